Background: an optimization exercise with open tools, aiming at small area and a short achievable clock period. Do not read the settings as production practice.
RTL that was checked went through simulation tests only; none was proved equivalent to the original.
Order is by start time. A run may have started before the one above it ended, and the first run may already hold edits.
Some runs may be left out. An edit can pass the tests and still lose a function that they never use.
The RTL of runs 2, 3, 5 and 6 was laid out without a check of its function.

<file path="flow/config.mk">
export PLATFORM = sky130hd
export DESIGN_NAME = P_MUL
export DESIGN_NICKNAME = P_MUL
export VERILOG_FILES = /design/flow/design.v
export SDC_FILE = /design/flow/constraint.sdc
export NUM_CORES = 4
export LEC_CHECK = 0
export CAP_MARGIN = 20
export CORE_MARGIN = 2
export CORE_UTILIZATION = 40
export SLEW_MARGIN = 20
</file>
<file path="flow/constraint.sdc">
create_clock -name core_clock -period 8.0 [get_ports {clk}]
set_input_delay 1.6000 -clock core_clock [delete_from_list [all_inputs] [get_ports {clk}]]
set_output_delay 1.6000 -clock core_clock [all_outputs]
set_load 0.01 [all_outputs]
</file>
<file path="flow/design.v">
module P_MUL(
	in_1,
	in_2,
	in_3,
	in_valid,
	rst_n,
	clk,
    out_valid,
	out
);
input [46:0] in_1, in_2;
input [47:0] in_3;
input in_valid, rst_n, clk;
output logic out_valid;
output logic [95:0] out;
logic in_valid_1, in_valid_1_comb;
logic [46:0] in_1_reg, in_1_comb, in_2_reg, in_2_comb;
logic [47:0] in_3_reg, in_3_comb;
logic [47:0] in_a_comb, in_a_reg;
logic [47:0] in_b_comb, in_b_reg;
logic in_valid_2;
logic in_valid_3;
logic [31:0] p1, p2, p3, p4, p5, p6, p7, p8, p9;
logic [31:0] p1_comb, p2_comb, p3_comb, p4_comb, p5_comb, p6_comb, p7_comb, p8_comb, p9_comb;
logic [95:0] p1_shift, p2_shift, p3_shift; 
logic [95:0] p4_shift, p5_shift, p6_shift; 
logic [95:0] p7_shift, p8_shift, p9_shift; 
logic [95:0] out_comb;
assign in_1_comb = (in_valid) ? in_1 : 0;
assign in_2_comb = (in_valid) ? in_2 : 0;
assign in_3_comb = (in_valid) ? in_3 : 0;
always_ff @(posedge clk or negedge rst_n) begin 
    if(!rst_n)
        in_1_reg <= 0;
    else
        in_1_reg <= in_1_comb;
end
always_ff @(posedge clk or negedge rst_n) begin 
    if(!rst_n)
        in_2_reg <= 0;
    else
        in_2_reg <= in_2_comb;
end
always_ff @(posedge clk or negedge rst_n) begin 
    if(!rst_n)
        in_3_reg <= 0;
    else
        in_3_reg <= in_3_comb;
end
always_ff @(posedge clk or negedge rst_n) begin 
    if(!rst_n)
        in_valid_1 <= 0;
    else
        in_valid_1 <= in_valid;
end
assign in_a_comb = in_1_reg + in_2_reg;
assign in_b_comb = in_3_reg;
always_ff @(posedge clk or negedge rst_n) begin 
    if(!rst_n)
        in_valid_2 <= 0;
    else
        in_valid_2 <= in_valid_1;
end
always_ff @(posedge clk or negedge rst_n) begin 
    if(!rst_n)
        in_a_reg <= 0;
    else
        in_a_reg <= in_a_comb;
end
always_ff @(posedge clk or negedge rst_n) begin 
    if(!rst_n)
        in_b_reg <= 0;
    else
        in_b_reg <= in_b_comb;
end
assign p1_comb = in_a_reg[15:0] * in_b_reg[15:0];
assign p2_comb = in_a_reg[31:16] * in_b_reg[15:0];
assign p3_comb = in_a_reg[47:32] * in_b_reg[15:0];
assign p4_comb = in_a_reg[15:0] * in_b_reg[31:16];
assign p5_comb = in_a_reg[31:16] * in_b_reg[31:16];
assign p6_comb = in_a_reg[47:32] * in_b_reg[31:16];
assign p7_comb = in_a_reg[15:0] * in_b_reg[47:32];
assign p8_comb = in_a_reg[31:16] * in_b_reg[47:32];
assign p9_comb = in_a_reg[47:32] * in_b_reg[47:32];
always_ff @(posedge clk or negedge rst_n) begin 
    if(!rst_n)
        in_valid_3 <= 0;
    else
        in_valid_3 <= in_valid_2;
end
always_ff @(posedge clk or negedge rst_n) begin 
    if(!rst_n) begin
        p1 <= 0;
        p2 <= 0;
        p3 <= 0;
        p4 <= 0;
        p5 <= 0;
        p6 <= 0;
        p7 <= 0;
        p8 <= 0;
        p9 <= 0;
    end else begin
        p1 <= p1_comb;
        p2 <= p2_comb;
        p3 <= p3_comb;
        p4 <= p4_comb;
        p5 <= p5_comb;
        p6 <= p6_comb;
        p7 <= p7_comb;
        p8 <= p8_comb;
        p9 <= p9_comb;
    end
end
always_ff @(posedge clk or negedge rst_n) begin 
    if(!rst_n)
        out_valid <= 0;
    else
        out_valid <= in_valid_3;
end
assign p1_shift = p1;
assign p2_shift = p2 << 16;
assign p3_shift = p3 << 32;
assign p4_shift = p4 << 16;
assign p5_shift = p5 << 32;
assign p6_shift = p6 << 48;
assign p7_shift = p7 << 32;
assign p8_shift = p8 << 48;
assign p9_shift = p9 << 64;
assign out_comb = (p1_shift + p2_shift + p3_shift) + (p4_shift + p5_shift + p6_shift) + (p7_shift + p8_shift + p9_shift);
always_ff @(posedge clk or negedge rst_n) begin 
    if(!rst_n)
        out <= 0;
    else
        out <= out_comb;
end
endmodule
</file>
<file path="flow/run.sh">
#!/bin/bash
# synth_recipe.tcl (not shown) runs the flow's synth.tcl, then flattens the netlist and writes it again
# the make line also repeats each setting of config.mk as NAME=value (left out here)
make -C /OpenROAD-flow-scripts/flow DESIGN_CONFIG=/design/flow/config.mk WORK_HOME=/design/flow/orfs CLKGATE_MAP_FILE= SYNTH_SCRIPT=/design/flow/synth_recipe.tcl finish
</file>
==> metrics.cfg, run 1 <==
[run_status]
status=finished clean

[die]
start_util_pct=40.2
core_sq_um=254000
row_count=185
die_height_microns=509
io_pins=242
dieArea_sq_um=259000
die_w_microns=509

[drt]
wirelength_microns=292000
viasPerCell=5.14
ant_nets=0
via_count=73000
drtIter0Drc=4706
route.detailed.drc=0
wl_per_cell_microns=20.6
drt_first_pass_iters=6

[placed_design]
io_buffers=241
place.gp.congestion=0.926
hpwl_microns=237000

[timing]
relSlewSlack_pct=19.6
worstMarginPinSlew_ps=1210
finalMaxSlewViolations=0
timing.setup.tns_ps=0
setup_violations=0
min_period_over_period_pct=90.9
fin_skew_ps=48.6
finalHoldViolCount=0
hold_ws_ps=345
min_period_ps=7270
rsz0062_at_grt=false
max_freq_ghz=0.138

[global_routing]
grt_pass1_wl_microns=460000
first_global_vias=79500
overflow=0
grt_usage_pct=23.0
grt_max_degree=150
antenna_found_initial=26

[synthesis]
synth_top_area_share_pct=36.8
ys.flop_type=dfrtp_1
syn_inst=10700
synth.distinct_cells=77
synth.avg_cell_area_sq_um=9.52
yosysSeqAreaShare_pct=15.3
ys_ff_latch=626
netlist_area_sq_um=102000
synthTopCellsByArea=fa_1 37%, dfrtp_1 15%, ha_1 14%, inv_1 7.7%, and2_1 7.4%
async_reset_ff_share_pct=100
yosys_warnings=1
synth_edf_count=0
synth_top_area_cell=fa_1

[final_layout]
largest_register=out
final_cell_mix=2,100 x inv_1, 1,876 x fa_1, 1,405 x nand2_1, 1,206 x and2_1, 1,111 x ha_1
area_delta_synth_final_pct=9.56
drive_gt1_share_pct=4.13
nets=13900
final_common_cell=inv_1
largest_reg_flops=96

[clocking]
h-tree-depth=3
root_buffer=clkbuf_16
postCtsHoldBufs=0
cts_made_buffers=86
cts_sinks=626
path_clk_slew_ps=70
cts_resized=0
clk_latency_ps=770
cts_tree=yes
post_cts_buffers=0
clockBufferDepth=3

[worst_setup_path]
worstSetupPathType=reg -> reg
worstPathMaxFanout=19
cp.arrival_ps=7940
cp-end-kind=flip-flop
start_kind=flip-flop
crit_required_ps=8670

[worst_hold_path]
hold_class=reg -> reg

[job]
maxCapViolations=0

[metrics by stage]
step | utilization [%] | instances | setup WS [ps] | instance area, sq um
2_1_floorplan | - | 10700 | 1350 | 102000
3_3_place_gp | 42.8 | 14000 | 752 | 109000
3_5_place_dp | 42.8 | 14000 | 721 | 109000
4_1_cts | 44.0 | 14200 | 689 | 112000
5_1_grt | 44.0 | 14200 | 313 | 112000
6_report | 44.0 | 14200 | 728 | 112000
[layer usage]
layer | GRT usage [%] | up-vias | share of wire, % | wire length (microns)
li1 | - | 32500 | - | -
met1 | 31.0 | 37700 | 43 | 124000
met2 | 37.5 | 2223 | 47 | 137000
met3 | 4.07 | 498 | 6.7 | 19500
met4 | 7.76 | 12 | 3.7 | 10800
met5 | 0 | - | 0.028 | 81
[worst max-delay path, stage by stage (launching register included)]
cell	delay [ps]
dfrtp_1	1080
buf_4	280
nand2_1	70
fa_1	510
inv_1	50
fa_1	530
ha_1	140
inv_1	50
fa_1	460
fa_1	560
inv_1	50
fa_1	440
ha_1	330
o21ai_0	200
nand2b_1	130
nand3_1	120
o21ai_1	110
a221o_1	430
a311oi_2	380
o21ai_1	290
o21a_1	320
a221o_1	310
a21oi_1	180
xnor2_1	130
[cell usage after synthesis, types with 9 or more instances]
| master | number |
|---|---|
| and3_1 | 37 |
| a21oi_1 | 317 |
| o211ai_1 | 15 |
| and4_1 | 9 |
| and2_1 | 1206 |
| clkbuf_1 | 543 |
| or2_2 | 16 |
| o31ai_1 | 17 |
| xor2_1 | 125 |
| a221oi_1 | 11 |
| inv_1 | 2100 |
| o21bai_1 | 63 |
| nand2_1 | 1405 |
| a31oi_1 | 33 |
| fa_1 | 1876 |
| o21ai_1 | 9 |
| nand2b_1 | 42 |
| a21o_1 | 216 |
| nand3_1 | 65 |
| o21ai_0 | 140 |
| dfrtp_1 | 626 |
| ha_1 | 1111 |
| o22ai_1 | 10 |
| a211oi_1 | 29 |
| nor2_1 | 160 |
| a21boi_0 | 11 |
| a221o_1 | 9 |
| xnor2_1 | 235 |
| or3_1 | 12 |
| nor2b_1 | 54 |
| o21a_1 | 41 |
| nor3_1 | 38 |
| nand4_1 | 44 |
[path summary, 6_finish.rpt]
path | from | end | slack [ps] | depth (start not counted)
worst min-delay path | p1[14] | out[14] | 340 | 0
max in group asynchronous | rst_n | p6[16] | 5420 | 3
worst max-delay path | in_a_reg[4] | p1[31] | 730 | 23
worst min register to register | p1[14] | out[14] | 340 | 0
worst max register to register | in_a_reg[4] | p1[31] | 730 | 23
min in group asynchronous | rst_n | out[21] | 880 | 1
[cell type report]
type	count	area (sq um)
multi-input combinational	7451	76500
antenna	6	15.0
clock buffer	109	2340
clock inverter	51	673
inverter	2100	7880
timing repair buffer	483	4570
tap	3366	4210
sequential	626	15700
fill	24300	142000
[logic make-up after synthesis]
family,share of synthesized area (%)
AOI/OAI and AO/OA,6.36
and+or+nand+nor,15.1
adders and majority gates,50.4
xor gates and xnor gates,3.09
DFF,15.3
buffers and inverters,9.75
Power of run 1 is not shown: the default activity estimate is doubtful for this run.
==> run 2: too many edits to list; what changed since run 1 <==
flow/design.v: 136 -> 6028 lines; modules unchanged: 0
  P_MUL: edited, 136 -> 6020 lines, shown in part
  pm_fa: new, 4 lines
  pm_ha: new, 4 lines
==> module P_MUL, changes in run 2, first 71 of 6143 lines <==
@@ -1,11 +1,11 @@
 module P_MUL(
-	in_1,
-	in_2,
-	in_3,
-	in_valid,
-	rst_n,
-	clk,
+    in_1,
+    in_2,
+    in_3,
+    in_valid,
+    rst_n,
+    clk,
     out_valid,
-	out
+    out
 );
 input [46:0] in_1, in_2;
@@ -14,123 +14,6007 @@
 output logic out_valid;
 output logic [95:0] out;
-logic in_valid_1, in_valid_1_comb;
-logic [46:0] in_1_reg, in_1_comb, in_2_reg, in_2_comb;
-logic [47:0] in_3_reg, in_3_comb;
-logic [47:0] in_a_comb, in_a_reg;
-logic [47:0] in_b_comb, in_b_reg;
-logic in_valid_2;
-logic in_valid_3;
-logic [31:0] p1, p2, p3, p4, p5, p6, p7, p8, p9;
-logic [31:0] p1_comb, p2_comb, p3_comb, p4_comb, p5_comb, p6_comb, p7_comb, p8_comb, p9_comb;
-logic [95:0] p1_shift, p2_shift, p3_shift; 
-logic [95:0] p4_shift, p5_shift, p6_shift; 
-logic [95:0] p7_shift, p8_shift, p9_shift; 
-logic [95:0] out_comb;
-assign in_1_comb = (in_valid) ? in_1 : 0;
-assign in_2_comb = (in_valid) ? in_2 : 0;
-assign in_3_comb = (in_valid) ? in_3 : 0;
-always_ff @(posedge clk or negedge rst_n) begin 
-    if(!rst_n)
-        in_1_reg <= 0;
-    else
-        in_1_reg <= in_1_comb;
+logic [47:0] s_r, c_r;
+logic v1, v2;
+always_ff @(posedge clk) begin
+    s_r <= {1'b0, in_1} + {1'b0, in_2};
+    c_r <= in_3;
 end
-always_ff @(posedge clk or negedge rst_n) begin 
-    if(!rst_n)
-        in_2_reg <= 0;
-    else
-        in_2_reg <= in_2_comb;
-end
-always_ff @(posedge clk or negedge rst_n) begin 
-    if(!rst_n)
-        in_3_reg <= 0;
-    else
-        in_3_reg <= in_3_comb;
-end
-always_ff @(posedge clk or negedge rst_n) begin 
-    if(!rst_n)
-        in_valid_1 <= 0;
-    else
-        in_valid_1 <= in_valid;
-end
-assign in_a_comb = in_1_reg + in_2_reg;
-assign in_b_comb = in_3_reg;
-always_ff @(posedge clk or negedge rst_n) begin 
-    if(!rst_n)
==> module pm_fa as of run 2 <==
module pm_fa(input a, input b, input c, output s, output co);
assign s = a ^ b ^ c;
assign co = (a & b) | (a & c) | (b & c);
endmodule
==> module pm_ha as of run 2 <==
module pm_ha(input a, input b, output s, output co);
assign s = a ^ b;
assign co = a & b;
endmodule
--- a/flow/config.mk
+++ b/flow/config.mk
@@ -6,6 +6,8 @@
 export NUM_CORES = 4
 export LEC_CHECK = 0
+export ABC_AREA = 1
 export CAP_MARGIN = 20
 export CORE_MARGIN = 2
 export CORE_UTILIZATION = 40
 export SLEW_MARGIN = 20
+export SYNTH_HIERARCHICAL = 1
==> metrics.cfg, run 2 <==
[die]
die_height_microns=403
dieArea_sq_um=162000
start_util_pct=40.3
core_sq_um=158000
die_w_microns=403
io_pins=242
row_count=146

[worst_setup_path]
worstSetupPathType=reg -> reg
cp-end-kind=flip-flop
critPathMostFrequentCell=fa_1
crit_cells=14
path_cells=nand2_1 -> inv_1 -> nor2_1 -> inv_1 -> buf_12 -> o22ai_1 -> xor2_1 -> fa_1 -> fa_1 -> fa_1 -> fa_1 -> fa_1 -> fa_1 -> fa_1
cp_top_family=adder cells
critPathBufInv=3
worstPathMaxFanout=34
slowest_stage=dfxtp_2
r2r_cells=14
start_kind=flip-flop
slowest_delay_ps=780
cp.arrival_ps=6640
crit_required_ps=8510

[drt]
ant_nets=0
wirelength_microns=305000
wl_per_cell_microns=31.8
via_count=59900
drtIter0Drc=8362
viasPerCell=6.24
route.detailed.drc=0
drt_first_pass_iters=12

[global_routing]
grt_max_degree=52
grt_usage_pct=37.0
first_global_vias=61100
antenna_found_initial=29
grt_pass1_wl_microns=434000
overflow=0

[timing]
min_period_ps=6120
max_freq_ghz=0.163
min_period_over_period_pct=76.5
relSlewSlack_pct=18.2
setup_violations=0
finalMaxSlewViolations=0
finalHoldViolCount=0
hold_ws_ps=351
timing.setup.tns_ps=0
rsz0062_at_grt=false
fin_skew_ps=39.8
worstMarginPinSlew_ps=1230

[final_layout]
largest_register=xq
largest_reg_flops=96
drive_gt1_share_pct=5.61
final_util_pct=43.8
multi_input_area_sq_um=52200
area_delta_synth_final_pct=8.69
fillers=15700
final_common_cell=nand2_1
nets=8934
regArea_sq_um=5880
final_area_sq_um=69200
top_regs=xq: 96 flops, yq: 95 flops
final_cell_mix=1,371 x nand2_1, 1,231 x xor2_1, 1,128 x o22ai_1, 1,105 x fa_1, 760 x inv_1

[clocking]
root_buffer=clkbuf_16
clk_latency_ps=670
clockBufferDepth=3
path_clk_slew_ps=60
cts_tree=yes
post_cts_buffers=0
cts_resized=0
cts_made_buffers=42
h-tree-depth=2
postCtsHoldBufs=0
cts_sinks=289

[worst_hold_path]
hold_class=reg -> reg
min_path_cells=0

[synthesis]
ys.flop_type=dfxtp_1
async_reset_ff_share_pct=0.692
netlist_area_sq_um=63700
ys_ff_latch=289
synth.avg_cell_area_sq_um=8.35
syn_inst=7622
yosysSeqAreaShare_pct=9.10
synth_top_area_share_pct=34.7
netlist_top_cells_count=1,372 x nand2_1, 1,232 x xor2_1, 1,128 x o22ai_1, 1,105 x fa_1, 773 x inv_1
synthMostInstantiatedCell=nand2_1
synth_top_area_cell=fa_1
yosys_warnings=7
synth_edf_count=0
synth.distinct_cells=42
synthTopCellsByArea=fa_1 35%, xor2_1 17%, o22ai_1 11%, dfxtp_1 9.0%, nand2_1 8.1%

[placed_design]
hpwl_microns=221000
place.gp.congestion=1.05
io_buffers=241
dpl-instance-area_sq_um=67700

[run_status]
status=finished clean

[job]
maxCapViolations=0

==> run 2: cell types whose count changed in the layout (fill, tap and decap cells not counted), moves of 192 or more <==
cell	previous run	this run
a21o_1	216	6
a21oi_1	317	125
and2_1	1206	6
dfrtp_1	604	2
dfxtp_1	0	263
fa_1	1876	1105
ha_1	1111	212
inv_1	2100	760
o22ai_1	10	1128
xnor2_1	235	5
xor2_1	125	1231
==> run 2: cell families after synthesis <==
| family | synth area share [%] |
|---|---|
| buffers and inverters | 9.46 |
| AOI/OAI and AO/OA | 13.1 |
| xor gates and xnor gates | 17.0 |
| other | 0.00589 |
| adders and majority gates | 38.9 |
| and+or+nand+nor | 12.4 |
| DFF | 9.10 |
==> run 2: layout make-up <==
type / instances / share of cell area (%)
Inverter: 820 / 4.45
Timing Repair Buffer: 415 / 5.68
Antenna cell: 13 / 0.0470
Multi-Input combinational cell: 5904 / 75.4
Clock inverter: 27 / 0.436
Clock buffer: 51 / 1.70
Sequential cell: 289 / 8.50
Tap cell: 2072 / 3.75
==> run 2: path summary, 6_finish.rpt <==
path,slack (ps),endpoint,startpoint
worst min register to register,350,v2,v1
max in group asynchronous,6770,v2,rst_n
worst max-delay path,1880,yq[44],c_r[1]
min in group asynchronous,1110,v1,rst_n
worst max register to register,1880,yq[44],c_r[1]
worst min-delay path,350,v2,v1
==> run 2: routing by layer <==
layer  vias to the layer above  routed length [microns]  share of wire, %  global-route usage [%]
li1                      24300                        -                 -                       -
met1                     29000                   107000                35                    43.8
met2                      5173                   126000                41                    54.7
met3                      1459                    45400                15                    16.2
met4                        30                    25200               8.3                    23.7
met5                         -                      404              0.13                       0
==> run 2: through the flow <==
step / setup WS, ps / std cells
floorplan: 3320 / 7645
finish: 1880 / 9591
global placement: 2020 / 9491
global route: 1830 / 9578
CTS: 2070 / 9576
detailed placement: 2100 / 9498
==> run 2: per-module statistics from Yosys, one instance, submodules excluded <==
module / times used / cells inside / cell area, sq um / flip-flops and latches
pm_ha: 70 / 1 / 12.5 / 0
P_MUL: 1 / 6448 / 40700 / 289
pm_fa: 1104 / 1 / 20.0 / 0
Power of run 2 is not shown: default switching activity piles up to over one toggle a cycle in this logic, so the estimate is an artifact.
--- run 3: outline of the changes from run 2 ---
flow/design.v: 6028 -> 8969 lines; modules unchanged: 2
  P_MUL: edited, 6020 -> 8400 lines, shown in part
  pm_o22ai: new, 3 lines
  pm_nor2: new, 3 lines
  pm_or2: new, 3 lines
  pm_xor2: new, 3 lines
  pm_xnor2: new, 3 lines
  pm_inv: new, 3 lines
  pm_padd: new, 172 lines
  pm_fadd: new, 371 lines
==> module P_MUL, changes in run 3, first 85 of 8415 lines <==
@@ -14,1195 +14,2376 @@
 output logic out_valid;
 output logic [95:0] out;
-logic [47:0] s_r, c_r;
-logic v1, v2;
+wire [47:0] ns_sum;   
+pm_padd u_padd (.a(in_1), .b(in_2), .s(ns_sum));
+wire [48:0] cx = {in_3, 1'b0};
+logic [47:0] ns_r;
+logic [23:0] none_r, ntwo_r, neg_r;
+logic nc47_r;
+logic v1, v2, v3;
 always_ff @(posedge clk) begin
-    s_r <= {1'b0, in_1} + {1'b0, in_2};
-    c_r <= in_3;
+    ns_r <= ns_sum;
+    nc47_r <= ~in_3[47];
 end
-logic [23:0] one, two, neg, nneg;
-wire [48:0] cx = {c_r, 1'b0};
 genvar gi;
 generate for (gi = 0; gi < 24; gi = gi + 1) begin : g_enc
-    assign one[gi]  = cx[2*gi+1] ^ cx[2*gi];
-    assign two[gi]  = (cx[2*gi+2] & ~cx[2*gi+1] & ~cx[2*gi]) | (~cx[2*gi+2] & cx[2*gi+1] & cx[2*gi]);
-    assign neg[gi]  = cx[2*gi+2];
-    assign nneg[gi] = ~cx[2*gi+2];
+    always_ff @(posedge clk) begin
+        none_r[gi] <= ~(cx[2*gi+1] ^ cx[2*gi]);
+        ntwo_r[gi] <= ~((cx[2*gi+2] & ~cx[2*gi+1] & ~cx[2*gi]) | (~cx[2*gi+2] & cx[2*gi+1] & cx[2*gi]));
+        neg_r[gi] <= cx[2*gi+2];
+    end
 end endgenerate
+wire [23:0] nneg = ~neg_r;
 wire pp0_0;
+wire sl0_0;
 wire pp0_1;
+wire sl0_1;
 wire pp0_2;
+wire sl0_2;
 wire pp0_3;
+wire sl0_3;
 wire pp0_4;
+wire sl0_4;
 wire pp0_5;
+wire sl0_5;
 wire pp0_6;
+wire sl0_6;
 wire pp0_7;
+wire sl0_7;
 wire pp0_8;
+wire sl0_8;
 wire pp0_9;
+wire sl0_9;
 wire pp0_10;
+wire sl0_10;
 wire pp0_11;
+wire sl0_11;
 wire pp0_12;
+wire sl0_12;
 wire pp0_13;
+wire sl0_13;
 wire pp0_14;
+wire sl0_14;
 wire pp0_15;
+wire sl0_15;
 wire pp0_16;
+wire sl0_16;
 wire pp0_17;
+wire sl0_17;
 wire pp0_18;
+wire sl0_18;
 wire pp0_19;
+wire sl0_19;
 wire pp0_20;
+wire sl0_20;
 wire pp0_21;
+wire sl0_21;
 wire pp0_22;
+wire sl0_22;
 wire pp0_23;
+wire sl0_23;
 wire pp0_24;
+wire sl0_24;
 wire pp0_25;
+wire sl0_25;
==> module pm_o22ai as of run 3 <==
module pm_o22ai(input a1, input a2, input b1, input b2, output y);
assign y = ~((a1 | a2) & (b1 | b2));
endmodule
==> module pm_nor2 as of run 3 <==
module pm_nor2(input a, input b, output y);
assign y = ~(a | b);
endmodule
==> module pm_or2 as of run 3 <==
module pm_or2(input a, input b, output y);
assign y = a | b;
endmodule
==> module pm_xor2 as of run 3 <==
module pm_xor2(input a, input b, output y);
assign y = a ^ b;
endmodule
==> module pm_xnor2 as of run 3 <==
module pm_xnor2(input a, input b, output y);
assign y = ~(a ^ b);
endmodule
==> module pm_inv as of run 3 <==
module pm_inv(input a, output y);
assign y = ~a;
endmodule
==> module pm_padd as of run 3 <==
module pm_padd(input [46:0] a, input [46:0] b, output [47:0] s);
wire [46:0] p0 = a ^ b;
wire [46:0] g0 = a & b;
wire gg0 = g0[1] | (p0[1] & g0[0]);
wire gg1 = g0[3] | (p0[3] & g0[2]);
wire pp1 = p0[3] & p0[2];
wire gg2 = g0[5] | (p0[5] & g0[4]);
wire pp2 = p0[5] & p0[4];
wire gg3 = g0[7] | (p0[7] & g0[6]);
wire pp3 = p0[7] & p0[6];
wire gg4 = g0[9] | (p0[9] & g0[8]);
wire pp4 = p0[9] & p0[8];
wire gg5 = g0[11] | (p0[11] & g0[10]);
wire pp5 = p0[11] & p0[10];
wire gg6 = g0[13] | (p0[13] & g0[12]);
wire pp6 = p0[13] & p0[12];
wire gg7 = g0[15] | (p0[15] & g0[14]);
wire pp7 = p0[15] & p0[14];
wire gg8 = g0[17] | (p0[17] & g0[16]);
wire pp8 = p0[17] & p0[16];
wire gg9 = g0[19] | (p0[19] & g0[18]);
wire pp9 = p0[19] & p0[18];
wire gg10 = g0[21] | (p0[21] & g0[20]);
wire pp10 = p0[21] & p0[20];
wire gg11 = g0[23] | (p0[23] & g0[22]);
wire pp11 = p0[23] & p0[22];
wire gg12 = g0[25] | (p0[25] & g0[24]);
wire pp12 = p0[25] & p0[24];
wire gg13 = g0[27] | (p0[27] & g0[26]);
wire pp13 = p0[27] & p0[26];
wire gg14 = g0[29] | (p0[29] & g0[28]);
wire pp14 = p0[29] & p0[28];
wire gg15 = g0[31] | (p0[31] & g0[30]);
wire pp15 = p0[31] & p0[30];
wire gg16 = g0[33] | (p0[33] & g0[32]);
wire pp16 = p0[33] & p0[32];
wire gg17 = g0[35] | (p0[35] & g0[34]);
wire pp17 = p0[35] & p0[34];
wire gg18 = g0[37] | (p0[37] & g0[36]);
wire pp18 = p0[37] & p0[36];
wire gg19 = g0[39] | (p0[39] & g0[38]);
wire pp19 = p0[39] & p0[38];
wire gg20 = g0[41] | (p0[41] & g0[40]);
wire pp20 = p0[41] & p0[40];
wire gg21 = g0[43] | (p0[43] & g0[42]);
wire pp21 = p0[43] & p0[42];
wire gg22 = g0[45] | (p0[45] & g0[44]);
wire pp22 = p0[45] & p0[44];
wire gg23 = gg1 | (pp1 & gg0);
wire gg24 = gg3 | (pp3 & gg2);
wire pp24 = pp3 & pp2;
wire gg25 = gg5 | (pp5 & gg4);
wire pp25 = pp5 & pp4;
wire gg26 = gg7 | (pp7 & gg6);
wire pp26 = pp7 & pp6;
wire gg27 = gg9 | (pp9 & gg8);
wire pp27 = pp9 & pp8;
wire gg28 = gg11 | (pp11 & gg10);
wire pp28 = pp11 & pp10;
wire gg29 = gg13 | (pp13 & gg12);
wire pp29 = pp13 & pp12;
wire gg30 = gg15 | (pp15 & gg14);
wire pp30 = pp15 & pp14;
wire gg31 = gg17 | (pp17 & gg16);
wire pp31 = pp17 & pp16;
wire gg32 = gg19 | (pp19 & gg18);
wire pp32 = pp19 & pp18;
wire gg33 = gg21 | (pp21 & gg20);
wire pp33 = pp21 & pp20;
wire gg34 = gg24 | (pp24 & gg23);
wire gg35 = gg26 | (pp26 & gg25);
wire pp35 = pp26 & pp25;
wire gg36 = gg28 | (pp28 & gg27);
wire pp36 = pp28 & pp27;
wire gg37 = gg30 | (pp30 & gg29);
wire pp37 = pp30 & pp29;
wire gg38 = gg32 | (pp32 & gg31);
wire pp38 = pp32 & pp31;
wire gg39 = gg35 | (pp35 & gg34);
wire gg40 = gg37 | (pp37 & gg36);
wire pp40 = pp37 & pp36;
wire gg41 = gg40 | (pp40 & gg39);
wire gg42 = gg36 | (pp36 & gg39);
wire gg43 = gg38 | (pp38 & gg41);
wire gg44 = gg25 | (pp25 & gg34);
wire gg45 = gg27 | (pp27 & gg39);
wire gg46 = gg29 | (pp29 & gg42);
wire gg47 = gg31 | (pp31 & gg41);
wire gg48 = gg33 | (pp33 & gg43);
wire gg49 = gg2 | (pp2 & gg23);
wire gg50 = gg4 | (pp4 & gg34);
wire gg51 = gg6 | (pp6 & gg44);
wire gg52 = gg8 | (pp8 & gg39);
wire gg53 = gg10 | (pp10 & gg45);
wire gg54 = gg12 | (pp12 & gg42);
wire gg55 = gg14 | (pp14 & gg46);
wire gg56 = gg16 | (pp16 & gg41);
wire gg57 = gg18 | (pp18 & gg47);
wire gg58 = gg20 | (pp20 & gg43);
wire gg59 = gg22 | (pp22 & gg48);
wire gg60 = g0[2] | (p0[2] & gg0);
wire gg61 = g0[4] | (p0[4] & gg23);
wire gg62 = g0[6] | (p0[6] & gg49);
wire gg63 = g0[8] | (p0[8] & gg34);
wire gg64 = g0[10] | (p0[10] & gg50);
wire gg65 = g0[12] | (p0[12] & gg44);
wire gg66 = g0[14] | (p0[14] & gg51);
wire gg67 = g0[16] | (p0[16] & gg39);
wire gg68 = g0[18] | (p0[18] & gg52);
wire gg69 = g0[20] | (p0[20] & gg45);
wire gg70 = g0[22] | (p0[22] & gg53);
wire gg71 = g0[24] | (p0[24] & gg42);
wire gg72 = g0[26] | (p0[26] & gg54);
wire gg73 = g0[28] | (p0[28] & gg46);
wire gg74 = g0[30] | (p0[30] & gg55);
wire gg75 = g0[32] | (p0[32] & gg41);
wire gg76 = g0[34] | (p0[34] & gg56);
wire gg77 = g0[36] | (p0[36] & gg47);
wire gg78 = g0[38] | (p0[38] & gg57);
wire gg79 = g0[40] | (p0[40] & gg43);
wire gg80 = g0[42] | (p0[42] & gg58);
wire gg81 = g0[44] | (p0[44] & gg48);
wire gg82 = g0[46] | (p0[46] & gg59);
assign s[0] = ~p0[0];
assign s[1] = ~(p0[1] ^ g0[0]);
assign s[2] = ~(p0[2] ^ gg0);
assign s[3] = ~(p0[3] ^ gg60);
assign s[4] = ~(p0[4] ^ gg23);
assign s[5] = ~(p0[5] ^ gg61);
assign s[6] = ~(p0[6] ^ gg49);
assign s[7] = ~(p0[7] ^ gg62);
assign s[8] = ~(p0[8] ^ gg34);
assign s[9] = ~(p0[9] ^ gg63);
assign s[10] = ~(p0[10] ^ gg50);
assign s[11] = ~(p0[11] ^ gg64);
assign s[12] = ~(p0[12] ^ gg44);
assign s[13] = ~(p0[13] ^ gg65);
assign s[14] = ~(p0[14] ^ gg51);
assign s[15] = ~(p0[15] ^ gg66);
assign s[16] = ~(p0[16] ^ gg39);
assign s[17] = ~(p0[17] ^ gg67);
assign s[18] = ~(p0[18] ^ gg52);
assign s[19] = ~(p0[19] ^ gg68);
assign s[20] = ~(p0[20] ^ gg45);
assign s[21] = ~(p0[21] ^ gg69);
assign s[22] = ~(p0[22] ^ gg53);
assign s[23] = ~(p0[23] ^ gg70);
assign s[24] = ~(p0[24] ^ gg42);
assign s[25] = ~(p0[25] ^ gg71);
assign s[26] = ~(p0[26] ^ gg54);
assign s[27] = ~(p0[27] ^ gg72);
assign s[28] = ~(p0[28] ^ gg46);
assign s[29] = ~(p0[29] ^ gg73);
assign s[30] = ~(p0[30] ^ gg55);
assign s[31] = ~(p0[31] ^ gg74);
assign s[32] = ~(p0[32] ^ gg41);
assign s[33] = ~(p0[33] ^ gg75);
assign s[34] = ~(p0[34] ^ gg56);
assign s[35] = ~(p0[35] ^ gg76);
assign s[36] = ~(p0[36] ^ gg47);
assign s[37] = ~(p0[37] ^ gg77);
assign s[38] = ~(p0[38] ^ gg57);
assign s[39] = ~(p0[39] ^ gg78);
assign s[40] = ~(p0[40] ^ gg43);
assign s[41] = ~(p0[41] ^ gg79);
assign s[42] = ~(p0[42] ^ gg58);
assign s[43] = ~(p0[43] ^ gg80);
assign s[44] = ~(p0[44] ^ gg48);
assign s[45] = ~(p0[45] ^ gg81);
assign s[46] = ~(p0[46] ^ gg59);
assign s[47] = ~gg82;
endmodule
==> module pm_fadd as of run 3 <==
module pm_fadd(input [95:0] a, input [95:0] b, output [95:0] s);
wire [95:0] p0 = a ^ b;
wire [95:0] g0 = a & b;
wire gg0 = g0[1] | (p0[1] & g0[0]);
wire gg1 = g0[3] | (p0[3] & g0[2]);
wire pp1 = p0[3] & p0[2];
wire gg2 = g0[5] | (p0[5] & g0[4]);
wire pp2 = p0[5] & p0[4];
wire gg3 = g0[7] | (p0[7] & g0[6]);
wire pp3 = p0[7] & p0[6];
wire gg4 = g0[9] | (p0[9] & g0[8]);
wire pp4 = p0[9] & p0[8];
wire gg5 = g0[11] | (p0[11] & g0[10]);
wire pp5 = p0[11] & p0[10];
wire gg6 = g0[13] | (p0[13] & g0[12]);
wire pp6 = p0[13] & p0[12];
wire gg7 = g0[15] | (p0[15] & g0[14]);
wire pp7 = p0[15] & p0[14];
wire gg8 = g0[17] | (p0[17] & g0[16]);
wire pp8 = p0[17] & p0[16];
wire gg9 = g0[19] | (p0[19] & g0[18]);
wire pp9 = p0[19] & p0[18];
wire gg10 = g0[21] | (p0[21] & g0[20]);
wire pp10 = p0[21] & p0[20];
wire gg11 = g0[23] | (p0[23] & g0[22]);
wire pp11 = p0[23] & p0[22];
wire gg12 = g0[25] | (p0[25] & g0[24]);
wire pp12 = p0[25] & p0[24];
wire gg13 = g0[27] | (p0[27] & g0[26]);
wire pp13 = p0[27] & p0[26];
wire gg14 = g0[29] | (p0[29] & g0[28]);
wire pp14 = p0[29] & p0[28];
wire gg15 = g0[31] | (p0[31] & g0[30]);
wire pp15 = p0[31] & p0[30];
wire gg16 = g0[33] | (p0[33] & g0[32]);
wire pp16 = p0[33] & p0[32];
wire gg17 = g0[35] | (p0[35] & g0[34]);
wire pp17 = p0[35] & p0[34];
wire gg18 = g0[37] | (p0[37] & g0[36]);
wire pp18 = p0[37] & p0[36];
wire gg19 = g0[39] | (p0[39] & g0[38]);
wire pp19 = p0[39] & p0[38];
wire gg20 = g0[41] | (p0[41] & g0[40]);
wire pp20 = p0[41] & p0[40];
wire gg21 = g0[43] | (p0[43] & g0[42]);
wire pp21 = p0[43] & p0[42];
wire gg22 = g0[45] | (p0[45] & g0[44]);
wire pp22 = p0[45] & p0[44];
wire gg23 = g0[47] | (p0[47] & g0[46]);
wire pp23 = p0[47] & p0[46];
wire gg24 = g0[49] | (p0[49] & g0[48]);
wire pp24 = p0[49] & p0[48];
wire gg25 = g0[51] | (p0[51] & g0[50]);
wire pp25 = p0[51] & p0[50];
wire gg26 = g0[53] | (p0[53] & g0[52]);
wire pp26 = p0[53] & p0[52];
wire gg27 = g0[55] | (p0[55] & g0[54]);
wire pp27 = p0[55] & p0[54];
wire gg28 = g0[57] | (p0[57] & g0[56]);
wire pp28 = p0[57] & p0[56];
wire gg29 = g0[59] | (p0[59] & g0[58]);
wire pp29 = p0[59] & p0[58];
wire gg30 = g0[61] | (p0[61] & g0[60]);
wire pp30 = p0[61] & p0[60];
wire gg31 = g0[63] | (p0[63] & g0[62]);
wire pp31 = p0[63] & p0[62];
wire gg32 = g0[65] | (p0[65] & g0[64]);
wire pp32 = p0[65] & p0[64];
wire gg33 = g0[67] | (p0[67] & g0[66]);
wire pp33 = p0[67] & p0[66];
wire gg34 = g0[69] | (p0[69] & g0[68]);
wire pp34 = p0[69] & p0[68];
wire gg35 = g0[71] | (p0[71] & g0[70]);
wire pp35 = p0[71] & p0[70];
wire gg36 = g0[73] | (p0[73] & g0[72]);
wire pp36 = p0[73] & p0[72];
wire gg37 = g0[75] | (p0[75] & g0[74]);
wire pp37 = p0[75] & p0[74];
wire gg38 = g0[77] | (p0[77] & g0[76]);
wire pp38 = p0[77] & p0[76];
wire gg39 = g0[79] | (p0[79] & g0[78]);
wire pp39 = p0[79] & p0[78];
wire gg40 = g0[81] | (p0[81] & g0[80]);
wire pp40 = p0[81] & p0[80];
wire gg41 = g0[83] | (p0[83] & g0[82]);
wire pp41 = p0[83] & p0[82];
wire gg42 = g0[85] | (p0[85] & g0[84]);
wire pp42 = p0[85] & p0[84];
wire gg43 = g0[87] | (p0[87] & g0[86]);
wire pp43 = p0[87] & p0[86];
wire gg44 = g0[89] | (p0[89] & g0[88]);
wire pp44 = p0[89] & p0[88];
wire gg45 = g0[91] | (p0[91] & g0[90]);
wire pp45 = p0[91] & p0[90];
wire gg46 = g0[93] | (p0[93] & g0[92]);
wire pp46 = p0[93] & p0[92];
wire gg47 = g0[95] | (p0[95] & g0[94]);
wire pp47 = p0[95] & p0[94];
wire gg48 = gg1 | (pp1 & gg0);
wire gg49 = gg3 | (pp3 & gg2);
wire pp49 = pp3 & pp2;
wire gg50 = gg5 | (pp5 & gg4);
wire pp50 = pp5 & pp4;
wire gg51 = gg7 | (pp7 & gg6);
wire pp51 = pp7 & pp6;
wire gg52 = gg9 | (pp9 & gg8);
wire pp52 = pp9 & pp8;
wire gg53 = gg11 | (pp11 & gg10);
wire pp53 = pp11 & pp10;
wire gg54 = gg13 | (pp13 & gg12);
wire pp54 = pp13 & pp12;
wire gg55 = gg15 | (pp15 & gg14);
wire pp55 = pp15 & pp14;
wire gg56 = gg17 | (pp17 & gg16);
wire pp56 = pp17 & pp16;
wire gg57 = gg19 | (pp19 & gg18);
wire pp57 = pp19 & pp18;
wire gg58 = gg21 | (pp21 & gg20);
wire pp58 = pp21 & pp20;
wire gg59 = gg23 | (pp23 & gg22);
wire pp59 = pp23 & pp22;
wire gg60 = gg25 | (pp25 & gg24);
wire pp60 = pp25 & pp24;
wire gg61 = gg27 | (pp27 & gg26);
wire pp61 = pp27 & pp26;
wire gg62 = gg29 | (pp29 & gg28);
wire pp62 = pp29 & pp28;
wire gg63 = gg31 | (pp31 & gg30);
wire pp63 = pp31 & pp30;
wire gg64 = gg33 | (pp33 & gg32);
wire pp64 = pp33 & pp32;
wire gg65 = gg35 | (pp35 & gg34);
wire pp65 = pp35 & pp34;
wire gg66 = gg37 | (pp37 & gg36);
wire pp66 = pp37 & pp36;
wire gg67 = gg39 | (pp39 & gg38);
wire pp67 = pp39 & pp38;
wire gg68 = gg41 | (pp41 & gg40);
wire pp68 = pp41 & pp40;
wire gg69 = gg43 | (pp43 & gg42);
wire pp69 = pp43 & pp42;
wire gg70 = gg45 | (pp45 & gg44);
wire pp70 = pp45 & pp44;
wire gg71 = gg47 | (pp47 & gg46);
wire pp71 = pp47 & pp46;
wire gg72 = gg49 | (pp49 & gg48);
wire gg73 = gg51 | (pp51 & gg50);
wire pp73 = pp51 & pp50;
wire gg74 = gg53 | (pp53 & gg52);
wire pp74 = pp53 & pp52;
wire gg75 = gg55 | (pp55 & gg54);
wire pp75 = pp55 & pp54;
wire gg76 = gg57 | (pp57 & gg56);
wire pp76 = pp57 & pp56;
wire gg77 = gg59 | (pp59 & gg58);
wire pp77 = pp59 & pp58;
wire gg78 = gg61 | (pp61 & gg60);
wire pp78 = pp61 & pp60;
wire gg79 = gg63 | (pp63 & gg62);
wire pp79 = pp63 & pp62;
wire gg80 = gg65 | (pp65 & gg64);
wire pp80 = pp65 & pp64;
wire gg81 = gg67 | (pp67 & gg66);
wire pp81 = pp67 & pp66;
wire gg82 = gg69 | (pp69 & gg68);
wire pp82 = pp69 & pp68;
wire gg83 = gg71 | (pp71 & gg70);
wire pp83 = pp71 & pp70;
wire gg84 = gg73 | (pp73 & gg72);
wire gg85 = gg75 | (pp75 & gg74);
wire pp85 = pp75 & pp74;
wire gg86 = gg77 | (pp77 & gg76);
wire pp86 = pp77 & pp76;
wire gg87 = gg79 | (pp79 & gg78);
wire pp87 = pp79 & pp78;
wire gg88 = gg81 | (pp81 & gg80);
wire pp88 = pp81 & pp80;
wire gg89 = gg83 | (pp83 & gg82);
wire pp89 = pp83 & pp82;
wire gg90 = gg85 | (pp85 & gg84);
wire gg91 = gg87 | (pp87 & gg86);
wire pp91 = pp87 & pp86;
wire gg92 = gg89 | (pp89 & gg88);
wire pp92 = pp89 & pp88;
wire gg93 = gg91 | (pp91 & gg90);
wire gg94 = gg92 | (pp92 & gg93);
wire gg95 = gg86 | (pp86 & gg90);
wire gg96 = gg88 | (pp88 & gg93);
wire gg97 = gg74 | (pp74 & gg84);
wire gg98 = gg76 | (pp76 & gg90);
wire gg99 = gg78 | (pp78 & gg95);
wire gg100 = gg80 | (pp80 & gg93);
wire gg101 = gg82 | (pp82 & gg96);
wire gg102 = gg50 | (pp50 & gg72);
wire gg103 = gg52 | (pp52 & gg84);
wire gg104 = gg54 | (pp54 & gg97);
wire gg105 = gg56 | (pp56 & gg90);
wire gg106 = gg58 | (pp58 & gg98);
wire gg107 = gg60 | (pp60 & gg95);
wire gg108 = gg62 | (pp62 & gg99);
wire gg109 = gg64 | (pp64 & gg93);
wire gg110 = gg66 | (pp66 & gg100);
wire gg111 = gg68 | (pp68 & gg96);
wire gg112 = gg70 | (pp70 & gg101);
wire gg113 = gg2 | (pp2 & gg48);
wire gg114 = gg4 | (pp4 & gg72);
wire gg115 = gg6 | (pp6 & gg102);
wire gg116 = gg8 | (pp8 & gg84);
wire gg117 = gg10 | (pp10 & gg103);
wire gg118 = gg12 | (pp12 & gg97);
wire gg119 = gg14 | (pp14 & gg104);
wire gg120 = gg16 | (pp16 & gg90);
wire gg121 = gg18 | (pp18 & gg105);
wire gg122 = gg20 | (pp20 & gg98);
wire gg123 = gg22 | (pp22 & gg106);
wire gg124 = gg24 | (pp24 & gg95);
wire gg125 = gg26 | (pp26 & gg107);
wire gg126 = gg28 | (pp28 & gg99);
wire gg127 = gg30 | (pp30 & gg108);
wire gg128 = gg32 | (pp32 & gg93);
wire gg129 = gg34 | (pp34 & gg109);
wire gg130 = gg36 | (pp36 & gg100);
wire gg131 = gg38 | (pp38 & gg110);
wire gg132 = gg40 | (pp40 & gg96);
wire gg133 = gg42 | (pp42 & gg111);
wire gg134 = gg44 | (pp44 & gg101);
wire gg135 = gg46 | (pp46 & gg112);
wire gg136 = g0[2] | (p0[2] & gg0);
wire gg137 = g0[4] | (p0[4] & gg48);
wire gg138 = g0[6] | (p0[6] & gg113);
wire gg139 = g0[8] | (p0[8] & gg72);
wire gg140 = g0[10] | (p0[10] & gg114);
wire gg141 = g0[12] | (p0[12] & gg102);
wire gg142 = g0[14] | (p0[14] & gg115);
wire gg143 = g0[16] | (p0[16] & gg84);
wire gg144 = g0[18] | (p0[18] & gg116);
wire gg145 = g0[20] | (p0[20] & gg103);
wire gg146 = g0[22] | (p0[22] & gg117);
wire gg147 = g0[24] | (p0[24] & gg97);
wire gg148 = g0[26] | (p0[26] & gg118);
wire gg149 = g0[28] | (p0[28] & gg104);
wire gg150 = g0[30] | (p0[30] & gg119);
wire gg151 = g0[32] | (p0[32] & gg90);
wire gg152 = g0[34] | (p0[34] & gg120);
wire gg153 = g0[36] | (p0[36] & gg105);
wire gg154 = g0[38] | (p0[38] & gg121);
wire gg155 = g0[40] | (p0[40] & gg98);
wire gg156 = g0[42] | (p0[42] & gg122);
wire gg157 = g0[44] | (p0[44] & gg106);
wire gg158 = g0[46] | (p0[46] & gg123);
wire gg159 = g0[48] | (p0[48] & gg95);
wire gg160 = g0[50] | (p0[50] & gg124);
wire gg161 = g0[52] | (p0[52] & gg107);
wire gg162 = g0[54] | (p0[54] & gg125);
wire gg163 = g0[56] | (p0[56] & gg99);
wire gg164 = g0[58] | (p0[58] & gg126);
wire gg165 = g0[60] | (p0[60] & gg108);
wire gg166 = g0[62] | (p0[62] & gg127);
wire gg167 = g0[64] | (p0[64] & gg93);
wire gg168 = g0[66] | (p0[66] & gg128);
wire gg169 = g0[68] | (p0[68] & gg109);
wire gg170 = g0[70] | (p0[70] & gg129);
wire gg171 = g0[72] | (p0[72] & gg100);
wire gg172 = g0[74] | (p0[74] & gg130);
wire gg173 = g0[76] | (p0[76] & gg110);
wire gg174 = g0[78] | (p0[78] & gg131);
wire gg175 = g0[80] | (p0[80] & gg96);
wire gg176 = g0[82] | (p0[82] & gg132);
wire gg177 = g0[84] | (p0[84] & gg111);
wire gg178 = g0[86] | (p0[86] & gg133);
wire gg179 = g0[88] | (p0[88] & gg101);
wire gg180 = g0[90] | (p0[90] & gg134);
wire gg181 = g0[92] | (p0[92] & gg112);
wire gg182 = g0[94] | (p0[94] & gg135);
assign s[0] = p0[0];
assign s[1] = (p0[1] ^ g0[0]);
assign s[2] = (p0[2] ^ gg0);
assign s[3] = (p0[3] ^ gg136);
assign s[4] = (p0[4] ^ gg48);
assign s[5] = (p0[5] ^ gg137);
assign s[6] = (p0[6] ^ gg113);
assign s[7] = (p0[7] ^ gg138);
assign s[8] = (p0[8] ^ gg72);
assign s[9] = (p0[9] ^ gg139);
assign s[10] = (p0[10] ^ gg114);
assign s[11] = (p0[11] ^ gg140);
assign s[12] = (p0[12] ^ gg102);
assign s[13] = (p0[13] ^ gg141);
assign s[14] = (p0[14] ^ gg115);
assign s[15] = (p0[15] ^ gg142);
assign s[16] = (p0[16] ^ gg84);
assign s[17] = (p0[17] ^ gg143);
assign s[18] = (p0[18] ^ gg116);
assign s[19] = (p0[19] ^ gg144);
assign s[20] = (p0[20] ^ gg103);
assign s[21] = (p0[21] ^ gg145);
assign s[22] = (p0[22] ^ gg117);
assign s[23] = (p0[23] ^ gg146);
assign s[24] = (p0[24] ^ gg97);
assign s[25] = (p0[25] ^ gg147);
assign s[26] = (p0[26] ^ gg118);
assign s[27] = (p0[27] ^ gg148);
assign s[28] = (p0[28] ^ gg104);
assign s[29] = (p0[29] ^ gg149);
assign s[30] = (p0[30] ^ gg119);
assign s[31] = (p0[31] ^ gg150);
assign s[32] = (p0[32] ^ gg90);
assign s[33] = (p0[33] ^ gg151);
assign s[34] = (p0[34] ^ gg120);
assign s[35] = (p0[35] ^ gg152);
assign s[36] = (p0[36] ^ gg105);
assign s[37] = (p0[37] ^ gg153);
assign s[38] = (p0[38] ^ gg121);
assign s[39] = (p0[39] ^ gg154);
assign s[40] = (p0[40] ^ gg98);
assign s[41] = (p0[41] ^ gg155);
assign s[42] = (p0[42] ^ gg122);
assign s[43] = (p0[43] ^ gg156);
assign s[44] = (p0[44] ^ gg106);
assign s[45] = (p0[45] ^ gg157);
assign s[46] = (p0[46] ^ gg123);
assign s[47] = (p0[47] ^ gg158);
assign s[48] = (p0[48] ^ gg95);
assign s[49] = (p0[49] ^ gg159);
assign s[50] = (p0[50] ^ gg124);
assign s[51] = (p0[51] ^ gg160);
assign s[52] = (p0[52] ^ gg107);
assign s[53] = (p0[53] ^ gg161);
assign s[54] = (p0[54] ^ gg125);
assign s[55] = (p0[55] ^ gg162);
assign s[56] = (p0[56] ^ gg99);
assign s[57] = (p0[57] ^ gg163);
assign s[58] = (p0[58] ^ gg126);
assign s[59] = (p0[59] ^ gg164);
assign s[60] = (p0[60] ^ gg108);
assign s[61] = (p0[61] ^ gg165);
assign s[62] = (p0[62] ^ gg127);
assign s[63] = (p0[63] ^ gg166);
assign s[64] = (p0[64] ^ gg93);
assign s[65] = (p0[65] ^ gg167);
assign s[66] = (p0[66] ^ gg128);
assign s[67] = (p0[67] ^ gg168);
assign s[68] = (p0[68] ^ gg109);
assign s[69] = (p0[69] ^ gg169);
assign s[70] = (p0[70] ^ gg129);
assign s[71] = (p0[71] ^ gg170);
assign s[72] = (p0[72] ^ gg100);
assign s[73] = (p0[73] ^ gg171);
assign s[74] = (p0[74] ^ gg130);
assign s[75] = (p0[75] ^ gg172);
assign s[76] = (p0[76] ^ gg110);
assign s[77] = (p0[77] ^ gg173);
assign s[78] = (p0[78] ^ gg131);
assign s[79] = (p0[79] ^ gg174);
assign s[80] = (p0[80] ^ gg96);
assign s[81] = (p0[81] ^ gg175);
assign s[82] = (p0[82] ^ gg132);
assign s[83] = (p0[83] ^ gg176);
assign s[84] = (p0[84] ^ gg111);
assign s[85] = (p0[85] ^ gg177);
assign s[86] = (p0[86] ^ gg133);
assign s[87] = (p0[87] ^ gg178);
assign s[88] = (p0[88] ^ gg101);
assign s[89] = (p0[89] ^ gg179);
assign s[90] = (p0[90] ^ gg134);
assign s[91] = (p0[91] ^ gg180);
assign s[92] = (p0[92] ^ gg112);
assign s[93] = (p0[93] ^ gg181);
assign s[94] = (p0[94] ^ gg135);
assign s[95] = (p0[95] ^ gg182);
endmodule
--- a/flow/config.mk
+++ b/flow/config.mk
@@ -6,5 +6,4 @@
 export NUM_CORES = 4
 export LEC_CHECK = 0
-export ABC_AREA = 1
 export CAP_MARGIN = 20
 export CORE_MARGIN = 2
==> metrics.cfg, run 3 <==
[run_status]
status=finished clean

[timing]
max_freq_ghz=0.191
min_period_ps=5250
fin_skew_ps=46.2
relSlewSlack_pct=16.9
rsz0062_at_grt=false
finalHoldViolCount=0
worstMarginPinSlew_ps=1250
setup_violations=0
timing.setup.tns_ps=0
min_period_over_period_pct=65.6
finalMaxSlewViolations=0

[global_routing]
grt_max_degree=52
grt_usage_pct=31.7
antenna_found_initial=14
overflow=0
first_global_vias=50500
grt_pass1_wl_microns=335000

[clocking]
cts_tree=yes
cts_sinks=411
post_cts_buffers=0
clockBufferDepth=3
clk_latency_ps=690
root_buffer=clkbuf_16
path_clk_slew_ps=60
h-tree-depth=2
cts_made_buffers=52
cts_resized=0
postCtsHoldBufs=0

[synthesis]
netlist_top_cells_count=1,224 x xor2_1, 1,158 x fa_1, 1,128 x o22ai_1, 408 x dfxtp_1, 202 x ha_1
ys.flop_type=dfxtp_1
synth.distinct_cells=61
synthTopCellsByArea=fa_1 42%, xor2_1 19%, dfxtp_1 15%, o22ai_1 13%, ha_1 4.5%
synth.avg_cell_area_sq_um=11.5
ys_ff_latch=411
synthMostInstantiatedCell=xor2_1
synth_top_area_share_pct=41.7
syn_inst=4812
netlist_area_sq_um=55600
synth_edf_count=0
yosysSeqAreaShare_pct=14.8
async_reset_ff_share_pct=0.730
yosys_warnings=7
synth_top_area_cell=fa_1

[final_layout]
area_delta_synth_final_pct=13.9
nets=6745
fillers=12600
top_regs=t_r: 191 flops, out: 96 flops, ns_r: 48 flops
final_cell_mix=1,224 x xor2_1, 1,158 x fa_1, 1,128 x o22ai_1, 288 x dfxtp_1, 241 x clkdlybuf4s50_1
drive_gt1_share_pct=6.91
multi_input_area_sq_um=46900
largest_reg_flops=191
largest_register=t_r
final_common_cell=xor2_1
regArea_sq_um=8460

[drt]
via_count=46900
wl_per_cell_microns=31.8
drtIter0Drc=6655
wirelength_microns=225000
viasPerCell=6.63
route.detailed.drc=0
ant_nets=0
drt_first_pass_iters=9

[worst_setup_path]
reg2reg_from=ntwo_r[16]
startpoint=ntwo_r[16]
worstSetupPathType=reg -> reg
r2r_cells=10
worstPathMaxFanout=33
cp.arrival_ps=5800
crit_required_ps=8550
cp-end-kind=flip-flop
start_kind=flip-flop

[placed_design]
hpwl_microns=149000
place.gp.congestion=0.975
io_buffers=241

[die]
dieArea_sq_um=142000
die_w_microns=377
io_pins=242
die_height_microns=377
core_sq_um=138000
start_util_pct=40.4
row_count=136

[worst_hold_path]
hold_class=reg -> reg
min_path_cells=0
worstHoldStart=v1

[job]
maxCapViolations=0

-- run 3: worst paths after layout --
check / endpoint / slack (ps)
max in group asynchronous: v2 / 6730
worst min register to register: v2 / 350
min in group asynchronous: out_valid / 1130
worst max-delay path: t_r[106] / 2750
worst max register to register: t_r[106] / 2750
worst min-delay path: v2 / 350
-- run 3: per-module statistics from Yosys, one instance, submodules excluded, excerpt --
| module | cells | cell area [sq um] |
|---|---|---|
| pm_nor2 | 1 | 3.75 |
| pm_fa | 1 | 20.0 |
| pm_or2 | 1 | 6.26 |
| pm_ha | 1 | 12.5 |
| pm_fadd | 456 | 4030 |
| pm_xnor2 | 1 | 8.76 |
| pm_xor2 | 1 | 8.76 |
-- run 3: area by class of cell --
type / instances / share of cell area, %
Clock inverter: 25 / 0.544
Tap cell: 1794 / 3.55
Multi-Input combinational cell: 4277 / 74.0
Sequential cell: 411 / 13.4
Timing Repair Buffer: 374 / 5.43
Clock buffer: 69 / 2.33
Antenna cell: 6 / 0.0237
Inverter: 124 / 0.735
-- run 3: worst max-delay path: stages, from the launching register on --
cell and delay (ps):
dfxtp_2 750, buf_4 580, o22ai_1 160, xor2_1 210, fa_1 500, fa_1 570
fa_1 440, fa_1 490, fa_1 410, fa_1 560, fa_1 420
-- run 3: cell families after synthesis --
group	share of synthesized area [%]
adders and majority gates	46.3
buffers and inverters	0.838
DFF	14.8
other	0.00675
AOI/OAI and AO/OA	15.3
and+or+nand+nor	2.47
xor gates and xnor gates	20.3
-- run 3: metrics by stage --
stage               area (sq um)  utilization (%)  std cells  hold slack [ps]  setup slack, ps
finish                     63300             46.0       7080              346             2750
detailed placement         61500             44.7       6980              338             2910
global route               63300             46.0       7076              355             2740
CTS                        63300             46.0       7074              350             2900
global placement           61500             44.7       6980              338             2950
floorplan                  55600                -       4812              331             2540
-- run 3: per-layer routing --
| layer | GRT usage, % | up-vias | wire length [microns] |
|---|---|---|---|
| li1 | - | 18100 | - |
| met2 | 48.3 | 4259 | 97600 |
| met1 | 39.4 | 23400 | 79700 |
| met3 | 11.0 | 1156 | 32900 |
| met5 | 0.549 | - | 138 |
| met4 | 17.1 | 20 | 14800 |
Power of run 3 is left out for the same reason.
==> run 4: changes to the inputs <==
--- a/flow/design.v
+++ b/flow/design.v
@@ -8194,194 +8194,194 @@
 pm_inv u_hs64 (.a(ppl_44), .y(hs64));
 assign hc64 = ppl_44;
-pm_ha u_hs65 (.a(neg_r[2]), .b(pp0_4), .s(hs65), .co(hc65));
-pm_ha u_hs66 (.a(pp0_5), .b(pp1_3), .s(hs66), .co(hc66));
-pm_fa u_fs924 (.a(pp1_4), .b(pp2_2), .c(pp3_0), .s(fs924), .co(fc924));
-pm_fa u_fs925 (.a(pp2_3), .b(pp3_1), .c(hc59), .s(fs925), .co(fc925));
-pm_fa u_fs926 (.a(pp4_0), .b(hc60), .c(fs760), .s(fs926), .co(fc926));
-pm_fa u_fs927 (.a(fc760), .b(hc61), .c(fs761), .s(fs927), .co(fc927));
-pm_fa u_fs928 (.a(fc761), .b(hc62), .c(fs762), .s(fs928), .co(fc928));
-pm_fa u_fs929 (.a(fc762), .b(fs764), .c(fc763), .s(fs929), .co(fc929));
-pm_fa u_fs930 (.a(fc764), .b(fs766), .c(fc765), .s(fs930), .co(fc930));
-pm_fa u_fs931 (.a(fc766), .b(fc767), .c(fs768), .s(fs931), .co(fc931));
-pm_fa u_fs932 (.a(fc768), .b(fc769), .c(fs770), .s(fs932), .co(fc932));
-pm_fa u_fs933 (.a(fc770), .b(fc771), .c(fs772), .s(fs933), .co(fc933));
-pm_fa u_fs934 (.a(fc772), .b(fc773), .c(fs774), .s(fs934), .co(fc934));
-pm_fa u_fs935 (.a(fc774), .b(fs776), .c(fc775), .s(fs935), .co(fc935));
-pm_fa u_fs936 (.a(fc776), .b(fs778), .c(fc777), .s(fs936), .co(fc936));
-pm_fa u_fs937 (.a(fc778), .b(fs780), .c(fc779), .s(fs937), .co(fc937));
-pm_fa u_fs938 (.a(fc780), .b(fc781), .c(fs782), .s(fs938), .co(fc938));
-pm_fa u_fs939 (.a(fc782), .b(fc783), .c(fs784), .s(fs939), .co(fc939));
-pm_fa u_fs940 (.a(fc784), .b(fc785), .c(fs786), .s(fs940), .co(fc940));
-pm_fa u_fs941 (.a(fc786), .b(fc787), .c(fs788), .s(fs941), .co(fc941));
-pm_fa u_fs942 (.a(fc788), .b(fc789), .c(fs790), .s(fs942), .co(fc942));
-pm_fa u_fs943 (.a(fc790), .b(fc791), .c(fs792), .s(fs943), .co(fc943));
-pm_fa u_fs944 (.a(fc792), .b(fs794), .c(fc793), .s(fs944), .co(fc944));
-pm_fa u_fs945 (.a(fc794), .b(fs796), .c(fc795), .s(fs945), .co(fc945));
-pm_fa u_fs946 (.a(fc796), .b(fs798), .c(fc797), .s(fs946), .co(fc946));
-pm_fa u_fs947 (.a(fc798), .b(fs800), .c(fc799), .s(fs947), .co(fc947));
-pm_fa u_fs948 (.a(fc800), .b(fc801), .c(fs802), .s(fs948), .co(fc948));
-pm_fa u_fs949 (.a(fc802), .b(fc803), .c(fs804), .s(fs949), .co(fc949));
-pm_fa u_fs950 (.a(fc804), .b(fc805), .c(fs806), .s(fs950), .co(fc950));
-pm_fa u_fs951 (.a(fc806), .b(fc807), .c(fs808), .s(fs951), .co(fc951));
-pm_fa u_fs952 (.a(fc808), .b(fc809), .c(fs810), .s(fs952), .co(fc952));
-pm_fa u_fs953 (.a(fc810), .b(fc811), .c(fs812), .s(fs953), .co(fc953));
-pm_fa u_fs954 (.a(fc812), .b(fc813), .c(fs814), .s(fs954), .co(fc954));
-pm_fa u_fs955 (.a(fc814), .b(fc815), .c(fs816), .s(fs955), .co(fc955));
-pm_fa u_fs956 (.a(fc816), .b(fc817), .c(fs818), .s(fs956), .co(fc956));
-pm_fa u_fs957 (.a(fc818), .b(fs820), .c(fc819), .s(fs957), .co(fc957));
-pm_fa u_fs958 (.a(fc820), .b(fs822), .c(fc821), .s(fs958), .co(fc958));
-pm_fa u_fs959 (.a(fc822), .b(fs824), .c(fc823), .s(fs959), .co(fc959));
-pm_fa u_fs960 (.a(fc824), .b(fs826), .c(fc825), .s(fs960), .co(fc960));
-pm_fa u_fs961 (.a(fc826), .b(fs828), .c(fc827), .s(fs961), .co(fc961));
-pm_fa u_fs962 (.a(fc828), .b(fs830), .c(fc829), .s(fs962), .co(fc962));
-pm_fa u_fs963 (.a(fc830), .b(fc831), .c(fs832), .s(fs963), .co(fc963));
-pm_fa u_fs964 (.a(fc832), .b(fc833), .c(fs834), .s(fs964), .co(fc964));
-pm_fa u_fs965 (.a(fc834), .b(fc835), .c(fs836), .s(fs965), .co(fc965));
-pm_fa u_fs966 (.a(fc836), .b(fc837), .c(fs838), .s(fs966), .co(fc966));
-pm_fa u_fs967 (.a(fc838), .b(fc839), .c(fs840), .s(fs967), .co(fc967));
-pm_fa u_fs968 (.a(fc840), .b(fc841), .c(fs842), .s(fs968), .co(fc968));
-pm_fa u_fs969 (.a(fc842), .b(fc843), .c(fs844), .s(fs969), .co(fc969));
-pm_fa u_fs970 (.a(fc844), .b(fc845), .c(fs846), .s(fs970), .co(fc970));
-pm_fa u_fs971 (.a(fc846), .b(fc847), .c(fs848), .s(fs971), .co(fc971));
-pm_fa u_fs972 (.a(fc848), .b(fc849), .c(fs850), .s(fs972), .co(fc972));
-pm_fa u_fs973 (.a(fc850), .b(fc851), .c(fs852), .s(fs973), .co(fc973));
-pm_fa u_fs974 (.a(fc852), .b(fc853), .c(fs854), .s(fs974), .co(fc974));
-pm_fa u_fs975 (.a(fc854), .b(fc855), .c(fs856), .s(fs975), .co(fc975));
-pm_fa u_fs976 (.a(fs858), .b(fc856), .c(fc857), .s(fs976), .co(fc976));
-pm_fa u_fs977 (.a(fc858), .b(fs860), .c(fc859), .s(fs977), .co(fc977));
-pm_fa u_fs978 (.a(fc860), .b(fs862), .c(fc861), .s(fs978), .co(fc978));
-pm_fa u_fs979 (.a(fc862), .b(fs864), .c(fc863), .s(fs979), .co(fc979));
-pm_fa u_fs980 (.a(fc864), .b(fs866), .c(fc865), .s(fs980), .co(fc980));
-pm_fa u_fs981 (.a(fc866), .b(fs868), .c(fc867), .s(fs981), .co(fc981));
-pm_fa u_fs982 (.a(fc868), .b(fs870), .c(fs871), .s(fs982), .co(fc982));
-pm_fa u_fs983 (.a(fc870), .b(fs872), .c(fs873), .s(fs983), .co(fc983));
-pm_fa u_fs984 (.a(fc872), .b(fc873), .c(fs874), .s(fs984), .co(fc984));
-pm_fa u_fs985 (.a(fc874), .b(fc875), .c(fs876), .s(fs985), .co(fc985));
-pm_fa u_fs986 (.a(fc876), .b(fc877), .c(fs878), .s(fs986), .co(fc986));
-pm_fa u_fs987 (.a(fc878), .b(fc879), .c(fs880), .s(fs987), .co(fc987));
-pm_fa u_fs988 (.a(fc880), .b(fc881), .c(fs882), .s(fs988), .co(fc988));
-pm_fa u_fs989 (.a(fc882), .b(fc883), .c(fs884), .s(fs989), .co(fc989));
-pm_fa u_fs990 (.a(fs886), .b(fc884), .c(fc885), .s(fs990), .co(fc990));
-pm_fa u_fs991 (.a(fc886), .b(fs888), .c(fc887), .s(fs991), .co(fc991));
-pm_fa u_fs992 (.a(fc888), .b(fs890), .c(fc889), .s(fs992), .co(fc992));
-pm_fa u_fs993 (.a(fc890), .b(fs892), .c(fc891), .s(fs993), .co(fc993));
-pm_fa u_fs994 (.a(fc892), .b(fs894), .c(fs895), .s(fs994), .co(fc994));
-pm_fa u_fs995 (.a(fc894), .b(fs896), .c(fs897), .s(fs995), .co(fc995));
-pm_fa u_fs996 (.a(fc896), .b(fc897), .c(fs898), .s(fs996), .co(fc996));
-pm_fa u_fs997 (.a(fc898), .b(fc899), .c(fs900), .s(fs997), .co(fc997));
-pm_fa u_fs998 (.a(fc900), .b(fc901), .c(fs902), .s(fs998), .co(fc998));
-pm_fa u_fs999 (.a(fs904), .b(fc902), .c(fc903), .s(fs999), .co(fc999));
-pm_fa u_fs1000 (.a(fc904), .b(fs906), .c(fc905), .s(fs1000), .co(fc1000));
-pm_fa u_fs1001 (.a(fc906), .b(fs908), .c(fc907), .s(fs1001), .co(fc1001));
-pm_fa u_fs1002 (.a(fc908), .b(fs910), .c(fs911), .s(fs1002), .co(fc1002));
-pm_fa u_fs1003 (.a(fc910), .b(fs912), .c(fs913), .s(fs1003), .co(fc1003));
-pm_fa u_fs1004 (.a(fc912), .b(fc913), .c(fs914), .s(fs1004), .co(fc1004));
-pm_fa u_fs1005 (.a(fs916), .b(fc914), .c(fc915), .s(fs1005), .co(fc1005));
-pm_fa u_fs1006 (.a(fc916), .b(fs918), .c(fc917), .s(fs1006), .co(fc1006));
-pm_fa u_fs1007 (.a(fc918), .b(fs920), .c(fs921), .s(fs1007), .co(fc1007));
-pm_fa u_fs1008 (.a(fc920), .b(fs922), .c(hs63), .s(fs1008), .co(fc1008));
-pm_fa u_fs1009 (.a(pp23_45), .b(fc922), .c(hc63), .s(fs1009), .co(fc1009));
-pm_fa u_fs1010 (.a(pp22_48), .b(pp23_46), .c(hs64), .s(fs1010), .co(fc1010));
-pm_fa u_fs1011 (.a(nneg[22]), .b(ppl_45), .c(pp23_47), .s(fs1011), .co(fc1011));
-pm_inv u_hs67 (.a(ppl_46), .y(hs67));
-assign hc67 = ppl_46;
-pm_ha u_hs68 (.a(neg_r[1]), .b(pp0_2), .s(hs68), .co(hc68));
-pm_ha u_hs69 (.a(pp0_3), .b(pp1_1), .s(hs69), .co(hc69));
-pm_fa u_fs1012 (.a(pp1_2), .b(pp2_0), .c(hs65), .s(fs1012), .co(fc1012));
-pm_fa u_fs1013 (.a(pp2_1), .b(hc65), .c(hs66), .s(fs1013), .co(fc1013));
-pm_fa u_fs1014 (.a(hc66), .b(fs924), .c(hs59), .s(fs1014), .co(fc1014));
-pm_fa u_fs1015 (.a(fc924), .b(hs60), .c(fs925), .s(fs1015), .co(fc1015));
-pm_fa u_fs1016 (.a(hs61), .b(fc925), .c(fs926), .s(fs1016), .co(fc1016));
-pm_fa u_fs1017 (.a(hs62), .b(fc926), .c(fs927), .s(fs1017), .co(fc1017));
-pm_fa u_fs1018 (.a(fc927), .b(fs928), .c(fs763), .s(fs1018), .co(fc1018));
-pm_fa u_fs1019 (.a(fc928), .b(fs765), .c(fs929), .s(fs1019), .co(fc1019));
-pm_fa u_fs1020 (.a(fs767), .b(fc929), .c(fs930), .s(fs1020), .co(fc1020));
-pm_fa u_fs1021 (.a(fs769), .b(fc930), .c(fs931), .s(fs1021), .co(fc1021));
-pm_fa u_fs1022 (.a(fs771), .b(fc931), .c(fs932), .s(fs1022), .co(fc1022));
-pm_fa u_fs1023 (.a(fs773), .b(fc932), .c(fs933), .s(fs1023), .co(fc1023));
-pm_fa u_fs1024 (.a(fc933), .b(fs934), .c(fs775), .s(fs1024), .co(fc1024));
-pm_fa u_fs1025 (.a(fc934), .b(fs777), .c(fs935), .s(fs1025), .co(fc1025));
-pm_fa u_fs1026 (.a(fs779), .b(fc935), .c(fs936), .s(fs1026), .co(fc1026));
-pm_fa u_fs1027 (.a(fs781), .b(fc936), .c(fs937), .s(fs1027), .co(fc1027));
-pm_fa u_fs1028 (.a(fs783), .b(fc937), .c(fs938), .s(fs1028), .co(fc1028));
-pm_fa u_fs1029 (.a(fs785), .b(fc938), .c(fs939), .s(fs1029), .co(fc1029));
-pm_fa u_fs1030 (.a(fs787), .b(fc939), .c(fs940), .s(fs1030), .co(fc1030));
-pm_fa u_fs1031 (.a(fs789), .b(fc940), .c(fs941), .s(fs1031), .co(fc1031));
-pm_fa u_fs1032 (.a(fs791), .b(fc941), .c(fs942), .s(fs1032), .co(fc1032));
-pm_fa u_fs1033 (.a(fc942), .b(fs943), .c(fs793), .s(fs1033), .co(fc1033));
-pm_fa u_fs1034 (.a(fc943), .b(fs795), .c(fs944), .s(fs1034), .co(fc1034));
-pm_fa u_fs1035 (.a(fs797), .b(fc944), .c(fs945), .s(fs1035), .co(fc1035));
-pm_fa u_fs1036 (.a(fs799), .b(fc945), .c(fs946), .s(fs1036), .co(fc1036));
-pm_fa u_fs1037 (.a(fs801), .b(fc946), .c(fs947), .s(fs1037), .co(fc1037));
-pm_fa u_fs1038 (.a(fs803), .b(fc947), .c(fs948), .s(fs1038), .co(fc1038));
-pm_fa u_fs1039 (.a(fs805), .b(fc948), .c(fs949), .s(fs1039), .co(fc1039));
-pm_fa u_fs1040 (.a(fs807), .b(fc949), .c(fs950), .s(fs1040), .co(fc1040));
-pm_fa u_fs1041 (.a(fs809), .b(fc950), .c(fs951), .s(fs1041), .co(fc1041));
-pm_fa u_fs1042 (.a(fs811), .b(fc951), .c(fs952), .s(fs1042), .co(fc1042));
-pm_fa u_fs1043 (.a(fs813), .b(fc952), .c(fs953), .s(fs1043), .co(fc1043));
-pm_fa u_fs1044 (.a(fs815), .b(fc953), .c(fs954), .s(fs1044), .co(fc1044));
-pm_fa u_fs1045 (.a(fs817), .b(fc954), .c(fs955), .s(fs1045), .co(fc1045));
-pm_fa u_fs1046 (.a(fc955), .b(fs956), .c(fs819), .s(fs1046), .co(fc1046));
-pm_fa u_fs1047 (.a(fc956), .b(fs821), .c(fs957), .s(fs1047), .co(fc1047));
-pm_fa u_fs1048 (.a(fs823), .b(fc957), .c(fs958), .s(fs1048), .co(fc1048));
-pm_fa u_fs1049 (.a(fs825), .b(fc958), .c(fs959), .s(fs1049), .co(fc1049));
-pm_fa u_fs1050 (.a(fs827), .b(fc959), .c(fs960), .s(fs1050), .co(fc1050));
-pm_fa u_fs1051 (.a(fs829), .b(fc960), .c(fs961), .s(fs1051), .co(fc1051));
-pm_fa u_fs1052 (.a(fs831), .b(fc961), .c(fs962), .s(fs1052), .co(fc1052));
-pm_fa u_fs1053 (.a(fs833), .b(fc962), .c(fs963), .s(fs1053), .co(fc1053));
-pm_fa u_fs1054 (.a(fs835), .b(fc963), .c(fs964), .s(fs1054), .co(fc1054));
-pm_fa u_fs1055 (.a(fs837), .b(fc964), .c(fs965), .s(fs1055), .co(fc1055));
-pm_fa u_fs1056 (.a(fs839), .b(fc965), .c(fs966), .s(fs1056), .co(fc1056));
-pm_fa u_fs1057 (.a(fs841), .b(fc966), .c(fs967), .s(fs1057), .co(fc1057));
-pm_fa u_fs1058 (.a(fs843), .b(fc967), .c(fs968), .s(fs1058), .co(fc1058));
-pm_fa u_fs1059 (.a(fs845), .b(fc968), .c(fs969), .s(fs1059), .co(fc1059));
-pm_fa u_fs1060 (.a(fs847), .b(fc969), .c(fs970), .s(fs1060), .co(fc1060));
-pm_fa u_fs1061 (.a(fs849), .b(fc970), .c(fs971), .s(fs1061), .co(fc1061));
-pm_fa u_fs1062 (.a(fs851), .b(fc971), .c(fs972), .s(fs1062), .co(fc1062));
-pm_fa u_fs1063 (.a(fs853), .b(fc972), .c(fs973), .s(fs1063), .co(fc1063));
-pm_fa u_fs1064 (.a(fs855), .b(fc973), .c(fs974), .s(fs1064), .co(fc1064));
-pm_fa u_fs1065 (.a(fs857), .b(fc974), .c(fs975), .s(fs1065), .co(fc1065));
-pm_fa u_fs1066 (.a(fs859), .b(fc975), .c(fs976), .s(fs1066), .co(fc1066));
-pm_fa u_fs1067 (.a(fs861), .b(fc976), .c(fs977), .s(fs1067), .co(fc1067));
-pm_fa u_fs1068 (.a(fs863), .b(fc977), .c(fs978), .s(fs1068), .co(fc1068));
-pm_fa u_fs1069 (.a(fs865), .b(fc978), .c(fs979), .s(fs1069), .co(fc1069));
-pm_fa u_fs1070 (.a(fs867), .b(fc979), .c(fs980), .s(fs1070), .co(fc1070));
-pm_fa u_fs1071 (.a(fs869), .b(fc980), .c(fs981), .s(fs1071), .co(fc1071));
-pm_fa u_fs1072 (.a(fc869), .b(fs982), .c(fc981), .s(fs1072), .co(fc1072));
-pm_fa u_fs1073 (.a(fc871), .b(fs983), .c(fc982), .s(fs1073), .co(fc1073));
-pm_fa u_fs1074 (.a(fs875), .b(fc983), .c(fs984), .s(fs1074), .co(fc1074));
-pm_fa u_fs1075 (.a(fs877), .b(fc984), .c(fs985), .s(fs1075), .co(fc1075));
-pm_fa u_fs1076 (.a(fs879), .b(fc985), .c(fs986), .s(fs1076), .co(fc1076));
-pm_fa u_fs1077 (.a(fs881), .b(fc986), .c(fs987), .s(fs1077), .co(fc1077));
-pm_fa u_fs1078 (.a(fs883), .b(fc987), .c(fs988), .s(fs1078), .co(fc1078));
-pm_fa u_fs1079 (.a(fs885), .b(fc988), .c(fs989), .s(fs1079), .co(fc1079));
-pm_fa u_fs1080 (.a(fs887), .b(fc989), .c(fs990), .s(fs1080), .co(fc1080));
-pm_fa u_fs1081 (.a(fs889), .b(fc990), .c(fs991), .s(fs1081), .co(fc1081));
-pm_fa u_fs1082 (.a(fs891), .b(fc991), .c(fs992), .s(fs1082), .co(fc1082));
-pm_fa u_fs1083 (.a(fs893), .b(fc992), .c(fs993), .s(fs1083), .co(fc1083));
-pm_fa u_fs1084 (.a(fc893), .b(fs994), .c(fc993), .s(fs1084), .co(fc1084));
-pm_fa u_fs1085 (.a(fc895), .b(fs995), .c(fc994), .s(fs1085), .co(fc1085));
-pm_fa u_fs1086 (.a(fs899), .b(fc995), .c(fs996), .s(fs1086), .co(fc1086));
-pm_fa u_fs1087 (.a(fs901), .b(fc996), .c(fs997), .s(fs1087), .co(fc1087));
-pm_fa u_fs1088 (.a(fs903), .b(fc997), .c(fs998), .s(fs1088), .co(fc1088));
-pm_fa u_fs1089 (.a(fs905), .b(fc998), .c(fs999), .s(fs1089), .co(fc1089));
-pm_fa u_fs1090 (.a(fs907), .b(fc999), .c(fs1000), .s(fs1090), .co(fc1090));
-pm_fa u_fs1091 (.a(fs909), .b(fc1000), .c(fs1001), .s(fs1091), .co(fc1091));
-pm_fa u_fs1092 (.a(fc909), .b(fs1002), .c(fc1001), .s(fs1092), .co(fc1092));
-pm_fa u_fs1093 (.a(fc911), .b(fs1003), .c(fc1002), .s(fs1093), .co(fc1093));
-pm_fa u_fs1094 (.a(fs915), .b(fc1003), .c(fs1004), .s(fs1094), .co(fc1094));
-pm_fa u_fs1095 (.a(fs917), .b(fc1004), .c(fs1005), .s(fs1095), .co(fc1095));
-pm_fa u_fs1096 (.a(fs919), .b(fc1005), .c(fs1006), .s(fs1096), .co(fc1096));
-pm_fa u_fs1097 (.a(fc919), .b(fs1007), .c(fc1006), .s(fs1097), .co(fc1097));
-pm_fa u_fs1098 (.a(fc921), .b(fs1008), .c(fc1007), .s(fs1098), .co(fc1098));
-pm_fa u_fs1099 (.a(fs923), .b(fc1008), .c(fs1009), .s(fs1099), .co(fc1099));
-pm_fa u_fs1100 (.a(fc923), .b(fs1010), .c(fc1009), .s(fs1100), .co(fc1100));
-pm_fa u_fs1101 (.a(hc64), .b(fs1011), .c(fc1010), .s(fs1101), .co(fc1101));
-pm_fa u_fs1102 (.a(pp23_48), .b(hs67), .c(fc1011), .s(fs1102), .co(fc1102));
-pm_fa u_fs1103 (.a(nneg[23]), .b(ppl_47), .c(hc67), .s(fs1103), .co(fc1103));
-logic [190:0] t_r;
-always_ff @(posedge clk) t_r <= {fs1103, fc1102, fs1102, fc1101, fs1101, fc1100, fs1100, fc1099, fs1099, fc1098, fs1098, fc1097, fs1097, fc1096, fs1096, fc1095, fs1095, fc1094, fs1094, fc1093, fs1093, fc1092, fs1092, fc1091, fs1091, fc1090, fs1090, fc1089, fs1089, fc1088, fs1088, fc1087, fs1087, fc1086, fs1086, fc1085, fs1085, fc1084, fs1084, fc1083, fs1083, fc1082, fs1082, fc1081, fs1081, fc1080, fs1080, fc1079, fs1079, fc1078, fs1078, fc1077, fs1077, fc1076, fs1076, fc1075, fs1075, fc1074, fs1074, fc1073, fs1073, fc1072, fs1072, fc1071, fs1071, fc1070, fs1070, fc1069, fs1069, fc1068, fs1068, fc1067, fs1067, fc1066, fs1066, fc1065, fs1065, fc1064, fs1064, fc1063, fs1063, fc1062, fs1062, fc1061, fs1061, fc1060, fs1060, fc1059, fs1059, fc1058, fs1058, fc1057, fs1057, fc1056, fs1056, fc1055, fs1055, fc1054, fs1054, fc1053, fs1053, fc1052, fs1052, fc1051, fs1051, fc1050, fs1050, fc1049, fs1049, fc1048, fs1048, fc1047, fs1047, fc1046, fs1046, fc1045, fs1045, fc1044, fs1044, fc1043, fs1043, fc1042, fs1042, fc1041, fs1041, fc1040, fs1040, fc1039, fs1039, fc1038, fs1038, fc1037, fs1037, fc1036, fs1036, fc1035, fs1035, fc1034, fs1034, fc1033, fs1033, fc1032, fs1032, fc1031, fs1031, fc1030, fs1030, fc1029, fs1029, fc1028, fs1028, fc1027, fs1027, fc1026, fs1026, fc1025, fs1025, fc1024, fs1024, fc1023, fs1023, fc1022, fs1022, fc1021, fs1021, fc1020, fs1020, fc1019, fs1019, fc1018, fs1018, fc1017, fs1017, fc1016, fs1016, fc1015, fs1015, fc1014, fs1014, fc1013, fs1013, fc1012, fs1012, hc69, hs69, hc68, pp1_0, hs68, pp0_1, pp0_0, neg_r[0]};
-wire [95:0] xs = {t_r[189], t_r[187], t_r[185], t_r[183], t_r[181], t_r[179], t_r[177], t_r[175], t_r[173], t_r[171], t_r[169], t_r[167], t_r[165], t_r[163], t_r[161], t_r[159], t_r[157], t_r[155], t_r[153], t_r[151], t_r[149], t_r[147], t_r[145], t_r[143], t_r[141], t_r[139], t_r[137], t_r[135], t_r[133], t_r[131], t_r[129], t_r[127], t_r[125], t_r[123], t_r[121], t_r[119], t_r[117], t_r[115], t_r[113], t_r[111], t_r[109], t_r[107], t_r[105], t_r[103], t_r[101], t_r[99], t_r[97], t_r[95], t_r[93], t_r[91], t_r[89], t_r[87], t_r[85], t_r[83], t_r[81], t_r[79], t_r[77], t_r[75], t_r[73], t_r[71], t_r[69], t_r[67], t_r[65], t_r[63], t_r[61], t_r[59], t_r[57], t_r[55], t_r[53], t_r[51], t_r[49], t_r[47], t_r[45], t_r[43], t_r[41], t_r[39], t_r[37], t_r[35], t_r[33], t_r[31], t_r[29], t_r[27], t_r[25], t_r[23], t_r[21], t_r[19], t_r[17], t_r[15], t_r[13], t_r[11], t_r[9], t_r[7], t_r[5], t_r[3], t_r[2], t_r[0]};
-wire [95:0] ys = {t_r[190], t_r[188], t_r[186], t_r[184], t_r[182], t_r[180], t_r[178], t_r[176], t_r[174], t_r[172], t_r[170], t_r[168], t_r[166], t_r[164], t_r[162], t_r[160], t_r[158], t_r[156], t_r[154], t_r[152], t_r[150], t_r[148], t_r[146], t_r[144], t_r[142], t_r[140], t_r[138], t_r[136], t_r[134], t_r[132], t_r[130], t_r[128], t_r[126], t_r[124], t_r[122], t_r[120], t_r[118], t_r[116], t_r[114], t_r[112], t_r[110], t_r[108], t_r[106], t_r[104], t_r[102], t_r[100], t_r[98], t_r[96], t_r[94], t_r[92], t_r[90], t_r[88], t_r[86], t_r[84], t_r[82], t_r[80], t_r[78], t_r[76], t_r[74], t_r[72], t_r[70], t_r[68], t_r[66], t_r[64], t_r[62], t_r[60], t_r[58], t_r[56], t_r[54], t_r[52], t_r[50], t_r[48], t_r[46], t_r[44], t_r[42], t_r[40], t_r[38], t_r[36], t_r[34], t_r[32], t_r[30], t_r[28], t_r[26], t_r[24], t_r[22], t_r[20], t_r[18], t_r[16], t_r[14], t_r[12], t_r[10], t_r[8], t_r[6], t_r[4], 1'b0, t_r[1]};
+logic [370:0] t_r;
+always_ff @(posedge clk) t_r <= {ppl_47, nneg[23], pp23_48, ppl_46, pp23_47, ppl_45, nneg[22], hc64, pp23_46, pp22_48, hs64, fc923, pp23_45, fs923, hc63, fc922, hs63, fs922, fc921, fc920, fs921, fs920, fc919, fc918, fs919, fs918, fc917, fc916, fs917, fs916, fc915, fc914, fs915, fs914, fc913, fc912, fs913, fs912, fc911, fc910, fs911, fs910, fc909, fc908, fs909, fs908, fc907, fc906, fs907, fs906, fc905, fc904, fs905, fs904, fc903, fc902, fs903, fs902, fc901, fc900, fs901, fs900, fc899, fc898, fs899, fs898, fc897, fc896, fs897, fs896, fc895, fc894, fs895, fs894, fc893, fc892, fs893, fs892, fc891, fc890, fs891, fs890, fc889, fc888, fs889, fs888, fc887, fc886, fs887, fs886, fc885, fc884, fs885, fs884, fc883, fc882, fs883, fs882, fc881, fc880, fs881, fs880, fc879, fc878, fs879, fs878, fc877, fc876, fs877, fs876, fc875, fc874, fs875, fs874, fc873, fc872, fs873, fs872, fc871, fc870, fs871, fs870, fc869, fc868, fs869, fs868, fc867, fc866, fs867, fs866, fc865, fc864, fs865, fs864, fc863, fc862, fs863, fs862, fc861, fc860, fs861, fs860, fc859, fc858, fs859, fs858, fc857, fc856, fs857, fs856, fc855, fc854, fs855, fs854, fc853, fc852, fs853, fs852, fc851, fc850, fs851, fs850, fc849, fc848, fs849, fs848, fc847, fc846, fs847, fs846, fc845, fc844, fs845, fs844, fc843, fc842, fs843, fs842, fc841, fc840, fs841, fs840, fc839, fc838, fs839, fs838, fc837, fc836, fs837, fs836, fc835, fc834, fs835, fs834, fc833, fc832, fs833, fs832, fc831, fc830, fs831, fs830, fc829, fc828, fs829, fs828, fc827, fc826, fs827, fs826, fc825, fc824, fs825, fs824, fc823, fc822, fs823, fs822, fc821, fc820, fs821, fs820, fc819, fc818, fs819, fs818, fc817, fc816, fs817, fs816, fc815, fc814, fs815, fs814, fc813, fc812, fs813, fs812, fc811, fc810, fs811, fs810, fc809, fc808, fs809, fs808, fc807, fc806, fs807, fs806, fc805, fc804, fs805, fs804, fc803, fc802, fs803, fs802, fc801, fc800, fs801, fs800, fc799, fc798, fs799, fs798, fc797, fc796, fs797, fs796, fc795, fc794, fs795, fs794, fc793, fc792, fs793, fs792, fc791, fc790, fs791, fs790, fc789, fc788, fs789, fs788, fc787, fc786, fs787, fs786, fc785, fc784, fs785, fs784, fc783, fc782, fs783, fs782, fc781, fc780, fs781, fs780, fc779, fc778, fs779, fs778, fc777, fc776, fs777, fs776, fc775, fc774, fs775, fs774, fc773, fc772, fs773, fs772, fc771, fc770, fs771, fs770, fc769, fc768, fs769, fs768, fc767, fc766, fs767, fs766, fc765, fc764, fs765, fs764, fc763, fc762, fs763, fs762, hc62, fc761, hs62, fs761, hc61, fc760, pp4_0, hs61, fs760, hc60, pp3_1, pp2_3, hs60, hc59, pp3_0, pp2_2, pp1_4, hs59, pp2_1, pp1_3, pp0_5, pp2_0, pp1_2, pp0_4, neg_r[2], pp1_1, pp0_3, pp1_0, pp0_2, neg_r[1], pp0_1, pp0_0, neg_r[0]};
+pm_ha u_hs65 (.a(t_r[8]), .b(t_r[9]), .s(hs65), .co(hc65));
+pm_ha u_hs66 (.a(t_r[12]), .b(t_r[13]), .s(hs66), .co(hc66));
+pm_fa u_fs924 (.a(t_r[15]), .b(t_r[16]), .c(t_r[17]), .s(fs924), .co(fc924));
+pm_fa u_fs925 (.a(t_r[19]), .b(t_r[20]), .c(t_r[21]), .s(fs925), .co(fc925));
+pm_fa u_fs926 (.a(t_r[23]), .b(t_r[24]), .c(t_r[25]), .s(fs926), .co(fc926));
+pm_fa u_fs927 (.a(t_r[27]), .b(t_r[28]), .c(t_r[29]), .s(fs927), .co(fc927));
+pm_fa u_fs928 (.a(t_r[31]), .b(t_r[32]), .c(t_r[33]), .s(fs928), .co(fc928));
+pm_fa u_fs929 (.a(t_r[35]), .b(t_r[36]), .c(t_r[37]), .s(fs929), .co(fc929));
+pm_fa u_fs930 (.a(t_r[39]), .b(t_r[40]), .c(t_r[41]), .s(fs930), .co(fc930));
+pm_fa u_fs931 (.a(t_r[43]), .b(t_r[44]), .c(t_r[45]), .s(fs931), .co(fc931));
+pm_fa u_fs932 (.a(t_r[47]), .b(t_r[48]), .c(t_r[49]), .s(fs932), .co(fc932));
+pm_fa u_fs933 (.a(t_r[51]), .b(t_r[52]), .c(t_r[53]), .s(fs933), .co(fc933));
+pm_fa u_fs934 (.a(t_r[55]), .b(t_r[56]), .c(t_r[57]), .s(fs934), .co(fc934));
+pm_fa u_fs935 (.a(t_r[59]), .b(t_r[60]), .c(t_r[61]), .s(fs935), .co(fc935));
+pm_fa u_fs936 (.a(t_r[63]), .b(t_r[64]), .c(t_r[65]), .s(fs936), .co(fc936));
+pm_fa u_fs937 (.a(t_r[67]), .b(t_r[68]), .c(t_r[69]), .s(fs937), .co(fc937));
+pm_fa u_fs938 (.a(t_r[71]), .b(t_r[72]), .c(t_r[73]), .s(fs938), .co(fc938));
+pm_fa u_fs939 (.a(t_r[75]), .b(t_r[76]), .c(t_r[77]), .s(fs939), .co(fc939));
+pm_fa u_fs940 (.a(t_r[79]), .b(t_r[80]), .c(t_r[81]), .s(fs940), .co(fc940));
+pm_fa u_fs941 (.a(t_r[83]), .b(t_r[84]), .c(t_r[85]), .s(fs941), .co(fc941));
+pm_fa u_fs942 (.a(t_r[87]), .b(t_r[88]), .c(t_r[89]), .s(fs942), .co(fc942));
+pm_fa u_fs943 (.a(t_r[91]), .b(t_r[92]), .c(t_r[93]), .s(fs943), .co(fc943));
+pm_fa u_fs944 (.a(t_r[95]), .b(t_r[96]), .c(t_r[97]), .s(fs944), .co(fc944));
+pm_fa u_fs945 (.a(t_r[99]), .b(t_r[100]), .c(t_r[101]), .s(fs945), .co(fc945));
+pm_fa u_fs946 (.a(t_r[103]), .b(t_r[104]), .c(t_r[105]), .s(fs946), .co(fc946));
+pm_fa u_fs947 (.a(t_r[107]), .b(t_r[108]), .c(t_r[109]), .s(fs947), .co(fc947));
+pm_fa u_fs948 (.a(t_r[111]), .b(t_r[112]), .c(t_r[113]), .s(fs948), .co(fc948));
+pm_fa u_fs949 (.a(t_r[115]), .b(t_r[116]), .c(t_r[117]), .s(fs949), .co(fc949));
+pm_fa u_fs950 (.a(t_r[119]), .b(t_r[120]), .c(t_r[121]), .s(fs950), .co(fc950));
+pm_fa u_fs951 (.a(t_r[123]), .b(t_r[124]), .c(t_r[125]), .s(fs951), .co(fc951));
+pm_fa u_fs952 (.a(t_r[127]), .b(t_r[128]), .c(t_r[129]), .s(fs952), .co(fc952));
+pm_fa u_fs953 (.a(t_r[131]), .b(t_r[132]), .c(t_r[133]), .s(fs953), .co(fc953));
+pm_fa u_fs954 (.a(t_r[135]), .b(t_r[136]), .c(t_r[137]), .s(fs954), .co(fc954));
+pm_fa u_fs955 (.a(t_r[139]), .b(t_r[140]), .c(t_r[141]), .s(fs955), .co(fc955));
+pm_fa u_fs956 (.a(t_r[143]), .b(t_r[144]), .c(t_r[145]), .s(fs956), .co(fc956));
+pm_fa u_fs957 (.a(t_r[147]), .b(t_r[148]), .c(t_r[149]), .s(fs957), .co(fc957));
+pm_fa u_fs958 (.a(t_r[151]), .b(t_r[152]), .c(t_r[153]), .s(fs958), .co(fc958));
+pm_fa u_fs959 (.a(t_r[155]), .b(t_r[156]), .c(t_r[157]), .s(fs959), .co(fc959));
+pm_fa u_fs960 (.a(t_r[159]), .b(t_r[160]), .c(t_r[161]), .s(fs960), .co(fc960));
+pm_fa u_fs961 (.a(t_r[163]), .b(t_r[164]), .c(t_r[165]), .s(fs961), .co(fc961));
+pm_fa u_fs962 (.a(t_r[167]), .b(t_r[168]), .c(t_r[169]), .s(fs962), .co(fc962));
+pm_fa u_fs963 (.a(t_r[171]), .b(t_r[172]), .c(t_r[173]), .s(fs963), .co(fc963));
+pm_fa u_fs964 (.a(t_r[175]), .b(t_r[176]), .c(t_r[177]), .s(fs964), .co(fc964));
+pm_fa u_fs965 (.a(t_r[179]), .b(t_r[180]), .c(t_r[181]), .s(fs965), .co(fc965));
+pm_fa u_fs966 (.a(t_r[183]), .b(t_r[184]), .c(t_r[185]), .s(fs966), .co(fc966));
+pm_fa u_fs967 (.a(t_r[187]), .b(t_r[188]), .c(t_r[189]), .s(fs967), .co(fc967));
+pm_fa u_fs968 (.a(t_r[191]), .b(t_r[192]), .c(t_r[193]), .s(fs968), .co(fc968));
+pm_fa u_fs969 (.a(t_r[195]), .b(t_r[196]), .c(t_r[197]), .s(fs969), .co(fc969));
+pm_fa u_fs970 (.a(t_r[199]), .b(t_r[200]), .c(t_r[201]), .s(fs970), .co(fc970));
+pm_fa u_fs971 (.a(t_r[203]), .b(t_r[204]), .c(t_r[205]), .s(fs971), .co(fc971));
+pm_fa u_fs972 (.a(t_r[207]), .b(t_r[208]), .c(t_r[209]), .s(fs972), .co(fc972));
+pm_fa u_fs973 (.a(t_r[211]), .b(t_r[212]), .c(t_r[213]), .s(fs973), .co(fc973));
+pm_fa u_fs974 (.a(t_r[215]), .b(t_r[216]), .c(t_r[217]), .s(fs974), .co(fc974));
+pm_fa u_fs975 (.a(t_r[219]), .b(t_r[220]), .c(t_r[221]), .s(fs975), .co(fc975));
+pm_fa u_fs976 (.a(t_r[223]), .b(t_r[224]), .c(t_r[225]), .s(fs976), .co(fc976));
+pm_fa u_fs977 (.a(t_r[227]), .b(t_r[228]), .c(t_r[229]), .s(fs977), .co(fc977));
+pm_fa u_fs978 (.a(t_r[231]), .b(t_r[232]), .c(t_r[233]), .s(fs978), .co(fc978));
+pm_fa u_fs979 (.a(t_r[235]), .b(t_r[236]), .c(t_r[237]), .s(fs979), .co(fc979));
+pm_fa u_fs980 (.a(t_r[239]), .b(t_r[240]), .c(t_r[241]), .s(fs980), .co(fc980));
+pm_fa u_fs981 (.a(t_r[243]), .b(t_r[244]), .c(t_r[245]), .s(fs981), .co(fc981));
+pm_fa u_fs982 (.a(t_r[247]), .b(t_r[248]), .c(t_r[249]), .s(fs982), .co(fc982));
+pm_fa u_fs983 (.a(t_r[251]), .b(t_r[252]), .c(t_r[253]), .s(fs983), .co(fc983));
+pm_fa u_fs984 (.a(t_r[255]), .b(t_r[256]), .c(t_r[257]), .s(fs984), .co(fc984));
+pm_fa u_fs985 (.a(t_r[259]), .b(t_r[260]), .c(t_r[261]), .s(fs985), .co(fc985));
+pm_fa u_fs986 (.a(t_r[263]), .b(t_r[264]), .c(t_r[265]), .s(fs986), .co(fc986));
+pm_fa u_fs987 (.a(t_r[267]), .b(t_r[268]), .c(t_r[269]), .s(fs987), .co(fc987));
+pm_fa u_fs988 (.a(t_r[271]), .b(t_r[272]), .c(t_r[273]), .s(fs988), .co(fc988));
+pm_fa u_fs989 (.a(t_r[275]), .b(t_r[276]), .c(t_r[277]), .s(fs989), .co(fc989));
+pm_fa u_fs990 (.a(t_r[279]), .b(t_r[280]), .c(t_r[281]), .s(fs990), .co(fc990));
+pm_fa u_fs991 (.a(t_r[283]), .b(t_r[284]), .c(t_r[285]), .s(fs991), .co(fc991));
+pm_fa u_fs992 (.a(t_r[287]), .b(t_r[288]), .c(t_r[289]), .s(fs992), .co(fc992));
+pm_fa u_fs993 (.a(t_r[291]), .b(t_r[292]), .c(t_r[293]), .s(fs993), .co(fc993));
+pm_fa u_fs994 (.a(t_r[295]), .b(t_r[296]), .c(t_r[297]), .s(fs994), .co(fc994));
+pm_fa u_fs995 (.a(t_r[299]), .b(t_r[300]), .c(t_r[301]), .s(fs995), .co(fc995));
+pm_fa u_fs996 (.a(t_r[303]), .b(t_r[304]), .c(t_r[305]), .s(fs996), .co(fc996));
+pm_fa u_fs997 (.a(t_r[307]), .b(t_r[308]), .c(t_r[309]), .s(fs997), .co(fc997));
+pm_fa u_fs998 (.a(t_r[311]), .b(t_r[312]), .c(t_r[313]), .s(fs998), .co(fc998));
+pm_fa u_fs999 (.a(t_r[315]), .b(t_r[316]), .c(t_r[317]), .s(fs999), .co(fc999));
+pm_fa u_fs1000 (.a(t_r[319]), .b(t_r[320]), .c(t_r[321]), .s(fs1000), .co(fc1000));
+pm_fa u_fs1001 (.a(t_r[323]), .b(t_r[324]), .c(t_r[325]), .s(fs1001), .co(fc1001));
+pm_fa u_fs1002 (.a(t_r[327]), .b(t_r[328]), .c(t_r[329]), .s(fs1002), .co(fc1002));
+pm_fa u_fs1003 (.a(t_r[331]), .b(t_r[332]), .c(t_r[333]), .s(fs1003), .co(fc1003));
+pm_fa u_fs1004 (.a(t_r[335]), .b(t_r[336]), .c(t_r[337]), .s(fs1004), .co(fc1004));
+pm_fa u_fs1005 (.a(t_r[339]), .b(t_r[340]), .c(t_r[341]), .s(fs1005), .co(fc1005));
+pm_fa u_fs1006 (.a(t_r[343]), .b(t_r[344]), .c(t_r[345]), .s(fs1006), .co(fc1006));
+pm_fa u_fs1007 (.a(t_r[347]), .b(t_r[348]), .c(t_r[349]), .s(fs1007), .co(fc1007));
+pm_fa u_fs1008 (.a(t_r[351]), .b(t_r[352]), .c(t_r[353]), .s(fs1008), .co(fc1008));
+pm_fa u_fs1009 (.a(t_r[355]), .b(t_r[356]), .c(t_r[357]), .s(fs1009), .co(fc1009));
+pm_fa u_fs1010 (.a(t_r[359]), .b(t_r[360]), .c(t_r[361]), .s(fs1010), .co(fc1010));
+pm_fa u_fs1011 (.a(t_r[363]), .b(t_r[364]), .c(t_r[365]), .s(fs1011), .co(fc1011));
+pm_inv u_hs67 (.a(t_r[367]), .y(hs67));
+assign hc67 = t_r[367];
+pm_ha u_hs68 (.a(t_r[3]), .b(t_r[4]), .s(hs68), .co(hc68));
+pm_ha u_hs69 (.a(t_r[6]), .b(t_r[7]), .s(hs69), .co(hc69));
+pm_fa u_fs1012 (.a(t_r[10]), .b(t_r[11]), .c(hs65), .s(fs1012), .co(fc1012));
+pm_fa u_fs1013 (.a(t_r[14]), .b(hc65), .c(hs66), .s(fs1013), .co(fc1013));
+pm_fa u_fs1014 (.a(t_r[18]), .b(hc66), .c(fs924), .s(fs1014), .co(fc1014));
+pm_fa u_fs1015 (.a(t_r[22]), .b(fc924), .c(fs925), .s(fs1015), .co(fc1015));
+pm_fa u_fs1016 (.a(t_r[26]), .b(fc925), .c(fs926), .s(fs1016), .co(fc1016));
+pm_fa u_fs1017 (.a(t_r[30]), .b(fc926), .c(fs927), .s(fs1017), .co(fc1017));
+pm_fa u_fs1018 (.a(t_r[34]), .b(fc927), .c(fs928), .s(fs1018), .co(fc1018));
+pm_fa u_fs1019 (.a(t_r[38]), .b(fc928), .c(fs929), .s(fs1019), .co(fc1019));
+pm_fa u_fs1020 (.a(t_r[42]), .b(fc929), .c(fs930), .s(fs1020), .co(fc1020));
+pm_fa u_fs1021 (.a(t_r[46]), .b(fc930), .c(fs931), .s(fs1021), .co(fc1021));
+pm_fa u_fs1022 (.a(t_r[50]), .b(fc931), .c(fs932), .s(fs1022), .co(fc1022));
+pm_fa u_fs1023 (.a(t_r[54]), .b(fc932), .c(fs933), .s(fs1023), .co(fc1023));
+pm_fa u_fs1024 (.a(t_r[58]), .b(fc933), .c(fs934), .s(fs1024), .co(fc1024));
+pm_fa u_fs1025 (.a(t_r[62]), .b(fc934), .c(fs935), .s(fs1025), .co(fc1025));
+pm_fa u_fs1026 (.a(t_r[66]), .b(fc935), .c(fs936), .s(fs1026), .co(fc1026));
+pm_fa u_fs1027 (.a(t_r[70]), .b(fc936), .c(fs937), .s(fs1027), .co(fc1027));
+pm_fa u_fs1028 (.a(t_r[74]), .b(fc937), .c(fs938), .s(fs1028), .co(fc1028));
+pm_fa u_fs1029 (.a(t_r[78]), .b(fc938), .c(fs939), .s(fs1029), .co(fc1029));
+pm_fa u_fs1030 (.a(t_r[82]), .b(fc939), .c(fs940), .s(fs1030), .co(fc1030));
+pm_fa u_fs1031 (.a(t_r[86]), .b(fc940), .c(fs941), .s(fs1031), .co(fc1031));
+pm_fa u_fs1032 (.a(t_r[90]), .b(fc941), .c(fs942), .s(fs1032), .co(fc1032));
+pm_fa u_fs1033 (.a(t_r[94]), .b(fc942), .c(fs943), .s(fs1033), .co(fc1033));
+pm_fa u_fs1034 (.a(t_r[98]), .b(fc943), .c(fs944), .s(fs1034), .co(fc1034));
+pm_fa u_fs1035 (.a(t_r[102]), .b(fc944), .c(fs945), .s(fs1035), .co(fc1035));
+pm_fa u_fs1036 (.a(t_r[106]), .b(fc945), .c(fs946), .s(fs1036), .co(fc1036));
+pm_fa u_fs1037 (.a(t_r[110]), .b(fc946), .c(fs947), .s(fs1037), .co(fc1037));
+pm_fa u_fs1038 (.a(t_r[114]), .b(fc947), .c(fs948), .s(fs1038), .co(fc1038));
+pm_fa u_fs1039 (.a(t_r[118]), .b(fc948), .c(fs949), .s(fs1039), .co(fc1039));
+pm_fa u_fs1040 (.a(t_r[122]), .b(fc949), .c(fs950), .s(fs1040), .co(fc1040));
+pm_fa u_fs1041 (.a(t_r[126]), .b(fc950), .c(fs951), .s(fs1041), .co(fc1041));
+pm_fa u_fs1042 (.a(t_r[130]), .b(fc951), .c(fs952), .s(fs1042), .co(fc1042));
+pm_fa u_fs1043 (.a(t_r[134]), .b(fc952), .c(fs953), .s(fs1043), .co(fc1043));
+pm_fa u_fs1044 (.a(t_r[138]), .b(fc953), .c(fs954), .s(fs1044), .co(fc1044));
+pm_fa u_fs1045 (.a(t_r[142]), .b(fc954), .c(fs955), .s(fs1045), .co(fc1045));
+pm_fa u_fs1046 (.a(t_r[146]), .b(fc955), .c(fs956), .s(fs1046), .co(fc1046));
+pm_fa u_fs1047 (.a(t_r[150]), .b(fc956), .c(fs957), .s(fs1047), .co(fc1047));
+pm_fa u_fs1048 (.a(t_r[154]), .b(fc957), .c(fs958), .s(fs1048), .co(fc1048));
+pm_fa u_fs1049 (.a(t_r[158]), .b(fc958), .c(fs959), .s(fs1049), .co(fc1049));
+pm_fa u_fs1050 (.a(t_r[162]), .b(fc959), .c(fs960), .s(fs1050), .co(fc1050));
+pm_fa u_fs1051 (.a(t_r[166]), .b(fc960), .c(fs961), .s(fs1051), .co(fc1051));
+pm_fa u_fs1052 (.a(t_r[170]), .b(fc961), .c(fs962), .s(fs1052), .co(fc1052));
+pm_fa u_fs1053 (.a(t_r[174]), .b(fc962), .c(fs963), .s(fs1053), .co(fc1053));
+pm_fa u_fs1054 (.a(t_r[178]), .b(fc963), .c(fs964), .s(fs1054), .co(fc1054));
+pm_fa u_fs1055 (.a(t_r[182]), .b(fc964), .c(fs965), .s(fs1055), .co(fc1055));
+pm_fa u_fs1056 (.a(t_r[186]), .b(fc965), .c(fs966), .s(fs1056), .co(fc1056));
+pm_fa u_fs1057 (.a(t_r[190]), .b(fc966), .c(fs967), .s(fs1057), .co(fc1057));
+pm_fa u_fs1058 (.a(t_r[194]), .b(fc967), .c(fs968), .s(fs1058), .co(fc1058));
+pm_fa u_fs1059 (.a(t_r[198]), .b(fc968), .c(fs969), .s(fs1059), .co(fc1059));
+pm_fa u_fs1060 (.a(t_r[202]), .b(fc969), .c(fs970), .s(fs1060), .co(fc1060));
+pm_fa u_fs1061 (.a(t_r[206]), .b(fc970), .c(fs971), .s(fs1061), .co(fc1061));
+pm_fa u_fs1062 (.a(t_r[210]), .b(fc971), .c(fs972), .s(fs1062), .co(fc1062));
+pm_fa u_fs1063 (.a(t_r[214]), .b(fc972), .c(fs973), .s(fs1063), .co(fc1063));
+pm_fa u_fs1064 (.a(t_r[218]), .b(fc973), .c(fs974), .s(fs1064), .co(fc1064));
+pm_fa u_fs1065 (.a(t_r[222]), .b(fc974), .c(fs975), .s(fs1065), .co(fc1065));
+pm_fa u_fs1066 (.a(t_r[226]), .b(fc975), .c(fs976), .s(fs1066), .co(fc1066));
+pm_fa u_fs1067 (.a(t_r[230]), .b(fc976), .c(fs977), .s(fs1067), .co(fc1067));
+pm_fa u_fs1068 (.a(t_r[234]), .b(fc977), .c(fs978), .s(fs1068), .co(fc1068));
+pm_fa u_fs1069 (.a(t_r[238]), .b(fc978), .c(fs979), .s(fs1069), .co(fc1069));
+pm_fa u_fs1070 (.a(t_r[242]), .b(fc979), .c(fs980), .s(fs1070), .co(fc1070));
+pm_fa u_fs1071 (.a(t_r[246]), .b(fc980), .c(fs981), .s(fs1071), .co(fc1071));
+pm_fa u_fs1072 (.a(t_r[250]), .b(fc981), .c(fs982), .s(fs1072), .co(fc1072));
+pm_fa u_fs1073 (.a(t_r[254]), .b(fc982), .c(fs983), .s(fs1073), .co(fc1073));
+pm_fa u_fs1074 (.a(t_r[258]), .b(fc983), .c(fs984), .s(fs1074), .co(fc1074));
+pm_fa u_fs1075 (.a(t_r[262]), .b(fc984), .c(fs985), .s(fs1075), .co(fc1075));
+pm_fa u_fs1076 (.a(t_r[266]), .b(fc985), .c(fs986), .s(fs1076), .co(fc1076));
+pm_fa u_fs1077 (.a(t_r[270]), .b(fc986), .c(fs987), .s(fs1077), .co(fc1077));
+pm_fa u_fs1078 (.a(t_r[274]), .b(fc987), .c(fs988), .s(fs1078), .co(fc1078));
+pm_fa u_fs1079 (.a(t_r[278]), .b(fc988), .c(fs989), .s(fs1079), .co(fc1079));
+pm_fa u_fs1080 (.a(t_r[282]), .b(fc989), .c(fs990), .s(fs1080), .co(fc1080));
+pm_fa u_fs1081 (.a(t_r[286]), .b(fc990), .c(fs991), .s(fs1081), .co(fc1081));
+pm_fa u_fs1082 (.a(t_r[290]), .b(fc991), .c(fs992), .s(fs1082), .co(fc1082));
+pm_fa u_fs1083 (.a(t_r[294]), .b(fc992), .c(fs993), .s(fs1083), .co(fc1083));
+pm_fa u_fs1084 (.a(t_r[298]), .b(fc993), .c(fs994), .s(fs1084), .co(fc1084));
+pm_fa u_fs1085 (.a(t_r[302]), .b(fc994), .c(fs995), .s(fs1085), .co(fc1085));
+pm_fa u_fs1086 (.a(t_r[306]), .b(fc995), .c(fs996), .s(fs1086), .co(fc1086));
+pm_fa u_fs1087 (.a(t_r[310]), .b(fc996), .c(fs997), .s(fs1087), .co(fc1087));
+pm_fa u_fs1088 (.a(t_r[314]), .b(fc997), .c(fs998), .s(fs1088), .co(fc1088));
+pm_fa u_fs1089 (.a(t_r[318]), .b(fc998), .c(fs999), .s(fs1089), .co(fc1089));
+pm_fa u_fs1090 (.a(t_r[322]), .b(fc999), .c(fs1000), .s(fs1090), .co(fc1090));
+pm_fa u_fs1091 (.a(t_r[326]), .b(fc1000), .c(fs1001), .s(fs1091), .co(fc1091));
+pm_fa u_fs1092 (.a(t_r[330]), .b(fc1001), .c(fs1002), .s(fs1092), .co(fc1092));
+pm_fa u_fs1093 (.a(t_r[334]), .b(fc1002), .c(fs1003), .s(fs1093), .co(fc1093));
+pm_fa u_fs1094 (.a(t_r[338]), .b(fc1003), .c(fs1004), .s(fs1094), .co(fc1094));
+pm_fa u_fs1095 (.a(t_r[342]), .b(fc1004), .c(fs1005), .s(fs1095), .co(fc1095));
+pm_fa u_fs1096 (.a(t_r[346]), .b(fc1005), .c(fs1006), .s(fs1096), .co(fc1096));
+pm_fa u_fs1097 (.a(t_r[350]), .b(fc1006), .c(fs1007), .s(fs1097), .co(fc1097));
+pm_fa u_fs1098 (.a(t_r[354]), .b(fc1007), .c(fs1008), .s(fs1098), .co(fc1098));
+pm_fa u_fs1099 (.a(t_r[358]), .b(fc1008), .c(fs1009), .s(fs1099), .co(fc1099));
+pm_fa u_fs1100 (.a(t_r[362]), .b(fc1009), .c(fs1010), .s(fs1100), .co(fc1100));
+pm_fa u_fs1101 (.a(t_r[366]), .b(fc1010), .c(fs1011), .s(fs1101), .co(fc1101));
+pm_fa u_fs1102 (.a(t_r[368]), .b(fc1011), .c(hs67), .s(fs1102), .co(fc1102));
+pm_fa u_fs1103 (.a(t_r[369]), .b(t_r[370]), .c(hc67), .s(fs1103), .co(fc1103));
+wire [95:0] xs = {fc1102, fc1101, fc1100, fc1099, fc1098, fc1097, fc1096, fc1095, fc1094, fc1093, fc1092, fc1091, fc1090, fc1089, fc1088, fc1087, fc1086, fc1085, fc1084, fc1083, fc1082, fc1081, fc1080, fc1079, fc1078, fc1077, fc1076, fc1075, fc1074, fc1073, fc1072, fc1071, fc1070, fc1069, fc1068, fc1067, fc1066, fc1065, fc1064, fc1063, fc1062, fc1061, fc1060, fc1059, fc1058, fc1057, fc1056, fc1055, fc1054, fc1053, fc1052, fc1051, fc1050, fc1049, fc1048, fc1047, fc1046, fc1045, fc1044, fc1043, fc1042, fc1041, fc1040, fc1039, fc1038, fc1037, fc1036, fc1035, fc1034, fc1033, fc1032, fc1031, fc1030, fc1029, fc1028, fc1027, fc1026, fc1025, fc1024, fc1023, fc1022, fc1021, fc1020, fc1019, fc1018, fc1017, fc1016, fc1015, fc1014, fc1013, fc1012, hc69, hc68, hs68, t_r[2], t_r[0]};
+wire [95:0] ys = {fs1103, fs1102, fs1101, fs1100, fs1099, fs1098, fs1097, fs1096, fs1095, fs1094, fs1093, fs1092, fs1091, fs1090, fs1089, fs1088, fs1087, fs1086, fs1085, fs1084, fs1083, fs1082, fs1081, fs1080, fs1079, fs1078, fs1077, fs1076, fs1075, fs1074, fs1073, fs1072, fs1071, fs1070, fs1069, fs1068, fs1067, fs1066, fs1065, fs1064, fs1063, fs1062, fs1061, fs1060, fs1059, fs1058, fs1057, fs1056, fs1055, fs1054, fs1053, fs1052, fs1051, fs1050, fs1049, fs1048, fs1047, fs1046, fs1045, fs1044, fs1043, fs1042, fs1041, fs1040, fs1039, fs1038, fs1037, fs1036, fs1035, fs1034, fs1033, fs1032, fs1031, fs1030, fs1029, fs1028, fs1027, fs1026, fs1025, fs1024, fs1023, fs1022, fs1021, fs1020, fs1019, fs1018, fs1017, fs1016, fs1015, fs1014, fs1013, fs1012, hs69, t_r[5], 1'b0, t_r[1]};
 wire [95:0] o_sum;
 pm_fadd u_fadd (.a(xs), .b(ys), .s(o_sum));
==> metrics.cfg, run 4 <==
[global_routing]
grt_max_degree=50
antenna_found_initial=7
grt_usage_pct=30.9
grt_most_used_layer=met2
first_global_vias=53000
grt_pass1_wl_microns=348000
use_met1_pct=39.0
grt_util_met2_pct=47.3
overflow=0
grt_util_met3_pct=10.3

[synthesis]
synthTopCellsByArea=fa_1 39%, dfxtp_1 20%, xor2_1 18%, o22ai_1 12%, ha_1 4.3%
synth.distinct_cells=61
async_reset_ff_share_pct=0.508
netlist_top_cells_count=1,224 x xor2_1, 1,158 x fa_1, 1,128 x o22ai_1, 588 x dfxtp_1, 202 x ha_1
ys_ff_latch=591
yosysSeqAreaShare_pct=20.0
netlist_area_sq_um=59200
yosys_warnings=7
synth_top_area_share_pct=39.2
synth.avg_cell_area_sq_um=11.9
ys.flop_type=dfxtp_1
synth_edf_count=0
synthMostInstantiatedCell=xor2_1
syn_inst=4992
synth_top_area_cell=fa_1

[placed_design]
io_buffers=241
hpwl_microns=141000
place.gp.congestion=0.898

[drt]
route.detailed.drc=0
drtIter0Drc=7265
ant_nets=0
wirelength_microns=235000
drt_first_pass_iters=9
wl_per_cell_microns=31.8
viasPerCell=6.63
via_count=48900

[timing]
worstMarginPinSlew_ps=1300
timing.setup.tns_ps=0
min_period_ps=5620
min_period_over_period_pct=70.3
max_freq_ghz=0.178
finalMaxSlewViolations=0
relSlewSlack_pct=12.9
rsz0062_at_grt=false
fin_skew_ps=45.1
finalHoldViolCount=0
setup_violations=0

[clocking]
post_cts_buffers=0
postCtsHoldBufs=0
cts_made_buffers=74
cts_resized=0
cts_tree=yes
clk_latency_ps=710
h-tree-depth=3
root_buffer=clkbuf_16
cts_sinks=591
path_clk_slew_ps=60
clockBufferDepth=3

[die]
io_pins=242
start_util_pct=40.2
die_w_microns=389
dieArea_sq_um=151000
row_count=141
die_height_microns=389
core_sq_um=147000

[final_layout]
largest_reg_flops=371
drive_gt1_share_pct=6.49
multi_input_area_sq_um=46900
regArea_sq_um=12100
nets=6901
fillers=13500
area_delta_synth_final_pct=14.2
final_cell_mix=1,224 x xor2_1, 1,158 x fa_1, 1,128 x o22ai_1, 472 x dfxtp_1, 241 x clkdlybuf4s50_1
top_regs=t_r: 371 flops, out: 96 flops, ns_r: 48 flops
final_common_cell=xor2_1
largest_register=t_r

[worst_setup_path]
worstSetupPathType=reg -> reg
cp_top_family=compound AO/OA/AOI/OAI gates
slowest_delay_ps=1010
path_cells=fa_1 -> fa_1 -> ha_1 -> a21oi_1 -> o21ai_0 -> a211oi_1 -> nor2_1 -> a211oi_4 -> o32a_1 -> and2b_1 -> o21ai_1 -> fa_1 -> xor2_1
cp.arrival_ps=6220
critPathMostFrequentCell=fa_1
cp-end-kind=flip-flop
start_kind=flip-flop
worstPathMaxFanout=7
crit_required_ps=8600
slowest_stage=a211oi_4
critPathBufInv=0

[worst_hold_path]
hold_class=reg -> reg

[run_status]
status=finished clean

[job]
maxCapViolations=0

-- run 4: per-module statistics from Yosys, one instance, submodules excluded --
module | copies in the design | flip-flops and latches | cells inside
pm_o22ai | 1128 | 0 | 1
pm_fadd | 1 | 0 | 456
pm_inv | 6 | 0 | 1
pm_xnor2 | 18 | 0 | 1
pm_fa | 1086 | 0 | 1
P_MUL | 1 | 591 | 711
pm_xor2 | 1176 | 0 | 1
pm_nor2 | 96 | 0 | 1
pm_padd | 1 | 0 | 233
pm_or2 | 18 | 0 | 1
pm_ha | 64 | 0 | 1
-- run 4: worst paths after layout --
check,startpoint,end,slack [ps],depth (start not counted)
max,t_r[91],out[85],2380,13
min,v1,v2,350,0
max reg2reg,t_r[91],out[85],2380,13
min reg2reg,v1,v2,350,0
max in group asynchronous,rst_n,out_valid,6740,1
min in group asynchronous,rst_n,v1,1110,1
-- run 4: through the flow --
step / util, % / cell area [sq um] / std cells / setup WS (ps) / hold slack, ps
final: 45.9 / 67600 / 7388 / 2380 / 355
after global routing: 45.9 / 67600 / 7384 / 2380 / 368
after CTS: 45.9 / 67600 / 7384 / 2630 / 363
after detailed placement: 44.1 / 64900 / 7250 / 2640 / 337
after global placement: 44.1 / 64900 / 7250 / 2730 / 337
after floorplan: - / 59200 / 4992 / 3430 / 331
-- run 4: routing by layer --
metal,vias up,wire (microns)
met2,4634,103000
met1,24500,83600
met4,4,14600
met5,-,21
met3,1144,33700
li1,18700,-
-- run 4: kinds of logic (layout without fill, tap and decap cells) --
family / Yosys count / after routing / synth area share (%)
fa+ha+maj: 1360 / 1360 / 43.4
compound gates: 1352 / 1352 / 14.4
xor+xnor: 1287 / 1287 / 19.0
flops: 591 / 591 / 20.0
simple gates: 277 / 277 / 2.32
buf+inv: 124 / 586 / 0.787
other cells: 1 / 5 / 0.00634
-- run 4: cell type report --
| type | instances | share of cell area [%] |
|---|---|---|
| diodes | 4 | 0.0148 |
| clock buffers | 92 | 3.03 |
| clock inverters | 42 | 0.872 |
| inverters | 124 | 0.689 |
| multi-input cells | 4277 | 69.3 |
| flip-flops and latches | 591 | 18.0 |
| well taps | 1930 | 3.57 |
| repair buffers | 328 | 4.53 |
Power of run 4 is left out for the same reason.
==> run 5: changes to the inputs <==
==> flow/design.v: back to that of run 3 <==
--- a/flow/config.mk
+++ b/flow/config.mk
@@ -9,4 +9,5 @@
 export CORE_MARGIN = 2
 export CORE_UTILIZATION = 40
+export SETUP_SLACK_MARGIN = 4.0
 export SLEW_MARGIN = 20
 export SYNTH_HIERARCHICAL = 1
==> metrics.cfg, run 5 <==
[drt]
wl_per_cell_microns=40.0
viasPerCell=7.16
wirelength_microns=306000
routed.top_layer=met5
via_count=54900
route.met2.wl_microns=118000
drt_first_pass_iters=20
drtIter0Drc=10500
route.detailed.drc=0
m1WireLength_microns=92200
dr_wl_met3_microns=59100
ant_nets=0

[worst_hold_path]
worstHoldStart=v1
min_path_cells=0
hold_class=reg -> reg
whs_endpoint=v2

[clocking]
root_buffer=clkbuf_16
postCtsHoldBufs=0
cts_tree=yes
clk_latency_ps=730
h-tree-depth=2
path_clk_slew_ps=70
cts_sinks=411
cts_made_buffers=53
clockBufferDepth=3

[synthesis]
netlist_area_sq_um=55600
synth_top_area_share_pct=41.7
synthTopCellsByArea=fa_1 42%, xor2_1 19%, dfxtp_1 15%, o22ai_1 13%, ha_1 4.5%
yosys_warnings=7
synth.distinct_cells=61
synth_top_area_cell=fa_1
ys.flop_type=dfxtp_1
synth.avg_cell_area_sq_um=11.5
ys_ff_latch=411
synth_edf_count=0
yosysSeqAreaShare_pct=14.8
syn_inst=4812
async_reset_ff_share_pct=0.730
synthMostInstantiatedCell=xor2_1
netlist_top_cells_count=1,224 x xor2_1, 1,158 x fa_1, 1,128 x o22ai_1, 408 x dfxtp_1, 202 x ha_1

[die]
die_height_microns=377
io_pins=242
die_w_microns=377
start_util_pct=40.4
row_count=136
core_sq_um=138000
dieArea_sq_um=142000

[placed_design]
hpwl_microns=143000
io_buffers=241
place.gp.congestion=0.957
pre_cts_slack_ps=3020

[worst_setup_path]
worstPathMaxFanout=6
start_kind=flip-flop
r2r_setup_slack_ps=3390
worstSetupPathType=reg -> reg
crit_required_ps=8580
cp-end-kind=flip-flop
reg2reg_to=t_r[94]
reg2reg_from=ns_r[40]
cp.arrival_ps=5190
r2r_cells=10

[timing]
setup_ws_ps=3390
finalHoldViolCount=0
timing.setup.tns_ps=0
fin_skew_ps=41.6
min_period_ps=4610
relSlewSlack_pct=27.6
setup_violations=0
worstMarginPinSlew_ps=1080
rsz0062_at_grt=true
min_period_over_period_pct=57.7
hold_ws_ps=345
max_freq_ghz=0.217
finalMaxSlewViolations=0

[global_routing]
first_global_vias=55600
antenna_found_initial=33
overflow=0
grt_pass1_wl_microns=416000
grt_usage_pct=41.6
grt_max_degree=50

[job]
maxCapViolations=0

[final_layout]
largest_register=t_r
drive_gt1_share_pct=27.3
nets=7291
fillers=11000
top_regs=t_r: 191 flops, out: 96 flops, ns_r: 48 flops
final_common_cell=xor2_1
final_cell_mix=1,115 x xor2_1, 932 x o22ai_1, 809 x fa_1, 349 x fa_2, 287 x dfxtp_1
largest_reg_flops=191
area_delta_synth_final_pct=37.6

[run_status]
status=finished clean

## run 5: cell types whose count changed after synthesis, sizes merged
cell,delta
dfxtp,-180
## run 5: through the flow
stage | std cells | area, sq um | utilization, %
6_report | 7666 | 76500 | 55.6
5_1_grt | 7646 | 76400 | 55.5
4_1_cts | 7521 | 73300 | 53.3
3_5_place_dp | 6949 | 61600 | 44.8
3_3_place_gp | 6949 | 61600 | 44.8
2_1_floorplan | 4812 | 56200 | -
## run 5: cell families (layout without fill, tap and decap cells)
family / after synthesis / after routing / share of synthesized area, %
compound gates: 1352 / 1352 / 15.3
xor+xnor: 1287 / 1287 / 20.3
fa+ha+maj: 1360 / 1360 / 46.3
buf+inv: 124 / 1142 / 0.838
flops: 411 / 411 / 14.8
other cells: 1 / 43 / 0.00675
simple gates: 277 / 277 / 2.47
## run 5: worst max path at each step
stage | startpoint | endpoint | slack (ps) | cells past startpoint
detailed placement | neg_r[7] | t_r[94] | 3020 | 9
global route | ns_r[40] | t_r[108] | 3330 | 10
CTS | ns_r[38] | t_r[94] | 3510 | 11
finish | ns_r[40] | t_r[94] | 3390 | 10
global placement | neg_r[7] | t_r[90] | 3080 | 9
floorplan | neg_r[4] | t_r[90] | 3670 | 8
## run 5: cell type report
class | count | area [sq um] | area share (%)
Multi-Input combinational cell | 4277 | 50600 | 66.1
Clock buffer | 64 | 1460 | 1.91
Sequential cell | 411 | 8680 | 11.4
Timing Repair Buffer | 919 | 12600 | 16.5
Antenna cell | 42 | 105 | 0.137
Clock inverter | 35 | 300 | 0.393
Tap cell | 1794 | 2240 | 2.93
Inverter | 124 | 465 | 0.609
## run 5: timing repair
| item | 4_1_cts | 5_1_grt |
|---|---|---|
| resized for setup | 693 | 358 |
| pin swaps | 237 | 265 |
| buffers inserted | 445 | 93 |
| gates cloned | 28 | 10 |
| setup endpoints to repair | 163 | 148 |
## run 5: layer usage
metal  vias to the layer above  track usage [%]
met5                         -             6.83
met3                      2513             28.0
met1                     26800             43.9
met2                      6317             56.4
li1                      19200                -
met4                        59             33.7
## run 5: worst max-delay path, cell delays in order (launching register included)
cell     delay (ps)
dfxtp_4         570
buf_12          190
o22ai_4          90
xor2_2          190
fa_1            540
fa_2            490
fa_1            560
fa_2            490
fa_2            390
fa_2            550
fa_2            420
## run 5: Yosys stat by module (local to each module, per instance)
module,flops+latches,cells inside
P_MUL,411,531
pm_fadd,0,456
pm_padd,0,233
pm_fa,0,1
pm_ha,0,1
pm_xnor2,0,1
pm_xor2,0,1
pm_o22ai,0,1
pm_or2,0,1
pm_inv,0,1
pm_nor2,0,1
Power of run 5 is left out for the same reason.
--- run 6: outline of the changes from run 5 ---
flow/design.v: 8969 -> 10577 lines; modules unchanged: 8
  P_MUL: edited, 8400 -> 8400 lines, shown in part
  pm_nand2: new, 3 lines
  pm_a21oi: new, 3 lines
  pm_o21ai: new, 3 lines
  pm_padd: edited, 172 -> 690 lines, not shown
  pm_fadd: edited, 371 -> 1452 lines, not shown
==> module P_MUL, changes in run 6, first 27 of 568 lines <==
@@ -8022,192 +8022,194 @@
 pm_inv u_hs58 (.a(ppl_40), .y(hs58));
 assign hc58 = ppl_40;
-pm_ha u_hs59 (.a(neg_r[3]), .b(pp0_6), .s(hs59), .co(hc59));
-pm_ha u_hs60 (.a(pp0_7), .b(pp1_5), .s(hs60), .co(hc60));
-pm_fa u_fs760 (.a(neg_r[4]), .b(pp0_8), .c(pp1_6), .s(fs760), .co(fc760));
-pm_ha u_hs61 (.a(pp2_4), .b(pp3_2), .s(hs61), .co(hc61));
-pm_fa u_fs761 (.a(pp0_9), .b(pp1_7), .c(pp2_5), .s(fs761), .co(fc761));
-pm_ha u_hs62 (.a(pp3_3), .b(pp4_1), .s(hs62), .co(hc62));
-pm_fa u_fs762 (.a(pp1_8), .b(pp2_6), .c(pp3_4), .s(fs762), .co(fc762));
-pm_fa u_fs763 (.a(pp4_2), .b(pp5_0), .c(hs50), .s(fs763), .co(fc763));
-pm_fa u_fs764 (.a(pp2_7), .b(pp3_5), .c(pp4_3), .s(fs764), .co(fc764));
-pm_fa u_fs765 (.a(pp5_1), .b(hc50), .c(hs51), .s(fs765), .co(fc765));
-pm_fa u_fs766 (.a(pp4_4), .b(pp5_2), .c(pp6_0), .s(fs766), .co(fc766));
-pm_fa u_fs767 (.a(hc51), .b(fs544), .c(hs52), .s(fs767), .co(fc767));
-pm_fa u_fs768 (.a(pp5_3), .b(pp6_1), .c(fc544), .s(fs768), .co(fc768));
-pm_fa u_fs769 (.a(hc52), .b(fs545), .c(hs53), .s(fs769), .co(fc769));
-pm_fa u_fs770 (.a(pp7_0), .b(fc545), .c(hc53), .s(fs770), .co(fc770));
-pm_fa u_fs771 (.a(fs546), .b(fs547), .c(hs54), .s(fs771), .co(fc771));
-pm_fa u_fs772 (.a(fc546), .b(fc547), .c(hc54), .s(fs772), .co(fc772));
-pm_fa u_fs773 (.a(fs548), .b(fs549), .c(hs55), .s(fs773), .co(fc773));
-pm_fa u_fs774 (.a(fc548), .b(fc549), .c(hc55), .s(fs774), .co(fc774));
-pm_fa u_fs775 (.a(fs550), .b(fs551), .c(fs552), .s(fs775), .co(fc775));
-pm_fa u_fs776 (.a(fc550), .b(fc551), .c(fs553), .s(fs776), .co(fc776));
-pm_fa u_fs777 (.a(fs554), .b(fc552), .c(fs555), .s(fs777), .co(fc777));
-pm_fa u_fs778 (.a(fc553), .b(fc554), .c(fs556), .s(fs778), .co(fc778));
-pm_fa u_fs779 (.a(fs557), .b(fc555), .c(fs558), .s(fs779), .co(fc779));
==> module pm_nand2 as of run 6 <==
module pm_nand2(input a, input b, output y);
assign y = ~(a & b);
endmodule
==> module pm_a21oi as of run 6 <==
module pm_a21oi(input a1, input a2, input b1, output y);
assign y = ~((a1 & a2) | b1);
endmodule
==> module pm_o21ai as of run 6 <==
module pm_o21ai(input a1, input a2, input b1, output y);
assign y = ~((a1 | a2) & b1);
endmodule
--- a/flow/config.mk
+++ b/flow/config.mk
@@ -9,5 +9,5 @@
 export CORE_MARGIN = 2
 export CORE_UTILIZATION = 40
-export SETUP_SLACK_MARGIN = 4.0
+export SETUP_SLACK_MARGIN = 4.5
 export SLEW_MARGIN = 20
 export SYNTH_HIERARCHICAL = 1
==> metrics.cfg, run 6 <==
[worst_setup_path]
cp-end-kind=flip-flop
r2r_cells=18
worstSetupPathType=reg -> reg
slowest_stage=fa_2
worstPathMaxFanout=3
path_cells=fa_1 -> fa_1 -> fa_2 -> nor2_1 -> nor2_2 -> nand2_2 -> nor2_4 -> nand2_4 -> o21ai_4 -> a21oi_4 -> buf_12 -> buf_4 -> buf_6 -> o21ai_4 -> buf_6 -> inv_2 -> o21ai_2 -> xor2_1
reg2reg_from=t_r[305]
r2r_setup_slack_ps=3800
cp.arrival_ps=4830
reg2reg_to=out[69]
crit_required_ps=8630
start_kind=flip-flop
slowest_delay_ps=600

[clocking]
cts_made_buffers=89
cts_sinks=753
postCtsHoldBufs=0
cts_tree=yes
clk_latency_ps=740
path_clk_slew_ps=60
root_buffer=clkbuf_16
clockBufferDepth=3
h-tree-depth=3

[final_layout]
largest_reg_flops=533
area_delta_synth_final_pct=18.6
final_cell_mix=1,390 x xor2_1, 1,128 x o22ai_1, 1,066 x fa_1, 619 x dfxtp_1, 287 x nor2_1
nets=7356
drive_gt1_share_pct=13.0
final_common_cell=xor2_1
largest_register=t_r
top_regs=t_r: 533 flops, out: 96 flops, ns_r: 48 flops

[placed_design]
io_buffers=241
place.gp.congestion=0.953
hpwl_microns=154000

[synthesis]
synth-xor-area-share_pct=20.8
ys_ff_latch=753
netlist_top_cells_count=1,398 x xor2_1, 1,128 x o22ai_1, 1,086 x fa_1, 750 x dfxtp_1, 342 x nor2_1
synth.avg_cell_area_sq_um=11.3
yosysSeqAreaShare_pct=23.9
syn_inst=5593
yosys.area_share.adder_pct=35.7
synth_mux_area_share_pct=0
synth_top_family_by_area=adder cells
yosys.area_share.simple_pct=3.60
async_reset_ff_share_pct=0.398
synthMostInstantiatedCell=xor2_1
ys.flop_type=dfxtp_1
synth_edf_count=0
synth_top_area_cell=fa_1
synth.distinct_cells=18
synthTopCellsByArea=fa_1 34%, dfxtp_1 24%, xor2_1 19%, o22ai_1 11%, nor2_1 2.0%
netlist_area_sq_um=63200
synth_top_area_share_pct=34.4
yosys_warnings=7
synth_compound_area_share_pct=13.9

[timing]
fin_skew_ps=31.7
max_freq_ghz=0.238
finalHoldViolCount=0
min_period_ps=4200
timing.setup.tns_ps=0
finalMaxSlewViolations=0
relSlewSlack_pct=24.0
setup_violations=0
worstMarginPinSlew_ps=1140
rsz0062_at_grt=true
min_period_over_period_pct=52.5

[die]
die_height_microns=401
start_util_pct=40.4
dieArea_sq_um=161000
core_sq_um=157000
die_w_microns=401
row_count=145
io_pins=242

[global_routing]
overflow=0
antenna_found_initial=15
grt_usage_pct=32.0
grt_pass1_wl_microns=379000
grt_max_degree=50
first_global_vias=55500

[drt]
drtIter0Drc=8211
wl_per_cell_microns=32.7
wirelength_microns=268000
via_count=52900
viasPerCell=6.45
route.detailed.drc=0
ant_nets=0
drt_first_pass_iters=10

[worst_hold_path]
hold_class=reg -> reg
min_path_cells=0
whs_endpoint=out_valid
worstHoldStart=v2

[job]
maxCapViolations=0

[run_status]
status=finished clean

==> run 6: changes by cell type after synthesis, moves of 40 or more <==
cell | before | now
a21oi_2 | 5 | 83
xor2_1 | 1224 | 1398
nand2_1 | 43 | 180
buf_4 | 0 | 144
a21oi_1 | 90 | 23
xnor2_1 | 63 | 103
inv_1 | 124 | 70
o21ai_1 | 3 | 177
nor2_1 | 134 | 342
ha_1 | 202 | 64
dfxtp_1 | 408 | 750
a21o_1 | 45 | 0
fa_1 | 1158 | 1086
==> run 6: Yosys stat by module, one instance, submodules excluded, a selection <==
module | cells | times used
pm_fa | 1 | 1086
pm_xnor2 | 1 | 80
pm_o21ai | 1 | 177
pm_a21oi | 1 | 83
pm_padd | 48 | 1
pm_nor2 | 1 | 319
P_MUL | 873 | 1
pm_o22ai | 1 | 1128
pm_or2 | 1 | 18
pm_fadd | 96 | 1
pm_xor2 | 1 | 1398
pm_ha | 1 | 64
pm_nand2 | 1 | 179
==> run 6: critical path, delay by kind of cell (launching register included) <==
kind,cells,cell delay (ps)
and+or+nand+nor,5,820
DFF,1,330
AOI/OAI and AO/OA,4,530
xor gates and xnor gates,1,230
adders and majority gates,3,1620
buffers and inverters,5,560
==> run 6: repair_timing <==
action                     in CTS  in global routing
cloned                          0                  2
setup buffers                  76                 77
resized for setup             249                192
pin swaps                      71                 65
hold endpoints to repair        0                  0
setup endpoints to repair     183                137
==> run 6: per-stage QoR <==
stage	util (%)	area, sq um	instances	worst slack (ps)	hold WS (ps)
2_1_floorplan	-	63300	5595	4120	331
5_1_grt	47.9	75000	8193	3730	359
6_report	47.9	75000	8193	3800	348
3_5_place_dp	43.7	68400	7873	2940	337
4_1_cts	46.8	73300	8112	3950	352
3_3_place_gp	43.7	68400	7873	3000	332
==> run 6: how the worst max path moves through the flow <==
| stage | from | end | slack (ps) | cells after the start |
|---|---|---|---|---|
| after floorplan | t_r[30] | out[95] | 4120 | 17 |
| after global placement | t_r[35] | out[95] | 3000 | 16 |
| after detailed placement | t_r[53] | out[79] | 2940 | 16 |
| after CTS | t_r[55] | out[95] | 3950 | 19 |
| after global routing | t_r[137] | out[63] | 3730 | 17 |
| final | t_r[305] | out[69] | 3800 | 18 |
==> run 6: logic make-up after synthesis <==
kind of cell,count (synthesis)
DFF,753
adders and majority gates,1150
other,1
AOI/OAI and AO/OA,1411
and+or+nand+nor,563
xor gates and xnor gates,1501
buffers and inverters,214
==> run 6: cell type report <==
| type | count | area, sq um |
|---|---|---|
| antenna | 2 | 5.00 |
| clock buffer | 126 | 2630 |
| clock inverter | 37 | 427 |
| fill | 14000 | 81600 |
| inverter | 70 | 274 |
| multi-input combinational | 4628 | 47700 |
| sequential | 753 | 15500 |
| tap | 2058 | 2570 |
| timing repair buffer | 519 | 5860 |
==> run 6: routing by layer <==
metal / part of all wire (%) / vias up / GRT usage [%]
li1: - / 20400 / -
met1: 35 / 26200 / 40.0
met2: 42 / 4896 / 47.4
met3: 16 / 1317 / 13.1
met4: 6.5 / 24 / 16.2
met5: 0.074 / - / 0.297
Power of run 6 is left out for the same reason.
==> run 7: changes to the inputs <==
--- a/flow/design.v
+++ b/flow/design.v
@@ -9802,4 +9802,310 @@
 wire w676;
 wire w677;
+wire w678;
+wire w679;
+wire w680;
+wire w681;
+wire w682;
+wire w683;
+wire w684;
+wire w685;
+wire w686;
+wire w687;
+wire w688;
+wire w689;
+wire w690;
+wire w691;
+wire w692;
+wire w693;
+wire w694;
+wire w695;
+wire w696;
+wire w697;
+wire w698;
+wire w699;
+wire w700;
+wire w701;
+wire w702;
+wire w703;
+wire w704;
+wire w705;
+wire w706;
+wire w707;
+wire w708;
+wire w709;
+wire w710;
+wire w711;
+wire w712;
+wire w713;
+wire w714;
+wire w715;
+wire w716;
+wire w717;
+wire w718;
+wire w719;
+wire w720;
+wire w721;
+wire w722;
+wire w723;
+wire w724;
+wire w725;
+wire w726;
+wire w727;
+wire w728;
+wire w729;
+wire w730;
+wire w731;
+wire w732;
+wire w733;
+wire w734;
+wire w735;
+wire w736;
+wire w737;
+wire w738;
+wire w739;
+wire w740;
+wire w741;
+wire w742;
+wire w743;
+wire w744;
+wire w745;
+wire w746;
+wire w747;
+wire w748;
+wire w749;
+wire w750;
+wire w751;
+wire w752;
+wire w753;
+wire w754;
+wire w755;
+wire w756;
+wire w757;
+wire w758;
+wire w759;
+wire w760;
+wire w761;
+wire w762;
+wire w763;
+wire w764;
+wire w765;
+wire w766;
+wire w767;
+wire w768;
+wire w769;
+wire w770;
+wire w771;
+wire w772;
+wire w773;
+wire w774;
+wire w775;
+wire w776;
+wire w777;
+wire w778;
+wire w779;
+wire w780;
+wire w781;
+wire w782;
+wire w783;
+wire w784;
+wire w785;
+wire w786;
+wire w787;
+wire w788;
+wire w789;
+wire w790;
+wire w791;
+wire w792;
+wire w793;
+wire w794;
+wire w795;
+wire w796;
+wire w797;
+wire w798;
+wire w799;
+wire w800;
+wire w801;
+wire w802;
+wire w803;
+wire w804;
+wire w805;
+wire w806;
+wire w807;
+wire w808;
+wire w809;
+wire w810;
+wire w811;
+wire w812;
+wire w813;
+wire w814;
+wire w815;
+wire w816;
+wire w817;
+wire w818;
+wire w819;
+wire w820;
+wire w821;
+wire w822;
+wire w823;
+wire w824;
+wire w825;
+wire w826;
+wire w827;
+wire w828;
+wire w829;
+wire w830;
+wire w831;
+wire w832;
+wire w833;
+wire w834;
+wire w835;
+wire w836;
+wire w837;
+wire w838;
+wire w839;
+wire w840;
+wire w841;
+wire w842;
+wire w843;
+wire w844;
+wire w845;
+wire w846;
+wire w847;
+wire w848;
+wire w849;
+wire w850;
+wire w851;
+wire w852;
+wire w853;
+wire w854;
+wire w855;
+wire w856;
+wire w857;
+wire w858;
+wire w859;
+wire w860;
+wire w861;
+wire w862;
+wire w863;
+wire w864;
+wire w865;
+wire w866;
+wire w867;
+wire w868;
+wire w869;
+wire w870;
+wire w871;
+wire w872;
+wire w873;
+wire w874;
+wire w875;
+wire w876;
+wire w877;
+wire w878;
+wire w879;
+wire w880;
+wire w881;
+wire w882;
+wire w883;
+wire w884;
+wire w885;
+wire w886;
+wire w887;
+wire w888;
+wire w889;
+wire w890;
+wire w891;
+wire w892;
+wire w893;
+wire w894;
+wire w895;
+wire w896;
+wire w897;
+wire w898;
+wire w899;
+wire w900;
+wire w901;
+wire w902;
+wire w903;
+wire w904;
+wire w905;
+wire w906;
+wire w907;
+wire w908;
+wire w909;
+wire w910;
+wire w911;
+wire w912;
+wire w913;
+wire w914;
+wire w915;
+wire w916;
+wire w917;
+wire w918;
+wire w919;
+wire w920;
+wire w921;
+wire w922;
+wire w923;
+wire w924;
+wire w925;
+wire w926;
+wire w927;
+wire w928;
+wire w929;
+wire w930;
+wire w931;
+wire w932;
+wire w933;
+wire w934;
+wire w935;
+wire w936;
+wire w937;
+wire w938;
+wire w939;
+wire w940;
+wire w941;
+wire w942;
+wire w943;
+wire w944;
+wire w945;
+wire w946;
+wire w947;
+wire w948;
+wire w949;
+wire w950;
+wire w951;
+wire w952;
+wire w953;
+wire w954;
+wire w955;
+wire w956;
+wire w957;
+wire w958;
+wire w959;
+wire w960;
+wire w961;
+wire w962;
+wire w963;
+wire w964;
+wire w965;
+wire w966;
+wire w967;
+wire w968;
+wire w969;
+wire w970;
+wire w971;
+wire w972;
+wire w973;
+wire w974;
+wire w975;
+wire w976;
+wire w977;
+wire w978;
+wire w979;
+wire w980;
+wire w981;
+wire w982;
+wire w983;
 pm_nand2 u_w1 (.a(a[0]), .b(b[0]), .y(w1));
 pm_xor2 u_w2 (.a(a[0]), .b(b[0]), .y(w2));
@@ -10184,394 +10490,700 @@
 pm_o21ai u_w381 (.a1(w286), .a2(w282), .b1(w285), .y(w381));
 pm_nor2 u_w382 (.a(w286), .b(w283), .y(w382));
-pm_a21oi u_w383 (.a1(w290), .a2(w288), .b1(w289), .y(w383));
-pm_a21oi u_w384 (.a1(w294), .a2(w291), .b1(w293), .y(w384));
-pm_nand2 u_w385 (.a(w294), .b(w292), .y(w385));
-pm_a21oi u_w386 (.a1(w298), .a2(w295), .b1(w297), .y(w386));
-pm_nand2 u_w387 (.a(w298), .b(w296), .y(w387));
-pm_a21oi u_w388 (.a1(w302), .a2(w299), .b1(w301), .y(w388));
-pm_nand2 u_w389 (.a(w302), .b(w300), .y(w389));
-pm_a21oi u_w390 (.a1(w306), .a2(w303), .b1(w305), .y(w390));
-pm_nand2 u_w391 (.a(w306), .b(w304), .y(w391));
-pm_a21oi u_w392 (.a1(w310), .a2(w307), .b1(w309), .y(w392));
-pm_nand2 u_w393 (.a(w310), .b(w308), .y(w393));
-pm_a21oi u_w394 (.a1(w314), .a2(w311), .b1(w313), .y(w394));
-pm_nand2 u_w395 (.a(w314), .b(w312), .y(w395));
-pm_a21oi u_w396 (.a1(w318), .a2(w315), .b1(w317), .y(w396));
-pm_nand2 u_w397 (.a(w318), .b(w316), .y(w397));
-pm_a21oi u_w398 (.a1(w322), .a2(w319), .b1(w321), .y(w398));
-pm_nand2 u_w399 (.a(w322), .b(w320), .y(w399));
-pm_a21oi u_w400 (.a1(w326), .a2(w323), .b1(w325), .y(w400));
-pm_nand2 u_w401 (.a(w326), .b(w324), .y(w401));
-pm_a21oi u_w402 (.a1(w330), .a2(w327), .b1(w329), .y(w402));
-pm_nand2 u_w403 (.a(w330), .b(w328), .y(w403));
-pm_a21oi u_w404 (.a1(w334), .a2(w331), .b1(w333), .y(w404));
-pm_nand2 u_w405 (.a(w334), .b(w332), .y(w405));
-pm_a21oi u_w406 (.a1(w338), .a2(w335), .b1(w337), .y(w406));
-pm_nand2 u_w407 (.a(w338), .b(w336), .y(w407));
-pm_a21oi u_w408 (.a1(w342), .a2(w339), .b1(w341), .y(w408));
-pm_nand2 u_w409 (.a(w342), .b(w340), .y(w409));
-pm_a21oi u_w410 (.a1(w346), .a2(w343), .b1(w345), .y(w410));
-pm_nand2 u_w411 (.a(w346), .b(w344), .y(w411));
-pm_a21oi u_w412 (.a1(w350), .a2(w347), .b1(w349), .y(w412));
-pm_nand2 u_w413 (.a(w350), .b(w348), .y(w413));
-pm_a21oi u_w414 (.a1(w354), .a2(w351), .b1(w353), .y(w414));
-pm_nand2 u_w415 (.a(w354), .b(w352), .y(w415));
-pm_a21oi u_w416 (.a1(w358), .a2(w355), .b1(w357), .y(w416));
-pm_nand2 u_w417 (.a(w358), .b(w356), .y(w417));
-pm_a21oi u_w418 (.a1(w362), .a2(w359), .b1(w361), .y(w418));
-pm_nand2 u_w419 (.a(w362), .b(w360), .y(w419));
-pm_a21oi u_w420 (.a1(w366), .a2(w363), .b1(w365), .y(w420));
-pm_nand2 u_w421 (.a(w366), .b(w364), .y(w421));
-pm_a21oi u_w422 (.a1(w370), .a2(w367), .b1(w369), .y(w422));
-pm_nand2 u_w423 (.a(w370), .b(w368), .y(w423));
-pm_a21oi u_w424 (.a1(w374), .a2(w371), .b1(w373), .y(w424));
-pm_nand2 u_w425 (.a(w374), .b(w372), .y(w425));
-pm_a21oi u_w426 (.a1(w378), .a2(w375), .b1(w377), .y(w426));
-pm_nand2 u_w427 (.a(w378), .b(w376), .y(w427));
-pm_a21oi u_w428 (.a1(w382), .a2(w379), .b1(w381), .y(w428));
-pm_nand2 u_w429 (.a(w382), .b(w380), .y(w429));
-pm_o21ai u_w430 (.a1(w385), .a2(w383), .b1(w384), .y(w430));
-pm_o21ai u_w431 (.a1(w389), .a2(w386), .b1(w388), .y(w431));
-pm_nor2 u_w432 (.a(w389), .b(w387), .y(w432));
-pm_o21ai u_w433 (.a1(w393), .a2(w390), .b1(w392), .y(w433));
-pm_nor2 u_w434 (.a(w393), .b(w391), .y(w434));
-pm_o21ai u_w435 (.a1(w397), .a2(w394), .b1(w396), .y(w435));
-pm_nor2 u_w436 (.a(w397), .b(w395), .y(w436));
-pm_o21ai u_w437 (.a1(w401), .a2(w398), .b1(w400), .y(w437));
-pm_nor2 u_w438 (.a(w401), .b(w399), .y(w438));
-pm_o21ai u_w439 (.a1(w405), .a2(w402), .b1(w404), .y(w439));
-pm_nor2 u_w440 (.a(w405), .b(w403), .y(w440));
-pm_o21ai u_w441 (.a1(w409), .a2(w406), .b1(w408), .y(w441));
-pm_nor2 u_w442 (.a(w409), .b(w407), .y(w442));
-pm_o21ai u_w443 (.a1(w413), .a2(w410), .b1(w412), .y(w443));
-pm_nor2 u_w444 (.a(w413), .b(w411), .y(w444));
-pm_o21ai u_w445 (.a1(w417), .a2(w414), .b1(w416), .y(w445));
-pm_nor2 u_w446 (.a(w417), .b(w415), .y(w446));
-pm_o21ai u_w447 (.a1(w421), .a2(w418), .b1(w420), .y(w447));
-pm_nor2 u_w448 (.a(w421), .b(w419), .y(w448));
-pm_o21ai u_w449 (.a1(w425), .a2(w422), .b1(w424), .y(w449));
-pm_nor2 u_w450 (.a(w425), .b(w423), .y(w450));
-pm_o21ai u_w451 (.a1(w429), .a2(w426), .b1(w428), .y(w451));
-pm_nor2 u_w452 (.a(w429), .b(w427), .y(w452));
-pm_a21oi u_w453 (.a1(w432), .a2(w430), .b1(w431), .y(w453));
-pm_a21oi u_w454 (.a1(w436), .a2(w433), .b1(w435), .y(w454));
-pm_nand2 u_w455 (.a(w436), .b(w434), .y(w455));
-pm_a21oi u_w456 (.a1(w440), .a2(w437), .b1(w439), .y(w456));
-pm_nand2 u_w457 (.a(w440), .b(w438), .y(w457));
-pm_a21oi u_w458 (.a1(w444), .a2(w441), .b1(w443), .y(w458));
-pm_nand2 u_w459 (.a(w444), .b(w442), .y(w459));
-pm_a21oi u_w460 (.a1(w448), .a2(w445), .b1(w447), .y(w460));
-pm_nand2 u_w461 (.a(w448), .b(w446), .y(w461));
-pm_a21oi u_w462 (.a1(w452), .a2(w449), .b1(w451), .y(w462));
-pm_nand2 u_w463 (.a(w452), .b(w450), .y(w463));
-pm_o21ai u_w464 (.a1(w455), .a2(w453), .b1(w454), .y(w464));
-pm_o21ai u_w465 (.a1(w459), .a2(w456), .b1(w458), .y(w465));
-pm_nor2 u_w466 (.a(w459), .b(w457), .y(w466));
-pm_o21ai u_w467 (.a1(w463), .a2(w460), .b1(w462), .y(w467));
-pm_nor2 u_w468 (.a(w463), .b(w461), .y(w468));
-pm_a21oi u_w469 (.a1(w466), .a2(w464), .b1(w465), .y(w469));
-pm_inv u_w470 (.a(w469), .y(w470));
-pm_a21oi u_w471 (.a1(w468), .a2(w470), .b1(w467), .y(w471));
-pm_inv u_w472 (.a(w464), .y(w472));
-pm_o21ai u_w473 (.a1(w457), .a2(w472), .b1(w456), .y(w473));
-pm_o21ai u_w474 (.a1(w461), .a2(w469), .b1(w460), .y(w474));
-pm_inv u_w475 (.a(w453), .y(w475));
-pm_a21oi u_w476 (.a1(w434), .a2(w475), .b1(w433), .y(w476));
-pm_a21oi u_w477 (.a1(w438), .a2(w464), .b1(w437), .y(w477));
-pm_a21oi u_w478 (.a1(w442), .a2(w473), .b1(w441), .y(w478));
-pm_a21oi u_w479 (.a1(w446), .a2(w470), .b1(w445), .y(w479));
-pm_a21oi u_w480 (.a1(w450), .a2(w474), .b1(w449), .y(w480));
-pm_inv u_w481 (.a(w430), .y(w481));
-pm_o21ai u_w482 (.a1(w387), .a2(w481), .b1(w386), .y(w482));
-pm_o21ai u_w483 (.a1(w391), .a2(w453), .b1(w390), .y(w483));
-pm_o21ai u_w484 (.a1(w395), .a2(w476), .b1(w394), .y(w484));
-pm_o21ai u_w485 (.a1(w399), .a2(w472), .b1(w398), .y(w485));
-pm_o21ai u_w486 (.a1(w403), .a2(w477), .b1(w402), .y(w486));
-pm_inv u_w487 (.a(w473), .y(w487));
-pm_o21ai u_w488 (.a1(w407), .a2(w487), .b1(w406), .y(w488));
-pm_o21ai u_w489 (.a1(w411), .a2(w478), .b1(w410), .y(w489));
-pm_o21ai u_w490 (.a1(w415), .a2(w469), .b1(w414), .y(w490));
-pm_o21ai u_w491 (.a1(w419), .a2(w479), .b1(w418), .y(w491));
-pm_inv u_w492 (.a(w474), .y(w492));
-pm_o21ai u_w493 (.a1(w423), .a2(w492), .b1(w422), .y(w493));
-pm_o21ai u_w494 (.a1(w427), .a2(w480), .b1(w426), .y(w494));
-pm_inv u_w495 (.a(w383), .y(w495));
-pm_a21oi u_w496 (.a1(w292), .a2(w495), .b1(w291), .y(w496));
-pm_a21oi u_w497 (.a1(w296), .a2(w430), .b1(w295), .y(w497));
-pm_a21oi u_w498 (.a1(w300), .a2(w482), .b1(w299), .y(w498));
-pm_a21oi u_w499 (.a1(w304), .a2(w475), .b1(w303), .y(w499));
-pm_a21oi u_w500 (.a1(w308), .a2(w483), .b1(w307), .y(w500));
-pm_inv u_w501 (.a(w476), .y(w501));
-pm_a21oi u_w502 (.a1(w312), .a2(w501), .b1(w311), .y(w502));
-pm_a21oi u_w503 (.a1(w316), .a2(w484), .b1(w315), .y(w503));
-pm_a21oi u_w504 (.a1(w320), .a2(w464), .b1(w319), .y(w504));
-pm_a21oi u_w505 (.a1(w324), .a2(w485), .b1(w323), .y(w505));
-pm_inv u_w506 (.a(w477), .y(w506));
-pm_a21oi u_w507 (.a1(w328), .a2(w506), .b1(w327), .y(w507));
-pm_a21oi u_w508 (.a1(w332), .a2(w486), .b1(w331), .y(w508));
-pm_a21oi u_w509 (.a1(w336), .a2(w473), .b1(w335), .y(w509));
-pm_a21oi u_w510 (.a1(w340), .a2(w488), .b1(w339), .y(w510));
-pm_inv u_w511 (.a(w478), .y(w511));
-pm_a21oi u_w512 (.a1(w344), .a2(w511), .b1(w343), .y(w512));
-pm_a21oi u_w513 (.a1(w348), .a2(w489), .b1(w347), .y(w513));
-pm_a21oi u_w514 (.a1(w352), .a2(w470), .b1(w351), .y(w514));
-pm_a21oi u_w515 (.a1(w356), .a2(w490), .b1(w355), .y(w515));
-pm_inv u_w516 (.a(w479), .y(w516));
-pm_a21oi u_w517 (.a1(w360), .a2(w516), .b1(w359), .y(w517));
-pm_a21oi u_w518 (.a1(w364), .a2(w491), .b1(w363), .y(w518));
-pm_a21oi u_w519 (.a1(w368), .a2(w474), .b1(w367), .y(w519));
-pm_a21oi u_w520 (.a1(w372), .a2(w493), .b1(w371), .y(w520));
-pm_inv u_w521 (.a(w480), .y(w521));
-pm_a21oi u_w522 (.a1(w376), .a2(w521), .b1(w375), .y(w522));
-pm_a21oi u_w523 (.a1(w380), .a2(w494), .b1(w379), .y(w523));
-pm_inv u_w524 (.a(w288), .y(w524));
-pm_o21ai u_w525 (.a1(w7), .a2(w524), .b1(w6), .y(w525));
-pm_o21ai u_w526 (.a1(w13), .a2(w383), .b1(w12), .y(w526));
-pm_o21ai u_w527 (.a1(w19), .a2(w496), .b1(w18), .y(w527));
-pm_o21ai u_w528 (.a1(w25), .a2(w481), .b1(w24), .y(w528));
-pm_o21ai u_w529 (.a1(w31), .a2(w497), .b1(w30), .y(w529));
-pm_inv u_w530 (.a(w482), .y(w530));
-pm_o21ai u_w531 (.a1(w37), .a2(w530), .b1(w36), .y(w531));
-pm_o21ai u_w532 (.a1(w43), .a2(w498), .b1(w42), .y(w532));
-pm_o21ai u_w533 (.a1(w49), .a2(w453), .b1(w48), .y(w533));
-pm_o21ai u_w534 (.a1(w55), .a2(w499), .b1(w54), .y(w534));
-pm_inv u_w535 (.a(w483), .y(w535));
-pm_o21ai u_w536 (.a1(w61), .a2(w535), .b1(w60), .y(w536));
-pm_o21ai u_w537 (.a1(w67), .a2(w500), .b1(w66), .y(w537));
-pm_o21ai u_w538 (.a1(w73), .a2(w476), .b1(w72), .y(w538));
-pm_o21ai u_w539 (.a1(w79), .a2(w502), .b1(w78), .y(w539));
-pm_inv u_w540 (.a(w484), .y(w540));
-pm_o21ai u_w541 (.a1(w85), .a2(w540), .b1(w84), .y(w541));
-pm_o21ai u_w542 (.a1(w91), .a2(w503), .b1(w90), .y(w542));
-pm_o21ai u_w543 (.a1(w97), .a2(w472), .b1(w96), .y(w543));
-pm_o21ai u_w544 (.a1(w103), .a2(w504), .b1(w102), .y(w544));
-pm_inv u_w545 (.a(w485), .y(w545));
-pm_o21ai u_w546 (.a1(w109), .a2(w545), .b1(w108), .y(w546));
-pm_o21ai u_w547 (.a1(w115), .a2(w505), .b1(w114), .y(w547));
-pm_o21ai u_w548 (.a1(w121), .a2(w477), .b1(w120), .y(w548));
-pm_o21ai u_w549 (.a1(w127), .a2(w507), .b1(w126), .y(w549));
-pm_inv u_w550 (.a(w486), .y(w550));
-pm_o21ai u_w551 (.a1(w133), .a2(w550), .b1(w132), .y(w551));
-pm_o21ai u_w552 (.a1(w139), .a2(w508), .b1(w138), .y(w552));
-pm_o21ai u_w553 (.a1(w145), .a2(w487), .b1(w144), .y(w553));
-pm_o21ai u_w554 (.a1(w151), .a2(w509), .b1(w150), .y(w554));
-pm_inv u_w555 (.a(w488), .y(w555));
-pm_o21ai u_w556 (.a1(w157), .a2(w555), .b1(w156), .y(w556));
-pm_o21ai u_w557 (.a1(w163), .a2(w510), .b1(w162), .y(w557));
-pm_o21ai u_w558 (.a1(w169), .a2(w478), .b1(w168), .y(w558));
-pm_o21ai u_w559 (.a1(w175), .a2(w512), .b1(w174), .y(w559));
-pm_inv u_w560 (.a(w489), .y(w560));
-pm_o21ai u_w561 (.a1(w181), .a2(w560), .b1(w180), .y(w561));
-pm_o21ai u_w562 (.a1(w187), .a2(w513), .b1(w186), .y(w562));
-pm_o21ai u_w563 (.a1(w193), .a2(w469), .b1(w192), .y(w563));
-pm_o21ai u_w564 (.a1(w199), .a2(w514), .b1(w198), .y(w564));
-pm_inv u_w565 (.a(w490), .y(w565));
-pm_o21ai u_w566 (.a1(w205), .a2(w565), .b1(w204), .y(w566));
-pm_o21ai u_w567 (.a1(w211), .a2(w515), .b1(w210), .y(w567));
-pm_o21ai u_w568 (.a1(w217), .a2(w479), .b1(w216), .y(w568));
-pm_o21ai u_w569 (.a1(w223), .a2(w517), .b1(w222), .y(w569));
-pm_inv u_w570 (.a(w491), .y(w570));
-pm_o21ai u_w571 (.a1(w229), .a2(w570), .b1(w228), .y(w571));
-pm_o21ai u_w572 (.a1(w235), .a2(w518), .b1(w234), .y(w572));
-pm_o21ai u_w573 (.a1(w241), .a2(w492), .b1(w240), .y(w573));
-pm_o21ai u_w574 (.a1(w247), .a2(w519), .b1(w246), .y(w574));
-pm_inv u_w575 (.a(w493), .y(w575));
-pm_o21ai u_w576 (.a1(w253), .a2(w575), .b1(w252), .y(w576));
-pm_o21ai u_w577 (.a1(w259), .a2(w520), .b1(w258), .y(w577));
-pm_o21ai u_w578 (.a1(w265), .a2(w480), .b1(w264), .y(w578));
-pm_o21ai u_w579 (.a1(w271), .a2(w522), .b1(w270), .y(w579));
-pm_inv u_w580 (.a(w494), .y(w580));
-pm_o21ai u_w581 (.a1(w277), .a2(w580), .b1(w276), .y(w581));
-pm_o21ai u_w582 (.a1(w283), .a2(w523), .b1(w282), .y(w582));
-pm_xnor2 u_w583 (.a(w5), .b(w1), .y(w583));
-pm_xor2 u_w584 (.a(w8), .b(w288), .y(w584));
-pm_xor2 u_w585 (.a(w11), .b(w525), .y(w585));
-pm_xnor2 u_w586 (.a(w14), .b(w383), .y(w586));
-pm_xor2 u_w587 (.a(w17), .b(w526), .y(w587));
-pm_xnor2 u_w588 (.a(w20), .b(w496), .y(w588));
-pm_xor2 u_w589 (.a(w23), .b(w527), .y(w589));
-pm_xor2 u_w590 (.a(w26), .b(w430), .y(w590));
-pm_xor2 u_w591 (.a(w29), .b(w528), .y(w591));
-pm_xnor2 u_w592 (.a(w32), .b(w497), .y(w592));
-pm_xor2 u_w593 (.a(w35), .b(w529), .y(w593));
-pm_xor2 u_w594 (.a(w38), .b(w482), .y(w594));
-pm_xor2 u_w595 (.a(w41), .b(w531), .y(w595));
-pm_xnor2 u_w596 (.a(w44), .b(w498), .y(w596));
-pm_xor2 u_w597 (.a(w47), .b(w532), .y(w597));
-pm_xnor2 u_w598 (.a(w50), .b(w453), .y(w598));
-pm_xor2 u_w599 (.a(w53), .b(w533), .y(w599));
-pm_xnor2 u_w600 (.a(w56), .b(w499), .y(w600));
-pm_xor2 u_w601 (.a(w59), .b(w534), .y(w601));
-pm_xor2 u_w602 (.a(w62), .b(w483), .y(w602));
-pm_xor2 u_w603 (.a(w65), .b(w536), .y(w603));
-pm_xnor2 u_w604 (.a(w68), .b(w500), .y(w604));
-pm_xor2 u_w605 (.a(w71), .b(w537), .y(w605));
-pm_xnor2 u_w606 (.a(w74), .b(w476), .y(w606));
-pm_xor2 u_w607 (.a(w77), .b(w538), .y(w607));
-pm_xnor2 u_w608 (.a(w80), .b(w502), .y(w608));
-pm_xor2 u_w609 (.a(w83), .b(w539), .y(w609));
-pm_xor2 u_w610 (.a(w86), .b(w484), .y(w610));
-pm_xor2 u_w611 (.a(w89), .b(w541), .y(w611));
-pm_xnor2 u_w612 (.a(w92), .b(w503), .y(w612));
-pm_xor2 u_w613 (.a(w95), .b(w542), .y(w613));
-pm_xor2 u_w614 (.a(w98), .b(w464), .y(w614));
-pm_xor2 u_w615 (.a(w101), .b(w543), .y(w615));
-pm_xnor2 u_w616 (.a(w104), .b(w504), .y(w616));
-pm_xor2 u_w617 (.a(w107), .b(w544), .y(w617));
-pm_xor2 u_w618 (.a(w110), .b(w485), .y(w618));
-pm_xor2 u_w619 (.a(w113), .b(w546), .y(w619));
-pm_xnor2 u_w620 (.a(w116), .b(w505), .y(w620));
-pm_xor2 u_w621 (.a(w119), .b(w547), .y(w621));
-pm_xnor2 u_w622 (.a(w122), .b(w477), .y(w622));
-pm_xor2 u_w623 (.a(w125), .b(w548), .y(w623));
-pm_xnor2 u_w624 (.a(w128), .b(w507), .y(w624));
-pm_xor2 u_w625 (.a(w131), .b(w549), .y(w625));
-pm_xor2 u_w626 (.a(w134), .b(w486), .y(w626));
-pm_xor2 u_w627 (.a(w137), .b(w551), .y(w627));
-pm_xnor2 u_w628 (.a(w140), .b(w508), .y(w628));
-pm_xor2 u_w629 (.a(w143), .b(w552), .y(w629));
-pm_xor2 u_w630 (.a(w146), .b(w473), .y(w630));
-pm_xor2 u_w631 (.a(w149), .b(w553), .y(w631));
-pm_xnor2 u_w632 (.a(w152), .b(w509), .y(w632));
-pm_xor2 u_w633 (.a(w155), .b(w554), .y(w633));
-pm_xor2 u_w634 (.a(w158), .b(w488), .y(w634));
-pm_xor2 u_w635 (.a(w161), .b(w556), .y(w635));
-pm_xnor2 u_w636 (.a(w164), .b(w510), .y(w636));
-pm_xor2 u_w637 (.a(w167), .b(w557), .y(w637));
-pm_xnor2 u_w638 (.a(w170), .b(w478), .y(w638));
-pm_xor2 u_w639 (.a(w173), .b(w558), .y(w639));
-pm_xnor2 u_w640 (.a(w176), .b(w512), .y(w640));
-pm_xor2 u_w641 (.a(w179), .b(w559), .y(w641));
-pm_xor2 u_w642 (.a(w182), .b(w489), .y(w642));
-pm_xor2 u_w643 (.a(w185), .b(w561), .y(w643));
-pm_xnor2 u_w644 (.a(w188), .b(w513), .y(w644));
-pm_xor2 u_w645 (.a(w191), .b(w562), .y(w645));
-pm_xnor2 u_w646 (.a(w194), .b(w469), .y(w646));
-pm_xor2 u_w647 (.a(w197), .b(w563), .y(w647));
-pm_xnor2 u_w648 (.a(w200), .b(w514), .y(w648));
-pm_xor2 u_w649 (.a(w203), .b(w564), .y(w649));
-pm_xor2 u_w650 (.a(w206), .b(w490), .y(w650));
-pm_xor2 u_w651 (.a(w209), .b(w566), .y(w651));
-pm_xnor2 u_w652 (.a(w212), .b(w515), .y(w652));
-pm_xor2 u_w653 (.a(w215), .b(w567), .y(w653));
-pm_xnor2 u_w654 (.a(w218), .b(w479), .y(w654));
-pm_xor2 u_w655 (.a(w221), .b(w568), .y(w655));
-pm_xnor2 u_w656 (.a(w224), .b(w517), .y(w656));
-pm_xor2 u_w657 (.a(w227), .b(w569), .y(w657));
-pm_xor2 u_w658 (.a(w230), .b(w491), .y(w658));
-pm_xor2 u_w659 (.a(w233), .b(w571), .y(w659));
-pm_xnor2 u_w660 (.a(w236), .b(w518), .y(w660));
-pm_xor2 u_w661 (.a(w239), .b(w572), .y(w661));
-pm_xor2 u_w662 (.a(w242), .b(w474), .y(w662));
-pm_xor2 u_w663 (.a(w245), .b(w573), .y(w663));
-pm_xnor2 u_w664 (.a(w248), .b(w519), .y(w664));
-pm_xor2 u_w665 (.a(w251), .b(w574), .y(w665));
-pm_xor2 u_w666 (.a(w254), .b(w493), .y(w666));
-pm_xor2 u_w667 (.a(w257), .b(w576), .y(w667));
-pm_xnor2 u_w668 (.a(w260), .b(w520), .y(w668));
-pm_xor2 u_w669 (.a(w263), .b(w577), .y(w669));
-pm_xnor2 u_w670 (.a(w266), .b(w480), .y(w670));
-pm_xor2 u_w671 (.a(w269), .b(w578), .y(w671));
-pm_xnor2 u_w672 (.a(w272), .b(w522), .y(w672));
-pm_xor2 u_w673 (.a(w275), .b(w579), .y(w673));
-pm_xor2 u_w674 (.a(w278), .b(w494), .y(w674));
-pm_xor2 u_w675 (.a(w281), .b(w581), .y(w675));
-pm_xnor2 u_w676 (.a(w284), .b(w523), .y(w676));
-pm_xor2 u_w677 (.a(w287), .b(w582), .y(w677));
+pm_inv u_w383 (.a(w288), .y(w383));
+pm_o21ai u_w384 (.a1(w7), .a2(w383), .b1(w6), .y(w384));
+pm_a21oi u_w385 (.a1(w290), .a2(w288), .b1(w289), .y(w385));
+pm_inv u_w386 (.a(w291), .y(w386));
+pm_inv u_w387 (.a(w292), .y(w387));
+pm_o21ai u_w388 (.a1(w19), .a2(w386), .b1(w18), .y(w388));
+pm_nor2 u_w389 (.a(w19), .b(w387), .y(w389));
+pm_a21oi u_w390 (.a1(w294), .a2(w291), .b1(w293), .y(w390));
+pm_nand2 u_w391 (.a(w294), .b(w292), .y(w391));
+pm_inv u_w392 (.a(w295), .y(w392));
+pm_inv u_w393 (.a(w296), .y(w393));
+pm_o21ai u_w394 (.a1(w31), .a2(w392), .b1(w30), .y(w394));
+pm_nor2 u_w395 (.a(w31), .b(w393), .y(w395));
+pm_a21oi u_w396 (.a1(w298), .a2(w295), .b1(w297), .y(w396));
+pm_nand2 u_w397 (.a(w298), .b(w296), .y(w397));
+pm_inv u_w398 (.a(w299), .y(w398));
+pm_inv u_w399 (.a(w300), .y(w399));
+pm_o21ai u_w400 (.a1(w43), .a2(w398), .b1(w42), .y(w400));
+pm_nor2 u_w401 (.a(w43), .b(w399), .y(w401));
+pm_a21oi u_w402 (.a1(w302), .a2(w299), .b1(w301), .y(w402));
+pm_nand2 u_w403 (.a(w302), .b(w300), .y(w403));
+pm_inv u_w404 (.a(w303), .y(w404));
+pm_inv u_w405 (.a(w304), .y(w405));
+pm_o21ai u_w406 (.a1(w55), .a2(w404), .b1(w54), .y(w406));
+pm_nor2 u_w407 (.a(w55), .b(w405), .y(w407));
+pm_a21oi u_w408 (.a1(w306), .a2(w303), .b1(w305), .y(w408));
+pm_nand2 u_w409 (.a(w306), .b(w304), .y(w409));
+pm_inv u_w410 (.a(w307), .y(w410));
+pm_inv u_w411 (.a(w308), .y(w411));
+pm_o21ai u_w412 (.a1(w67), .a2(w410), .b1(w66), .y(w412));
+pm_nor2 u_w413 (.a(w67), .b(w411), .y(w413));
+pm_a21oi u_w414 (.a1(w310), .a2(w307), .b1(w309), .y(w414));
+pm_nand2 u_w415 (.a(w310), .b(w308), .y(w415));
+pm_inv u_w416 (.a(w311), .y(w416));
+pm_inv u_w417 (.a(w312), .y(w417));
+pm_o21ai u_w418 (.a1(w79), .a2(w416), .b1(w78), .y(w418));
+pm_nor2 u_w419 (.a(w79), .b(w417), .y(w419));
+pm_a21oi u_w420 (.a1(w314), .a2(w311), .b1(w313), .y(w420));
+pm_nand2 u_w421 (.a(w314), .b(w312), .y(w421));
+pm_inv u_w422 (.a(w315), .y(w422));
+pm_inv u_w423 (.a(w316), .y(w423));
+pm_o21ai u_w424 (.a1(w91), .a2(w422), .b1(w90), .y(w424));
+pm_nor2 u_w425 (.a(w91), .b(w423), .y(w425));
+pm_a21oi u_w426 (.a1(w318), .a2(w315), .b1(w317), .y(w426));
+pm_nand2 u_w427 (.a(w318), .b(w316), .y(w427));
+pm_inv u_w428 (.a(w319), .y(w428));
+pm_inv u_w429 (.a(w320), .y(w429));
+pm_o21ai u_w430 (.a1(w103), .a2(w428), .b1(w102), .y(w430));
+pm_nor2 u_w431 (.a(w103), .b(w429), .y(w431));
+pm_a21oi u_w432 (.a1(w322), .a2(w319), .b1(w321), .y(w432));
+pm_nand2 u_w433 (.a(w322), .b(w320), .y(w433));
+pm_inv u_w434 (.a(w323), .y(w434));
+pm_inv u_w435 (.a(w324), .y(w435));
+pm_o21ai u_w436 (.a1(w115), .a2(w434), .b1(w114), .y(w436));
+pm_nor2 u_w437 (.a(w115), .b(w435), .y(w437));
+pm_a21oi u_w438 (.a1(w326), .a2(w323), .b1(w325), .y(w438));
+pm_nand2 u_w439 (.a(w326), .b(w324), .y(w439));
+pm_inv u_w440 (.a(w327), .y(w440));
+pm_inv u_w441 (.a(w328), .y(w441));
+pm_o21ai u_w442 (.a1(w127), .a2(w440), .b1(w126), .y(w442));
+pm_nor2 u_w443 (.a(w127), .b(w441), .y(w443));
+pm_a21oi u_w444 (.a1(w330), .a2(w327), .b1(w329), .y(w444));
+pm_nand2 u_w445 (.a(w330), .b(w328), .y(w445));
+pm_inv u_w446 (.a(w331), .y(w446));
+pm_inv u_w447 (.a(w332), .y(w447));
+pm_o21ai u_w448 (.a1(w139), .a2(w446), .b1(w138), .y(w448));
+pm_nor2 u_w449 (.a(w139), .b(w447), .y(w449));
+pm_a21oi u_w450 (.a1(w334), .a2(w331), .b1(w333), .y(w450));
+pm_nand2 u_w451 (.a(w334), .b(w332), .y(w451));
+pm_inv u_w452 (.a(w335), .y(w452));
+pm_inv u_w453 (.a(w336), .y(w453));
+pm_o21ai u_w454 (.a1(w151), .a2(w452), .b1(w150), .y(w454));
+pm_nor2 u_w455 (.a(w151), .b(w453), .y(w455));
+pm_a21oi u_w456 (.a1(w338), .a2(w335), .b1(w337), .y(w456));
+pm_nand2 u_w457 (.a(w338), .b(w336), .y(w457));
+pm_inv u_w458 (.a(w339), .y(w458));
+pm_inv u_w459 (.a(w340), .y(w459));
+pm_o21ai u_w460 (.a1(w163), .a2(w458), .b1(w162), .y(w460));
+pm_nor2 u_w461 (.a(w163), .b(w459), .y(w461));
+pm_a21oi u_w462 (.a1(w342), .a2(w339), .b1(w341), .y(w462));
+pm_nand2 u_w463 (.a(w342), .b(w340), .y(w463));
+pm_inv u_w464 (.a(w343), .y(w464));
+pm_inv u_w465 (.a(w344), .y(w465));
+pm_o21ai u_w466 (.a1(w175), .a2(w464), .b1(w174), .y(w466));
+pm_nor2 u_w467 (.a(w175), .b(w465), .y(w467));
+pm_a21oi u_w468 (.a1(w346), .a2(w343), .b1(w345), .y(w468));
+pm_nand2 u_w469 (.a(w346), .b(w344), .y(w469));
+pm_inv u_w470 (.a(w347), .y(w470));
+pm_inv u_w471 (.a(w348), .y(w471));
+pm_o21ai u_w472 (.a1(w187), .a2(w470), .b1(w186), .y(w472));
+pm_nor2 u_w473 (.a(w187), .b(w471), .y(w473));
+pm_a21oi u_w474 (.a1(w350), .a2(w347), .b1(w349), .y(w474));
+pm_nand2 u_w475 (.a(w350), .b(w348), .y(w475));
+pm_inv u_w476 (.a(w351), .y(w476));
+pm_inv u_w477 (.a(w352), .y(w477));
+pm_o21ai u_w478 (.a1(w199), .a2(w476), .b1(w198), .y(w478));
+pm_nor2 u_w479 (.a(w199), .b(w477), .y(w479));
+pm_a21oi u_w480 (.a1(w354), .a2(w351), .b1(w353), .y(w480));
+pm_nand2 u_w481 (.a(w354), .b(w352), .y(w481));
+pm_inv u_w482 (.a(w355), .y(w482));
+pm_inv u_w483 (.a(w356), .y(w483));
+pm_o21ai u_w484 (.a1(w211), .a2(w482), .b1(w210), .y(w484));
+pm_nor2 u_w485 (.a(w211), .b(w483), .y(w485));
+pm_a21oi u_w486 (.a1(w358), .a2(w355), .b1(w357), .y(w486));
+pm_nand2 u_w487 (.a(w358), .b(w356), .y(w487));
+pm_inv u_w488 (.a(w359), .y(w488));
+pm_inv u_w489 (.a(w360), .y(w489));
+pm_o21ai u_w490 (.a1(w223), .a2(w488), .b1(w222), .y(w490));
+pm_nor2 u_w491 (.a(w223), .b(w489), .y(w491));
+pm_a21oi u_w492 (.a1(w362), .a2(w359), .b1(w361), .y(w492));
+pm_nand2 u_w493 (.a(w362), .b(w360), .y(w493));
+pm_inv u_w494 (.a(w363), .y(w494));
+pm_inv u_w495 (.a(w364), .y(w495));
+pm_o21ai u_w496 (.a1(w235), .a2(w494), .b1(w234), .y(w496));
+pm_nor2 u_w497 (.a(w235), .b(w495), .y(w497));
+pm_a21oi u_w498 (.a1(w366), .a2(w363), .b1(w365), .y(w498));
+pm_nand2 u_w499 (.a(w366), .b(w364), .y(w499));
+pm_inv u_w500 (.a(w367), .y(w500));
+pm_inv u_w501 (.a(w368), .y(w501));
+pm_o21ai u_w502 (.a1(w247), .a2(w500), .b1(w246), .y(w502));
+pm_nor2 u_w503 (.a(w247), .b(w501), .y(w503));
+pm_a21oi u_w504 (.a1(w370), .a2(w367), .b1(w369), .y(w504));
+pm_nand2 u_w505 (.a(w370), .b(w368), .y(w505));
+pm_inv u_w506 (.a(w371), .y(w506));
+pm_inv u_w507 (.a(w372), .y(w507));
+pm_o21ai u_w508 (.a1(w259), .a2(w506), .b1(w258), .y(w508));
+pm_nor2 u_w509 (.a(w259), .b(w507), .y(w509));
+pm_a21oi u_w510 (.a1(w374), .a2(w371), .b1(w373), .y(w510));
+pm_nand2 u_w511 (.a(w374), .b(w372), .y(w511));
+pm_inv u_w512 (.a(w375), .y(w512));
+pm_inv u_w513 (.a(w376), .y(w513));
+pm_o21ai u_w514 (.a1(w271), .a2(w512), .b1(w270), .y(w514));
+pm_nor2 u_w515 (.a(w271), .b(w513), .y(w515));
+pm_a21oi u_w516 (.a1(w378), .a2(w375), .b1(w377), .y(w516));
+pm_nand2 u_w517 (.a(w378), .b(w376), .y(w517));
+pm_inv u_w518 (.a(w379), .y(w518));
+pm_inv u_w519 (.a(w380), .y(w519));
+pm_o21ai u_w520 (.a1(w283), .a2(w518), .b1(w282), .y(w520));
+pm_nor2 u_w521 (.a(w283), .b(w519), .y(w521));
+pm_a21oi u_w522 (.a1(w382), .a2(w379), .b1(w381), .y(w522));
+pm_nand2 u_w523 (.a(w382), .b(w380), .y(w523));
+pm_o21ai u_w524 (.a1(w13), .a2(w385), .b1(w12), .y(w524));
+pm_inv u_w525 (.a(w385), .y(w525));
+pm_a21oi u_w526 (.a1(w292), .a2(w525), .b1(w291), .y(w526));
+pm_a21oi u_w527 (.a1(w389), .a2(w525), .b1(w388), .y(w527));
+pm_o21ai u_w528 (.a1(w391), .a2(w385), .b1(w390), .y(w528));
+pm_o21ai u_w529 (.a1(w37), .a2(w396), .b1(w36), .y(w529));
+pm_nor2 u_w530 (.a(w37), .b(w397), .y(w530));
+pm_inv u_w531 (.a(w396), .y(w531));
+pm_inv u_w532 (.a(w397), .y(w532));
+pm_a21oi u_w533 (.a1(w300), .a2(w531), .b1(w299), .y(w533));
+pm_nand2 u_w534 (.a(w300), .b(w532), .y(w534));
+pm_a21oi u_w535 (.a1(w401), .a2(w531), .b1(w400), .y(w535));
+pm_nand2 u_w536 (.a(w401), .b(w532), .y(w536));
+pm_o21ai u_w537 (.a1(w403), .a2(w396), .b1(w402), .y(w537));
+pm_nor2 u_w538 (.a(w403), .b(w397), .y(w538));
+pm_o21ai u_w539 (.a1(w61), .a2(w408), .b1(w60), .y(w539));
+pm_nor2 u_w540 (.a(w61), .b(w409), .y(w540));
+pm_inv u_w541 (.a(w408), .y(w541));
+pm_inv u_w542 (.a(w409), .y(w542));
+pm_a21oi u_w543 (.a1(w308), .a2(w541), .b1(w307), .y(w543));
+pm_nand2 u_w544 (.a(w308), .b(w542), .y(w544));
+pm_a21oi u_w545 (.a1(w413), .a2(w541), .b1(w412), .y(w545));
+pm_nand2 u_w546 (.a(w413), .b(w542), .y(w546));
+pm_o21ai u_w547 (.a1(w415), .a2(w408), .b1(w414), .y(w547));
+pm_nor2 u_w548 (.a(w415), .b(w409), .y(w548));
+pm_o21ai u_w549 (.a1(w85), .a2(w420), .b1(w84), .y(w549));
+pm_nor2 u_w550 (.a(w85), .b(w421), .y(w550));
+pm_inv u_w551 (.a(w420), .y(w551));
+pm_inv u_w552 (.a(w421), .y(w552));
+pm_a21oi u_w553 (.a1(w316), .a2(w551), .b1(w315), .y(w553));
+pm_nand2 u_w554 (.a(w316), .b(w552), .y(w554));
+pm_a21oi u_w555 (.a1(w425), .a2(w551), .b1(w424), .y(w555));
+pm_nand2 u_w556 (.a(w425), .b(w552), .y(w556));
+pm_o21ai u_w557 (.a1(w427), .a2(w420), .b1(w426), .y(w557));
+pm_nor2 u_w558 (.a(w427), .b(w421), .y(w558));
+pm_o21ai u_w559 (.a1(w109), .a2(w432), .b1(w108), .y(w559));
+pm_nor2 u_w560 (.a(w109), .b(w433), .y(w560));
+pm_inv u_w561 (.a(w432), .y(w561));
+pm_inv u_w562 (.a(w433), .y(w562));
+pm_a21oi u_w563 (.a1(w324), .a2(w561), .b1(w323), .y(w563));
+pm_nand2 u_w564 (.a(w324), .b(w562), .y(w564));
+pm_a21oi u_w565 (.a1(w437), .a2(w561), .b1(w436), .y(w565));
+pm_nand2 u_w566 (.a(w437), .b(w562), .y(w566));
+pm_o21ai u_w567 (.a1(w439), .a2(w432), .b1(w438), .y(w567));
+pm_nor2 u_w568 (.a(w439), .b(w433), .y(w568));
+pm_o21ai u_w569 (.a1(w133), .a2(w444), .b1(w132), .y(w569));
+pm_nor2 u_w570 (.a(w133), .b(w445), .y(w570));
+pm_inv u_w571 (.a(w444), .y(w571));
+pm_inv u_w572 (.a(w445), .y(w572));
+pm_a21oi u_w573 (.a1(w332), .a2(w571), .b1(w331), .y(w573));
+pm_nand2 u_w574 (.a(w332), .b(w572), .y(w574));
+pm_a21oi u_w575 (.a1(w449), .a2(w571), .b1(w448), .y(w575));
+pm_nand2 u_w576 (.a(w449), .b(w572), .y(w576));
+pm_o21ai u_w577 (.a1(w451), .a2(w444), .b1(w450), .y(w577));
+pm_nor2 u_w578 (.a(w451), .b(w445), .y(w578));
+pm_o21ai u_w579 (.a1(w157), .a2(w456), .b1(w156), .y(w579));
+pm_nor2 u_w580 (.a(w157), .b(w457), .y(w580));
+pm_inv u_w581 (.a(w456), .y(w581));
+pm_inv u_w582 (.a(w457), .y(w582));
+pm_a21oi u_w583 (.a1(w340), .a2(w581), .b1(w339), .y(w583));
+pm_nand2 u_w584 (.a(w340), .b(w582), .y(w584));
+pm_a21oi u_w585 (.a1(w461), .a2(w581), .b1(w460), .y(w585));
+pm_nand2 u_w586 (.a(w461), .b(w582), .y(w586));
+pm_o21ai u_w587 (.a1(w463), .a2(w456), .b1(w462), .y(w587));
+pm_nor2 u_w588 (.a(w463), .b(w457), .y(w588));
+pm_o21ai u_w589 (.a1(w181), .a2(w468), .b1(w180), .y(w589));
+pm_nor2 u_w590 (.a(w181), .b(w469), .y(w590));
+pm_inv u_w591 (.a(w468), .y(w591));
+pm_inv u_w592 (.a(w469), .y(w592));
+pm_a21oi u_w593 (.a1(w348), .a2(w591), .b1(w347), .y(w593));
+pm_nand2 u_w594 (.a(w348), .b(w592), .y(w594));
+pm_a21oi u_w595 (.a1(w473), .a2(w591), .b1(w472), .y(w595));
+pm_nand2 u_w596 (.a(w473), .b(w592), .y(w596));
+pm_o21ai u_w597 (.a1(w475), .a2(w468), .b1(w474), .y(w597));
+pm_nor2 u_w598 (.a(w475), .b(w469), .y(w598));
+pm_o21ai u_w599 (.a1(w205), .a2(w480), .b1(w204), .y(w599));
+pm_nor2 u_w600 (.a(w205), .b(w481), .y(w600));
+pm_inv u_w601 (.a(w480), .y(w601));
+pm_inv u_w602 (.a(w481), .y(w602));
+pm_a21oi u_w603 (.a1(w356), .a2(w601), .b1(w355), .y(w603));
+pm_nand2 u_w604 (.a(w356), .b(w602), .y(w604));
+pm_a21oi u_w605 (.a1(w485), .a2(w601), .b1(w484), .y(w605));
+pm_nand2 u_w606 (.a(w485), .b(w602), .y(w606));
+pm_o21ai u_w607 (.a1(w487), .a2(w480), .b1(w486), .y(w607));
+pm_nor2 u_w608 (.a(w487), .b(w481), .y(w608));
+pm_o21ai u_w609 (.a1(w229), .a2(w492), .b1(w228), .y(w609));
+pm_nor2 u_w610 (.a(w229), .b(w493), .y(w610));
+pm_inv u_w611 (.a(w492), .y(w611));
+pm_inv u_w612 (.a(w493), .y(w612));
+pm_a21oi u_w613 (.a1(w364), .a2(w611), .b1(w363), .y(w613));
+pm_nand2 u_w614 (.a(w364), .b(w612), .y(w614));
+pm_a21oi u_w615 (.a1(w497), .a2(w611), .b1(w496), .y(w615));
+pm_nand2 u_w616 (.a(w497), .b(w612), .y(w616));
+pm_o21ai u_w617 (.a1(w499), .a2(w492), .b1(w498), .y(w617));
+pm_nor2 u_w618 (.a(w499), .b(w493), .y(w618));
+pm_o21ai u_w619 (.a1(w253), .a2(w504), .b1(w252), .y(w619));
+pm_nor2 u_w620 (.a(w253), .b(w505), .y(w620));
+pm_inv u_w621 (.a(w504), .y(w621));
+pm_inv u_w622 (.a(w505), .y(w622));
+pm_a21oi u_w623 (.a1(w372), .a2(w621), .b1(w371), .y(w623));
+pm_nand2 u_w624 (.a(w372), .b(w622), .y(w624));
+pm_a21oi u_w625 (.a1(w509), .a2(w621), .b1(w508), .y(w625));
+pm_nand2 u_w626 (.a(w509), .b(w622), .y(w626));
+pm_o21ai u_w627 (.a1(w511), .a2(w504), .b1(w510), .y(w627));
+pm_nor2 u_w628 (.a(w511), .b(w505), .y(w628));
+pm_o21ai u_w629 (.a1(w277), .a2(w516), .b1(w276), .y(w629));
+pm_nor2 u_w630 (.a(w277), .b(w517), .y(w630));
+pm_inv u_w631 (.a(w516), .y(w631));
+pm_inv u_w632 (.a(w517), .y(w632));
+pm_a21oi u_w633 (.a1(w380), .a2(w631), .b1(w379), .y(w633));
+pm_nand2 u_w634 (.a(w380), .b(w632), .y(w634));
+pm_a21oi u_w635 (.a1(w521), .a2(w631), .b1(w520), .y(w635));
+pm_nand2 u_w636 (.a(w521), .b(w632), .y(w636));
+pm_o21ai u_w637 (.a1(w523), .a2(w516), .b1(w522), .y(w637));
+pm_nor2 u_w638 (.a(w523), .b(w517), .y(w638));
+pm_inv u_w639 (.a(w528), .y(w639));
+pm_o21ai u_w640 (.a1(w25), .a2(w639), .b1(w24), .y(w640));
+pm_a21oi u_w641 (.a1(w296), .a2(w528), .b1(w295), .y(w641));
+pm_a21oi u_w642 (.a1(w395), .a2(w528), .b1(w394), .y(w642));
+pm_o21ai u_w643 (.a1(w397), .a2(w639), .b1(w396), .y(w643));
+pm_a21oi u_w644 (.a1(w530), .a2(w528), .b1(w529), .y(w644));
+pm_o21ai u_w645 (.a1(w534), .a2(w639), .b1(w533), .y(w645));
+pm_o21ai u_w646 (.a1(w536), .a2(w639), .b1(w535), .y(w646));
+pm_a21oi u_w647 (.a1(w538), .a2(w528), .b1(w537), .y(w647));
+pm_inv u_w648 (.a(w547), .y(w648));
+pm_inv u_w649 (.a(w548), .y(w649));
+pm_o21ai u_w650 (.a1(w73), .a2(w648), .b1(w72), .y(w650));
+pm_nor2 u_w651 (.a(w73), .b(w649), .y(w651));
+pm_a21oi u_w652 (.a1(w312), .a2(w547), .b1(w311), .y(w652));
+pm_nand2 u_w653 (.a(w312), .b(w548), .y(w653));
+pm_a21oi u_w654 (.a1(w419), .a2(w547), .b1(w418), .y(w654));
+pm_nand2 u_w655 (.a(w419), .b(w548), .y(w655));
+pm_o21ai u_w656 (.a1(w421), .a2(w648), .b1(w420), .y(w656));
+pm_nor2 u_w657 (.a(w421), .b(w649), .y(w657));
+pm_a21oi u_w658 (.a1(w550), .a2(w547), .b1(w549), .y(w658));
+pm_nand2 u_w659 (.a(w550), .b(w548), .y(w659));
+pm_o21ai u_w660 (.a1(w554), .a2(w648), .b1(w553), .y(w660));
+pm_nor2 u_w661 (.a(w554), .b(w649), .y(w661));
+pm_o21ai u_w662 (.a1(w556), .a2(w648), .b1(w555), .y(w662));
+pm_nor2 u_w663 (.a(w556), .b(w649), .y(w663));
+pm_a21oi u_w664 (.a1(w558), .a2(w547), .b1(w557), .y(w664));
+pm_nand2 u_w665 (.a(w558), .b(w548), .y(w665));
+pm_inv u_w666 (.a(w567), .y(w666));
+pm_inv u_w667 (.a(w568), .y(w667));
+pm_o21ai u_w668 (.a1(w121), .a2(w666), .b1(w120), .y(w668));
+pm_nor2 u_w669 (.a(w121), .b(w667), .y(w669));
+pm_a21oi u_w670 (.a1(w328), .a2(w567), .b1(w327), .y(w670));
+pm_nand2 u_w671 (.a(w328), .b(w568), .y(w671));
+pm_a21oi u_w672 (.a1(w443), .a2(w567), .b1(w442), .y(w672));
+pm_nand2 u_w673 (.a(w443), .b(w568), .y(w673));
+pm_o21ai u_w674 (.a1(w445), .a2(w666), .b1(w444), .y(w674));
+pm_nor2 u_w675 (.a(w445), .b(w667), .y(w675));
+pm_a21oi u_w676 (.a1(w570), .a2(w567), .b1(w569), .y(w676));
+pm_nand2 u_w677 (.a(w570), .b(w568), .y(w677));
+pm_o21ai u_w678 (.a1(w574), .a2(w666), .b1(w573), .y(w678));
+pm_nor2 u_w679 (.a(w574), .b(w667), .y(w679));
+pm_o21ai u_w680 (.a1(w576), .a2(w666), .b1(w575), .y(w680));
+pm_nor2 u_w681 (.a(w576), .b(w667), .y(w681));
+pm_a21oi u_w682 (.a1(w578), .a2(w567), .b1(w577), .y(w682));
+pm_nand2 u_w683 (.a(w578), .b(w568), .y(w683));
+pm_inv u_w684 (.a(w587), .y(w684));
+pm_inv u_w685 (.a(w588), .y(w685));
+pm_o21ai u_w686 (.a1(w169), .a2(w684), .b1(w168), .y(w686));
+pm_nor2 u_w687 (.a(w169), .b(w685), .y(w687));
+pm_a21oi u_w688 (.a1(w344), .a2(w587), .b1(w343), .y(w688));
+pm_nand2 u_w689 (.a(w344), .b(w588), .y(w689));
+pm_a21oi u_w690 (.a1(w467), .a2(w587), .b1(w466), .y(w690));
+pm_nand2 u_w691 (.a(w467), .b(w588), .y(w691));
+pm_o21ai u_w692 (.a1(w469), .a2(w684), .b1(w468), .y(w692));
+pm_nor2 u_w693 (.a(w469), .b(w685), .y(w693));
+pm_a21oi u_w694 (.a1(w590), .a2(w587), .b1(w589), .y(w694));
+pm_nand2 u_w695 (.a(w590), .b(w588), .y(w695));
+pm_o21ai u_w696 (.a1(w594), .a2(w684), .b1(w593), .y(w696));
+pm_nor2 u_w697 (.a(w594), .b(w685), .y(w697));
+pm_o21ai u_w698 (.a1(w596), .a2(w684), .b1(w595), .y(w698));
+pm_nor2 u_w699 (.a(w596), .b(w685), .y(w699));
+pm_a21oi u_w700 (.a1(w598), .a2(w587), .b1(w597), .y(w700));
+pm_nand2 u_w701 (.a(w598), .b(w588), .y(w701));
+pm_inv u_w702 (.a(w607), .y(w702));
+pm_inv u_w703 (.a(w608), .y(w703));
+pm_o21ai u_w704 (.a1(w217), .a2(w702), .b1(w216), .y(w704));
+pm_nor2 u_w705 (.a(w217), .b(w703), .y(w705));
+pm_a21oi u_w706 (.a1(w360), .a2(w607), .b1(w359), .y(w706));
+pm_nand2 u_w707 (.a(w360), .b(w608), .y(w707));
+pm_a21oi u_w708 (.a1(w491), .a2(w607), .b1(w490), .y(w708));
+pm_nand2 u_w709 (.a(w491), .b(w608), .y(w709));
+pm_o21ai u_w710 (.a1(w493), .a2(w702), .b1(w492), .y(w710));
+pm_nor2 u_w711 (.a(w493), .b(w703), .y(w711));
+pm_a21oi u_w712 (.a1(w610), .a2(w607), .b1(w609), .y(w712));
+pm_nand2 u_w713 (.a(w610), .b(w608), .y(w713));
+pm_o21ai u_w714 (.a1(w614), .a2(w702), .b1(w613), .y(w714));
+pm_nor2 u_w715 (.a(w614), .b(w703), .y(w715));
+pm_o21ai u_w716 (.a1(w616), .a2(w702), .b1(w615), .y(w716));
+pm_nor2 u_w717 (.a(w616), .b(w703), .y(w717));
+pm_a21oi u_w718 (.a1(w618), .a2(w607), .b1(w617), .y(w718));
+pm_nand2 u_w719 (.a(w618), .b(w608), .y(w719));
+pm_inv u_w720 (.a(w627), .y(w720));
+pm_inv u_w721 (.a(w628), .y(w721));
+pm_o21ai u_w722 (.a1(w265), .a2(w720), .b1(w264), .y(w722));
+pm_nor2 u_w723 (.a(w265), .b(w721), .y(w723));
+pm_a21oi u_w724 (.a1(w376), .a2(w627), .b1(w375), .y(w724));
+pm_nand2 u_w725 (.a(w376), .b(w628), .y(w725));
+pm_a21oi u_w726 (.a1(w515), .a2(w627), .b1(w514), .y(w726));
+pm_nand2 u_w727 (.a(w515), .b(w628), .y(w727));
+pm_o21ai u_w728 (.a1(w517), .a2(w720), .b1(w516), .y(w728));
+pm_nor2 u_w729 (.a(w517), .b(w721), .y(w729));
+pm_a21oi u_w730 (.a1(w630), .a2(w627), .b1(w629), .y(w730));
+pm_nand2 u_w731 (.a(w630), .b(w628), .y(w731));
+pm_o21ai u_w732 (.a1(w634), .a2(w720), .b1(w633), .y(w732));
+pm_nor2 u_w733 (.a(w634), .b(w721), .y(w733));
+pm_o21ai u_w734 (.a1(w636), .a2(w720), .b1(w635), .y(w734));
+pm_nor2 u_w735 (.a(w636), .b(w721), .y(w735));
+pm_a21oi u_w736 (.a1(w638), .a2(w627), .b1(w637), .y(w736));
+pm_nand2 u_w737 (.a(w638), .b(w628), .y(w737));
+pm_o21ai u_w738 (.a1(w49), .a2(w647), .b1(w48), .y(w738));
+pm_inv u_w739 (.a(w647), .y(w739));
+pm_a21oi u_w740 (.a1(w304), .a2(w739), .b1(w303), .y(w740));
+pm_a21oi u_w741 (.a1(w407), .a2(w739), .b1(w406), .y(w741));
+pm_o21ai u_w742 (.a1(w409), .a2(w647), .b1(w408), .y(w742));
+pm_a21oi u_w743 (.a1(w540), .a2(w739), .b1(w539), .y(w743));
+pm_o21ai u_w744 (.a1(w544), .a2(w647), .b1(w543), .y(w744));
+pm_o21ai u_w745 (.a1(w546), .a2(w647), .b1(w545), .y(w745));
+pm_a21oi u_w746 (.a1(w548), .a2(w739), .b1(w547), .y(w746));
+pm_a21oi u_w747 (.a1(w651), .a2(w739), .b1(w650), .y(w747));
+pm_o21ai u_w748 (.a1(w653), .a2(w647), .b1(w652), .y(w748));
+pm_o21ai u_w749 (.a1(w655), .a2(w647), .b1(w654), .y(w749));
+pm_a21oi u_w750 (.a1(w657), .a2(w739), .b1(w656), .y(w750));
+pm_o21ai u_w751 (.a1(w659), .a2(w647), .b1(w658), .y(w751));
+pm_a21oi u_w752 (.a1(w661), .a2(w739), .b1(w660), .y(w752));
+pm_a21oi u_w753 (.a1(w663), .a2(w739), .b1(w662), .y(w753));
+pm_o21ai u_w754 (.a1(w665), .a2(w647), .b1(w664), .y(w754));
+pm_o21ai u_w755 (.a1(w145), .a2(w682), .b1(w144), .y(w755));
+pm_nor2 u_w756 (.a(w145), .b(w683), .y(w756));
+pm_inv u_w757 (.a(w682), .y(w757));
+pm_inv u_w758 (.a(w683), .y(w758));
+pm_a21oi u_w759 (.a1(w336), .a2(w757), .b1(w335), .y(w759));
+pm_nand2 u_w760 (.a(w336), .b(w758), .y(w760));
+pm_a21oi u_w761 (.a1(w455), .a2(w757), .b1(w454), .y(w761));
+pm_nand2 u_w762 (.a(w455), .b(w758), .y(w762));
+pm_o21ai u_w763 (.a1(w457), .a2(w682), .b1(w456), .y(w763));
+pm_nor2 u_w764 (.a(w457), .b(w683), .y(w764));
+pm_a21oi u_w765 (.a1(w580), .a2(w757), .b1(w579), .y(w765));
+pm_nand2 u_w766 (.a(w580), .b(w758), .y(w766));
+pm_o21ai u_w767 (.a1(w584), .a2(w682), .b1(w583), .y(w767));
+pm_nor2 u_w768 (.a(w584), .b(w683), .y(w768));
+pm_o21ai u_w769 (.a1(w586), .a2(w682), .b1(w585), .y(w769));
+pm_nor2 u_w770 (.a(w586), .b(w683), .y(w770));
+pm_a21oi u_w771 (.a1(w588), .a2(w757), .b1(w587), .y(w771));
+pm_nand2 u_w772 (.a(w588), .b(w758), .y(w772));
+pm_a21oi u_w773 (.a1(w687), .a2(w757), .b1(w686), .y(w773));
+pm_nand2 u_w774 (.a(w687), .b(w758), .y(w774));
+pm_o21ai u_w775 (.a1(w689), .a2(w682), .b1(w688), .y(w775));
+pm_nor2 u_w776 (.a(w689), .b(w683), .y(w776));
+pm_o21ai u_w777 (.a1(w691), .a2(w682), .b1(w690), .y(w777));
+pm_nor2 u_w778 (.a(w691), .b(w683), .y(w778));
+pm_a21oi u_w779 (.a1(w693), .a2(w757), .b1(w692), .y(w779));
+pm_nand2 u_w780 (.a(w693), .b(w758), .y(w780));
+pm_o21ai u_w781 (.a1(w695), .a2(w682), .b1(w694), .y(w781));
+pm_nor2 u_w782 (.a(w695), .b(w683), .y(w782));
+pm_a21oi u_w783 (.a1(w697), .a2(w757), .b1(w696), .y(w783));
+pm_nand2 u_w784 (.a(w697), .b(w758), .y(w784));
+pm_a21oi u_w785 (.a1(w699), .a2(w757), .b1(w698), .y(w785));
+pm_nand2 u_w786 (.a(w699), .b(w758), .y(w786));
+pm_o21ai u_w787 (.a1(w701), .a2(w682), .b1(w700), .y(w787));
+pm_nor2 u_w788 (.a(w701), .b(w683), .y(w788));
+pm_o21ai u_w789 (.a1(w241), .a2(w718), .b1(w240), .y(w789));
+pm_nor2 u_w790 (.a(w241), .b(w719), .y(w790));
+pm_inv u_w791 (.a(w718), .y(w791));
+pm_inv u_w792 (.a(w719), .y(w792));
+pm_a21oi u_w793 (.a1(w368), .a2(w791), .b1(w367), .y(w793));
+pm_nand2 u_w794 (.a(w368), .b(w792), .y(w794));
+pm_a21oi u_w795 (.a1(w503), .a2(w791), .b1(w502), .y(w795));
+pm_nand2 u_w796 (.a(w503), .b(w792), .y(w796));
+pm_o21ai u_w797 (.a1(w505), .a2(w718), .b1(w504), .y(w797));
+pm_nor2 u_w798 (.a(w505), .b(w719), .y(w798));
+pm_a21oi u_w799 (.a1(w620), .a2(w791), .b1(w619), .y(w799));
+pm_nand2 u_w800 (.a(w620), .b(w792), .y(w800));
+pm_o21ai u_w801 (.a1(w624), .a2(w718), .b1(w623), .y(w801));
+pm_nor2 u_w802 (.a(w624), .b(w719), .y(w802));
+pm_o21ai u_w803 (.a1(w626), .a2(w718), .b1(w625), .y(w803));
+pm_nor2 u_w804 (.a(w626), .b(w719), .y(w804));
+pm_a21oi u_w805 (.a1(w628), .a2(w791), .b1(w627), .y(w805));
+pm_nand2 u_w806 (.a(w628), .b(w792), .y(w806));
+pm_a21oi u_w807 (.a1(w723), .a2(w791), .b1(w722), .y(w807));
+pm_nand2 u_w808 (.a(w723), .b(w792), .y(w808));
+pm_o21ai u_w809 (.a1(w725), .a2(w718), .b1(w724), .y(w809));
+pm_nor2 u_w810 (.a(w725), .b(w719), .y(w810));
+pm_o21ai u_w811 (.a1(w727), .a2(w718), .b1(w726), .y(w811));
+pm_nor2 u_w812 (.a(w727), .b(w719), .y(w812));
+pm_a21oi u_w813 (.a1(w729), .a2(w791), .b1(w728), .y(w813));
+pm_nand2 u_w814 (.a(w729), .b(w792), .y(w814));
+pm_o21ai u_w815 (.a1(w731), .a2(w718), .b1(w730), .y(w815));
+pm_nor2 u_w816 (.a(w731), .b(w719), .y(w816));
+pm_a21oi u_w817 (.a1(w733), .a2(w791), .b1(w732), .y(w817));
+pm_nand2 u_w818 (.a(w733), .b(w792), .y(w818));
+pm_a21oi u_w819 (.a1(w735), .a2(w791), .b1(w734), .y(w819));
+pm_nand2 u_w820 (.a(w735), .b(w792), .y(w820));
+pm_o21ai u_w821 (.a1(w737), .a2(w718), .b1(w736), .y(w821));
+pm_nor2 u_w822 (.a(w737), .b(w719), .y(w822));
+pm_inv u_w823 (.a(w754), .y(w823));
+pm_o21ai u_w824 (.a1(w97), .a2(w823), .b1(w96), .y(w824));
+pm_a21oi u_w825 (.a1(w320), .a2(w754), .b1(w319), .y(w825));
+pm_a21oi u_w826 (.a1(w431), .a2(w754), .b1(w430), .y(w826));
+pm_o21ai u_w827 (.a1(w433), .a2(w823), .b1(w432), .y(w827));
+pm_a21oi u_w828 (.a1(w560), .a2(w754), .b1(w559), .y(w828));
+pm_o21ai u_w829 (.a1(w564), .a2(w823), .b1(w563), .y(w829));
+pm_o21ai u_w830 (.a1(w566), .a2(w823), .b1(w565), .y(w830));
+pm_a21oi u_w831 (.a1(w568), .a2(w754), .b1(w567), .y(w831));
+pm_a21oi u_w832 (.a1(w669), .a2(w754), .b1(w668), .y(w832));
+pm_o21ai u_w833 (.a1(w671), .a2(w823), .b1(w670), .y(w833));
+pm_o21ai u_w834 (.a1(w673), .a2(w823), .b1(w672), .y(w834));
+pm_a21oi u_w835 (.a1(w675), .a2(w754), .b1(w674), .y(w835));
+pm_o21ai u_w836 (.a1(w677), .a2(w823), .b1(w676), .y(w836));
+pm_a21oi u_w837 (.a1(w679), .a2(w754), .b1(w678), .y(w837));
+pm_a21oi u_w838 (.a1(w681), .a2(w754), .b1(w680), .y(w838));
+pm_o21ai u_w839 (.a1(w683), .a2(w823), .b1(w682), .y(w839));
+pm_a21oi u_w840 (.a1(w756), .a2(w754), .b1(w755), .y(w840));
+pm_o21ai u_w841 (.a1(w760), .a2(w823), .b1(w759), .y(w841));
+pm_o21ai u_w842 (.a1(w762), .a2(w823), .b1(w761), .y(w842));
+pm_a21oi u_w843 (.a1(w764), .a2(w754), .b1(w763), .y(w843));
+pm_o21ai u_w844 (.a1(w766), .a2(w823), .b1(w765), .y(w844));
+pm_a21oi u_w845 (.a1(w768), .a2(w754), .b1(w767), .y(w845));
+pm_a21oi u_w846 (.a1(w770), .a2(w754), .b1(w769), .y(w846));
+pm_o21ai u_w847 (.a1(w772), .a2(w823), .b1(w771), .y(w847));
+pm_o21ai u_w848 (.a1(w774), .a2(w823), .b1(w773), .y(w848));
+pm_a21oi u_w849 (.a1(w776), .a2(w754), .b1(w775), .y(w849));
+pm_a21oi u_w850 (.a1(w778), .a2(w754), .b1(w777), .y(w850));
+pm_o21ai u_w851 (.a1(w780), .a2(w823), .b1(w779), .y(w851));
+pm_a21oi u_w852 (.a1(w782), .a2(w754), .b1(w781), .y(w852));
+pm_o21ai u_w853 (.a1(w784), .a2(w823), .b1(w783), .y(w853));
+pm_o21ai u_w854 (.a1(w786), .a2(w823), .b1(w785), .y(w854));
+pm_a21oi u_w855 (.a1(w788), .a2(w754), .b1(w787), .y(w855));
+pm_o21ai u_w856 (.a1(w193), .a2(w855), .b1(w192), .y(w856));
+pm_inv u_w857 (.a(w855), .y(w857));
+pm_a21oi u_w858 (.a1(w352), .a2(w857), .b1(w351), .y(w858));
+pm_a21oi u_w859 (.a1(w479), .a2(w857), .b1(w478), .y(w859));
+pm_o21ai u_w860 (.a1(w481), .a2(w855), .b1(w480), .y(w860));
+pm_a21oi u_w861 (.a1(w600), .a2(w857), .b1(w599), .y(w861));
+pm_o21ai u_w862 (.a1(w604), .a2(w855), .b1(w603), .y(w862));
+pm_o21ai u_w863 (.a1(w606), .a2(w855), .b1(w605), .y(w863));
+pm_a21oi u_w864 (.a1(w608), .a2(w857), .b1(w607), .y(w864));
+pm_a21oi u_w865 (.a1(w705), .a2(w857), .b1(w704), .y(w865));
+pm_o21ai u_w866 (.a1(w707), .a2(w855), .b1(w706), .y(w866));
+pm_o21ai u_w867 (.a1(w709), .a2(w855), .b1(w708), .y(w867));
+pm_a21oi u_w868 (.a1(w711), .a2(w857), .b1(w710), .y(w868));
+pm_o21ai u_w869 (.a1(w713), .a2(w855), .b1(w712), .y(w869));
+pm_a21oi u_w870 (.a1(w715), .a2(w857), .b1(w714), .y(w870));
+pm_a21oi u_w871 (.a1(w717), .a2(w857), .b1(w716), .y(w871));
+pm_o21ai u_w872 (.a1(w719), .a2(w855), .b1(w718), .y(w872));
+pm_a21oi u_w873 (.a1(w790), .a2(w857), .b1(w789), .y(w873));
+pm_o21ai u_w874 (.a1(w794), .a2(w855), .b1(w793), .y(w874));
+pm_o21ai u_w875 (.a1(w796), .a2(w855), .b1(w795), .y(w875));
+pm_a21oi u_w876 (.a1(w798), .a2(w857), .b1(w797), .y(w876));
+pm_o21ai u_w877 (.a1(w800), .a2(w855), .b1(w799), .y(w877));
+pm_a21oi u_w878 (.a1(w802), .a2(w857), .b1(w801), .y(w878));
+pm_a21oi u_w879 (.a1(w804), .a2(w857), .b1(w803), .y(w879));
+pm_o21ai u_w880 (.a1(w806), .a2(w855), .b1(w805), .y(w880));
+pm_o21ai u_w881 (.a1(w808), .a2(w855), .b1(w807), .y(w881));
+pm_a21oi u_w882 (.a1(w810), .a2(w857), .b1(w809), .y(w882));
+pm_a21oi u_w883 (.a1(w812), .a2(w857), .b1(w811), .y(w883));
+pm_o21ai u_w884 (.a1(w814), .a2(w855), .b1(w813), .y(w884));
+pm_a21oi u_w885 (.a1(w816), .a2(w857), .b1(w815), .y(w885));
+pm_o21ai u_w886 (.a1(w818), .a2(w855), .b1(w817), .y(w886));
+pm_o21ai u_w887 (.a1(w820), .a2(w855), .b1(w819), .y(w887));
+pm_a21oi u_w888 (.a1(w822), .a2(w857), .b1(w821), .y(w888));
+pm_xnor2 u_w889 (.a(w5), .b(w1), .y(w889));
+pm_xor2 u_w890 (.a(w8), .b(w288), .y(w890));
+pm_xor2 u_w891 (.a(w11), .b(w384), .y(w891));
+pm_xnor2 u_w892 (.a(w14), .b(w385), .y(w892));
+pm_xor2 u_w893 (.a(w17), .b(w524), .y(w893));
+pm_xnor2 u_w894 (.a(w20), .b(w526), .y(w894));
+pm_xnor2 u_w895 (.a(w23), .b(w527), .y(w895));
+pm_xor2 u_w896 (.a(w26), .b(w528), .y(w896));
+pm_xor2 u_w897 (.a(w29), .b(w640), .y(w897));
+pm_xnor2 u_w898 (.a(w32), .b(w641), .y(w898));
+pm_xnor2 u_w899 (.a(w35), .b(w642), .y(w899));
+pm_xor2 u_w900 (.a(w38), .b(w643), .y(w900));
+pm_xnor2 u_w901 (.a(w41), .b(w644), .y(w901));
+pm_xor2 u_w902 (.a(w44), .b(w645), .y(w902));
+pm_xor2 u_w903 (.a(w47), .b(w646), .y(w903));
+pm_xnor2 u_w904 (.a(w50), .b(w647), .y(w904));
+pm_xor2 u_w905 (.a(w53), .b(w738), .y(w905));
+pm_xnor2 u_w906 (.a(w56), .b(w740), .y(w906));
+pm_xnor2 u_w907 (.a(w59), .b(w741), .y(w907));
+pm_xor2 u_w908 (.a(w62), .b(w742), .y(w908));
+pm_xnor2 u_w909 (.a(w65), .b(w743), .y(w909));
+pm_xor2 u_w910 (.a(w68), .b(w744), .y(w910));
+pm_xor2 u_w911 (.a(w71), .b(w745), .y(w911));
+pm_xnor2 u_w912 (.a(w74), .b(w746), .y(w912));
+pm_xnor2 u_w913 (.a(w77), .b(w747), .y(w913));
+pm_xor2 u_w914 (.a(w80), .b(w748), .y(w914));
+pm_xor2 u_w915 (.a(w83), .b(w749), .y(w915));
+pm_xnor2 u_w916 (.a(w86), .b(w750), .y(w916));
+pm_xor2 u_w917 (.a(w89), .b(w751), .y(w917));
+pm_xnor2 u_w918 (.a(w92), .b(w752), .y(w918));
+pm_xnor2 u_w919 (.a(w95), .b(w753), .y(w919));
+pm_xor2 u_w920 (.a(w98), .b(w754), .y(w920));
+pm_xor2 u_w921 (.a(w101), .b(w824), .y(w921));
+pm_xnor2 u_w922 (.a(w104), .b(w825), .y(w922));
+pm_xnor2 u_w923 (.a(w107), .b(w826), .y(w923));
+pm_xor2 u_w924 (.a(w110), .b(w827), .y(w924));
+pm_xnor2 u_w925 (.a(w113), .b(w828), .y(w925));
+pm_xor2 u_w926 (.a(w116), .b(w829), .y(w926));
+pm_xor2 u_w927 (.a(w119), .b(w830), .y(w927));
+pm_xnor2 u_w928 (.a(w122), .b(w831), .y(w928));
+pm_xnor2 u_w929 (.a(w125), .b(w832), .y(w929));
+pm_xor2 u_w930 (.a(w128), .b(w833), .y(w930));
+pm_xor2 u_w931 (.a(w131), .b(w834), .y(w931));
+pm_xnor2 u_w932 (.a(w134), .b(w835), .y(w932));
+pm_xor2 u_w933 (.a(w137), .b(w836), .y(w933));
+pm_xnor2 u_w934 (.a(w140), .b(w837), .y(w934));
+pm_xnor2 u_w935 (.a(w143), .b(w838), .y(w935));
+pm_xor2 u_w936 (.a(w146), .b(w839), .y(w936));
+pm_xnor2 u_w937 (.a(w149), .b(w840), .y(w937));
+pm_xor2 u_w938 (.a(w152), .b(w841), .y(w938));
+pm_xor2 u_w939 (.a(w155), .b(w842), .y(w939));
+pm_xnor2 u_w940 (.a(w158), .b(w843), .y(w940));
+pm_xor2 u_w941 (.a(w161), .b(w844), .y(w941));
+pm_xnor2 u_w942 (.a(w164), .b(w845), .y(w942));
+pm_xnor2 u_w943 (.a(w167), .b(w846), .y(w943));
+pm_xor2 u_w944 (.a(w170), .b(w847), .y(w944));
+pm_xor2 u_w945 (.a(w173), .b(w848), .y(w945));
+pm_xnor2 u_w946 (.a(w176), .b(w849), .y(w946));
+pm_xnor2 u_w947 (.a(w179), .b(w850), .y(w947));
+pm_xor2 u_w948 (.a(w182), .b(w851), .y(w948));
+pm_xnor2 u_w949 (.a(w185), .b(w852), .y(w949));
+pm_xor2 u_w950 (.a(w188), .b(w853), .y(w950));
+pm_xor2 u_w951 (.a(w191), .b(w854), .y(w951));
+pm_xnor2 u_w952 (.a(w194), .b(w855), .y(w952));
+pm_xor2 u_w953 (.a(w197), .b(w856), .y(w953));
+pm_xnor2 u_w954 (.a(w200), .b(w858), .y(w954));
+pm_xnor2 u_w955 (.a(w203), .b(w859), .y(w955));
+pm_xor2 u_w956 (.a(w206), .b(w860), .y(w956));
+pm_xnor2 u_w957 (.a(w209), .b(w861), .y(w957));
+pm_xor2 u_w958 (.a(w212), .b(w862), .y(w958));
+pm_xor2 u_w959 (.a(w215), .b(w863), .y(w959));
+pm_xnor2 u_w960 (.a(w218), .b(w864), .y(w960));
+pm_xnor2 u_w961 (.a(w221), .b(w865), .y(w961));
+pm_xor2 u_w962 (.a(w224), .b(w866), .y(w962));
+pm_xor2 u_w963 (.a(w227), .b(w867), .y(w963));
+pm_xnor2 u_w964 (.a(w230), .b(w868), .y(w964));
+pm_xor2 u_w965 (.a(w233), .b(w869), .y(w965));
+pm_xnor2 u_w966 (.a(w236), .b(w870), .y(w966));
+pm_xnor2 u_w967 (.a(w239), .b(w871), .y(w967));
+pm_xor2 u_w968 (.a(w242), .b(w872), .y(w968));
+pm_xnor2 u_w969 (.a(w245), .b(w873), .y(w969));
+pm_xor2 u_w970 (.a(w248), .b(w874), .y(w970));
+pm_xor2 u_w971 (.a(w251), .b(w875), .y(w971));
+pm_xnor2 u_w972 (.a(w254), .b(w876), .y(w972));
+pm_xor2 u_w973 (.a(w257), .b(w877), .y(w973));
+pm_xnor2 u_w974 (.a(w260), .b(w878), .y(w974));
+pm_xnor2 u_w975 (.a(w263), .b(w879), .y(w975));
+pm_xor2 u_w976 (.a(w266), .b(w880), .y(w976));
+pm_xor2 u_w977 (.a(w269), .b(w881), .y(w977));
+pm_xnor2 u_w978 (.a(w272), .b(w882), .y(w978));
+pm_xnor2 u_w979 (.a(w275), .b(w883), .y(w979));
+pm_xor2 u_w980 (.a(w278), .b(w884), .y(w980));
+pm_xnor2 u_w981 (.a(w281), .b(w885), .y(w981));
+pm_xor2 u_w982 (.a(w284), .b(w886), .y(w982));
+pm_xor2 u_w983 (.a(w287), .b(w887), .y(w983));
 assign s[0] = w2;
-assign s[1] = w583;
-assign s[2] = w584;
-assign s[3] = w585;
-assign s[4] = w586;
-assign s[5] = w587;
-assign s[6] = w588;
-assign s[7] = w589;
-assign s[8] = w590;
-assign s[9] = w591;
-assign s[10] = w592;
-assign s[11] = w593;
-assign s[12] = w594;
-assign s[13] = w595;
-assign s[14] = w596;
-assign s[15] = w597;
-assign s[16] = w598;
-assign s[17] = w599;
-assign s[18] = w600;
-assign s[19] = w601;
-assign s[20] = w602;
-assign s[21] = w603;
-assign s[22] = w604;
-assign s[23] = w605;
-assign s[24] = w606;
-assign s[25] = w607;
-assign s[26] = w608;
-assign s[27] = w609;
-assign s[28] = w610;
-assign s[29] = w611;
-assign s[30] = w612;
-assign s[31] = w613;
-assign s[32] = w614;
-assign s[33] = w615;
-assign s[34] = w616;
-assign s[35] = w617;
-assign s[36] = w618;
-assign s[37] = w619;
-assign s[38] = w620;
-assign s[39] = w621;
-assign s[40] = w622;
-assign s[41] = w623;
-assign s[42] = w624;
-assign s[43] = w625;
-assign s[44] = w626;
-assign s[45] = w627;
-assign s[46] = w628;
-assign s[47] = w629;
-assign s[48] = w630;
-assign s[49] = w631;
-assign s[50] = w632;
-assign s[51] = w633;
-assign s[52] = w634;
-assign s[53] = w635;
-assign s[54] = w636;
-assign s[55] = w637;
-assign s[56] = w638;
-assign s[57] = w639;
-assign s[58] = w640;
-assign s[59] = w641;
-assign s[60] = w642;
-assign s[61] = w643;
-assign s[62] = w644;
-assign s[63] = w645;
-assign s[64] = w646;
-assign s[65] = w647;
-assign s[66] = w648;
-assign s[67] = w649;
-assign s[68] = w650;
-assign s[69] = w651;
-assign s[70] = w652;
-assign s[71] = w653;
-assign s[72] = w654;
-assign s[73] = w655;
-assign s[74] = w656;
-assign s[75] = w657;
-assign s[76] = w658;
-assign s[77] = w659;
-assign s[78] = w660;
-assign s[79] = w661;
-assign s[80] = w662;
-assign s[81] = w663;
-assign s[82] = w664;
-assign s[83] = w665;
-assign s[84] = w666;
-assign s[85] = w667;
-assign s[86] = w668;
-assign s[87] = w669;
-assign s[88] = w670;
-assign s[89] = w671;
-assign s[90] = w672;
-assign s[91] = w673;
-assign s[92] = w674;
-assign s[93] = w675;
-assign s[94] = w676;
-assign s[95] = w677;
+assign s[1] = w889;
+assign s[2] = w890;
+assign s[3] = w891;
+assign s[4] = w892;
+assign s[5] = w893;
+assign s[6] = w894;
+assign s[7] = w895;
+assign s[8] = w896;
+assign s[9] = w897;
+assign s[10] = w898;
+assign s[11] = w899;
+assign s[12] = w900;
+assign s[13] = w901;
+assign s[14] = w902;
+assign s[15] = w903;
+assign s[16] = w904;
+assign s[17] = w905;
+assign s[18] = w906;
+assign s[19] = w907;
+assign s[20] = w908;
+assign s[21] = w909;
+assign s[22] = w910;
+assign s[23] = w911;
+assign s[24] = w912;
+assign s[25] = w913;
+assign s[26] = w914;
+assign s[27] = w915;
+assign s[28] = w916;
+assign s[29] = w917;
+assign s[30] = w918;
+assign s[31] = w919;
+assign s[32] = w920;
+assign s[33] = w921;
+assign s[34] = w922;
+assign s[35] = w923;
+assign s[36] = w924;
+assign s[37] = w925;
+assign s[38] = w926;
+assign s[39] = w927;
+assign s[40] = w928;
+assign s[41] = w929;
+assign s[42] = w930;
+assign s[43] = w931;
+assign s[44] = w932;
+assign s[45] = w933;
+assign s[46] = w934;
+assign s[47] = w935;
+assign s[48] = w936;
+assign s[49] = w937;
+assign s[50] = w938;
+assign s[51] = w939;
+assign s[52] = w940;
+assign s[53] = w941;
+assign s[54] = w942;
+assign s[55] = w943;
+assign s[56] = w944;
+assign s[57] = w945;
+assign s[58] = w946;
+assign s[59] = w947;
+assign s[60] = w948;
+assign s[61] = w949;
+assign s[62] = w950;
+assign s[63] = w951;
+assign s[64] = w952;
+assign s[65] = w953;
+assign s[66] = w954;
+assign s[67] = w955;
+assign s[68] = w956;
+assign s[69] = w957;
+assign s[70] = w958;
+assign s[71] = w959;
+assign s[72] = w960;
+assign s[73] = w961;
+assign s[74] = w962;
+assign s[75] = w963;
+assign s[76] = w964;
+assign s[77] = w965;
+assign s[78] = w966;
+assign s[79] = w967;
+assign s[80] = w968;
+assign s[81] = w969;
+assign s[82] = w970;
+assign s[83] = w971;
+assign s[84] = w972;
+assign s[85] = w973;
+assign s[86] = w974;
+assign s[87] = w975;
+assign s[88] = w976;
+assign s[89] = w977;
+assign s[90] = w978;
+assign s[91] = w979;
+assign s[92] = w980;
+assign s[93] = w981;
+assign s[94] = w982;
+assign s[95] = w983;
 endmodule
==> metrics.cfg, run 7 <==
[final_layout]
nets=7635
area_delta_synth_final_pct=18.7
top_regs=t_r: 533 flops, out: 96 flops, ns_r: 48 flops
final_cell_mix=1,377 x xor2_1, 1,128 x o22ai_1, 1,063 x fa_1, 619 x dfxtp_1, 339 x nor2_1
largest_register=t_r
fillers=14400
final_common_cell=xor2_1
drive_gt1_share_pct=13.8
largest_reg_flops=533

[drt]
routed.top_layer=met5
via_count=54200
dr_wl_met3_microns=37800
drt_first_pass_iters=7
route.met2.wl_microns=116000
viasPerCell=6.31
wirelength_microns=267000
ant_nets=0
wl_per_cell_microns=31.1
route.detailed.drc=0
drtIter0Drc=7944
m1WireLength_microns=95000

[worst_setup_path]
reg2reg_to=out[82]
critPathBufInv=4
startpoint=t_r[169]
slowest_delay_ps=620
reg2reg_from=t_r[169]
cp-end-kind=flip-flop
cp.arrival_ps=4530
r2r_setup_slack_ps=4170
r2r_cells=16
cp_top_family=adder cells
start_kind=flip-flop
crit_required_ps=8700
worstSetupPathType=reg -> reg
slowest_stage=fa_2
path_cells=fa_1 -> fa_1 -> fa_2 -> nand2_2 -> o21ai_4 -> a21oi_2 -> buf_6 -> o21ai_4 -> a21oi_4 -> o21ai_2 -> a21oi_4 -> buf_12 -> buf_4 -> buf_12 -> o21ai_1 -> xor2_1
worstPathMaxFanout=9

[synthesis]
synth.avg_cell_area_sq_um=11.0
synthTopCellsByArea=fa_1 34%, dfxtp_1 23%, xor2_1 19%, o22ai_1 11%, nor2_1 2.4%
synth_mux_area_share_pct=0
async_reset_ff_share_pct=0.398
yosysSeqAreaShare_pct=23.3
synthMostInstantiatedCell=xor2_1
synth_compound_area_share_pct=14.9
ys.flop_type=dfxtp_1
yosys.area_share.simple_pct=4.22
netlist_area_sq_um=64700
yosys_warnings=7
synth_edf_count=0
yosys.area_share.adder_pct=34.8
synth_top_area_share_pct=33.6
synth.distinct_cells=18
netlist_top_cells_count=1,383 x xor2_1, 1,128 x o22ai_1, 1,086 x fa_1, 750 x dfxtp_1, 410 x nor2_1
syn_inst=5899
synth_top_family_by_area=adder cells
synth-xor-area-share_pct=20.3
synth_top_area_cell=fa_1
ys_ff_latch=753

[timing]
timing.setup.tns_ps=0
finalMaxSlewViolations=0
relSlewSlack_pct=25.2
worstMarginPinSlew_ps=1120
rsz0062_at_grt=true
max_freq_ghz=0.261
fin_skew_ps=86.8
min_period_ps=3830
setup_violations=0
finalHoldViolCount=0
min_period_over_period_pct=47.9

[worst_hold_path]
worstHoldStart=v2
min_path_cells=0
hold_class=reg -> reg
whs_endpoint=out_valid

[die]
core_sq_um=161000
die_height_microns=406
die_w_microns=406
io_pins=242
row_count=147
dieArea_sq_um=165000
start_util_pct=40.3

[placed_design]
place.gp.congestion=0.943
io_buffers=241
hpwl_microns=155000

[job]
maxCapViolations=0

[clocking]
cts_made_buffers=93
cts_tree=yes
cts_sinks=753
clk_latency_ps=780
clockBufferDepth=3
postCtsHoldBufs=0
path_clk_slew_ps=60
root_buffer=clkbuf_16
h-tree-depth=3

[global_routing]
grt_usage_pct=31.5
first_global_vias=57200
grt_max_degree=50
overflow=0
antenna_found_initial=6
grt_pass1_wl_microns=382000

[run_status]
status=finished clean

## run 7: area by class of cell
cell class | instances | area [sq um] | area share [%]
inverters | 134 | 522 | 0.679
flip-flops and latches | 753 | 15500 | 20.2
clock buffers | 121 | 2620 | 3.40
clock inverters | 54 | 707 | 0.920
multi-input cells | 4870 | 49300 | 64.2
well taps | 2160 | 2700 | 3.52
diodes | 7 | 17.5 | 0.0228
repair buffers | 488 | 5420 | 7.06
## run 7: per-layer routing
layer / global-route usage [%] / vias up
met5: 0 / -
met4: 18.3 / 4
met3: 11.2 / 1339
met2: 47.6 / 4788
met1: 38.9 / 26700
li1: - / 21300
## run 7: worst max path at each step
stage          endpoint  slack (ps)  cells after the start
6_report        out[82]        4170                     16
5_1_grt         out[48]        4040                     16
4_1_cts         out[87]        4200                     16
3_5_place_dp    out[72]        2910                     14
3_3_place_gp    out[72]        2940                     14
2_1_floorplan   out[72]        3860                     14
## run 7: what timing repair did
action                                  CTS  global route
resized for setup                       256           198
endpoints found under the setup margin  177           120
pin swaps                                48            70
endpoints found under the hold margin     0             0
setup buffers                            78            58
gates cloned                              1             0
## run 7: cells by family (layout without fill, tap and decap cells)
logic type                 count (synthesis)  after routing
AOI/OAI and AO/OA                       1532           1532
xor gates and xnor gates                1501           1501
adders and majority gates               1150           1150
DFF                                      753            753
and+or+nand+nor                          684            684
buffers and inverters                    278            797
other                                      1             10
## run 7: stage by stage
step	setup slack, ps	util, %	instances	hold slack (ps)	instance area (sq um)
after floorplan	3860	-	5901	331	64900
after global placement	2940	43.6	8268	337	70100
after detailed placement	2910	43.6	8268	338	70100
after CTS	4200	46.9	8522	351	75400
after global routing	4040	47.8	8581	357	76800
final	4170	47.8	8587	346	76800
## run 7: Yosys stat by module (local to each module, per instance), excerpt
module / cells inside / area [sq um]
pm_ha: 1 / 12.5
pm_a21oi: 1 / 8.76
pm_nand2: 1 / 3.75
pm_or2: 1 / 6.26
pm_fa: 1 / 20.0
pm_inv: 1 / 3.75
pm_o21ai: 1 / 5.00
pm_nor2: 1 / 3.75
pm_padd: 48 / 360
pm_fadd: 96 / 721
Power of run 7 is left out for the same reason.
==> run 8: changes to the inputs <==
==> flow/design.v: back to that of run 4 <==
--- a/flow/config.mk
+++ b/flow/config.mk
@@ -9,5 +9,5 @@
 export CORE_MARGIN = 2
 export CORE_UTILIZATION = 40
-export SETUP_SLACK_MARGIN = 4.5
+export SETUP_SLACK_MARGIN = 4.0
 export SLEW_MARGIN = 20
 export SYNTH_HIERARCHICAL = 1
==> metrics.cfg, run 8 <==
[run_status]
status=finished clean

[die]
start_util_pct=40.2
dieArea_sq_um=151000
io_pins=242
die_height_microns=389
core_sq_um=147000
die_w_microns=389
row_count=141

[worst_setup_path]
cp-end-kind=flip-flop
cp.arrival_ps=4860
crit_required_ps=8570
worstPathMaxFanout=4
worstSetupPathType=reg -> reg
start_kind=flip-flop

[final_layout]
largest_reg_flops=371
final_cell_mix=1,218 x xor2_1, 1,128 x o22ai_1, 1,126 x fa_1, 463 x dfxtp_1, 214 x clkdlybuf4s50_1
nets=7000
drive_gt1_share_pct=10.4
top_regs=t_r: 371 flops, out: 96 flops, ns_r: 48 flops
largest_register=t_r
final_common_cell=xor2_1
area_delta_synth_final_pct=18.1
final_util_pct=47.4
final_area_sq_um=69900

[drt]
drtIter0Drc=7537
ant_nets=0
via_count=49900
route.detailed.drc=0
wl_per_cell_microns=33.8
drt_first_pass_iters=9
wirelength_microns=253000
viasPerCell=6.66

[clocking]
root_buffer=clkbuf_16
h-tree-depth=3
path_clk_slew_ps=60
cts_made_buffers=72
cts_sinks=591
postCtsHoldBufs=0
clk_latency_ps=760
cts_tree=yes
clockBufferDepth=3

[placed_design]
place.gp.congestion=0.909
dpl-instance-area_sq_um=65000
hpwl_microns=142000
io_buffers=241
pre_cts_slack_ps=2860

[synthesis]
synth.avg_cell_area_sq_um=11.9
netlist_top_cells_count=1,224 x xor2_1, 1,158 x fa_1, 1,128 x o22ai_1, 588 x dfxtp_1, 202 x ha_1
synth_top_area_cell=fa_1
ys_ff_latch=591
synth.distinct_cells=61
yosysSeqAreaShare_pct=20.0
synthTopCellsByArea=fa_1 39%, dfxtp_1 20%, xor2_1 18%, o22ai_1 12%, ha_1 4.3%
syn_inst=4992
yosys_warnings=7
synth_edf_count=0
ys.flop_type=dfxtp_1
async_reset_ff_share_pct=0.508
netlist_area_sq_um=59200
synthMostInstantiatedCell=xor2_1
synth_top_area_share_pct=39.2

[timing]
fin_skew_ps=80.2
timing.setup.tns_ps=0
max_freq_ghz=0.233
relSlewSlack_pct=22.4
setup_violations=0
min_period_over_period_pct=53.6
finalMaxSlewViolations=0
min_period_ps=4290
setup_ws_ps=3710
rsz0062_at_grt=true
worstMarginPinSlew_ps=1160
finalHoldViolCount=0

[job]
maxCapViolations=0

[worst_hold_path]
hold_class=reg -> reg

[global_routing]
grt_max_degree=50
overflow=0
use_met1_pct=39.2
grt_util_met2_pct=47.8
grt_util_met3_pct=13.5
grt_most_used_layer=met2
first_global_vias=53600
grt_pass1_wl_microns=361000
antenna_found_initial=10
grt_usage_pct=32.5

## run 8: cell count changes after synthesis, sizes merged, moves of 45 or more
| cell | change |
|---|---|
| buf | -144 |
| nand2 | -190 |
| dfxtp | -162 |
| xor2 | -159 |
| nor2 | -276 |
| xnor2 | -55 |
| o21ai | -192 |
| ha | +138 |
| a21o | +45 |
| fa | +72 |
| a21oi | -79 |
## run 8: path summary, 6_finish.rpt
kind,slack (ps),start,to,cells past startpoint
worst max-delay path,3710,t_r[15],out[85],14
worst min-delay path,350,v1,v2,0
worst max register to register,3710,t_r[15],out[85],14
worst min register to register,350,v1,v2,0
max in group asynchronous,6780,rst_n,v2,1
min in group asynchronous,1080,rst_n,v1,1
## run 8: routing by layer
| layer | vias up | share of wire, % |
|---|---|---|
| li1 | 18800 | - |
| met1 | 24800 | 34 |
| met2 | 4756 | 42 |
| met3 | 1443 | 16 |
| met4 | 24 | 8.2 |
| met5 | - | 0.12 |
## run 8: worst max-delay path, stage by stage (launching register included)
cell and delay (ps):
dfxtp_2 320, fa_1 480, fa_1 560, ha_4 220, o21ai_2 120, a21oi_2 70, nor3b_2 150, a2111o_2 570
a211oi_4 290, buf_12 180, o32a_4 280, and2b_2 240, o21ai_1 90, fa_1 390, xor2_1 170
## run 8: repair_timing
action / CTS / global route
setup buffers: 40 / 50
hold endpoints to repair: 0 / 0
pin swaps: 40 / 73
endpoints found under the setup margin: 189 / 128
gates resized for setup: 162 / 163
## run 8: cell families (layout without fill, tap and decap cells)
group / count (synthesis) / after routing / share of synthesized area (%)
compound gates: 1352 / 1352 / 14.4
xor+xnor: 1287 / 1287 / 19.0
fa+ha+maj: 1360 / 1360 / 43.4
buf+inv: 124 / 681 / 0.787
flops: 591 / 591 / 20.0
other cells: 1 / 7 / 0.00634
simple gates: 277 / 277 / 2.32
## run 8: cell type report
class / count / area, sq um
fill: 13400 / 77400
multi-input combinational: 4277 / 47700
sequential: 591 / 12200
timing repair buffer: 429 / 4720
tap: 1930 / 2410
clock buffer: 99 / 2050
inverter: 124 / 470
clock inverter: 29 / 314
antenna: 6 / 15.0
## run 8: per-module statistics from Yosys, one instance, submodules excluded
module	copies in the design	cells inside	cell area (sq um)
pm_xor2	1176	1	8.76
pm_inv	6	1	3.75
pm_nor2	96	1	3.75
pm_fa	1086	1	20.0
pm_padd	1	233	2030
P_MUL	1	711	12600
pm_o22ai	1128	1	6.26
pm_fadd	1	456	4030
pm_or2	18	1	6.26
pm_xnor2	18	1	8.76
pm_ha	64	1	12.5
## run 8: stage by stage
stage	hold WS (ps)	std cells
finish	350	7485
detailed placement	336	7261
CTS	357	7429
floorplan	331	4992
global placement	337	7260
global route	365	7480
Power of run 8 is left out for the same reason.
==> run 9: changes to the inputs <==
==> flow/design.v: back to that of run 7 <==
==> flow/flow/run.sh (new file) <==
#!/bin/bash
set -euo pipefail
export BUFFER_PORTS_ARGS="-buffer_cell sky130_fd_sc_hd__buf_1"
bash standard.sh > flow_make.log 2>&1
==> flow/standard.sh (new file) <==
#!/bin/bash
# synth_recipe.tcl (not shown) runs the flow's synth.tcl, then flattens the netlist and writes it again
# the make line also repeats each setting of config.mk as NAME=value (left out here)
make -C /OpenROAD-flow-scripts/flow DESIGN_CONFIG=/design/flow/config.mk WORK_HOME=/design/flow/orfs CLKGATE_MAP_FILE= SYNTH_SCRIPT=/design/flow/synth_recipe.tcl "${@:-finish}"
--- a/flow/config.mk
+++ b/flow/config.mk
@@ -9,5 +9,5 @@
 export CORE_MARGIN = 2
 export CORE_UTILIZATION = 40
-export SETUP_SLACK_MARGIN = 4.0
+export SETUP_SLACK_MARGIN = 4.5
 export SLEW_MARGIN = 20
 export SYNTH_HIERARCHICAL = 1
removed: flow/run.sh
==> metrics.cfg, run 9 <==
[run_status]
status=finished clean

[timing]
worstMarginPinSlew_ps=1190
finalHoldViolCount=0
hold_ws_ps=349
max_freq_ghz=0.254
min_period_over_period_pct=49.2
relSlewSlack_pct=20.5
timing.setup.tns_ps=0
rsz0062_at_grt=true
fin_skew_ps=61.2
min_period_ps=3940
setup_violations=0
finalMaxSlewViolations=0

[clocking]
clk_latency_ps=780
clockBufferDepth=3
root_buffer=clkbuf_16
path_clk_slew_ps=60
h-tree-depth=3
cts_made_buffers=92
cts_sinks=753
cts_tree=yes

[worst_hold_path]
min_path_cells=0
worstHoldStart=v1
hold_class=reg -> reg
whs_endpoint=v2

[placed_design]
io_buffers=241
hpwl_microns=155000
place.gp.congestion=0.945
dpl-instance-area_sq_um=68600

[job]
maxCapViolations=0

[final_layout]
largest_reg_flops=533
final_common_cell=xor2_1
final_area_sq_um=75300
drive_gt1_share_pct=13.8
area_delta_synth_final_pct=16.3
largest_register=t_r
nets=7657
fillers=14600
final_cell_mix=1,377 x xor2_1, 1,128 x o22ai_1, 1,066 x fa_1, 623 x dfxtp_1, 342 x nor2_1
top_regs=t_r: 533 flops, out: 96 flops, ns_r: 48 flops

[synthesis]
ys.flop_type=dfxtp_1
yosysSeqAreaShare_pct=23.3
netlist_top_cells_count=1,383 x xor2_1, 1,128 x o22ai_1, 1,086 x fa_1, 750 x dfxtp_1, 410 x nor2_1
netlist_area_sq_um=64700
synth_top_area_cell=fa_1
yosys_warnings=7
synth_top_area_share_pct=33.6
syn_inst=5899
synth_edf_count=0
synth.avg_cell_area_sq_um=11.0
ys_ff_latch=753
synthMostInstantiatedCell=xor2_1
async_reset_ff_share_pct=0.398
synth.distinct_cells=18
synthTopCellsByArea=fa_1 34%, dfxtp_1 23%, xor2_1 19%, o22ai_1 11%, nor2_1 2.4%

[worst_setup_path]
start_kind=flip-flop
crit_required_ps=8690
r2r_setup_slack_ps=4060
r2r_cells=16
cp-end-kind=flip-flop
reg2reg_to=out[72]
worstSetupPathType=reg -> reg
reg2reg_from=t_r[119]
cp.arrival_ps=4630
worstPathMaxFanout=12

[drt]
wl_per_cell_microns=31.4
ant_nets=0
wirelength_microns=270000
viasPerCell=6.33
via_count=54500
drt_first_pass_iters=7
route.detailed.drc=0
drtIter0Drc=7537

[die]
io_pins=242
core_sq_um=161000
die_w_microns=406
start_util_pct=40.3
dieArea_sq_um=165000
die_height_microns=406
row_count=147

[global_routing]
grt_usage_pct=31.7
grt_max_degree=52
antenna_found_initial=11
first_global_vias=57300
grt_pass1_wl_microns=382000
overflow=0

-- run 9: cell types whose count changed in the layout (fill, tap and decap cells not counted), moves of 159 or more --
cell,delta
xor2_1,+159
nand2_1,+176
nor2_1,+213
dfxtp_1,+160
o21ai_1,+172
clkdlybuf4s50_1,-214
buf_1,+241
-- run 9: layer usage --
layer / global-route usage (%) / up-vias / part of all wire [%]
li1: - / 21400 / -
met1: 38.9 / 26900 / 35
met2: 47.4 / 4837 / 42
met3: 11.9 / 1390 / 15
met4: 18.9 / 8 / 7.5
met5: 0.297 / - / 0.044
-- run 9: critical path: stages, from the launching register on --
cell and delay (ps):
dfxtp_1 310, fa_1 450, fa_1 570, fa_2 480
nor2_2 240, o21ai_4 110, a21oi_2 190, o21ai_1 110
a21oi_2 180, o21ai_4 90, buf_12 150, a21oi_4 160
buf_12 190, clkinvlp_4 130, buf_12 180, a21oi_2 160
xnor2_1 130
-- run 9: worst max path at each step --
stage	start	to	slack, ps	cells past startpoint
floorplan	t_r[30]	out[72]	3860	14
global placement	t_r[173]	out[72]	2980	14
detailed placement	t_r[173]	out[72]	2960	14
CTS	t_r[79]	out[72]	4140	16
global route	t_r[119]	out[91]	3990	16
finish	t_r[119]	out[72]	4060	16
-- run 9: Yosys stat by module (local to each module, per instance), a selection --
module    flops+latches  cells inside  copies in the design  cell area [sq um]
P_MUL               753           873                     1              15800
pm_ha                 0             1                    64               12.5
pm_fadd               0            96                     1                721
pm_nor2               0             1                   387               3.75
pm_o21ai              0             1                   230               5.00
pm_xnor2              0             1                    95               8.76
pm_xor2               0             1                  1383               8.76
pm_nand2              0             1                   232               3.75
pm_fa                 0             1                  1086               20.0
pm_padd               0            48                     1                360
-- run 9: area by class of cell --
type	count	area, sq um	share of cell area, %
Antenna cell	2	5.00	0.00665
Clock buffer	114	2500	3.31
Clock inverter	57	825	1.09
Inverter	134	526	0.698
Multi-Input combinational cell	4870	49100	65.2
Sequential cell	753	15500	20.6
Tap cell	2160	2700	3.59
Timing Repair Buffer	511	4130	5.49
-- run 9: cells by family (layout without fill, tap and decap cells) --
group / after synthesis / count (layout) / share of synthesized area, %
fa+ha+maj: 1150 / 1150 / 34.8
flops: 753 / 753 / 23.3
other cells: 1 / 5 / 0.00579
buf+inv: 278 / 816 / 2.45
compound gates: 1532 / 1532 / 14.9
xor+xnor: 1501 / 1501 / 20.3
simple gates: 684 / 684 / 4.22
-- run 9: timing repair --
action | in CTS | in global routing
gates resized for setup | 267 | 122
endpoints found under the setup margin | 176 | 113
pin swaps | 68 | 33
buffers inserted | 97 | 63
hold buffers | 0 | 0
-- run 9: through the flow --
stage	worst slack [ps]	instances	utilization [%]
final	4060	8601	46.9
after global routing	3990	8599	46.9
after CTS	4140	8536	46.1
after detailed placement	2960	8268	42.7
after global placement	2980	8268	42.7
after floorplan	3860	5901	-
Power of run 9 is left out for the same reason.
==> run 10: changes to the inputs <==
--- a/flow/design.v
+++ b/flow/design.v
@@ -8026,360 +8026,360 @@
 pm_ha u_hs59 (.a(t_r[15]), .b(t_r[16]), .s(hs59), .co(hc59));
 pm_ha u_hs60 (.a(t_r[20]), .b(t_r[21]), .s(hs60), .co(hc60));
-pm_fa u_fs760 (.a(t_r[24]), .b(t_r[25]), .c(t_r[26]), .s(fs760), .co(fc760));
+pm_fa_fast u_fs760 (.a(t_r[24]), .b(t_r[25]), .c(t_r[26]), .s(fs760), .co(fc760));
 pm_ha u_hs61 (.a(t_r[27]), .b(t_r[28]), .s(hs61), .co(hc61));
-pm_fa u_fs761 (.a(t_r[30]), .b(t_r[31]), .c(t_r[32]), .s(fs761), .co(fc761));
+pm_fa_fast u_fs761 (.a(t_r[30]), .b(t_r[31]), .c(t_r[32]), .s(fs761), .co(fc761));
 pm_ha u_hs62 (.a(t_r[33]), .b(t_r[34]), .s(hs62), .co(hc62));
-pm_fa u_fs762 (.a(t_r[35]), .b(t_r[36]), .c(t_r[37]), .s(fs762), .co(fc762));
-pm_fa u_fs763 (.a(t_r[38]), .b(t_r[39]), .c(t_r[40]), .s(fs763), .co(fc763));
-pm_fa u_fs764 (.a(t_r[41]), .b(t_r[42]), .c(t_r[43]), .s(fs764), .co(fc764));
-pm_fa u_fs765 (.a(t_r[44]), .b(t_r[45]), .c(t_r[46]), .s(fs765), .co(fc765));
-pm_fa u_fs766 (.a(t_r[47]), .b(t_r[48]), .c(t_r[49]), .s(fs766), .co(fc766));
-pm_fa u_fs767 (.a(t_r[50]), .b(t_r[51]), .c(t_r[52]), .s(fs767), .co(fc767));
-pm_fa u_fs768 (.a(t_r[53]), .b(t_r[54]), .c(t_r[55]), .s(fs768), .co(fc768));
-pm_fa u_fs769 (.a(t_r[56]), .b(t_r[57]), .c(t_r[58]), .s(fs769), .co(fc769));
-pm_fa u_fs770 (.a(t_r[59]), .b(t_r[60]), .c(t_r[61]), .s(fs770), .co(fc770));
-pm_fa u_fs771 (.a(t_r[62]), .b(t_r[63]), .c(t_r[64]), .s(fs771), .co(fc771));
-pm_fa u_fs772 (.a(t_r[65]), .b(t_r[66]), .c(t_r[67]), .s(fs772), .co(fc772));
-pm_fa u_fs773 (.a(t_r[68]), .b(t_r[69]), .c(t_r[70]), .s(fs773), .co(fc773));
-pm_fa u_fs774 (.a(t_r[71]), .b(t_r[72]), .c(t_r[73]), .s(fs774), .co(fc774));
-pm_fa u_fs775 (.a(t_r[74]), .b(t_r[75]), .c(t_r[76]), .s(fs775), .co(fc775));
-pm_fa u_fs776 (.a(t_r[77]), .b(t_r[78]), .c(t_r[79]), .s(fs776), .co(fc776));
-pm_fa u_fs777 (.a(t_r[80]), .b(t_r[81]), .c(t_r[82]), .s(fs777), .co(fc777));
-pm_fa u_fs778 (.a(t_r[83]), .b(t_r[84]), .c(t_r[85]), .s(fs778), .co(fc778));
-pm_fa u_fs779 (.a(t_r[86]), .b(t_r[87]), .c(t_r[88]), .s(fs779), .co(fc779));
-pm_fa u_fs780 (.a(t_r[89]), .b(t_r[90]), .c(t_r[91]), .s(fs780), .co(fc780));
-pm_fa u_fs781 (.a(t_r[92]), .b(t_r[93]), .c(t_r[94]), .s(fs781), .co(fc781));
-pm_fa u_fs782 (.a(t_r[95]), .b(t_r[96]), .c(t_r[97]), .s(fs782), .co(fc782));
-pm_fa u_fs783 (.a(t_r[98]), .b(t_r[99]), .c(t_r[100]), .s(fs783), .co(fc783));
-pm_fa u_fs784 (.a(t_r[101]), .b(t_r[102]), .c(t_r[103]), .s(fs784), .co(fc784));
-pm_fa u_fs785 (.a(t_r[104]), .b(t_r[105]), .c(t_r[106]), .s(fs785), .co(fc785));
-pm_fa u_fs786 (.a(t_r[107]), .b(t_r[108]), .c(t_r[109]), .s(fs786), .co(fc786));
-pm_fa u_fs787 (.a(t_r[110]), .b(t_r[111]), .c(t_r[112]), .s(fs787), .co(fc787));
-pm_fa u_fs788 (.a(t_r[113]), .b(t_r[114]), .c(t_r[115]), .s(fs788), .co(fc788));
-pm_fa u_fs789 (.a(t_r[116]), .b(t_r[117]), .c(t_r[118]), .s(fs789), .co(fc789));
-pm_fa u_fs790 (.a(t_r[119]), .b(t_r[120]), .c(t_r[121]), .s(fs790), .co(fc790));
-pm_fa u_fs791 (.a(t_r[122]), .b(t_r[123]), .c(t_r[124]), .s(fs791), .co(fc791));
-pm_fa u_fs792 (.a(t_r[125]), .b(t_r[126]), .c(t_r[127]), .s(fs792), .co(fc792));
-pm_fa u_fs793 (.a(t_r[128]), .b(t_r[129]), .c(t_r[130]), .s(fs793), .co(fc793));
-pm_fa u_fs794 (.a(t_r[131]), .b(t_r[132]), .c(t_r[133]), .s(fs794), .co(fc794));
-pm_fa u_fs795 (.a(t_r[134]), .b(t_r[135]), .c(t_r[136]), .s(fs795), .co(fc795));
-pm_fa u_fs796 (.a(t_r[137]), .b(t_r[138]), .c(t_r[139]), .s(fs796), .co(fc796));
-pm_fa u_fs797 (.a(t_r[140]), .b(t_r[141]), .c(t_r[142]), .s(fs797), .co(fc797));
-pm_fa u_fs798 (.a(t_r[143]), .b(t_r[144]), .c(t_r[145]), .s(fs798), .co(fc798));
-pm_fa u_fs799 (.a(t_r[146]), .b(t_r[147]), .c(t_r[148]), .s(fs799), .co(fc799));
-pm_fa u_fs800 (.a(t_r[149]), .b(t_r[150]), .c(t_r[151]), .s(fs800), .co(fc800));
-pm_fa u_fs801 (.a(t_r[152]), .b(t_r[153]), .c(t_r[154]), .s(fs801), .co(fc801));
-pm_fa u_fs802 (.a(t_r[155]), .b(t_r[156]), .c(t_r[157]), .s(fs802), .co(fc802));
-pm_fa u_fs803 (.a(t_r[158]), .b(t_r[159]), .c(t_r[160]), .s(fs803), .co(fc803));
-pm_fa u_fs804 (.a(t_r[161]), .b(t_r[162]), .c(t_r[163]), .s(fs804), .co(fc804));
-pm_fa u_fs805 (.a(t_r[164]), .b(t_r[165]), .c(t_r[166]), .s(fs805), .co(fc805));
-pm_fa u_fs806 (.a(t_r[167]), .b(t_r[168]), .c(t_r[169]), .s(fs806), .co(fc806));
-pm_fa u_fs807 (.a(t_r[170]), .b(t_r[171]), .c(t_r[172]), .s(fs807), .co(fc807));
-pm_fa u_fs808 (.a(t_r[173]), .b(t_r[174]), .c(t_r[175]), .s(fs808), .co(fc808));
-pm_fa u_fs809 (.a(t_r[176]), .b(t_r[177]), .c(t_r[178]), .s(fs809), .co(fc809));
-pm_fa u_fs810 (.a(t_r[179]), .b(t_r[180]), .c(t_r[181]), .s(fs810), .co(fc810));
-pm_fa u_fs811 (.a(t_r[182]), .b(t_r[183]), .c(t_r[184]), .s(fs811), .co(fc811));
-pm_fa u_fs812 (.a(t_r[185]), .b(t_r[186]), .c(t_r[187]), .s(fs812), .co(fc812));
-pm_fa u_fs813 (.a(t_r[188]), .b(t_r[189]), .c(t_r[190]), .s(fs813), .co(fc813));
-pm_fa u_fs814 (.a(t_r[191]), .b(t_r[192]), .c(t_r[193]), .s(fs814), .co(fc814));
-pm_fa u_fs815 (.a(t_r[194]), .b(t_r[195]), .c(t_r[196]), .s(fs815), .co(fc815));
-pm_fa u_fs816 (.a(t_r[197]), .b(t_r[198]), .c(t_r[199]), .s(fs816), .co(fc816));
-pm_fa u_fs817 (.a(t_r[200]), .b(t_r[201]), .c(t_r[202]), .s(fs817), .co(fc817));
-pm_fa u_fs818 (.a(t_r[203]), .b(t_r[204]), .c(t_r[205]), .s(fs818), .co(fc818));
-pm_fa u_fs819 (.a(t_r[206]), .b(t_r[207]), .c(t_r[208]), .s(fs819), .co(fc819));
-pm_fa u_fs820 (.a(t_r[209]), .b(t_r[210]), .c(t_r[211]), .s(fs820), .co(fc820));
-pm_fa u_fs821 (.a(t_r[212]), .b(t_r[213]), .c(t_r[214]), .s(fs821), .co(fc821));
-pm_fa u_fs822 (.a(t_r[215]), .b(t_r[216]), .c(t_r[217]), .s(fs822), .co(fc822));
-pm_fa u_fs823 (.a(t_r[218]), .b(t_r[219]), .c(t_r[220]), .s(fs823), .co(fc823));
-pm_fa u_fs824 (.a(t_r[221]), .b(t_r[222]), .c(t_r[223]), .s(fs824), .co(fc824));
-pm_fa u_fs825 (.a(t_r[224]), .b(t_r[225]), .c(t_r[226]), .s(fs825), .co(fc825));
-pm_fa u_fs826 (.a(t_r[227]), .b(t_r[228]), .c(t_r[229]), .s(fs826), .co(fc826));
-pm_fa u_fs827 (.a(t_r[230]), .b(t_r[231]), .c(t_r[232]), .s(fs827), .co(fc827));
-pm_fa u_fs828 (.a(t_r[233]), .b(t_r[234]), .c(t_r[235]), .s(fs828), .co(fc828));
-pm_fa u_fs829 (.a(t_r[236]), .b(t_r[237]), .c(t_r[238]), .s(fs829), .co(fc829));
-pm_fa u_fs830 (.a(t_r[239]), .b(t_r[240]), .c(t_r[241]), .s(fs830), .co(fc830));
-pm_fa u_fs831 (.a(t_r[242]), .b(t_r[243]), .c(t_r[244]), .s(fs831), .co(fc831));
-pm_fa u_fs832 (.a(t_r[245]), .b(t_r[246]), .c(t_r[247]), .s(fs832), .co(fc832));
-pm_fa u_fs833 (.a(t_r[248]), .b(t_r[249]), .c(t_r[250]), .s(fs833), .co(fc833));
-pm_fa u_fs834 (.a(t_r[251]), .b(t_r[252]), .c(t_r[253]), .s(fs834), .co(fc834));
-pm_fa u_fs835 (.a(t_r[254]), .b(t_r[255]), .c(t_r[256]), .s(fs835), .co(fc835));
-pm_fa u_fs836 (.a(t_r[257]), .b(t_r[258]), .c(t_r[259]), .s(fs836), .co(fc836));
-pm_fa u_fs837 (.a(t_r[260]), .b(t_r[261]), .c(t_r[262]), .s(fs837), .co(fc837));
-pm_fa u_fs838 (.a(t_r[263]), .b(t_r[264]), .c(t_r[265]), .s(fs838), .co(fc838));
-pm_fa u_fs839 (.a(t_r[266]), .b(t_r[267]), .c(t_r[268]), .s(fs839), .co(fc839));
-pm_fa u_fs840 (.a(t_r[269]), .b(t_r[270]), .c(t_r[271]), .s(fs840), .co(fc840));
-pm_fa u_fs841 (.a(t_r[272]), .b(t_r[273]), .c(t_r[274]), .s(fs841), .co(fc841));
-pm_fa u_fs842 (.a(t_r[275]), .b(t_r[276]), .c(t_r[277]), .s(fs842), .co(fc842));
-pm_fa u_fs843 (.a(t_r[278]), .b(t_r[279]), .c(t_r[280]), .s(fs843), .co(fc843));
-pm_fa u_fs844 (.a(t_r[281]), .b(t_r[282]), .c(t_r[283]), .s(fs844), .co(fc844));
-pm_fa u_fs845 (.a(t_r[284]), .b(t_r[285]), .c(t_r[286]), .s(fs845), .co(fc845));
-pm_fa u_fs846 (.a(t_r[287]), .b(t_r[288]), .c(t_r[289]), .s(fs846), .co(fc846));
-pm_fa u_fs847 (.a(t_r[290]), .b(t_r[291]), .c(t_r[292]), .s(fs847), .co(fc847));
-pm_fa u_fs848 (.a(t_r[293]), .b(t_r[294]), .c(t_r[295]), .s(fs848), .co(fc848));
-pm_fa u_fs849 (.a(t_r[296]), .b(t_r[297]), .c(t_r[298]), .s(fs849), .co(fc849));
-pm_fa u_fs850 (.a(t_r[299]), .b(t_r[300]), .c(t_r[301]), .s(fs850), .co(fc850));
-pm_fa u_fs851 (.a(t_r[302]), .b(t_r[303]), .c(t_r[304]), .s(fs851), .co(fc851));
-pm_fa u_fs852 (.a(t_r[305]), .b(t_r[306]), .c(t_r[307]), .s(fs852), .co(fc852));
-pm_fa u_fs853 (.a(t_r[308]), .b(t_r[309]), .c(t_r[310]), .s(fs853), .co(fc853));
-pm_fa u_fs854 (.a(t_r[311]), .b(t_r[312]), .c(t_r[313]), .s(fs854), .co(fc854));
-pm_fa u_fs855 (.a(t_r[314]), .b(t_r[315]), .c(t_r[316]), .s(fs855), .co(fc855));
-pm_fa u_fs856 (.a(t_r[317]), .b(t_r[318]), .c(t_r[319]), .s(fs856), .co(fc856));
-pm_fa u_fs857 (.a(t_r[320]), .b(t_r[321]), .c(t_r[322]), .s(fs857), .co(fc857));
-pm_fa u_fs858 (.a(t_r[323]), .b(t_r[324]), .c(t_r[325]), .s(fs858), .co(fc858));
-pm_fa u_fs859 (.a(t_r[326]), .b(t_r[327]), .c(t_r[328]), .s(fs859), .co(fc859));
-pm_fa u_fs860 (.a(t_r[329]), .b(t_r[330]), .c(t_r[331]), .s(fs860), .co(fc860));
-pm_fa u_fs861 (.a(t_r[332]), .b(t_r[333]), .c(t_r[334]), .s(fs861), .co(fc861));
-pm_fa u_fs862 (.a(t_r[335]), .b(t_r[336]), .c(t_r[337]), .s(fs862), .co(fc862));
-pm_fa u_fs863 (.a(t_r[338]), .b(t_r[339]), .c(t_r[340]), .s(fs863), .co(fc863));
-pm_fa u_fs864 (.a(t_r[341]), .b(t_r[342]), .c(t_r[343]), .s(fs864), .co(fc864));
-pm_fa u_fs865 (.a(t_r[344]), .b(t_r[345]), .c(t_r[346]), .s(fs865), .co(fc865));
-pm_fa u_fs866 (.a(t_r[347]), .b(t_r[348]), .c(t_r[349]), .s(fs866), .co(fc866));
-pm_fa u_fs867 (.a(t_r[350]), .b(t_r[351]), .c(t_r[352]), .s(fs867), .co(fc867));
-pm_fa u_fs868 (.a(t_r[353]), .b(t_r[354]), .c(t_r[355]), .s(fs868), .co(fc868));
-pm_fa u_fs869 (.a(t_r[356]), .b(t_r[357]), .c(t_r[358]), .s(fs869), .co(fc869));
-pm_fa u_fs870 (.a(t_r[359]), .b(t_r[360]), .c(t_r[361]), .s(fs870), .co(fc870));
-pm_fa u_fs871 (.a(t_r[362]), .b(t_r[363]), .c(t_r[364]), .s(fs871), .co(fc871));
-pm_fa u_fs872 (.a(t_r[365]), .b(t_r[366]), .c(t_r[367]), .s(fs872), .co(fc872));
-pm_fa u_fs873 (.a(t_r[368]), .b(t_r[369]), .c(t_r[370]), .s(fs873), .co(fc873));
-pm_fa u_fs874 (.a(t_r[371]), .b(t_r[372]), .c(t_r[373]), .s(fs874), .co(fc874));
-pm_fa u_fs875 (.a(t_r[374]), .b(t_r[375]), .c(t_r[376]), .s(fs875), .co(fc875));
-pm_fa u_fs876 (.a(t_r[377]), .b(t_r[378]), .c(t_r[379]), .s(fs876), .co(fc876));
-pm_fa u_fs877 (.a(t_r[380]), .b(t_r[381]), .c(t_r[382]), .s(fs877), .co(fc877));
-pm_fa u_fs878 (.a(t_r[383]), .b(t_r[384]), .c(t_r[385]), .s(fs878), .co(fc878));
-pm_fa u_fs879 (.a(t_r[386]), .b(t_r[387]), .c(t_r[388]), .s(fs879), .co(fc879));
-pm_fa u_fs880 (.a(t_r[389]), .b(t_r[390]), .c(t_r[391]), .s(fs880), .co(fc880));
-pm_fa u_fs881 (.a(t_r[392]), .b(t_r[393]), .c(t_r[394]), .s(fs881), .co(fc881));
-pm_fa u_fs882 (.a(t_r[395]), .b(t_r[396]), .c(t_r[397]), .s(fs882), .co(fc882));
-pm_fa u_fs883 (.a(t_r[398]), .b(t_r[399]), .c(t_r[400]), .s(fs883), .co(fc883));
-pm_fa u_fs884 (.a(t_r[401]), .b(t_r[402]), .c(t_r[403]), .s(fs884), .co(fc884));
-pm_fa u_fs885 (.a(t_r[404]), .b(t_r[405]), .c(t_r[406]), .s(fs885), .co(fc885));
-pm_fa u_fs886 (.a(t_r[407]), .b(t_r[408]), .c(t_r[409]), .s(fs886), .co(fc886));
-pm_fa u_fs887 (.a(t_r[410]), .b(t_r[411]), .c(t_r[412]), .s(fs887), .co(fc887));
-pm_fa u_fs888 (.a(t_r[413]), .b(t_r[414]), .c(t_r[415]), .s(fs888), .co(fc888));
-pm_fa u_fs889 (.a(t_r[416]), .b(t_r[417]), .c(t_r[418]), .s(fs889), .co(fc889));
-pm_fa u_fs890 (.a(t_r[419]), .b(t_r[420]), .c(t_r[421]), .s(fs890), .co(fc890));
-pm_fa u_fs891 (.a(t_r[422]), .b(t_r[423]), .c(t_r[424]), .s(fs891), .co(fc891));
-pm_fa u_fs892 (.a(t_r[425]), .b(t_r[426]), .c(t_r[427]), .s(fs892), .co(fc892));
-pm_fa u_fs893 (.a(t_r[428]), .b(t_r[429]), .c(t_r[430]), .s(fs893), .co(fc893));
-pm_fa u_fs894 (.a(t_r[431]), .b(t_r[432]), .c(t_r[433]), .s(fs894), .co(fc894));
-pm_fa u_fs895 (.a(t_r[434]), .b(t_r[435]), .c(t_r[436]), .s(fs895), .co(fc895));
-pm_fa u_fs896 (.a(t_r[437]), .b(t_r[438]), .c(t_r[439]), .s(fs896), .co(fc896));
-pm_fa u_fs897 (.a(t_r[440]), .b(t_r[441]), .c(t_r[442]), .s(fs897), .co(fc897));
-pm_fa u_fs898 (.a(t_r[443]), .b(t_r[444]), .c(t_r[445]), .s(fs898), .co(fc898));
-pm_fa u_fs899 (.a(t_r[446]), .b(t_r[447]), .c(t_r[448]), .s(fs899), .co(fc899));
-pm_fa u_fs900 (.a(t_r[449]), .b(t_r[450]), .c(t_r[451]), .s(fs900), .co(fc900));
-pm_fa u_fs901 (.a(t_r[452]), .b(t_r[453]), .c(t_r[454]), .s(fs901), .co(fc901));
-pm_fa u_fs902 (.a(t_r[455]), .b(t_r[456]), .c(t_r[457]), .s(fs902), .co(fc902));
-pm_fa u_fs903 (.a(t_r[458]), .b(t_r[459]), .c(t_r[460]), .s(fs903), .co(fc903));
-pm_fa u_fs904 (.a(t_r[461]), .b(t_r[462]), .c(t_r[463]), .s(fs904), .co(fc904));
-pm_fa u_fs905 (.a(t_r[464]), .b(t_r[465]), .c(t_r[466]), .s(fs905), .co(fc905));
-pm_fa u_fs906 (.a(t_r[467]), .b(t_r[468]), .c(t_r[469]), .s(fs906), .co(fc906));
-pm_fa u_fs907 (.a(t_r[470]), .b(t_r[471]), .c(t_r[472]), .s(fs907), .co(fc907));
-pm_fa u_fs908 (.a(t_r[473]), .b(t_r[474]), .c(t_r[475]), .s(fs908), .co(fc908));
-pm_fa u_fs909 (.a(t_r[476]), .b(t_r[477]), .c(t_r[478]), .s(fs909), .co(fc909));
-pm_fa u_fs910 (.a(t_r[479]), .b(t_r[480]), .c(t_r[481]), .s(fs910), .co(fc910));
-pm_fa u_fs911 (.a(t_r[482]), .b(t_r[483]), .c(t_r[484]), .s(fs911), .co(fc911));
-pm_fa u_fs912 (.a(t_r[485]), .b(t_r[486]), .c(t_r[487]), .s(fs912), .co(fc912));
-pm_fa u_fs913 (.a(t_r[488]), .b(t_r[489]), .c(t_r[490]), .s(fs913), .co(fc913));
-pm_fa u_fs914 (.a(t_r[491]), .b(t_r[492]), .c(t_r[493]), .s(fs914), .co(fc914));
-pm_fa u_fs915 (.a(t_r[494]), .b(t_r[495]), .c(t_r[496]), .s(fs915), .co(fc915));
-pm_fa u_fs916 (.a(t_r[497]), .b(t_r[498]), .c(t_r[499]), .s(fs916), .co(fc916));
-pm_fa u_fs917 (.a(t_r[500]), .b(t_r[501]), .c(t_r[502]), .s(fs917), .co(fc917));
-pm_fa u_fs918 (.a(t_r[503]), .b(t_r[504]), .c(t_r[505]), .s(fs918), .co(fc918));
-pm_fa u_fs919 (.a(t_r[506]), .b(t_r[507]), .c(t_r[508]), .s(fs919), .co(fc919));
-pm_fa u_fs920 (.a(t_r[509]), .b(t_r[510]), .c(t_r[511]), .s(fs920), .co(fc920));
-pm_fa u_fs921 (.a(t_r[512]), .b(t_r[513]), .c(t_r[514]), .s(fs921), .co(fc921));
+pm_fa_fast u_fs762 (.a(t_r[35]), .b(t_r[36]), .c(t_r[37]), .s(fs762), .co(fc762));
+pm_fa_fast u_fs763 (.a(t_r[38]), .b(t_r[39]), .c(t_r[40]), .s(fs763), .co(fc763));
+pm_fa_fast u_fs764 (.a(t_r[41]), .b(t_r[42]), .c(t_r[43]), .s(fs764), .co(fc764));
+pm_fa_fast u_fs765 (.a(t_r[44]), .b(t_r[45]), .c(t_r[46]), .s(fs765), .co(fc765));
+pm_fa_fast u_fs766 (.a(t_r[47]), .b(t_r[48]), .c(t_r[49]), .s(fs766), .co(fc766));
+pm_fa_fast u_fs767 (.a(t_r[50]), .b(t_r[51]), .c(t_r[52]), .s(fs767), .co(fc767));
+pm_fa_fast u_fs768 (.a(t_r[53]), .b(t_r[54]), .c(t_r[55]), .s(fs768), .co(fc768));
+pm_fa_fast u_fs769 (.a(t_r[56]), .b(t_r[57]), .c(t_r[58]), .s(fs769), .co(fc769));
+pm_fa_fast u_fs770 (.a(t_r[59]), .b(t_r[60]), .c(t_r[61]), .s(fs770), .co(fc770));
+pm_fa_fast u_fs771 (.a(t_r[62]), .b(t_r[63]), .c(t_r[64]), .s(fs771), .co(fc771));
+pm_fa_fast u_fs772 (.a(t_r[65]), .b(t_r[66]), .c(t_r[67]), .s(fs772), .co(fc772));
+pm_fa_fast u_fs773 (.a(t_r[68]), .b(t_r[69]), .c(t_r[70]), .s(fs773), .co(fc773));
+pm_fa_fast u_fs774 (.a(t_r[71]), .b(t_r[72]), .c(t_r[73]), .s(fs774), .co(fc774));
+pm_fa_fast u_fs775 (.a(t_r[74]), .b(t_r[75]), .c(t_r[76]), .s(fs775), .co(fc775));
+pm_fa_fast u_fs776 (.a(t_r[77]), .b(t_r[78]), .c(t_r[79]), .s(fs776), .co(fc776));
+pm_fa_fast u_fs777 (.a(t_r[80]), .b(t_r[81]), .c(t_r[82]), .s(fs777), .co(fc777));
+pm_fa_fast u_fs778 (.a(t_r[83]), .b(t_r[84]), .c(t_r[85]), .s(fs778), .co(fc778));
+pm_fa_fast u_fs779 (.a(t_r[86]), .b(t_r[87]), .c(t_r[88]), .s(fs779), .co(fc779));
+pm_fa_fast u_fs780 (.a(t_r[89]), .b(t_r[90]), .c(t_r[91]), .s(fs780), .co(fc780));
+pm_fa_fast u_fs781 (.a(t_r[92]), .b(t_r[93]), .c(t_r[94]), .s(fs781), .co(fc781));
+pm_fa_fast u_fs782 (.a(t_r[95]), .b(t_r[96]), .c(t_r[97]), .s(fs782), .co(fc782));
+pm_fa_fast u_fs783 (.a(t_r[98]), .b(t_r[99]), .c(t_r[100]), .s(fs783), .co(fc783));
+pm_fa_fast u_fs784 (.a(t_r[101]), .b(t_r[102]), .c(t_r[103]), .s(fs784), .co(fc784));
+pm_fa_fast u_fs785 (.a(t_r[104]), .b(t_r[105]), .c(t_r[106]), .s(fs785), .co(fc785));
+pm_fa_fast u_fs786 (.a(t_r[107]), .b(t_r[108]), .c(t_r[109]), .s(fs786), .co(fc786));
+pm_fa_fast u_fs787 (.a(t_r[110]), .b(t_r[111]), .c(t_r[112]), .s(fs787), .co(fc787));
+pm_fa_fast u_fs788 (.a(t_r[113]), .b(t_r[114]), .c(t_r[115]), .s(fs788), .co(fc788));
+pm_fa_fast u_fs789 (.a(t_r[116]), .b(t_r[117]), .c(t_r[118]), .s(fs789), .co(fc789));
+pm_fa_fast u_fs790 (.a(t_r[119]), .b(t_r[120]), .c(t_r[121]), .s(fs790), .co(fc790));
+pm_fa_fast u_fs791 (.a(t_r[122]), .b(t_r[123]), .c(t_r[124]), .s(fs791), .co(fc791));
+pm_fa_fast u_fs792 (.a(t_r[125]), .b(t_r[126]), .c(t_r[127]), .s(fs792), .co(fc792));
+pm_fa_fast u_fs793 (.a(t_r[128]), .b(t_r[129]), .c(t_r[130]), .s(fs793), .co(fc793));
+pm_fa_fast u_fs794 (.a(t_r[131]), .b(t_r[132]), .c(t_r[133]), .s(fs794), .co(fc794));
+pm_fa_fast u_fs795 (.a(t_r[134]), .b(t_r[135]), .c(t_r[136]), .s(fs795), .co(fc795));
+pm_fa_fast u_fs796 (.a(t_r[137]), .b(t_r[138]), .c(t_r[139]), .s(fs796), .co(fc796));
+pm_fa_fast u_fs797 (.a(t_r[140]), .b(t_r[141]), .c(t_r[142]), .s(fs797), .co(fc797));
+pm_fa_fast u_fs798 (.a(t_r[143]), .b(t_r[144]), .c(t_r[145]), .s(fs798), .co(fc798));
+pm_fa_fast u_fs799 (.a(t_r[146]), .b(t_r[147]), .c(t_r[148]), .s(fs799), .co(fc799));
+pm_fa_fast u_fs800 (.a(t_r[149]), .b(t_r[150]), .c(t_r[151]), .s(fs800), .co(fc800));
+pm_fa_fast u_fs801 (.a(t_r[152]), .b(t_r[153]), .c(t_r[154]), .s(fs801), .co(fc801));
+pm_fa_fast u_fs802 (.a(t_r[155]), .b(t_r[156]), .c(t_r[157]), .s(fs802), .co(fc802));
+pm_fa_fast u_fs803 (.a(t_r[158]), .b(t_r[159]), .c(t_r[160]), .s(fs803), .co(fc803));
+pm_fa_fast u_fs804 (.a(t_r[161]), .b(t_r[162]), .c(t_r[163]), .s(fs804), .co(fc804));
+pm_fa_fast u_fs805 (.a(t_r[164]), .b(t_r[165]), .c(t_r[166]), .s(fs805), .co(fc805));
+pm_fa_fast u_fs806 (.a(t_r[167]), .b(t_r[168]), .c(t_r[169]), .s(fs806), .co(fc806));
+pm_fa_fast u_fs807 (.a(t_r[170]), .b(t_r[171]), .c(t_r[172]), .s(fs807), .co(fc807));
+pm_fa_fast u_fs808 (.a(t_r[173]), .b(t_r[174]), .c(t_r[175]), .s(fs808), .co(fc808));
+pm_fa_fast u_fs809 (.a(t_r[176]), .b(t_r[177]), .c(t_r[178]), .s(fs809), .co(fc809));
+pm_fa_fast u_fs810 (.a(t_r[179]), .b(t_r[180]), .c(t_r[181]), .s(fs810), .co(fc810));
+pm_fa_fast u_fs811 (.a(t_r[182]), .b(t_r[183]), .c(t_r[184]), .s(fs811), .co(fc811));
+pm_fa_fast u_fs812 (.a(t_r[185]), .b(t_r[186]), .c(t_r[187]), .s(fs812), .co(fc812));
+pm_fa_fast u_fs813 (.a(t_r[188]), .b(t_r[189]), .c(t_r[190]), .s(fs813), .co(fc813));
+pm_fa_fast u_fs814 (.a(t_r[191]), .b(t_r[192]), .c(t_r[193]), .s(fs814), .co(fc814));
+pm_fa_fast u_fs815 (.a(t_r[194]), .b(t_r[195]), .c(t_r[196]), .s(fs815), .co(fc815));
+pm_fa_fast u_fs816 (.a(t_r[197]), .b(t_r[198]), .c(t_r[199]), .s(fs816), .co(fc816));
+pm_fa_fast u_fs817 (.a(t_r[200]), .b(t_r[201]), .c(t_r[202]), .s(fs817), .co(fc817));
+pm_fa_fast u_fs818 (.a(t_r[203]), .b(t_r[204]), .c(t_r[205]), .s(fs818), .co(fc818));
+pm_fa_fast u_fs819 (.a(t_r[206]), .b(t_r[207]), .c(t_r[208]), .s(fs819), .co(fc819));
+pm_fa_fast u_fs820 (.a(t_r[209]), .b(t_r[210]), .c(t_r[211]), .s(fs820), .co(fc820));
+pm_fa_fast u_fs821 (.a(t_r[212]), .b(t_r[213]), .c(t_r[214]), .s(fs821), .co(fc821));
+pm_fa_fast u_fs822 (.a(t_r[215]), .b(t_r[216]), .c(t_r[217]), .s(fs822), .co(fc822));
+pm_fa_fast u_fs823 (.a(t_r[218]), .b(t_r[219]), .c(t_r[220]), .s(fs823), .co(fc823));
+pm_fa_fast u_fs824 (.a(t_r[221]), .b(t_r[222]), .c(t_r[223]), .s(fs824), .co(fc824));
+pm_fa_fast u_fs825 (.a(t_r[224]), .b(t_r[225]), .c(t_r[226]), .s(fs825), .co(fc825));
+pm_fa_fast u_fs826 (.a(t_r[227]), .b(t_r[228]), .c(t_r[229]), .s(fs826), .co(fc826));
+pm_fa_fast u_fs827 (.a(t_r[230]), .b(t_r[231]), .c(t_r[232]), .s(fs827), .co(fc827));
+pm_fa_fast u_fs828 (.a(t_r[233]), .b(t_r[234]), .c(t_r[235]), .s(fs828), .co(fc828));
+pm_fa_fast u_fs829 (.a(t_r[236]), .b(t_r[237]), .c(t_r[238]), .s(fs829), .co(fc829));
+pm_fa_fast u_fs830 (.a(t_r[239]), .b(t_r[240]), .c(t_r[241]), .s(fs830), .co(fc830));
+pm_fa_fast u_fs831 (.a(t_r[242]), .b(t_r[243]), .c(t_r[244]), .s(fs831), .co(fc831));
+pm_fa_fast u_fs832 (.a(t_r[245]), .b(t_r[246]), .c(t_r[247]), .s(fs832), .co(fc832));
+pm_fa_fast u_fs833 (.a(t_r[248]), .b(t_r[249]), .c(t_r[250]), .s(fs833), .co(fc833));
+pm_fa_fast u_fs834 (.a(t_r[251]), .b(t_r[252]), .c(t_r[253]), .s(fs834), .co(fc834));
+pm_fa_fast u_fs835 (.a(t_r[254]), .b(t_r[255]), .c(t_r[256]), .s(fs835), .co(fc835));
+pm_fa_fast u_fs836 (.a(t_r[257]), .b(t_r[258]), .c(t_r[259]), .s(fs836), .co(fc836));
+pm_fa_fast u_fs837 (.a(t_r[260]), .b(t_r[261]), .c(t_r[262]), .s(fs837), .co(fc837));
+pm_fa_fast u_fs838 (.a(t_r[263]), .b(t_r[264]), .c(t_r[265]), .s(fs838), .co(fc838));
+pm_fa_fast u_fs839 (.a(t_r[266]), .b(t_r[267]), .c(t_r[268]), .s(fs839), .co(fc839));
+pm_fa_fast u_fs840 (.a(t_r[269]), .b(t_r[270]), .c(t_r[271]), .s(fs840), .co(fc840));
+pm_fa_fast u_fs841 (.a(t_r[272]), .b(t_r[273]), .c(t_r[274]), .s(fs841), .co(fc841));
+pm_fa_fast u_fs842 (.a(t_r[275]), .b(t_r[276]), .c(t_r[277]), .s(fs842), .co(fc842));
+pm_fa_fast u_fs843 (.a(t_r[278]), .b(t_r[279]), .c(t_r[280]), .s(fs843), .co(fc843));
+pm_fa_fast u_fs844 (.a(t_r[281]), .b(t_r[282]), .c(t_r[283]), .s(fs844), .co(fc844));
+pm_fa_fast u_fs845 (.a(t_r[284]), .b(t_r[285]), .c(t_r[286]), .s(fs845), .co(fc845));
+pm_fa_fast u_fs846 (.a(t_r[287]), .b(t_r[288]), .c(t_r[289]), .s(fs846), .co(fc846));
+pm_fa_fast u_fs847 (.a(t_r[290]), .b(t_r[291]), .c(t_r[292]), .s(fs847), .co(fc847));
+pm_fa_fast u_fs848 (.a(t_r[293]), .b(t_r[294]), .c(t_r[295]), .s(fs848), .co(fc848));
+pm_fa_fast u_fs849 (.a(t_r[296]), .b(t_r[297]), .c(t_r[298]), .s(fs849), .co(fc849));
+pm_fa_fast u_fs850 (.a(t_r[299]), .b(t_r[300]), .c(t_r[301]), .s(fs850), .co(fc850));
+pm_fa_fast u_fs851 (.a(t_r[302]), .b(t_r[303]), .c(t_r[304]), .s(fs851), .co(fc851));
+pm_fa_fast u_fs852 (.a(t_r[305]), .b(t_r[306]), .c(t_r[307]), .s(fs852), .co(fc852));
+pm_fa_fast u_fs853 (.a(t_r[308]), .b(t_r[309]), .c(t_r[310]), .s(fs853), .co(fc853));
+pm_fa_fast u_fs854 (.a(t_r[311]), .b(t_r[312]), .c(t_r[313]), .s(fs854), .co(fc854));
+pm_fa_fast u_fs855 (.a(t_r[314]), .b(t_r[315]), .c(t_r[316]), .s(fs855), .co(fc855));
+pm_fa_fast u_fs856 (.a(t_r[317]), .b(t_r[318]), .c(t_r[319]), .s(fs856), .co(fc856));
+pm_fa_fast u_fs857 (.a(t_r[320]), .b(t_r[321]), .c(t_r[322]), .s(fs857), .co(fc857));
+pm_fa_fast u_fs858 (.a(t_r[323]), .b(t_r[324]), .c(t_r[325]), .s(fs858), .co(fc858));
+pm_fa_fast u_fs859 (.a(t_r[326]), .b(t_r[327]), .c(t_r[328]), .s(fs859), .co(fc859));
+pm_fa_fast u_fs860 (.a(t_r[329]), .b(t_r[330]), .c(t_r[331]), .s(fs860), .co(fc860));
+pm_fa_fast u_fs861 (.a(t_r[332]), .b(t_r[333]), .c(t_r[334]), .s(fs861), .co(fc861));
+pm_fa_fast u_fs862 (.a(t_r[335]), .b(t_r[336]), .c(t_r[337]), .s(fs862), .co(fc862));
+pm_fa_fast u_fs863 (.a(t_r[338]), .b(t_r[339]), .c(t_r[340]), .s(fs863), .co(fc863));
+pm_fa_fast u_fs864 (.a(t_r[341]), .b(t_r[342]), .c(t_r[343]), .s(fs864), .co(fc864));
+pm_fa_fast u_fs865 (.a(t_r[344]), .b(t_r[345]), .c(t_r[346]), .s(fs865), .co(fc865));
+pm_fa_fast u_fs866 (.a(t_r[347]), .b(t_r[348]), .c(t_r[349]), .s(fs866), .co(fc866));
+pm_fa_fast u_fs867 (.a(t_r[350]), .b(t_r[351]), .c(t_r[352]), .s(fs867), .co(fc867));
+pm_fa_fast u_fs868 (.a(t_r[353]), .b(t_r[354]), .c(t_r[355]), .s(fs868), .co(fc868));
+pm_fa_fast u_fs869 (.a(t_r[356]), .b(t_r[357]), .c(t_r[358]), .s(fs869), .co(fc869));
+pm_fa_fast u_fs870 (.a(t_r[359]), .b(t_r[360]), .c(t_r[361]), .s(fs870), .co(fc870));
+pm_fa_fast u_fs871 (.a(t_r[362]), .b(t_r[363]), .c(t_r[364]), .s(fs871), .co(fc871));
+pm_fa_fast u_fs872 (.a(t_r[365]), .b(t_r[366]), .c(t_r[367]), .s(fs872), .co(fc872));
+pm_fa_fast u_fs873 (.a(t_r[368]), .b(t_r[369]), .c(t_r[370]), .s(fs873), .co(fc873));
+pm_fa_fast u_fs874 (.a(t_r[371]), .b(t_r[372]), .c(t_r[373]), .s(fs874), .co(fc874));
+pm_fa_fast u_fs875 (.a(t_r[374]), .b(t_r[375]), .c(t_r[376]), .s(fs875), .co(fc875));
+pm_fa_fast u_fs876 (.a(t_r[377]), .b(t_r[378]), .c(t_r[379]), .s(fs876), .co(fc876));
+pm_fa_fast u_fs877 (.a(t_r[380]), .b(t_r[381]), .c(t_r[382]), .s(fs877), .co(fc877));
+pm_fa_fast u_fs878 (.a(t_r[383]), .b(t_r[384]), .c(t_r[385]), .s(fs878), .co(fc878));
+pm_fa_fast u_fs879 (.a(t_r[386]), .b(t_r[387]), .c(t_r[388]), .s(fs879), .co(fc879));
+pm_fa_fast u_fs880 (.a(t_r[389]), .b(t_r[390]), .c(t_r[391]), .s(fs880), .co(fc880));
+pm_fa_fast u_fs881 (.a(t_r[392]), .b(t_r[393]), .c(t_r[394]), .s(fs881), .co(fc881));
+pm_fa_fast u_fs882 (.a(t_r[395]), .b(t_r[396]), .c(t_r[397]), .s(fs882), .co(fc882));
+pm_fa_fast u_fs883 (.a(t_r[398]), .b(t_r[399]), .c(t_r[400]), .s(fs883), .co(fc883));
+pm_fa_fast u_fs884 (.a(t_r[401]), .b(t_r[402]), .c(t_r[403]), .s(fs884), .co(fc884));
+pm_fa_fast u_fs885 (.a(t_r[404]), .b(t_r[405]), .c(t_r[406]), .s(fs885), .co(fc885));
+pm_fa_fast u_fs886 (.a(t_r[407]), .b(t_r[408]), .c(t_r[409]), .s(fs886), .co(fc886));
+pm_fa_fast u_fs887 (.a(t_r[410]), .b(t_r[411]), .c(t_r[412]), .s(fs887), .co(fc887));
+pm_fa_fast u_fs888 (.a(t_r[413]), .b(t_r[414]), .c(t_r[415]), .s(fs888), .co(fc888));
+pm_fa_fast u_fs889 (.a(t_r[416]), .b(t_r[417]), .c(t_r[418]), .s(fs889), .co(fc889));
+pm_fa_fast u_fs890 (.a(t_r[419]), .b(t_r[420]), .c(t_r[421]), .s(fs890), .co(fc890));
+pm_fa_fast u_fs891 (.a(t_r[422]), .b(t_r[423]), .c(t_r[424]), .s(fs891), .co(fc891));
+pm_fa_fast u_fs892 (.a(t_r[425]), .b(t_r[426]), .c(t_r[427]), .s(fs892), .co(fc892));
+pm_fa_fast u_fs893 (.a(t_r[428]), .b(t_r[429]), .c(t_r[430]), .s(fs893), .co(fc893));
+pm_fa_fast u_fs894 (.a(t_r[431]), .b(t_r[432]), .c(t_r[433]), .s(fs894), .co(fc894));
+pm_fa_fast u_fs895 (.a(t_r[434]), .b(t_r[435]), .c(t_r[436]), .s(fs895), .co(fc895));
+pm_fa_fast u_fs896 (.a(t_r[437]), .b(t_r[438]), .c(t_r[439]), .s(fs896), .co(fc896));
+pm_fa_fast u_fs897 (.a(t_r[440]), .b(t_r[441]), .c(t_r[442]), .s(fs897), .co(fc897));
+pm_fa_fast u_fs898 (.a(t_r[443]), .b(t_r[444]), .c(t_r[445]), .s(fs898), .co(fc898));
+pm_fa_fast u_fs899 (.a(t_r[446]), .b(t_r[447]), .c(t_r[448]), .s(fs899), .co(fc899));
+pm_fa_fast u_fs900 (.a(t_r[449]), .b(t_r[450]), .c(t_r[451]), .s(fs900), .co(fc900));
+pm_fa_fast u_fs901 (.a(t_r[452]), .b(t_r[453]), .c(t_r[454]), .s(fs901), .co(fc901));
+pm_fa_fast u_fs902 (.a(t_r[455]), .b(t_r[456]), .c(t_r[457]), .s(fs902), .co(fc902));
+pm_fa_fast u_fs903 (.a(t_r[458]), .b(t_r[459]), .c(t_r[460]), .s(fs903), .co(fc903));
+pm_fa_fast u_fs904 (.a(t_r[461]), .b(t_r[462]), .c(t_r[463]), .s(fs904), .co(fc904));
+pm_fa_fast u_fs905 (.a(t_r[464]), .b(t_r[465]), .c(t_r[466]), .s(fs905), .co(fc905));
+pm_fa_fast u_fs906 (.a(t_r[467]), .b(t_r[468]), .c(t_r[469]), .s(fs906), .co(fc906));
+pm_fa_fast u_fs907 (.a(t_r[470]), .b(t_r[471]), .c(t_r[472]), .s(fs907), .co(fc907));
+pm_fa_fast u_fs908 (.a(t_r[473]), .b(t_r[474]), .c(t_r[475]), .s(fs908), .co(fc908));
+pm_fa_fast u_fs909 (.a(t_r[476]), .b(t_r[477]), .c(t_r[478]), .s(fs909), .co(fc909));
+pm_fa_fast u_fs910 (.a(t_r[479]), .b(t_r[480]), .c(t_r[481]), .s(fs910), .co(fc910));
+pm_fa_fast u_fs911 (.a(t_r[482]), .b(t_r[483]), .c(t_r[484]), .s(fs911), .co(fc911));
+pm_fa_fast u_fs912 (.a(t_r[485]), .b(t_r[486]), .c(t_r[487]), .s(fs912), .co(fc912));
+pm_fa_fast u_fs913 (.a(t_r[488]), .b(t_r[489]), .c(t_r[490]), .s(fs913), .co(fc913));
+pm_fa_fast u_fs914 (.a(t_r[491]), .b(t_r[492]), .c(t_r[493]), .s(fs914), .co(fc914));
+pm_fa_fast u_fs915 (.a(t_r[494]), .b(t_r[495]), .c(t_r[496]), .s(fs915), .co(fc915));
+pm_fa_fast u_fs916 (.a(t_r[497]), .b(t_r[498]), .c(t_r[499]), .s(fs916), .co(fc916));
+pm_fa_fast u_fs917 (.a(t_r[500]), .b(t_r[501]), .c(t_r[502]), .s(fs917), .co(fc917));
+pm_fa_fast u_fs918 (.a(t_r[503]), .b(t_r[504]), .c(t_r[505]), .s(fs918), .co(fc918));
+pm_fa_fast u_fs919 (.a(t_r[506]), .b(t_r[507]), .c(t_r[508]), .s(fs919), .co(fc919));
+pm_fa_fast u_fs920 (.a(t_r[509]), .b(t_r[510]), .c(t_r[511]), .s(fs920), .co(fc920));
+pm_fa_fast u_fs921 (.a(t_r[512]), .b(t_r[513]), .c(t_r[514]), .s(fs921), .co(fc921));
 pm_xnor2 u_fs922 (.a(t_r[515]), .b(t_r[516]), .y(fs922));
 pm_or2 u_fc922 (.a(t_r[515]), .b(t_r[516]), .y(fc922));
 pm_ha u_hs63 (.a(t_r[517]), .b(t_r[518]), .s(hs63), .co(hc63));
-pm_fa u_fs923 (.a(t_r[519]), .b(t_r[520]), .c(t_r[521]), .s(fs923), .co(fc923));
+pm_fa_fast u_fs923 (.a(t_r[519]), .b(t_r[520]), .c(t_r[521]), .s(fs923), .co(fc923));
 pm_inv u_hs64 (.a(t_r[523]), .y(hs64));
 assign hc64 = t_r[523];
 pm_ha u_hs65 (.a(t_r[8]), .b(t_r[9]), .s(hs65), .co(hc65));
 pm_ha u_hs66 (.a(t_r[12]), .b(t_r[13]), .s(hs66), .co(hc66));
-pm_fa u_fs924 (.a(t_r[17]), .b(t_r[18]), .c(t_r[19]), .s(fs924), .co(fc924));
-pm_fa u_fs925 (.a(t_r[22]), .b(t_r[23]), .c(hc59), .s(fs925), .co(fc925));
-pm_fa u_fs926 (.a(t_r[29]), .b(hc60), .c(fs760), .s(fs926), .co(fc926));
-pm_fa u_fs927 (.a(fc760), .b(hc61), .c(fs761), .s(fs927), .co(fc927));
-pm_fa u_fs928 (.a(fc761), .b(hc62), .c(fs762), .s(fs928), .co(fc928));
-pm_fa u_fs929 (.a(fc762), .b(fc763), .c(fs764), .s(fs929), .co(fc929));
-pm_fa u_fs930 (.a(fc764), .b(fc765), .c(fs766), .s(fs930), .co(fc930));
-pm_fa u_fs931 (.a(fc766), .b(fc767), .c(fs768), .s(fs931), .co(fc931));
-pm_fa u_fs932 (.a(fc768), .b(fc769), .c(fs770), .s(fs932), .co(fc932));
-pm_fa u_fs933 (.a(fc770), .b(fc771), .c(fs772), .s(fs933), .co(fc933));
-pm_fa u_fs934 (.a(fc772), .b(fc773), .c(fs774), .s(fs934), .co(fc934));
-pm_fa u_fs935 (.a(fc774), .b(fc775), .c(fs776), .s(fs935), .co(fc935));
-pm_fa u_fs936 (.a(fc776), .b(fc777), .c(fs778), .s(fs936), .co(fc936));
-pm_fa u_fs937 (.a(fc778), .b(fc779), .c(fs780), .s(fs937), .co(fc937));
-pm_fa u_fs938 (.a(fc780), .b(fc781), .c(fs782), .s(fs938), .co(fc938));
-pm_fa u_fs939 (.a(fc782), .b(fc783), .c(fs784), .s(fs939), .co(fc939));
-pm_fa u_fs940 (.a(fc784), .b(fc785), .c(fs786), .s(fs940), .co(fc940));
-pm_fa u_fs941 (.a(fc786), .b(fc787), .c(fs788), .s(fs941), .co(fc941));
-pm_fa u_fs942 (.a(fc788), .b(fc789), .c(fs790), .s(fs942), .co(fc942));
-pm_fa u_fs943 (.a(fc790), .b(fc791), .c(fs792), .s(fs943), .co(fc943));
-pm_fa u_fs944 (.a(fc792), .b(fc793), .c(fs794), .s(fs944), .co(fc944));
-pm_fa u_fs945 (.a(fc794), .b(fc795), .c(fs796), .s(fs945), .co(fc945));
-pm_fa u_fs946 (.a(fc796), .b(fc797), .c(fs798), .s(fs946), .co(fc946));
-pm_fa u_fs947 (.a(fc798), .b(fc799), .c(fs800), .s(fs947), .co(fc947));
-pm_fa u_fs948 (.a(fc800), .b(fc801), .c(fs802), .s(fs948), .co(fc948));
-pm_fa u_fs949 (.a(fc802), .b(fc803), .c(fs804), .s(fs949), .co(fc949));
-pm_fa u_fs950 (.a(fc804), .b(fc805), .c(fs806), .s(fs950), .co(fc950));
-pm_fa u_fs951 (.a(fc806), .b(fc807), .c(fs808), .s(fs951), .co(fc951));
-pm_fa u_fs952 (.a(fc808), .b(fc809), .c(fs810), .s(fs952), .co(fc952));
-pm_fa u_fs953 (.a(fc810), .b(fc811), .c(fs812), .s(fs953), .co(fc953));
-pm_fa u_fs954 (.a(fc812), .b(fc813), .c(fs814), .s(fs954), .co(fc954));
-pm_fa u_fs955 (.a(fc814), .b(fc815), .c(fs816), .s(fs955), .co(fc955));
-pm_fa u_fs956 (.a(fc816), .b(fc817), .c(fs818), .s(fs956), .co(fc956));
-pm_fa u_fs957 (.a(fc818), .b(fc819), .c(fs820), .s(fs957), .co(fc957));
-pm_fa u_fs958 (.a(fc820), .b(fc821), .c(fs822), .s(fs958), .co(fc958));
-pm_fa u_fs959 (.a(fc822), .b(fc823), .c(fs824), .s(fs959), .co(fc959));
-pm_fa u_fs960 (.a(fc824), .b(fc825), .c(fs826), .s(fs960), .co(fc960));
-pm_fa u_fs961 (.a(fc826), .b(fc827), .c(fs828), .s(fs961), .co(fc961));
-pm_fa u_fs962 (.a(fc828), .b(fc829), .c(fs830), .s(fs962), .co(fc962));
-pm_fa u_fs963 (.a(fc830), .b(fc831), .c(fs832), .s(fs963), .co(fc963));
-pm_fa u_fs964 (.a(fc832), .b(fc833), .c(fs834), .s(fs964), .co(fc964));
-pm_fa u_fs965 (.a(fc834), .b(fc835), .c(fs836), .s(fs965), .co(fc965));
-pm_fa u_fs966 (.a(fc836), .b(fc837), .c(fs838), .s(fs966), .co(fc966));
-pm_fa u_fs967 (.a(fc838), .b(fc839), .c(fs840), .s(fs967), .co(fc967));
-pm_fa u_fs968 (.a(fc840), .b(fc841), .c(fs842), .s(fs968), .co(fc968));
-pm_fa u_fs969 (.a(fc842), .b(fc843), .c(fs844), .s(fs969), .co(fc969));
-pm_fa u_fs970 (.a(fc844), .b(fc845), .c(fs846), .s(fs970), .co(fc970));
-pm_fa u_fs971 (.a(fc846), .b(fc847), .c(fs848), .s(fs971), .co(fc971));
-pm_fa u_fs972 (.a(fc848), .b(fc849), .c(fs850), .s(fs972), .co(fc972));
-pm_fa u_fs973 (.a(fc850), .b(fc851), .c(fs852), .s(fs973), .co(fc973));
-pm_fa u_fs974 (.a(fc852), .b(fc853), .c(fs854), .s(fs974), .co(fc974));
-pm_fa u_fs975 (.a(fc854), .b(fc855), .c(fs856), .s(fs975), .co(fc975));
-pm_fa u_fs976 (.a(fc856), .b(fc857), .c(fs858), .s(fs976), .co(fc976));
-pm_fa u_fs977 (.a(fc858), .b(fc859), .c(fs860), .s(fs977), .co(fc977));
-pm_fa u_fs978 (.a(fc860), .b(fc861), .c(fs862), .s(fs978), .co(fc978));
-pm_fa u_fs979 (.a(fc862), .b(fc863), .c(fs864), .s(fs979), .co(fc979));
-pm_fa u_fs980 (.a(fc864), .b(fc865), .c(fs866), .s(fs980), .co(fc980));
-pm_fa u_fs981 (.a(fc866), .b(fc867), .c(fs868), .s(fs981), .co(fc981));
-pm_fa u_fs982 (.a(fc868), .b(fc869), .c(fs870), .s(fs982), .co(fc982));
-pm_fa u_fs983 (.a(fc870), .b(fc871), .c(fs872), .s(fs983), .co(fc983));
-pm_fa u_fs984 (.a(fc872), .b(fc873), .c(fs874), .s(fs984), .co(fc984));
-pm_fa u_fs985 (.a(fc874), .b(fc875), .c(fs876), .s(fs985), .co(fc985));
-pm_fa u_fs986 (.a(fc876), .b(fc877), .c(fs878), .s(fs986), .co(fc986));
-pm_fa u_fs987 (.a(fc878), .b(fc879), .c(fs880), .s(fs987), .co(fc987));
-pm_fa u_fs988 (.a(fc880), .b(fc881), .c(fs882), .s(fs988), .co(fc988));
-pm_fa u_fs989 (.a(fc882), .b(fc883), .c(fs884), .s(fs989), .co(fc989));
-pm_fa u_fs990 (.a(fc884), .b(fc885), .c(fs886), .s(fs990), .co(fc990));
-pm_fa u_fs991 (.a(fc886), .b(fc887), .c(fs888), .s(fs991), .co(fc991));
-pm_fa u_fs992 (.a(fc888), .b(fc889), .c(fs890), .s(fs992), .co(fc992));
-pm_fa u_fs993 (.a(fc890), .b(fc891), .c(fs892), .s(fs993), .co(fc993));
-pm_fa u_fs994 (.a(fc892), .b(fc893), .c(fs894), .s(fs994), .co(fc994));
-pm_fa u_fs995 (.a(fc894), .b(fc895), .c(fs896), .s(fs995), .co(fc995));
-pm_fa u_fs996 (.a(fc896), .b(fc897), .c(fs898), .s(fs996), .co(fc996));
-pm_fa u_fs997 (.a(fc898), .b(fc899), .c(fs900), .s(fs997), .co(fc997));
-pm_fa u_fs998 (.a(fc900), .b(fc901), .c(fs902), .s(fs998), .co(fc998));
-pm_fa u_fs999 (.a(fc902), .b(fc903), .c(fs904), .s(fs999), .co(fc999));
-pm_fa u_fs1000 (.a(fc904), .b(fc905), .c(fs906), .s(fs1000), .co(fc1000));
-pm_fa u_fs1001 (.a(fc906), .b(fc907), .c(fs908), .s(fs1001), .co(fc1001));
-pm_fa u_fs1002 (.a(fc908), .b(fc909), .c(fs910), .s(fs1002), .co(fc1002));
-pm_fa u_fs1003 (.a(fc910), .b(fc911), .c(fs912), .s(fs1003), .co(fc1003));
-pm_fa u_fs1004 (.a(fc912), .b(fc913), .c(fs914), .s(fs1004), .co(fc1004));
-pm_fa u_fs1005 (.a(fc914), .b(fc915), .c(fs916), .s(fs1005), .co(fc1005));
-pm_fa u_fs1006 (.a(fc916), .b(fc917), .c(fs918), .s(fs1006), .co(fc1006));
-pm_fa u_fs1007 (.a(fc918), .b(fc919), .c(fs920), .s(fs1007), .co(fc1007));
-pm_fa u_fs1008 (.a(fc920), .b(fc921), .c(fs922), .s(fs1008), .co(fc1008));
-pm_fa u_fs1009 (.a(t_r[522]), .b(fc922), .c(hc63), .s(fs1009), .co(fc1009));
-pm_fa u_fs1010 (.a(t_r[524]), .b(t_r[525]), .c(fc923), .s(fs1010), .co(fc1010));
-pm_fa u_fs1011 (.a(t_r[526]), .b(t_r[527]), .c(t_r[528]), .s(fs1011), .co(fc1011));
+pm_fa_fast u_fs924 (.a(t_r[17]), .b(t_r[18]), .c(t_r[19]), .s(fs924), .co(fc924));
+pm_fa_fast u_fs925 (.a(t_r[22]), .b(t_r[23]), .c(hc59), .s(fs925), .co(fc925));
+pm_fa_fast u_fs926 (.a(t_r[29]), .b(hc60), .c(fs760), .s(fs926), .co(fc926));
+pm_fa_fast u_fs927 (.a(fc760), .b(hc61), .c(fs761), .s(fs927), .co(fc927));
+pm_fa_fast u_fs928 (.a(fc761), .b(hc62), .c(fs762), .s(fs928), .co(fc928));
+pm_fa_fast u_fs929 (.a(fc762), .b(fc763), .c(fs764), .s(fs929), .co(fc929));
+pm_fa_fast u_fs930 (.a(fc764), .b(fc765), .c(fs766), .s(fs930), .co(fc930));
+pm_fa_fast u_fs931 (.a(fc766), .b(fc767), .c(fs768), .s(fs931), .co(fc931));
+pm_fa_fast u_fs932 (.a(fc768), .b(fc769), .c(fs770), .s(fs932), .co(fc932));
+pm_fa_fast u_fs933 (.a(fc770), .b(fc771), .c(fs772), .s(fs933), .co(fc933));
+pm_fa_fast u_fs934 (.a(fc772), .b(fc773), .c(fs774), .s(fs934), .co(fc934));
+pm_fa_fast u_fs935 (.a(fc774), .b(fc775), .c(fs776), .s(fs935), .co(fc935));
+pm_fa_fast u_fs936 (.a(fc776), .b(fc777), .c(fs778), .s(fs936), .co(fc936));
+pm_fa_fast u_fs937 (.a(fc778), .b(fc779), .c(fs780), .s(fs937), .co(fc937));
+pm_fa_fast u_fs938 (.a(fc780), .b(fc781), .c(fs782), .s(fs938), .co(fc938));
+pm_fa_fast u_fs939 (.a(fc782), .b(fc783), .c(fs784), .s(fs939), .co(fc939));
+pm_fa_fast u_fs940 (.a(fc784), .b(fc785), .c(fs786), .s(fs940), .co(fc940));
+pm_fa_fast u_fs941 (.a(fc786), .b(fc787), .c(fs788), .s(fs941), .co(fc941));
+pm_fa_fast u_fs942 (.a(fc788), .b(fc789), .c(fs790), .s(fs942), .co(fc942));
+pm_fa_fast u_fs943 (.a(fc790), .b(fc791), .c(fs792), .s(fs943), .co(fc943));
+pm_fa_fast u_fs944 (.a(fc792), .b(fc793), .c(fs794), .s(fs944), .co(fc944));
+pm_fa_fast u_fs945 (.a(fc794), .b(fc795), .c(fs796), .s(fs945), .co(fc945));
+pm_fa_fast u_fs946 (.a(fc796), .b(fc797), .c(fs798), .s(fs946), .co(fc946));
+pm_fa_fast u_fs947 (.a(fc798), .b(fc799), .c(fs800), .s(fs947), .co(fc947));
+pm_fa_fast u_fs948 (.a(fc800), .b(fc801), .c(fs802), .s(fs948), .co(fc948));
+pm_fa_fast u_fs949 (.a(fc802), .b(fc803), .c(fs804), .s(fs949), .co(fc949));
+pm_fa_fast u_fs950 (.a(fc804), .b(fc805), .c(fs806), .s(fs950), .co(fc950));
+pm_fa_fast u_fs951 (.a(fc806), .b(fc807), .c(fs808), .s(fs951), .co(fc951));
+pm_fa_fast u_fs952 (.a(fc808), .b(fc809), .c(fs810), .s(fs952), .co(fc952));
+pm_fa_fast u_fs953 (.a(fc810), .b(fc811), .c(fs812), .s(fs953), .co(fc953));
+pm_fa_fast u_fs954 (.a(fc812), .b(fc813), .c(fs814), .s(fs954), .co(fc954));
+pm_fa_fast u_fs955 (.a(fc814), .b(fc815), .c(fs816), .s(fs955), .co(fc955));
+pm_fa_fast u_fs956 (.a(fc816), .b(fc817), .c(fs818), .s(fs956), .co(fc956));
+pm_fa_fast u_fs957 (.a(fc818), .b(fc819), .c(fs820), .s(fs957), .co(fc957));
+pm_fa_fast u_fs958 (.a(fc820), .b(fc821), .c(fs822), .s(fs958), .co(fc958));
+pm_fa_fast u_fs959 (.a(fc822), .b(fc823), .c(fs824), .s(fs959), .co(fc959));
+pm_fa_fast u_fs960 (.a(fc824), .b(fc825), .c(fs826), .s(fs960), .co(fc960));
+pm_fa_fast u_fs961 (.a(fc826), .b(fc827), .c(fs828), .s(fs961), .co(fc961));
+pm_fa_fast u_fs962 (.a(fc828), .b(fc829), .c(fs830), .s(fs962), .co(fc962));
+pm_fa_fast u_fs963 (.a(fc830), .b(fc831), .c(fs832), .s(fs963), .co(fc963));
+pm_fa_fast u_fs964 (.a(fc832), .b(fc833), .c(fs834), .s(fs964), .co(fc964));
+pm_fa_fast u_fs965 (.a(fc834), .b(fc835), .c(fs836), .s(fs965), .co(fc965));
+pm_fa_fast u_fs966 (.a(fc836), .b(fc837), .c(fs838), .s(fs966), .co(fc966));
+pm_fa_fast u_fs967 (.a(fc838), .b(fc839), .c(fs840), .s(fs967), .co(fc967));
+pm_fa_fast u_fs968 (.a(fc840), .b(fc841), .c(fs842), .s(fs968), .co(fc968));
+pm_fa_fast u_fs969 (.a(fc842), .b(fc843), .c(fs844), .s(fs969), .co(fc969));
+pm_fa_fast u_fs970 (.a(fc844), .b(fc845), .c(fs846), .s(fs970), .co(fc970));
+pm_fa_fast u_fs971 (.a(fc846), .b(fc847), .c(fs848), .s(fs971), .co(fc971));
+pm_fa_fast u_fs972 (.a(fc848), .b(fc849), .c(fs850), .s(fs972), .co(fc972));
+pm_fa_fast u_fs973 (.a(fc850), .b(fc851), .c(fs852), .s(fs973), .co(fc973));
+pm_fa_fast u_fs974 (.a(fc852), .b(fc853), .c(fs854), .s(fs974), .co(fc974));
+pm_fa_fast u_fs975 (.a(fc854), .b(fc855), .c(fs856), .s(fs975), .co(fc975));
+pm_fa_fast u_fs976 (.a(fc856), .b(fc857), .c(fs858), .s(fs976), .co(fc976));
+pm_fa_fast u_fs977 (.a(fc858), .b(fc859), .c(fs860), .s(fs977), .co(fc977));
+pm_fa_fast u_fs978 (.a(fc860), .b(fc861), .c(fs862), .s(fs978), .co(fc978));
+pm_fa_fast u_fs979 (.a(fc862), .b(fc863), .c(fs864), .s(fs979), .co(fc979));
+pm_fa_fast u_fs980 (.a(fc864), .b(fc865), .c(fs866), .s(fs980), .co(fc980));
+pm_fa_fast u_fs981 (.a(fc866), .b(fc867), .c(fs868), .s(fs981), .co(fc981));
+pm_fa_fast u_fs982 (.a(fc868), .b(fc869), .c(fs870), .s(fs982), .co(fc982));
+pm_fa_fast u_fs983 (.a(fc870), .b(fc871), .c(fs872), .s(fs983), .co(fc983));
+pm_fa_fast u_fs984 (.a(fc872), .b(fc873), .c(fs874), .s(fs984), .co(fc984));
+pm_fa_fast u_fs985 (.a(fc874), .b(fc875), .c(fs876), .s(fs985), .co(fc985));
+pm_fa_fast u_fs986 (.a(fc876), .b(fc877), .c(fs878), .s(fs986), .co(fc986));
+pm_fa_fast u_fs987 (.a(fc878), .b(fc879), .c(fs880), .s(fs987), .co(fc987));
+pm_fa_fast u_fs988 (.a(fc880), .b(fc881), .c(fs882), .s(fs988), .co(fc988));
+pm_fa_fast u_fs989 (.a(fc882), .b(fc883), .c(fs884), .s(fs989), .co(fc989));
+pm_fa_fast u_fs990 (.a(fc884), .b(fc885), .c(fs886), .s(fs990), .co(fc990));
+pm_fa_fast u_fs991 (.a(fc886), .b(fc887), .c(fs888), .s(fs991), .co(fc991));
+pm_fa_fast u_fs992 (.a(fc888), .b(fc889), .c(fs890), .s(fs992), .co(fc992));
+pm_fa_fast u_fs993 (.a(fc890), .b(fc891), .c(fs892), .s(fs993), .co(fc993));
+pm_fa_fast u_fs994 (.a(fc892), .b(fc893), .c(fs894), .s(fs994), .co(fc994));
+pm_fa_fast u_fs995 (.a(fc894), .b(fc895), .c(fs896), .s(fs995), .co(fc995));
+pm_fa_fast u_fs996 (.a(fc896), .b(fc897), .c(fs898), .s(fs996), .co(fc996));
+pm_fa_fast u_fs997 (.a(fc898), .b(fc899), .c(fs900), .s(fs997), .co(fc997));
+pm_fa_fast u_fs998 (.a(fc900), .b(fc901), .c(fs902), .s(fs998), .co(fc998));
+pm_fa_fast u_fs999 (.a(fc902), .b(fc903), .c(fs904), .s(fs999), .co(fc999));
+pm_fa_fast u_fs1000 (.a(fc904), .b(fc905), .c(fs906), .s(fs1000), .co(fc1000));
+pm_fa_fast u_fs1001 (.a(fc906), .b(fc907), .c(fs908), .s(fs1001), .co(fc1001));
+pm_fa_fast u_fs1002 (.a(fc908), .b(fc909), .c(fs910), .s(fs1002), .co(fc1002));
+pm_fa_fast u_fs1003 (.a(fc910), .b(fc911), .c(fs912), .s(fs1003), .co(fc1003));
+pm_fa_fast u_fs1004 (.a(fc912), .b(fc913), .c(fs914), .s(fs1004), .co(fc1004));
+pm_fa_fast u_fs1005 (.a(fc914), .b(fc915), .c(fs916), .s(fs1005), .co(fc1005));
+pm_fa_fast u_fs1006 (.a(fc916), .b(fc917), .c(fs918), .s(fs1006), .co(fc1006));
+pm_fa_fast u_fs1007 (.a(fc918), .b(fc919), .c(fs920), .s(fs1007), .co(fc1007));
+pm_fa_fast u_fs1008 (.a(fc920), .b(fc921), .c(fs922), .s(fs1008), .co(fc1008));
+pm_fa_fast u_fs1009 (.a(t_r[522]), .b(fc922), .c(hc63), .s(fs1009), .co(fc1009));
+pm_fa_fast u_fs1010 (.a(t_r[524]), .b(t_r[525]), .c(fc923), .s(fs1010), .co(fc1010));
+pm_fa_fast u_fs1011 (.a(t_r[526]), .b(t_r[527]), .c(t_r[528]), .s(fs1011), .co(fc1011));
 pm_inv u_hs67 (.a(t_r[529]), .y(hs67));
 assign hc67 = t_r[529];
 pm_ha u_hs68 (.a(t_r[3]), .b(t_r[4]), .s(hs68), .co(hc68));
 pm_ha u_hs69 (.a(t_r[6]), .b(t_r[7]), .s(hs69), .co(hc69));
-pm_fa u_fs1012 (.a(t_r[10]), .b(t_r[11]), .c(hs65), .s(fs1012), .co(fc1012));
-pm_fa u_fs1013 (.a(t_r[14]), .b(hc65), .c(hs66), .s(fs1013), .co(fc1013));
-pm_fa u_fs1014 (.a(hc66), .b(fs924), .c(hs59), .s(fs1014), .co(fc1014));
-pm_fa u_fs1015 (.a(fc924), .b(hs60), .c(fs925), .s(fs1015), .co(fc1015));
-pm_fa u_fs1016 (.a(hs61), .b(fc925), .c(fs926), .s(fs1016), .co(fc1016));
-pm_fa u_fs1017 (.a(hs62), .b(fc926), .c(fs927), .s(fs1017), .co(fc1017));
-pm_fa u_fs1018 (.a(fs763), .b(fc927), .c(fs928), .s(fs1018), .co(fc1018));
-pm_fa u_fs1019 (.a(fs765), .b(fc928), .c(fs929), .s(fs1019), .co(fc1019));
-pm_fa u_fs1020 (.a(fs767), .b(fc929), .c(fs930), .s(fs1020), .co(fc1020));
-pm_fa u_fs1021 (.a(fs769), .b(fc930), .c(fs931), .s(fs1021), .co(fc1021));
-pm_fa u_fs1022 (.a(fs771), .b(fc931), .c(fs932), .s(fs1022), .co(fc1022));
-pm_fa u_fs1023 (.a(fs773), .b(fc932), .c(fs933), .s(fs1023), .co(fc1023));
-pm_fa u_fs1024 (.a(fs775), .b(fc933), .c(fs934), .s(fs1024), .co(fc1024));
-pm_fa u_fs1025 (.a(fs777), .b(fc934), .c(fs935), .s(fs1025), .co(fc1025));
-pm_fa u_fs1026 (.a(fs779), .b(fc935), .c(fs936), .s(fs1026), .co(fc1026));
-pm_fa u_fs1027 (.a(fs781), .b(fc936), .c(fs937), .s(fs1027), .co(fc1027));
-pm_fa u_fs1028 (.a(fs783), .b(fc937), .c(fs938), .s(fs1028), .co(fc1028));
-pm_fa u_fs1029 (.a(fs785), .b(fc938), .c(fs939), .s(fs1029), .co(fc1029));
-pm_fa u_fs1030 (.a(fs787), .b(fc939), .c(fs940), .s(fs1030), .co(fc1030));
-pm_fa u_fs1031 (.a(fs789), .b(fc940), .c(fs941), .s(fs1031), .co(fc1031));
-pm_fa u_fs1032 (.a(fs791), .b(fc941), .c(fs942), .s(fs1032), .co(fc1032));
-pm_fa u_fs1033 (.a(fs793), .b(fc942), .c(fs943), .s(fs1033), .co(fc1033));
-pm_fa u_fs1034 (.a(fs795), .b(fc943), .c(fs944), .s(fs1034), .co(fc1034));
-pm_fa u_fs1035 (.a(fs797), .b(fc944), .c(fs945), .s(fs1035), .co(fc1035));
-pm_fa u_fs1036 (.a(fs799), .b(fc945), .c(fs946), .s(fs1036), .co(fc1036));
-pm_fa u_fs1037 (.a(fs801), .b(fc946), .c(fs947), .s(fs1037), .co(fc1037));
-pm_fa u_fs1038 (.a(fs803), .b(fc947), .c(fs948), .s(fs1038), .co(fc1038));
-pm_fa u_fs1039 (.a(fs805), .b(fc948), .c(fs949), .s(fs1039), .co(fc1039));
-pm_fa u_fs1040 (.a(fs807), .b(fc949), .c(fs950), .s(fs1040), .co(fc1040));
-pm_fa u_fs1041 (.a(fs809), .b(fc950), .c(fs951), .s(fs1041), .co(fc1041));
-pm_fa u_fs1042 (.a(fs811), .b(fc951), .c(fs952), .s(fs1042), .co(fc1042));
-pm_fa u_fs1043 (.a(fs813), .b(fc952), .c(fs953), .s(fs1043), .co(fc1043));
-pm_fa u_fs1044 (.a(fs815), .b(fc953), .c(fs954), .s(fs1044), .co(fc1044));
-pm_fa u_fs1045 (.a(fs817), .b(fc954), .c(fs955), .s(fs1045), .co(fc1045));
-pm_fa u_fs1046 (.a(fs819), .b(fc955), .c(fs956), .s(fs1046), .co(fc1046));
-pm_fa u_fs1047 (.a(fs821), .b(fc956), .c(fs957), .s(fs1047), .co(fc1047));
-pm_fa u_fs1048 (.a(fs823), .b(fc957), .c(fs958), .s(fs1048), .co(fc1048));
-pm_fa u_fs1049 (.a(fs825), .b(fc958), .c(fs959), .s(fs1049), .co(fc1049));
-pm_fa u_fs1050 (.a(fs827), .b(fc959), .c(fs960), .s(fs1050), .co(fc1050));
-pm_fa u_fs1051 (.a(fs829), .b(fc960), .c(fs961), .s(fs1051), .co(fc1051));
-pm_fa u_fs1052 (.a(fs831), .b(fc961), .c(fs962), .s(fs1052), .co(fc1052));
-pm_fa u_fs1053 (.a(fs833), .b(fc962), .c(fs963), .s(fs1053), .co(fc1053));
-pm_fa u_fs1054 (.a(fs835), .b(fc963), .c(fs964), .s(fs1054), .co(fc1054));
-pm_fa u_fs1055 (.a(fs837), .b(fc964), .c(fs965), .s(fs1055), .co(fc1055));
-pm_fa u_fs1056 (.a(fs839), .b(fc965), .c(fs966), .s(fs1056), .co(fc1056));
-pm_fa u_fs1057 (.a(fs841), .b(fc966), .c(fs967), .s(fs1057), .co(fc1057));
-pm_fa u_fs1058 (.a(fs843), .b(fc967), .c(fs968), .s(fs1058), .co(fc1058));
-pm_fa u_fs1059 (.a(fs845), .b(fc968), .c(fs969), .s(fs1059), .co(fc1059));
-pm_fa u_fs1060 (.a(fs847), .b(fc969), .c(fs970), .s(fs1060), .co(fc1060));
-pm_fa u_fs1061 (.a(fs849), .b(fc970), .c(fs971), .s(fs1061), .co(fc1061));
-pm_fa u_fs1062 (.a(fs851), .b(fc971), .c(fs972), .s(fs1062), .co(fc1062));
-pm_fa u_fs1063 (.a(fs853), .b(fc972), .c(fs973), .s(fs1063), .co(fc1063));
-pm_fa u_fs1064 (.a(fs855), .b(fc973), .c(fs974), .s(fs1064), .co(fc1064));
-pm_fa u_fs1065 (.a(fs857), .b(fc974), .c(fs975), .s(fs1065), .co(fc1065));
-pm_fa u_fs1066 (.a(fs859), .b(fc975), .c(fs976), .s(fs1066), .co(fc1066));
-pm_fa u_fs1067 (.a(fs861), .b(fc976), .c(fs977), .s(fs1067), .co(fc1067));
-pm_fa u_fs1068 (.a(fs863), .b(fc977), .c(fs978), .s(fs1068), .co(fc1068));
-pm_fa u_fs1069 (.a(fs865), .b(fc978), .c(fs979), .s(fs1069), .co(fc1069));
-pm_fa u_fs1070 (.a(fs867), .b(fc979), .c(fs980), .s(fs1070), .co(fc1070));
-pm_fa u_fs1071 (.a(fs869), .b(fc980), .c(fs981), .s(fs1071), .co(fc1071));
-pm_fa u_fs1072 (.a(fs871), .b(fc981), .c(fs982), .s(fs1072), .co(fc1072));
-pm_fa u_fs1073 (.a(fs873), .b(fc982), .c(fs983), .s(fs1073), .co(fc1073));
-pm_fa u_fs1074 (.a(fs875), .b(fc983), .c(fs984), .s(fs1074), .co(fc1074));
-pm_fa u_fs1075 (.a(fs877), .b(fc984), .c(fs985), .s(fs1075), .co(fc1075));
-pm_fa u_fs1076 (.a(fs879), .b(fc985), .c(fs986), .s(fs1076), .co(fc1076));
-pm_fa u_fs1077 (.a(fs881), .b(fc986), .c(fs987), .s(fs1077), .co(fc1077));
-pm_fa u_fs1078 (.a(fs883), .b(fc987), .c(fs988), .s(fs1078), .co(fc1078));
-pm_fa u_fs1079 (.a(fs885), .b(fc988), .c(fs989), .s(fs1079), .co(fc1079));
-pm_fa u_fs1080 (.a(fs887), .b(fc989), .c(fs990), .s(fs1080), .co(fc1080));
-pm_fa u_fs1081 (.a(fs889), .b(fc990), .c(fs991), .s(fs1081), .co(fc1081));
-pm_fa u_fs1082 (.a(fs891), .b(fc991), .c(fs992), .s(fs1082), .co(fc1082));
-pm_fa u_fs1083 (.a(fs893), .b(fc992), .c(fs993), .s(fs1083), .co(fc1083));
-pm_fa u_fs1084 (.a(fs895), .b(fc993), .c(fs994), .s(fs1084), .co(fc1084));
-pm_fa u_fs1085 (.a(fs897), .b(fc994), .c(fs995), .s(fs1085), .co(fc1085));
-pm_fa u_fs1086 (.a(fs899), .b(fc995), .c(fs996), .s(fs1086), .co(fc1086));
-pm_fa u_fs1087 (.a(fs901), .b(fc996), .c(fs997), .s(fs1087), .co(fc1087));
-pm_fa u_fs1088 (.a(fs903), .b(fc997), .c(fs998), .s(fs1088), .co(fc1088));
-pm_fa u_fs1089 (.a(fs905), .b(fc998), .c(fs999), .s(fs1089), .co(fc1089));
-pm_fa u_fs1090 (.a(fs907), .b(fc999), .c(fs1000), .s(fs1090), .co(fc1090));
-pm_fa u_fs1091 (.a(fs909), .b(fc1000), .c(fs1001), .s(fs1091), .co(fc1091));
-pm_fa u_fs1092 (.a(fs911), .b(fc1001), .c(fs1002), .s(fs1092), .co(fc1092));
-pm_fa u_fs1093 (.a(fs913), .b(fc1002), .c(fs1003), .s(fs1093), .co(fc1093));
-pm_fa u_fs1094 (.a(fs915), .b(fc1003), .c(fs1004), .s(fs1094), .co(fc1094));
-pm_fa u_fs1095 (.a(fs917), .b(fc1004), .c(fs1005), .s(fs1095), .co(fc1095));
-pm_fa u_fs1096 (.a(fs919), .b(fc1005), .c(fs1006), .s(fs1096), .co(fc1096));
-pm_fa u_fs1097 (.a(fs921), .b(fc1006), .c(fs1007), .s(fs1097), .co(fc1097));
-pm_fa u_fs1098 (.a(hs63), .b(fc1007), .c(fs1008), .s(fs1098), .co(fc1098));
-pm_fa u_fs1099 (.a(fs923), .b(fc1008), .c(fs1009), .s(fs1099), .co(fc1099));
-pm_fa u_fs1100 (.a(hs64), .b(fc1009), .c(fs1010), .s(fs1100), .co(fc1100));
-pm_fa u_fs1101 (.a(fs1011), .b(hc64), .c(fc1010), .s(fs1101), .co(fc1101));
-pm_fa u_fs1102 (.a(t_r[530]), .b(fc1011), .c(hs67), .s(fs1102), .co(fc1102));
-pm_fa u_fs1103 (.a(t_r[531]), .b(t_r[532]), .c(hc67), .s(fs1103), .co(fc1103));
+pm_fa_fast u_fs1012 (.a(t_r[10]), .b(t_r[11]), .c(hs65), .s(fs1012), .co(fc1012));
+pm_fa_fast u_fs1013 (.a(t_r[14]), .b(hc65), .c(hs66), .s(fs1013), .co(fc1013));
+pm_fa_fast u_fs1014 (.a(hc66), .b(fs924), .c(hs59), .s(fs1014), .co(fc1014));
+pm_fa_fast u_fs1015 (.a(fc924), .b(hs60), .c(fs925), .s(fs1015), .co(fc1015));
+pm_fa_fast u_fs1016 (.a(hs61), .b(fc925), .c(fs926), .s(fs1016), .co(fc1016));
+pm_fa_fast u_fs1017 (.a(hs62), .b(fc926), .c(fs927), .s(fs1017), .co(fc1017));
+pm_fa_fast u_fs1018 (.a(fs763), .b(fc927), .c(fs928), .s(fs1018), .co(fc1018));
+pm_fa_fast u_fs1019 (.a(fs765), .b(fc928), .c(fs929), .s(fs1019), .co(fc1019));
+pm_fa_fast u_fs1020 (.a(fs767), .b(fc929), .c(fs930), .s(fs1020), .co(fc1020));
+pm_fa_fast u_fs1021 (.a(fs769), .b(fc930), .c(fs931), .s(fs1021), .co(fc1021));
+pm_fa_fast u_fs1022 (.a(fs771), .b(fc931), .c(fs932), .s(fs1022), .co(fc1022));
+pm_fa_fast u_fs1023 (.a(fs773), .b(fc932), .c(fs933), .s(fs1023), .co(fc1023));
+pm_fa_fast u_fs1024 (.a(fs775), .b(fc933), .c(fs934), .s(fs1024), .co(fc1024));
+pm_fa_fast u_fs1025 (.a(fs777), .b(fc934), .c(fs935), .s(fs1025), .co(fc1025));
+pm_fa_fast u_fs1026 (.a(fs779), .b(fc935), .c(fs936), .s(fs1026), .co(fc1026));
+pm_fa_fast u_fs1027 (.a(fs781), .b(fc936), .c(fs937), .s(fs1027), .co(fc1027));
+pm_fa_fast u_fs1028 (.a(fs783), .b(fc937), .c(fs938), .s(fs1028), .co(fc1028));
+pm_fa_fast u_fs1029 (.a(fs785), .b(fc938), .c(fs939), .s(fs1029), .co(fc1029));
+pm_fa_fast u_fs1030 (.a(fs787), .b(fc939), .c(fs940), .s(fs1030), .co(fc1030));
+pm_fa_fast u_fs1031 (.a(fs789), .b(fc940), .c(fs941), .s(fs1031), .co(fc1031));
+pm_fa_fast u_fs1032 (.a(fs791), .b(fc941), .c(fs942), .s(fs1032), .co(fc1032));
+pm_fa_fast u_fs1033 (.a(fs793), .b(fc942), .c(fs943), .s(fs1033), .co(fc1033));
+pm_fa_fast u_fs1034 (.a(fs795), .b(fc943), .c(fs944), .s(fs1034), .co(fc1034));
+pm_fa_fast u_fs1035 (.a(fs797), .b(fc944), .c(fs945), .s(fs1035), .co(fc1035));
+pm_fa_fast u_fs1036 (.a(fs799), .b(fc945), .c(fs946), .s(fs1036), .co(fc1036));
+pm_fa_fast u_fs1037 (.a(fs801), .b(fc946), .c(fs947), .s(fs1037), .co(fc1037));
+pm_fa_fast u_fs1038 (.a(fs803), .b(fc947), .c(fs948), .s(fs1038), .co(fc1038));
+pm_fa_fast u_fs1039 (.a(fs805), .b(fc948), .c(fs949), .s(fs1039), .co(fc1039));
+pm_fa_fast u_fs1040 (.a(fs807), .b(fc949), .c(fs950), .s(fs1040), .co(fc1040));
+pm_fa_fast u_fs1041 (.a(fs809), .b(fc950), .c(fs951), .s(fs1041), .co(fc1041));
+pm_fa_fast u_fs1042 (.a(fs811), .b(fc951), .c(fs952), .s(fs1042), .co(fc1042));
+pm_fa_fast u_fs1043 (.a(fs813), .b(fc952), .c(fs953), .s(fs1043), .co(fc1043));
+pm_fa_fast u_fs1044 (.a(fs815), .b(fc953), .c(fs954), .s(fs1044), .co(fc1044));
+pm_fa_fast u_fs1045 (.a(fs817), .b(fc954), .c(fs955), .s(fs1045), .co(fc1045));
+pm_fa_fast u_fs1046 (.a(fs819), .b(fc955), .c(fs956), .s(fs1046), .co(fc1046));
+pm_fa_fast u_fs1047 (.a(fs821), .b(fc956), .c(fs957), .s(fs1047), .co(fc1047));
+pm_fa_fast u_fs1048 (.a(fs823), .b(fc957), .c(fs958), .s(fs1048), .co(fc1048));
+pm_fa_fast u_fs1049 (.a(fs825), .b(fc958), .c(fs959), .s(fs1049), .co(fc1049));
+pm_fa_fast u_fs1050 (.a(fs827), .b(fc959), .c(fs960), .s(fs1050), .co(fc1050));
+pm_fa_fast u_fs1051 (.a(fs829), .b(fc960), .c(fs961), .s(fs1051), .co(fc1051));
+pm_fa_fast u_fs1052 (.a(fs831), .b(fc961), .c(fs962), .s(fs1052), .co(fc1052));
+pm_fa_fast u_fs1053 (.a(fs833), .b(fc962), .c(fs963), .s(fs1053), .co(fc1053));
+pm_fa_fast u_fs1054 (.a(fs835), .b(fc963), .c(fs964), .s(fs1054), .co(fc1054));
+pm_fa_fast u_fs1055 (.a(fs837), .b(fc964), .c(fs965), .s(fs1055), .co(fc1055));
+pm_fa_fast u_fs1056 (.a(fs839), .b(fc965), .c(fs966), .s(fs1056), .co(fc1056));
+pm_fa_fast u_fs1057 (.a(fs841), .b(fc966), .c(fs967), .s(fs1057), .co(fc1057));
+pm_fa_fast u_fs1058 (.a(fs843), .b(fc967), .c(fs968), .s(fs1058), .co(fc1058));
+pm_fa_fast u_fs1059 (.a(fs845), .b(fc968), .c(fs969), .s(fs1059), .co(fc1059));
+pm_fa_fast u_fs1060 (.a(fs847), .b(fc969), .c(fs970), .s(fs1060), .co(fc1060));
+pm_fa_fast u_fs1061 (.a(fs849), .b(fc970), .c(fs971), .s(fs1061), .co(fc1061));
+pm_fa_fast u_fs1062 (.a(fs851), .b(fc971), .c(fs972), .s(fs1062), .co(fc1062));
+pm_fa_fast u_fs1063 (.a(fs853), .b(fc972), .c(fs973), .s(fs1063), .co(fc1063));
+pm_fa_fast u_fs1064 (.a(fs855), .b(fc973), .c(fs974), .s(fs1064), .co(fc1064));
+pm_fa_fast u_fs1065 (.a(fs857), .b(fc974), .c(fs975), .s(fs1065), .co(fc1065));
+pm_fa_fast u_fs1066 (.a(fs859), .b(fc975), .c(fs976), .s(fs1066), .co(fc1066));
+pm_fa_fast u_fs1067 (.a(fs861), .b(fc976), .c(fs977), .s(fs1067), .co(fc1067));
+pm_fa_fast u_fs1068 (.a(fs863), .b(fc977), .c(fs978), .s(fs1068), .co(fc1068));
+pm_fa_fast u_fs1069 (.a(fs865), .b(fc978), .c(fs979), .s(fs1069), .co(fc1069));
+pm_fa_fast u_fs1070 (.a(fs867), .b(fc979), .c(fs980), .s(fs1070), .co(fc1070));
+pm_fa_fast u_fs1071 (.a(fs869), .b(fc980), .c(fs981), .s(fs1071), .co(fc1071));
+pm_fa_fast u_fs1072 (.a(fs871), .b(fc981), .c(fs982), .s(fs1072), .co(fc1072));
+pm_fa_fast u_fs1073 (.a(fs873), .b(fc982), .c(fs983), .s(fs1073), .co(fc1073));
+pm_fa_fast u_fs1074 (.a(fs875), .b(fc983), .c(fs984), .s(fs1074), .co(fc1074));
+pm_fa_fast u_fs1075 (.a(fs877), .b(fc984), .c(fs985), .s(fs1075), .co(fc1075));
+pm_fa_fast u_fs1076 (.a(fs879), .b(fc985), .c(fs986), .s(fs1076), .co(fc1076));
+pm_fa_fast u_fs1077 (.a(fs881), .b(fc986), .c(fs987), .s(fs1077), .co(fc1077));
+pm_fa_fast u_fs1078 (.a(fs883), .b(fc987), .c(fs988), .s(fs1078), .co(fc1078));
+pm_fa_fast u_fs1079 (.a(fs885), .b(fc988), .c(fs989), .s(fs1079), .co(fc1079));
+pm_fa_fast u_fs1080 (.a(fs887), .b(fc989), .c(fs990), .s(fs1080), .co(fc1080));
+pm_fa_fast u_fs1081 (.a(fs889), .b(fc990), .c(fs991), .s(fs1081), .co(fc1081));
+pm_fa_fast u_fs1082 (.a(fs891), .b(fc991), .c(fs992), .s(fs1082), .co(fc1082));
+pm_fa_fast u_fs1083 (.a(fs893), .b(fc992), .c(fs993), .s(fs1083), .co(fc1083));
+pm_fa_fast u_fs1084 (.a(fs895), .b(fc993), .c(fs994), .s(fs1084), .co(fc1084));
+pm_fa_fast u_fs1085 (.a(fs897), .b(fc994), .c(fs995), .s(fs1085), .co(fc1085));
+pm_fa_fast u_fs1086 (.a(fs899), .b(fc995), .c(fs996), .s(fs1086), .co(fc1086));
+pm_fa_fast u_fs1087 (.a(fs901), .b(fc996), .c(fs997), .s(fs1087), .co(fc1087));
+pm_fa_fast u_fs1088 (.a(fs903), .b(fc997), .c(fs998), .s(fs1088), .co(fc1088));
+pm_fa_fast u_fs1089 (.a(fs905), .b(fc998), .c(fs999), .s(fs1089), .co(fc1089));
+pm_fa_fast u_fs1090 (.a(fs907), .b(fc999), .c(fs1000), .s(fs1090), .co(fc1090));
+pm_fa_fast u_fs1091 (.a(fs909), .b(fc1000), .c(fs1001), .s(fs1091), .co(fc1091));
+pm_fa_fast u_fs1092 (.a(fs911), .b(fc1001), .c(fs1002), .s(fs1092), .co(fc1092));
+pm_fa_fast u_fs1093 (.a(fs913), .b(fc1002), .c(fs1003), .s(fs1093), .co(fc1093));
+pm_fa_fast u_fs1094 (.a(fs915), .b(fc1003), .c(fs1004), .s(fs1094), .co(fc1094));
+pm_fa_fast u_fs1095 (.a(fs917), .b(fc1004), .c(fs1005), .s(fs1095), .co(fc1095));
+pm_fa_fast u_fs1096 (.a(fs919), .b(fc1005), .c(fs1006), .s(fs1096), .co(fc1096));
+pm_fa_fast u_fs1097 (.a(fs921), .b(fc1006), .c(fs1007), .s(fs1097), .co(fc1097));
+pm_fa_fast u_fs1098 (.a(hs63), .b(fc1007), .c(fs1008), .s(fs1098), .co(fc1098));
+pm_fa_fast u_fs1099 (.a(fs923), .b(fc1008), .c(fs1009), .s(fs1099), .co(fc1099));
+pm_fa_fast u_fs1100 (.a(hs64), .b(fc1009), .c(fs1010), .s(fs1100), .co(fc1100));
+pm_fa_fast u_fs1101 (.a(fs1011), .b(hc64), .c(fc1010), .s(fs1101), .co(fc1101));
+pm_fa_fast u_fs1102 (.a(t_r[530]), .b(fc1011), .c(hs67), .s(fs1102), .co(fc1102));
+pm_fa_fast u_fs1103 (.a(t_r[531]), .b(t_r[532]), .c(hc67), .s(fs1103), .co(fc1103));
 wire [95:0] xs = {fc1102, fc1101, fc1100, fc1099, fc1098, fc1097, fc1096, fc1095, fc1094, fc1093, fc1092, fc1091, fc1090, fc1089, fc1088, fc1087, fc1086, fc1085, fc1084, fc1083, fc1082, fc1081, fc1080, fc1079, fc1078, fc1077, fc1076, fc1075, fc1074, fc1073, fc1072, fc1071, fc1070, fc1069, fc1068, fc1067, fc1066, fc1065, fc1064, fc1063, fc1062, fc1061, fc1060, fc1059, fc1058, fc1057, fc1056, fc1055, fc1054, fc1053, fc1052, fc1051, fc1050, fc1049, fc1048, fc1047, fc1046, fc1045, fc1044, fc1043, fc1042, fc1041, fc1040, fc1039, fc1038, fc1037, fc1036, fc1035, fc1034, fc1033, fc1032, fc1031, fc1030, fc1029, fc1028, fc1027, fc1026, fc1025, fc1024, fc1023, fc1022, fc1021, fc1020, fc1019, fc1018, fc1017, fc1016, fc1015, fc1014, fc1013, fc1012, hc69, hc68, hs68, t_r[2], t_r[0]};
 wire [95:0] ys = {fs1103, fs1102, fs1101, fs1100, fs1099, fs1098, fs1097, fs1096, fs1095, fs1094, fs1093, fs1092, fs1091, fs1090, fs1089, fs1088, fs1087, fs1086, fs1085, fs1084, fs1083, fs1082, fs1081, fs1080, fs1079, fs1078, fs1077, fs1076, fs1075, fs1074, fs1073, fs1072, fs1071, fs1070, fs1069, fs1068, fs1067, fs1066, fs1065, fs1064, fs1063, fs1062, fs1061, fs1060, fs1059, fs1058, fs1057, fs1056, fs1055, fs1054, fs1053, fs1052, fs1051, fs1050, fs1049, fs1048, fs1047, fs1046, fs1045, fs1044, fs1043, fs1042, fs1041, fs1040, fs1039, fs1038, fs1037, fs1036, fs1035, fs1034, fs1033, fs1032, fs1031, fs1030, fs1029, fs1028, fs1027, fs1026, fs1025, fs1024, fs1023, fs1022, fs1021, fs1020, fs1019, fs1018, fs1017, fs1016, fs1015, fs1014, fs1013, fs1012, hs69, t_r[5], 1'b0, t_r[1]};
@@ -8403,4 +8403,13 @@
 assign co = (a & b) | (a & c) | (b & c);
 endmodule
+module pm_fa_fast(input a, input b, input c, output s, output co);
+wire x;
+pm_xor2 u_x1 (.a(a), .b(b), .y(x));
+pm_xor2 u_x2 (.a(x), .b(c), .y(s));
+pm_maj3 u_m (.a(a), .b(b), .c(c), .y(co));
+endmodule
+module pm_maj3(input a, input b, input c, output y);
+assign y = (a & b) | (a & c) | (b & c);
+endmodule
 module pm_ha(input a, input b, output s, output co);
 assign s = a ^ b;
==> metrics.cfg, run 10 <==
[final_layout]
final_cell_mix=2,008 x xor2_1, 1,128 x o22ai_1, 743 x fa_1, 622 x dfxtp_1, 355 x nor2_1
fin_cells=9347
top_regs=t_r: 533 flops, out: 96 flops, ns_r: 48 flops
drive_gt1_share_pct=17.1
largest_register=t_r
area_delta_synth_final_pct=15.1
largest_reg_flops=533
final_common_cell=xor2_1
fillers=15700
nets=8004

[timing]
min_period_ps=3560
min_period_over_period_pct=44.5
rsz0062_at_grt=true
finalHoldViolCount=0
worstMarginPinSlew_ps=1110
max_freq_ghz=0.281
timing.setup.tns_ps=0
fin_skew_ps=49.4
relSlewSlack_pct=26.2
setup_violations=0
finalMaxSlewViolations=0

[clocking]
cts_made_buffers=91
h-tree-depth=3
cts_tree=yes
clockBufferDepth=3
clk_latency_ps=760
cts_sinks=753
root_buffer=clkbuf_16
path_clk_slew_ps=60
postCtsHoldBufs=0

[worst_setup_path]
cp.arrival_ps=4170
start_kind=flip-flop
slowest_stage=maj3_2
path_cells=xor2_1 -> xor2_1 -> buf_4 -> maj3_2 -> xor2_2 -> xor2_2 -> nor2_4 -> o21ai_4 -> a21oi_4 -> o21ai_4 -> a21oi_4 -> buf_12 -> buf_6 -> buf_8 -> clkinvlp_4 -> a21oi_2 -> o21ai_1 -> xor2_1
crit_required_ps=8610
worstSetupPathType=reg -> reg
critPathMostFrequentCell=xor2_1
cp-end-kind=flip-flop
worstPathMaxFanout=8
slowest_delay_ps=330

[drt]
viasPerCell=6.27
route.detailed.drc=0
drt_first_pass_iters=8
wl_per_cell_microns=29.3
via_count=58600
wirelength_microns=274000
drtIter0Drc=8010
ant_nets=0

[placed_design]
io_buffers=241
hpwl_microns=155000
placedCellCount=8999
place.gp.congestion=0.918

[die]
io_pins=242
start_util_pct=40.1
row_count=151
die_height_microns=416
core_sq_um=169000
die_w_microns=416
dieArea_sq_um=173000

[job]
maxCapViolations=0

[synthesis]
synth.avg_cell_area_sq_um=10.3
syn_inst=6584
yosys_warnings=7
netlist_area_sq_um=67700

[global_routing]
overflow=0
first_global_vias=59900
antenna_found_initial=5
grt_usage_pct=30.2
grt_max_degree=50
grt_pass1_wl_microns=390000

[run_status]
status=finished clean

[worst_hold_path]
hold_class=reg -> reg

-- run 10: metal layers --
metal | wire length [microns] | global-route usage [%] | vias to the layer above
met3 | 38900 | 11.4 | 1414
met1 | 98300 | 36.5 | 28600
met2 | 118000 | 46.1 | 4767
met4 | 18400 | 16.9 | 4
met5 | 80 | 0 | -
li1 | - | - | 23800
-- run 10: worst max-delay path: cells and delay by family, from the launching register on --
kind,cells,cell delay (ps)
fa+ha+maj,1,330
flops,1,320
compound gates,6,950
simple gates,1,150
buf+inv,5,790
xor+xnor,5,880
-- run 10: worst paths after layout --
path,slack [ps],cells past startpoint,to,start
setup reg to reg,4440,18,out[51],t_r[168]
hold reg to reg,350,0,v2,v1
hold / removal,350,0,v2,v1
setup / recovery,4440,18,out[51],t_r[168]
max in group asynchronous,7170,1,v1,rst_n
min in group asynchronous,680,1,v2,rst_n
-- run 10: area by class of cell --
type	count	area [sq um]	area share, %
Antenna cell	4	10.0	0.0128
Clock buffer	126	2650	3.40
Clock inverter	40	425	0.546
Inverter	134	518	0.664
Multi-Input combinational cell	5555	52100	66.9
Sequential cell	753	15500	19.8
Tap cell	2218	2780	3.56
Timing Repair Buffer	517	3960	5.08
-- run 10: stage by stage --
stage          instance area (sq um)  setup slack [ps]  hold slack (ps)  utilization [%]
3_3_place_gp                   71500              3280              336             42.4
4_1_cts                        75900              4480              360             45.0
5_1_grt                        77900              4350              361             46.2
2_1_floorplan                  67900              4350              331                -
6_report                       78000              4440              354             46.2
3_5_place_dp                   71500              3240              336             42.4
-- run 10: repair_timing --
action,in CTS,in global routing
cloned,0,1
pin swaps,21,116
gates resized for setup,130,195
endpoints found under the setup margin,152,142
buffers inserted,53,124
Power of run 10 is left out for the same reason.
==> run 11: too many edits to list; what changed since run 10 <==
flow/design.v: 11198 -> 11198 lines; modules unchanged: 15
  P_MUL: edited, 8400 -> 8400 lines, shown in part
==> module P_MUL, changes in run 11, first 89 of 814 lines <==
@@ -4072,16 +4072,8 @@
 wire hs58;
 wire hc58;
-wire hs59;
-wire hc59;
-wire hs60;
-wire hc60;
 wire fs760;
 wire fc760;
-wire hs61;
-wire hc61;
 wire fs761;
 wire fc761;
-wire hs62;
-wire hc62;
 wire fs762;
 wire fc762;
@@ -4280,4 +4272,6 @@
 wire fs859;
 wire fc859;
+wire hs59;
+wire hc59;
 wire fs860;
 wire fc860;
@@ -4406,14 +4400,6 @@
 wire fs922;
 wire fc922;
-wire hs63;
-wire hc63;
 wire fs923;
 wire fc923;
-wire hs64;
-wire hc64;
-wire hs65;
-wire hc65;
-wire hs66;
-wire hc66;
 wire fs924;
 wire fc924;
@@ -4494,4 +4480,6 @@
 wire fs962;
 wire fc962;
+wire hs60;
+wire hc60;
 wire fs963;
 wire fc963;
@@ -4592,10 +4580,4 @@
 wire fs1011;
 wire fc1011;
-wire hs67;
-wire hc67;
-wire hs68;
-wire hc68;
-wire hs69;
-wire hc69;
 wire fs1012;
 wire fc1012;
@@ -4636,4 +4618,8 @@
 wire fs1030;
 wire fc1030;
+wire hs61;
+wire hc61;
+wire hs62;
+wire hc62;
 wire fs1031;
 wire fc1031;
@@ -4782,4 +4768,18 @@
 wire fs1103;
 wire fc1103;
+wire fs1104;
+wire fc1104;
+wire fs1105;
+wire fc1105;
+wire fs1106;
+wire fc1106;
+wire fs1107;
+wire fc1107;
+wire fs1108;
+wire fc1108;
+wire hs63;
+wire hc63;
+wire hs64;
+wire hc64;
 pm_nor2 u_sl0_0 (.a(none_r[0]), .b(ns_r[0]), .y(sl0_0));
 pm_xor2 u_pp0_0 (.a(sl0_0), .b(neg_r[0]), .y(pp0_0));
@@ -8022,366 +8022,366 @@
 pm_inv u_hs58 (.a(ppl_40), .y(hs58));
 assign hc58 = ppl_40;
-logic [532:0] t_r;
==> metrics.cfg, run 11 <==
[die]
die_height_microns=407
core_sq_um=162000
dieArea_sq_um=166000
row_count=148
io_pins=242
die_w_microns=407
start_util_pct=40.1

[worst_setup_path]
path_cells=buf_12 -> o22ai_1 -> xor2_1 -> fa_1 -> fa_1 -> fa_1 -> fa_1
slowest_delay_ps=740
worstPathMaxFanout=14
crit_required_ps=8630
start_kind=flip-flop
slowest_stage=dfxtp_4
critPathMostFrequentCell=fa_1
cp_top_family=adder cells
critPathBufInv=1
cp-end-kind=flip-flop
worstSetupPathType=reg -> reg
cp.arrival_ps=4200

[worst_hold_path]
hold_class=reg -> reg

[final_layout]
fillers=15100
largest_reg_flops=437
nets=7862
regArea_sq_um=13500
largest_register=t_r
final_cell_mix=1,849 x xor2_1, 1,128 x o22ai_1, 838 x fa_1, 524 x dfxtp_1, 360 x nor2_1
final_common_cell=xor2_1
top_regs=t_r: 437 flops, out: 96 flops, ns_r: 48 flops
area_delta_synth_final_pct=16.8
drive_gt1_share_pct=16.4
multi_input_area_sq_um=51200

[drt]
wl_per_cell_microns=31.0
drtIter0Drc=9031
ant_nets=0
drt_first_pass_iters=9
via_count=58800
route.detailed.drc=0
viasPerCell=6.48
wirelength_microns=281000

[clocking]
cts_made_buffers=82
clockBufferDepth=3
path_clk_slew_ps=60
cts_sinks=657
h-tree-depth=3
cts_tree=yes
root_buffer=clkbuf_16
postCtsHoldBufs=0
clk_latency_ps=760

[global_routing]
grt_pass1_wl_microns=393000
grt_max_degree=50
first_global_vias=59700
antenna_found_initial=20
overflow=0
grt_usage_pct=31.8

[synthesis]
synth_top_area_share_pct=25.8
netlist_top_cells_count=1,885 x xor2_1, 1,128 x o22ai_1, 838 x fa_1, 654 x dfxtp_1, 410 x nor2_1
ys.flop_type=dfxtp_1
synth.avg_cell_area_sq_um=10.3
async_reset_ff_share_pct=0.457
synthMostInstantiatedCell=xor2_1
yosys_warnings=7
yosysSeqAreaShare_pct=20.2
ys_ff_latch=657
synth_top_area_cell=fa_1
netlist_area_sq_um=65100
synth.distinct_cells=19
synth_edf_count=0
synthTopCellsByArea=fa_1 26%, xor2_1 25%, dfxtp_1 20%, o22ai_1 11%, maj3_2 4.3%
syn_inst=6307

[timing]
max_freq_ghz=0.280
rsz0062_at_grt=true
relSlewSlack_pct=23.9
finalMaxSlewViolations=0
setup_violations=0
min_period_ps=3570
timing.setup.tns_ps=0
fin_skew_ps=91.2
worstMarginPinSlew_ps=1140
min_period_over_period_pct=44.7
finalHoldViolCount=0

[run_status]
status=finished clean

[job]
maxCapViolations=0

[placed_design]
hpwl_microns=153000
io_buffers=241
place.gp.congestion=0.925

## run 11: per-module statistics from Yosys (local to each module, per instance), a selection
| module | flops+latches | area (sq um) |
|---|---|---|
| pm_nand2 | 0 | 3.75 |
| pm_ha | 0 | 12.5 |
| pm_inv | 0 | 3.75 |
| pm_padd | 0 | 360 |
| pm_nor2 | 0 | 3.75 |
| pm_o22ai | 0 | 6.26 |
| pm_or2 | 0 | 6.26 |
## run 11: final cells by class
| cell class | count | area share (%) |
|---|---|---|
| clock buffer | 102 | 3.03 |
| tap | 2175 | 3.58 |
| inverter | 132 | 0.677 |
| antenna | 18 | 0.0593 |
| timing repair buffer | 554 | 6.58 |
| multi-input combinational | 5391 | 67.4 |
| sequential | 657 | 17.8 |
| clock inverter | 46 | 0.815 |
## run 11: routing by layer
metal  track usage (%)  wire (microns)  vias to the layer above
li1                  -               -                    22900
met1              37.4           96000                    28300
met2              47.0          116000                     5631
met3              13.6           45200                     1908
met5             0.833             367                        -
met4              20.7           23700                       22
## run 11: kinds of logic (layout without fill, tap and decap cells)
group / count (synthesis) / in the layout / synth area share, %
AO/OA/AOI/OAI: 1532 / 1532 / 14.8
XOR/XNOR: 2005 / 2005 / 27.0
adder cells (fa/ha/maj): 1150 / 1150 / 31.3
buffers and inverters: 276 / 834 / 2.42
flip-flops: 657 / 657 / 20.2
other: 1 / 36 / 0.00576
AND/OR/NAND/NOR: 686 / 686 / 4.21
## run 11: worst register-to-register path, stage by stage (launching register included)
cell and delay (ps):
dfxtp_4 740, buf_12 310, o22ai_1 190, xor2_1 250, fa_1 490, fa_1 470
fa_1 610, fa_1 420
## run 11: stage by stage
| step | hold WS [ps] | utilization (%) | worst slack, ps | cells | area (sq um) |
|---|---|---|---|---|---|
| after floorplan | 331 | - | 4380 | 6324 | 65300 |
| after global placement | 336 | 42.5 | 3400 | 8714 | 68900 |
| after detailed placement | 336 | 42.5 | 3350 | 8714 | 68900 |
| after CTS | 348 | 45.5 | 4500 | 8954 | 73900 |
| after global routing | 352 | 46.8 | 4260 | 9059 | 75900 |
| final | 345 | 46.8 | 4430 | 9075 | 76000 |
## run 11: timing repair
action,CTS,global route
gates resized for setup,201,188
buffers inserted,92,101
cloned,0,2
pin swaps,26,50
endpoints found under the hold margin,0,0
endpoints found under the setup margin,223,162
## run 11: final timing paths
| path | from | to | slack, ps | cells past startpoint |
|---|---|---|---|---|
| max | ns_r[34] | t_r[233] | 4430 | 7 |
| min | v1 | v2 | 340 | 0 |
| max reg2reg | ns_r[34] | t_r[233] | 4430 | 7 |
| min reg2reg | v1 | v2 | 340 | 0 |
| max in group asynchronous | rst_n | out_valid | 7140 | 1 |
| min in group asynchronous | rst_n | v2 | 700 | 1 |
Power of run 11 is left out for the same reason.
==> run 12: changes to the inputs <==
--- a/flow/config.mk
+++ b/flow/config.mk
@@ -9,5 +9,5 @@
 export CORE_MARGIN = 2
 export CORE_UTILIZATION = 40
-export SETUP_SLACK_MARGIN = 4.5
+export SETUP_SLACK_MARGIN = 5.0
 export SLEW_MARGIN = 20
 export SYNTH_HIERARCHICAL = 1
==> metrics.cfg, run 12 <==
[synthesis]
ys.flop_type=dfxtp_1
netlist_area_sq_um=65100
synth_top_area_share_pct=25.8
synth_top_area_cell=fa_1
syn_inst=6307
synth.avg_cell_area_sq_um=10.3
synthMostInstantiatedCell=xor2_1
async_reset_ff_share_pct=0.457
synth.distinct_cells=19
synthTopCellsByArea=fa_1 26%, xor2_1 25%, dfxtp_1 20%, o22ai_1 11%, maj3_2 4.3%
ys_ff_latch=657
synth_edf_count=0
yosys_warnings=7
netlist_top_cells_count=1,885 x xor2_1, 1,128 x o22ai_1, 838 x fa_1, 654 x dfxtp_1, 410 x nor2_1
yosysSeqAreaShare_pct=20.2

[run_status]
stop_stage=global routing (5_1_grt)
tool.error=[ERROR GRT-0232] Routing congestion too high. Check the congestion heatmap in the GUI.
status=did not finish

[clocking]
root_buffer=clkbuf_16
cts_sinks=657
cts_made_buffers=83
clockBufferDepth=3
h-tree-depth=3

[die]
die_height_microns=407
io_pins=242
die_w_microns=407
start_util_pct=40.1
row_count=148

[placed_design]
dpl-instance-area_sq_um=69100
hpwl_microns=151000
place.gp.congestion=0.940
io_buffers=241
placedCellCount=8676

[global_routing]
grt_max_degree=50

run 12: worst min path at each step:
stage,start,to,cells past startpoint
global placement,v1,v2,0
detailed placement,v2,out_valid,0
CTS,v2,out_valid,0
floorplan,v2,out_valid,0
run 12: logic make-up after synthesis:
group                      Yosys count  share of synthesized area, %
xor gates and xnor gates          2005                          27.0
other                                1                       0.00576
and+or+nand+nor                    686                          4.21
DFF                                657                          20.2
AOI/OAI and AO/OA                 1532                          14.8
buffers and inverters              276                          2.42
adders and majority gates         1150                          31.3
run 12: stage by stage:
step	hold WS, ps	worst slack (ps)	utilization (%)
2_1_floorplan	331	4380	-
3_3_place_gp	336	2690	42.6
3_5_place_dp	346	2630	42.6
4_1_cts	358	4530	52.3
run 12: modules after synthesis (local to each module, per instance), a selection:
module | flip-flops and latches | cells | times used
pm_nand2 | 0 | 1 | 232
pm_o22ai | 0 | 1 | 1128
pm_fadd | 0 | 96 | 1
pm_padd | 0 | 48 | 1
pm_xnor2 | 0 | 1 | 97
pm_a21oi | 0 | 1 | 151
P_MUL | 657 | 777 | 1
pm_nor2 | 0 | 1 | 387
pm_or2 | 0 | 1 | 20
pm_inv | 0 | 1 | 106
pm_maj3 | 0 | 1 | 251
pm_xor2 | 0 | 1 | 1885
run 12: what timing repair did:
item | in CTS
setup buffers | 572
pin swaps | 425
cloned | 52
hold buffers | 0
gates resized for setup | 914
setup endpoints to repair | 356
==> run 13: changes to the inputs <==
--- a/flow/config.mk
+++ b/flow/config.mk
@@ -9,5 +9,6 @@
 export CORE_MARGIN = 2
 export CORE_UTILIZATION = 40
-export SETUP_SLACK_MARGIN = 5.0
+export SETUP_SLACK_MARGIN = 4.5
 export SLEW_MARGIN = 20
 export SYNTH_HIERARCHICAL = 1
+export TNS_END_PERCENT = 10
==> metrics.cfg, run 13 <==
[global_routing]
grt_pass1_wl_microns=390000
grt_max_degree=50
overflow=0
antenna_found_initial=17
first_global_vias=59100
grt_usage_pct=31.5

[die]
die_w_microns=407
row_count=148
core_sq_um=162000
die_height_microns=407
start_util_pct=40.1
io_pins=242
dieArea_sq_um=166000

[drt]
viasPerCell=6.38
drt_first_pass_iters=13
wirelength_microns=274000
route.detailed.drc=0
routed.top_layer=met5
drtIter0Drc=8369
ant_nets=0
m1WireLength_microns=95500
route.met2.wl_microns=114000
via_count=57500
dr_wl_met3_microns=40500
wl_per_cell_microns=30.4

[timing]
finalHoldViolCount=0
min_period_over_period_pct=46.4
max_freq_ghz=0.269
rsz0062_at_grt=true
fin_skew_ps=60.4
timing.setup.tns_ps=0
worstMarginPinSlew_ps=1240
setup_ws_ps=4290
min_period_ps=3710
finalMaxSlewViolations=0
relSlewSlack_pct=17.2
setup_violations=0

[synthesis]
syn_inst=6307
synthTopCellsByArea=fa_1 26%, xor2_1 25%, dfxtp_1 20%, o22ai_1 11%, maj3_2 4.3%
synth.avg_cell_area_sq_um=10.3
synthMostInstantiatedCell=xor2_1
async_reset_ff_share_pct=0.457
netlist_area_sq_um=65100
synth_top_area_cell=fa_1
synth_top_area_share_pct=25.8
synth_edf_count=0
synth.distinct_cells=19
yosys_warnings=7
netlist_top_cells_count=1,885 x xor2_1, 1,128 x o22ai_1, 838 x fa_1, 654 x dfxtp_1, 410 x nor2_1
ys_ff_latch=657
yosysSeqAreaShare_pct=20.2
ys.flop_type=dfxtp_1

[clocking]
cts_sinks=657
h-tree-depth=3
root_buffer=clkbuf_16
clockBufferDepth=3
clk_latency_ps=750
cts_tree=yes
cts_made_buffers=83
path_clk_slew_ps=60

[worst_setup_path]
start_kind=flip-flop
worstSetupPathType=reg -> reg
slowest_delay_ps=890
crit_required_ps=8600
cp-end-kind=flip-flop
worstPathMaxFanout=26
slowest_stage=dfxtp_4
path_cells=buf_12 -> o22ai_1 -> xor2_1 -> fa_1 -> fa_1 -> fa_1 -> fa_1
cp.arrival_ps=4320
critPathMostFrequentCell=fa_1

[final_layout]
fillers=15100
drive_gt1_share_pct=15.7
largest_register=t_r
fin_cells=9021
final_common_cell=xor2_1
top_regs=t_r: 437 flops, out: 96 flops, ns_r: 48 flops
final_util_pct=46.1
area_delta_synth_final_pct=15.0
final_cell_mix=1,834 x xor2_1, 1,128 x o22ai_1, 838 x fa_1, 528 x dfxtp_1, 357 x nor2_1
largest_reg_flops=437
nets=7812

[placed_design]
io_buffers=241
placedCellCount=8714
pre_cts_slack_ps=3520
hpwl_microns=154000
place.gp.congestion=0.925

[run_status]
status=finished clean

[worst_hold_path]
hold_class=reg -> reg

[job]
maxCapViolations=0

run 13: cell counts after synthesis:
Identical to the previous run, type by type.
run 13: metrics by stage:
stage | hold WS, ps | cell area, sq um
after CTS | 354 | 73500
after global placement | 338 | 68900
after detailed placement | 342 | 68900
final | 350 | 74800
after floorplan | 331 | 65300
after global routing | 366 | 74800
run 13: final timing paths:
kind                          start   endpoint  slack (ps)  cells past startpoint
max in group asynchronous     rst_n  out_valid        7180                      1
max                        ns_r[40]   t_r[293]        4290                      7
max reg2reg                ns_r[40]   t_r[293]        4290                      7
min reg2reg                      v2  out_valid         350                      0
min in group asynchronous     rst_n         v2         670                      1
min                              v2  out_valid         350                      0
run 13: layout make-up:
cell class	instances	area, sq um	area share, %
diodes	11	27.5	0.0368
clock buffers	116	2360	3.16
clock inverters	36	480	0.642
inverters	132	510	0.682
multi-input cells	5391	51300	68.5
flip-flops and latches	657	13500	18.1
well taps	2175	2720	3.64
repair buffers	503	3920	5.23
run 13: logic make-up (layout without fill, tap and decap cells):
logic type / count (synthesis) / count (layout) / synth area share (%)
other: 1 / 29 / 0.00576
flip-flops: 657 / 657 / 20.2
buffers and inverters: 276 / 787 / 2.42
adder cells (fa/ha/maj): 1150 / 1150 / 31.3
AND/OR/NAND/NOR: 686 / 686 / 4.21
XOR/XNOR: 2005 / 2005 / 27.0
AO/OA/AOI/OAI: 1532 / 1532 / 14.8
run 13: worst max-delay path: cells and delay by family (launching register included):
kind,cells,cell delay (ps)
AOI/OAI and AO/OA,1,150
xor gates and xnor gates,1,230
adders and majority gates,4,1930
buffers and inverters,1,360
DFF,1,890
run 13: per-layer routing:
layer	global-route usage, %	up-vias
met5	0.460	-
met4	20.9	30
met3	12.9	1673
met2	47.0	5116
met1	37.2	27900
li1	-	22800
run 13: per-module statistics from Yosys (local to each module, per instance), a selection:
module	flip-flops and latches	cell area [sq um]	times used	cells
pm_xnor2	0	8.76	97	1
pm_fa	0	20.0	838	1
pm_ha	0	12.5	61	1
pm_a21oi	0	8.76	151	1
pm_xor2	0	8.76	1885	1
pm_nor2	0	3.75	387	1
pm_or2	0	6.26	20	1
pm_o22ai	0	6.26	1128	1
pm_nand2	0	3.75	232	1
run 13: timing repair:
action / 4_1_cts / 5_1_grt
resized for setup: 181 / 145
gates cloned: 0 / 0
endpoints found under the setup margin: 265 / 181
pin swaps: 25 / 81
setup buffers: 80 / 64
hold buffers: 0 / 0
endpoints found under the hold margin: 0 / 0
Power of run 13 is left out for the same reason.

==> static timing again, ports no longer ideal <==
How much do the figures lean on ideal ports? The routed layouts below were timed once more, with nothing changed but the port constraints. Step 1 (the two cells are an assumption about what drives the block):
set clk [get_ports {clk}]
set_driving_cell -lib_cell sky130_fd_sc_hd__clkbuf_16 $clk
set_driving_cell -lib_cell sky130_fd_sc_hd__buf_2 [delete_from_list [all_inputs] $clk]
Step 2 moves the port delays by t, midway between the first and last clock arrival at a register: inputs arrive t later, outputs are due t later. That takes back most of the time a late clock gives input paths. Three values: ideal ports, drivers, drivers and shift; two values: the first two.
| run | shift t [ns] | setup WS [ns] | worst register clock-pin slew, ns |
|---|---|---|---|
| run 1 | 0.839 | 0.728 / 0.728 / 0.728 | 0.07 / 0.07 |
| run 2 | 0.732 | 1.878 / 1.878 / 1.878 | 0.07 / 0.07 |
| run 3 | 0.742 | 2.751 / 2.751 / 2.751 | 0.09 / 0.09 |
| run 4 | 0.770 | 2.376 / 2.377 / 2.377 | 0.07 / 0.07 |
| run 5 | 0.784 | 3.385 / 3.385 / 3.345 | 0.08 / 0.08 |
| run 6 | 0.802 | 3.800 / 3.800 / 3.800 | 0.07 / 0.07 |
| run 7 | 0.826 | 4.167 / 4.167 / 3.949 | 0.08 / 0.08 |
| run 8 | 0.797 | 3.714 / 3.714 / 3.358 | 0.09 / 0.09 |
| run 9 | 0.829 | 4.065 / 4.065 / 4.043 | 0.08 / 0.08 |
| run 10 | 0.818 | 4.441 / 4.441 / 4.043 | 0.07 / 0.07 |
| run 11 | 0.803 | 4.426 / 4.426 / 4.059 | 0.07 / 0.07 |
| run 13 | 0.803 | 4.286 / 4.286 / 4.001 | 0.07 / 0.07 |
After both steps every run listed still meets setup and hold. The setup slack of run 10, which loses most, moves by 0.000 ns with the drivers and by -0.398 ns with both steps.
